Source: an optimization exercise on an open RTL-to-GDS flow (aim: small area). Production flows keep margins and buffers that such runs may drop.
Where RTL was checked, it was by simulation tests only, not by an equivalence proof against the original.
The runs stand in the order in which they began. Some may have run side by side, so a run need not build on the results above it, and the first need not be the original design.
Not every run is shown, and edits may drop behaviour that the tests do not exercise.
The RTL of runs 4 to 8 was laid out without a check of its function.
Power and IR drop assume default switching activity.

[flow/design.v]
`timescale 1ns / 1ps
`timescale 1ns / 1ps
module ROM(
input reset,
input wire [1:0]AD,
input wire [3:0]lsby,
output reg [7:0]data,
input wire [3:0] sel_caracter
);
reg [7:0]adress;
always @*
adress <= {AD,lsby};
always @*
if(reset)
		data <=0;
else begin
if (sel_caracter==1) begin
	case (adress)
		16: data <= 8'b00000000;   
		6'h11: data <= 8'b00111110;
		6'h12: data <= 8'b01000000;
		6'h13: data <= 8'b01000000;
		6'h14: data <= 8'b01000000;
		6'h15: data <= 8'b01000000;
		6'h16: data <= 8'b01000000;
		6'h17: data <= 8'b00111110;
		6'h18: data <= 8'b01000000;
		6'h19: data <= 8'b01000000;
		6'h1a: data <= 8'b01000000;
		6'h1b: data <= 8'b01000000;
		6'h1c: data <= 8'b01000000;
		6'h1d: data <= 8'b01000000;
		6'h1e: data <= 8'b00000000;
		6'h1f: data <= 8'b00000000;
		6'h20: data <= 8'b00000000; 
		6'h21: data <= 8'b00111110;
		6'h22: data <= 8'b01000000;
		6'h23: data <= 8'b01000000;
		6'h24: data <= 8'b01000000;
		6'h25: data <= 8'b01000000;
		6'h26: data <= 8'b01000000;
		6'h27: data <= 8'b00111110;
		6'h28: data <= 8'b01000000;
		6'h29: data <= 8'b01000000;
		6'h2a: data <= 8'b01000000;
		6'h2b: data <= 8'b01000000;
		6'h2c: data <= 8'b01000000;
		6'h2d: data <= 8'b00111110;
		6'h2e: data <= 8'b00000000;
		6'h2f: data <= 8'b00000000;
		6'h30: data <= 8'b00000000; 
		6'h31: data <= 8'b00111110;
		6'h32: data <= 8'b01000000;
		6'h33: data <= 8'b01000000;
		6'h34: data <= 8'b01000000;
		6'h35: data <= 8'b01000000;
		6'h36: data <= 8'b01000000;
		6'h37: data <= 8'b01000000;
		6'h38: data <= 8'b01000000;
		6'h39: data <= 8'b01000000;
		6'h3a: data <= 8'b01000000;
		6'h3b: data <= 8'b01000000;
		6'h3c: data <= 8'b01000000;
		6'h3d: data <= 8'b00111110;
		6'h3e: data <= 8'b00000000;
		6'h3f: data <= 8'b00000000;
	default : data <= 8'b11111111;
	endcase
	end
else if(sel_caracter==2)begin
	case (adress)
		6'h00: data <= 8'b00000000; 
		6'h01: data <= 8'b01000010;
		6'h02: data <= 8'b01000010;
		6'h03: data <= 8'b01000010;
		6'h04: data <= 8'b01000010;
		6'h05: data <= 8'b01000010;
		6'h06: data <= 8'b01000010;
		6'h07: data <= 8'b00111100;
		6'h08: data <= 8'b01000010;
		6'h09: data <= 8'b01000010;
		6'h0a: data <= 8'b01000010;
		6'h0b: data <= 8'b01000010;
		6'h0c: data <= 8'b01000010;
		6'h0d: data <= 8'b01000010;
		6'h0e: data <= 8'b00000000;
		6'h0f: data <= 8'b00000000;
		6'h10: data <= 8'b00000000; 
		6'h11: data <= 8'b00111100;
		6'h12: data <= 8'b01000010;
		6'h13: data <= 8'b01000010;
		6'h14: data <= 8'b01000010;
		6'h15: data <= 8'b01000010;
		6'h16: data <= 8'b01000010;
		6'h17: data <= 8'b01111110;
		6'h18: data <= 8'b01000010;
		6'h19: data <= 8'b01000010;
		6'h1a: data <= 8'b01000010;
		6'h1b: data <= 8'b01000010;
		6'h1c: data <= 8'b01000010;
		6'h1d: data <= 8'b01000010;
		6'h1e: data <= 8'b00000000;
		6'h1f: data <= 8'b00000000;
		6'h20: data <= 8'b00000000; 
		6'h21: data <= 8'b01111110;
		6'h22: data <= 8'b00010000;
		6'h23: data <= 8'b00010000;
		6'h24: data <= 8'b00010000;
		6'h25: data <= 8'b00010000;
		6'h26: data <= 8'b00010000;
		6'h27: data <= 8'b00010000;
		6'h28: data <= 8'b00010000;
		6'h29: data <= 8'b00010000;
		6'h2a: data <= 8'b00010000;
		6'h2b: data <= 8'b00010000;
		6'h2c: data <= 8'b00010000;
		6'h2d: data <= 8'b00010000;
		6'h2e: data <= 8'b00000000;
		6'h2f: data <= 8'b00000000;
		6'h30: data <= 8'b00000000; 
		6'h31: data <= 8'b01111110;
		6'h32: data <= 8'b00010000;
		6'h33: data <= 8'b00010000;
		6'h34: data <= 8'b00010000;
		6'h35: data <= 8'b00010000;
		6'h36: data <= 8'b00010000;
		6'h37: data <= 8'b00010000;
		6'h38: data <= 8'b00010000;
		6'h39: data <= 8'b00010000;
		6'h3a: data <= 8'b00010000;
		6'h3b: data <= 8'b00010000;
		6'h3c: data <= 8'b00010000;
		6'h3d: data <= 8'b01111110;
		6'h3e: data <= 8'b00000000;
		6'h3f: data <= 8'b00000000;
		default : data <= 8'b11111111;
		endcase
	end
else if (sel_caracter==3) begin
	case (adress)
		6'h30: data <= 8'b00000000; 
		6'h31: data <= 8'b00111100;
		6'h32: data <= 8'b01000010;
		6'h33: data <= 8'b01000010;
		6'h34: data <= 8'b01000010;
		6'h35: data <= 8'b01000010;
		6'h36: data <= 8'b01000010;
		6'h37: data <= 8'b00111100;
		6'h38: data <= 8'b01001100;
		6'h39: data <= 8'b01000110;
		6'h3a: data <= 8'b01000010;
		6'h3b: data <= 8'b01000010;
		6'h3c: data <= 8'b01000010;
		6'h3d: data <= 8'b01000010;
		6'h3e: data <= 8'b00000000;
		6'h3f: data <= 8'b00000000;
		6'h10: data <= 8'b00000000; 
		6'h11: data <= 8'b01111110;
		6'h12: data <= 8'b01000010;
		6'h13: data <= 8'b01000010;
		6'h14: data <= 8'b01000010;
		6'h15: data <= 8'b01000010;
		6'h16: data <= 8'b01000010;
		6'h17: data <= 8'b01000010;
		6'h18: data <= 8'b01000010;
		6'h19: data <= 8'b01000010;
		6'h1a: data <= 8'b01000010;
		6'h1b: data <= 8'b01000010;
		6'h1c: data <= 8'b01000010;
		6'h1d: data <= 8'b01111110;
		6'h1e: data <= 8'b00000000;
		6'h1f: data <= 8'b00000000;
		6'h20: data <= 8'b00000000; 
		6'h21: data <= 8'b01000010;
		6'h22: data <= 8'b01100110;
		6'h23: data <= 8'b01011010;
		6'h24: data <= 8'b01011010;
		6'h25: data <= 8'b01000010;
		6'h26: data <= 8'b01000010;
		6'h27: data <= 8'b01000010;
		6'h28: data <= 8'b01000010;
		6'h29: data <= 8'b01000010;
		6'h2a: data <= 8'b01000010;
		6'h2b: data <= 8'b01000010;
		6'h2c: data <= 8'b01000010;
		6'h2d: data <= 8'b01000010;
		6'h2e: data <= 8'b00000000;
		6'h2f: data <= 8'b00000000;
		6'h00: data <= 8'b00000100; 
		6'h01: data <= 8'b00000100;
		6'h02: data <= 8'b00001100;
		6'h03: data <= 8'b00001000;
		6'h04: data <= 8'b00001000;
		6'h05: data <= 8'b00011000;
		6'h06: data <= 8'b00010000;
		6'h07: data <= 8'b00010000;
		6'h08: data <= 8'b00110000;
		6'h09: data <= 8'b00100000;
		6'h0a: data <= 8'b00100000;
		6'h0b: data <= 8'b01100000;
		6'h0c: data <= 8'b01100000;
		6'h0d: data <= 8'b01000000;
		6'h0e: data <= 8'b01000000;
		6'h0f: data <= 8'b01000000;
		default : data <= 8'b00000000;
		endcase
		end
else if(sel_caracter==4)begin
	case (adress)
		6'h00: data <= 8'b00000000; 
		6'h01: data <= 8'b00111100;
		6'h02: data <= 8'b01000010;
		6'h03: data <= 8'b01000010;
		6'h04: data <= 8'b01000010;
		6'h05: data <= 8'b01000010;
		6'h06: data <= 8'b01000010;
		6'h07: data <= 8'b01000010;
		6'h08: data <= 8'b01000010;
		6'h09: data <= 8'b01000010;
		6'h0a: data <= 8'b01000010;
		6'h0b: data <= 8'b01000010;
		6'h0c: data <= 8'b01000010;
		6'h0d: data <= 8'b00111100;
		6'h0e: data <= 8'b00000000;
		6'h0f: data <= 8'b00000000;
		6'h10: data <= 8'b00000000; 
		6'h11: data <= 8'b00010000;
		6'h12: data <= 8'b00010000;
		6'h13: data <= 8'b00010000;
		6'h14: data <= 8'b00010000;
		6'h15: data <= 8'b00010000;
		6'h16: data <= 8'b00010000;
		6'h17: data <= 8'b00000000;
		6'h18: data <= 8'b00010000;
		6'h19: data <= 8'b00010000;
		6'h1a: data <= 8'b00010000;
		6'h1b: data <= 8'b00010000;
		6'h1c: data <= 8'b00010000;
		6'h1d: data <= 8'b00010000;
		6'h1e: data <= 8'b00000000;
		6'h1f: data <= 8'b00000000;
		6'h20: data <= 8'b00000000; 
		6'h21: data <= 8'b01111100;
		6'h22: data <= 8'b00000010;
		6'h23: data <= 8'b00000010;
		6'h24: data <= 8'b00000010;
		6'h25: data <= 8'b00000010;
		6'h26: data <= 8'b00000010;
		6'h27: data <= 8'b00111100;
		6'h28: data <= 8'b01000000;
		6'h29: data <= 8'b01000000;
		6'h2a: data <= 8'b01000000;
		6'h2b: data <= 8'b01000000;
		6'h2c: data <= 8'b01000000;
		6'h2d: data <= 8'b00111110;
		6'h2e: data <= 8'b00000000;
		6'h2f: data <= 8'b00000000;
		6'h30: data <= 8'b00000000; 
		6'h31: data <= 8'b01111100;
		6'h32: data <= 8'b00000010;
		6'h33: data <= 8'b00000010;
		6'h34: data <= 8'b00000010;
		6'h35: data <= 8'b00000010;
		6'h36: data <= 8'b00000010;
		6'h37: data <= 8'b01111100;
		6'h38: data <= 8'b00000010;
		6'h39: data <= 8'b00000010;
		6'h3a: data <= 8'b00000010;
		6'h3b: data <= 8'b00000010;
		6'h3c: data <= 8'b00000010;
		6'h3d: data <= 8'b01111100;
		6'h3e: data <= 8'b00000000;
		6'h3f: data <= 8'b00000000;
		default : data <= 8'b00000000;
		endcase
	end
else if(sel_caracter==5)begin
	case (adress)
		6'h00: data <= 8'b00000000; 
		6'h01: data <= 8'b01000010;
		6'h02: data <= 8'b01000010;
		6'h03: data <= 8'b01000010;
		6'h04: data <= 8'b01000010;
		6'h05: data <= 8'b01000010;
		6'h06: data <= 8'b01000010;
		6'h07: data <= 8'b00111100;
		6'h08: data <= 8'b00000010;
		6'h09: data <= 8'b00000010;
		6'h0a: data <= 8'b00000010;
		6'h0b: data <= 8'b00000010;
		6'h0c: data <= 8'b00000010;
		6'h0d: data <= 8'b00000010;
		6'h0e: data <= 8'b00000000;
		6'h0f: data <= 8'b00000000;
		6'h10: data <= 8'b00000000; 
		6'h11: data <= 8'b00111110;
		6'h12: data <= 8'b01000000;
		6'h13: data <= 8'b01000000;
		6'h14: data <= 8'b01000000;
		6'h15: data <= 8'b01000000;
		6'h16: data <= 8'b01000000;
		6'h17: data <= 8'b00111100;
		6'h18: data <= 8'b00000010;
		6'h19: data <= 8'b00000010;
		6'h1a: data <= 8'b00000010;
		6'h1b: data <= 8'b00000010;
		6'h1c: data <= 8'b00000010;
		6'h1d: data <= 8'b01111100;
		6'h1e: data <= 8'b00000000;
		6'h1f: data <= 8'b00000000;
		6'h20: data <= 8'b00000000; 
		6'h21: data <= 8'b00111110;
		6'h22: data <= 8'b01000000;
		6'h23: data <= 8'b01000000;
		6'h24: data <= 8'b01000000;
		6'h25: data <= 8'b01000000;
		6'h26: data <= 8'b01000000;
		6'h27: data <= 8'b00111100;
		6'h28: data <= 8'b01000010;
		6'h29: data <= 8'b01000010;
		6'h2a: data <= 8'b01000010;
		6'h2b: data <= 8'b01000010;
		6'h2c: data <= 8'b01000010;
		6'h2d: data <= 8'b00111100;
		6'h2e: data <= 8'b00000000;
		6'h2f: data <= 8'b00000000;
		6'h30: data <= 8'b00000000; 
		6'h31: data <= 8'b01111100;
		6'h32: data <= 8'b00000010;
		6'h33: data <= 8'b00000010;
		6'h34: data <= 8'b00000010;
		6'h35: data <= 8'b00000010;
		6'h36: data <= 8'b00000010;
		6'h37: data <= 8'b00000010;
		6'h38: data <= 8'b00000010;
		6'h39: data <= 8'b00000010;
		6'h3a: data <= 8'b00000010;
		6'h3b: data <= 8'b00000010;
		6'h3c: data <= 8'b00000010;
		6'h3d: data <= 8'b00000010;
		6'h3e: data <= 8'b00000000;
		6'h3f: data <= 8'b00000000;
		default : data <= 8'b00000000;
		endcase
	end
else if(sel_caracter==6)begin
	case (adress)
		6'h00: data <= 8'b00000000; 
		6'h01: data <= 8'b00111100;
		6'h02: data <= 8'b01000010;
		6'h03: data <= 8'b01000010;
		6'h04: data <= 8'b01000010;
		6'h05: data <= 8'b01000010;
		6'h06: data <= 8'b01000010;
		6'h07: data <= 8'b00111100;
		6'h08: data <= 8'b01000010;
		6'h09: data <= 8'b01000010;
		6'h0a: data <= 8'b01000010;
		6'h0b: data <= 8'b01000010;
		6'h0c: data <= 8'b01000010;
		6'h0d: data <= 8'b00111100;
		6'h0e: data <= 8'b00000000;
		6'h0f: data <= 8'b00000000;
		6'h10: data <= 8'b00000000; 
		6'h11: data <= 8'b00111100;
		6'h12: data <= 8'b01000010;
		6'h13: data <= 8'b01000010;
		6'h14: data <= 8'b01000010;
		6'h15: data <= 8'b01000010;
		6'h16: data <= 8'b01000010;
		6'h17: data <= 8'b00111100;
		6'h18: data <= 8'b00000010;
		6'h19: data <= 8'b00000010;
		6'h1a: data <= 8'b00000010;
		6'h1b: data <= 8'b00000010;
		6'h1c: data <= 8'b00000010;
		6'h1d: data <= 8'b00000010;
		6'h1e: data <= 8'b00000000;
		6'h1f: data <= 8'b00000000;
		6'h20: data <= 8'b00000000; 
		6'h21: data <= 8'b00000000;
		6'h22: data <= 8'b00000000;
		6'h23: data <= 8'b00000000;
		6'h24: data <= 8'b00000000;
		6'h25: data <= 8'b00110000;
		6'h26: data <= 8'b00000000;
		6'h27: data <= 8'b00000000;
		6'h28: data <= 8'b00000000;
		6'h29: data <= 8'b00000000;
		6'h2a: data <= 8'b00000000;
		6'h2b: data <= 8'b00110000;
		6'h2c: data <= 8'b00000000;
		6'h2d: data <= 8'b00000000;
		6'h2e: data <= 8'b00000000;
		6'h2f: data <= 8'b00000000;
		6'h30: data <= 8'b00000000; 
		6'h31: data <= 8'b00000000;
		6'h32: data <= 8'b00000000;
		6'h33: data <= 8'b00000000;
		6'h34: data <= 8'b00000000;
		6'h35: data <= 8'b10010010;
		6'h36: data <= 8'b10010010;
		6'h37: data <= 8'b10010010;
		6'h38: data <= 8'b00000000;
		6'h39: data <= 8'b10010010;
		6'h3a: data <= 8'b00000000;
		6'h3b: data <= 8'b00000000;
		6'h3c: data <= 8'b00000000;
		6'h3d: data <= 8'b00000000;
		6'h3e: data <= 8'b00000000;
		6'h3f: data <= 8'b00000000;
		default : data <= 8'b00000000;
		endcase
	end
else if(sel_caracter==7)begin
	case (adress)
		6'h00: data <= 8'b00000000; 
		6'h01: data <= 8'b00000000;
		6'h02: data <= 8'b00000000;
		6'h03: data <= 8'b00000000;
		6'h04: data <= 8'b00111000;
		6'h05: data <= 8'b01111100;
		6'h06: data <= 8'b11111110;
		6'h07: data <= 8'b11111110;
		6'h08: data <= 8'b11111110;
		6'h09: data <= 8'b01111100;
		6'h0a: data <= 8'b00111000;
		6'h0b: data <= 8'b00000000;
		6'h0c: data <= 8'b00000000;
		6'h0d: data <= 8'b00000000;
		6'h0e: data <= 8'b00000000;
		6'h0f: data <= 8'b00000000;
		default : data <= 8'b00000000;
		endcase
	end
else
	data <= 8'b00000000;
end
endmodule
`timescale 1ns / 1ps
module DECODER(
  input enable,
  input [3:0] bcd_num,
  output  reg [1:0] address_out_reg, 
  output   reg [3:0] sel_address_out_reg  
    );
always@* begin
	 if(enable) begin
          case(bcd_num)
             4'b0000 :begin
                  address_out_reg = 2'h0;
                  sel_address_out_reg=4;end
             4'b0001 :begin
                  address_out_reg = 2'h1;
                 sel_address_out_reg=4;end
             4'b0010 :begin
					        address_out_reg = 2'h2;
                  sel_address_out_reg=4;end
             4'b0011 :begin
                    address_out_reg = 2'h3;
                    sel_address_out_reg=4;end
             4'b0100 :begin
                   address_out_reg = 2'h0;
                   sel_address_out_reg=5;end
             4'b0101 : begin
                   address_out_reg = 2'h1;
                   sel_address_out_reg=5;end
             4'b0110 : begin
                    address_out_reg = 2'h2;
                    sel_address_out_reg=5;end
             4'b0111 : begin
                   address_out_reg = 2'h3;
                   sel_address_out_reg=5;end
             4'b1000 : begin
                   address_out_reg = 2'h0;
                   sel_address_out_reg=6;end
             4'b1001 : begin
                   address_out_reg = 2'h1;
                   sel_address_out_reg=6;end
             default:  begin address_out_reg = 0;sel_address_out_reg=0;end
        	endcase
		  end
		  else begin
		   address_out_reg = 0;sel_address_out_reg=0;end
		end
endmodule
`timescale 1ns / 1ps
module SINCRONIZADOR(
	input wire clk, reset,  
	output wire hsync, vsync, video_activado, instante_pulso,  
	output wire [9:0] pixel_x, pixel_y  
   );
	localparam Horizontal_Display = 640;
	localparam Horizontal_front_border=48;  
	localparam Horizontal_back_border=16;  
	localparam Hor_retrace=96;  
	localparam Ver_Display = 480;
	localparam Ver_left_border= 10;  
	localparam Ver_right_border=30;  
	localparam Ver_retrace= 2;  
	reg modo2_reg;  
	wire modo2_siguiente;
	reg [9:0] h_contador_reg, h_contador_siguiente;  
	reg [9:0] v_contador_reg, v_contador_siguiente;	 
	reg v_sync_reg,h_sync_reg;
	wire v_sync_next, h_sync_next;
	wire h_final,v_final,pixel_tick;  
	always @(posedge clk)   
		if (reset)
			begin
			modo2_reg <=1'b0;  
			v_contador_reg <= 0;
			h_contador_reg <= 0;
			v_sync_reg <= 1'b0;
			h_sync_reg <= 1'b0;
			end
		else
			begin  
			modo2_reg <= modo2_siguiente;
			v_contador_reg <= v_contador_siguiente;
			h_contador_reg <= h_contador_siguiente;
			v_sync_reg <= v_sync_next ;
			h_sync_reg <= h_sync_next;
			end
	reg [1:0]modo4reg;	 
	wire [1:0]mode4next;
	always @(posedge clk)
			if(reset)
				modo4reg <= 0;
			else
				modo4reg <= modo4reg + 1;
	assign modo2_siguiente=~modo2_reg;
	wire enable;
	wire enable2;
	wire enable2tick;
	assign enable2tick=enable2;
	assign pixel_tick=enable;
	assign enable=modo4reg[1];
	assign enable2=modo4reg[0];
	assign h_final=(h_contador_reg==(Hor_retrace+Horizontal_Display+Horizontal_front_border+Horizontal_back_border-1));
	assign v_final=(v_contador_reg==(Ver_left_border+Ver_right_border+Ver_retrace+Ver_Display-1));
	always@*  
		if (pixel_tick & enable2tick)  
			if(h_final)
				h_contador_siguiente = 0;
			else
				h_contador_siguiente = h_contador_reg + 1;
		else
			h_contador_siguiente=h_contador_reg;
	always@*
		if ((pixel_tick) & (enable2tick) & (h_final))  
			if(v_final)
				v_contador_siguiente=0;
			else
				v_contador_siguiente= v_contador_reg+1;
		else
			v_contador_siguiente=v_contador_reg;
	assign h_sync_next=(h_contador_reg>=(Horizontal_Display+Horizontal_back_border) && h_contador_reg<=(Horizontal_Display+Horizontal_back_border+Hor_retrace-1));
	assign v_sync_next=(v_contador_reg>=(Ver_Display+Ver_right_border) && v_contador_reg<=(Ver_Display+Ver_right_border+Ver_retrace-1));
	assign video_activado=(h_contador_reg<Horizontal_Display) && (v_contador_reg<Ver_Display);
	assign hsync= ~h_sync_reg;
	assign vsync= ~v_sync_reg;
	assign pixel_x= h_contador_reg;
	assign pixel_y= v_contador_reg;
	assign instante_pulso=pixel_tick;
endmodule
`timescale 1ns / 1ps
module SIMBOLOS(
input okmaquina,
input [9:0] pix_y, pix_x,
input wire video_on,
input clk,reset,
output wire [11:0] rgbtext
);
reg pixelbit;
wire ruedaon1;
wire [2:0] lsbx;
wire [3:0] lsby;
reg [2:0] lsbx_reg;
reg [3:0] lsby_reg;
assign lsbx= lsbx_reg;
assign lsby=lsby_reg;
reg [11:0] letter_rgb;
wire barrafecha;
wire [7:0] Data_rom;
   reg [1:0] AD;
   reg [3:0] sel_car;
ROM FONT(reset,AD,lsby,Data_rom,sel_car);
parameter h0=0,h1=1;
reg state;
always @(posedge clk) begin
      if(reset) begin
          AD<=0;
          sel_car<=0;
        	 lsby_reg<= 0;
          lsbx_reg<= 0;
          state<=h0;
        end
      else if (okmaquina) begin
        case(state)
        		h0: begin
            		if (ruedaon1)begin
            				  AD <=2'h2;
            				  lsby_reg<= pix_y[5:2];lsbx_reg<= pix_x[2:0];
            				  sel_car<=6;
            				  state<=h0;end
            		else if (~ruedaon1)
            				state<=h1;end
        		h1: begin
            		if (barrafecha)begin
            				  AD <=2'h0 ;
            				  lsby_reg<= pix_y[5:2];lsbx_reg<= pix_x[2:0];
            				  sel_car<=3;
            				  state<=h1;
            				  end
            		else if (~barrafecha)
            			state<=h0;
      			   	end
              default: begin  state<=h0;sel_car<=15;AD <=2'h3; end
        		endcase
				end
		else begin
		    AD<=1;
          sel_car<=15;
        	 lsby_reg<= 0;
          lsbx_reg<= 0;
			 end
end
  assign ruedaon1= ((280<=pix_x) && (pix_x<=287) && ((64<=pix_y) && (pix_y<=127)|(320<=pix_y) && (pix_y<=383)))|
  ((416<=pix_x) && (pix_x<=423) && ((64<=pix_y) && (pix_y<=127)|(320<=pix_y) && (pix_y<=383)));
  assign barrafecha=((416<=pix_x) && (pix_x<=423) && (192<=pix_y) && (pix_y<=255))|(
      (256<=pix_x) && (pix_x<=263) && (192<=pix_y) && (pix_y<=255));
    always @*
    if(reset)
        pixelbit<=0;
    else begin
      case (lsbx)
        0: pixelbit <= Data_rom[7];
        1: pixelbit <= Data_rom[6];
        2: pixelbit <= Data_rom[5];
        3: pixelbit <= Data_rom[4];
        4: pixelbit <= Data_rom[3];
        5: pixelbit <= Data_rom[2];
        6: pixelbit <= Data_rom[1];
        7: pixelbit <= Data_rom[0];
        default:pixelbit<=0;
      endcase
      end
    always @(posedge clk)
    if(reset)
        letter_rgb<=12'hfff;
    else begin
        if (pixelbit)
          letter_rgb <= 12'h0ff;
        else
          letter_rgb <= 12'h000;end
reg [11:0]rgbtext1;
always@(posedge clk)
  if(~video_on)
        rgbtext1<=12'hfff;
   else begin
          if (barrafecha | ruedaon1)
              rgbtext1 <= letter_rgb;
          else
              rgbtext1<=0;
        end
  assign rgbtext=rgbtext1;
endmodule
`timescale 1ns / 1ps
module HOURNUMBERS(
		input okmaquina,
		input [9:0] pix_y, pix_x,
		input wire video_on,programar_on,
    input [3:0] direccion_actual_pantalla,
		input clk,reset,
		output wire [11:0] rgbtext,
		input [7:0] hour_in1,hour_in2,hour_in3
);
wire hora_1,hora_2,hora_3,hora_4,hora_5,hora_6;
	assign hora_1 =(192<=pix_x) && (pix_x<=223) &&(64<=pix_y) && (pix_y<=127);
	assign hora_2 =(224<=pix_x) && (pix_x<=255) && (64<=pix_y) && (pix_y<=127);
	assign hora_3 =(320<=pix_x) && (pix_x<=351) &&(64<=pix_y) && (pix_y<=127);
	assign hora_4 =(352<=pix_x) && (pix_x<=383) && (64<=pix_y) && (pix_y<=127);
	assign hora_5 =(448<=pix_x) && (pix_x<=479) &&(64<=pix_y) && (pix_y<=127);
	assign hora_6 =(480<=pix_x) && (pix_x<=511) &&(64<=pix_y) && (pix_y<=127);
reg pixelbit;
wire enable;  
reg enablereg;
assign enable=enablereg;
wire [2:0] lsbx;
wire [3:0] lsby;
reg [2:0] lsbx_reg;
reg [3:0] lsby_reg;
assign lsbx= lsbx_reg;
assign lsby=lsby_reg;
reg [11:0] letter_rgb;
wire hour_1,hour_2,hour_3,hour_4,hour_5,hour_6;
wire [7:0] Data_rom;
wire [1:0] AD_from_deco;  
reg [3:0] bcd_to_deco;  
wire [3:0] bcd_to_deco_out;
wire [3:0] sel_car_from_deco;  
DECODER deco(.enable(enable),
  .bcd_num(bcd_to_deco),
  .address_out_reg(AD_from_deco),
  .sel_address_out_reg(sel_car_from_deco));
ROM FONT(reset,AD_from_deco,lsby,Data_rom,sel_car_from_deco);
parameter  h1=1,h2=2,h3=3,h4=4,h5=5,h6=6;
reg [2:0] estado;
always @(posedge clk) begin
		if(reset) begin
			bcd_to_deco<=0;
			lsby_reg<=0;
			lsbx_reg<=0;
			enablereg<=0;
			estado<=h1;end
		else if(okmaquina) begin
				case(estado)
						h1: begin
								if (hora_1)begin
								      bcd_to_deco<=hour_in1[7:4];
											enablereg<=1;
								      lsby_reg<= pix_y[5:2];lsbx_reg<= pix_x[4:2];
											estado<=h1;
											end
								else if(~hora_1)
										estado<=h2;
								end
						h2:begin
							if (hora_2)begin
								      bcd_to_deco<=hour_in1[3:0];enablereg<=1;
								      lsby_reg<= pix_y[5:2];lsbx_reg<= pix_x[4:2];
											estado<=h2;
											end
								else if(~hora_2)
										estado<=h3;end
						h3:begin
								 if (hora_3)begin
								    bcd_to_deco<=hour_in2[7:4];enablereg<=1;
								    lsby_reg<= pix_y[5:2];lsbx_reg<= pix_x[4:2];
										estado<=h3;
										end
							else if(~hora_3)
									estado<=h4;end
						h4:begin
								if (hora_4)begin
								    bcd_to_deco<=hour_in2[3:0];enablereg<=1;
								    lsby_reg<= pix_y[5:2];lsbx_reg<= pix_x[4:2];
										estado<=h4;
										end
							else if(~hora_4)
									estado<=h5;end
						h5:begin
							 if (hora_5)begin
								   bcd_to_deco<=hour_in3[7:4];enablereg<=1;
								   lsby_reg<= pix_y[5:2];lsbx_reg<= pix_x[4:2];
									 estado<=h5;
			 						end
			 			else if(~hora_5)
			 					estado<=h6;end
						h6: begin
								 if (hora_6)begin
								    bcd_to_deco<=hour_in3[3:0];enablereg<=1;
								    lsby_reg<= pix_y[5:2];lsbx_reg<= pix_x[4:2];
										estado<=h6;
									 end
						 else if(~hora_6)
								 estado<=h1;end
						default:  estado<=h1;
					endcase
			end
		else begin
			bcd_to_deco<=0;
			lsby_reg<=0;
			lsbx_reg<=0;
			enablereg<=0;end
end
  always @*
  if(reset)
        pixelbit<=0;
  else begin
      case (lsbx)
        0: pixelbit <= Data_rom[7];
        1: pixelbit <= Data_rom[6];
        2: pixelbit <= Data_rom[5];
        3: pixelbit <= Data_rom[4];
        4: pixelbit <= Data_rom[3];
        5: pixelbit <= Data_rom[2];
        6: pixelbit <= Data_rom[1];
        7: pixelbit <= Data_rom[0];
        default:pixelbit<=0;
      endcase
end
						parameter progra=0,noprogra=1;
		        reg state;
		        always @(posedge clk)
		        if (reset) begin
		            letter_rgb<=12'hfff;
		            state<=0;
		            end
		        else begin
		            case(state)
		                  noprogra: begin
		                      if(~programar_on)begin
		                              state<=noprogra;
		                          		if (pixelbit)
		                          			letter_rgb <=12'h0ff;
		                          		else
		                          			letter_rgb <= 0; end
		                      else if(programar_on)
		                          state<=progra;
		                  end
		                  progra: begin
		                      if(programar_on)begin
		                            state<=progra;
		                            if (pixelbit && (hora_1|hora_2))begin
		                                  if(direccion_actual_pantalla==0)
		                                      letter_rgb <=12'hf00;
		                                  else letter_rgb <=12'h0ff;end
		                            else if (pixelbit && (hora_3|hora_4))begin
		                                  if(direccion_actual_pantalla==1)
		                                      letter_rgb <=12'hf00;
		                                  else letter_rgb <=12'h0ff;end
		                            else if (pixelbit && (hora_5|hora_6))begin
		                                  if(direccion_actual_pantalla==2)
		                                      letter_rgb <=12'hf00;
		                                  else letter_rgb <=12'h0ff;end
		                            else
		                              letter_rgb <= 0;
		                      end
		                      else if(~programar_on)
		                            state<=noprogra;
		                  end
		            endcase
		            end
reg [11:0] rgbtext1;
always@*
  if(~video_on)
        rgbtext1<=12'hfff;
  else begin
          if ( hora_1|hora_2|hora_3|hora_4|hora_5|hora_6)
              rgbtext1 <= letter_rgb;
          else
              rgbtext1<=0;
        end
assign rgbtext=rgbtext1;
endmodule
`timescale 1ns / 1ps
module DATENUMBERS(
    input okmaquina,
    input [9:0] pix_y, pix_x,
    input wire video_on,programar_on,
    input [3:0] direccion_actual_pantalla,
    input clk,reset,
    output [11:0] rgbtext,
    input [7:0] fecha_in1,fecha_in2,fecha_in3
    );
    wire enable;  
    reg enablereg;
    assign enable=enablereg;
     reg pixelbit;
	  wire [2:0] lsbx;
  	  wire [3:0] lsby;
	  reg [2:0] lsbx_reg;
	  reg [3:0] lsby_reg;
    assign lsbx= lsbx_reg;
    assign lsby=lsby_reg;
	  reg [11:0] letter_rgb;
    wire fecha_1,fecha_2,fecha_3,fecha_4,fecha_5,fecha_6;
    wire [7:0] Data_rom;
    wire [1:0] AD_from_deco;  
    reg [3:0] bcd_to_deco;  
    wire [3:0] bcd_to_deco_out;
    wire [3:0] sel_car_from_deco;  
     DECODER deco(.enable(enable),
       .bcd_num(bcd_to_deco),
       .address_out_reg(AD_from_deco),
       .sel_address_out_reg(sel_car_from_deco));
     ROM FONT(reset,AD_from_deco,lsby,Data_rom,sel_car_from_deco);
parameter  h1=1,h2=2,h3=3,h4=4,h5=5,h6=6;
reg [2:0] estado;
always @(posedge clk) begin
		if(reset) begin
			bcd_to_deco<=0;
			lsby_reg<=0;
			lsbx_reg<=0;
			enablereg<=0;
			estado<=h1;end
		else  if(okmaquina) begin
				case(estado)
						h1: begin
								if (fecha_1)begin
								      bcd_to_deco<=fecha_in1[7:4];
											enablereg<=1;
								      lsby_reg<= pix_y[5:2];lsbx_reg<= pix_x[4:2];
											estado<=h1;
											end
								else if(~fecha_1)
										estado<=h2;
								end
						h2:begin
							if (fecha_2)begin
								      bcd_to_deco<=fecha_in1[3:0];enablereg<=1;
								      lsby_reg<= pix_y[5:2];lsbx_reg<= pix_x[4:2];
											estado<=h2;
											end
								else if(~fecha_2)
										estado<=h3;end
						h3:begin
								 if (fecha_3)begin
								    bcd_to_deco<=fecha_in2[7:4];enablereg<=1;
								    lsby_reg<= pix_y[5:2];lsbx_reg<= pix_x[4:2];
										estado<=h3;
										end
							else if(~fecha_3)
									estado<=h4;end
						h4:begin
								if (fecha_4)begin
								    bcd_to_deco<=fecha_in2[3:0];enablereg<=1;
								    lsby_reg<= pix_y[5:2];lsbx_reg<= pix_x[4:2];
										estado<=h4;
										end
							else if(~fecha_4)
									estado<=h5;end
						h5:begin
							 if (fecha_5)begin
								   bcd_to_deco<=fecha_in3[7:4];enablereg<=1;
								   lsby_reg<= pix_y[5:2];lsbx_reg<= pix_x[4:2];
									 estado<=h5;
			 						end
			 			else if(~fecha_5)
			 					estado<=h6;end
						h6: begin
								 if (fecha_6)begin
								    bcd_to_deco<=fecha_in3[3:0];enablereg<=1;
								    lsby_reg<= pix_y[5:2];lsbx_reg<= pix_x[4:2];
										estado<=h6;
									 end
						 else if(~fecha_6)
								 estado<=h1;end
						default:  estado<=h1;
					endcase
			end
			else begin
			bcd_to_deco<=0;
			lsby_reg<=0;
			lsbx_reg<=0;
			enablereg<=0;end
     end
    	assign fecha_1 =(160<=pix_x) && (pix_x<=192) && (192<=pix_y) && (pix_y<=255);
    	assign fecha_2 =(192<=pix_x) && (pix_x<=223) &&(192<=pix_y) && (pix_y<=255);
      assign fecha_3 =(320<=pix_x) && (pix_x<=351) &&(192<=pix_y) && (pix_y<=255);
      assign fecha_4 =(352<=pix_x) && (pix_x<=383) && (192<=pix_y) && (pix_y<=255);
      assign fecha_5 =(480<=pix_x) && (pix_x<=511) &&(192<=pix_y) && (pix_y<=255);
      assign fecha_6 =(512<=pix_x) && (pix_x<=543) && (192<=pix_y) && (pix_y<=255);
        always @*
          if(reset)
              pixelbit<=0;
        else begin
        	case (lsbx)
        		0: pixelbit <= Data_rom[7];
        		1: pixelbit <= Data_rom[6];
        		2: pixelbit <= Data_rom[5];
        		3: pixelbit <= Data_rom[4];
        		4: pixelbit <= Data_rom[3];
        		5: pixelbit <= Data_rom[2];
        		6: pixelbit <= Data_rom[1];
        		7: pixelbit <= Data_rom[0];
            default:pixelbit<=0;
        	endcase
        end
        parameter progra=0,noprogra=1;
        reg state;
        always @(posedge clk)
        if (reset) begin
            letter_rgb<=12'hfff;
            state<=0;
            end
        else begin
            case(state)
                  noprogra: begin
                      if(~programar_on)begin
                              state<=noprogra;
                          		if (pixelbit)
                          			letter_rgb <=12'h0ff;
                          		else
                          			letter_rgb <= 0; end
                      else if(programar_on)
                          state<=progra;
                  end
                  progra: begin
                      if(programar_on)begin
                            state<=progra;
                            if (pixelbit && (fecha_1|fecha_2))begin
                                  if(direccion_actual_pantalla==3)
                                      letter_rgb <=12'hf00;
                                  else letter_rgb <=12'h0ff;end
                            else if (pixelbit && (fecha_3|fecha_4))begin
                                  if(direccion_actual_pantalla==4)
                                      letter_rgb <=12'hf00;
                                  else letter_rgb <=12'h0ff;end
                            else if (pixelbit && (fecha_5|fecha_6))begin
                                  if(direccion_actual_pantalla==5)
                                      letter_rgb <=12'hf00;
                                  else letter_rgb <=12'h0ff;end
                            else
                              letter_rgb <= 0;
                      end
                      else if(~programar_on)
                            state<=noprogra;
                  end
            endcase
            end
 reg [11:0] rgbtext1;
 always@*
   		if(~video_on)
      			rgbtext1<=0;
    		else begin
          		if ( fecha_1  | fecha_2 | fecha_3 | fecha_4 | fecha_5 | fecha_6)
          				rgbtext1 <= letter_rgb;
          		else
          				rgbtext1<=0;
        		end
	assign rgbtext=rgbtext1;
  endmodule
`timescale 1ns / 1ps
module TIMERNUMBERS(
      input okmaquina,
      input [9:0] pix_y, pix_x,
      input wire video_on,programar_on,
      input [3:0] direccion_actual_pantalla,
      input clk,reset,
      output [11:0] rgbtext,
      input [7:0] timer_in1,timer_in2,timer_in3
      );
wire enable;  
reg enablereg;
assign enable=enablereg;
reg pixelbit;
wire [2:0] lsbx;
wire [3:0] lsby;
reg [2:0] lsbx_reg;
reg [3:0] lsby_reg;
assign lsbx= lsbx_reg;
assign lsby=lsby_reg;
reg [11:0] letter_rgb;
wire timer_1,timer_2,timer_3,timer_4,timer_5,timer_6;
      assign timer_1 =(192<=pix_x) && (pix_x<=223) && (320<=pix_y) && (pix_y<=383);
      assign timer_2 =(224<=pix_x) && (pix_x<=255) &&(320<=pix_y) && (pix_y<=383);
      assign timer_3 =(320<=pix_x) && (pix_x<=351) &&(320<=pix_y) && (pix_y<=383);
      assign timer_4 =(352<=pix_x) && (pix_x<=383) && (320<=pix_y) && (pix_y<=383);
      assign timer_5 =(448<=pix_x) && (pix_x<=479) &&(320<=pix_y) && (pix_y<=383);
      assign timer_6 =(480<=pix_x) && (pix_x<=511) && (320<=pix_y) && (pix_y<=383);
wire [7:0] Data_rom;
wire [1:0] AD_from_deco;
reg  [3:0] bcd_to_deco;
wire [3:0] sel_car_from_deco;  
DECODER deco(.enable(enable),
  .bcd_num(bcd_to_deco),
  .address_out_reg(AD_from_deco),
  .sel_address_out_reg(sel_car_from_deco));
ROM FONT(reset,AD_from_deco,lsby,Data_rom,sel_car_from_deco);
parameter  h1=1,h2=2,h3=3,h4=4,h5=5,h6=6;
reg [2:0] estado;
always @(posedge clk) begin
		if(reset) begin
			bcd_to_deco<=0;
			lsby_reg<=0;
			lsbx_reg<=0;
			enablereg<=0;
			estado<=h1;end
		else if(okmaquina) begin
				case(estado)
						h1: begin
								if (timer_1)begin
								      bcd_to_deco<=timer_in1[7:4];
											enablereg<=1;
								      lsby_reg<= pix_y[5:2];lsbx_reg<= pix_x[4:2];
											estado<=h1;
											end
								else if(~timer_1)
										estado<=h2;end
							h2:begin
                  if (timer_2) begin
								      bcd_to_deco<=timer_in1[3:0];enablereg<=1;
								      lsby_reg<= pix_y[5:2];lsbx_reg<= pix_x[4:2];
											estado<=h2;
											end
								else if(~timer_2)
										estado<=h3;end
						h3:begin
								 if (timer_3)begin
								    bcd_to_deco<=timer_in2[7:4];enablereg<=1;
								    lsby_reg<= pix_y[5:2];lsbx_reg<= pix_x[4:2];
										estado<=h3;
										end
							else if(~timer_3)
									estado<=h4;end
						h4:begin
								if (timer_4)begin
								    bcd_to_deco<=timer_in2[3:0];enablereg<=1;
								    lsby_reg<= pix_y[5:2];lsbx_reg<= pix_x[4:2];
										estado<=h4;
										end
							else if(~timer_4)
									estado<=h5;end
						h5:begin
							 if (timer_5)begin
								   bcd_to_deco<=timer_in3[7:4];enablereg<=1;
								   lsby_reg<= pix_y[5:2];lsbx_reg<= pix_x[4:2];
									 estado<=h5;
			 						end
			 			else if(~timer_5)
			 					estado<=h6;end
						h6: begin
								 if (timer_6)begin
								    bcd_to_deco<=timer_in3[3:0];enablereg<=1;
								    lsby_reg<= pix_y[5:2];lsbx_reg<= pix_x[4:2];
										estado<=h6;
									 end
						 else if(~timer_6)
								 estado<=h1;
                 end
						default:  estado<=h1;
					endcase
    end
	 else begin
			bcd_to_deco<=0;
			lsby_reg<=0;
			lsbx_reg<=0;
			enablereg<=0;end
end
          always @*
          if(reset)
              pixelbit<=0;
          else begin
            case (lsbx)
              0: pixelbit <= Data_rom[7];
              1: pixelbit <= Data_rom[6];
              2: pixelbit <= Data_rom[5];
              3: pixelbit <= Data_rom[4];
              4: pixelbit <= Data_rom[3];
              5: pixelbit <= Data_rom[2];
              6: pixelbit <= Data_rom[1];
              7: pixelbit <= Data_rom[0];
              default:pixelbit<=0;
            endcase
          end
          parameter progra=0,noprogra=1;
          reg state;
          always @(posedge clk)
          if (reset) begin
              letter_rgb<=12'hfff;
              state<=0;
              end
          else begin
              case(state)
                    noprogra: begin
                        if(~programar_on)begin
                                state<=noprogra;
                                if (pixelbit)
                                  letter_rgb <=12'h0ff;
                                else
                                  letter_rgb <= 0; end
                        else if(programar_on)
                            state<=progra;
                    end
                    progra: begin
                        if(programar_on)begin
                              state<=progra;
                              if (pixelbit && (timer_1|timer_2))begin
                                    if(direccion_actual_pantalla==6)
                                        letter_rgb <=12'hf00;
                                    else letter_rgb <=12'h0ff;end
                              else if (pixelbit && (timer_3|timer_4))begin
                                    if(direccion_actual_pantalla==7)
                                        letter_rgb <=12'hf00;
                                    else letter_rgb <=12'h0ff;end
                              else if (pixelbit && (timer_5|timer_6))begin
                                    if(direccion_actual_pantalla==8)
                                        letter_rgb <=12'hf00;
                                    else letter_rgb <=12'h0ff;end
                              else
                                letter_rgb <= 0;
                        end
                        else if(~programar_on)
                              state<=noprogra;
                    end
              endcase
              end
reg [11:0] rgbtext1;
      always@*
        if(~video_on)
              rgbtext1<=12'hfff;
          else begin
                if ( timer_1  | timer_2  | timer_3 | timer_4 | timer_5 | timer_6)
                    rgbtext1 <= letter_rgb;
                else
                    rgbtext1<=0;
              end
assign rgbtext=rgbtext1;
endmodule
`timescale 1ns / 1ps
module RING(
	 input activar_alarma,
    input okmaquina,
    input [9:0] pix_y, pix_x,
    input wire video_on,
    input clk,reset,
    output wire [11:0] rgbtext
  );
  reg pixelbit;
	wire [2:0] lsbx;
	wire [3:0] lsby;
	reg [2:0] lsbx_reg;
	reg [3:0] lsby_reg;
  assign lsbx= lsbx_reg;
  assign lsby=lsby_reg;
	reg [3:0] sel_car;
	reg [11:0] letter_rgb;
	wire [7:0] Data;
	reg [1:0] AD;
ROM FONT(reset,AD,lsby,Data,sel_car); 
	wire on_ring;
  wire bola_ring;
	assign on_ring =(608<=pix_x) && (pix_x<=623) &&(320<=pix_y) && (pix_y<=383);
  assign bola_ring =(576<=pix_x) && (pix_x<=607) &&(320<=pix_y) && (pix_y<=383);
parameter h1=0,h2=1;
reg state;
always @(posedge clk) begin
	if(reset) begin
    		AD<=0;
    		sel_car<=0;
    		lsby_reg<=0;
    		lsbx_reg<=0;
    		state<=h1;
	      end
	else if(okmaquina && activar_alarma) begin
      case(state)
      h1: begin
    		if (on_ring) begin
    			AD <= 2'h3;   
    			sel_car<=6;
    			lsby_reg<= pix_y[5:2];lsbx_reg<= pix_x[3:1];
          state<=h1;
    			end
        else if(~on_ring)
            state<=h2;
      end
        h2: begin
         if (bola_ring) begin
        			AD <= 2'h0;   
        			sel_car<=7;
        			lsby_reg<= pix_y[5:2];lsbx_reg<= pix_x[4:2];
              state<=h2;
        			end
          else if (~bola_ring)
            state<=h1;
        end
        default:  begin state<=h1;AD <= 2'h3;   
        			sel_car<=15;end
      endcase
	end
	else begin
    		AD<=1;
    		sel_car<=15;
    		lsby_reg<=0;
    		lsbx_reg<=0;
	      end
end
always @*
if(reset)
      pixelbit<=0;
else begin
	case (lsbx)
		0: pixelbit <= Data[7];
		1: pixelbit <= Data[6];
		2: pixelbit <= Data[5];
		3: pixelbit <= Data[4];
		4: pixelbit <= Data[3];
		5: pixelbit <= Data[2];
		6: pixelbit <= Data[1];
		7: pixelbit <= Data[0];
    default:pixelbit<=0;
	endcase
end
always @(posedge clk)
  if(reset)
      letter_rgb<=12'hfff;
  else begin
		  if (pixelbit)
			   letter_rgb <= 12'hf00;   
		  else
			    letter_rgb <= 0;end     
reg [11:0] rgbtext1;
always@(posedge clk)
		if(~video_on)
			rgbtext1<=12'hfff;
		else begin
  		if (on_ring|bola_ring)
  				rgbtext1 <= letter_rgb;
  		else
  				rgbtext1<=0;
		end
  assign rgbtext=rgbtext1;
endmodule
`timescale 1ns / 1ps
module SQUARE(
	input [9:0] pix_y, pix_x,
	 input wire video_on,
	 input reset,
	 output  [11:0] rgbtext
);
	 localparam MAX_Y= 480;
	 localparam MAX_X= 640;
	wire [11:0] color_rgb;  
	localparam grande1v_left=169;
	localparam grande1v_right=173;
	localparam grande1v_y_t = 40;
	localparam grande1v_y_b = 150;
	wire  grande1v_on;
	assign grande1v_on = (grande1v_left<=pix_x) && (pix_x<=grande1v_right) &&
	(grande1v_y_t<=pix_y) && (pix_y<=grande1v_y_b);
	localparam grande2v_left=530;
	localparam grande2v_right=534;
	localparam grande2v_y_t = 40;
	localparam grande2v_y_b = 150;
	wire  grande2v_on;
	assign grande2v_on = (grande2v_left<=pix_x) && (pix_x<=grande2v_right) &&
	(grande2v_y_t<=pix_y) && (pix_y<=grande2v_y_b);
	localparam grande1h_left=174;
	localparam grande1h_right=529;
	localparam grande1h_y_t = 40;
	localparam grande1h_y_b = 44;
	wire  grande1h_on;
	assign grande1h_on = (grande1h_left<=pix_x) && (pix_x<=grande1h_right) &&
	(grande1h_y_t<=pix_y) && (pix_y<=grande1h_y_b);
	localparam grande2h_left=174;
	localparam grande2h_right=529;
	localparam grande2h_y_t = 146;
	localparam grande2h_y_b = 150;
	wire  grande2h_on;
	assign grande2h_on = (grande2h_left<=pix_x) && (pix_x<=grande2h_right) &&
	(grande2h_y_t<=pix_y) && (pix_y<=grande2h_y_b);
	localparam grandef1v_left=140;
	localparam grandef1v_right=144;
	localparam grandef1v_y_t = 175;
	localparam grandef1v_y_b = 275;
	wire  grandef1v_on;
	assign grandef1v_on = (grandef1v_left<=pix_x) && (pix_x<=grandef1v_right) &&
	(grandef1v_y_t<=pix_y) && (pix_y<=grandef1v_y_b);
	localparam grandef2v_left=564;
	localparam grandef2v_right=568;
	localparam grandef2v_y_t = 175;
	localparam grandef2v_y_b = 275;
	wire  grandef2v_on;
	assign grandef2v_on = (grandef2v_left<=pix_x) && (pix_x<=grandef2v_right) &&
	(grandef2v_y_t<=pix_y) && (pix_y<=grandef2v_y_b);
	localparam grandef1h_left=145;
	localparam grandef1h_right=563;
	localparam grandef1h_y_t = 175;
	localparam grandef1h_y_b = 179;
	wire  grandef1h_on;
	assign grandef1h_on = (grandef1h_left<=pix_x) && (pix_x<=grandef1h_right) &&
	(grandef1h_y_t<=pix_y) && (pix_y<=grandef1h_y_b);
	localparam grandef2h_left=145;
	localparam grandef2h_right=563;
	localparam grandef2h_y_t = 271;
	localparam grandef2h_y_b = 275;
	wire  grandef2h_on;
	assign grandef2h_on = (grandef2h_left<=pix_x) && (pix_x<=grandef2h_right) &&
	(grandef2h_y_t<=pix_y) && (pix_y<=grandef2h_y_b);
	localparam grandec1v_left=169;
	localparam grandec1v_right=173;
	localparam grandec1v_y_t = 298;
	localparam grandec1v_y_b = 410;
	wire  grandec1v_on;
	assign grandec1v_on = (grandec1v_left<=pix_x) && (pix_x<=grandec1v_right) &&
	(grandec1v_y_t<=pix_y) && (pix_y<=grandec1v_y_b);
	localparam grandec2v_left=530;
	localparam grandec2v_right=534;
	localparam grandec2v_y_t = 298;
	localparam grandec2v_y_b = 410;
	wire  grandec2v_on;
	assign grandec2v_on = (grandec2v_left<=pix_x) && (pix_x<=grandec2v_right) &&
	(grandec2v_y_t<=pix_y) && (pix_y<=grandec2v_y_b);
	localparam grandec1h_left=174;
	localparam grandec1h_right=529;
	localparam grandec1h_y_t = 298;
	localparam grandec1h_y_b = 302;
	wire  grandec1h_on;
	assign grandec1h_on = (grandec1h_left<=pix_x) && (pix_x<=grandec1h_right) &&
	(grandec1h_y_t<=pix_y) && (pix_y<=grandec1h_y_b);
	localparam grandec2h_left=174;
	localparam grandec2h_right=529;
	localparam grandec2h_y_t = 406;
	localparam grandec2h_y_b = 410;
	wire  grandec2h_on;
	assign grandec2h_on = (grandec2h_left<=pix_x) && (pix_x<=grandec2h_right) &&
	(grandec2h_y_t<=pix_y) && (pix_y<=grandec2h_y_b);
	localparam media1v_left=179;
	localparam media1v_right=182;
	localparam media1v_y_t = 54;
	localparam media1v_y_b = 137;
	wire  media1v_on;
	assign media1v_on = (media1v_left<=pix_x) && (pix_x<=media1v_right) &&
	(media1v_y_t<=pix_y) && (pix_y<=media1v_y_b);
	localparam media2v_left=265;
	localparam media2v_right=268;
	localparam media2v_y_t = 54;
	localparam media2v_y_b = 137;
	wire  media2v_on;
	assign media2v_on = (media2v_left<=pix_x) && (pix_x<=media2v_right) &&
	(media2v_y_t<=pix_y) && (pix_y<=media2v_y_b);
	localparam media1h_left=183;
	localparam media1h_right=264;
	localparam media1h_y_t = 54;
	localparam media1h_y_b = 57;
	wire  media1h_on;
	assign media1h_on = (media1h_left<=pix_x) && (pix_x<=media1h_right) &&
	(media1h_y_t<=pix_y) && (pix_y<=media1h_y_b);
	localparam media2h_left=183;
	localparam media2h_right=264;
	localparam media2h_y_t = 134;
	localparam media2h_y_b = 137;
	wire  media2h_on;
	assign media2h_on = (media2h_left<=pix_x) && (pix_x<=media2h_right) &&
	(media2h_y_t<=pix_y) && (pix_y<=media2h_y_b);
	localparam media1v2_left=307;
	localparam media1v2_right=310;
	localparam media1v2_y_t = 54;  
	localparam media1v2_y_b = 137;
	wire  media1v2_on;
	assign media1v2_on = (media1v2_left<=pix_x) && (pix_x<=media1v2_right) &&
	(media1v2_y_t<=pix_y) && (pix_y<=media1v2_y_b);
	localparam media2v2_left=393;
	localparam media2v2_right=396;
	localparam media2v2_y_t = 54;
	localparam media2v2_y_b = 137;
	wire  media2v2_on;
	assign media2v2_on = (media2v2_left<=pix_x) && (pix_x<=media2v2_right) &&
	(media2v2_y_t<=pix_y) && (pix_y<=media2v2_y_b);
	localparam media1h2_left=307;
	localparam media1h2_right=392;
	localparam media1h2_y_t = 54;
	localparam media1h2_y_b = 57;
	wire  media1h2_on;
	assign media1h2_on = (media1h2_left<=pix_x) && (pix_x<=media1h2_right) &&
	(media1h2_y_t<=pix_y) && (pix_y<=media1h2_y_b);
	localparam media2h2_left=307;
	localparam media2h2_right=392;
	localparam media2h2_y_t = 134;  
	localparam media2h2_y_b = 137;
	wire  media2h2_on;
	assign media2h2_on = (media2h2_left<=pix_x) && (pix_x<=media2h2_right) &&
	(media2h2_y_t<=pix_y) && (pix_y<=media2h2_y_b);
	localparam media1v3_left=435;
	localparam media1v3_right=438;
	localparam media1v3_y_t = 54;  
	localparam media1v3_y_b = 137;
	wire  media1v3_on;
	assign media1v3_on = (media1v3_left<=pix_x) && (pix_x<=media1v3_right) &&
	(media1v3_y_t<=pix_y) && (pix_y<=media1v3_y_b);
	localparam media2v3_left=521;
	localparam media2v3_right=523;
	localparam media2v3_y_t = 54;
	localparam media2v3_y_b = 137;
	wire  media2v3_on;
	assign media2v3_on = (media2v3_left<=pix_x) && (pix_x<=media2v3_right) &&
	(media2v3_y_t<=pix_y) && (pix_y<=media2v3_y_b);
	localparam media1h3_left=436;
	localparam media1h3_right=520;
	localparam media1h3_y_t = 54;
	localparam media1h3_y_b = 57;
	wire  media1h3_on;
	assign media1h3_on = (media1h3_left<=pix_x) && (pix_x<=media1h3_right) &&
	(media1h3_y_t<=pix_y) && (pix_y<=media1h3_y_b);
	localparam media2h3_left=436;
	localparam media2h3_right=520;
	localparam media2h3_y_t = 134;  
	localparam media2h3_y_b = 137;
	wire  media2h3_on;
	assign media2h3_on = (media2h3_left<=pix_x) && (pix_x<=media2h3_right) &&
	(media2h3_y_t<=pix_y) && (pix_y<=media2h3_y_b);
	localparam fecha1v_left=150;
	localparam fecha1v_right=153;
	localparam fecha1v_y_t = 182;
	localparam fecha1v_y_b = 265;
	wire  fecha1v_on;
	assign fecha1v_on = (fecha1v_left<=pix_x) && (pix_x<=fecha1v_right) &&
	(fecha1v_y_t<=pix_y) && (pix_y<=fecha1v_y_b);
	localparam fecha2v_left=232;
	localparam fecha2v_right=235;
	localparam fecha2v_y_t = 182;  
	localparam fecha2v_y_b = 265;
	wire  fecha2v_on;
	assign fecha2v_on = (fecha2v_left<=pix_x) && (pix_x<=fecha2v_right) &&
	(fecha2v_y_t<=pix_y) && (pix_y<=fecha2v_y_b);
	localparam fecha1h_left=154;
	localparam fecha1h_right=231;
	localparam fecha1h_y_t = 182;  
	localparam fecha1h_y_b = 185;
	wire  fecha1h_on;
	assign fecha1h_on = (fecha1h_left<=pix_x) && (pix_x<=fecha1h_right) &&
	(fecha1h_y_t<=pix_y) && (pix_y<=fecha1h_y_b);
	localparam fecha2h_left=154;
	localparam fecha2h_right=231;
	localparam fecha2h_y_t = 262;  
	localparam fecha2h_y_b = 265;
	wire  fecha2h_on;
	assign fecha2h_on = (fecha2h_left<=pix_x) && (pix_x<=fecha2h_right) &&
	(fecha2h_y_t<=pix_y) && (pix_y<=fecha2h_y_b);
	localparam fecha1v2_left=307;
	localparam fecha1v2_right=310;
	localparam fecha1v2_y_t = 182;   
	localparam fecha1v2_y_b = 265;
	wire  fecha1v2_on;
	assign fecha1v2_on = (fecha1v2_left<=pix_x) && (pix_x<=fecha1v2_right) &&
	(fecha1v2_y_t<=pix_y) && (pix_y<=fecha1v2_y_b);
	localparam fecha2v2_left=389;
	localparam fecha2v2_right=392;
	localparam fecha2v2_y_t = 182;
	localparam fecha2v2_y_b = 265;
	wire  fecha2v2_on;
	assign fecha2v2_on = (fecha2v2_left<=pix_x) && (pix_x<=fecha2v2_right) &&
	(fecha2v2_y_t<=pix_y) && (pix_y<=fecha2v2_y_b);
	localparam fecha1h2_left=311;
	localparam fecha1h2_right=388;
	localparam fecha1h2_y_t = 182; 
	localparam fecha1h2_y_b = 185;
	wire  fecha1h2_on;
	assign fecha1h2_on = (fecha1h2_left<=pix_x) && (pix_x<=fecha1h2_right) &&
	(fecha1h2_y_t<=pix_y) && (pix_y<=fecha1h2_y_b);
	localparam fecha2h2_left=311;
	localparam fecha2h2_right=388;
	localparam fecha2h2_y_t = 262; 
	localparam fecha2h2_y_b = 265;
	wire  fecha2h2_on;
	assign fecha2h2_on = (fecha2h2_left<=pix_x) && (pix_x<=fecha2h2_right) &&
	(fecha2h2_y_t<=pix_y) && (pix_y<=fecha2h2_y_b);
	localparam fecha1v3_left=469;
	localparam fecha1v3_right=472;
	localparam fecha1v3_y_t = 182;  
	localparam fecha1v3_y_b = 265;
	wire  fecha1v3_on;
	assign fecha1v3_on = (fecha1v3_left<=pix_x) && (pix_x<=fecha1v3_right) &&
	(fecha1v3_y_t<=pix_y) && (pix_y<=fecha1v3_y_b);
	localparam fecha2v3_left=552;
	localparam fecha2v3_right=555;
	localparam fecha2v3_y_t = 182;
	localparam fecha2v3_y_b = 265;
	wire  fecha2v3_on;
	assign fecha2v3_on = (fecha2v3_left<=pix_x) && (pix_x<=fecha2v3_right) &&
	(fecha2v3_y_t<=pix_y) && (pix_y<=fecha2v3_y_b);
	localparam fecha1h3_left=473;
	localparam fecha1h3_right=551;
	localparam fecha1h3_y_t = 182; 
	localparam fecha1h3_y_b = 185;
	wire  fecha1h3_on;
	assign fecha1h3_on = (fecha1h3_left<=pix_x) && (pix_x<=fecha1h3_right) &&
	(fecha1h3_y_t<=pix_y) && (pix_y<=fecha1h3_y_b);
	localparam fecha2h3_left=473;
	localparam fecha2h3_right=551;
	localparam fecha2h3_y_t = 262; 
	localparam fecha2h3_y_b = 265;
	wire  fecha2h3_on;
	assign fecha2h3_on = (fecha2h3_left<=pix_x) && (pix_x<=fecha2h3_right) &&
	(fecha2h3_y_t<=pix_y) && (pix_y<=fecha2h3_y_b);
	localparam crono1v_left=179;
	localparam crono1v_right=182;
	localparam crono1v_y_t = 310;
	localparam crono1v_y_b = 393;
	wire  crono1v_on;
	assign crono1v_on = (crono1v_left<=pix_x) && (pix_x<=crono1v_right) &&
	(crono1v_y_t<=pix_y) && (pix_y<=crono1v_y_b);
	localparam crono2v_left=265;
	localparam crono2v_right=268;
	localparam crono2v_y_t = 310;
	localparam crono2v_y_b = 393;
	wire  crono2v_on;
	assign crono2v_on = (crono2v_left<=pix_x) && (pix_x<=crono2v_right) &&
	(crono2v_y_t<=pix_y) && (pix_y<=crono2v_y_b);
	localparam crono1h_left=183;
	localparam crono1h_right=264;
	localparam crono1h_y_t = 310;
	localparam crono1h_y_b = 313;
	wire  crono1h_on;
	assign crono1h_on = (crono1h_left<=pix_x) && (pix_x<=crono1h_right) &&
	(crono1h_y_t<=pix_y) && (pix_y<=crono1h_y_b);
	localparam crono2h_left=183;
	localparam crono2h_right=264;
	localparam crono2h_y_t = 390;
	localparam crono2h_y_b = 393;
	wire  crono2h_on;
	assign crono2h_on = (crono2h_left<=pix_x) && (pix_x<=crono2h_right) &&
	(crono2h_y_t<=pix_y) && (pix_y<=crono2h_y_b);
	localparam crono1v2_left=307;
	localparam crono1v2_right=310;
	localparam crono1v2_y_t = 310;
	localparam crono1v2_y_b = 393;
	wire  crono1v2_on;
	assign crono1v2_on = (crono1v2_left<=pix_x) && (pix_x<=crono1v2_right) &&
	(crono1v2_y_t<=pix_y) && (pix_y<=crono1v2_y_b);
	localparam crono2v2_left=393;
	localparam crono2v2_right=396;
	localparam crono2v2_y_t = 310;
	localparam crono2v2_y_b = 393;
	wire  crono2v2_on;
	assign crono2v2_on = (crono2v2_left<=pix_x) && (pix_x<=crono2v2_right) &&
	(crono2v2_y_t<=pix_y) && (pix_y<=crono2v2_y_b);
	localparam crono1h2_left=307;
	localparam crono1h2_right=392;
	localparam crono1h2_y_t = 310;
	localparam crono1h2_y_b = 313;
	wire  crono1h2_on;
	assign crono1h2_on = (crono1h2_left<=pix_x) && (pix_x<=crono1h2_right) &&
	(crono1h2_y_t<=pix_y) && (pix_y<=crono1h2_y_b);
	localparam crono2h2_left=307;
	localparam crono2h2_right=392;
	localparam crono2h2_y_t = 390;
	localparam crono2h2_y_b = 393;
	wire  crono2h2_on;
	assign crono2h2_on = (crono2h2_left<=pix_x) && (pix_x<=crono2h2_right) &&
	(crono2h2_y_t<=pix_y) && (pix_y<=crono2h2_y_b);
	localparam crono1v3_left=435;
	localparam crono1v3_right=438;
	localparam crono1v3_y_t = 310;
	localparam crono1v3_y_b = 393;
	wire  crono1v3_on;
	assign crono1v3_on = (crono1v3_left<=pix_x) && (pix_x<=crono1v3_right) &&
	(crono1v3_y_t<=pix_y) && (pix_y<=crono1v3_y_b);
	localparam crono2v3_left=521;
	localparam crono2v3_right=523;
	localparam crono2v3_y_t = 310;
	localparam crono2v3_y_b = 393;
	wire  crono2v3_on;
	assign crono2v3_on = (crono2v3_left<=pix_x) && (pix_x<=crono2v3_right) &&
	(crono2v3_y_t<=pix_y) && (pix_y<=crono2v3_y_b);
	localparam crono1h3_left=436; 
	localparam crono1h3_right=520;
	localparam crono1h3_y_t = 310;
	localparam crono1h3_y_b = 313;
	wire  crono1h3_on;
	assign crono1h3_on = (crono1h3_left<=pix_x) && (pix_x<=crono1h3_right) &&
	(crono1h3_y_t<=pix_y) && (pix_y<=crono1h3_y_b);
	localparam crono2h3_left=436;
	localparam crono2h3_right=520;
	localparam crono2h3_y_t = 390;
	localparam crono2h3_y_b = 393;
	wire  crono2h3_on;
	assign crono2h3_on = (crono2h3_left<=pix_x) && (pix_x<=crono2h3_right) &&
	(crono2h3_y_t<=pix_y) && (pix_y<=crono2h3_y_b);
	localparam B1v2_left=28;
	localparam B1v2_right=30;
	localparam B1v2_y_t = 30;
	localparam B1v2_y_b = 157;
	wire  B1v2_on;
	assign B1v2_on = (B1v2_left<=pix_x) && (pix_x<=B1v2_right) &&
	(B1v2_y_t<=pix_y) && (pix_y<=B1v2_y_b);
	localparam B2v2_left=548;
	localparam B2v2_right=550;
	localparam B2v2_y_t = 30;
	localparam B2v2_y_b = 157;
	wire  B2v2_on;
	assign B2v2_on = (B2v2_left<=pix_x) && (pix_x<=B2v2_right) &&
	(B2v2_y_t<=pix_y) && (pix_y<=B2v2_y_b);
	localparam B1h2_left=31;
	localparam B1h2_right=547;
	localparam B1h2_y_t = 30;
	localparam B1h2_y_b = 32;
	wire  B1h2_on;
	assign B1h2_on = (B1h2_left<=pix_x) && (pix_x<=B1h2_right) &&
	(B1h2_y_t<=pix_y) && (pix_y<=B1h2_y_b);
	localparam B2h2_left=31;
	localparam B2h2_right=547;
	localparam B2h2_y_t = 155;
	localparam B2h2_y_b = 157;
	wire  B2h2_on;
	assign B2h2_on = (B2h2_left<=pix_x) && (pix_x<=B2h2_right) &&
	(B2h2_y_t<=pix_y) && (pix_y<=B2h2_y_b);
	localparam B1v2b_left=28;
	localparam B1v2b_right=30;
	localparam B1v2b_y_t = 165;
	localparam B1v2b_y_b = 285;
	wire  B1v2b_on;
	assign B1v2b_on = (B1v2b_left<=pix_x) && (pix_x<=B1v2b_right) &&
	(B1v2b_y_t<=pix_y) && (pix_y<=B1v2b_y_b);
	localparam B2v2b_left=578;
	localparam B2v2b_right=580;
	localparam B2v2b_y_t = 165;
	localparam B2v2b_y_b = 285;
	wire  B2v2b_on;
	assign B2v2b_on = (B2v2b_left<=pix_x) && (pix_x<=B2v2b_right) &&
	(B2v2b_y_t<=pix_y) && (pix_y<=B2v2b_y_b);
	localparam B1h2b_left=31;
	localparam B1h2b_right=577;
	localparam B1h2b_y_t = 165;
	localparam B1h2b_y_b = 167;
	wire  B1h2b_on;
	assign B1h2b_on = (B1h2b_left<=pix_x) && (pix_x<=B1h2b_right) &&
	(B1h2b_y_t<=pix_y) && (pix_y<=B1h2b_y_b);
	localparam B2h2b_left=31;
	localparam B2h2b_right=577;
	localparam B2h2b_y_t = 283;
	localparam B2h2b_y_b = 285;
	wire  B2h2b_on;
	assign B2h2b_on = (B2h2b_left<=pix_x) && (pix_x<=B2h2b_right) &&
	(B2h2b_y_t<=pix_y) && (pix_y<=B2h2b_y_b);
	localparam B1v2c_left=28;
	localparam B1v2c_right=30;
	localparam B1v2c_y_t = 290;
	localparam B1v2c_y_b = 420;
	wire  B1v2c_on;
	assign B1v2c_on = (B1v2c_left<=pix_x) && (pix_x<=B1v2c_right) &&
	(B1v2c_y_t<=pix_y) && (pix_y<=B1v2c_y_b);
	localparam B2v2c_left=545;
	localparam B2v2c_right=547;
	localparam B2v2c_y_t = 290;
	localparam B2v2c_y_b = 420;
	wire  B2v2c_on;
	assign B2v2c_on = (B2v2c_left<=pix_x) && (pix_x<=B2v2c_right) &&
	(B2v2c_y_t<=pix_y) && (pix_y<=B2v2c_y_b);
	localparam B1h2c_left=31;
	localparam B1h2c_right=544;
	localparam B1h2c_y_t = 290;
	localparam B1h2c_y_b = 292;
	wire  B1h2c_on;
	assign B1h2c_on = (B1h2c_left<=pix_x) && (pix_x<=B1h2c_right) &&
	(B1h2c_y_t<=pix_y) && (pix_y<=B1h2c_y_b);
	localparam B2h2c_left=31;
	localparam B2h2c_right=544;
	localparam B2h2c_y_t = 418;
	localparam B2h2c_y_b = 420;
	wire  B2h2c_on;
	assign B2h2c_on = (B2h2c_left<=pix_x) && (pix_x<=B2h2c_right) &&
	(B2h2c_y_t<=pix_y) && (pix_y<=B2h2c_y_b);
wire [11:0] color;
assign color=12'h009;
reg [11:0] rgbtext1;
always@*
if(reset)
		rgbtext1<=12'hfff;
else begin
	case(video_on)
	0: begin
			rgbtext1<=12'hfff;
			end
	1: begin
				if (grandec2h_on | grandec1h_on | grandec1v_on |grandec2v_on | grandef2h_on | grandef1h_on | grandef2v_on | grandef1v_on | grande2h_on | grande1h_on | grande2v_on | grande1v_on)
					rgbtext1<=12'h00f;
				else if (media1v_on | media2v_on | media1h_on | media2h_on |media1v2_on | media2v2_on|media1h2_on |media2h2_on |media1v3_on | media2v3_on|media1h3_on |media2h3_on)
					rgbtext1<=color;
				else if(fecha1v_on | fecha2v_on | fecha1h_on | fecha2h_on |fecha1v2_on | fecha2v2_on | fecha1h2_on | fecha2h2_on |fecha1v3_on | fecha2v3_on | fecha1h3_on | fecha2h3_on)
					rgbtext1<=color;
				else if(crono1v_on | crono2v_on | crono1h_on | crono2h_on |crono1v2_on | crono2v2_on | crono1h2_on | crono2h2_on |crono1v3_on | crono2v3_on | crono1h3_on | crono2h3_on)
					rgbtext1<=color;
				else if(B2h2_on | B1h2_on |B1v2_on | B2v2_on|B2h2b_on | B1h2b_on |B1v2b_on | B2v2b_on|B2h2c_on | B1h2c_on |B1v2c_on | B2v2c_on)
						rgbtext1<=12'h049;
				else
				rgbtext1<=0;
	   end
	default:
		rgbtext1<=12'hfff;
	endcase
end
assign rgbtext=rgbtext1;
endmodule
`timescale 1ns / 1ps
module TEXTO(
	 input [9:0] pix_y, pix_x,
	 input wire video_on,
	 input clk,reset,
	 output [11:0] rgbtext
    );
	wire [2:0] lsbx;
	wire [3:0] lsby;
	reg [2:0] lsbx_reg;
	reg [3:0] lsby_reg;
	assign lsbx = lsbx_reg;
	assign lsby = lsby_reg;
	reg [3:0] sel_car;
	reg [11:0] letter_rgb;
	wire [7:0] Data;
	reg [1:0] AD;
	wire Fon, Eon, Con,Hon,Aon,Ton, Ion, Ron,Oon,Mon;
	assign Hon =((64<=pix_x) && (pix_x<=79) &&(64<=pix_y) && (pix_y<=95))|
	((96<=pix_x) && (pix_x<=111) &&(192<=pix_y) && (pix_y<=223));
	assign Fon =(48<=pix_x) && (pix_x<=63) &&(192<=pix_y) && (pix_y<=223);
	assign Eon =((64<=pix_x) && (pix_x<=79) && (192<=pix_y) && (pix_y<=223))|(
		(112<=pix_x) && (pix_x<=127) && (320<=pix_y) && (pix_y<=351));
	assign Con =(80<=pix_x) && (pix_x<=95) &&(192<=pix_y) && (pix_y<=223);
	assign Aon =((112<=pix_x) && (pix_x<=127) &&	(64<=pix_y) && (pix_y<=95))|
	((112<=pix_x) && (pix_x<=127) &&(192<=pix_y) && (pix_y<=223));
	assign Ton =	(64<=pix_x) && (pix_x<=79) &&	(320<=pix_y) && (pix_y<=351);
	assign Ion =	(80<=pix_x) && (pix_x<=95) &&	(320<=pix_y) && (pix_y<=351);
	assign Ron =	((96<=pix_x) && (pix_x<=111) &&(64<=pix_y) && (pix_y<=95))|
	((128<=pix_x) && (pix_x<=143) &&(320<=pix_y) && (pix_y<=351));
	assign Oon =	(80<=pix_x) && (pix_x<=95) &&(64<=pix_y) && (pix_y<=95);
	assign Mon =	(96<=pix_x) && (pix_x<=111) &&(320<=pix_y) && (pix_y<=351);
always @(posedge clk) begin
	if(reset) begin
		AD<=0;
		sel_car<=0;
		lsbx_reg<=0;
		lsby_reg<=0;
	end
	else begin
	lsbx_reg<=pix_x[3:1];
	lsby_reg<=pix_y[4:1];
		if (Fon) begin
			AD <= 2'h1;
			sel_car<=1;end
		else if (Eon)begin
			AD <= 2'h2;
			sel_car<=1;end
		else if (Con)begin
			AD <= 2'h3;
			sel_car<=1;end
		else if (Hon)begin
			AD <= 2'h0;
			sel_car<=2;end
		else if (Aon)begin
			AD <= 2'h1;
			sel_car<=2;end
		else if (Ton)begin
			AD <= 2'h2;
			sel_car<=2;end
		else if (Ion)begin
			AD <= 2'h3;
			sel_car<=2;end
		else if (Ron)begin
			AD <= 2'h3;
			sel_car<=3;end
		else if (Oon)begin
			AD <= 2'h1;
			sel_car<=3;end
		else if (Mon)begin
			AD <= 2'h2;
			sel_car<=3;end
		else begin
			AD <= 2'h0;sel_car<=15;end
	    end
	end
	ROM FONT(reset,AD,lsby,Data,sel_car);
	reg pixelbit;
	always @*
	if(reset)
				pixelbit<=0;
	else begin
	case (lsbx)
		0: pixelbit <= Data[7];
		1: pixelbit <= Data[6];
		2: pixelbit <= Data[5];
		3: pixelbit <= Data[4];
		4: pixelbit <= Data[3];
		5: pixelbit <= Data[2];
		6: pixelbit <= Data[1];
		7: pixelbit <= Data[0];
		default:pixelbit<=0;
	endcase
	end
	always @*
	if(reset)
			letter_rgb<=12'hfff;
	else begin
		if (pixelbit)
			letter_rgb <= 12'hfff;
		else
			letter_rgb <= 0;end
	reg [11:0] rgbtext1;
	always@*
		if(~video_on)
			rgbtext1<=0;
		else begin
			if (Fon|Eon|Con|Hon|Aon|Ton|Ron|Oon|Ion|Mon)
				rgbtext1 <= letter_rgb;
			else if(~Fon|~Eon|~Con|~Hon|~Aon|~Ton|~Ron|~Oon|~Ion|~Mon)
				rgbtext1<=0;
			else
				rgbtext1<=12'b111111111111;
			end
assign rgbtext=rgbtext1;
endmodule
`timescale 1ns / 1ps
module SELECCIONADOR_RGB(
    input clk,
    input wire video_on,reset,
    input wire [9:0] pix_x,pix_y,
    input wire [11:0] rgb_numero_hora,rgb_numero_fecha,rgb_numero_timer,
    input wire [11:0] rgb_ring,rgb_letra,rgb_bordes,rgb_simbolo,
    output wire [11:0] rgb_screen,
    output reg okh,okf,okt,oksimbolo,okring
    );
    wire hour1on,hour2on,hour3on;
    wire date1on,date2on,date3on;
    wire timer1on,timer2on,timer3on;
    assign hour1on=(192<=pix_x) && (pix_x<=255) &&(64<=pix_y) && (pix_y<=127);
    assign hour2on=(320<=pix_x) && (pix_x<=383) &&(64<=pix_y) && (pix_y<=127);
    assign hour3on=(448<=pix_x) && (pix_x<=511) &&(64<=pix_y) && (pix_y<=127);
    assign date1on=(160<=pix_x) && (pix_x<=223) &&(192<=pix_y) && (pix_y<=255);
    assign date2on=(320<=pix_x) && (pix_x<=383) &&(192<=pix_y) && (pix_y<=255);
    assign date3on=(480<=pix_x) && (pix_x<=543) &&(192<=pix_y) && (pix_y<=255);
    assign timer1on=(192<=pix_x) && (pix_x<=255) &&(320<=pix_y) && (pix_y<=383);
    assign timer2on=(320<=pix_x) && (pix_x<=383) &&(320<=pix_y) && (pix_y<=383);
    assign timer3on=(448<=pix_x) && (pix_x<=511) &&(320<=pix_y) && (pix_y<=383);
  wire barrafecha_on;
  wire ruedaon1_on;
assign barrafecha_on=((416<=pix_x) && (pix_x<=423) && (192<=pix_y) && (pix_y<=255))|(
  (256<=pix_x) && (pix_x<=263) && (192<=pix_y) && (pix_y<=255));
assign ruedaon1_on= ((280<=pix_x) && (pix_x<=287) && ((64<=pix_y) && (pix_y<=127)|(320<=pix_y) && (pix_y<=383)))|
  ((416<=pix_x) && (pix_x<=423) && ((64<=pix_y) && (pix_y<=127)|(320<=pix_y) && (pix_y<=383)));
    wire fecha_word,hora_word,timer_word;
    assign fecha_word=(48<=pix_x) && (pix_x<=127) &&(192<=pix_y) && (pix_y<=223);
    assign hora_word=(64<=pix_x) && (pix_x<=127) &&(64<=pix_y) && (pix_y<=95);
    assign timer_word=(64<=pix_x) && (pix_x<=143) &&(320<=pix_y) && (pix_y<=351);
    wire ring_word;
    assign ring_word=(576<=pix_x) && (pix_x<=623) &&(320<=pix_y) && (pix_y<=383);
     reg [11:0] rgb_screenreg;
always@(posedge clk)
    if(reset) begin
        rgb_screenreg<=0;
        okf<=0;
        oksimbolo<=0;
        okh<=0;
        okt<=0;
		    okring<=0;
    end
    else begin
            		if(~video_on)
            			rgb_screenreg<=0;
            		else begin
              		if  (hour1on | hour2on | hour3on ) begin
              				rgb_screenreg <= rgb_numero_hora;
                      okh<=1;end
                  else if ( date1on | date2on | date3on )begin
              				rgb_screenreg <= rgb_numero_fecha;
                      okf<=1;end
                  else if ( timer1on | timer2on | timer3on) begin
              				rgb_screenreg <= rgb_numero_timer;
                      okt<=1;end
              		else if(fecha_word | hora_word | timer_word)
              				rgb_screenreg <= rgb_letra;
                  else if (barrafecha_on | ruedaon1_on ) begin
              				rgb_screenreg <= rgb_simbolo;oksimbolo<=1;end
                  else if(ring_word) begin
                  			rgb_screenreg <= rgb_ring;
                        okring<=1;
                        end
                  else
                    rgb_screenreg <= rgb_bordes;
                  end
            end
 assign rgb_screen=rgb_screenreg;
endmodule
`timescale 1ns / 1ps
module VGATOP(
	input wire clk,reset,
	input activar_alarma,
  	output wire hsync, vsync,
  	output wire [11:0] rgb,
	input [7:0] hour_in1,
	input programar_on,
	input [3:0] direccion_actual_pantalla
);
wire [7:0] fecha_in1,fecha_in2,fecha_in3;
wire [7:0] timer_in1,timer_in2,timer_in3;
wire [7:0] hour_in2,hour_in3;
assign fecha_in1= hour_in1;
assign fecha_in2= hour_in1;
assign fecha_in3= hour_in1;
assign timer_in1= hour_in1;
assign timer_in2= hour_in1;
assign timer_in3= hour_in1;
assign hour_in2=hour_in1;
assign hour_in3=hour_in1;
  wire [9:0] pixel_y,pixel_x;
  wire video_on , pixel_tick;
  reg [11:0] rgb_reg;
  wire [11:0] rgb_next;
  wire [11:0] rgb_ring,rgb_letra,rgb_bordes;
  reg [11:0] rgb_ring_reg;
  reg [11:0]rgb_letra_reg;
  reg [11:0]rgb_bordes_reg;
  wire [11:0] rgb_ring_next,rgb_letra_next,rgb_bordes_next;
  wire [11:0] rgb_numero_hora;
  wire [11:0] rgb_numero_hora_next;
  reg [11:0] rgb_numero_hora_reg;
  wire [11:0] rgb_numero_fecha;
  wire [11:0] rgb_numero_fecha_next;
  reg [11:0] rgb_numero_fecha_reg;
  wire [11:0] rgb_numero_timer;
  wire [11:0] rgb_numero_timer_next;
  reg [11:0] rgb_numero_timer_reg;
	wire [11:0] rgb_simbolo;
	wire [11:0] rgb_simbolo_next;
	reg [11:0] rgb_simbolo_reg;
wire okh,okf,okt,oksimbolo,okring;
SIMBOLOS simb(.okmaquina(oksimbolo),
.pix_y(pixel_y),.pix_x(pixel_x),
.video_on(video_on),
.clk(clk),.reset(reset),
.rgbtext(rgb_simbolo_next)
);
HOURNUMBERS horasvga(
 .okmaquina(okh),
 .pix_y(pixel_y), .pix_x(pixel_x),
 .video_on(video_on),.programar_on(programar_on),
 .direccion_actual_pantalla(direccion_actual_pantalla),
 .clk(clk),.reset(reset),
 .rgbtext(rgb_numero_hora_next),
 .hour_in1(hour_in1),.hour_in2(hour_in2),.hour_in3(hour_in3)
 );
 DATENUMBERS datevg(
	.okmaquina(okf),
  .pix_y(pixel_y), .pix_x(pixel_x),
  .video_on(video_on),.programar_on(programar_on),
  .direccion_actual_pantalla(direccion_actual_pantalla),
  .clk(clk),.reset(reset),
  .rgbtext(rgb_numero_fecha_next),
  .fecha_in1(fecha_in1),.fecha_in2(fecha_in2),.fecha_in3(fecha_in3)
  );
  TIMERNUMBERS cronovga(
	 .okmaquina(okt),
   .pix_y(pixel_y), .pix_x(pixel_x),
   .video_on(video_on),.programar_on(programar_on),
   .direccion_actual_pantalla(direccion_actual_pantalla),
   .clk(clk),.reset(reset),
   .rgbtext(rgb_numero_timer_next),
   .timer_in1(timer_in1),.timer_in2(timer_in2),.timer_in3(timer_in3)
   );
SINCRONIZADOR sync(.clk(clk),
.reset(reset),
.hsync(hsync),
.vsync(vsync),
.video_activado(video_on),
.instante_pulso(pixel_tick),
.pixel_x(pixel_x),
.pixel_y(pixel_y)
);
RING finish(.activar_alarma(activar_alarma),
.okmaquina(okring),
.pix_y(pixel_y),
.pix_x(pixel_x),
.video_on(video_on),
.clk(clk),
.reset(reset),
.rgbtext(rgb_ring_next)
);
SQUARE sq(
.pix_y(pixel_y),.pix_x(pixel_x),
.video_on(video_on),
.reset(reset),
.rgbtext(rgb_bordes_next)
);
TEXTO texto(
.pix_y(pixel_y),.pix_x(pixel_x),
.video_on(video_on),
.clk(clk),.reset(reset),
.rgbtext(rgb_letra_next)
);
SELECCIONADOR_RGB selector(.clk(clk),.video_on(video_on),.reset(reset),.pix_x(pixel_x),.pix_y(pixel_y),
.rgb_numero_hora(rgb_numero_hora),.rgb_numero_fecha(rgb_numero_fecha),.rgb_numero_timer(rgb_numero_timer),
.rgb_ring(rgb_ring),.rgb_letra(rgb_letra),.rgb_simbolo(rgb_simbolo),
.rgb_bordes(rgb_bordes),.rgb_screen(rgb_next),
.okh(okh),.okf(okf),.okt(okt),.oksimbolo(oksimbolo),.okring(okring)
);
always @(posedge clk)
if(reset)begin
	rgb_reg <= 0;
  rgb_numero_hora_reg<=0;
  rgb_numero_fecha_reg<=0;
  rgb_numero_timer_reg<=0;
  rgb_ring_reg<=0;
  rgb_letra_reg<=0;
  rgb_bordes_reg<=0;
	rgb_simbolo_reg<=0;
end
else if(pixel_tick) begin
  rgb_reg <= rgb_next;
  rgb_numero_hora_reg<=rgb_numero_hora_next;
  rgb_numero_fecha_reg<=rgb_numero_fecha_next;
  rgb_numero_timer_reg<=rgb_numero_timer_next;
  rgb_ring_reg<=rgb_ring_next;
  rgb_letra_reg<=rgb_letra_next;
  rgb_bordes_reg<=rgb_bordes_next;
	rgb_simbolo_reg<=rgb_simbolo_next;
  end
assign rgb_simbolo=rgb_simbolo_reg;
assign rgb=rgb_reg;
assign rgb_numero_hora=rgb_numero_hora_reg;
assign rgb_numero_fecha=rgb_numero_fecha_reg;
assign rgb_numero_timer=rgb_numero_timer_reg;
assign rgb_ring=rgb_ring_reg;
assign rgb_letra=rgb_letra_reg;
assign rgb_bordes = rgb_bordes_reg;
endmodule
[flow/run.sh]
#!/bin/bash
# synth_recipe.tcl (not shown) runs the flow's synth.tcl, then flattens the netlist and writes it again
# the make line also repeats each setting of config.mk as NAME=value (left out here)
make -C /OpenROAD-flow-scripts/flow DESIGN_CONFIG=/design/flow/config.mk WORK_HOME=/design/flow/orfs CLKGATE_MAP_FILE= SYNTH_SCRIPT=/design/flow/synth_recipe.tcl finish
[flow/config.mk]
export PLATFORM = sky130hd
export DESIGN_NAME = VGATOP
export DESIGN_NICKNAME = VGATOP
export VERILOG_FILES = /design/flow/design.v
export SDC_FILE = /design/flow/constraint.sdc
export NUM_CORES = 4
export LEC_CHECK = 0
export CAP_MARGIN = 20
export CORE_MARGIN = 2
export CORE_UTILIZATION = 40
export SLEW_MARGIN = 20
[flow/constraint.sdc]
create_clock -name core_clock -period 10.0 [get_ports {clk}]
set_input_delay 2.0000 -clock core_clock [delete_from_list [all_inputs] [get_ports {clk}]]
set_output_delay 2.0000 -clock core_clock [all_outputs]
set_load 0.01 [all_outputs]
==> summary.md, run 1 <==
| Metric | Value |
|---|---|
| Routed vias/inst | 6.38 |
| Internal reg-to-reg setup slack | 6.21 ns |
| Hpwl dp | 37.9 mm |
| Clock root cell | sky130_fd_sc_hd__clkbuf_16 |
| Vertical die dimension | 206 microns |
| Largest net degree at the start of global routing | 72 |
| Element type at the critical path end | flip-flop |
| Hold-fix buffers, CTS | 0 |
| Top cells by area in the synthesized netlist | sky130_fd_sc_hd__dfxtp_1 22%, sky130_fd_sc_hd__a21oi_1 6.9%, sky130_fd_sc_hd__nor2_1 6.2%, sky130_fd_sc_hd__o21ai_0 5.7%, sky130_fd_sc_hd__nand2_1 5.6% |
| Final Net Count | 2,327 |
| Row count | 74 |
| DRC violation count after routing | 0 |
| Power per Cell Area | 87.4 mW/mm^2 |
| Total met3 wirelength after detailed routing | 4.15 mm |
| Amount of wire on met2 after detailed routing | 23.8 mm |
| Wire length of the first global-routing pass | 86.1 mm |
| Sequential-to-total area share from yosys stat | 0.221 |
| Cts bufs inserted | 17 |
| Max Buffers Root-to-Sink | 2 |
| CP Class | in -> reg |
| Final setup TNS | 0 ns |
| Vias | 18,022 |
| Count of final hold-check violations | 0 |
| Core footprint | 0.0406 sq mm |
| Most common cell after layout, fill and taps aside | sky130_fd_sc_hd__nor2_1 |
| Worst-Skew Late Latency | 0.44 ns |
| Number of synthesized register bits | 181 |
| Highest layer used for signal routing | met5 |
| Count of max-cap constraint violations | 0 |
| Clock H-tree levels | 4 |
| Post-CTS Setup Bufs | 0 |
| Unrepaired setup endpoints after global routing | false |
| Worst EP required | 10.31 ns |
| Number of antenna violations at the first check in global routing | 1 |
| Post-layout min period | 4.64 ns |
| Result of the run | timing/DRC/antenna clean |
| Inserted Diodes | 0 |
| Worst-case vdd ir drop | 0.000102 V |
| Fmax | 215 MHz |
| Horiz. Die Dim | 206 microns |
| Commonest cells after routing, fill and taps aside | 270 x sky130_fd_sc_hd__nor2_1, 245 x sky130_fd_sc_hd__nand2_1, 225 x sky130_fd_sc_hd__a21oi_1, 186 x sky130_fd_sc_hd__o21ai_0, 180 x sky130_fd_sc_hd__dfxtp_1 |
| Area leader, netlist | sky130_fd_sc_hd__dfxtp_1 |
| Initial Utilization | 0.403 |
| Fraction of the cycle the final worst path needs | 0.464 |
| Data arrival time of the critical path | 4.95 ns |
| All-layer global routing usage | 0.248 |
| Portion of synthesized cell area occupied by the leading cell type | 0.221 |
| Global route total overflow | 0 |
| Share of flip-flops with an asynchronous set or reset | 0 |
| Last weighted congestion value of the routability-driven placer | 0.956 |
| Setup violations, final | 0 |
| Worst Tran Pin Value | 1.05 ns |
| Antenna-violating nets left | 0 |
| Number of pins exceeding their max-slew limit in the final report | 0 |
| Clock slew at the register clock pins of the worst setup and hold paths | 0.07 ns |
| Initial detailed-routing violation count | 2,336 |
| Peak fanout along the critical path | 71 |
| Path class of the lowest-slack min-delay path | reg -> reg |
| CTS sink cnt | 181 |
| Synthesized area | 0.0164 sq mm |
| Worst clock skew | 0.0121 ns |
| Hold slack final | 0.409 ns |
| Post-synth EDFFs | 0 |
| Clock tree from TritonCTS | done |
| Number of resized instances in the post-cts repair step | 0 |
| Most used flip-flop cell after synthesis | sky130_fd_sc_hd__dfxtp_1 |
| Area of the die | 0.0425 sq mm |
| Distinct cells, synth | 91 |
| Syn. warnings | 12 |
| Average footprint of a synthesized cell | 6.77 sq um |
| Met1 WL | 24.5 mm |
| Via count of the first global-routing pass | 16,047 |
| Detailed-route wire length per cell | 19.1 microns |
| Syn nets | 2,465 |
| Rel. slew slack | 0.298 |
| Fraction of final layout cells sized beyond drive strength 1 | 0.0484 |
| Routed WL | 54.1 mm |
| Number of port buffers | 29 |
| P_leak | 5.82 nW |
| Number of search-and-repair iterations in the first detailed-routing pass | 8 |
| Number of standard cells after synthesis | 2,419 |
| Num ports | 30 |
| Critical path launch point type | input port |
| Layout overhead on the synthesized area | 5.37% |
[layer usage]
layer | up-vias | track usage
met3 | 128 | 0.0356
met2 | 852 | 0.383
li1 | 8646 | -
met5 | - | 0
met1 | 8394 | 0.350
met4 | 2 | 0.0870
[Yosys cell counts, types with 11 or more instances]
master and count:
sky130_fd_sc_hd__or2_2 13, sky130_fd_sc_hd__o311ai_0 11, sky130_fd_sc_hd__o22ai_1 26, sky130_fd_sc_hd__nand4_1 28, sky130_fd_sc_hd__nand2b_1 57, sky130_fd_sc_hd__a311oi_1 17, sky130_fd_sc_hd__nor3_1 92, sky130_fd_sc_hd__o21a_1 16
sky130_fd_sc_hd__a211o_1 11, sky130_fd_sc_hd__nor4_1 22, sky130_fd_sc_hd__and2_1 21, sky130_fd_sc_hd__a211oi_1 34, sky130_fd_sc_hd__buf_2 26, sky130_fd_sc_hd__o21bai_1 11, sky130_fd_sc_hd__nand3_1 82, sky130_fd_sc_hd__mux2i_1 60
sky130_fd_sc_hd__buf_1 27, sky130_fd_sc_hd__nand3b_1 15, sky130_fd_sc_hd__a21o_1 17, sky130_fd_sc_hd__a31oi_1 57, sky130_fd_sc_hd__xor2_1 16, sky130_fd_sc_hd__nor2b_1 50, sky130_fd_sc_hd__nor2_1 270, sky130_fd_sc_hd__dfxtp_1 181
sky130_fd_sc_hd__o21ai_0 186, sky130_fd_sc_hd__o31ai_1 26, sky130_fd_sc_hd__a21oi_1 225, sky130_fd_sc_hd__inv_1 54, sky130_fd_sc_hd__nand2_1 245, sky130_fd_sc_hd__or3_1 22, sky130_fd_sc_hd__clkbuf_1 152, sky130_fd_sc_hd__o211ai_1 30
sky130_fd_sc_hd__and3_1 23, sky130_fd_sc_hd__a32oi_1 13, sky130_fd_sc_hd__xnor2_1 16, sky130_fd_sc_hd__ha_1 30
[power by group]
group	leakage [nW]	total, mW	internal [mW]	switching, mW
clock	0.296	0.687	0.363	0.324
sequential	1.47	0.744	0.731	0.0124
combinational	4.05	0.0755	0.0310	0.0445
[critical path, stage by stage]
cell                       delay, ns
sky130_fd_sc_hd__buf_2          0.08
sky130_fd_sc_hd__buf_4          0.61
sky130_fd_sc_hd__clkinv_1       0.88
sky130_fd_sc_hd__nand2_1        0.78
sky130_fd_sc_hd__nor2_1         0.20
sky130_fd_sc_hd__o21ai_0        0.22
sky130_fd_sc_hd__o21ai_0        0.11
[final cells by class]
cell class,count,area (sq um)
inverters,64,240
clock inverters,14,158
flip-flops and latches,181,3620
repair buffers,58,503
multi-input cells,1959,11600
well taps,532,666
fillers,4171,23400
clock buffers,18,439
[kinds of logic (layout without fill, tap and decap cells)]
family,count (synthesis),count (layout),share of synthesized area
buf+inv,279,154,0.0690
simple gates,1008,1008,0.305
fa+ha+maj,34,34,0.0254
flops,181,181,0.221
xor+xnor,32,32,0.0171
compound gates,819,819,0.321
mux,66,66,0.0410
[metrics by stage]
stage / worst slack (ns) / std cells / utilization / area (sq um) / power [mW]
after floorplan: 6.70 / 2419 / - / 16400 / 0.808
after global placement: 5.00 / 2794 / 0.410 / 16600 / 0.834
after detailed placement: 4.88 / 2794 / 0.410 / 16600 / 0.835
after CTS: 5.35 / 2826 / 0.424 / 17200 / 1.52
after global routing: 5.11 / 2826 / 0.424 / 17200 / 1.56
final: 5.36 / 2826 / 0.424 / 17200 / 1.51
[final timing paths]
path / cells past startpoint / from / endpoint
setup / recovery: 7 / reset / flip-flop
hold / removal: 1 / sync.modo4reg[0] / sync.modo4reg[0]
setup reg to reg: 10 / sync.h_contador_reg[1] / flip-flop
hold reg to reg: 1 / sync.modo4reg[0] / sync.modo4reg[0]
==> inputs of run 2 (changes only) <==
==> flow/design.v (replaced) <==
module ROM_DIGIT(input wire [3:0] nib, input wire [3:0] row, output reg [7:0] data);
always @* begin
  case ({nib, row})
    8'h01: data = 8'b00111100;
    8'h02: data = 8'b01000010;
    8'h03: data = 8'b01000010;
    8'h04: data = 8'b01000010;
    8'h05: data = 8'b01000010;
    8'h06: data = 8'b01000010;
    8'h07: data = 8'b01000010;
    8'h08: data = 8'b01000010;
    8'h09: data = 8'b01000010;
    8'h0a: data = 8'b01000010;
    8'h0b: data = 8'b01000010;
    8'h0c: data = 8'b01000010;
    8'h0d: data = 8'b00111100;
    8'h11: data = 8'b00010000;
    8'h12: data = 8'b00010000;
    8'h13: data = 8'b00010000;
    8'h14: data = 8'b00010000;
    8'h15: data = 8'b00010000;
    8'h16: data = 8'b00010000;
    8'h18: data = 8'b00010000;
    8'h19: data = 8'b00010000;
    8'h1a: data = 8'b00010000;
    8'h1b: data = 8'b00010000;
    8'h1c: data = 8'b00010000;
    8'h1d: data = 8'b00010000;
    8'h21: data = 8'b01111100;
    8'h22: data = 8'b00000010;
    8'h23: data = 8'b00000010;
    8'h24: data = 8'b00000010;
    8'h25: data = 8'b00000010;
    8'h26: data = 8'b00000010;
    8'h27: data = 8'b00111100;
    8'h28: data = 8'b01000000;
    8'h29: data = 8'b01000000;
    8'h2a: data = 8'b01000000;
    8'h2b: data = 8'b01000000;
    8'h2c: data = 8'b01000000;
    8'h2d: data = 8'b00111110;
    8'h31: data = 8'b01111100;
    8'h32: data = 8'b00000010;
    8'h33: data = 8'b00000010;
    8'h34: data = 8'b00000010;
    8'h35: data = 8'b00000010;
    8'h36: data = 8'b00000010;
    8'h37: data = 8'b01111100;
    8'h38: data = 8'b00000010;
    8'h39: data = 8'b00000010;
    8'h3a: data = 8'b00000010;
    8'h3b: data = 8'b00000010;
    8'h3c: data = 8'b00000010;
    8'h3d: data = 8'b01111100;
    8'h41: data = 8'b01000010;
    8'h42: data = 8'b01000010;
    8'h43: data = 8'b01000010;
    8'h44: data = 8'b01000010;
    8'h45: data = 8'b01000010;
    8'h46: data = 8'b01000010;
    8'h47: data = 8'b00111100;
    8'h48: data = 8'b00000010;
    8'h49: data = 8'b00000010;
    8'h4a: data = 8'b00000010;
    8'h4b: data = 8'b00000010;
    8'h4c: data = 8'b00000010;
    8'h4d: data = 8'b00000010;
    8'h51: data = 8'b00111110;
    8'h52: data = 8'b01000000;
    8'h53: data = 8'b01000000;
    8'h54: data = 8'b01000000;
    8'h55: data = 8'b01000000;
    8'h56: data = 8'b01000000;
    8'h57: data = 8'b00111100;
    8'h58: data = 8'b00000010;
    8'h59: data = 8'b00000010;
    8'h5a: data = 8'b00000010;
    8'h5b: data = 8'b00000010;
    8'h5c: data = 8'b00000010;
    8'h5d: data = 8'b01111100;
    8'h61: data = 8'b00111110;
    8'h62: data = 8'b01000000;
    8'h63: data = 8'b01000000;
    8'h64: data = 8'b01000000;
    8'h65: data = 8'b01000000;
    8'h66: data = 8'b01000000;
    8'h67: data = 8'b00111100;
    8'h68: data = 8'b01000010;
    8'h69: data = 8'b01000010;
    8'h6a: data = 8'b01000010;
    8'h6b: data = 8'b01000010;
    8'h6c: data = 8'b01000010;
    8'h6d: data = 8'b00111100;
    8'h71: data = 8'b01111100;
    8'h72: data = 8'b00000010;
    8'h73: data = 8'b00000010;
    8'h74: data = 8'b00000010;
    8'h75: data = 8'b00000010;
    8'h76: data = 8'b00000010;
    8'h77: data = 8'b00000010;
    8'h78: data = 8'b00000010;
    8'h79: data = 8'b00000010;
    8'h7a: data = 8'b00000010;
    8'h7b: data = 8'b00000010;
    8'h7c: data = 8'b00000010;
    8'h7d: data = 8'b00000010;
    8'h81: data = 8'b00111100;
    8'h82: data = 8'b01000010;
    8'h83: data = 8'b01000010;
    8'h84: data = 8'b01000010;
    8'h85: data = 8'b01000010;
    8'h86: data = 8'b01000010;
    8'h87: data = 8'b00111100;
    8'h88: data = 8'b01000010;
    8'h89: data = 8'b01000010;
    8'h8a: data = 8'b01000010;
    8'h8b: data = 8'b01000010;
    8'h8c: data = 8'b01000010;
    8'h8d: data = 8'b00111100;
    8'h91: data = 8'b00111100;
    8'h92: data = 8'b01000010;
    8'h93: data = 8'b01000010;
    8'h94: data = 8'b01000010;
    8'h95: data = 8'b01000010;
    8'h96: data = 8'b01000010;
    8'h97: data = 8'b00111100;
    8'h98: data = 8'b00000010;
    8'h99: data = 8'b00000010;
    8'h9a: data = 8'b00000010;
    8'h9b: data = 8'b00000010;
    8'h9c: data = 8'b00000010;
    8'h9d: data = 8'b00000010;
    default: data = 8'b00000000;
  endcase
end
endmodule
module ROM_GLYPH(input wire [3:0] code, input wire [3:0] row, output reg [7:0] data);
always @* begin
  case ({code, row})
    8'h01: data = 8'b00111110;
    8'h02: data = 8'b01000000;
    8'h03: data = 8'b01000000;
    8'h04: data = 8'b01000000;
    8'h05: data = 8'b01000000;
    8'h06: data = 8'b01000000;
    8'h07: data = 8'b00111110;
    8'h08: data = 8'b01000000;
    8'h09: data = 8'b01000000;
    8'h0a: data = 8'b01000000;
    8'h0b: data = 8'b01000000;
    8'h0c: data = 8'b01000000;
    8'h0d: data = 8'b01000000;
    8'h11: data = 8'b00111110;
    8'h12: data = 8'b01000000;
    8'h13: data = 8'b01000000;
    8'h14: data = 8'b01000000;
    8'h15: data = 8'b01000000;
    8'h16: data = 8'b01000000;
    8'h17: data = 8'b00111110;
    8'h18: data = 8'b01000000;
    8'h19: data = 8'b01000000;
    8'h1a: data = 8'b01000000;
    8'h1b: data = 8'b01000000;
    8'h1c: data = 8'b01000000;
    8'h1d: data = 8'b00111110;
    8'h21: data = 8'b00111110;
    8'h22: data = 8'b01000000;
    8'h23: data = 8'b01000000;
    8'h24: data = 8'b01000000;
    8'h25: data = 8'b01000000;
    8'h26: data = 8'b01000000;
    8'h27: data = 8'b01000000;
    8'h28: data = 8'b01000000;
    8'h29: data = 8'b01000000;
    8'h2a: data = 8'b01000000;
    8'h2b: data = 8'b01000000;
    8'h2c: data = 8'b01000000;
    8'h2d: data = 8'b00111110;
    8'h31: data = 8'b01000010;
    8'h32: data = 8'b01000010;
    8'h33: data = 8'b01000010;
    8'h34: data = 8'b01000010;
    8'h35: data = 8'b01000010;
    8'h36: data = 8'b01000010;
    8'h37: data = 8'b00111100;
    8'h38: data = 8'b01000010;
    8'h39: data = 8'b01000010;
    8'h3a: data = 8'b01000010;
    8'h3b: data = 8'b01000010;
    8'h3c: data = 8'b01000010;
    8'h3d: data = 8'b01000010;
    8'h41: data = 8'b00111100;
    8'h42: data = 8'b01000010;
    8'h43: data = 8'b01000010;
    8'h44: data = 8'b01000010;
    8'h45: data = 8'b01000010;
    8'h46: data = 8'b01000010;
    8'h47: data = 8'b01111110;
    8'h48: data = 8'b01000010;
    8'h49: data = 8'b01000010;
    8'h4a: data = 8'b01000010;
    8'h4b: data = 8'b01000010;
    8'h4c: data = 8'b01000010;
    8'h4d: data = 8'b01000010;
    8'h51: data = 8'b01111110;
    8'h52: data = 8'b00010000;
    8'h53: data = 8'b00010000;
    8'h54: data = 8'b00010000;
    8'h55: data = 8'b00010000;
    8'h56: data = 8'b00010000;
    8'h57: data = 8'b00010000;
    8'h58: data = 8'b00010000;
    8'h59: data = 8'b00010000;
    8'h5a: data = 8'b00010000;
    8'h5b: data = 8'b00010000;
    8'h5c: data = 8'b00010000;
    8'h5d: data = 8'b00010000;
    8'h61: data = 8'b01111110;
    8'h62: data = 8'b00010000;
    8'h63: data = 8'b00010000;
    8'h64: data = 8'b00010000;
    8'h65: data = 8'b00010000;
    8'h66: data = 8'b00010000;
    8'h67: data = 8'b00010000;
    8'h68: data = 8'b00010000;
    8'h69: data = 8'b00010000;
    8'h6a: data = 8'b00010000;
    8'h6b: data = 8'b00010000;
    8'h6c: data = 8'b00010000;
    8'h6d: data = 8'b01111110;
    8'h71: data = 8'b00111100;
    8'h72: data = 8'b01000010;
    8'h73: data = 8'b01000010;
    8'h74: data = 8'b01000010;
    8'h75: data = 8'b01000010;
    8'h76: data = 8'b01000010;
    8'h77: data = 8'b00111100;
    8'h78: data = 8'b01001100;
    8'h79: data = 8'b01000110;
    8'h7a: data = 8'b01000010;
    8'h7b: data = 8'b01000010;
    8'h7c: data = 8'b01000010;
    8'h7d: data = 8'b01000010;
    8'h81: data = 8'b01111110;
    8'h82: data = 8'b01000010;
    8'h83: data = 8'b01000010;
    8'h84: data = 8'b01000010;
    8'h85: data = 8'b01000010;
    8'h86: data = 8'b01000010;
    8'h87: data = 8'b01000010;
    8'h88: data = 8'b01000010;
    8'h89: data = 8'b01000010;
    8'h8a: data = 8'b01000010;
    8'h8b: data = 8'b01000010;
    8'h8c: data = 8'b01000010;
    8'h8d: data = 8'b01111110;
    8'h91: data = 8'b01000010;
    8'h92: data = 8'b01100110;
    8'h93: data = 8'b01011010;
    8'h94: data = 8'b01011010;
    8'h95: data = 8'b01000010;
    8'h96: data = 8'b01000010;
    8'h97: data = 8'b01000010;
    8'h98: data = 8'b01000010;
    8'h99: data = 8'b01000010;
    8'h9a: data = 8'b01000010;
    8'h9b: data = 8'b01000010;
    8'h9c: data = 8'b01000010;
    8'h9d: data = 8'b01000010;
    8'ha5: data = 8'b00110000;
    8'hab: data = 8'b00110000;
    8'hb0: data = 8'b00000100;
    8'hb1: data = 8'b00000100;
    8'hb2: data = 8'b00001100;
    8'hb3: data = 8'b00001000;
    8'hb4: data = 8'b00001000;
    8'hb5: data = 8'b00011000;
    8'hb6: data = 8'b00010000;
    8'hb7: data = 8'b00010000;
    8'hb8: data = 8'b00110000;
    8'hb9: data = 8'b00100000;
    8'hba: data = 8'b00100000;
    8'hbb: data = 8'b01100000;
    8'hbc: data = 8'b01100000;
    8'hbd: data = 8'b01000000;
    8'hbe: data = 8'b01000000;
    8'hbf: data = 8'b01000000;
    8'hc5: data = 8'b10010010;
    8'hc6: data = 8'b10010010;
    8'hc7: data = 8'b10010010;
    8'hc9: data = 8'b10010010;
    8'hd4: data = 8'b00111000;
    8'hd5: data = 8'b01111100;
    8'hd6: data = 8'b11111110;
    8'hd7: data = 8'b11111110;
    8'hd8: data = 8'b11111110;
    8'hd9: data = 8'b01111100;
    8'hda: data = 8'b00111000;
    default: data = 8'b00000000;
  endcase
end
endmodule
module SQUARE(
	input [9:0] pix_y, pix_x,
	input wire video_on,
	output reg [3:0] code
);
	 localparam MAX_Y= 480;
	 localparam MAX_X= 640;
	localparam grande1v_left=169;
	localparam grande1v_right=173;
	localparam grande1v_y_t = 40;
	localparam grande1v_y_b = 150;
	wire  grande1v_on;
	assign grande1v_on = (grande1v_left<=pix_x) && (pix_x<=grande1v_right) &&
	(grande1v_y_t<=pix_y) && (pix_y<=grande1v_y_b);
	localparam grande2v_left=530;
	localparam grande2v_right=534;
	localparam grande2v_y_t = 40;
	localparam grande2v_y_b = 150;
	wire  grande2v_on;
	assign grande2v_on = (grande2v_left<=pix_x) && (pix_x<=grande2v_right) &&
	(grande2v_y_t<=pix_y) && (pix_y<=grande2v_y_b);
	localparam grande1h_left=174;
	localparam grande1h_right=529;
	localparam grande1h_y_t = 40;
	localparam grande1h_y_b = 44;
	wire  grande1h_on;
	assign grande1h_on = (grande1h_left<=pix_x) && (pix_x<=grande1h_right) &&
	(grande1h_y_t<=pix_y) && (pix_y<=grande1h_y_b);
	localparam grande2h_left=174;
	localparam grande2h_right=529;
	localparam grande2h_y_t = 146;
	localparam grande2h_y_b = 150;
	wire  grande2h_on;
	assign grande2h_on = (grande2h_left<=pix_x) && (pix_x<=grande2h_right) &&
	(grande2h_y_t<=pix_y) && (pix_y<=grande2h_y_b);
	localparam grandef1v_left=140;
	localparam grandef1v_right=144;
	localparam grandef1v_y_t = 175;
	localparam grandef1v_y_b = 275;
	wire  grandef1v_on;
	assign grandef1v_on = (grandef1v_left<=pix_x) && (pix_x<=grandef1v_right) &&
	(grandef1v_y_t<=pix_y) && (pix_y<=grandef1v_y_b);
	localparam grandef2v_left=564;
	localparam grandef2v_right=568;
	localparam grandef2v_y_t = 175;
	localparam grandef2v_y_b = 275;
	wire  grandef2v_on;
	assign grandef2v_on = (grandef2v_left<=pix_x) && (pix_x<=grandef2v_right) &&
	(grandef2v_y_t<=pix_y) && (pix_y<=grandef2v_y_b);
	localparam grandef1h_left=145;
	localparam grandef1h_right=563;
	localparam grandef1h_y_t = 175;
	localparam grandef1h_y_b = 179;
	wire  grandef1h_on;
	assign grandef1h_on = (grandef1h_left<=pix_x) && (pix_x<=grandef1h_right) &&
	(grandef1h_y_t<=pix_y) && (pix_y<=grandef1h_y_b);
	localparam grandef2h_left=145;
	localparam grandef2h_right=563;
	localparam grandef2h_y_t = 271;
	localparam grandef2h_y_b = 275;
	wire  grandef2h_on;
	assign grandef2h_on = (grandef2h_left<=pix_x) && (pix_x<=grandef2h_right) &&
	(grandef2h_y_t<=pix_y) && (pix_y<=grandef2h_y_b);
	localparam grandec1v_left=169;
	localparam grandec1v_right=173;
	localparam grandec1v_y_t = 298;
	localparam grandec1v_y_b = 410;
	wire  grandec1v_on;
	assign grandec1v_on = (grandec1v_left<=pix_x) && (pix_x<=grandec1v_right) &&
	(grandec1v_y_t<=pix_y) && (pix_y<=grandec1v_y_b);
	localparam grandec2v_left=530;
	localparam grandec2v_right=534;
	localparam grandec2v_y_t = 298;
	localparam grandec2v_y_b = 410;
	wire  grandec2v_on;
	assign grandec2v_on = (grandec2v_left<=pix_x) && (pix_x<=grandec2v_right) &&
	(grandec2v_y_t<=pix_y) && (pix_y<=grandec2v_y_b);
	localparam grandec1h_left=174;
	localparam grandec1h_right=529;
	localparam grandec1h_y_t = 298;
	localparam grandec1h_y_b = 302;
	wire  grandec1h_on;
	assign grandec1h_on = (grandec1h_left<=pix_x) && (pix_x<=grandec1h_right) &&
	(grandec1h_y_t<=pix_y) && (pix_y<=grandec1h_y_b);
	localparam grandec2h_left=174;
	localparam grandec2h_right=529;
	localparam grandec2h_y_t = 406;
	localparam grandec2h_y_b = 410;
	wire  grandec2h_on;
	assign grandec2h_on = (grandec2h_left<=pix_x) && (pix_x<=grandec2h_right) &&
	(grandec2h_y_t<=pix_y) && (pix_y<=grandec2h_y_b);
	localparam media1v_left=179;
	localparam media1v_right=182;
	localparam media1v_y_t = 54;
	localparam media1v_y_b = 137;
	wire  media1v_on;
	assign media1v_on = (media1v_left<=pix_x) && (pix_x<=media1v_right) &&
	(media1v_y_t<=pix_y) && (pix_y<=media1v_y_b);
	localparam media2v_left=265;
	localparam media2v_right=268;
	localparam media2v_y_t = 54;
	localparam media2v_y_b = 137;
	wire  media2v_on;
	assign media2v_on = (media2v_left<=pix_x) && (pix_x<=media2v_right) &&
	(media2v_y_t<=pix_y) && (pix_y<=media2v_y_b);
	localparam media1h_left=183;
	localparam media1h_right=264;
	localparam media1h_y_t = 54;
	localparam media1h_y_b = 57;
	wire  media1h_on;
	assign media1h_on = (media1h_left<=pix_x) && (pix_x<=media1h_right) &&
	(media1h_y_t<=pix_y) && (pix_y<=media1h_y_b);
	localparam media2h_left=183;
	localparam media2h_right=264;
	localparam media2h_y_t = 134;
	localparam media2h_y_b = 137;
	wire  media2h_on;
	assign media2h_on = (media2h_left<=pix_x) && (pix_x<=media2h_right) &&
	(media2h_y_t<=pix_y) && (pix_y<=media2h_y_b);
	localparam media1v2_left=307;
	localparam media1v2_right=310;
	localparam media1v2_y_t = 54;  
	localparam media1v2_y_b = 137;
	wire  media1v2_on;
	assign media1v2_on = (media1v2_left<=pix_x) && (pix_x<=media1v2_right) &&
	(media1v2_y_t<=pix_y) && (pix_y<=media1v2_y_b);
	localparam media2v2_left=393;
	localparam media2v2_right=396;
	localparam media2v2_y_t = 54;
	localparam media2v2_y_b = 137;
	wire  media2v2_on;
	assign media2v2_on = (media2v2_left<=pix_x) && (pix_x<=media2v2_right) &&
	(media2v2_y_t<=pix_y) && (pix_y<=media2v2_y_b);
	localparam media1h2_left=307;
	localparam media1h2_right=392;
	localparam media1h2_y_t = 54;
	localparam media1h2_y_b = 57;
	wire  media1h2_on;
	assign media1h2_on = (media1h2_left<=pix_x) && (pix_x<=media1h2_right) &&
	(media1h2_y_t<=pix_y) && (pix_y<=media1h2_y_b);
	localparam media2h2_left=307;
	localparam media2h2_right=392;
	localparam media2h2_y_t = 134;  
	localparam media2h2_y_b = 137;
	wire  media2h2_on;
	assign media2h2_on = (media2h2_left<=pix_x) && (pix_x<=media2h2_right) &&
	(media2h2_y_t<=pix_y) && (pix_y<=media2h2_y_b);
	localparam media1v3_left=435;
	localparam media1v3_right=438;
	localparam media1v3_y_t = 54;  
	localparam media1v3_y_b = 137;
	wire  media1v3_on;
	assign media1v3_on = (media1v3_left<=pix_x) && (pix_x<=media1v3_right) &&
	(media1v3_y_t<=pix_y) && (pix_y<=media1v3_y_b);
	localparam media2v3_left=521;
	localparam media2v3_right=523;
	localparam media2v3_y_t = 54;
	localparam media2v3_y_b = 137;
	wire  media2v3_on;
	assign media2v3_on = (media2v3_left<=pix_x) && (pix_x<=media2v3_right) &&
	(media2v3_y_t<=pix_y) && (pix_y<=media2v3_y_b);
	localparam media1h3_left=436;
	localparam media1h3_right=520;
	localparam media1h3_y_t = 54;
	localparam media1h3_y_b = 57;
	wire  media1h3_on;
	assign media1h3_on = (media1h3_left<=pix_x) && (pix_x<=media1h3_right) &&
	(media1h3_y_t<=pix_y) && (pix_y<=media1h3_y_b);
	localparam media2h3_left=436;
	localparam media2h3_right=520;
	localparam media2h3_y_t = 134;  
	localparam media2h3_y_b = 137;
	wire  media2h3_on;
	assign media2h3_on = (media2h3_left<=pix_x) && (pix_x<=media2h3_right) &&
	(media2h3_y_t<=pix_y) && (pix_y<=media2h3_y_b);
	localparam fecha1v_left=150;
	localparam fecha1v_right=153;
	localparam fecha1v_y_t = 182;
	localparam fecha1v_y_b = 265;
	wire  fecha1v_on;
	assign fecha1v_on = (fecha1v_left<=pix_x) && (pix_x<=fecha1v_right) &&
	(fecha1v_y_t<=pix_y) && (pix_y<=fecha1v_y_b);
	localparam fecha2v_left=232;
	localparam fecha2v_right=235;
	localparam fecha2v_y_t = 182;  
	localparam fecha2v_y_b = 265;
	wire  fecha2v_on;
	assign fecha2v_on = (fecha2v_left<=pix_x) && (pix_x<=fecha2v_right) &&
	(fecha2v_y_t<=pix_y) && (pix_y<=fecha2v_y_b);
	localparam fecha1h_left=154;
	localparam fecha1h_right=231;
	localparam fecha1h_y_t = 182;  
	localparam fecha1h_y_b = 185;
	wire  fecha1h_on;
	assign fecha1h_on = (fecha1h_left<=pix_x) && (pix_x<=fecha1h_right) &&
	(fecha1h_y_t<=pix_y) && (pix_y<=fecha1h_y_b);
	localparam fecha2h_left=154;
	localparam fecha2h_right=231;
	localparam fecha2h_y_t = 262;  
	localparam fecha2h_y_b = 265;
	wire  fecha2h_on;
	assign fecha2h_on = (fecha2h_left<=pix_x) && (pix_x<=fecha2h_right) &&
	(fecha2h_y_t<=pix_y) && (pix_y<=fecha2h_y_b);
	localparam fecha1v2_left=307;
	localparam fecha1v2_right=310;
	localparam fecha1v2_y_t = 182;   
	localparam fecha1v2_y_b = 265;
	wire  fecha1v2_on;
	assign fecha1v2_on = (fecha1v2_left<=pix_x) && (pix_x<=fecha1v2_right) &&
	(fecha1v2_y_t<=pix_y) && (pix_y<=fecha1v2_y_b);
	localparam fecha2v2_left=389;
	localparam fecha2v2_right=392;
	localparam fecha2v2_y_t = 182;
	localparam fecha2v2_y_b = 265;
	wire  fecha2v2_on;
	assign fecha2v2_on = (fecha2v2_left<=pix_x) && (pix_x<=fecha2v2_right) &&
	(fecha2v2_y_t<=pix_y) && (pix_y<=fecha2v2_y_b);
	localparam fecha1h2_left=311;
	localparam fecha1h2_right=388;
	localparam fecha1h2_y_t = 182; 
	localparam fecha1h2_y_b = 185;
	wire  fecha1h2_on;
	assign fecha1h2_on = (fecha1h2_left<=pix_x) && (pix_x<=fecha1h2_right) &&
	(fecha1h2_y_t<=pix_y) && (pix_y<=fecha1h2_y_b);
	localparam fecha2h2_left=311;
	localparam fecha2h2_right=388;
	localparam fecha2h2_y_t = 262; 
	localparam fecha2h2_y_b = 265;
	wire  fecha2h2_on;
	assign fecha2h2_on = (fecha2h2_left<=pix_x) && (pix_x<=fecha2h2_right) &&
	(fecha2h2_y_t<=pix_y) && (pix_y<=fecha2h2_y_b);
	localparam fecha1v3_left=469;
	localparam fecha1v3_right=472;
	localparam fecha1v3_y_t = 182;  
	localparam fecha1v3_y_b = 265;
	wire  fecha1v3_on;
	assign fecha1v3_on = (fecha1v3_left<=pix_x) && (pix_x<=fecha1v3_right) &&
	(fecha1v3_y_t<=pix_y) && (pix_y<=fecha1v3_y_b);
	localparam fecha2v3_left=552;
	localparam fecha2v3_right=555;
	localparam fecha2v3_y_t = 182;
	localparam fecha2v3_y_b = 265;
	wire  fecha2v3_on;
	assign fecha2v3_on = (fecha2v3_left<=pix_x) && (pix_x<=fecha2v3_right) &&
	(fecha2v3_y_t<=pix_y) && (pix_y<=fecha2v3_y_b);
	localparam fecha1h3_left=473;
	localparam fecha1h3_right=551;
	localparam fecha1h3_y_t = 182; 
	localparam fecha1h3_y_b = 185;
	wire  fecha1h3_on;
	assign fecha1h3_on = (fecha1h3_left<=pix_x) && (pix_x<=fecha1h3_right) &&
	(fecha1h3_y_t<=pix_y) && (pix_y<=fecha1h3_y_b);
	localparam fecha2h3_left=473;
	localparam fecha2h3_right=551;
	localparam fecha2h3_y_t = 262; 
	localparam fecha2h3_y_b = 265;
	wire  fecha2h3_on;
	assign fecha2h3_on = (fecha2h3_left<=pix_x) && (pix_x<=fecha2h3_right) &&
	(fecha2h3_y_t<=pix_y) && (pix_y<=fecha2h3_y_b);
	localparam crono1v_left=179;
	localparam crono1v_right=182;
	localparam crono1v_y_t = 310;
	localparam crono1v_y_b = 393;
	wire  crono1v_on;
	assign crono1v_on = (crono1v_left<=pix_x) && (pix_x<=crono1v_right) &&
	(crono1v_y_t<=pix_y) && (pix_y<=crono1v_y_b);
	localparam crono2v_left=265;
	localparam crono2v_right=268;
	localparam crono2v_y_t = 310;
	localparam crono2v_y_b = 393;
	wire  crono2v_on;
	assign crono2v_on = (crono2v_left<=pix_x) && (pix_x<=crono2v_right) &&
	(crono2v_y_t<=pix_y) && (pix_y<=crono2v_y_b);
	localparam crono1h_left=183;
	localparam crono1h_right=264;
	localparam crono1h_y_t = 310;
	localparam crono1h_y_b = 313;
	wire  crono1h_on;
	assign crono1h_on = (crono1h_left<=pix_x) && (pix_x<=crono1h_right) &&
	(crono1h_y_t<=pix_y) && (pix_y<=crono1h_y_b);
	localparam crono2h_left=183;
	localparam crono2h_right=264;
	localparam crono2h_y_t = 390;
	localparam crono2h_y_b = 393;
	wire  crono2h_on;
	assign crono2h_on = (crono2h_left<=pix_x) && (pix_x<=crono2h_right) &&
	(crono2h_y_t<=pix_y) && (pix_y<=crono2h_y_b);
	localparam crono1v2_left=307;
	localparam crono1v2_right=310;
	localparam crono1v2_y_t = 310;
	localparam crono1v2_y_b = 393;
	wire  crono1v2_on;
	assign crono1v2_on = (crono1v2_left<=pix_x) && (pix_x<=crono1v2_right) &&
	(crono1v2_y_t<=pix_y) && (pix_y<=crono1v2_y_b);
	localparam crono2v2_left=393;
	localparam crono2v2_right=396;
	localparam crono2v2_y_t = 310;
	localparam crono2v2_y_b = 393;
	wire  crono2v2_on;
	assign crono2v2_on = (crono2v2_left<=pix_x) && (pix_x<=crono2v2_right) &&
	(crono2v2_y_t<=pix_y) && (pix_y<=crono2v2_y_b);
	localparam crono1h2_left=307;
	localparam crono1h2_right=392;
	localparam crono1h2_y_t = 310;
	localparam crono1h2_y_b = 313;
	wire  crono1h2_on;
	assign crono1h2_on = (crono1h2_left<=pix_x) && (pix_x<=crono1h2_right) &&
	(crono1h2_y_t<=pix_y) && (pix_y<=crono1h2_y_b);
	localparam crono2h2_left=307;
	localparam crono2h2_right=392;
	localparam crono2h2_y_t = 390;
	localparam crono2h2_y_b = 393;
	wire  crono2h2_on;
	assign crono2h2_on = (crono2h2_left<=pix_x) && (pix_x<=crono2h2_right) &&
	(crono2h2_y_t<=pix_y) && (pix_y<=crono2h2_y_b);
	localparam crono1v3_left=435;
	localparam crono1v3_right=438;
	localparam crono1v3_y_t = 310;
	localparam crono1v3_y_b = 393;
	wire  crono1v3_on;
	assign crono1v3_on = (crono1v3_left<=pix_x) && (pix_x<=crono1v3_right) &&
	(crono1v3_y_t<=pix_y) && (pix_y<=crono1v3_y_b);
	localparam crono2v3_left=521;
	localparam crono2v3_right=523;
	localparam crono2v3_y_t = 310;
	localparam crono2v3_y_b = 393;
	wire  crono2v3_on;
	assign crono2v3_on = (crono2v3_left<=pix_x) && (pix_x<=crono2v3_right) &&
	(crono2v3_y_t<=pix_y) && (pix_y<=crono2v3_y_b);
	localparam crono1h3_left=436; 
	localparam crono1h3_right=520;
	localparam crono1h3_y_t = 310;
	localparam crono1h3_y_b = 313;
	wire  crono1h3_on;
	assign crono1h3_on = (crono1h3_left<=pix_x) && (pix_x<=crono1h3_right) &&
	(crono1h3_y_t<=pix_y) && (pix_y<=crono1h3_y_b);
	localparam crono2h3_left=436;
	localparam crono2h3_right=520;
	localparam crono2h3_y_t = 390;
	localparam crono2h3_y_b = 393;
	wire  crono2h3_on;
	assign crono2h3_on = (crono2h3_left<=pix_x) && (pix_x<=crono2h3_right) &&
	(crono2h3_y_t<=pix_y) && (pix_y<=crono2h3_y_b);
	localparam B1v2_left=28;
	localparam B1v2_right=30;
	localparam B1v2_y_t = 30;
	localparam B1v2_y_b = 157;
	wire  B1v2_on;
	assign B1v2_on = (B1v2_left<=pix_x) && (pix_x<=B1v2_right) &&
	(B1v2_y_t<=pix_y) && (pix_y<=B1v2_y_b);
	localparam B2v2_left=548;
	localparam B2v2_right=550;
	localparam B2v2_y_t = 30;
	localparam B2v2_y_b = 157;
	wire  B2v2_on;
	assign B2v2_on = (B2v2_left<=pix_x) && (pix_x<=B2v2_right) &&
	(B2v2_y_t<=pix_y) && (pix_y<=B2v2_y_b);
	localparam B1h2_left=31;
	localparam B1h2_right=547;
	localparam B1h2_y_t = 30;
	localparam B1h2_y_b = 32;
	wire  B1h2_on;
	assign B1h2_on = (B1h2_left<=pix_x) && (pix_x<=B1h2_right) &&
	(B1h2_y_t<=pix_y) && (pix_y<=B1h2_y_b);
	localparam B2h2_left=31;
	localparam B2h2_right=547;
	localparam B2h2_y_t = 155;
	localparam B2h2_y_b = 157;
	wire  B2h2_on;
	assign B2h2_on = (B2h2_left<=pix_x) && (pix_x<=B2h2_right) &&
	(B2h2_y_t<=pix_y) && (pix_y<=B2h2_y_b);
	localparam B1v2b_left=28;
	localparam B1v2b_right=30;
	localparam B1v2b_y_t = 165;
	localparam B1v2b_y_b = 285;
	wire  B1v2b_on;
	assign B1v2b_on = (B1v2b_left<=pix_x) && (pix_x<=B1v2b_right) &&
	(B1v2b_y_t<=pix_y) && (pix_y<=B1v2b_y_b);
	localparam B2v2b_left=578;
	localparam B2v2b_right=580;
	localparam B2v2b_y_t = 165;
	localparam B2v2b_y_b = 285;
	wire  B2v2b_on;
	assign B2v2b_on = (B2v2b_left<=pix_x) && (pix_x<=B2v2b_right) &&
	(B2v2b_y_t<=pix_y) && (pix_y<=B2v2b_y_b);
	localparam B1h2b_left=31;
	localparam B1h2b_right=577;
	localparam B1h2b_y_t = 165;
	localparam B1h2b_y_b = 167;
	wire  B1h2b_on;
	assign B1h2b_on = (B1h2b_left<=pix_x) && (pix_x<=B1h2b_right) &&
	(B1h2b_y_t<=pix_y) && (pix_y<=B1h2b_y_b);
	localparam B2h2b_left=31;
	localparam B2h2b_right=577;
	localparam B2h2b_y_t = 283;
	localparam B2h2b_y_b = 285;
	wire  B2h2b_on;
	assign B2h2b_on = (B2h2b_left<=pix_x) && (pix_x<=B2h2b_right) &&
	(B2h2b_y_t<=pix_y) && (pix_y<=B2h2b_y_b);
	localparam B1v2c_left=28;
	localparam B1v2c_right=30;
	localparam B1v2c_y_t = 290;
	localparam B1v2c_y_b = 420;
	wire  B1v2c_on;
	assign B1v2c_on = (B1v2c_left<=pix_x) && (pix_x<=B1v2c_right) &&
	(B1v2c_y_t<=pix_y) && (pix_y<=B1v2c_y_b);
	localparam B2v2c_left=545;
	localparam B2v2c_right=547;
	localparam B2v2c_y_t = 290;
	localparam B2v2c_y_b = 420;
	wire  B2v2c_on;
	assign B2v2c_on = (B2v2c_left<=pix_x) && (pix_x<=B2v2c_right) &&
	(B2v2c_y_t<=pix_y) && (pix_y<=B2v2c_y_b);
	localparam B1h2c_left=31;
	localparam B1h2c_right=544;
	localparam B1h2c_y_t = 290;
	localparam B1h2c_y_b = 292;
	wire  B1h2c_on;
	assign B1h2c_on = (B1h2c_left<=pix_x) && (pix_x<=B1h2c_right) &&
	(B1h2c_y_t<=pix_y) && (pix_y<=B1h2c_y_b);
	localparam B2h2c_left=31;
	localparam B2h2c_right=544;
	localparam B2h2c_y_t = 418;
	localparam B2h2c_y_b = 420;
	wire  B2h2c_on;
	assign B2h2c_on = (B2h2c_left<=pix_x) && (pix_x<=B2h2c_right) &&
	(B2h2c_y_t<=pix_y) && (pix_y<=B2h2c_y_b);
wire big = grandec2h_on | grandec1h_on | grandec1v_on |grandec2v_on | grandef2h_on | grandef1h_on | grandef2v_on | grandef1v_on | grande2h_on | grande1h_on | grande2v_on | grande1v_on;
wire mid = media1v_on | media2v_on | media1h_on | media2h_on |media1v2_on | media2v2_on|media1h2_on |media2h2_on |media1v3_on | media2v3_on|media1h3_on |media2h3_on |
	fecha1v_on | fecha2v_on | fecha1h_on | fecha2h_on |fecha1v2_on | fecha2v2_on | fecha1h2_on | fecha2h2_on |fecha1v3_on | fecha2v3_on | fecha1h3_on | fecha2h3_on |
	crono1v_on | crono2v_on | crono1h_on | crono2h_on |crono1v2_on | crono2v2_on | crono1h2_on | crono2h2_on |crono1v3_on | crono2v3_on | crono1h3_on | crono2h3_on;
wire outer = B2h2_on | B1h2_on |B1v2_on | B2v2_on|B2h2b_on | B1h2b_on |B1v2b_on | B2v2b_on|B2h2c_on | B1h2c_on |B1v2c_on | B2v2c_on;
always @*
	if (!video_on)  code = 4'b1111;
	else if (big)   code = 4'b0011;
	else if (mid)   code = 4'b0010;
	else if (outer) code = 4'b0110;
	else            code = 4'b0000;
endmodule
`timescale 1ns / 1ps
module VGATOP(
	input wire clk,reset,
	input activar_alarma,
	output wire hsync, vsync,
	output wire [11:0] rgb,
	input [7:0] hour_in1,
	input programar_on,
	input [3:0] direccion_actual_pantalla
);
function inr;
	input [9:0] v;
	input [9:0] lo, hi;
	inr = (v >= lo) && (v <= hi);
endfunction
reg [1:0] m;
reg [9:0] x, y;
wire hend = (x == 10'd799);
wire vend = (y == 10'd521);
reg hs_q, vs_q;
always @(posedge clk)
	if (reset) begin
		m <= 2'd0; x <= 10'd0; y <= 10'd0;
		hs_q <= 1'b0; vs_q <= 1'b0;
	end else begin
		m <= m + 2'd1;
		if (m == 2'd3) begin
			x <= hend ? 10'd0 : x + 10'd1;
			if (hend) y <= vend ? 10'd0 : y + 10'd1;
		end
		hs_q <= inr(x, 656, 751);
		vs_q <= inr(y, 510, 511);
	end
assign hsync = ~hs_q;
assign vsync = ~vs_q;
wire video = (x < 10'd640) && (y < 10'd480);
wire rowH = inr(y, 64, 127);
wire rowF = inr(y, 192, 255);
wire rowT = inr(y, 320, 383);
wire colHT = inr(x, 192, 255) | inr(x, 320, 383) | inr(x, 448, 511);
wire colF  = inr(x, 160, 223) | inr(x, 320, 383) | inr(x, 480, 543);
wire dig_on = ((rowH | rowT) & colHT) | (rowF & colF);
wire hi = rowF ? (x[5] ^ inr(x, 320, 383)) : ~x[5];
wire [3:0] nib = hi ? hour_in1[7:4] : hour_in1[3:0];
wire [7:0] dig_row;
ROM_DIGIT fdig(.nib(nib), .row(y[5:2]), .data(dig_row));
reg pb;
always @(posedge clk)
	pb <= dig_on & dig_row[~x[4:2]];
wire [1:0] rowc = rowH ? 2'd1 : rowF ? 2'd2 : 2'd3;
wire [1:0] pair = (x < 10'd288) ? 2'd0 : (x < 10'd416) ? 2'd1 : 2'd2;
wire [3:0] idx = {2'b00, pair} + (rowH ? 4'd0 : rowF ? 4'd3 : 4'd6);
wire red = programar_on & (direccion_actual_pantalla == idx);
reg pprog;
reg [2:0] e;
always @(posedge clk)
	if (reset) begin
		pprog <= 1'b1;
		e <= 3'b100;
	end else begin
		pprog <= programar_on;
		if (programar_on == pprog)
			e <= pb ? {red, rowc} : 3'b000;
	end
wire on_ring = inr(x, 608, 623) & rowT;
wire bola    = inr(x, 576, 607) & rowT;
reg okr, rs, en_r;
wire act = okr & activar_alarma;
always @(posedge clk)
	if (reset) begin
		okr <= 1'b0;
		rs <= 1'b0;
	end else begin
		if (on_ring | bola) okr <= 1'b1;
		if (act) rs <= on_ring ? 1'b0 : bola ? 1'b1 : ~rs;
	end
always @(posedge clk)
	if (m == 2'd0)
		en_r <= act & (rs ? bola : on_ring);
wire [7:0] ring_row;
ROM_GLYPH fring(.code(on_ring ? 4'd12 : 4'd13), .row(y[5:2]), .data(ring_row));
wire ring_bit = on_ring ? ring_row[~x[3:1]] : ring_row[~x[4:2]];
wire yw1 = inr(y, 64, 95);
wire yw2 = inr(y, 192, 223);
wire yw3 = inr(y, 320, 351);
reg [3:0] tcode;
always @* begin
	tcode = 4'd15;
	case (x[9:4])
		6'd3: if (yw2) tcode = 4'd0;                                    
		6'd4: if (yw1) tcode = 4'd3; else if (yw2) tcode = 4'd1; else if (yw3) tcode = 4'd5;  
		6'd5: if (yw1) tcode = 4'd8; else if (yw2) tcode = 4'd2; else if (yw3) tcode = 4'd6;  
		6'd6: if (yw1) tcode = 4'd7; else if (yw2) tcode = 4'd3; else if (yw3) tcode = 4'd9;  
		6'd7: if (yw1 | yw2) tcode = 4'd4; else if (yw3) tcode = 4'd1;    
		6'd8: if (yw3) tcode = 4'd7;                                    
		default: tcode = 4'd15;
	endcase
end
wire [7:0] txt_row;
ROM_GLYPH ftxt(.code(tcode), .row(y[4:1]), .data(txt_row));
wire txt_bit = txt_row[~x[3:1]];
wire rueda = (inr(x, 280, 287) | inr(x, 416, 423)) & (rowH | rowT);
wire barra = (inr(x, 416, 423) | inr(x, 256, 263)) & rowF;
wire [7:0] sym_row;
ROM_GLYPH fsym(.code(barra ? 4'd11 : 4'd10), .row(y[5:2]), .data(sym_row));
wire sym_bit = (rueda | barra) & sym_row[~x[2:0]];
wire [3:0] sq;
SQUARE fr(.pix_x(x), .pix_y(y), .video_on(video), .code(sq));
wire v_n = (x < 10'd639 && y < 10'd480) || (hend && (y < 10'd479 || vend));
wire digsel_n = ((rowH | rowT) & (inr(x, 191, 254) | inr(x, 319, 382) | inr(x, 447, 510))) |
                (rowF & (inr(x, 159, 222) | inr(x, 319, 382) | inr(x, 479, 542)));
wire word_n = (inr(y, 64, 95) & inr(x, 63, 126)) | (inr(y, 192, 223) & inr(x, 47, 126)) |
              (inr(y, 320, 351) & inr(x, 63, 142));
wire sym_n = ((inr(x, 415, 422) | inr(x, 255, 262)) & rowF) |
             ((inr(x, 279, 286) | inr(x, 415, 422)) & (rowH | rowT));
wire ring_n = inr(x, 575, 622) & rowT;
reg [3:0] dig_c;
always @*
	if (dig_on && e[1:0] != 2'd0 && e[1:0] == rowc)
		dig_c = e[2] ? 4'b1000 : 4'b0111;
	else if (dig_on && e == 3'b100)
		dig_c = 4'b1111;
	else
		dig_c = 4'b0000;
reg [3:0] s_n;
always @*
	if (!v_n)                 s_n = 4'b0000;
	else if (digsel_n)        s_n = dig_c;
	else if (word_n)          s_n = (tcode != 4'd15 && txt_bit) ? 4'b1111 : 4'b0000;
	else if (sym_n)           s_n = sym_bit ? 4'b0111 : 4'b0000;
	else if (ring_n)          s_n = (en_r && ring_bit) ? 4'b1000 : 4'b0000;
	else                      s_n = sq;
reg [3:0] nxt, cur;
always @(posedge clk)
	if (reset) begin
		nxt <= 4'd0;
		cur <= 4'd0;
	end else begin
		if (m == 2'd3) nxt <= s_n;
		if (m == 2'd2) cur <= nxt;
	end
wire g = cur[2] & cur[0];
assign rgb = {cur[3], cur[3], cur[3], cur[3], g, cur[2], g, g, cur[1], cur[0], cur[0], cur[1]};
endmodule
==> summary.md, run 2 <==
| Metric | Value |
|---|---|
| Result of the run | timing/DRC/antenna clean |
| Final Net Count | 1,016 |
| Number of port buffers | 29 |
| Final setup TNS | 0 ns |
| DRC violation count after routing | 0 |
| Start of the worst register-to-register path | y[3] |
| Psw | 0.0975 mW |
| Highest-delay cell along the critical path | sky130_fd_sc_hd__nor2_1 |
| Post-layout min period | 4.17 ns |
| Path class of the lowest-slack min-delay path | reg -> reg |
| Number of search-and-repair iterations in the first detailed-routing pass | 6 |
| Row count | 47 |
| Core footprint | 0.0166 sq mm |
| Clock tree from TritonCTS | done |
| Initial Utilization | 0.409 |
| Distinct cells, synth | 97 |
| Vertical die dimension | 134 microns |
| Worst clock skew | 0.00989 ns |
| P_leak | 2.32 nW |
| Count of final hold-check violations | 0 |
| Top cells by instance count after synthesis | 117 x sky130_fd_sc_hd__nor2_1, 89 x sky130_fd_sc_hd__nand2_1, 86 x sky130_fd_sc_hd__a21oi_1, 65 x sky130_fd_sc_hd__o21ai_0, 44 x sky130_fd_sc_hd__clkbuf_1 |
| Max Buffers Root-to-Sink | 2 |
| Routed WL | 26.3 mm |
| Worst-Skew Late Latency | 0.30 ns |
| All-layer global routing usage | 0.283 |
| Number of antenna violations at the first check in global routing | 1 |
| Routed vias/inst | 6.79 |
| Share of power burned in registers | 0.417 |
| Setup violations, final | 0 |
| Worst-case vdd ir drop | 0.0000592 V |
| Portion of synthesized cell area occupied by the leading cell type | 0.115 |
| Data arrival time of the critical path | 4.39 ns |
| Horiz. Die Dim | 134 microns |
| Antenna-violating nets left | 0 |
| Share of flip-flops with an asynchronous set or reset | 0 |
| Post-CTS Setup Bufs | 0 |
| Hpwl dp | 18.3 mm |
| Peak fanout along the critical path | 13 |
| Most common cell after layout, fill and taps aside | sky130_fd_sc_hd__nor2_1 |
| Critical path launch point type | input port |
| Num ports | 30 |
| Clock H-tree levels | 2 |
| CTS sink cnt | 40 |
| Fmax | 240 MHz |
| Clock slew at the register clock pins of the worst setup and hold paths | 0.07 ns |
| Cts bufs inserted | 5 |
| Top cells by area in the synthesized netlist | sky130_fd_sc_hd__dfxtp_1 12%, sky130_fd_sc_hd__nor2_1 6.5%, sky130_fd_sc_hd__a21oi_1 6.4%, sky130_fd_sc_hd__nand2_1 4.9%, sky130_fd_sc_hd__o21ai_0 4.8% |
| Internal power component | 0.295 mW |
| Largest net degree at the start of global routing | 49 |
| Via count of the first global-routing pass | 7,150 |
| Number of synthesized register bits | 40 |
| Wire length of the first global-routing pass | 40.9 mm |
| Number of resized instances in the post-cts repair step | 0 |
| Average footprint of a synthesized cell | 6.67 sq um |
| Number of standard cells after synthesis | 1,016 |
| Number of pins exceeding their max-slew limit in the final report | 0 |
| Most repeated cell in the gate-level netlist after synthesis | sky130_fd_sc_hd__nor2_1 |
| Startpoint of the tightest hold check path | m[0] |
| Hold-fix buffers, CTS | 0 |
| Element type at the critical path end | flip-flop |
| CP most frequent cell | sky130_fd_sc_hd__nor2_1 |
| Detailed-route wire length per cell | 22.0 microns |
| Syn nets | 1,058 |
| Share of power burned in the clock network | 0.502 |
| Commonest cells after routing, fill and taps aside | 117 x sky130_fd_sc_hd__nor2_1, 89 x sky130_fd_sc_hd__nand2_1, 86 x sky130_fd_sc_hd__a21oi_1, 65 x sky130_fd_sc_hd__o21ai_0, 39 x sky130_fd_sc_hd__dfxtp_1 |
| CP Class | in -> reg |
| Fraction of power spent switching nets | 0.249 |
| Fill cell total of the finished layout | 1,791 |
| Combinational power share | 0.081 |
| Count of max-cap constraint violations | 0 |
| Registers with the most flip-flops | x (10), y (10) |
| Sequential-to-total area share from yosys stat | 0.120 |
| Total power | 0.392 mW |
| Placed Cells incl. Taps | 1,187 |
| Inserted Diodes | 0 |
| Area leader, netlist | sky130_fd_sc_hd__dfxtp_1 |
| Unrepaired setup endpoints after global routing | false |
| Rel. slew slack | 0.261 |
| Layout overhead on the synthesized area | 6.19% |
| Util after Layout | 0.434 |
| Power per Cell Area | 54.5 mW/mm^2 |
| Fraction of final layout cells sized beyond drive strength 1 | 0.0687 |
| Clock root cell | sky130_fd_sc_hd__clkbuf_16 |
| Synthesized area | 0.00678 sq mm |
| Worst Tran Pin Value | 1.11 ns |
| Critical path, cell by cell | clkdlybuf4s50_1 > a21boi_0 > nor2_1 > nor2_1 > o311ai_0 > o211ai_1 > a211o_1 > a41oi_1 |
| Vias | 8,112 |
| Worst setup path start | hour_in1[0] |
| Syn. warnings | 4 |
| Post-synth EDFFs | 1 |
| Initial detailed-routing violation count | 1,325 |
| Fraction of the cycle the final worst path needs | 0.417 |
| Filler-free cell count of the finished design | 1,195 |
| Global route total overflow | 0 |
| Area of the die | 0.0180 sq mm |
| Worst EP required | 10.23 ns |
| Most used flip-flop cell after synthesis | sky130_fd_sc_hd__dfxtp_1 |
| Peak per-stage delay on the critical path | 0.69 ns |
| Last weighted congestion value of the routability-driven placer | 1.02 |
[run 2: cell count changes in the layout (fill, tap and decap cells not counted), sizes merged, moves of 29 or more]
cell	before	now
dfxtp	181	39
nand2b	57	26
inv	65	26
o21ai	193	68
a31oi	57	16
mux2i	61	15
a21oi	225	88
nand2	246	90
nor2	271	118
nor3	92	34
nand3	82	26
nor2b	50	21
[run 2: stage by stage]
step / hold WS (ns) / setup WS (ns) / instance area (sq um)
after floorplan: 0.417 / 6.56 / 6780
after global placement: 0.429 / 5.57 / 7020
after detailed placement: 0.440 / 5.55 / 7020
after CTS: 0.455 / 5.84 / 7200
after global routing: 0.497 / 5.68 / 7200
final: 0.447 / 5.83 / 7200
[run 2: layout make-up]
class	instances	area (sq um)	share of cell area
Clock inverter	3	46.3	0.00643
Multi-Input combinational cell	852	5400	0.751
Clock buffer	5	125	0.0174
Inverter	27	101	0.0141
Tap cell	220	275	0.0383
Timing Repair Buffer	48	433	0.0602
Sequential cell	40	811	0.113
[run 2: power by group through the flow]
stage	combinational (mW)	clock (mW)	sequential (mW)
final	0.0319	0.197	0.163
after global routing	0.0347	0.207	0.164
after CTS	0.0315	0.198	0.163
after detailed placement	0.0314	0	0.167
after global placement	0.0312	0	0.167
after floorplan	0.0182	0	0.167
[run 2: layer usage]
metal,GRT usage,part of all wire,vias to the layer above,routed length (microns)
met2,0.413,0.43,503,11200
met3,0.0510,0.11,86,2780
met1,0.415,0.43,3809,11400
met4,0.0953,0.034,0,882
met5,0,0,-,0
li1,-,-,3714,-
[run 2: cells by family (layout without fill, tap and decap cells)]
| logic type | Yosys count | in the layout | synth area share |
|---|---|---|---|
| and+or+nand+nor | 451 | 451 | 0.359 |
| AOI/OAI and AO/OA | 332 | 332 | 0.328 |
| buffers and inverters | 124 | 83 | 0.0829 |
| DFF | 40 | 40 | 0.120 |
| adders and majority gates | 27 | 27 | 0.0506 |
| xor gates and xnor gates | 25 | 25 | 0.0323 |
| muxes | 17 | 17 | 0.0273 |
[run 2: critical path, delay by kind of cell]
family / cells / cell delay, ns
AND/OR/NAND/NOR: 2 / 0.81
buffers and inverters: 1 / 0.44
AO/OA/AOI/OAI: 5 / 1.16
[run 2: path summary, 6_finish.rpt]
kind	end	slack, ns	cells after the start
hold / removal	m[0]	0.45	1
setup / recovery	pb	5.83	8
hold reg to reg	m[0]	0.45	1
setup reg to reg	nxt[2]	5.96	10
==> inputs of run 3 (changes only) <==
==> flow/design.v (replaced) <==
module ROM_DIGIT(input wire [3:0] nib, input wire [3:0] row, output reg [7:0] data);
always @* begin
  case ({nib, row})
    8'h01: data = 8'b00111100;
    8'h02: data = 8'b01000010;
    8'h03: data = 8'b01000010;
    8'h04: data = 8'b01000010;
    8'h05: data = 8'b01000010;
    8'h06: data = 8'b01000010;
    8'h07: data = 8'b01000010;
    8'h08: data = 8'b01000010;
    8'h09: data = 8'b01000010;
    8'h0a: data = 8'b01000010;
    8'h0b: data = 8'b01000010;
    8'h0c: data = 8'b01000010;
    8'h0d: data = 8'b00111100;
    8'h11: data = 8'b00010000;
    8'h12: data = 8'b00010000;
    8'h13: data = 8'b00010000;
    8'h14: data = 8'b00010000;
    8'h15: data = 8'b00010000;
    8'h16: data = 8'b00010000;
    8'h18: data = 8'b00010000;
    8'h19: data = 8'b00010000;
    8'h1a: data = 8'b00010000;
    8'h1b: data = 8'b00010000;
    8'h1c: data = 8'b00010000;
    8'h1d: data = 8'b00010000;
    8'h21: data = 8'b01111100;
    8'h22: data = 8'b00000010;
    8'h23: data = 8'b00000010;
    8'h24: data = 8'b00000010;
    8'h25: data = 8'b00000010;
    8'h26: data = 8'b00000010;
    8'h27: data = 8'b00111100;
    8'h28: data = 8'b01000000;
    8'h29: data = 8'b01000000;
    8'h2a: data = 8'b01000000;
    8'h2b: data = 8'b01000000;
    8'h2c: data = 8'b01000000;
    8'h2d: data = 8'b00111110;
    8'h31: data = 8'b01111100;
    8'h32: data = 8'b00000010;
    8'h33: data = 8'b00000010;
    8'h34: data = 8'b00000010;
    8'h35: data = 8'b00000010;
    8'h36: data = 8'b00000010;
    8'h37: data = 8'b01111100;
    8'h38: data = 8'b00000010;
    8'h39: data = 8'b00000010;
    8'h3a: data = 8'b00000010;
    8'h3b: data = 8'b00000010;
    8'h3c: data = 8'b00000010;
    8'h3d: data = 8'b01111100;
    8'h41: data = 8'b01000010;
    8'h42: data = 8'b01000010;
    8'h43: data = 8'b01000010;
    8'h44: data = 8'b01000010;
    8'h45: data = 8'b01000010;
    8'h46: data = 8'b01000010;
    8'h47: data = 8'b00111100;
    8'h48: data = 8'b00000010;
    8'h49: data = 8'b00000010;
    8'h4a: data = 8'b00000010;
    8'h4b: data = 8'b00000010;
    8'h4c: data = 8'b00000010;
    8'h4d: data = 8'b00000010;
    8'h51: data = 8'b00111110;
    8'h52: data = 8'b01000000;
    8'h53: data = 8'b01000000;
    8'h54: data = 8'b01000000;
    8'h55: data = 8'b01000000;
    8'h56: data = 8'b01000000;
    8'h57: data = 8'b00111100;
    8'h58: data = 8'b00000010;
    8'h59: data = 8'b00000010;
    8'h5a: data = 8'b00000010;
    8'h5b: data = 8'b00000010;
    8'h5c: data = 8'b00000010;
    8'h5d: data = 8'b01111100;
    8'h61: data = 8'b00111110;
    8'h62: data = 8'b01000000;
    8'h63: data = 8'b01000000;
    8'h64: data = 8'b01000000;
    8'h65: data = 8'b01000000;
    8'h66: data = 8'b01000000;
    8'h67: data = 8'b00111100;
    8'h68: data = 8'b01000010;
    8'h69: data = 8'b01000010;
    8'h6a: data = 8'b01000010;
    8'h6b: data = 8'b01000010;
    8'h6c: data = 8'b01000010;
    8'h6d: data = 8'b00111100;
    8'h71: data = 8'b01111100;
    8'h72: data = 8'b00000010;
    8'h73: data = 8'b00000010;
    8'h74: data = 8'b00000010;
    8'h75: data = 8'b00000010;
    8'h76: data = 8'b00000010;
    8'h77: data = 8'b00000010;
    8'h78: data = 8'b00000010;
    8'h79: data = 8'b00000010;
    8'h7a: data = 8'b00000010;
    8'h7b: data = 8'b00000010;
    8'h7c: data = 8'b00000010;
    8'h7d: data = 8'b00000010;
    8'h81: data = 8'b00111100;
    8'h82: data = 8'b01000010;
    8'h83: data = 8'b01000010;
    8'h84: data = 8'b01000010;
    8'h85: data = 8'b01000010;
    8'h86: data = 8'b01000010;
    8'h87: data = 8'b00111100;
    8'h88: data = 8'b01000010;
    8'h89: data = 8'b01000010;
    8'h8a: data = 8'b01000010;
    8'h8b: data = 8'b01000010;
    8'h8c: data = 8'b01000010;
    8'h8d: data = 8'b00111100;
    8'h91: data = 8'b00111100;
    8'h92: data = 8'b01000010;
    8'h93: data = 8'b01000010;
    8'h94: data = 8'b01000010;
    8'h95: data = 8'b01000010;
    8'h96: data = 8'b01000010;
    8'h97: data = 8'b00111100;
    8'h98: data = 8'b00000010;
    8'h99: data = 8'b00000010;
    8'h9a: data = 8'b00000010;
    8'h9b: data = 8'b00000010;
    8'h9c: data = 8'b00000010;
    8'h9d: data = 8'b00000010;
    default: data = 8'b00000000;
  endcase
end
endmodule
module ROM_GLYPH(input wire [3:0] code, input wire [3:0] row, output reg [7:0] data);
always @* begin
  case ({code, row})
    8'h01: data = 8'b00111110;
    8'h02: data = 8'b01000000;
    8'h03: data = 8'b01000000;
    8'h04: data = 8'b01000000;
    8'h05: data = 8'b01000000;
    8'h06: data = 8'b01000000;
    8'h07: data = 8'b00111110;
    8'h08: data = 8'b01000000;
    8'h09: data = 8'b01000000;
    8'h0a: data = 8'b01000000;
    8'h0b: data = 8'b01000000;
    8'h0c: data = 8'b01000000;
    8'h0d: data = 8'b01000000;
    8'h11: data = 8'b00111110;
    8'h12: data = 8'b01000000;
    8'h13: data = 8'b01000000;
    8'h14: data = 8'b01000000;
    8'h15: data = 8'b01000000;
    8'h16: data = 8'b01000000;
    8'h17: data = 8'b00111110;
    8'h18: data = 8'b01000000;
    8'h19: data = 8'b01000000;
    8'h1a: data = 8'b01000000;
    8'h1b: data = 8'b01000000;
    8'h1c: data = 8'b01000000;
    8'h1d: data = 8'b00111110;
    8'h21: data = 8'b00111110;
    8'h22: data = 8'b01000000;
    8'h23: data = 8'b01000000;
    8'h24: data = 8'b01000000;
    8'h25: data = 8'b01000000;
    8'h26: data = 8'b01000000;
    8'h27: data = 8'b01000000;
    8'h28: data = 8'b01000000;
    8'h29: data = 8'b01000000;
    8'h2a: data = 8'b01000000;
    8'h2b: data = 8'b01000000;
    8'h2c: data = 8'b01000000;
    8'h2d: data = 8'b00111110;
    8'h31: data = 8'b01000010;
    8'h32: data = 8'b01000010;
    8'h33: data = 8'b01000010;
    8'h34: data = 8'b01000010;
    8'h35: data = 8'b01000010;
    8'h36: data = 8'b01000010;
    8'h37: data = 8'b00111100;
    8'h38: data = 8'b01000010;
    8'h39: data = 8'b01000010;
    8'h3a: data = 8'b01000010;
    8'h3b: data = 8'b01000010;
    8'h3c: data = 8'b01000010;
    8'h3d: data = 8'b01000010;
    8'h41: data = 8'b00111100;
    8'h42: data = 8'b01000010;
    8'h43: data = 8'b01000010;
    8'h44: data = 8'b01000010;
    8'h45: data = 8'b01000010;
    8'h46: data = 8'b01000010;
    8'h47: data = 8'b01111110;
    8'h48: data = 8'b01000010;
    8'h49: data = 8'b01000010;
    8'h4a: data = 8'b01000010;
    8'h4b: data = 8'b01000010;
    8'h4c: data = 8'b01000010;
    8'h4d: data = 8'b01000010;
    8'h51: data = 8'b01111110;
    8'h52: data = 8'b00010000;
    8'h53: data = 8'b00010000;
    8'h54: data = 8'b00010000;
    8'h55: data = 8'b00010000;
    8'h56: data = 8'b00010000;
    8'h57: data = 8'b00010000;
    8'h58: data = 8'b00010000;
    8'h59: data = 8'b00010000;
    8'h5a: data = 8'b00010000;
    8'h5b: data = 8'b00010000;
    8'h5c: data = 8'b00010000;
    8'h5d: data = 8'b00010000;
    8'h61: data = 8'b01111110;
    8'h62: data = 8'b00010000;
    8'h63: data = 8'b00010000;
    8'h64: data = 8'b00010000;
    8'h65: data = 8'b00010000;
    8'h66: data = 8'b00010000;
    8'h67: data = 8'b00010000;
    8'h68: data = 8'b00010000;
    8'h69: data = 8'b00010000;
    8'h6a: data = 8'b00010000;
    8'h6b: data = 8'b00010000;
    8'h6c: data = 8'b00010000;
    8'h6d: data = 8'b01111110;
    8'h71: data = 8'b00111100;
    8'h72: data = 8'b01000010;
    8'h73: data = 8'b01000010;
    8'h74: data = 8'b01000010;
    8'h75: data = 8'b01000010;
    8'h76: data = 8'b01000010;
    8'h77: data = 8'b00111100;
    8'h78: data = 8'b01001100;
    8'h79: data = 8'b01000110;
    8'h7a: data = 8'b01000010;
    8'h7b: data = 8'b01000010;
    8'h7c: data = 8'b01000010;
    8'h7d: data = 8'b01000010;
    8'h81: data = 8'b01111110;
    8'h82: data = 8'b01000010;
    8'h83: data = 8'b01000010;
    8'h84: data = 8'b01000010;
    8'h85: data = 8'b01000010;
    8'h86: data = 8'b01000010;
    8'h87: data = 8'b01000010;
    8'h88: data = 8'b01000010;
    8'h89: data = 8'b01000010;
    8'h8a: data = 8'b01000010;
    8'h8b: data = 8'b01000010;
    8'h8c: data = 8'b01000010;
    8'h8d: data = 8'b01111110;
    8'h91: data = 8'b01000010;
    8'h92: data = 8'b01100110;
    8'h93: data = 8'b01011010;
    8'h94: data = 8'b01011010;
    8'h95: data = 8'b01000010;
    8'h96: data = 8'b01000010;
    8'h97: data = 8'b01000010;
    8'h98: data = 8'b01000010;
    8'h99: data = 8'b01000010;
    8'h9a: data = 8'b01000010;
    8'h9b: data = 8'b01000010;
    8'h9c: data = 8'b01000010;
    8'h9d: data = 8'b01000010;
    8'ha5: data = 8'b00110000;
    8'hab: data = 8'b00110000;
    8'hb0: data = 8'b00000100;
    8'hb1: data = 8'b00000100;
    8'hb2: data = 8'b00001100;
    8'hb3: data = 8'b00001000;
    8'hb4: data = 8'b00001000;
    8'hb5: data = 8'b00011000;
    8'hb6: data = 8'b00010000;
    8'hb7: data = 8'b00010000;
    8'hb8: data = 8'b00110000;
    8'hb9: data = 8'b00100000;
    8'hba: data = 8'b00100000;
    8'hbb: data = 8'b01100000;
    8'hbc: data = 8'b01100000;
    8'hbd: data = 8'b01000000;
    8'hbe: data = 8'b01000000;
    8'hbf: data = 8'b01000000;
    8'hc5: data = 8'b10010010;
    8'hc6: data = 8'b10010010;
    8'hc7: data = 8'b10010010;
    8'hc9: data = 8'b10010010;
    8'hd4: data = 8'b00111000;
    8'hd5: data = 8'b01111100;
    8'hd6: data = 8'b11111110;
    8'hd7: data = 8'b11111110;
    8'hd8: data = 8'b11111110;
    8'hd9: data = 8'b01111100;
    8'hda: data = 8'b00111000;
    default: data = 8'b00000000;
  endcase
end
endmodule
module SQUARE(
	input [9:0] pix_y, pix_x,
	input wire video_on,
	output reg [3:0] code
);
function ge10;    
	input [9:0] v;
	input [9:0] k;
	integer i;
	reg gt, eq;
	begin
		gt = 1'b0; eq = 1'b1;
		for (i = 9; i >= 0; i = i - 1) begin
			gt = gt | (eq & v[i] & ~k[i]);
			eq = eq & ~(v[i] ^ k[i]);
		end
		ge10 = gt | eq;
	end
endfunction
function inr;
	input [9:0] v;
	input [9:0] lo, hi;
	inr = ge10(v, lo) & ge10(hi, v);
endfunction
function frame;
	input [9:0] x, y;
	input [9:0] x0, x1, y0, y1;    
	input [9:0] x2, x3, y2, y3;    
	frame = inr(x, x0, x1) && inr(y, y0, y1) && !(inr(x, x2, x3) && inr(y, y2, y3));
endfunction
wire [9:0] x = pix_x, y = pix_y;
wire big = frame(x, y, 169, 534,  40, 150, 174, 529,  45, 145) |
           frame(x, y, 140, 568, 175, 275, 145, 563, 180, 270) |
           frame(x, y, 169, 534, 298, 410, 174, 529, 303, 405);
wire mid = frame(x, y, 179, 268,  54, 137, 183, 264,  58, 133) |
           frame(x, y, 307, 396,  54, 137, 311, 392,  58, 133) |
           frame(x, y, 435, 523,  54, 137, 439, 520,  58, 133) |
           frame(x, y, 150, 235, 182, 265, 154, 231, 186, 261) |
           frame(x, y, 307, 392, 182, 265, 311, 388, 186, 261) |
           frame(x, y, 469, 555, 182, 265, 473, 551, 186, 261) |
           frame(x, y, 179, 268, 310, 393, 183, 264, 314, 389) |
           frame(x, y, 307, 396, 310, 393, 311, 392, 314, 389) |
           frame(x, y, 435, 523, 310, 393, 439, 520, 314, 389);
wire outer = frame(x, y, 28, 550,  30, 157, 31, 547,  33, 154) |
             frame(x, y, 28, 580, 165, 285, 31, 577, 168, 282) |
             frame(x, y, 28, 547, 290, 420, 31, 544, 293, 417);
always @*
	if (!video_on)  code = 4'b1111;
	else if (big)   code = 4'b0011;
	else if (mid)   code = 4'b0010;
	else if (outer) code = 4'b0110;
	else            code = 4'b0000;
endmodule
`timescale 1ns / 1ps
module VGATOP(
	input wire clk,reset,
	input activar_alarma,
	output wire hsync, vsync,
	output wire [11:0] rgb,
	input [7:0] hour_in1,
	input programar_on,
	input [3:0] direccion_actual_pantalla
);
function ge10;    
	input [9:0] v;
	input [9:0] k;
	integer i;
	reg gt, eq;
	begin
		gt = 1'b0; eq = 1'b1;
		for (i = 9; i >= 0; i = i - 1) begin
			gt = gt | (eq & v[i] & ~k[i]);
			eq = eq & ~(v[i] ^ k[i]);
		end
		ge10 = gt | eq;
	end
endfunction
function inr;
	input [9:0] v;
	input [9:0] lo, hi;
	inr = ge10(v, lo) & ge10(hi, v);
endfunction
reg [1:0] m;
reg [9:0] x, y;
wire hend = (x == 10'd799);
wire vend = (y == 10'd521);
reg hs_q, vs_q;
always @(posedge clk)
	if (reset) begin
		m <= 2'd0; x <= 10'd0; y <= 10'd0;
		hs_q <= 1'b0; vs_q <= 1'b0;
	end else begin
		m <= m + 2'd1;
		if (m == 2'd3) begin
			x <= hend ? 10'd0 : x + 10'd1;
			if (hend) y <= vend ? 10'd0 : y + 10'd1;
		end
		hs_q <= inr(x, 656, 751);
		vs_q <= inr(y, 510, 511);
	end
assign hsync = ~hs_q;
assign vsync = ~vs_q;
wire video = ~ge10(x, 640) & ~ge10(y, 480);
wire rowH = inr(y, 64, 127);
wire rowF = inr(y, 192, 255);
wire rowT = inr(y, 320, 383);
wire colHT = inr(x, 192, 255) | inr(x, 320, 383) | inr(x, 448, 511);
wire colF  = inr(x, 160, 223) | inr(x, 320, 383) | inr(x, 480, 543);
wire dig_on = ((rowH | rowT) & colHT) | (rowF & colF);
wire hi = rowF ? (x[5] ^ inr(x, 320, 383)) : ~x[5];
wire [3:0] nib = hi ? hour_in1[7:4] : hour_in1[3:0];
wire [7:0] dig_row;
ROM_DIGIT fdig(.nib(nib), .row(y[5:2]), .data(dig_row));
reg pb;
always @(posedge clk)
	pb <= dig_on & dig_row[~x[4:2]];
wire [1:0] rowc = rowH ? 2'd1 : rowF ? 2'd2 : 2'd3;
wire [1:0] pair = ~ge10(x, 288) ? 2'd0 : ~ge10(x, 416) ? 2'd1 : 2'd2;
wire [3:0] idx = {2'b00, pair} + (rowH ? 4'd0 : rowF ? 4'd3 : 4'd6);
wire red = programar_on & (direccion_actual_pantalla == idx);
reg pprog;
reg [2:0] e;
always @(posedge clk)
	if (reset) begin
		pprog <= 1'b1;
		e <= 3'b100;
	end else begin
		pprog <= programar_on;
		if (programar_on == pprog)
			e <= pb ? {red, rowc} : 3'b000;
	end
wire on_ring = inr(x, 608, 623) & rowT;
wire bola    = inr(x, 576, 607) & rowT;
reg okr, rs, en_r;
wire act = okr & activar_alarma;
always @(posedge clk)
	if (reset) begin
		okr <= 1'b0;
		rs <= 1'b0;
	end else begin
		if (on_ring | bola) okr <= 1'b1;
		if (act) rs <= on_ring ? 1'b0 : bola ? 1'b1 : ~rs;
	end
always @(posedge clk)
	if (m == 2'd0)
		en_r <= act & (rs ? bola : on_ring);
wire [7:0] ring_row;
ROM_GLYPH fring(.code(on_ring ? 4'd12 : 4'd13), .row(y[5:2]), .data(ring_row));
wire ring_bit = on_ring ? ring_row[~x[3:1]] : ring_row[~x[4:2]];
wire yw1 = inr(y, 64, 95);
wire yw2 = inr(y, 192, 223);
wire yw3 = inr(y, 320, 351);
reg [3:0] tcode;
always @* begin
	tcode = 4'd15;
	case (x[9:4])
		6'd3: if (yw2) tcode = 4'd0;                                    
		6'd4: if (yw1) tcode = 4'd3; else if (yw2) tcode = 4'd1; else if (yw3) tcode = 4'd5;  
		6'd5: if (yw1) tcode = 4'd8; else if (yw2) tcode = 4'd2; else if (yw3) tcode = 4'd6;  
		6'd6: if (yw1) tcode = 4'd7; else if (yw2) tcode = 4'd3; else if (yw3) tcode = 4'd9;  
		6'd7: if (yw1 | yw2) tcode = 4'd4; else if (yw3) tcode = 4'd1;    
		6'd8: if (yw3) tcode = 4'd7;                                    
		default: tcode = 4'd15;
	endcase
end
wire [7:0] txt_row;
ROM_GLYPH ftxt(.code(tcode), .row(y[4:1]), .data(txt_row));
wire txt_bit = txt_row[~x[3:1]];
wire rueda = (inr(x, 280, 287) | inr(x, 416, 423)) & (rowH | rowT);
wire barra = (inr(x, 416, 423) | inr(x, 256, 263)) & rowF;
wire [7:0] sym_row;
ROM_GLYPH fsym(.code(barra ? 4'd11 : 4'd10), .row(y[5:2]), .data(sym_row));
wire sym_bit = (rueda | barra) & sym_row[~x[2:0]];
wire [3:0] sq;
SQUARE fr(.pix_x(x), .pix_y(y), .video_on(video), .code(sq));
wire v_n = (~ge10(x, 639) & ~ge10(y, 480)) | (hend & (~ge10(y, 479) | vend));
wire digsel_n = ((rowH | rowT) & (inr(x, 191, 254) | inr(x, 319, 382) | inr(x, 447, 510))) |
                (rowF & (inr(x, 159, 222) | inr(x, 319, 382) | inr(x, 479, 542)));
wire word_n = (inr(y, 64, 95) & inr(x, 63, 126)) | (inr(y, 192, 223) & inr(x, 47, 126)) |
              (inr(y, 320, 351) & inr(x, 63, 142));
wire sym_n = ((inr(x, 415, 422) | inr(x, 255, 262)) & rowF) |
             ((inr(x, 279, 286) | inr(x, 415, 422)) & (rowH | rowT));
wire ring_n = inr(x, 575, 622) & rowT;
reg [3:0] dig_c;
always @*
	if (dig_on && e[1:0] != 2'd0 && e[1:0] == rowc)
		dig_c = e[2] ? 4'b1000 : 4'b0111;
	else if (dig_on && e == 3'b100)
		dig_c = 4'b1111;
	else
		dig_c = 4'b0000;
reg [3:0] s_n;
always @*
	if (!v_n)                 s_n = 4'b0000;
	else if (digsel_n)        s_n = dig_c;
	else if (word_n)          s_n = (tcode != 4'd15 && txt_bit) ? 4'b1111 : 4'b0000;
	else if (sym_n)           s_n = sym_bit ? 4'b0111 : 4'b0000;
	else if (ring_n)          s_n = (en_r && ring_bit) ? 4'b1000 : 4'b0000;
	else                      s_n = sq;
reg [3:0] nxt, cur;
always @(posedge clk)
	if (reset) begin
		nxt <= 4'd0;
		cur <= 4'd0;
	end else begin
		if (m == 2'd3) nxt <= s_n;
		if (m == 2'd2) cur <= nxt;
	end
wire g = cur[2] & cur[0];
assign rgb = {cur[3], cur[3], cur[3], cur[3], g, cur[2], g, g, cur[1], cur[0], cur[0], cur[1]};
endmodule
==> flow/flow/run.sh (new file) <==
#!/bin/bash
# Own layout flow: the standard flow, except that synthesis maps the logic
# with an area-oriented ABC script (flow/area.abc) instead of ORFS's speed script.
# Registers, their names and cell types are those of the standard synthesis.
set -euo pipefail
W=$PWD
# ORFS's synth.tcl with only its ABC call changed to run flow/area.abc
sed 's#^\(\s*\)log_cmd abc {\*}\$abc_args#\1log_cmd abc -script '"$W"'/flow/area.abc {*}[lrange $abc_args 2 end]#' \
  "$FLOW_HOME/scripts/synth.tcl" > "$W/synth_area.tcl"
grep -q 'flow/area.abc' "$W/synth_area.tcl"
sed "s#\$::env(SCRIPTS_DIR)/synth.tcl#$W/synth_area.tcl#" synth_recipe.tcl > "$W/synth_top.tcl"
grep -q 'synth_area.tcl' "$W/synth_top.tcl"
sed "s#SYNTH_SCRIPT=[^ ]*#SYNTH_SCRIPT=$W/synth_top.tcl#" standard.sh > "$W/synth_only.sh"
grep -q 'synth_top.tcl' "$W/synth_only.sh"
bash "$W/synth_only.sh" synth > "$W/synth.log" 2>&1
bash standard.sh finish > "$W/layout.log" 2>&1
==> flow/flow/area.abc (new file) <==
strash
&get -n
&deepsyn -T 60
&put
dch -f
amap
topo
==> flow/standard.sh (new file) <==
#!/bin/bash
# synth_recipe.tcl (not shown) runs the flow's synth.tcl, then flattens the netlist and writes it again
# the make line also repeats each setting of config.mk as NAME=value (left out here)
make -C /OpenROAD-flow-scripts/flow DESIGN_CONFIG=/design/flow/config.mk WORK_HOME=/design/flow/orfs CLKGATE_MAP_FILE= SYNTH_SCRIPT=/design/flow/synth_recipe.tcl "${@:-finish}"
removed: flow/run.sh
==> summary.md, run 3 <==
| Metric | Value |
|---|---|
| Count of max-cap constraint violations | 0 |
| Syn. warnings | 4 |
| Number of search-and-repair iterations in the first detailed-routing pass | 5 |
| Sequential-to-total area share from yosys stat | 0.225 |
| Number of synthesized register bits | 40 |
| P_leak | 1.35 nW |
| Syn nets | 596 |
| Element type at the critical path end | flip-flop |
| Worst Tran Pin Value | 0.691 ns |
| Fmax | 232 MHz |
| Routed WL | 14.2 mm |
| Cell area after layout | 0.00412 sq mm |
| Antenna-violating nets left | 0 |
| Most common cell after layout, fill and taps aside | sky130_fd_sc_hd__nor2_1 |
| Wire length of the first global-routing pass | 22.5 mm |
| Share of flip-flops with an asynchronous set or reset | 0 |
| Global route total overflow | 0 |
| Path class of the lowest-slack min-delay path | reg -> reg |
| Clock H-tree levels | 2 |
| Number of antenna violations at the first check in global routing | 0 |
| Initial detailed-routing violation count | 425 |
| Internal reg-to-reg setup slack | 5.69 ns |
| Portion of synthesized cell area occupied by the leading cell type | 0.216 |
| Placed cell areas | 0.00400 sq mm |
| Horiz. Die Dim | 99.0 microns |
| Unrepaired setup endpoints after global routing | false |
| Post-synth EDFFs | 1 |
| Largest net degree at the start of global routing | 20 |
| All-layer global routing usage | 0.291 |
| DRC violation count after routing | 0 |
| Registers with the most flip-flops | x (10), y (10) |
| Amount of wire on met2 after detailed routing | 6.35 mm |
| Initial Utilization | 0.414 |
| Worst clock skew | 0.00757 ns |
| Top cells by area in the synthesized netlist | sky130_fd_sc_hd__dfxtp_1 22%, sky130_fd_sc_hd__nor2_1 13%, sky130_fd_sc_hd__clkinv_1 9.7%, sky130_fd_sc_hd__ha_1 5.5%, sky130_fd_sc_hd__nand2_1 5.1% |
| Last weighted congestion value of the routability-driven placer | 1.01 |
| Core footprint | 0.00872 sq mm |
| Synthesized area | 0.00361 sq mm |
| Final Net Count | 627 |
| Area leader, netlist | sky130_fd_sc_hd__dfxtp_1 |
| Row count | 34 |
| Power per Cell Area | 81.1 mW/mm^2 |
| Via count of the first global-routing pass | 4,099 |
| Hold slack final | 0.459 ns |
| Result of the run | timing/DRC/antenna clean |
| Area of the die | 0.00979 sq mm |
| Setup violations, final | 0 |
| Worst-Skew Late Latency | 0.30 ns |
| Most repeated cell in the gate-level netlist after synthesis | sky130_fd_sc_hd__nor2_1 |
| Depth of the worst hold-timing path | 1 |
| Highest layer used for signal routing | met4 |
| Most used flip-flop cell after synthesis | sky130_fd_sc_hd__dfxtp_1 |
| Clock root cell | sky130_fd_sc_hd__clkbuf_8 |
| Rel. slew slack | 0.539 |
| Fraction of the cycle the final worst path needs | 0.431 |
| Layout overhead on the synthesized area | 14.1% |
| CTS sink cnt | 40 |
| Data arrival time of the critical path | 4.56 ns |
| Commonest cells after routing, fill and taps aside | 128 x sky130_fd_sc_hd__nor2_1, 93 x sky130_fd_sc_hd__clkinv_1, 49 x sky130_fd_sc_hd__nand2_1, 39 x sky130_fd_sc_hd__dfxtp_1, 32 x sky130_fd_sc_hd__o21ai_0 |
| Peak fanout along the critical path | 12 |
| Vertical die dimension | 99.0 microns |
| Number of resized instances in the post-cts repair step | 0 |
| Max Buffers Root-to-Sink | 2 |
| Hold-fix buffers, CTS | 0 |
| Number of pins exceeding their max-slew limit in the final report | 0 |
| Detailed-route wire length per cell | 20.2 microns |
| Post-CTS Setup Bufs | 0 |
| Worst EP required | 10.25 ns |
| Number of port buffers | 29 |
| Worst-case vdd ir drop | 0.0000434 V |
| Routed vias/inst | 6.29 |
| Distinct cells, synth | 45 |
| Critical path launch point type | flip-flop |
| Fraction of final layout cells sized beyond drive strength 1 | 0.0185 |
| Inserted Diodes | 0 |
| Count of final hold-check violations | 0 |
| Vias | 4,422 |
| Num ports | 30 |
| Average footprint of a synthesized cell | 6.41 sq um |
| Clock slew at the register clock pins of the worst setup and hold paths | 0.09 ns |
| Total met3 wirelength after detailed routing | 1.09 mm |
| Hpwl dp | 11.2 mm |
| Util after Layout | 0.472 |
| Final setup TNS | 0 ns |
| CP Class | reg -> reg |
| Reg2Reg Depth | 13 |
| Cts bufs inserted | 5 |
| Number of standard cells after synthesis | 563 |
| Met1 WL | 6.40 mm |
| Top cells by instance count after synthesis | 128 x sky130_fd_sc_hd__nor2_1, 93 x sky130_fd_sc_hd__clkinv_1, 49 x sky130_fd_sc_hd__nand2_1, 39 x sky130_fd_sc_hd__dfxtp_1, 32 x sky130_fd_sc_hd__o21ai_0 |
| Clock tree from TritonCTS | done |
| Post-layout min period | 4.31 ns |
## run 3: layout make-up
class | count | area (sq um)
clock buffers | 8 | 121
repair buffers | 32 | 313
well taps | 108 | 135
fillers | 921 | 4600
inverters | 93 | 349
multi-input cells | 422 | 2390
flip-flops and latches | 40 | 811
## run 3: critical path, cell delays in order (launching register included)
cell                        delay (ns)
sky130_fd_sc_hd__dfxtp_1          0.70
sky130_fd_sc_hd__clkinv_1         0.53
sky130_fd_sc_hd__o21ai_0          0.40
sky130_fd_sc_hd__nand2_1          0.08
sky130_fd_sc_hd__o21ai_0          0.23
sky130_fd_sc_hd__clkinv_1         0.29
sky130_fd_sc_hd__o22ai_1          0.44
sky130_fd_sc_hd__clkinv_1         0.33
sky130_fd_sc_hd__nor2_1           0.21
sky130_fd_sc_hd__nor2_1           0.06
sky130_fd_sc_hd__a2111oi_0        0.43
sky130_fd_sc_hd__nor3_1           0.13
sky130_fd_sc_hd__a211oi_1         0.27
sky130_fd_sc_hd__o21a_1           0.16
## run 3: final timing paths
kind	start	to
max reg2reg	y[7]	pb
min reg2reg	m[0]	m[0]
max	y[7]	pb
min	m[0]	m[0]
## run 3: kinds of logic after synthesis
group,count (synthesis),synth area share
buffers and inverters,101,0.113
XOR/XNOR,1,0.00243
AO/OA/AOI/OAI,171,0.326
AND/OR/NAND/NOR,233,0.273
adder cells (fa/ha/maj),17,0.0610
flip-flops,40,0.225
## run 3: power by group
| part | leakage (nW) | switching [mW] | internal (mW) |
|---|---|---|---|
| clock network | 0.0627 | 0.0651 | 0.0782 |
| registers | 0.326 | 0.00145 | 0.162 |
| logic | 0.957 | 0.0158 | 0.0116 |
| total | 1.35 | 0.0823 | 0.252 |
## run 3: through the flow
| step | instances | power (mW) | setup slack [ns] |
|---|---|---|---|
| detailed placement | 695 | 0.194 | 5.58 |
| global route | 703 | 0.346 | 5.24 |
| finish | 703 | 0.334 | 5.69 |
| global placement | 695 | 0.193 | 5.66 |
| floorplan | 563 | 0.181 | 6.32 |
| CTS | 703 | 0.336 | 5.82 |
## run 3: metal layers
metal,vias to the layer above,global-route usage
li1,2079,-
met1,2063,0.412
met2,243,0.459
met3,37,0.0397
met4,0,0.0885
met5,-,0
==> inputs of run 4 (changes only) <==
--- a/flow/design.v
+++ b/flow/design.v
@@ -302,8 +302,7 @@
 endmodule
 module SQUARE(
 	input [9:0] pix_y, pix_x,
-	input wire video_on,
-	output reg [3:0] code
+	output reg [2:0] code
 );
 function ge10;    
 	input [9:0] v;
@@ -347,11 +346,10 @@
              frame(x, y, 28, 580, 165, 285, 31, 577, 168, 282) |
              frame(x, y, 28, 547, 290, 420, 31, 544, 293, 417);
 always @*
-	if (!video_on)  code = 4'b1111;
-	else if (big)   code = 4'b0011;
-	else if (mid)   code = 4'b0010;
-	else if (outer) code = 4'b0110;
-	else            code = 4'b0000;
+	if (big)        code = 3'b101;
+	else if (mid)   code = 3'b001;
+	else if (outer) code = 3'b011;
+	else            code = 3'b000;
 endmodule
 `timescale 1ns / 1ps
 module VGATOP(
@@ -390,16 +388,17 @@
 always @(posedge clk)
 	if (reset) begin
 		m <= 2'd0; x <= 10'd0; y <= 10'd0;
-		hs_q <= 1'b0; vs_q <= 1'b0;
 	end else begin
 		m <= m + 2'd1;
 		if (m == 2'd3) begin
 			x <= hend ? 10'd0 : x + 10'd1;
 			if (hend) y <= vend ? 10'd0 : y + 10'd1;
 		end
-		hs_q <= inr(x, 656, 751);
-		vs_q <= inr(y, 510, 511);
 	end
+always @(posedge clk) begin
+	hs_q <= inr(x, 656, 751);
+	vs_q <= inr(y, 510, 511);
+end
 assign hsync = ~hs_q;
 assign vsync = ~vs_q;
 wire video = ~ge10(x, 640) & ~ge10(y, 480);
@@ -473,41 +472,38 @@
 wire [7:0] sym_row;
 ROM_GLYPH fsym(.code(barra ? 4'd11 : 4'd10), .row(y[5:2]), .data(sym_row));
 wire sym_bit = (rueda | barra) & sym_row[~x[2:0]];
-wire [3:0] sq;
-SQUARE fr(.pix_x(x), .pix_y(y), .video_on(video), .code(sq));
-wire v_n = (~ge10(x, 639) & ~ge10(y, 480)) | (hend & (~ge10(y, 479) | vend));
-wire digsel_n = ((rowH | rowT) & (inr(x, 191, 254) | inr(x, 319, 382) | inr(x, 447, 510))) |
-                (rowF & (inr(x, 159, 222) | inr(x, 319, 382) | inr(x, 479, 542)));
-wire word_n = (inr(y, 64, 95) & inr(x, 63, 126)) | (inr(y, 192, 223) & inr(x, 47, 126)) |
-              (inr(y, 320, 351) & inr(x, 63, 142));
-wire sym_n = ((inr(x, 415, 422) | inr(x, 255, 262)) & rowF) |
-             ((inr(x, 279, 286) | inr(x, 415, 422)) & (rowH | rowT));
-wire ring_n = inr(x, 575, 622) & rowT;
-reg [3:0] dig_c;
+wire [2:0] sq;
+SQUARE fr(.pix_x(x), .pix_y(y), .code(sq));
+wire dig_last = ~hi & (x[4:0] == 5'b11111);
+reg [2:0] dig_c;
 always @*
-	if (dig_on && e[1:0] != 2'd0 && e[1:0] == rowc)
-		dig_c = e[2] ? 4'b1000 : 4'b0111;
-	else if (dig_on && e == 3'b100)
-		dig_c = 4'b1111;
+	if (e[1:0] != 2'd0 && e[1:0] == rowc)
+		dig_c = e[2] ? 3'b100 : 3'b111;
+	else if (e == 3'b100)
+		dig_c = 3'b110;
 	else
-		dig_c = 4'b0000;
-reg [3:0] s_n;
+		dig_c = 3'b000;
+reg [2:0] s_n;
 always @*
-	if (!v_n)                 s_n = 4'b0000;
-	else if (digsel_n)        s_n = dig_c;
-	else if (word_n)          s_n = (tcode != 4'd15 && txt_bit) ? 4'b1111 : 4'b0000;
-	else if (sym_n)           s_n = sym_bit ? 4'b0111 : 4'b0000;
-	else if (ring_n)          s_n = (en_r && ring_bit) ? 4'b1000 : 4'b0000;
-	else                      s_n = sq;
-reg [3:0] nxt, cur;
+	if (dig_on)               s_n = dig_last ? 3'b000 : dig_c;
+	else if (tcode != 4'd15)  s_n = txt_bit ? 3'b110 : 3'b000;
+	else if (rueda | barra)   s_n = sym_bit ? 3'b111 : 3'b000;
+	else if (on_ring | bola)  s_n = (en_r && ring_bit) ? 3'b100 : 3'b000;
+	else if (video)           s_n = sq;
+	else                      s_n = (hend & (~ge10(y, 479) | vend)) ? 3'b110 : 3'b000;
+reg [2:0] nxt, cur;
 always @(posedge clk)
 	if (reset) begin
-		nxt <= 4'd0;
-		cur <= 4'd0;
+		nxt <= 3'd0;
+		cur <= 3'd0;
 	end else begin
 		if (m == 2'd3) nxt <= s_n;
 		if (m == 2'd2) cur <= nxt;
 	end
-wire g = cur[2] & cur[0];
-assign rgb = {cur[3], cur[3], cur[3], cur[3], g, cur[2], g, g, cur[1], cur[0], cur[0], cur[1]};
+wire r_o   = cur[2] & ~cur[0];
+wire g_o   = cur[2] & cur[1];
+wire g6_o  = cur[1];
+wire b30_o = cur[0] | (cur[2] & cur[1]);
+wire b21_o = cur[2] & (cur[1] | cur[0]);
+assign rgb = {r_o, r_o, r_o, r_o, g_o, g6_o, g_o, g_o, b30_o, b21_o, b21_o, b30_o};
 endmodule
--- a/flow/flow/run.sh
+++ b/flow/flow/run.sh
@@ -2,6 +2,7 @@
 # Own layout flow: the standard flow, except that synthesis maps the logic
 # with an area-oriented ABC script (flow/area.abc) instead of ORFS's speed script.
 # Registers, their names and cell types are those of the standard synthesis.
+# Ports are buffered with the smallest buffer cell.
 set -euo pipefail
 W=$PWD
 # ORFS's synth.tcl with only its ABC call changed to run flow/area.abc
@@ -13,4 +14,6 @@
 sed "s#SYNTH_SCRIPT=[^ ]*#SYNTH_SCRIPT=$W/synth_top.tcl#" standard.sh > "$W/synth_only.sh"
 grep -q 'synth_top.tcl' "$W/synth_only.sh"
 bash "$W/synth_only.sh" synth > "$W/synth.log" 2>&1
+# port buffers: the smallest buffer cell
+export BUFFER_PORTS_ARGS="-buffer_cell sky130_fd_sc_hd__buf_1"
 bash standard.sh finish > "$W/layout.log" 2>&1
--- a/flow/config.mk
+++ b/flow/config.mk
@@ -8,4 +8,8 @@
 export CAP_MARGIN = 20
 export CORE_MARGIN = 2
 export CORE_UTILIZATION = 40
+export CTS_BUF_LIST = sky130_fd_sc_hd__clkbuf_8
+export CTS_CLUSTER_DIAMETER = 200
+export CTS_CLUSTER_SIZE = 50
+export GPL_TIMING_DRIVEN = 0
 export SLEW_MARGIN = 20
==> summary.md, run 4 <==
| Metric | Value |
|---|---|
| Result of the run | timing/DRC/antenna clean |
| Layout overhead on the synthesized area | 10.4% |
| Count of max-cap constraint violations | 0 |
| Core footprint | 0.00915 sq mm |
| Commonest cells after routing, fill and taps aside | 143 x sky130_fd_sc_hd__nor2_1, 87 x sky130_fd_sc_hd__clkinv_1, 52 x sky130_fd_sc_hd__nand2_1, 37 x sky130_fd_sc_hd__dfxtp_1, 36 x sky130_fd_sc_hd__o21ai_0 |
| All-layer global routing usage | 0.291 |
| Top cells by instance count after synthesis | 143 x sky130_fd_sc_hd__nor2_1, 87 x sky130_fd_sc_hd__clkinv_1, 52 x sky130_fd_sc_hd__nand2_1, 37 x sky130_fd_sc_hd__dfxtp_1, 36 x sky130_fd_sc_hd__o21ai_0 |
| Worst-case vdd ir drop | 0.0000620 V |
| P_leak | 1.36 nW |
| Vias | 4,639 |
| Cell depth of the worst setup path | 13 |
| Initial detailed-routing violation count | 479 |
| Critical path, cell by cell | clkinv_1 > nor3_1 > o21ai_0 > a21oi_1 > clkinv_1 > o22ai_1 > clkinv_1 > nor2_1 > nor4_1 > a2111oi_0 > o21ai_0 > a31oi_1 > o21a_1 |
| Count of final hold-check violations | 0 |
| Via count of the first global-routing pass | 4,330 |
| Post-layout min period | 4.85 ns |
| Endpoint of the most critical register-to-register path | pb |
| Worst Tran Pin Value | 0.869 ns |
| Initial Utilization | 0.410 |
| Post-synth EDFFs | 1 |
| Most common cell after layout, fill and taps aside | sky130_fd_sc_hd__nor2_1 |
| Vertical die dimension | 101 microns |
| Post-synthesis mux area share | 0 |
| Area leader, netlist | sky130_fd_sc_hd__dfxtp_1 |
| Element type at the critical path end | flip-flop |
| CP Class | reg -> reg |
| Final Net Count | 664 |
| DRC violation count after routing | 0 |
| Xor/xnor share of the synthesized area | 0.00233 |
| Power per Cell Area | 83.8 mW/mm^2 |
| GR Layer Usage met2 | 0.462 |
| Num ports | 30 |
| GR Layer Usage met3 | 0.0374 |
| Hpwl dp | 11.4 mm |
| Clock root cell | sky130_fd_sc_hd__clkbuf_8 |
| Data arrival time of the critical path | 5.12 ns |
| Largest family of logic cells by synthesized area | compound AO/OA/AOI/OAI gates |
| Highest-utilization routing layer at the global route stage | met2 |
| CP most frequent cell | sky130_fd_sc_hd__clkinv_1 |
| Peak fanout along the critical path | 17 |
| Peak per-stage delay on the critical path | 0.81 ns |
| Number of antenna violations at the first check in global routing | 0 |
| Unrepaired setup endpoints after global routing | false |
| Number of resized instances in the post-cts repair step | 0 |
| Setup violations, final | 0 |
| Routed vias/inst | 6.26 |
| Rel. slew slack | 0.420 |
| Psw | 0.0848 mW |
| Hold slack final | 0.457 ns |
| Distinct cells, synth | 49 |
| Critical path launch point type | flip-flop |
| Internal reg-to-reg setup slack | 5.15 ns |
| Share of power burned in registers | 0.452 |
| Row count | 35 |
| Antenna-violating nets left | 0 |
| Area of the die | 0.0102 sq mm |
| Combinational power share | 0.064 |
| Fraction of the cycle the final worst path needs | 0.485 |
| CP delay by family, top | compound AO/OA/AOI/OAI gates |
| Most used flip-flop cell after synthesis | sky130_fd_sc_hd__dfxtp_1 |
| Clock tree from TritonCTS | done |
| Clock H-tree levels | 2 |
| Horiz. Die Dim | 101 microns |
| Start of the worst register-to-register path | y[7] |
| Number of synthesized register bits | 38 |
| Global route total overflow | 0 |
| Last weighted congestion value of the routability-driven placer | 0.996 |
| Synthesized-area fraction occupied by ao, oa, aoi and oai cells | 0.326 |
| Clock slew at the register clock pins of the worst setup and hold paths | 0.11 ns |
| Post-CTS Setup Bufs | 0 |
| Fmax | 206 MHz |
| Synthesized area | 0.00375 sq mm |
| Worst-Skew Late Latency | 0.32 ns |
| Reg2Reg Depth | 13 |
| Total power | 0.347 mW |
| Top cells by area in the synthesized netlist | sky130_fd_sc_hd__dfxtp_1 20%, sky130_fd_sc_hd__nor2_1 14%, sky130_fd_sc_hd__clkinv_1 8.7%, sky130_fd_sc_hd__ha_1 6.0%, sky130_fd_sc_hd__nand2_1 5.2% |
| Final setup TNS | 0 ns |
| Registers with the most flip-flops | x (10), y (10) |
| Share of flip-flops with an asynchronous set or reset | 0 |
| Syn nets | 628 |
| Worst EP required | 10.27 ns |
| Cts bufs inserted | 5 |
| Max Buffers Root-to-Sink | 2 |
| Fraction of power spent switching nets | 0.244 |
| CTS sink cnt | 38 |
| Post-synthesis share of cell area spent on full adders, half adders and majority gates | 0.0653 |
| Crit path buffers/inverters | 3 |
| Highest-delay cell along the critical path | sky130_fd_sc_hd__nor3_1 |
| Routed WL | 14.5 mm |
| Number of pins exceeding their max-slew limit in the final report | 0 |
| Number of standard cells after synthesis | 593 |
| Portion of synthesized cell area occupied by the leading cell type | 0.197 |
| Hold-fix buffers, CTS | 0 |
| Share of power burned in the clock network | 0.485 |
| Fraction of final layout cells sized beyond drive strength 1 | 0.0333 |
| Worst clock skew | 0.0199 ns |
| Number of port buffers | 29 |
| Wire length of the first global-routing pass | 23.1 mm |
| Synth Area in Simple Gates | 0.290 |
| Sequential-to-total area share from yosys stat | 0.205 |
| Path class of the lowest-slack min-delay path | reg -> reg |
| Critical path capture point | pb |
| Average footprint of a synthesized cell | 6.33 sq um |
| Global Route met1 Usage | 0.406 |
| Number of search-and-repair iterations in the first detailed-routing pass | 6 |
| Worst setup path start | y[7] |
| Inserted Diodes | 0 |
| Syn. warnings | 4 |
| Internal power component | 0.263 mW |
| Detailed-route wire length per cell | 19.6 microns |
| Largest net degree at the start of global routing | 25 |
| Most repeated cell in the gate-level netlist after synthesis | sky130_fd_sc_hd__nor2_1 |
==> run 4: worst min path at each step <==
stage,end,cells after the start,startpoint
floorplan,m[0],1,m[0]
global placement,m[0],1,m[0]
detailed placement,m[0],1,m[0]
CTS,m[0],1,m[0]
global route,m[0],1,m[0]
finish,m[0],1,m[0]
==> run 4: kinds of logic after synthesis <==
kind of cell               count (synthesis)
adders and majority gates                 19
and+or+nand+nor                          258
buffers and inverters                     99
AOI/OAI and AO/OA                        178
xor gates and xnor gates                   1
DFF                                       38
==> run 4: power groups by stage <==
| stage | clock (mW) | sequential (mW) | combinational (mW) |
|---|---|---|---|
| finish | 0.168 | 0.157 | 0.0221 |
| global route | 0.175 | 0.157 | 0.0252 |
| CTS | 0.169 | 0.157 | 0.0220 |
| detailed placement | 0 | 0.160 | 0.0219 |
| global placement | 0 | 0.160 | 0.0218 |
| floorplan | 0 | 0.160 | 0.0139 |
==> run 4: cell type report <==
| class | count | area, sq um |
|---|---|---|
| clock buffers | 5 | 68.8 |
| fillers | 1002 | 5010 |
| clock inverters | 3 | 68.8 |
| plain buffers | 12 | 90.1 |
| well taps | 111 | 139 |
| flip-flops and latches | 38 | 771 |
| multi-input cells | 456 | 2570 |
| repair buffers | 29 | 109 |
| inverters | 87 | 327 |
==> run 4: per-layer routing <==
layer,share of wire,wire (microns)
met5,0,0
met4,0.029,423
met3,0.075,1090
met2,0.45,6580
met1,0.44,6440
==> run 4: metrics by stage <==
step	area, sq um	instances	setup slack, ns	util
final	4140	741	5.15	0.453
after floorplan	3750	593	6.52	-
after global routing	4140	741	4.64	0.453
after global placement	4000	733	5.27	0.437
after detailed placement	4000	733	5.31	0.437
after CTS	4140	741	5.28	0.452
==> run 4: worst reg2reg max path: cells and delay by family, from the launching register on <==
family                 cells  cell delay, ns
buffers and inverters      3            1.04
AO/OA/AOI/OAI              7            2.06
AND/OR/NAND/NOR            3            1.17
flip-flops                 1            0.54
==> inputs of run 5 (changes only) <==
--- a/flow/flow/run.sh
+++ b/flow/flow/run.sh
@@ -16,4 +16,5 @@
 bash "$W/synth_only.sh" synth > "$W/synth.log" 2>&1
 # port buffers: the smallest buffer cell
 export BUFFER_PORTS_ARGS="-buffer_cell sky130_fd_sc_hd__buf_1"
+export CTS_ARGS="-sink_clustering_enable -repair_clock_nets -sink_clustering_size 50 -sink_clustering_max_diameter 500 -buf_list sky130_fd_sc_hd__clkbuf_8 -root_buf sky130_fd_sc_hd__clkbuf_8 -dont_use_dummy_load"
 bash standard.sh finish > "$W/layout.log" 2>&1
==> summary.md, run 5 <==
| Metric | Value |
|---|---|
| Setup violations, final | 0 |
| Final setup TNS | 0 ns |
| Number of synthesized register bits | 38 |
| GR Layer Usage met3 | 0.0374 |
| Hpwl dp | 11.4 mm |
| Result of the run | timing/DRC/antenna clean |
| Final Net Count | 664 |
| Most repeated cell in the gate-level netlist after synthesis | sky130_fd_sc_hd__nor2_1 |
| Highest-utilization routing layer at the global route stage | met2 |
| CP Class | reg -> reg |
| Global Route met1 Usage | 0.405 |
| Post-CTS Setup Bufs | 0 |
| Worst EP required | 10.25 ns |
| Syn nets | 628 |
| Portion of synthesized cell area occupied by the leading cell type | 0.197 |
| All-layer global routing usage | 0.290 |
| Util after Layout | 0.445 |
| Fraction of final layout cells sized beyond drive strength 1 | 0.0287 |
| Commonest cells after routing, fill and taps aside | 143 x sky130_fd_sc_hd__nor2_1, 87 x sky130_fd_sc_hd__clkinv_1, 52 x sky130_fd_sc_hd__nand2_1, 37 x sky130_fd_sc_hd__dfxtp_1, 36 x sky130_fd_sc_hd__o21ai_0 |
| Max Buffers Root-to-Sink | 2 |
| Syn. warnings | 4 |
| Filler-free cell count of the finished design | 738 |
| Startpoint of the tightest hold check path | m[0] |
| Initial Utilization | 0.410 |
| Antenna-violating nets left | 0 |
| Fill cell total of the finished layout | 1,005 |
| Fraction of the cycle the final worst path needs | 0.485 |
| Clock H-tree levels | 2 |
| Share of flip-flops with an asynchronous set or reset | 0 |
| Area leader, netlist | sky130_fd_sc_hd__dfxtp_1 |
| Element type at the critical path end | flip-flop |
| Fmax | 206 MHz |
| Cts bufs inserted | 5 |
| P_leak | 1.32 nW |
| Rel. slew slack | 0.434 |
| Distinct cells, synth | 49 |
| Count of max-cap constraint violations | 0 |
| Most used flip-flop cell after synthesis | sky130_fd_sc_hd__dfxtp_1 |
| Hold-fix buffers, CTS | 0 |
| Via count of the first global-routing pass | 4,329 |
| Clock root cell | sky130_fd_sc_hd__clkbuf_8 |
| Number of standard cells after synthesis | 593 |
| GR Layer Usage met2 | 0.462 |
| Power per Cell Area | 69.5 mW/mm^2 |
| Number of pins exceeding their max-slew limit in the final report | 0 |
| Worst-case vdd ir drop | 0.0000356 V |
| Clock tree from TritonCTS | done |
| Most common cell after layout, fill and taps aside | sky130_fd_sc_hd__nor2_1 |
| Critical path launch point type | flip-flop |
| Worst setup path start | y[7] |
| Registers with the most flip-flops | x (10), y (10) |
| Routed vias/inst | 6.29 |
| Average footprint of a synthesized cell | 6.33 sq um |
| Layout overhead on the synthesized area | 8.57% |
| Placed Cells incl. Taps | 733 |
| Number of port buffers | 29 |
| Global route total overflow | 0 |
| Start of the worst register-to-register path | y[7] |
| Num ports | 30 |
| Detailed-route wire length per cell | 19.7 microns |
| Number of search-and-repair iterations in the first detailed-routing pass | 5 |
| CTS sink cnt | 38 |
| Top cells by area in the synthesized netlist | sky130_fd_sc_hd__dfxtp_1 20%, sky130_fd_sc_hd__nor2_1 14%, sky130_fd_sc_hd__clkinv_1 8.7%, sky130_fd_sc_hd__ha_1 6.0%, sky130_fd_sc_hd__nand2_1 5.2% |
| Internal reg-to-reg setup slack | 5.15 ns |
| Area of the die | 0.0102 sq mm |
| Clock slew at the register clock pins of the worst setup and hold paths | 0.09 ns |
| Unrepaired setup endpoints after global routing | false |
| Post-layout min period | 4.85 ns |
| Vias | 4,641 |
| Top cells by instance count after synthesis | 143 x sky130_fd_sc_hd__nor2_1, 87 x sky130_fd_sc_hd__clkinv_1, 52 x sky130_fd_sc_hd__nand2_1, 37 x sky130_fd_sc_hd__dfxtp_1, 36 x sky130_fd_sc_hd__o21ai_0 |
| Sequential-to-total area share from yosys stat | 0.205 |
| Last weighted congestion value of the routability-driven placer | 0.996 |
| Inserted Diodes | 0 |
| Peak fanout along the critical path | 17 |
| Count of final hold-check violations | 0 |
| Number of antenna violations at the first check in global routing | 0 |
| Worst-Skew Late Latency | 0.30 ns |
| Synthesized area | 0.00375 sq mm |
| Routed WL | 14.5 mm |
| DRC violation count after routing | 0 |
| Post-synth EDFFs | 1 |
| Worst Tran Pin Value | 0.848 ns |
| Path class of the lowest-slack min-delay path | reg -> reg |
| Vertical die dimension | 101 microns |
| Data arrival time of the critical path | 5.10 ns |
| Number of resized instances in the post-cts repair step | 0 |
| Row count | 35 |
| Wire length of the first global-routing pass | 23.1 mm |
| Horiz. Die Dim | 101 microns |
| Initial detailed-routing violation count | 500 |
| Largest net degree at the start of global routing | 25 |
| Core footprint | 0.00915 sq mm |
| Worst clock skew | 0.0151 ns |
==> run 5: cell counts after synthesis <==
Identical to the previous run, type by type.
==> run 5: area by class of cell <==
| type | instances | area (sq um) | share of cell area |
|---|---|---|---|
| sequential | 38 | 771 | 0.189 |
| multi-input combinational | 456 | 2570 | 0.631 |
| inverter | 87 | 327 | 0.0801 |
| clock buffer | 5 | 68.8 | 0.0169 |
| timing repair buffer | 29 | 109 | 0.0267 |
| tap | 111 | 139 | 0.0341 |
| buffer | 12 | 90.1 | 0.0221 |
==> run 5: cells by family after synthesis <==
logic type | count (synthesis) | share of synthesized area
compound gates | 178 | 0.326
xor+xnor | 1 | 0.00233
fa+ha+maj | 19 | 0.0653
buf+inv | 99 | 0.111
flops | 38 | 0.205
simple gates | 258 | 0.290
==> run 5: path summary, 6_finish.rpt <==
| path | to | depth (start not counted) |
|---|---|---|
| setup / recovery | pb | 13 |
| hold / removal | m[0] | 1 |
| hold reg to reg | m[0] | 1 |
| setup reg to reg | pb | 13 |
==> run 5: routing by layer <==
layer / share of wire / routed length (microns)
met2: 0.45 / 6590
met4: 0.027 / 397
met5: 0 / 0
met3: 0.078 / 1130
met1: 0.44 / 6380
==> run 5: report_power, final <==
group / internal, mW / switching, mW / total (mW)
clock: 0.0452 / 0.0590 / 0.104
sequential: 0.155 / 0.00223 / 0.157
combinational: 0.00771 / 0.0144 / 0.0221
total: 0.208 / 0.0756 / 0.283
==> run 5: through the flow <==
| step | setup WS, ns | area, sq um | total power, mW | hold WS, ns |
|---|---|---|---|---|
| 2_1_floorplan | 6.52 | 3750 | 0.174 | 0.421 |
| 3_3_place_gp | 5.27 | 4000 | 0.182 | 0.430 |
| 3_5_place_dp | 5.31 | 4000 | 0.182 | 0.440 |
| 4_1_cts | 5.28 | 4070 | 0.284 | 0.460 |
| 5_1_grt | 4.64 | 4080 | 0.293 | 0.488 |
| 6_report | 5.15 | 4080 | 0.283 | 0.459 |
==> run 5: worst max-delay path, stage by stage (launching register included) <==
cell,delay (ns)
sky130_fd_sc_hd__dfxtp_1,0.54
sky130_fd_sc_hd__clkinv_1,0.51
sky130_fd_sc_hd__nor3_1,0.81
sky130_fd_sc_hd__o21ai_0,0.32
sky130_fd_sc_hd__a21oi_1,0.46
sky130_fd_sc_hd__clkinv_1,0.26
sky130_fd_sc_hd__o22ai_1,0.45
sky130_fd_sc_hd__clkinv_1,0.27
sky130_fd_sc_hd__nor2_1,0.25
sky130_fd_sc_hd__nor4_1,0.10
sky130_fd_sc_hd__a2111oi_0,0.33
sky130_fd_sc_hd__o21ai_0,0.15
sky130_fd_sc_hd__a31oi_1,0.20
sky130_fd_sc_hd__o21a_1,0.14
==> inputs of run 6 (changes only) <==
--- a/flow/flow/run.sh
+++ b/flow/flow/run.sh
@@ -16,5 +16,5 @@
 bash "$W/synth_only.sh" synth > "$W/synth.log" 2>&1
 # port buffers: the smallest buffer cell
 export BUFFER_PORTS_ARGS="-buffer_cell sky130_fd_sc_hd__buf_1"
-export CTS_ARGS="-sink_clustering_enable -repair_clock_nets -sink_clustering_size 50 -sink_clustering_max_diameter 500 -buf_list sky130_fd_sc_hd__clkbuf_8 -root_buf sky130_fd_sc_hd__clkbuf_8 -dont_use_dummy_load"
+export CTS_ARGS="-repair_clock_nets -buf_list sky130_fd_sc_hd__clkbuf_16 -root_buf sky130_fd_sc_hd__clkbuf_16 -dont_use_dummy_load"
 bash standard.sh finish > "$W/layout.log" 2>&1
==> summary.md, run 6 <==
| Metric | Value |
|---|---|
| Worst EP required | 10.23 ns |
| Fraction of the cycle the final worst path needs | 0.482 |
| Share of flip-flops with an asynchronous set or reset | 0 |
| Distinct cells, synth | 49 |
| Initial Utilization | 0.410 |
| Path class of the lowest-slack min-delay path | reg -> reg |
| Most common cell after layout, fill and taps aside | sky130_fd_sc_hd__nor2_1 |
| Post-synth EDFFs | 1 |
| Count of max-cap constraint violations | 0 |
| Worst-case vdd ir drop | 0.0000575 V |
| Depth of the worst hold-timing path | 1 |
| Peak fanout along the critical path | 17 |
| Worst-Skew Late Latency | 0.28 ns |
| Average footprint of a synthesized cell | 6.33 sq um |
| Number of antenna violations at the first check in global routing | 0 |
| Via count of the first global-routing pass | 4,328 |
| Worst setup path start | y[7] |
| Fmax | 207 MHz |
| Internal reg-to-reg setup slack | 5.18 ns |
| Inserted Diodes | 0 |
| Critical path capture point | pb |
| Setup violations, final | 0 |
| Global route total overflow | 0 |
| All-layer global routing usage | 0.290 |
| Horiz. Die Dim | 101 microns |
| Detailed-route wire length per cell | 19.8 microns |
| Post-placement worst setup slack | 5.31 ns |
| CTS sink cnt | 38 |
| Placed Cells incl. Taps | 733 |
| Reg2Reg Depth | 13 |
| Number of search-and-repair iterations in the first detailed-routing pass | 9 |
| Most used flip-flop cell after synthesis | sky130_fd_sc_hd__dfxtp_1 |
| Fill cell total of the finished layout | 997 |
| Antenna-violating nets left | 0 |
| Commonest cells after routing, fill and taps aside | 143 x sky130_fd_sc_hd__nor2_1, 87 x sky130_fd_sc_hd__clkinv_1, 52 x sky130_fd_sc_hd__nand2_1, 37 x sky130_fd_sc_hd__dfxtp_1, 36 x sky130_fd_sc_hd__o21ai_0 |
| Hold-fix buffers, CTS | 0 |
| Count of final hold-check violations | 0 |
| Layout overhead on the synthesized area | 10.1% |
| Vias | 4,666 |
| Top cells by instance count after synthesis | 143 x sky130_fd_sc_hd__nor2_1, 87 x sky130_fd_sc_hd__clkinv_1, 52 x sky130_fd_sc_hd__nand2_1, 37 x sky130_fd_sc_hd__dfxtp_1, 36 x sky130_fd_sc_hd__o21ai_0 |
| Unrepaired setup endpoints after global routing | false |
| Routed WL | 14.6 mm |
| Num ports | 30 |
| GR Layer Usage met3 | 0.0374 |
| Number of synthesized register bits | 38 |
| Core footprint | 0.00915 sq mm |
| Post-CTS Setup Bufs | 0 |
| Clock tree from TritonCTS | done |
| Result of the run | timing/DRC/antenna clean |
| Global Route met1 Usage | 0.406 |
| Area of the die | 0.0102 sq mm |
| Final WS setup | 5.18 ns |
| Sequential-to-total area share from yosys stat | 0.205 |
| Registers with the most flip-flops | x (10), y (10) |
| Synthesized area | 0.00375 sq mm |
| Filler-free cell count of the finished design | 738 |
| P_leak | 1.35 nW |
| Max Buffers Root-to-Sink | 2 |
| Fraction of final layout cells sized beyond drive strength 1 | 0.0287 |
| CP Class | reg -> reg |
| Final Net Count | 664 |
| Syn. warnings | 4 |
| Critical path launch point type | flip-flop |
| Largest net degree at the start of global routing | 25 |
| Post-layout min period | 4.82 ns |
| Number of standard cells after synthesis | 593 |
| Clock root cell | sky130_fd_sc_hd__clkbuf_16 |
| Number of pins exceeding their max-slew limit in the final report | 0 |
| Number of resized instances in the post-cts repair step | 0 |
| Endpoint of the most critical register-to-register path | pb |
| Data arrival time of the critical path | 5.05 ns |
| Hpwl dp | 11.4 mm |
| Area leader, netlist | sky130_fd_sc_hd__dfxtp_1 |
| Final setup TNS | 0 ns |
| DRC violation count after routing | 0 |
| Element type at the critical path end | flip-flop |
| Most repeated cell in the gate-level netlist after synthesis | sky130_fd_sc_hd__nor2_1 |
| Portion of synthesized cell area occupied by the leading cell type | 0.197 |
| Clock H-tree levels | 2 |
| Cts bufs inserted | 5 |
| Vertical die dimension | 101 microns |
| Row count | 35 |
| Top cells by area in the synthesized netlist | sky130_fd_sc_hd__dfxtp_1 20%, sky130_fd_sc_hd__nor2_1 14%, sky130_fd_sc_hd__clkinv_1 8.7%, sky130_fd_sc_hd__ha_1 6.0%, sky130_fd_sc_hd__nand2_1 5.2% |
| Worst Tran Pin Value | 0.818 ns |
| Number of port buffers | 29 |
| Syn nets | 628 |
| Start of the worst register-to-register path | y[7] |
| Hold slack final | 0.451 ns |
| Rel. slew slack | 0.441 |
| Worst clock skew | 0.00730 ns |
| Initial detailed-routing violation count | 524 |
| Last weighted congestion value of the routability-driven placer | 0.996 |
| Wire length of the first global-routing pass | 23.1 mm |
| GR Layer Usage met2 | 0.462 |
| Clock slew at the register clock pins of the worst setup and hold paths | 0.06 ns |
| Highest-utilization routing layer at the global route stage | met2 |
| Util after Layout | 0.451 |
| Routed vias/inst | 6.32 |
| Power per Cell Area | 80.2 mW/mm^2 |
[run 6: cell counts after synthesis]
No cell type changed its count.
[run 6: stage by stage]
step / area, sq um / total power, mW
after floorplan: 3750 / 0.174
after global placement: 4000 / 0.182
after detailed placement: 4000 / 0.182
after CTS: 4130 / 0.332
after global routing: 4130 / 0.342
final: 4130 / 0.331
[run 6: power breakdown]
group          internal, mW  switching, mW  total (mW)
registers             0.155        0.00226       0.157
logic               0.00771         0.0144      0.0221
clock network        0.0884         0.0636       0.152
total                 0.251         0.0803       0.331
[run 6: logic make-up (layout without fill, tap and decap cells)]
| family | count (synthesis) | count (layout) | share of synthesized area |
|---|---|---|---|
| adders and majority gates | 19 | 19 | 0.0653 |
| buffers and inverters | 99 | 133 | 0.111 |
| and+or+nand+nor | 258 | 258 | 0.290 |
| AOI/OAI and AO/OA | 178 | 178 | 0.326 |
| xor gates and xnor gates | 1 | 1 | 0.00233 |
| DFF | 38 | 38 | 0.205 |
[run 6: how the worst min path moves through the flow]
| stage | slack [ns] | startpoint | end |
|---|---|---|---|
| after detailed placement | 0.44 | m[0] | m[0] |
| after floorplan | 0.42 | m[0] | m[0] |
| final | 0.45 | m[0] | m[0] |
| after global placement | 0.43 | m[0] | m[0] |
| after global routing | 0.48 | m[0] | m[0] |
| after CTS | 0.45 | m[0] | m[0] |
[run 6: layout make-up]
type / count / area, sq um / share of cell area
Buffer: 12 / 90.1 / 0.0218
Clock buffer: 5 / 125 / 0.0303
Inverter: 87 / 327 / 0.0790
Multi-Input combinational cell: 456 / 2570 / 0.622
Sequential cell: 38 / 771 / 0.187
Tap cell: 111 / 139 / 0.0336
Timing Repair Buffer: 29 / 109 / 0.0263
[run 6: critical path, cell delays in order (launching register included)]
cell and delay [ns]:
sky130_fd_sc_hd__dfxtp_1 0.53, sky130_fd_sc_hd__clkinv_1 0.51, sky130_fd_sc_hd__nor3_1 0.78, sky130_fd_sc_hd__o21ai_0 0.32, sky130_fd_sc_hd__a21oi_1 0.46, sky130_fd_sc_hd__clkinv_1 0.26, sky130_fd_sc_hd__o22ai_1 0.45, sky130_fd_sc_hd__clkinv_1 0.27
sky130_fd_sc_hd__nor2_1 0.25, sky130_fd_sc_hd__nor4_1 0.10, sky130_fd_sc_hd__a2111oi_0 0.33, sky130_fd_sc_hd__o21ai_0 0.15, sky130_fd_sc_hd__a31oi_1 0.20, sky130_fd_sc_hd__o21a_1 0.14
[run 6: metal layers]
| metal | up-vias | wire [microns] |
|---|---|---|
| met1 | 2142 | 6430 |
| met2 | 272 | 6490 |
| met5 | - | 0 |
| met4 | 0 | 478 |
| li1 | 2198 | - |
| met3 | 54 | 1170 |
==> inputs of run 7 (changes only) <==
--- a/flow/flow/run.sh
+++ b/flow/flow/run.sh
@@ -16,5 +16,5 @@
 bash "$W/synth_only.sh" synth > "$W/synth.log" 2>&1
 # port buffers: the smallest buffer cell
 export BUFFER_PORTS_ARGS="-buffer_cell sky130_fd_sc_hd__buf_1"
-export CTS_ARGS="-repair_clock_nets -buf_list sky130_fd_sc_hd__clkbuf_16 -root_buf sky130_fd_sc_hd__clkbuf_16 -dont_use_dummy_load"
+export CTS_ARGS="-sink_clustering_enable -repair_clock_nets -sink_clustering_size 50 -sink_clustering_max_diameter 500 -buf_list sky130_fd_sc_hd__clkbuf_16 -root_buf sky130_fd_sc_hd__clkbuf_16 -dont_use_dummy_load -sink_buffer_max_cap_derate 1.0"
 bash standard.sh finish > "$W/layout.log" 2>&1
==> summary.md, run 7 <==
| Metric | Value |
|---|---|
| Commonest cells after routing, fill and taps aside | 143 x sky130_fd_sc_hd__nor2_1, 87 x sky130_fd_sc_hd__clkinv_1, 52 x sky130_fd_sc_hd__nand2_1, 37 x sky130_fd_sc_hd__dfxtp_1, 36 x sky130_fd_sc_hd__o21ai_0 |
| Initial detailed-routing violation count | 524 |
| Worst-case vdd ir drop | 0.0000575 V |
| Count of final hold-check violations | 0 |
| Worst-Skew Late Latency | 0.28 ns |
| Average footprint of a synthesized cell | 6.33 sq um |
| Peak fanout along the critical path | 17 |
| CTS sink cnt | 38 |
| Fmax | 207 MHz |
| Power per Cell Area | 80.2 mW/mm^2 |
| Max Buffers Root-to-Sink | 2 |
| Rel. slew slack | 0.441 |
| Horiz. Die Dim | 101 microns |
| All-layer global routing usage | 0.290 |
| Setup violations, final | 0 |
| Path class of the lowest-slack min-delay path | reg -> reg |
| Vias | 4,666 |
| Inserted Diodes | 0 |
| Fraction of final layout cells sized beyond drive strength 1 | 0.0287 |
| Num ports | 30 |
| CP Class | reg -> reg |
| Hpwl dp | 11.4 mm |
| Worst EP required | 10.23 ns |
| P_leak | 1.35 nW |
| Fill cell total of the finished layout | 997 |
| Syn. warnings | 4 |
| Syn nets | 628 |
| Most common cell after layout, fill and taps aside | sky130_fd_sc_hd__nor2_1 |
| Clock root cell | sky130_fd_sc_hd__clkbuf_16 |
| Worst clock skew | 0.00730 ns |
| Top cells by instance count after synthesis | 143 x sky130_fd_sc_hd__nor2_1, 87 x sky130_fd_sc_hd__clkinv_1, 52 x sky130_fd_sc_hd__nand2_1, 37 x sky130_fd_sc_hd__dfxtp_1, 36 x sky130_fd_sc_hd__o21ai_0 |
| Routed vias/inst | 6.32 |
| Worst Tran Pin Value | 0.818 ns |
| Via count of the first global-routing pass | 4,328 |
| Post-layout min period | 4.82 ns |
| Result of the run | timing/DRC/antenna clean |
| Most used flip-flop cell after synthesis | sky130_fd_sc_hd__dfxtp_1 |
| Cts bufs inserted | 5 |
| Area leader, netlist | sky130_fd_sc_hd__dfxtp_1 |
| Number of synthesized register bits | 38 |
| Data arrival time of the critical path | 5.05 ns |
| Global route total overflow | 0 |
| Initial Utilization | 0.410 |
| Critical path launch point type | flip-flop |
| Unrepaired setup endpoints after global routing | false |
| Row count | 35 |
| Number of pins exceeding their max-slew limit in the final report | 0 |
| Wire length of the first global-routing pass | 23.1 mm |
| Portion of synthesized cell area occupied by the leading cell type | 0.197 |
| Met1 WL | 6.43 mm |
| Clock slew at the register clock pins of the worst setup and hold paths | 0.06 ns |
| Routed WL | 14.6 mm |
| Most repeated cell in the gate-level netlist after synthesis | sky130_fd_sc_hd__nor2_1 |
| Amount of wire on met2 after detailed routing | 6.49 mm |
| Post-CTS Setup Bufs | 0 |
| Number of search-and-repair iterations in the first detailed-routing pass | 9 |
| Detailed-route wire length per cell | 19.8 microns |
| Distinct cells, synth | 49 |
| Hold-fix buffers, CTS | 0 |
| Highest layer used for signal routing | met4 |
| Synthesized area | 0.00375 sq mm |
| Number of standard cells after synthesis | 593 |
| Clock H-tree levels | 2 |
| Fraction of the cycle the final worst path needs | 0.482 |
| Final setup TNS | 0 ns |
| Antenna-violating nets left | 0 |
| Last weighted congestion value of the routability-driven placer | 0.996 |
| Share of flip-flops with an asynchronous set or reset | 0 |
| Hold slack final | 0.451 ns |
| Registers with the most flip-flops | x (10), y (10) |
| Element type at the critical path end | flip-flop |
| Post-synth EDFFs | 1 |
| Number of antenna violations at the first check in global routing | 0 |
| Sequential-to-total area share from yosys stat | 0.205 |
| Number of port buffers | 29 |
| Count of max-cap constraint violations | 0 |
| Largest net degree at the start of global routing | 25 |
| DRC violation count after routing | 0 |
| Final Net Count | 664 |
| Total met3 wirelength after detailed routing | 1.17 mm |
| Number of resized instances in the post-cts repair step | 0 |
| Layout overhead on the synthesized area | 10.1% |
| Area of the die | 0.0102 sq mm |
| Clock tree from TritonCTS | done |
| Vertical die dimension | 101 microns |
| Top cells by area in the synthesized netlist | sky130_fd_sc_hd__dfxtp_1 20%, sky130_fd_sc_hd__nor2_1 14%, sky130_fd_sc_hd__clkinv_1 8.7%, sky130_fd_sc_hd__ha_1 6.0%, sky130_fd_sc_hd__nand2_1 5.2% |
| Core footprint | 0.00915 sq mm |
==> run 7: worst paths after layout <==
check / start / to / slack [ns] / depth (start not counted)
min reg2reg: m[0] / m[0] / 0.45 / 1
max: y[7] / pb / 5.18 / 13
min: m[0] / m[0] / 0.45 / 1
max reg2reg: y[7] / pb / 5.18 / 13
==> run 7: layout make-up <==
| type | count | area (sq um) | area share |
|---|---|---|---|
| Buffer | 12 | 90.1 | 0.0218 |
| Multi-Input combinational cell | 456 | 2570 | 0.622 |
| Timing Repair Buffer | 29 | 109 | 0.0263 |
| Clock buffer | 5 | 125 | 0.0303 |
| Sequential cell | 38 | 771 | 0.187 |
| Inverter | 87 | 327 | 0.0790 |
| Tap cell | 111 | 139 | 0.0336 |
==> run 7: per-layer routing <==
metal,vias up,global-route usage
met4,0,0.0927
met3,54,0.0374
met2,272,0.462
met5,-,0
met1,2142,0.406
li1,2198,-
==> run 7: logic make-up after synthesis <==
logic type,after synthesis,share of synthesized area
AND/OR/NAND/NOR,258,0.290
AO/OA/AOI/OAI,178,0.326
buffers and inverters,99,0.111
flip-flops,38,0.205
adder cells (fa/ha/maj),19,0.0653
XOR/XNOR,1,0.00233
==> run 7: stage by stage <==
stage | cell area, sq um | util | std cells | setup WS, ns | total power [mW]
global placement | 4000 | 0.437 | 733 | 5.27 | 0.182
detailed placement | 4000 | 0.437 | 733 | 5.31 | 0.182
global route | 4130 | 0.451 | 738 | 4.64 | 0.342
finish | 4130 | 0.451 | 738 | 5.18 | 0.331
CTS | 4130 | 0.451 | 738 | 5.28 | 0.332
floorplan | 3750 | - | 593 | 6.52 | 0.174
==> run 7: power by group <==
group,internal [mW],total [mW],switching (mW),leakage [nW]
Clock,0.0884,0.152,0.0636,0.0616
Sequential,0.155,0.157,0.00226,0.310
Combinational,0.00771,0.0221,0.0144,0.977
==> run 7: critical path, stage by stage, from the launching register on <==
cell	delay, ns
sky130_fd_sc_hd__dfxtp_1	0.53
sky130_fd_sc_hd__clkinv_1	0.51
sky130_fd_sc_hd__nor3_1	0.78
sky130_fd_sc_hd__o21ai_0	0.32
sky130_fd_sc_hd__a21oi_1	0.46
sky130_fd_sc_hd__clkinv_1	0.26
sky130_fd_sc_hd__o22ai_1	0.45
sky130_fd_sc_hd__clkinv_1	0.27
sky130_fd_sc_hd__nor2_1	0.25
sky130_fd_sc_hd__nor4_1	0.10
sky130_fd_sc_hd__a2111oi_0	0.33
sky130_fd_sc_hd__o21ai_0	0.15
sky130_fd_sc_hd__a31oi_1	0.20
sky130_fd_sc_hd__o21a_1	0.14
==> inputs of run 8 (changes only) <==
--- a/flow/flow/run.sh
+++ b/flow/flow/run.sh
@@ -16,5 +16,5 @@
 bash "$W/synth_only.sh" synth > "$W/synth.log" 2>&1
 # port buffers: the smallest buffer cell
 export BUFFER_PORTS_ARGS="-buffer_cell sky130_fd_sc_hd__buf_1"
-export CTS_ARGS="-sink_clustering_enable -repair_clock_nets -sink_clustering_size 50 -sink_clustering_max_diameter 500 -buf_list sky130_fd_sc_hd__clkbuf_16 -root_buf sky130_fd_sc_hd__clkbuf_16 -dont_use_dummy_load -sink_buffer_max_cap_derate 1.0"
+export CTS_ARGS="-sink_clustering_enable -repair_clock_nets -sink_clustering_size 50 -sink_clustering_max_diameter 500 -buf_list sky130_fd_sc_hd__clkbuf_8 -root_buf sky130_fd_sc_hd__clkbuf_8 -dont_use_dummy_load -sink_buffer_max_cap_derate 1.0"
 bash standard.sh finish > "$W/layout.log" 2>&1
==> summary.md, run 8 <==
| Metric | Value |
|---|---|
| Result of the run | timing/DRC/antenna clean |
| Clock H-tree levels | 2 |
| Inserted Diodes | 0 |
| Combinational power share | 0.078 |
| Final Net Count | 664 |
| DRC violation count after routing | 0 |
| Fill cell total of the finished layout | 1,005 |
| Worst-case vdd ir drop | 0.0000356 V |
| Final setup TNS | 0 ns |
| Wire length of the first global-routing pass | 23.1 mm |
| Number of port buffers | 29 |
| Most repeated cell in the gate-level netlist after synthesis | sky130_fd_sc_hd__nor2_1 |
| CP most frequent cell | sky130_fd_sc_hd__clkinv_1 |
| Count of final hold-check violations | 0 |
| Setup violations, final | 0 |
| Path class of the lowest-slack min-delay path | reg -> reg |
| Most used flip-flop cell after synthesis | sky130_fd_sc_hd__dfxtp_1 |
| Core footprint | 0.00915 sq mm |
| Worst setup path start | y[7] |
| Internal reg-to-reg setup slack | 5.15 ns |
| Peak per-stage delay on the critical path | 0.81 ns |
| Row count | 35 |
| Layout overhead on the synthesized area | 8.57% |
| Power per Cell Area | 69.5 mW/mm^2 |
| Share of power burned in registers | 0.554 |
| Initial Utilization | 0.410 |
| Top cells by area in the synthesized netlist | sky130_fd_sc_hd__dfxtp_1 20%, sky130_fd_sc_hd__nor2_1 14%, sky130_fd_sc_hd__clkinv_1 8.7%, sky130_fd_sc_hd__ha_1 6.0%, sky130_fd_sc_hd__nand2_1 5.2% |
| Worst-Skew Late Latency | 0.30 ns |
| Hpwl dp | 11.4 mm |
| Number of standard cells after synthesis | 593 |
| CTS sink cnt | 38 |
| All-layer global routing usage | 0.290 |
| Average footprint of a synthesized cell | 6.33 sq um |
| Fraction of final layout cells sized beyond drive strength 1 | 0.0287 |
| Element type at the critical path end | flip-flop |
| Number of search-and-repair iterations in the first detailed-routing pass | 5 |
| Start of the worst register-to-register path | y[7] |
| Portion of synthesized cell area occupied by the leading cell type | 0.197 |
| Share of power burned in the clock network | 0.368 |
| Worst EP required | 10.25 ns |
| Hold-fix buffers, CTS | 0 |
| Worst Tran Pin Value | 0.848 ns |
| Worst clock skew | 0.0151 ns |
| Syn nets | 628 |
| Distinct cells, synth | 49 |
| Commonest cells after routing, fill and taps aside | 143 x sky130_fd_sc_hd__nor2_1, 87 x sky130_fd_sc_hd__clkinv_1, 52 x sky130_fd_sc_hd__nand2_1, 37 x sky130_fd_sc_hd__dfxtp_1, 36 x sky130_fd_sc_hd__o21ai_0 |
| Horiz. Die Dim | 101 microns |
| Synthesized area | 0.00375 sq mm |
| Initial detailed-routing violation count | 500 |
| Unrepaired setup endpoints after global routing | false |
| Critical path capture point | pb |
| Count of max-cap constraint violations | 0 |
| Via count of the first global-routing pass | 4,329 |
| Top cells by instance count after synthesis | 143 x sky130_fd_sc_hd__nor2_1, 87 x sky130_fd_sc_hd__clkinv_1, 52 x sky130_fd_sc_hd__nand2_1, 37 x sky130_fd_sc_hd__dfxtp_1, 36 x sky130_fd_sc_hd__o21ai_0 |
| Fraction of power spent switching nets | 0.267 |
| Highest-delay cell along the critical path | sky130_fd_sc_hd__nor3_1 |
| Psw | 0.0756 mW |
| Last weighted congestion value of the routability-driven placer | 0.996 |
| Endpoint of the most critical register-to-register path | pb |
| Number of antenna violations at the first check in global routing | 0 |
| Number of resized instances in the post-cts repair step | 0 |
| Reg2Reg Depth | 13 |
| Share of flip-flops with an asynchronous set or reset | 0 |
| Area of the die | 0.0102 sq mm |
| Number of synthesized register bits | 38 |
| Cell area after layout | 0.00408 sq mm |
| Cts bufs inserted | 5 |
| Routed vias/inst | 6.29 |
| Post-CTS Setup Bufs | 0 |
| Routed WL | 14.5 mm |
| P_leak | 1.32 nW |
| Number of pins exceeding their max-slew limit in the final report | 0 |
| Internal power component | 0.208 mW |
| Antenna-violating nets left | 0 |
| Num ports | 30 |
| Placed cell areas | 0.00400 sq mm |
| Critical path launch point type | flip-flop |
| Syn. warnings | 4 |
| Data arrival time of the critical path | 5.10 ns |
| CP Class | reg -> reg |
| Clock slew at the register clock pins of the worst setup and hold paths | 0.09 ns |
| Peak fanout along the critical path | 17 |
| Post-synth EDFFs | 1 |
| Total power | 0.283 mW |
| Sequential-to-total area share from yosys stat | 0.205 |
| Critical path, cell by cell | clkinv_1 > nor3_1 > o21ai_0 > a21oi_1 > clkinv_1 > o22ai_1 > clkinv_1 > nor2_1 > nor4_1 > a2111oi_0 > o21ai_0 > a31oi_1 > o21a_1 |
| Vias | 4,641 |
| Post-layout min period | 4.85 ns |
| Clock root cell | sky130_fd_sc_hd__clkbuf_8 |
| Registers with the most flip-flops | x (10), y (10) |
| Vertical die dimension | 101 microns |
| Max Buffers Root-to-Sink | 2 |
| CP delay by family, top | compound AO/OA/AOI/OAI gates |
| Largest net degree at the start of global routing | 25 |
| Global route total overflow | 0 |
| Cell depth of the worst setup path | 13 |
| Most common cell after layout, fill and taps aside | sky130_fd_sc_hd__nor2_1 |
| Clock tree from TritonCTS | done |
| Fraction of the cycle the final worst path needs | 0.485 |
| Fmax | 206 MHz |
| Crit path buffers/inverters | 3 |
| Rel. slew slack | 0.434 |
| Area leader, netlist | sky130_fd_sc_hd__dfxtp_1 |
| Detailed-route wire length per cell | 19.7 microns |
run 8: cell counts after synthesis:
No cell type changed its count.
run 8: power by group through the flow:
stage / Combinational, mW / Clock [mW] / Sequential, mW
after global placement: 0.0218 / 0 / 0.160
after global routing: 0.0252 / 0.111 / 0.157
final: 0.0221 / 0.104 / 0.157
after detailed placement: 0.0219 / 0 / 0.160
after floorplan: 0.0139 / 0 / 0.160
after CTS: 0.0220 / 0.105 / 0.157
run 8: metal layers:
| metal | track usage | share of wire | vias up |
|---|---|---|---|
| li1 | - | - | 2201 |
| met3 | 0.0374 | 0.078 | 40 |
| met1 | 0.405 | 0.44 | 2147 |
| met5 | 0 | 0 | - |
| met4 | 0.0959 | 0.027 | 0 |
| met2 | 0.462 | 0.45 | 253 |
run 8: layout make-up:
cell class	instances	area, sq um	area share
Multi-Input combinational cell	456	2570	0.631
Sequential cell	38	771	0.189
Inverter	87	327	0.0801
Tap cell	111	139	0.0341
Timing Repair Buffer	29	109	0.0267
Buffer	12	90.1	0.0221
Clock buffer	5	68.8	0.0169
run 8: worst min path at each step:
stage | from | end | slack (ns) | depth (start not counted)
finish | m[0] | m[0] | 0.46 | 1
CTS | m[0] | m[0] | 0.46 | 1
global placement | m[0] | m[0] | 0.43 | 1
floorplan | m[0] | m[0] | 0.42 | 1
detailed placement | m[0] | m[0] | 0.44 | 1
global route | m[0] | m[0] | 0.49 | 1
run 8: cells by family (layout without fill, tap and decap cells):
group                    count (synthesis)  after routing  synth area share
AND/OR/NAND/NOR                        258            258             0.290
buffers and inverters                   99            133             0.111
AO/OA/AOI/OAI                          178            178             0.326
flip-flops                              38             38             0.205
XOR/XNOR                                 1              1           0.00233
adder cells (fa/ha/maj)                 19             19            0.0653
run 8: metrics by stage:
step | cells | hold WS [ns] | util | worst slack (ns)
finish | 738 | 0.459 | 0.445 | 5.15
floorplan | 593 | 0.421 | - | 6.52
global placement | 733 | 0.430 | 0.437 | 5.27
global route | 738 | 0.488 | 0.445 | 4.64
CTS | 738 | 0.460 | 0.445 | 5.28
detailed placement | 733 | 0.440 | 0.437 | 5.31
==> inputs of run 9 (changes only) <==
==> flow/design.v (replaced) <==
module VGATOP(clk, reset, activar_alarma, hsync, vsync, rgb, hour_in1, programar_on, direccion_actual_pantalla);
  input clk;
  wire clk;
  input reset;
  wire reset;
  input activar_alarma;
  wire activar_alarma;
  output hsync;
  wire hsync;
  output vsync;
  wire vsync;
  output [11:0] rgb;
  wire [11:0] rgb;
  input [7:0] hour_in1;
  wire [7:0] hour_in1;
  input programar_on;
  wire programar_on;
  input [3:0] direccion_actual_pantalla;
  wire [3:0] direccion_actual_pantalla;
  wire _0000_;
  wire _0001_;
  wire _0002_;
  wire _0003_;
  wire _0004_;
  wire _0005_;
  wire _0006_;
  wire _0007_;
  wire _0008_;
  wire _0009_;
  wire _0010_;
  wire _0011_;
  wire _0012_;
  wire _0013_;
  wire _0014_;
  wire _0015_;
  wire _0016_;
  wire _0017_;
  wire _0018_;
  wire _0019_;
  wire _0020_;
  wire _0021_;
  wire _0022_;
  wire _0023_;
  wire _0024_;
  wire _0025_;
  wire _0026_;
  wire _0027_;
  wire _0028_;
  wire _0029_;
  wire _0030_;
  wire _0031_;
  wire _0032_;
  wire _0033_;
  wire _0034_;
  wire _0035_;
  wire _0036_;
  wire _0037_;
  wire _0038_;
  wire _0039_;
  wire _0040_;
  wire _0041_;
  wire _0042_;
  wire _0043_;
  wire _0044_;
  wire _0045_;
  wire _0046_;
  wire _0047_;
  wire _0048_;
  wire _0049_;
  wire _0050_;
  wire _0051_;
  wire _0052_;
  wire _0053_;
  wire _0054_;
  wire _0055_;
  wire _0056_;
  wire _0057_;
  wire _0058_;
  wire _0059_;
  wire _0060_;
  wire _0061_;
  wire _0062_;
  wire _0063_;
  wire _0064_;
  wire _0065_;
  wire _0066_;
  wire _0067_;
  wire _0068_;
  wire _0069_;
  wire _0070_;
  wire _0071_;
  wire _0072_;
  wire _0073_;
  wire _0074_;
  wire _0075_;
  wire _0076_;
  wire _0077_;
  wire _0078_;
  wire _0079_;
  wire _0080_;
  wire _0081_;
  wire _0082_;
  wire _0083_;
  wire _0084_;
  wire _0085_;
  wire _0086_;
  wire _0087_;
  wire _0088_;
  wire _0089_;
  wire _0090_;
  wire _0091_;
  wire _0092_;
  wire _0093_;
  wire _0094_;
  wire _0095_;
  wire _0096_;
  wire _0097_;
  wire _0098_;
  wire _0099_;
  wire _0100_;
  wire _0101_;
  wire _0102_;
  wire _0103_;
  wire _0104_;
  wire _0105_;
  wire _0106_;
  wire _0107_;
  wire _0108_;
  wire _0109_;
  wire _0110_;
  wire _0111_;
  wire _0112_;
  wire _0113_;
  wire _0114_;
  wire _0115_;
  wire _0116_;
  wire _0117_;
  wire _0118_;
  wire _0119_;
  wire _0120_;
  wire _0121_;
  wire _0122_;
  wire _0123_;
  wire _0124_;
  wire _0125_;
  wire _0126_;
  wire _0127_;
  wire _0128_;
  wire _0129_;
  wire _0130_;
  wire _0131_;
  wire _0132_;
  wire _0133_;
  wire _0134_;
  wire _0135_;
  wire _0136_;
  wire _0137_;
  wire _0138_;
  wire _0139_;
  wire _0140_;
  wire _0141_;
  wire _0142_;
  wire _0143_;
  wire _0144_;
  wire _0145_;
  wire _0146_;
  wire _0147_;
  wire _0148_;
  wire _0149_;
  wire _0150_;
  wire _0151_;
  wire _0152_;
  wire _0153_;
  wire _0154_;
  wire _0155_;
  wire _0156_;
  wire _0157_;
  wire _0158_;
  wire _0159_;
  wire _0160_;
  wire _0161_;
  wire _0162_;
  wire _0163_;
  wire _0164_;
  wire _0165_;
  wire _0166_;
  wire _0167_;
  wire _0168_;
  wire _0169_;
  wire _0170_;
  wire _0171_;
  wire _0172_;
  wire _0173_;
  wire _0174_;
  wire _0175_;
  wire _0176_;
  wire _0177_;
  wire _0178_;
  wire _0179_;
  wire _0180_;
  wire _0181_;
  wire _0182_;
  wire _0183_;
  wire _0184_;
  wire _0185_;
  wire _0186_;
  wire _0187_;
  wire _0188_;
  wire _0189_;
  wire _0190_;
  wire _0191_;
  wire _0192_;
  wire _0193_;
  wire _0194_;
  wire _0195_;
  wire _0196_;
  wire _0197_;
  wire _0198_;
  wire _0199_;
  wire _0200_;
  wire _0201_;
  wire _0202_;
  wire _0203_;
  wire _0204_;
  wire _0205_;
  wire _0206_;
  wire _0207_;
  wire _0208_;
  wire _0209_;
  wire _0210_;
  wire _0211_;
  wire _0212_;
  wire _0213_;
  wire _0214_;
  wire _0215_;
  wire _0216_;
  wire _0217_;
  wire _0218_;
  wire _0219_;
  wire _0220_;
  wire _0221_;
  wire _0222_;
  wire _0223_;
  wire _0224_;
  wire _0225_;
  wire _0226_;
  wire _0227_;
  wire _0228_;
  wire _0229_;
  wire _0230_;
  wire _0231_;
  wire _0232_;
  wire _0233_;
  wire _0234_;
  wire _0235_;
  wire _0236_;
  wire _0237_;
  wire _0238_;
  wire _0239_;
  wire _0240_;
  wire _0241_;
  wire _0242_;
  wire _0243_;
  wire _0244_;
  wire _0245_;
  wire _0246_;
  wire _0247_;
  wire _0248_;
  wire _0249_;
  wire _0250_;
  wire _0251_;
  wire _0252_;
  wire _0253_;
  wire _0254_;
  wire _0255_;
  wire _0256_;
  wire _0257_;
  wire _0258_;
  wire _0259_;
  wire _0260_;
  wire _0261_;
  wire _0262_;
  wire _0263_;
  wire _0264_;
  wire _0265_;
  wire _0266_;
  wire _0267_;
  wire _0268_;
  wire _0269_;
  wire _0270_;
  wire _0271_;
  wire _0272_;
  wire _0273_;
  wire _0274_;
  wire _0275_;
  wire _0276_;
  wire _0277_;
  wire _0278_;
  wire _0279_;
  wire _0280_;
  wire _0281_;
  wire _0282_;
  wire _0283_;
  wire _0284_;
  wire _0285_;
  wire _0286_;
  wire _0287_;
  wire _0288_;
  wire _0289_;
  wire _0290_;
  wire _0291_;
  wire _0292_;
  wire _0293_;
  wire _0294_;
  wire _0295_;
  wire _0296_;
  wire _0297_;
  wire _0298_;
  wire _0299_;
  wire _0300_;
  wire _0301_;
  wire _0302_;
  wire _0303_;
  wire _0304_;
  wire _0305_;
  wire _0306_;
  wire _0307_;
  wire _0308_;
  wire _0309_;
  wire _0310_;
  wire _0311_;
  wire _0312_;
  wire _0313_;
  wire _0314_;
  wire _0315_;
  wire _0316_;
  wire _0317_;
  wire _0318_;
  wire _0319_;
  wire _0320_;
  wire _0321_;
  wire _0322_;
  wire _0323_;
  wire _0324_;
  wire _0325_;
  wire _0326_;
  wire _0327_;
  wire _0328_;
  wire _0329_;
  wire _0330_;
  wire _0331_;
  wire _0332_;
  wire _0333_;
  wire _0334_;
  wire _0335_;
  wire _0336_;
  wire _0337_;
  wire _0338_;
  wire _0339_;
  wire _0340_;
  wire _0341_;
  wire _0342_;
  wire _0343_;
  wire _0344_;
  wire _0345_;
  wire _0346_;
  wire _0347_;
  wire _0348_;
  wire _0349_;
  wire _0350_;
  wire _0351_;
  wire _0352_;
  wire _0353_;
  wire _0354_;
  wire _0355_;
  wire _0356_;
  wire _0357_;
  wire _0358_;
  wire _0359_;
  wire _0360_;
  wire _0361_;
  wire _0362_;
  wire _0363_;
  wire _0364_;
  wire _0365_;
  wire _0366_;
  wire _0367_;
  wire _0368_;
  wire _0369_;
  wire _0370_;
  wire _0371_;
  wire _0372_;
  wire _0373_;
  wire _0374_;
  wire _0375_;
  wire _0376_;
  wire _0377_;
  wire _0378_;
  wire _0379_;
  wire _0380_;
  wire _0381_;
  wire _0382_;
  wire _0383_;
  wire _0384_;
  wire _0385_;
  wire _0386_;
  wire _0387_;
  wire _0388_;
  wire _0389_;
  wire _0390_;
  wire _0391_;
  wire _0392_;
  wire _0393_;
  wire _0394_;
  wire _0395_;
  wire _0396_;
  wire _0397_;
  wire _0398_;
  wire _0399_;
  wire _0400_;
  wire _0401_;
  wire _0402_;
  wire _0403_;
  wire _0404_;
  wire _0405_;
  wire _0406_;
  wire _0407_;
  wire _0408_;
  wire _0409_;
  wire _0410_;
  wire _0411_;
  wire _0412_;
  wire _0413_;
  wire _0414_;
  wire _0415_;
  wire _0416_;
  wire _0417_;
  wire _0418_;
  wire _0419_;
  wire _0420_;
  wire _0421_;
  wire _0422_;
  wire _0423_;
  wire _0424_;
  wire _0425_;
  wire _0426_;
  wire _0427_;
  wire _0428_;
  wire _0429_;
  wire _0430_;
  wire _0431_;
  wire _0432_;
  wire _0433_;
  wire _0434_;
  wire _0435_;
  wire _0436_;
  wire _0437_;
  wire _0438_;
  wire _0439_;
  wire _0440_;
  wire _0441_;
  wire _0442_;
  wire _0443_;
  wire _0444_;
  wire _0445_;
  wire _0446_;
  wire _0447_;
  wire _0448_;
  wire _0449_;
  wire _0450_;
  wire _0451_;
  wire _0452_;
  wire _0453_;
  wire _0454_;
  wire _0455_;
  wire _0456_;
  wire _0457_;
  wire _0458_;
  wire _0459_;
  wire _0460_;
  wire _0461_;
  wire _0462_;
  wire _0463_;
  wire _0464_;
  wire _0465_;
  wire _0466_;
  wire _0467_;
  wire _0468_;
  wire _0469_;
  wire _0470_;
  wire _0471_;
  wire _0472_;
  wire _0473_;
  wire _0474_;
  wire _0475_;
  wire _0476_;
  wire _0477_;
  wire _0478_;
  wire _0479_;
  wire _0480_;
  wire _0481_;
  wire _0482_;
  wire _0483_;
  wire _0484_;
  wire _0485_;
  wire _0486_;
  wire _0487_;
  wire _0488_;
  wire _0489_;
  wire _0490_;
  wire _0491_;
  wire _0492_;
  wire _0493_;
  wire _0494_;
  wire _0495_;
  wire _0496_;
  wire _0497_;
  wire _0498_;
  wire _0499_;
  wire _0500_;
  wire _0501_;
  wire _0502_;
  wire _0503_;
  wire _0504_;
  wire _0505_;
  wire _0506_;
  wire _0507_;
  wire _0508_;
  wire _0509_;
  wire _0510_;
  wire _0511_;
  wire _0512_;
  wire _0513_;
  wire _0514_;
  wire _0515_;
  wire _0516_;
  wire _0517_;
  wire _0518_;
  wire _0519_;
  wire _0520_;
  wire _0521_;
  wire _0522_;
  wire _0523_;
  wire _0524_;
  wire _0525_;
  wire _0526_;
  wire _0527_;
  wire _0528_;
  wire _0529_;
  wire _0530_;
  wire _0531_;
  wire _0532_;
  wire _0533_;
  wire _0534_;
  wire _0535_;
  wire _0536_;
  wire _0537_;
  wire _0538_;
  wire _0539_;
  wire _0540_;
  wire _0541_;
  wire _0542_;
  wire _0543_;
  wire _0544_;
  wire _0545_;
  wire _0546_;
  wire _0547_;
  wire _0548_;
  wire _0549_;
  wire _0550_;
  wire _0551_;
  wire _0552_;
  wire _0553_;
  wire _0554_;
  wire _0555_;
  wire _0556_;
  wire _0557_;
  wire _0558_;
  wire _0559_;
  wire _0560_;
  wire _0561_;
  wire _0562_;
  wire _0563_;
  wire _0564_;
  wire _0565_;
  wire _0566_;
  wire _0567_;
  wire _0568_;
  wire _0569_;
  wire _0570_;
  wire _0571_;
  wire _0572_;
  wire _0573_;
  wire _0574_;
  wire _0575_;
  wire _0576_;
  wire _0577_;
  wire _0578_;
  wire _0579_;
  wire _0580_;
  wire _0581_;
  wire _0582_;
  wire _0583_;
  wire _0584_;
  wire _0585_;
  wire _0586_;
  wire _0587_;
  wire _0588_;
  wire _0589_;
  wire _0590_;
  wire _0591_;
  wire _0592_;
  wire _0593_;
  wire _0594_;
  wire _0595_;
  wire _0596_;
  wire _0597_;
  wire _0598_;
  wire _0599_;
  wire _0600_;
  wire _0601_;
  wire _0602_;
  wire _0603_;
  wire _0604_;
  wire _0605_;
  wire _0606_;
  wire _0607_;
  wire _0608_;
  wire _0609_;
  wire _0610_;
  wire _0611_;
  wire _0612_;
  wire _0613_;
  wire _0614_;
  wire _0615_;
  wire _0616_;
  wire _0617_;
  wire _0618_;
  wire _0619_;
  wire _0620_;
  wire _0621_;
  wire _0622_;
  wire _0623_;
  wire _0624_;
  wire _0625_;
  wire _0626_;
  wire _0627_;
  wire _0628_;
  wire _0629_;
  wire _0630_;
  wire _0631_;
  wire _0632_;
  wire _0633_;
  wire _0634_;
  wire _0635_;
  wire _0636_;
  wire _0637_;
  wire _0638_;
  wire _0639_;
  wire _0640_;
  wire _0641_;
  wire [1:0] _0642_;
  wire [1:0] _0643_;
  wire act;
  wire b21_o;
  wire b30_o;
  wire [2:0] cur;
  reg [2:0] e;
  reg en_r;
  wire g_o;
  reg hs_q;
  reg [1:0] m;
  reg [2:0] nxt;
  reg okr;
  reg pb;
  reg pprog;
  wire r_o;
  reg rs;
  wire [2:0] s_n;
  reg vs_q;
  reg [9:0] x;
  reg [9:0] y;
  assign _0007_ = 4'h7 >> m;
  assign _0005_ = 4'he >> m;
  assign _0643_[1] = 4'h8 >> { _0005_, _0007_ };
  assign _0641_ = 4'h8 >> { x[4], x[5] };
  assign _0034_ = 4'h4 >> { y[6], y[9] };
  assign _0035_ = 4'h4 >> { _0034_, y[7] };
  assign _0036_ = 4'h8 >> { _0035_, y[8] };
  assign _0037_ = 4'h4 >> { x[6], x[7] };
  assign _0038_ = 4'h2 >> { x[8], x[9] };
  assign _0039_ = 4'h8 >> { _0038_, _0037_ };
  assign _0040_ = 4'h8 >> { _0039_, _0036_ };
  assign _0009_ = 4'h4 >> { _0040_, _0641_ };
  assign _0041_ = 4'h8 >> { _0035_, x[6] };
  assign _0042_ = 4'h4 >> { _0034_, y[8] };
  assign _0043_ = 4'h8 >> { _0042_, y[7] };
  assign _0044_ = 4'h1 >> { _0043_, _0041_ };
  assign _0045_ = 4'h1 >> { x[6], x[7] };
  assign _0046_ = 4'h8 >> { _0045_, _0038_ };
  assign _0047_ = 4'h1 >> { x[8], x[9] };
  assign _0048_ = 4'h8 >> { _0047_, x[7] };
  assign _0049_ = 4'h8 >> { _0048_, x[6] };
  assign _0050_ = 4'h1 >> { _0049_, _0046_ };
  assign _0051_ = 4'h1 >> { _0050_, x[5] };
  assign _0052_ = 4'h2 >> { x[5], x[7] };
  assign _0053_ = 4'h4 >> { x[8], x[9] };
  assign _0054_ = 4'h8 >> { _0053_, x[6] };
  assign _0055_ = 4'h4 >> { _0048_, x[6] };
  assign _0056_ = 4'h1 >> { _0055_, _0054_ };
  assign _0057_ = 4'h1 >> { _0056_, _0052_ };
  assign _0058_ = 4'h1 >> { _0057_, _0051_ };
  assign _0059_ = 4'h1 >> { y[7], x[9] };
  assign _0060_ = 4'h8 >> { _0059_, x[7] };
  assign _0061_ = 4'h2 >> { _0060_, _0058_ };
  assign _0062_ = 4'h1 >> { _0061_, _0044_ };
  assign _0063_ = 4'h8 >> { x[3], x[4] };
  assign _0064_ = 4'h8 >> { x[0], x[1] };
  assign _0065_ = 4'h8 >> { _0064_, x[2] };
  assign _0066_ = 4'h8 >> { _0065_, _0063_ };
  assign _0067_ = 4'h2 >> { _0037_, y[7] };
  assign _0068_ = 4'h2 >> { _0067_, x[5] };
  assign _0069_ = 4'h4 >> { _0067_, x[5] };
  assign _0070_ = 4'h1 >> { _0069_, _0068_ };
  assign _0071_ = 4'h2 >> { _0070_, _0066_ };
  assign _0072_ = 4'h2 >> { _0071_, _0062_ };
  assign _0073_ = 4'h4 >> { e[1], y[8] };
  assign _0074_ = 4'h8 >> { _0073_, e[0] };
  assign _0075_ = 4'h1 >> { e[0], y[7] };
  assign _0076_ = 4'h1 >> y[8:7];
  assign _0077_ = 4'h1 >> { _0076_, e[1] };
  assign _0078_ = 4'h1 >> { _0077_, _0075_ };
  assign _0079_ = 4'h4 >> { _0078_, _0074_ };
  assign _0080_ = 4'h8 >> { _0079_, _0072_ };
  assign _0081_ = 4'h4 >> { _0080_, e[2] };
  assign _0082_ = 4'h1 >> y[4:3];
  assign _0083_ = 4'h4 >> { _0082_, y[6] };
  assign _0084_ = 4'h8 >> { _0083_, y[7] };
  assign _0085_ = 4'h4 >> { _0084_, y[2] };
  assign _0086_ = 4'h1 >> y[6:5];
  assign _0087_ = 4'h2 >> { _0086_, y[7] };
  assign _0088_ = 4'h4 >> { _0086_, y[7] };
  assign _0089_ = 4'h1 >> { _0088_, _0087_ };
  assign _0090_ = 4'h1 >> { _0089_, _0085_ };
  assign _0091_ = 4'h1 >> y[3:2];
  assign _0092_ = 4'h1 >> y[7:6];
  assign _0093_ = 4'h4 >> { _0092_, y[4] };
  assign _0094_ = 4'h8 >> { _0093_, _0091_ };
  assign _0095_ = 4'h1 >> { _0094_, _0090_ };
  assign _0096_ = 4'h1 >> { y[0], y[1] };
  assign _0097_ = 4'h2 >> { _0096_, y[2] };
  assign _0098_ = 4'h1 >> y[2:1];
  assign _0099_ = 4'h2 >> { _0098_, _0083_ };
  assign _0100_ = 4'h4 >> { _0099_, _0097_ };
  assign _0101_ = 4'h1 >> { _0100_, _0095_ };
  assign _0102_ = 4'h4 >> { _0101_, y[8] };
  assign _0103_ = 4'h8 >> { y[4], y[2] };
  assign _0104_ = 4'h8 >> { _0103_, y[3] };
  assign _0105_ = 4'h8 >> { _0104_, y[1] };
  assign _0106_ = 4'h2 >> { _0105_, _0088_ };
  assign _0107_ = 4'h1 >> { _0106_, _0102_ };
  assign _0108_ = 4'h1 >> { _0107_, _0076_ };
  assign _0109_ = 4'h8 >> { x[2], x[3] };
  assign _0110_ = 4'h4 >> { _0109_, x[1] };
  assign _0111_ = 4'h8 >> { x[1], x[2] };
  assign _0112_ = 4'h1 >> { x[1], x[2] };
  assign _0113_ = 4'h1 >> { _0112_, _0111_ };
  assign _0114_ = 4'h1 >> { _0113_, x[3] };
  assign _0115_ = 4'h1 >> { _0114_, _0110_ };
  assign _0116_ = 4'h8 >> { x[6], x[9] };
  assign _0117_ = 4'h8 >> { _0116_, _0115_ };
  assign _0118_ = 4'h1 >> { x[5], x[6] };
  assign _0119_ = 4'h8 >> { _0118_, _0047_ };
  assign _0120_ = 4'h4 >> { _0119_, x[7] };
  assign _0121_ = 4'h4 >> { _0120_, _0064_ };
  assign _0122_ = 4'h8 >> { y[0], y[1] };
  assign _0123_ = 4'h1 >> { _0122_, y[2] };
  assign _0124_ = 4'h8 >> y[4:3];
  assign _0125_ = 4'h8 >> { _0124_, _0086_ };
  assign _0126_ = 4'h4 >> { _0125_, _0123_ };
  assign _0127_ = 4'h1 >> { _0126_, _0121_ };
  assign _0128_ = 4'h4 >> { _0127_, _0084_ };
  assign _0129_ = 4'h4 >> { _0128_, _0117_ };
  assign _0130_ = 4'h2 >> { _0046_, x[9] };
  assign _0131_ = 4'h1 >> { x[0], x[1] };
  assign _0132_ = 4'h2 >> { _0131_, x[2] };
  assign _0133_ = 4'h1 >> { _0132_, x[3] };
  assign _0134_ = 4'h1 >> { x[4], x[5] };
  assign _0135_ = 4'h1 >> { x[7], x[8] };
  assign _0136_ = 4'h8 >> { _0135_, _0134_ };
  assign _0137_ = 4'h8 >> { _0136_, _0133_ };
  assign _0138_ = 4'h2 >> { _0137_, _0130_ };
  assign _0139_ = 4'h1 >> { _0138_, _0129_ };
  assign _0140_ = 4'h8 >> { _0139_, _0108_ };
  assign _0141_ = 4'h4 >> { _0101_, y[0] };
  assign _0142_ = 4'h8 >> { x[5], x[9] };
  assign _0143_ = 4'h8 >> { _0142_, x[2] };
  assign _0144_ = 4'h2 >> { _0143_, _0127_ };
  assign _0145_ = 4'h4 >> { _0144_, _0141_ };
  assign _0146_ = 4'h1 >> { _0145_, y[8] };
  assign _0147_ = 4'h4 >> { _0142_, _0131_ };
  assign _0148_ = 4'h8 >> { _0100_, y[5] };
  assign _0149_ = 4'h1 >> { _0148_, _0147_ };
  assign _0150_ = 4'h2 >> { _0149_, y[8] };
  assign _0151_ = 4'h1 >> { _0150_, _0121_ };
  assign _0152_ = 4'h1 >> { _0143_, _0101_ };
  assign _0153_ = 4'h4 >> { _0152_, _0151_ };
  assign _0154_ = 4'h1 >> { _0153_, _0146_ };
  assign _0155_ = 4'h1 >> { x[3], x[4] };
  assign _0156_ = 4'h4 >> { _0155_, _0050_ };
  assign _0157_ = 4'h1 >> { _0156_, _0051_ };
  assign _0158_ = 4'h8 >> { _0157_, x[9] };
  assign _0159_ = 4'h8 >> { _0143_, _0064_ };
  assign _0160_ = 4'h1 >> { _0159_, _0158_ };
  assign _0161_ = 4'h2 >> y[8:7];
  assign _0162_ = 4'h2 >> { _0105_, _0086_ };
  assign _0163_ = 4'h2 >> { _0162_, _0161_ };
  assign _0164_ = 4'h1 >> { _0163_, _0106_ };
  assign _0165_ = 4'h8 >> { _0164_, _0160_ };
  assign _0166_ = 4'h4 >> { _0165_, _0154_ };
  assign _0167_ = 4'h1 >> { _0166_, _0140_ };
  assign _0168_ = 4'h1 >> { _0109_, x[5] };
  assign _0169_ = 4'h1 >> { _0168_, _0134_ };
  assign _0170_ = 4'h2 >> { _0169_, _0120_ };
  assign _0171_ = 4'h1 >> { _0170_, y[9] };
  assign _0172_ = 4'h4 >> { _0171_, _0167_ };
  assign _0173_ = 4'h1 >> { _0172_, _0081_ };
  assign _0174_ = 4'h1 >> { _0118_, _0044_ };
  assign _0175_ = 4'h1 >> { _0174_, x[7] };
  assign _0176_ = 4'h1 >> { x[4], x[6] };
  assign _0177_ = 4'h2 >> { _0176_, x[7] };
  assign _0178_ = 4'h2 >> { _0177_, _0047_ };
  assign _0179_ = 4'h4 >> { _0178_, y[5] };
  assign _0180_ = 4'h4 >> { _0179_, _0175_ };
  assign _0181_ = 4'h2 >> { x[4], x[5] };
  assign _0182_ = 4'h8 >> { _0181_, _0036_ };
  assign _0183_ = 4'h4 >> { _0176_, _0036_ };
  assign _0184_ = 4'h1 >> { _0183_, _0182_ };
  assign _0185_ = 4'h8 >> { _0184_, _0180_ };
  assign _0186_ = 4'h2 >> { x[5], y[8] };
  assign _0187_ = 4'h4 >> { x[5], y[8] };
  assign _0188_ = 4'h4 >> { _0187_, y[7] };
  assign _0189_ = 4'h1 >> { _0188_, _0186_ };
  assign _0190_ = 4'h1 >> { _0134_, x[6] };
  assign _0191_ = 4'h2 >> { _0641_, x[6] };
  assign _0192_ = 4'h1 >> { _0191_, _0190_ };
  assign _0193_ = 4'h4 >> { _0192_, y[8] };
  assign _0194_ = 4'h2 >> { _0193_, _0189_ };
  assign _0195_ = 4'h8 >> { _0098_, _0082_ };
  assign _0196_ = 4'h1 >> { _0195_, _0104_ };
  assign _0197_ = 4'h4 >> { _0196_, _0194_ };
  assign _0198_ = 4'h8 >> { _0197_, _0185_ };
  assign _0199_ = 4'h4 >> { _0641_, y[3] };
  assign _0200_ = 4'h8 >> { _0134_, x[6] };
  assign _0201_ = 4'h1 >> { _0200_, _0199_ };
  assign _0202_ = 4'h2 >> { x[6], y[8] };
  assign _0203_ = 4'h1 >> { _0202_, _0187_ };
  assign _0204_ = 4'h8 >> y[3:2];
  assign _0205_ = 4'h1 >> { _0204_, _0091_ };
  assign _0206_ = 4'h2 >> { y[4], y[1] };
  assign _0207_ = 4'h4 >> { _0206_, _0205_ };
  assign _0208_ = 4'h1 >> { _0207_, _0203_ };
  assign _0209_ = 4'h4 >> { _0208_, _0091_ };
  assign _0210_ = 4'h1 >> { _0194_, _0082_ };
  assign _0211_ = 4'h1 >> { _0124_, _0082_ };
  assign _0212_ = 4'h2 >> y[2:1];
  assign _0213_ = 4'h4 >> { _0212_, _0211_ };
  assign _0214_ = 4'h8 >> { x[5], y[7] };
  assign _0215_ = 4'h2 >> { _0214_, _0213_ };
  assign _0216_ = 4'h1 >> { _0215_, _0207_ };
  assign _0217_ = 4'h4 >> { _0216_, _0210_ };
  assign _0218_ = 4'h4 >> { _0210_, _0201_ };
  assign _0219_ = 4'h1 >> { x[5], y[7] };
  assign _0220_ = 4'h1 >> { _0219_, _0181_ };
  assign _0221_ = 4'h2 >> { _0220_, _0213_ };
  assign _0222_ = 4'h8 >> { _0221_, _0189_ };
  assign _0223_ = 4'h4 >> { x[4], x[5] };
  assign _0224_ = 4'h4 >> { _0223_, _0213_ };
  assign _0225_ = 4'h1 >> { _0224_, _0222_ };
  assign _0226_ = 4'h4 >> { _0225_, _0218_ };
  assign _0227_ = 4'h4 >> { _0226_, _0217_ };
  assign _0228_ = 4'h8 >> { _0227_, _0185_ };
  assign _0229_ = 4'h4 >> { _0228_, _0209_ };
  assign _0230_ = 4'h4 >> { _0229_, _0201_ };
  assign _0231_ = 4'h1 >> { _0208_, x[4] };
  assign _0232_ = 4'h1 >> { _0231_, _0224_ };
  assign _0233_ = 4'h1 >> { _0232_, _0230_ };
  assign _0234_ = 4'h2 >> { _0233_, _0198_ };
  assign _0235_ = 4'h4 >> { _0194_, _0176_ };
  assign _0236_ = 4'h8 >> { _0235_, _0180_ };
  assign _0237_ = 4'h4 >> { _0220_, x[1] };
  assign _0238_ = 4'h2 >> { _0237_, _0196_ };
  assign _0239_ = 4'h8 >> { _0238_, _0236_ };
  assign _0240_ = 4'h4 >> { _0239_, _0229_ };
  assign _0241_ = 4'h1 >> { _0240_, _0234_ };
  assign _0242_ = 4'h8 >> { _0232_, _0230_ };
  assign _0243_ = 4'h4 >> { _0229_, y[1] };
  assign _0244_ = 4'h2 >> { _0243_, _0110_ };
  assign _0245_ = 4'h1 >> { x[2], x[3] };
  assign _0246_ = 4'h8 >> { _0245_, x[1] };
  assign _0247_ = 4'h1 >> { _0246_, _0244_ };
  assign _0248_ = 4'h1 >> { _0247_, _0242_ };
  assign _0249_ = 4'h4 >> { _0248_, _0241_ };
  assign _0250_ = 4'h2 >> { _0160_, _0045_ };
  assign _0251_ = 4'h2 >> { _0250_, _0066_ };
  assign _0252_ = 4'h1 >> { _0251_, x[5] };
  assign _0253_ = 4'h8 >> { _0252_, _0066_ };
  assign _0254_ = 4'h1 >> { y[3], y[1] };
  assign _0255_ = 4'h1 >> { _0254_, _0212_ };
  assign _0256_ = 4'h1 >> { y[4], y[2] };
  assign _0257_ = 4'h8 >> { _0256_, _0255_ };
  assign _0258_ = 4'h2 >> { y[5], y[9] };
  assign _0259_ = 4'h4 >> { y[0], y[8] };
  assign _0260_ = 4'h8 >> { _0259_, _0258_ };
  assign _0261_ = 4'h8 >> { _0260_, _0092_ };
  assign _0262_ = 4'h8 >> { _0261_, _0257_ };
  assign _0263_ = 4'h2 >> { _0262_, y[9] };
  assign _0264_ = 4'h8 >> y[8:7];
  assign _0265_ = 4'h8 >> { _0264_, _0034_ };
  assign _0266_ = 4'h8 >> { _0204_, _0122_ };
  assign _0267_ = 4'h8 >> { _0266_, y[4] };
  assign _0268_ = 4'h1 >> { _0267_, y[5] };
  assign _0269_ = 4'h2 >> { _0268_, _0265_ };
  assign _0270_ = 4'h1 >> { _0269_, _0263_ };
  assign _0271_ = 4'h8 >> { _0270_, _0253_ };
  assign _0272_ = 4'h4 >> { x[2], x[3] };
  assign _0273_ = 4'h4 >> { _0272_, _0208_ };
  assign _0274_ = 4'h4 >> { _0273_, x[1] };
  assign _0275_ = 4'h2 >> { x[2], x[3] };
  assign _0276_ = 4'h2 >> { _0208_, y[1] };
  assign _0277_ = 4'h1 >> { _0203_, y[1] };
  assign _0278_ = 4'h1 >> { _0277_, x[1] };
  assign _0279_ = 4'h4 >> { _0278_, _0276_ };
  assign _0280_ = 4'h2 >> { _0279_, _0275_ };
  assign _0281_ = 4'h1 >> { _0280_, _0274_ };
  assign _0282_ = 4'h4 >> { _0205_, x[4] };
  assign _0283_ = 4'h1 >> { _0282_, _0213_ };
  assign _0284_ = 4'h2 >> { y[4], y[8] };
  assign _0285_ = 4'h8 >> { _0284_, _0254_ };
  assign _0286_ = 4'h1 >> { _0285_, _0223_ };
  assign _0287_ = 4'h1 >> { _0286_, _0283_ };
  assign _0288_ = 4'h8 >> { _0287_, _0236_ };
  assign _0289_ = 4'h1 >> { _0288_, _0229_ };
  assign _0290_ = 4'h1 >> { _0289_, _0281_ };
  assign _0291_ = 4'h8 >> { _0198_, x[1] };
  assign _0292_ = 4'h1 >> { _0291_, _0228_ };
  assign _0293_ = 4'h2 >> { _0292_, _0273_ };
  assign _0294_ = 4'h8 >> { x[7], x[8] };
  assign _0295_ = 4'h4 >> { _0294_, _0118_ };
  assign _0296_ = 4'h1 >> { _0295_, x[9] };
  assign _0297_ = 4'h4 >> { _0296_, _0063_ };
  assign _0298_ = 4'h4 >> { y[4], y[5] };
  assign _0299_ = 4'h2 >> { y[4], y[5] };
  assign _0300_ = 4'h1 >> { _0299_, _0298_ };
  assign _0301_ = 4'h2 >> { _0300_, _0211_ };
  assign _0302_ = 4'h8 >> { x[1], y[2] };
  assign _0303_ = 4'h8 >> { _0302_, _0035_ };
  assign _0304_ = 4'h8 >> { _0303_, _0301_ };
  assign _0305_ = 4'h4 >> { _0304_, _0297_ };
  assign _0306_ = 4'h2 >> { _0091_, x[0] };
  assign _0307_ = 4'h8 >> { _0306_, _0298_ };
  assign _0308_ = 4'h4 >> { _0091_, y[4] };
  assign _0309_ = 4'h2 >> { _0308_, x[0] };
  assign _0310_ = 4'h2 >> { _0091_, y[4] };
  assign _0311_ = 4'h2 >> { _0310_, y[5] };
  assign _0312_ = 4'h4 >> { _0311_, _0309_ };
  assign _0313_ = 4'h1 >> { _0312_, _0307_ };
  assign _0314_ = 4'h2 >> { _0313_, x[1] };
  assign _0315_ = 4'h1 >> { _0204_, y[4] };
  assign _0316_ = 4'h2 >> { _0315_, x[0] };
  assign _0317_ = 4'h2 >> { _0316_, y[5] };
  assign _0318_ = 4'h1 >> { x[2], y[5] };
  assign _0319_ = 4'h1 >> { _0318_, x[1] };
  assign _0320_ = 4'h4 >> { _0319_, _0317_ };
  assign _0321_ = 4'h1 >> { _0320_, _0314_ };
  assign _0322_ = 4'h1 >> { _0118_, x[7] };
  assign _0323_ = 4'h1 >> { _0322_, _0052_ };
  assign _0324_ = 4'h2 >> { _0323_, _0053_ };
  assign _0325_ = 4'h4 >> { _0324_, _0295_ };
  assign _0326_ = 4'h2 >> { _0325_, _0043_ };
  assign _0327_ = 4'h8 >> { _0326_, _0155_ };
  assign _0328_ = 4'h4 >> { _0327_, _0321_ };
  assign _0329_ = 4'h1 >> { _0328_, _0305_ };
  assign _0330_ = 4'h4 >> { _0082_, x[0] };
  assign _0331_ = 4'h1 >> { _0124_, x[1] };
  assign _0332_ = 4'h4 >> { _0331_, _0330_ };
  assign _0333_ = 4'h4 >> { _0332_, _0316_ };
  assign _0334_ = 4'h2 >> { _0333_, x[2] };
  assign _0335_ = 4'h8 >> { x[3], x[5] };
  assign _0336_ = 4'h1 >> { _0335_, x[6] };
  assign _0337_ = 4'h8 >> { x[4], x[7] };
  assign _0338_ = 4'h2 >> { _0337_, _0053_ };
  assign _0339_ = 4'h8 >> { _0338_, _0336_ };
  assign _0340_ = 4'h4 >> { _0339_, _0334_ };
  assign _0341_ = 4'h4 >> { _0340_, _0329_ };
  assign _0342_ = 4'h2 >> { _0223_, _0220_ };
  assign _0343_ = 4'h2 >> { _0342_, _0283_ };
  assign _0344_ = 4'h2 >> { _0216_, _0110_ };
  assign _0345_ = 4'h1 >> { _0245_, _0109_ };
  assign _0346_ = 4'h4 >> { _0345_, _0113_ };
  assign _0347_ = 4'h8 >> y[2:1];
  assign _0348_ = 4'h1 >> { _0347_, _0098_ };
  assign _0349_ = 4'h8 >> { _0284_, _0181_ };
  assign _0350_ = 4'h4 >> { _0349_, _0348_ };
  assign _0351_ = 4'h1 >> { _0350_, _0223_ };
  assign _0352_ = 4'h2 >> { _0351_, _0346_ };
  assign _0353_ = 4'h1 >> { _0352_, _0344_ };
  assign _0354_ = 4'h1 >> { _0353_, _0343_ };
  assign _0355_ = 4'h8 >> { _0354_, _0236_ };
  assign _0356_ = 4'h2 >> { e[1], e[2] };
  assign _0357_ = 4'h4 >> { _0356_, e[0] };
  assign _0358_ = 4'h8 >> { _0357_, _0072_ };
  assign _0359_ = 4'h1 >> { _0358_, _0355_ };
  assign _0360_ = 4'h4 >> { _0359_, _0341_ };
  assign _0361_ = 4'h4 >> { _0360_, _0293_ };
  assign _0362_ = 4'h4 >> { _0361_, _0290_ };
  assign _0363_ = 4'h4 >> { _0362_, _0271_ };
  assign _0364_ = 4'h4 >> { _0363_, _0249_ };
  assign s_n[1] = 4'h7 >> { _0364_, _0173_ };
  assign _0365_ = 4'h4 >> { _0310_, _0254_ };
  assign _0366_ = 4'h8 >> { _0365_, y[5] };
  assign _0367_ = 4'h1 >> { _0366_, y[6] };
  assign _0368_ = 4'h1 >> { _0257_, _0082_ };
  assign _0369_ = 4'h2 >> { _0368_, y[8] };
  assign _0370_ = 4'h2 >> { _0369_, _0367_ };
  assign _0371_ = 4'h1 >> { _0370_, _0164_ };
  assign _0372_ = 4'h2 >> { _0133_, x[4] };
  assign _0373_ = 4'h1 >> { _0372_, x[5] };
  assign _0374_ = 4'h2 >> { _0373_, _0054_ };
  assign _0375_ = 4'h4 >> { _0119_, x[3] };
  assign _0376_ = 4'h8 >> { _0190_, _0048_ };
  assign _0377_ = 4'h2 >> { _0376_, _0157_ };
  assign _0378_ = 4'h1 >> { _0377_, _0375_ };
  assign _0379_ = 4'h1 >> { _0378_, _0374_ };
  assign _0380_ = 4'h1 >> { _0204_, y[6] };
  assign _0381_ = 4'h8 >> { _0380_, _0255_ };
  assign _0382_ = 4'h4 >> { _0381_, _0379_ };
  assign _0383_ = 4'h8 >> { _0275_, _0181_ };
  assign _0384_ = 4'h4 >> { _0383_, _0050_ };
  assign _0385_ = 4'h8 >> { _0337_, _0119_ };
  assign _0386_ = 4'h8 >> { _0385_, _0346_ };
  assign _0387_ = 4'h1 >> { _0386_, _0384_ };
  assign _0388_ = 4'h4 >> { _0387_, _0382_ };
  assign _0389_ = 4'h2 >> { _0388_, _0371_ };
  assign _0390_ = 4'h1 >> { _0053_, _0049_ };
  assign _0391_ = 4'h8 >> { _0390_, _0058_ };
  assign _0392_ = 4'h2 >> { _0391_, _0089_ };
  assign _0393_ = 4'h2 >> { _0065_, x[5] };
  assign _0394_ = 4'h4 >> { _0112_, x[0] };
  assign _0395_ = 4'h2 >> { _0394_, x[3] };
  assign _0396_ = 4'h1 >> { _0395_, _0393_ };
  assign _0397_ = 4'h2 >> { _0396_, _0336_ };
  assign _0398_ = 4'h1 >> { _0397_, _0381_ };
  assign _0399_ = 4'h2 >> { _0368_, y[7] };
  assign _0400_ = 4'h2 >> { _0399_, _0367_ };
  assign _0401_ = 4'h1 >> { _0400_, _0398_ };
  assign _0402_ = 4'h8 >> { _0401_, _0392_ };
  assign _0403_ = 4'h2 >> { _0374_, x[6] };
  assign _0404_ = 4'h1 >> { _0403_, _0395_ };
  assign _0405_ = 4'h2 >> { _0404_, x[7] };
  assign _0406_ = 4'h8 >> { _0371_, _0324_ };
  assign _0407_ = 4'h4 >> { _0406_, _0405_ };
  assign _0408_ = 4'h1 >> { _0407_, _0402_ };
  assign _0409_ = 4'h2 >> { _0133_, x[7] };
  assign _0410_ = 4'h2 >> { _0409_, _0398_ };
  assign _0411_ = 4'h4 >> { _0131_, x[9] };
  assign _0412_ = 4'h2 >> { _0411_, _0109_ };
  assign _0413_ = 4'h2 >> { _0412_, _0134_ };
  assign _0414_ = 4'h4 >> { _0245_, _0064_ };
  assign _0415_ = 4'h2 >> { _0414_, _0641_ };
  assign _0416_ = 4'h1 >> { _0415_, x[6] };
  assign _0417_ = 4'h4 >> { _0416_, _0413_ };
  assign _0418_ = 4'h1 >> { _0417_, _0410_ };
  assign _0419_ = 4'h4 >> { _0418_, _0408_ };
  assign _0420_ = 4'h1 >> { _0419_, _0389_ };
  assign _0421_ = 4'h1 >> { _0420_, y[9] };
  assign _0422_ = 4'h8 >> { x[4], x[9] };
  assign _0423_ = 4'h8 >> { _0422_, x[5] };
  assign _0424_ = 4'h4 >> { _0423_, _0245_ };
  assign _0425_ = 4'h8 >> { _0245_, _0131_ };
  assign _0426_ = 4'h2 >> { _0425_, x[4] };
  assign _0427_ = 4'h2 >> { _0426_, _0119_ };
  assign _0428_ = 4'h1 >> { _0427_, _0424_ };
  assign _0429_ = 4'h4 >> { y[4], y[8] };
  assign _0430_ = 4'h1 >> { _0429_, _0284_ };
  assign _0431_ = 4'h4 >> { _0430_, _0043_ };
  assign _0432_ = 4'h1 >> { _0431_, _0428_ };
  assign _0433_ = 4'h1 >> { _0266_, y[4] };
  assign _0028_ = 4'h1 >> { _0433_, _0267_ };
  assign _0434_ = 4'h1 >> { _0310_, _0043_ };
  assign _0435_ = 4'h8 >> { _0434_, _0028_ };
  assign _0436_ = 4'h1 >> { _0435_, _0432_ };
  assign _0437_ = 4'h2 >> { _0168_, x[7] };
  assign _0438_ = 4'h2 >> { _0437_, _0178_ };
  assign _0439_ = 4'h1 >> { _0438_, _0130_ };
  assign _0440_ = 4'h4 >> { _0439_, _0436_ };
  assign _0441_ = 4'h8 >> { _0440_, _0108_ };
  assign _0442_ = 4'h8 >> { _0161_, y[4] };
  assign _0443_ = 4'h8 >> { _0347_, y[0] };
  assign _0444_ = 4'h1 >> { _0443_, y[3] };
  assign _0445_ = 4'h2 >> { _0444_, _0442_ };
  assign _0446_ = 4'h8 >> { _0365_, y[7] };
  assign _0447_ = 4'h4 >> { _0178_, _0111_ };
  assign _0448_ = 4'h4 >> { _0422_, _0112_ };
  assign _0449_ = 4'h4 >> { _0442_, _0098_ };
  assign _0450_ = 4'h1 >> { _0449_, _0448_ };
  assign _0451_ = 4'h4 >> { _0450_, _0447_ };
  assign _0452_ = 4'h4 >> { _0451_, _0446_ };
  assign _0453_ = 4'h1 >> { _0452_, _0445_ };
  assign _0454_ = 4'h4 >> { _0097_, y[8] };
  assign _0455_ = 4'h2 >> { _0443_, _0093_ };
  assign _0456_ = 4'h4 >> { _0455_, _0454_ };
  assign _0457_ = 4'h1 >> { _0456_, _0453_ };
  assign _0458_ = 4'h1 >> { _0369_, _0082_ };
  assign _0459_ = 4'h2 >> { _0458_, _0092_ };
  assign _0460_ = 4'h1 >> { _0065_, x[3] };
  assign _0461_ = 4'h2 >> { _0460_, _0422_ };
  assign _0462_ = 4'h2 >> { _0395_, _0178_ };
  assign _0463_ = 4'h1 >> { _0462_, _0126_ };
  assign _0464_ = 4'h4 >> { _0463_, _0461_ };
  assign _0465_ = 4'h4 >> { _0464_, _0459_ };
  assign _0466_ = 4'h8 >> { _0465_, _0392_ };
  assign _0467_ = 4'h4 >> { _0466_, _0457_ };
  assign _0468_ = 4'h1 >> { _0467_, _0441_ };
  assign _0469_ = 4'h8 >> { _0423_, _0395_ };
  assign _0470_ = 4'h1 >> { _0469_, y[9] };
  assign _0471_ = 4'h4 >> { _0470_, _0468_ };
  assign _0472_ = 4'h1 >> { _0471_, _0341_ };
  assign _0473_ = 4'h4 >> { _0472_, _0421_ };
  assign s_n[0] = 4'h7 >> { _0473_, _0173_ };
  assign _0008_ = 4'hb >> m;
  assign _0474_ = 4'h4 >> { _0035_, y[8] };
  assign _0011_ = 4'h2 >> { _0474_, pb };
  assign _0010_ = 4'h2 >> { _0043_, pb };
  assign _0475_ = 4'h2 >> { programar_on, pprog };
  assign _0476_ = 4'h4 >> { programar_on, pprog };
  assign _0006_ = 4'he >> { _0476_, _0475_ };
  assign _0477_ = 4'h8 >> { _0267_, y[5] };
  assign _0478_ = 4'h8 >> { _0477_, y[6] };
  assign _0479_ = 4'h8 >> { _0478_, y[7] };
  assign _0480_ = 4'h1 >> { _0479_, y[8] };
  assign _0481_ = 4'h8 >> { _0479_, y[8] };
  assign _0032_ = 4'h1 >> { _0481_, _0480_ };
  assign _0482_ = 4'h1 >> { _0478_, y[7] };
  assign _0031_ = 4'h1 >> { _0482_, _0479_ };
  assign _0483_ = 4'h1 >> { _0477_, y[6] };
  assign _0030_ = 4'h1 >> { _0483_, _0478_ };
  assign _0029_ = 4'h1 >> { _0477_, _0268_ };
  assign _0484_ = 4'h1 >> { _0444_, _0266_ };
  assign _0027_ = 4'h4 >> { _0484_, _0262_ };
  assign _0026_ = 4'h1 >> { _0443_, _0123_ };
  assign _0485_ = 4'h1 >> { _0122_, _0096_ };
  assign _0025_ = 4'h4 >> { _0485_, _0262_ };
  assign _0486_ = 4'h8 >> { _0066_, x[5] };
  assign _0487_ = 4'h8 >> { _0486_, x[6] };
  assign _0488_ = 4'h8 >> { _0487_, x[7] };
  assign _0489_ = 4'h1 >> { _0488_, x[8] };
  assign _0490_ = 4'h8 >> { _0488_, x[8] };
  assign _0491_ = 4'h1 >> { _0490_, _0253_ };
  assign _0022_ = 4'h4 >> { _0491_, _0489_ };
  assign _0492_ = 4'h1 >> { _0487_, x[7] };
  assign _0021_ = 4'h1 >> { _0492_, _0488_ };
  assign _0493_ = 4'h1 >> { _0486_, x[6] };
  assign _0020_ = 4'h1 >> { _0493_, _0487_ };
  assign _0019_ = 4'h1 >> { _0486_, _0252_ };
  assign _0494_ = 4'h2 >> { _0065_, x[4] };
  assign _0495_ = 4'h1 >> { _0155_, _0063_ };
  assign _0496_ = 4'h8 >> { _0495_, _0065_ };
  assign _0018_ = 4'he >> { _0496_, _0494_ };
  assign _0497_ = 4'h1 >> { _0064_, x[2] };
  assign _0016_ = 4'h1 >> { _0497_, _0065_ };
  assign _0498_ = 4'h1 >> { _0016_, _0345_ };
  assign _0017_ = 4'h1 >> { _0498_, _0460_ };
  assign _0015_ = 4'h1 >> { _0131_, _0064_ };
  assign _0004_ = 4'h4 >> { _0253_, _0007_ };
  assign _0499_ = 4'h4 >> { _0495_, _0272_ };
  assign _0500_ = 4'h1 >> { _0308_, _0124_ };
  assign _0501_ = 4'h8 >> { _0272_, y[2] };
  assign _0502_ = 4'h2 >> { _0501_, _0500_ };
  assign _0503_ = 4'h4 >> { _0502_, _0499_ };
  assign _0504_ = 4'h1 >> { _0503_, _0169_ };
  assign _0505_ = 4'h4 >> { _0181_, _0091_ };
  assign _0506_ = 4'h4 >> { _0505_, _0115_ };
  assign _0507_ = 4'h1 >> { _0506_, _0504_ };
  assign _0508_ = 4'h8 >> { _0082_, y[5] };
  assign _0509_ = 4'h1 >> { _0508_, _0298_ };
  assign _0510_ = 4'h1 >> { x[5], y[2] };
  assign _0511_ = 4'h8 >> { _0510_, _0299_ };
  assign _0512_ = 4'h2 >> { _0511_, _0509_ };
  assign _0513_ = 4'h8 >> { _0040_, en_r };
  assign _0514_ = 4'h4 >> { _0513_, _0512_ };
  assign _0515_ = 4'h4 >> { _0514_, _0507_ };
  assign _0516_ = 4'h1 >> { _0515_, _0080_ };
  assign _0517_ = 4'h4 >> { _0516_, _0471_ };
  assign s_n[2] = 4'h7 >> { _0517_, _0364_ };
  assign g_o = 4'h8 >> { cur[2], rgb[6] };
  assign b30_o = 4'he >> { g_o, cur[0] };
  assign b21_o = 4'h8 >> { b30_o, cur[2] };
  assign r_o = 4'h4 >> { cur[2], cur[0] };
  assign act = 4'h8 >> { okr, activar_alarma };
  assign _0518_ = 4'h2 >> { rs, x[5] };
  assign _0519_ = 4'h4 >> { rs, x[5] };
  assign _0520_ = 4'h1 >> { _0519_, _0518_ };
  assign _0521_ = 4'h2 >> { _0520_, act };
  assign _0003_ = 4'h8 >> { _0521_, _0009_ };
  assign _0522_ = 4'h4 >> { _0040_, x[4] };
  assign _0523_ = 4'h1 >> { _0522_, rs };
  assign _0524_ = 4'h4 >> { _0040_, x[5] };
  assign _0013_ = 4'he >> { _0524_, _0523_ };
  assign _0525_ = 4'h4 >> { _0325_, _0043_ };
  assign _0526_ = 4'h1 >> { _0525_, _0326_ };
  assign _0527_ = 4'h1 >> { _0526_, direccion_actual_pantalla[0] };
  assign _0528_ = 4'h8 >> { _0526_, direccion_actual_pantalla[0] };
  assign _0529_ = 4'h1 >> { _0296_, direccion_actual_pantalla[1] };
  assign _0530_ = 4'h8 >> { _0529_, direccion_actual_pantalla[3] };
  assign _0531_ = 4'h8 >> { _0296_, direccion_actual_pantalla[1] };
  assign _0532_ = 4'h8 >> { _0531_, _0042_ };
  assign _0533_ = 4'h1 >> { _0474_, direccion_actual_pantalla[2] };
  assign _0534_ = 4'h4 >> { _0533_, _0532_ };
  assign _0535_ = 4'h4 >> { _0534_, _0530_ };
  assign _0536_ = 4'h8 >> { programar_on, pb };
  assign _0537_ = 4'h4 >> { _0536_, _0535_ };
  assign _0538_ = 4'h4 >> { _0537_, _0528_ };
  assign _0539_ = 4'h4 >> { _0538_, _0527_ };
  assign _0540_ = 4'h1 >> { _0531_, _0529_ };
  assign _0541_ = 4'h1 >> { _0540_, _0326_ };
  assign _0542_ = 4'h1 >> { _0541_, direccion_actual_pantalla[3] };
  assign _0543_ = 4'h2 >> { _0542_, _0042_ };
  assign _0544_ = 4'h2 >> { _0529_, _0326_ };
  assign _0545_ = 4'h1 >> { _0531_, _0043_ };
  assign _0546_ = 4'h1 >> { _0545_, direccion_actual_pantalla[3] };
  assign _0547_ = 4'h4 >> { _0546_, _0544_ };
  assign _0548_ = 4'h2 >> { _0547_, direccion_actual_pantalla[2] };
  assign _0549_ = 4'h1 >> { _0548_, _0543_ };
  assign _0012_ = 4'h8 >> { _0549_, _0539_ };
  assign _0550_ = 4'h2 >> { _0103_, y[5] };
  assign _0551_ = 4'h1 >> { _0550_, _0082_ };
  assign _0552_ = 4'h4 >> { _0551_, _0104_ };
  assign _0553_ = 4'h8 >> { _0070_, hour_in1[5] };
  assign _0554_ = 4'h2 >> { _0070_, hour_in1[1] };
  assign _0555_ = 4'h1 >> { _0554_, _0553_ };
  assign _0556_ = 4'h8 >> { _0070_, hour_in1[6] };
  assign _0557_ = 4'h2 >> { _0070_, hour_in1[2] };
  assign _0558_ = 4'h1 >> { _0557_, _0556_ };
  assign _0559_ = 4'h8 >> { _0558_, _0555_ };
  assign _0560_ = 4'h8 >> { _0070_, hour_in1[4] };
  assign _0561_ = 4'h2 >> { _0070_, hour_in1[0] };
  assign _0562_ = 4'h1 >> { _0561_, _0560_ };
  assign _0563_ = 4'h8 >> { _0562_, _0559_ };
  assign _0564_ = 4'h4 >> { _0555_, _0124_ };
  assign _0565_ = 4'h8 >> { _0564_, _0562_ };
  assign _0566_ = 4'h2 >> { _0555_, y[4] };
  assign _0567_ = 4'h4 >> { _0566_, _0562_ };
  assign _0568_ = 4'h1 >> { _0567_, _0565_ };
  assign _0569_ = 4'h1 >> { _0568_, _0558_ };
  assign _0570_ = 4'h4 >> { _0509_, _0211_ };
  assign _0571_ = 4'h2 >> { _0301_, _0103_ };
  assign _0572_ = 4'h1 >> { _0571_, _0570_ };
  assign _0573_ = 4'h1 >> { _0572_, _0298_ };
  assign _0574_ = 4'h8 >> { _0573_, _0500_ };
  assign _0575_ = 4'h4 >> { y[2], y[5] };
  assign _0576_ = 4'h8 >> { _0575_, _0124_ };
  assign _0577_ = 4'h4 >> { _0576_, _0559_ };
  assign _0578_ = 4'h1 >> { _0577_, _0574_ };
  assign _0579_ = 4'h1 >> { _0578_, _0569_ };
  assign _0580_ = 4'h8 >> { _0572_, _0559_ };
  assign _0581_ = 4'h1 >> { _0580_, _0579_ };
  assign _0582_ = 4'h1 >> { _0581_, _0563_ };
  assign _0583_ = 4'h4 >> { _0582_, _0552_ };
  assign _0584_ = 4'h8 >> { _0070_, hour_in1[7] };
  assign _0585_ = 4'h2 >> { _0070_, hour_in1[3] };
  assign _0586_ = 4'h1 >> { _0585_, _0584_ };
  assign _0587_ = 4'h2 >> { _0573_, _0563_ };
  assign _0588_ = 4'h2 >> { _0587_, _0586_ };
  assign _0589_ = 4'h1 >> { _0562_, _0555_ };
  assign _0590_ = 4'h4 >> { _0570_, y[2] };
  assign _0591_ = 4'h1 >> { _0590_, _0589_ };
  assign _0592_ = 4'h2 >> { _0562_, _0552_ };
  assign _0593_ = 4'h2 >> { _0592_, y[5] };
  assign _0594_ = 4'h1 >> { _0593_, _0558_ };
  assign _0595_ = 4'h2 >> { _0555_, _0550_ };
  assign _0596_ = 4'h1 >> { _0595_, _0594_ };
  assign _0597_ = 4'h2 >> { _0596_, _0591_ };
  assign _0598_ = 4'h2 >> { _0597_, _0588_ };
  assign _0599_ = 4'h1 >> { _0598_, x[3] };
  assign _0600_ = 4'h4 >> { _0599_, _0583_ };
  assign _0601_ = 4'h2 >> { _0566_, _0562_ };
  assign _0602_ = 4'h1 >> { _0589_, x[3] };
  assign _0603_ = 4'h4 >> { _0602_, _0601_ };
  assign _0604_ = 4'h2 >> { _0603_, _0598_ };
  assign _0605_ = 4'h8 >> { _0604_, _0582_ };
  assign _0606_ = 4'h1 >> { _0605_, _0600_ };
  assign _0607_ = 4'h1 >> { _0586_, _0572_ };
  assign _0608_ = 4'h4 >> { x[2], x[4] };
  assign _0609_ = 4'h4 >> { _0608_, _0607_ };
  assign _0610_ = 4'h4 >> { _0609_, _0606_ };
  assign _0611_ = 4'h2 >> { _0562_, _0559_ };
  assign _0612_ = 4'h2 >> { _0611_, _0579_ };
  assign _0613_ = 4'h8 >> { _0607_, _0575_ };
  assign _0614_ = 4'h1 >> { _0613_, _0612_ };
  assign _0615_ = 4'h2 >> { _0614_, _0495_ };
  assign _0616_ = 4'h4 >> { _0589_, _0570_ };
  assign _0617_ = 4'h4 >> { _0616_, _0579_ };
  assign _0618_ = 4'h2 >> { _0555_, _0551_ };
  assign _0619_ = 4'h1 >> { _0618_, _0558_ };
  assign _0620_ = 4'h8 >> { _0618_, _0558_ };
  assign _0621_ = 4'h1 >> { _0620_, _0619_ };
  assign _0622_ = 4'h1 >> { _0592_, _0104_ };
  assign _0623_ = 4'h8 >> { _0622_, _0591_ };
  assign _0624_ = 4'h4 >> { _0623_, _0621_ };
  assign _0625_ = 4'h2 >> { _0624_, _0588_ };
  assign _0626_ = 4'h4 >> { _0625_, _0617_ };
  assign _0627_ = 4'h4 >> { _0607_, _0592_ };
  assign _0628_ = 4'h8 >> { _0275_, x[4] };
  assign _0629_ = 4'h4 >> { _0628_, _0627_ };
  assign _0630_ = 4'h4 >> { _0629_, _0626_ };
  assign _0631_ = 4'h1 >> { _0630_, _0615_ };
  assign _0632_ = 4'h4 >> { _0631_, _0610_ };
  assign _0633_ = 4'h1 >> { _0586_, _0559_ };
  assign _0634_ = 4'h2 >> { _0633_, _0062_ };
  assign _0002_ = 4'h4 >> { _0634_, _0632_ };
  assign _0635_ = 4'h8 >> { _0265_, y[5] };
  assign _0001_ = 4'h8 >> { _0635_, _0105_ };
  assign _0636_ = 4'h8 >> { _0038_, x[7] };
  assign _0000_ = 4'h4 >> { _0636_, _0192_ };
  assign _0637_ = 4'h4 >> { _0481_, _0263_ };
  assign _0638_ = 4'h2 >> { _0481_, _0263_ };
  assign _0033_ = 4'he >> { _0638_, _0637_ };
  assign _0639_ = 4'h8 >> { _0491_, x[9] };
  assign _0640_ = 4'h4 >> { _0490_, x[9] };
  assign _0023_ = 4'he >> { _0640_, _0639_ };
  assign _0642_[0] = 2'h1 >> m[0];
  assign _0024_ = 2'h1 >> y[0];
  assign _0014_ = 2'h1 >> x[0];
  assign vsync = 2'h1 >> vs_q;
  assign hsync = 2'h1 >> hs_q;
  always @(posedge clk)
    if (reset) nxt[0] <= 1'h0;
    else if (!_0007_) nxt[0] <= s_n[0];
  always @(posedge clk)
    if (reset) nxt[1] <= 1'h0;
    else if (!_0007_) nxt[1] <= s_n[1];
  always @(posedge clk)
    if (reset) nxt[2] <= 1'h0;
    else if (!_0007_) nxt[2] <= s_n[2];
  reg \cur_reg[0] ;
  always @(posedge clk)
    if (reset) \cur_reg[0]  <= 1'h0;
    else if (!_0008_) \cur_reg[0]  <= nxt[0];
  assign cur[0] = \cur_reg[0] ;
  reg \rgb_reg[6] ;
  always @(posedge clk)
    if (reset) \rgb_reg[6]  <= 1'h0;
    else if (!_0008_) \rgb_reg[6]  <= nxt[1];
  assign rgb[6] = \rgb_reg[6] ;
  reg \cur_reg[2] ;
  always @(posedge clk)
    if (reset) \cur_reg[2]  <= 1'h0;
    else if (!_0008_) \cur_reg[2]  <= nxt[2];
  assign cur[2] = \cur_reg[2] ;
  always @(posedge clk)
    if (!_0005_) en_r <= _0003_;
  always @(posedge clk)
    if (reset) okr <= 1'h0;
    else if (_0009_) okr <= 1'h1;
  always @(posedge clk)
    if (reset) rs <= 1'h0;
    else if (act) rs <= _0013_;
  always @(posedge clk)
    if (reset) pprog <= 1'h1;
    else pprog <= programar_on;
  always @(posedge clk)
    if (reset) e[0] <= 1'h0;
    else if (!_0006_) e[0] <= _0010_;
  always @(posedge clk)
    if (reset) e[1] <= 1'h0;
    else if (!_0006_) e[1] <= _0011_;
  always @(posedge clk)
    if (reset) e[2] <= 1'h1;
    else if (!_0006_) e[2] <= _0012_;
  always @(posedge clk)
    if (reset) y[0] <= 1'h0;
    else if (_0004_) y[0] <= _0024_;
  always @(posedge clk)
    if (reset) y[1] <= 1'h0;
    else if (_0004_) y[1] <= _0025_;
  always @(posedge clk)
    if (reset) y[2] <= 1'h0;
    else if (_0004_) y[2] <= _0026_;
  always @(posedge clk)
    if (reset) y[3] <= 1'h0;
    else if (_0004_) y[3] <= _0027_;
  always @(posedge clk)
    if (reset) y[4] <= 1'h0;
    else if (_0004_) y[4] <= _0028_;
  always @(posedge clk)
    if (reset) y[5] <= 1'h0;
    else if (_0004_) y[5] <= _0029_;
  always @(posedge clk)
    if (reset) y[6] <= 1'h0;
    else if (_0004_) y[6] <= _0030_;
  always @(posedge clk)
    if (reset) y[7] <= 1'h0;
    else if (_0004_) y[7] <= _0031_;
  always @(posedge clk)
    if (reset) y[8] <= 1'h0;
    else if (_0004_) y[8] <= _0032_;
  always @(posedge clk)
    if (reset) y[9] <= 1'h0;
    else if (_0004_) y[9] <= _0033_;
  always @(posedge clk)
    if (reset) m[0] <= 1'h0;
    else m[0] <= _0642_[0];
  always @(posedge clk)
    if (reset) m[1] <= 1'h0;
    else m[1] <= _0643_[1];
  always @(posedge clk)
    if (reset) x[0] <= 1'h0;
    else if (!_0007_) x[0] <= _0014_;
  always @(posedge clk)
    if (reset) x[1] <= 1'h0;
    else if (!_0007_) x[1] <= _0015_;
  always @(posedge clk)
    if (reset) x[2] <= 1'h0;
    else if (!_0007_) x[2] <= _0016_;
  always @(posedge clk)
    if (reset) x[3] <= 1'h0;
    else if (!_0007_) x[3] <= _0017_;
  always @(posedge clk)
    if (reset) x[4] <= 1'h0;
    else if (!_0007_) x[4] <= _0018_;
  always @(posedge clk)
    if (reset) x[5] <= 1'h0;
    else if (!_0007_) x[5] <= _0019_;
  always @(posedge clk)
    if (reset) x[6] <= 1'h0;
    else if (!_0007_) x[6] <= _0020_;
  always @(posedge clk)
    if (reset) x[7] <= 1'h0;
    else if (!_0007_) x[7] <= _0021_;
  always @(posedge clk)
    if (reset) x[8] <= 1'h0;
    else if (!_0007_) x[8] <= _0022_;
  always @(posedge clk)
    if (reset) x[9] <= 1'h0;
    else if (!_0007_) x[9] <= _0023_;
  always @(posedge clk)
    pb <= _0002_;
  always @(posedge clk)
    hs_q <= _0000_;
  always @(posedge clk)
    vs_q <= _0001_;
  assign _0642_[1] = m[1];
  assign _0643_[0] = _0642_[0];
  assign cur[1] = rgb[6];
  assign { rgb[11:7], rgb[5:0] } = { r_o, r_o, r_o, r_o, g_o, g_o, g_o, b30_o, b21_o, b21_o, b30_o };
endmodule
==> flow/flow/run.sh (replaced) <==
#!/bin/bash
# Own layout flow: the standard flow, except that synthesis maps the logic
# with an area-oriented ABC script (flow/area.abc) instead of ORFS's speed script.
# ADDER_MAP_FILE is cleared so that ABC also maps the counters, the ports are
# buffered with buf_1, and CTS uses clkbuf_8 without dummy loads.
# Registers, their names and cell types are those of the standard synthesis.
set -euo pipefail
W=$PWD
# ORFS's synth.tcl with only its ABC call changed to run flow/area.abc
sed 's#^\(\s*\)log_cmd abc {\*}\$abc_args#\1log_cmd abc -script '"$W"'/flow/area.abc {*}[lrange $abc_args 2 end]#' \
  "$FLOW_HOME/scripts/synth.tcl" > "$W/synth_area.tcl"
grep -q 'flow/area.abc' "$W/synth_area.tcl"
sed "s#\$::env(SCRIPTS_DIR)/synth.tcl#$W/synth_area.tcl#" synth_recipe.tcl > "$W/synth_top.tcl"
grep -q 'synth_area.tcl' "$W/synth_top.tcl"
sed "s#SYNTH_SCRIPT=[^ ]*#SYNTH_SCRIPT=$W/synth_top.tcl#" standard.sh > "$W/synth_only.sh"
grep -q 'synth_top.tcl' "$W/synth_only.sh"
# no half/full adder cells: ABC maps the counters along with the rest
sed -i 's#"\${@:-finish}"#ADDER_MAP_FILE= "${@:-finish}"#' "$W/synth_only.sh"
grep -q 'ADDER_MAP_FILE= ' "$W/synth_only.sh"
bash "$W/synth_only.sh" synth > "$W/synth.log" 2>&1
# port buffers: the smallest buffer cell
export BUFFER_PORTS_ARGS="-buffer_cell sky130_fd_sc_hd__buf_1"
export CTS_ARGS="-sink_clustering_enable -repair_clock_nets -sink_clustering_size 50 -sink_clustering_max_diameter 500 -buf_list sky130_fd_sc_hd__clkbuf_8 -root_buf sky130_fd_sc_hd__clkbuf_8 -dont_use_dummy_load"
bash standard.sh finish > "$W/layout.log" 2>&1
--- a/flow/config.mk
+++ b/flow/config.mk
@@ -8,8 +8,5 @@
 export CAP_MARGIN = 20
 export CORE_MARGIN = 2
 export CORE_UTILIZATION = 40
-export CTS_BUF_LIST = sky130_fd_sc_hd__clkbuf_8
-export CTS_CLUSTER_DIAMETER = 200
-export CTS_CLUSTER_SIZE = 50
 export GPL_TIMING_DRIVEN = 0
 export SLEW_MARGIN = 20
==> summary.md, run 9 <==
| Metric | Value |
|---|---|
| Result of the run | timing/DRC/antenna clean |
| DRC violation count after routing | 0 |
| Most repeated cell in the gate-level netlist after synthesis | sky130_fd_sc_hd__nor2_1 |
| Hold slack final | 0.446 ns |
| Most used flip-flop cell after synthesis | sky130_fd_sc_hd__dfxtp_1 |
| Post-layout min period | 4.90 ns |
| Internal reg-to-reg setup slack | 5.10 ns |
| Inserted Diodes | 0 |
| Vias | 3,960 |
| Setup violations, final | 0 |
| Number of pins exceeding their max-slew limit in the final report | 0 |
| Distinct cells, synth | 44 |
| CP most frequent cell | sky130_fd_sc_hd__clkinv_1 |
| Area of the die | 0.00862 sq mm |
| Critical path launch point type | flip-flop |
| Clock tree from TritonCTS | done |
| Clock slew at the register clock pins of the worst setup and hold paths | 0.08 ns |
| Worst-case vdd ir drop | 0.0000454 V |
| Share of flip-flops with an asynchronous set or reset | 0 |
| Top cells by area in the synthesized netlist | sky130_fd_sc_hd__dfxtp_1 23%, sky130_fd_sc_hd__nor2_1 15%, sky130_fd_sc_hd__clkinv_1 8.0%, sky130_fd_sc_hd__nand2_1 4.6%, sky130_fd_sc_hd__o21ai_0 4.6% |
| Final WS setup | 5.10 ns |
| Layout overhead on the synthesized area | 9.71% |
| Initial Utilization | 0.410 |
| Rel. slew slack | 0.520 |
| Number of search-and-repair iterations in the first detailed-routing pass | 5 |
| Filler-free cell count of the finished design | 639 |
| Post-placement worst setup slack | 5.27 ns |
| Row count | 32 |
| Registers with the most flip-flops | x (10), y (10) |
| Number of standard cells after synthesis | 503 |
| Syn. warnings | 1 |
| Number of resized instances in the post-cts repair step | 0 |
| Portion of synthesized cell area occupied by the leading cell type | 0.235 |
| Critical path, cell by cell | clkinv_1 > a21oi_1 > clkinv_1 > o22ai_1 > clkinv_1 > nor2_1 > clkinv_1 > a32o_1 > nand3_1 > nand2_1 > o221ai_1 > o21ai_0 > o311a_1 > a2111oi_0 > a31oi_1 > o32ai_1 > o211a_1 |
| Peak fanout along the critical path | 17 |
| Global route total overflow | 0 |
| Unrepaired setup endpoints after global routing | false |
| Final setup TNS | 0 ns |
| Average footprint of a synthesized cell | 6.27 sq um |
| Post-synth EDFFs | 1 |
| Power per Cell Area | 80.3 mW/mm^2 |
| Clock root cell | sky130_fd_sc_hd__clkbuf_8 |
| Clock H-tree levels | 2 |
| Most common cell after layout, fill and taps aside | sky130_fd_sc_hd__nor2_1 |
| Fill cell total of the finished layout | 866 |
| Worst Tran Pin Value | 0.718 ns |
| Peak per-stage delay on the critical path | 0.79 ns |
| Last weighted congestion value of the routability-driven placer | 0.976 |
| Synthesized area | 0.00316 sq mm |
| Cts bufs inserted | 5 |
| Highest-delay cell along the critical path | sky130_fd_sc_hd__dfxtp_1 |
| CP Class | reg -> reg |
| Sequential-to-total area share from yosys stat | 0.244 |
| Commonest cells after routing, fill and taps aside | 128 x sky130_fd_sc_hd__nor2_1, 67 x sky130_fd_sc_hd__clkinv_1, 39 x sky130_fd_sc_hd__nand2_1, 37 x sky130_fd_sc_hd__dfxtp_1, 29 x sky130_fd_sc_hd__o21ai_0 |
| Num ports | 30 |
| Path class of the lowest-slack min-delay path | reg -> reg |
| Antenna-violating nets left | 0 |
| Placed Cells incl. Taps | 634 |
| Routed WL | 12.4 mm |
| Number of synthesized register bits | 38 |
| Element type at the critical path end | flip-flop |
| Worst clock skew | 0.0103 ns |
| Fmax | 204 MHz |
| Count of max-cap constraint violations | 0 |
| Detailed-route wire length per cell | 19.4 microns |
| Post-CTS Setup Bufs | 0 |
| CP delay by family, top | compound AO/OA/AOI/OAI gates |
| Worst-Skew Late Latency | 0.29 ns |
| Crit path buffers/inverters | 4 |
| Syn nets | 519 |
| Fraction of the cycle the final worst path needs | 0.490 |
| CTS sink cnt | 38 |
| Via count of the first global-routing pass | 3,690 |
| Final Net Count | 555 |
| P_leak | 1.06 nW |
| Routed vias/inst | 6.20 |
| Wire length of the first global-routing pass | 19.9 mm |
| Hold-fix buffers, CTS | 0 |
| Data arrival time of the critical path | 5.13 ns |
| Largest net degree at the start of global routing | 29 |
| Top cells by instance count after synthesis | 128 x sky130_fd_sc_hd__nor2_1, 67 x sky130_fd_sc_hd__clkinv_1, 39 x sky130_fd_sc_hd__nand2_1, 37 x sky130_fd_sc_hd__dfxtp_1, 29 x sky130_fd_sc_hd__o21ai_0 |
| Horiz. Die Dim | 92.8 microns |
| Max Buffers Root-to-Sink | 2 |
| Core footprint | 0.00769 sq mm |
| Area leader, netlist | sky130_fd_sc_hd__dfxtp_1 |
| All-layer global routing usage | 0.298 |
| Vertical die dimension | 92.8 microns |
| Worst EP required | 10.23 ns |
| Number of port buffers | 29 |
| Number of antenna violations at the first check in global routing | 0 |
| Count of final hold-check violations | 0 |
| Initial detailed-routing violation count | 369 |
| Fraction of final layout cells sized beyond drive strength 1 | 0.0335 |
| Hpwl dp | 9.58 mm |
## run 9: cell count changes in the layout (fill, tap and decap cells not counted), sizes merged, moves of 4 or more
cell / before / now
a22oi: 2 / 6
ha: 18 / 0
nand2: 52 / 39
nand3: 10 / 5
clkinv: 87 / 67
or2: 5 / 1
o211ai: 6 / 2
o21ai: 36 / 29
nor3: 23 / 28
a31oi: 14 / 9
nor2: 143 / 128
## run 9: per-stage QoR
step	area, sq um	utilization	power (mW)
final	3460	0.450	0.278
after global routing	3460	0.450	0.289
after CTS	3460	0.450	0.280
after detailed placement	3390	0.441	0.181
after global placement	3390	0.441	0.180
after floorplan	3160	-	0.172
## run 9: worst reg2reg max path, stage by stage (launching register included)
cell	delay [ns]
sky130_fd_sc_hd__dfxtp_1	0.79
sky130_fd_sc_hd__clkinv_1	0.62
sky130_fd_sc_hd__a21oi_1	0.64
sky130_fd_sc_hd__clkinv_1	0.25
sky130_fd_sc_hd__o22ai_1	0.39
sky130_fd_sc_hd__clkinv_1	0.19
sky130_fd_sc_hd__nor2_1	0.24
sky130_fd_sc_hd__clkinv_1	0.17
sky130_fd_sc_hd__a32o_1	0.22
sky130_fd_sc_hd__nand3_1	0.10
sky130_fd_sc_hd__nand2_1	0.08
sky130_fd_sc_hd__o221ai_1	0.18
sky130_fd_sc_hd__o21ai_0	0.12
sky130_fd_sc_hd__o311a_1	0.12
sky130_fd_sc_hd__a2111oi_0	0.28
sky130_fd_sc_hd__a31oi_1	0.08
sky130_fd_sc_hd__o32ai_1	0.13
sky130_fd_sc_hd__o211a_1	0.25
## run 9: report_power, final
group	internal [mW]	switching, mW
Combinational	0.00733	0.0142
Sequential	0.154	0.00159
Clock	0.0451	0.0552
Total	0.207	0.0710
## run 9: per-layer routing
metal	global-route usage	wire (microns)	vias to the layer above
li1	-	-	1885
met3	0.0480	1060	27
met1	0.424	5570	1854
met5	0	0	-
met4	0.0931	316	0
met2	0.458	5450	194
## run 9: area by class of cell
type                    instances  area (sq um)  share of cell area
inverters                      67           251              0.0726
plain buffers                  12          90.1              0.0260
clock buffers                   5          68.8              0.0199
repair buffers                 29           110              0.0318
well taps                     102           128              0.0369
multi-input cells             386          2040               0.590
flip-flops and latches         38           771               0.223
## run 9: cell families (layout without fill, tap and decap cells)
group	after synthesis	in the layout	synth area share
AO/OA/AOI/OAI	157	157	0.337
flip-flops	38	38	0.244
AND/OR/NAND/NOR	229	229	0.310
buffers and inverters	79	113	0.108
## run 9: path summary, 6_finish.rpt
kind	endpoint	start	cells after the start
min reg2reg	m[0]	m[0]	1
max	pb	x[5]	17
min	m[0]	m[0]	1
max reg2reg	pb	x[5]	17
==> inputs of run 10 (changes only) <==
==> flow/design.v (replaced) <==
module VGATOP(clk, reset, activar_alarma, hsync, vsync, rgb, hour_in1, programar_on, direccion_actual_pantalla);
  input clk;
  wire clk;
  input reset;
  wire reset;
  input activar_alarma;
  wire activar_alarma;
  output hsync;
  reg hsync;
  output vsync;
  reg vsync;
  output [11:0] rgb;
  wire [11:0] rgb;
  input [7:0] hour_in1;
  wire [7:0] hour_in1;
  input programar_on;
  wire programar_on;
  input [3:0] direccion_actual_pantalla;
  wire [3:0] direccion_actual_pantalla;
  wire _0000_;
  wire _0001_;
  wire _0002_;
  wire _0003_;
  wire _0004_;
  wire _0005_;
  wire _0006_;
  wire _0007_;
  wire _0008_;
  wire _0009_;
  wire _0010_;
  wire _0011_;
  wire _0012_;
  wire _0013_;
  wire _0014_;
  wire _0015_;
  wire _0016_;
  wire _0017_;
  wire _0018_;
  wire _0019_;
  wire _0020_;
  wire _0021_;
  wire _0022_;
  wire _0023_;
  wire _0024_;
  wire _0025_;
  wire _0026_;
  wire _0027_;
  wire _0028_;
  wire _0029_;
  wire _0030_;
  wire _0031_;
  wire _0032_;
  wire _0033_;
  wire _0034_;
  wire _0035_;
  wire _0036_;
  wire _0037_;
  wire _0038_;
  wire _0039_;
  wire _0040_;
  wire _0041_;
  wire _0042_;
  wire _0043_;
  wire _0044_;
  wire _0045_;
  wire _0046_;
  wire _0047_;
  wire _0048_;
  wire _0049_;
  wire _0050_;
  wire _0051_;
  wire _0052_;
  wire _0053_;
  wire _0054_;
  wire _0055_;
  wire _0056_;
  wire _0057_;
  wire _0058_;
  wire _0059_;
  wire _0060_;
  wire _0061_;
  wire _0062_;
  wire _0063_;
  wire _0064_;
  wire _0065_;
  wire _0066_;
  wire _0067_;
  wire _0068_;
  wire _0069_;
  wire _0070_;
  wire _0071_;
  wire _0072_;
  wire _0073_;
  wire _0074_;
  wire _0075_;
  wire _0076_;
  wire _0077_;
  wire _0078_;
  wire _0079_;
  wire _0080_;
  wire _0081_;
  wire _0082_;
  wire _0083_;
  wire _0084_;
  wire _0085_;
  wire _0086_;
  wire _0087_;
  wire _0088_;
  wire _0089_;
  wire _0090_;
  wire _0091_;
  wire _0092_;
  wire _0093_;
  wire _0094_;
  wire _0095_;
  wire _0096_;
  wire _0097_;
  wire _0098_;
  wire _0099_;
  wire _0100_;
  wire _0101_;
  wire _0102_;
  wire _0103_;
  wire _0104_;
  wire _0105_;
  wire _0106_;
  wire _0107_;
  wire _0108_;
  wire _0109_;
  wire _0110_;
  wire _0111_;
  wire _0112_;
  wire _0113_;
  wire _0114_;
  wire _0115_;
  wire _0116_;
  wire _0117_;
  wire _0118_;
  wire _0119_;
  wire _0120_;
  wire _0121_;
  wire _0122_;
  wire _0123_;
  wire _0124_;
  wire _0125_;
  wire _0126_;
  wire _0127_;
  wire _0128_;
  wire _0129_;
  wire _0130_;
  wire _0131_;
  wire _0132_;
  wire _0133_;
  wire _0134_;
  wire _0135_;
  wire _0136_;
  wire _0137_;
  wire _0138_;
  wire _0139_;
  wire _0140_;
  wire _0141_;
  wire _0142_;
  wire _0143_;
  wire _0144_;
  wire _0145_;
  wire _0146_;
  wire _0147_;
  wire _0148_;
  wire _0149_;
  wire _0150_;
  wire _0151_;
  wire _0152_;
  wire _0153_;
  wire _0154_;
  wire _0155_;
  wire _0156_;
  wire _0157_;
  wire _0158_;
  wire _0159_;
  wire _0160_;
  wire _0161_;
  wire _0162_;
  wire _0163_;
  wire _0164_;
  wire _0165_;
  wire _0166_;
  wire _0167_;
  wire _0168_;
  wire _0169_;
  wire _0170_;
  wire _0171_;
  wire _0172_;
  wire _0173_;
  wire _0174_;
  wire _0175_;
  wire _0176_;
  wire _0177_;
  wire _0178_;
  wire _0179_;
  wire _0180_;
  wire _0181_;
  wire _0182_;
  wire _0183_;
  wire _0184_;
  wire _0185_;
  wire _0186_;
  wire _0187_;
  wire _0188_;
  wire _0189_;
  wire _0190_;
  wire _0191_;
  wire _0192_;
  wire _0193_;
  wire _0194_;
  wire _0195_;
  wire _0196_;
  wire _0197_;
  wire _0198_;
  wire _0199_;
  wire _0200_;
  wire _0201_;
  wire _0202_;
  wire _0203_;
  wire _0204_;
  wire _0205_;
  wire _0206_;
  wire _0207_;
  wire _0208_;
  wire _0209_;
  wire _0210_;
  wire _0211_;
  wire _0212_;
  wire _0213_;
  wire _0214_;
  wire _0215_;
  wire _0216_;
  wire _0217_;
  wire _0218_;
  wire _0219_;
  wire _0220_;
  wire _0221_;
  wire _0222_;
  wire _0223_;
  wire _0224_;
  wire _0225_;
  wire _0226_;
  wire _0227_;
  wire _0228_;
  wire _0229_;
  wire _0230_;
  wire _0231_;
  wire _0232_;
  wire _0233_;
  wire _0234_;
  wire _0235_;
  wire _0236_;
  wire _0237_;
  wire _0238_;
  wire _0239_;
  wire _0240_;
  wire _0241_;
  wire _0242_;
  wire _0243_;
  wire _0244_;
  wire _0245_;
  wire _0246_;
  wire _0247_;
  wire _0248_;
  wire _0249_;
  wire _0250_;
  wire _0251_;
  wire _0252_;
  wire _0253_;
  wire _0254_;
  wire _0255_;
  wire _0256_;
  wire _0257_;
  wire _0258_;
  wire _0259_;
  wire _0260_;
  wire _0261_;
  wire _0262_;
  wire _0263_;
  wire _0264_;
  wire _0265_;
  wire _0266_;
  wire _0267_;
  wire _0268_;
  wire _0269_;
  wire _0270_;
  wire _0271_;
  wire _0272_;
  wire _0273_;
  wire _0274_;
  wire _0275_;
  wire _0276_;
  wire _0277_;
  wire _0278_;
  wire _0279_;
  wire _0280_;
  wire _0281_;
  wire _0282_;
  wire _0283_;
  wire _0284_;
  wire _0285_;
  wire _0286_;
  wire _0287_;
  wire _0288_;
  wire _0289_;
  wire _0290_;
  wire _0291_;
  wire _0292_;
  wire _0293_;
  wire _0294_;
  wire _0295_;
  wire _0296_;
  wire _0297_;
  wire _0298_;
  wire _0299_;
  wire _0300_;
  wire _0301_;
  wire _0302_;
  wire _0303_;
  wire _0304_;
  wire _0305_;
  wire _0306_;
  wire _0307_;
  wire _0308_;
  wire _0309_;
  wire _0310_;
  wire _0311_;
  wire _0312_;
  wire _0313_;
  wire _0314_;
  wire _0315_;
  wire _0316_;
  wire _0317_;
  wire _0318_;
  wire _0319_;
  wire _0320_;
  wire _0321_;
  wire _0322_;
  wire _0323_;
  wire _0324_;
  wire _0325_;
  wire _0326_;
  wire _0327_;
  wire _0328_;
  wire _0329_;
  wire _0330_;
  wire _0331_;
  wire _0332_;
  wire _0333_;
  wire _0334_;
  wire _0335_;
  wire _0336_;
  wire _0337_;
  wire _0338_;
  wire _0339_;
  wire _0340_;
  wire _0341_;
  wire _0342_;
  wire _0343_;
  wire _0344_;
  wire _0345_;
  wire _0346_;
  wire _0347_;
  wire _0348_;
  wire _0349_;
  wire _0350_;
  wire _0351_;
  wire _0352_;
  wire _0353_;
  wire _0354_;
  wire _0355_;
  wire _0356_;
  wire _0357_;
  wire _0358_;
  wire _0359_;
  wire _0360_;
  wire _0361_;
  wire _0362_;
  wire _0363_;
  wire _0364_;
  wire _0365_;
  wire _0366_;
  wire _0367_;
  wire _0368_;
  wire _0369_;
  wire _0370_;
  wire _0371_;
  wire _0372_;
  wire _0373_;
  wire _0374_;
  wire _0375_;
  wire _0376_;
  wire _0377_;
  wire _0378_;
  wire _0379_;
  wire _0380_;
  wire _0381_;
  wire _0382_;
  wire _0383_;
  wire _0384_;
  wire _0385_;
  wire _0386_;
  wire _0387_;
  wire _0388_;
  wire _0389_;
  wire _0390_;
  wire _0391_;
  wire _0392_;
  wire _0393_;
  wire _0394_;
  wire _0395_;
  wire _0396_;
  wire _0397_;
  wire _0398_;
  wire _0399_;
  wire _0400_;
  wire _0401_;
  wire _0402_;
  wire _0403_;
  wire _0404_;
  wire _0405_;
  wire _0406_;
  wire _0407_;
  wire _0408_;
  wire _0409_;
  wire _0410_;
  wire _0411_;
  wire _0412_;
  wire _0413_;
  wire _0414_;
  wire _0415_;
  wire _0416_;
  wire _0417_;
  wire _0418_;
  wire _0419_;
  wire _0420_;
  wire _0421_;
  wire _0422_;
  wire _0423_;
  wire _0424_;
  wire _0425_;
  wire _0426_;
  wire _0427_;
  wire _0428_;
  wire _0429_;
  wire _0430_;
  wire _0431_;
  wire _0432_;
  wire _0433_;
  wire _0434_;
  wire _0435_;
  wire _0436_;
  wire _0437_;
  wire _0438_;
  wire _0439_;
  wire _0440_;
  wire _0441_;
  wire _0442_;
  wire _0443_;
  wire _0444_;
  wire _0445_;
  wire _0446_;
  wire _0447_;
  wire _0448_;
  wire _0449_;
  wire _0450_;
  wire _0451_;
  wire _0452_;
  wire _0453_;
  wire _0454_;
  wire _0455_;
  wire _0456_;
  wire _0457_;
  wire _0458_;
  wire _0459_;
  wire _0460_;
  wire _0461_;
  wire _0462_;
  wire _0463_;
  wire _0464_;
  wire _0465_;
  wire _0466_;
  wire _0467_;
  wire _0468_;
  wire _0469_;
  wire _0470_;
  wire _0471_;
  wire _0472_;
  wire _0473_;
  wire _0474_;
  wire _0475_;
  wire _0476_;
  wire _0477_;
  wire _0478_;
  wire _0479_;
  wire _0480_;
  wire _0481_;
  wire _0482_;
  wire _0483_;
  wire _0484_;
  wire _0485_;
  wire _0486_;
  wire _0487_;
  wire _0488_;
  wire _0489_;
  wire _0490_;
  wire _0491_;
  wire _0492_;
  wire _0493_;
  wire _0494_;
  wire _0495_;
  wire _0496_;
  wire _0497_;
  wire _0498_;
  wire _0499_;
  wire _0500_;
  wire _0501_;
  wire _0502_;
  wire _0503_;
  wire _0504_;
  wire _0505_;
  wire _0506_;
  wire _0507_;
  wire _0508_;
  wire _0509_;
  wire _0510_;
  wire _0511_;
  wire _0512_;
  wire _0513_;
  wire _0514_;
  wire _0515_;
  wire _0516_;
  wire _0517_;
  wire _0518_;
  wire _0519_;
  wire _0520_;
  wire _0521_;
  wire _0522_;
  wire _0523_;
  wire _0524_;
  wire _0525_;
  wire _0526_;
  wire _0527_;
  wire _0528_;
  wire _0529_;
  wire _0530_;
  wire _0531_;
  wire _0532_;
  wire _0533_;
  wire _0534_;
  wire _0535_;
  wire _0536_;
  wire _0537_;
  wire _0538_;
  wire _0539_;
  wire _0540_;
  wire _0541_;
  wire _0542_;
  wire _0543_;
  wire _0544_;
  wire _0545_;
  wire _0546_;
  wire _0547_;
  wire _0548_;
  wire _0549_;
  wire _0550_;
  wire _0551_;
  wire _0552_;
  wire _0553_;
  wire _0554_;
  wire _0555_;
  wire _0556_;
  wire _0557_;
  wire _0558_;
  wire _0559_;
  wire _0560_;
  wire _0561_;
  wire _0562_;
  wire _0563_;
  wire _0564_;
  wire _0565_;
  wire _0566_;
  wire _0567_;
  wire _0568_;
  wire _0569_;
  wire _0570_;
  wire _0571_;
  wire _0572_;
  wire _0573_;
  wire _0574_;
  wire _0575_;
  wire _0576_;
  wire _0577_;
  wire _0578_;
  wire _0579_;
  wire _0580_;
  wire _0581_;
  wire _0582_;
  wire _0583_;
  wire _0584_;
  wire _0585_;
  wire _0586_;
  wire _0587_;
  wire _0588_;
  wire _0589_;
  wire _0590_;
  wire _0591_;
  wire _0592_;
  wire _0593_;
  wire _0594_;
  wire _0595_;
  wire _0596_;
  wire _0597_;
  wire _0598_;
  wire _0599_;
  wire _0600_;
  wire _0601_;
  wire _0602_;
  wire _0603_;
  wire _0604_;
  wire _0605_;
  wire _0606_;
  wire _0607_;
  wire _0608_;
  wire _0609_;
  wire _0610_;
  wire _0611_;
  wire _0612_;
  wire _0613_;
  wire _0614_;
  wire _0615_;
  wire _0616_;
  wire _0617_;
  wire _0618_;
  wire _0619_;
  wire _0620_;
  wire _0621_;
  wire _0622_;
  wire _0623_;
  wire _0624_;
  wire _0625_;
  wire _0626_;
  wire _0627_;
  wire _0628_;
  wire _0629_;
  wire _0630_;
  wire _0631_;
  wire _0632_;
  wire [1:0] _0633_;
  wire [1:0] _0634_;
  wire act;
  wire b21_o;
  wire b30_o;
  wire [2:0] cur;
  reg [2:0] e;
  reg en_r;
  wire g_o;
  reg [1:0] m;
  reg [2:0] nxt;
  reg okr;
  reg pb;
  reg pprog;
  wire r_o;
  reg rs;
  wire [2:0] s_n;
  reg [9:0] x;
  reg [9:0] y;
  assign _0005_ = 4'he >> m;
  assign _0007_ = 4'h7 >> m;
  assign _0634_[1] = 4'h8 >> { _0007_, _0005_ };
  assign _0628_ = 4'h8 >> { x[4], x[5] };
  assign _0629_ = 4'h8 >> y[8:7];
  assign _0630_ = 4'h4 >> { y[6], y[9] };
  assign _0631_ = 4'h4 >> { _0630_, _0629_ };
  assign _0632_ = 4'h8 >> { x[6], x[9] };
  assign _0034_ = 4'h1 >> { x[7], x[8] };
  assign _0035_ = 4'h8 >> { _0034_, y[8] };
  assign _0036_ = 4'h8 >> { _0035_, _0632_ };
  assign _0037_ = 4'h8 >> { _0036_, _0631_ };
  assign _0009_ = 4'h4 >> { _0037_, _0628_ };
  assign _0038_ = 4'h1 >> { x[4], x[6] };
  assign _0039_ = 4'h8 >> { x[4], x[6] };
  assign _0040_ = 4'h1 >> { _0039_, _0038_ };
  assign _0041_ = 4'h8 >> { x[5], y[7] };
  assign _0042_ = 4'h8 >> { _0041_, _0040_ };
  assign _0043_ = 4'h2 >> { x[5], x[6] };
  assign _0044_ = 4'h1 >> { _0043_, y[8] };
  assign _0045_ = 4'h4 >> { _0044_, _0042_ };
  assign _0046_ = 4'h1 >> { x[8], x[9] };
  assign _0047_ = 4'h4 >> { _0046_, y[5] };
  assign _0048_ = 4'h8 >> { _0047_, _0631_ };
  assign _0049_ = 4'h8 >> { x[5], x[6] };
  assign _0050_ = 4'h2 >> { _0049_, y[8] };
  assign _0051_ = 4'h1 >> { _0050_, x[7] };
  assign _0052_ = 4'h8 >> { _0051_, _0048_ };
  assign _0053_ = 4'h4 >> { _0052_, _0045_ };
  assign _0054_ = 4'h4 >> { _0038_, x[7] };
  assign _0055_ = 4'h2 >> { _0054_, _0048_ };
  assign _0056_ = 4'h1 >> { x[6], y[7] };
  assign _0057_ = 4'h1 >> { _0056_, x[7] };
  assign _0058_ = 4'h1 >> { _0057_, _0038_ };
  assign _0059_ = 4'h4 >> { x[6], y[8] };
  assign _0060_ = 4'h4 >> { _0059_, x[4] };
  assign _0061_ = 4'h2 >> { x[5], y[8] };
  assign _0062_ = 4'h1 >> { _0061_, _0628_ };
  assign _0063_ = 4'h4 >> { _0062_, _0060_ };
  assign _0064_ = 4'h1 >> { _0063_, _0058_ };
  assign _0065_ = 4'h8 >> { _0064_, _0055_ };
  assign _0066_ = 4'h1 >> y[3:2];
  assign _0067_ = 4'h4 >> { _0066_, y[4] };
  assign _0068_ = 4'h8 >> y[4:3];
  assign _0069_ = 4'h1 >> { _0068_, _0067_ };
  assign _0070_ = 4'h2 >> y[2:1];
  assign _0071_ = 4'h4 >> { _0070_, _0069_ };
  assign _0072_ = 4'h8 >> { _0071_, x[4] };
  assign _0073_ = 4'h8 >> { x[1], x[2] };
  assign _0074_ = 4'h2 >> { _0073_, _0043_ };
  assign _0075_ = 4'h4 >> { _0074_, _0067_ };
  assign _0076_ = 4'h4 >> { _0075_, _0072_ };
  assign _0077_ = 4'h2 >> { _0076_, _0065_ };
  assign _0078_ = 4'h1 >> { _0077_, _0053_ };
  assign _0079_ = 4'h1 >> y[2:1];
  assign _0080_ = 4'h2 >> { _0079_, y[3] };
  assign _0081_ = 4'h2 >> y[3:2];
  assign _0082_ = 4'h4 >> { _0081_, y[1] };
  assign _0083_ = 4'h1 >> { _0082_, _0066_ };
  assign _0084_ = 4'h4 >> { _0083_, _0080_ };
  assign _0085_ = 4'h1 >> { x[1], x[3] };
  assign _0086_ = 4'h8 >> { x[1], x[3] };
  assign _0087_ = 4'h1 >> { _0086_, _0085_ };
  assign _0088_ = 4'h8 >> { _0087_, _0084_ };
  assign _0089_ = 4'h1 >> { x[1], x[2] };
  assign _0090_ = 4'h1 >> { _0089_, _0073_ };
  assign _0091_ = 4'h8 >> { _0090_, _0082_ };
  assign _0092_ = 4'h1 >> { _0091_, _0088_ };
  assign _0093_ = 4'h2 >> { y[4], y[8] };
  assign _0094_ = 4'h4 >> { _0093_, _0092_ };
  assign _0095_ = 4'h1 >> { _0072_, _0065_ };
  assign _0096_ = 4'h8 >> { x[2], x[3] };
  assign _0097_ = 4'h1 >> { x[2], x[3] };
  assign _0098_ = 4'h1 >> { _0097_, _0096_ };
  assign _0099_ = 4'h4 >> { _0098_, _0095_ };
  assign _0100_ = 4'h1 >> { _0099_, _0094_ };
  assign _0101_ = 4'h1 >> y[8:7];
  assign _0102_ = 4'h8 >> { x[4], y[2] };
  assign _0103_ = 4'h2 >> { _0102_, y[7] };
  assign _0104_ = 4'h2 >> { _0103_, x[5] };
  assign _0105_ = 4'h4 >> { x[4], y[3] };
  assign _0106_ = 4'h4 >> { _0103_, x[5] };
  assign _0107_ = 4'h1 >> { _0106_, _0105_ };
  assign _0108_ = 4'h4 >> { _0107_, _0104_ };
  assign _0109_ = 4'h1 >> { _0108_, _0101_ };
  assign _0110_ = 4'h8 >> { _0109_, _0071_ };
  assign _0111_ = 4'h8 >> y[3:2];
  assign _0112_ = 4'h8 >> { _0111_, y[4] };
  assign _0113_ = 4'h4 >> { _0067_, y[1] };
  assign _0114_ = 4'h1 >> { _0113_, _0112_ };
  assign _0115_ = 4'h1 >> { _0067_, _0043_ };
  assign _0116_ = 4'h2 >> { _0115_, _0114_ };
  assign _0117_ = 4'h8 >> { _0066_, y[4] };
  assign _0118_ = 4'h2 >> { x[1], y[1] };
  assign _0119_ = 4'h4 >> { x[3], x[4] };
  assign _0120_ = 4'h4 >> { _0119_, _0118_ };
  assign _0121_ = 4'h8 >> { _0120_, _0117_ };
  assign _0122_ = 4'h1 >> { _0121_, _0116_ };
  assign _0123_ = 4'h1 >> { _0122_, _0053_ };
  assign _0124_ = 4'h8 >> { _0111_, y[1] };
  assign _0125_ = 4'h4 >> { _0124_, y[4] };
  assign _0126_ = 4'h2 >> { _0125_, _0065_ };
  assign _0127_ = 4'h4 >> { _0126_, _0123_ };
  assign _0128_ = 4'h4 >> { _0127_, _0110_ };
  assign _0129_ = 4'h1 >> { _0128_, _0100_ };
  assign _0130_ = 4'h1 >> { _0124_, _0071_ };
  assign _0131_ = 4'h1 >> { _0130_, _0108_ };
  assign _0132_ = 4'h2 >> { _0131_, x[1] };
  assign _0133_ = 4'h4 >> { _0131_, x[1] };
  assign _0134_ = 4'h2 >> { x[4], x[5] };
  assign _0135_ = 4'h1 >> { _0134_, _0101_ };
  assign _0136_ = 4'h8 >> { _0135_, _0053_ };
  assign _0137_ = 4'h4 >> { _0136_, _0133_ };
  assign _0138_ = 4'h4 >> { _0137_, _0132_ };
  assign _0139_ = 4'h4 >> { _0124_, x[4] };
  assign _0140_ = 4'h4 >> { _0139_, _0109_ };
  assign _0141_ = 4'h4 >> { _0067_, _0043_ };
  assign _0142_ = 4'h1 >> { _0141_, _0121_ };
  assign _0143_ = 4'h1 >> { _0142_, _0053_ };
  assign _0144_ = 4'h8 >> { _0090_, _0087_ };
  assign _0145_ = 4'h8 >> { _0144_, _0114_ };
  assign _0146_ = 4'h4 >> { _0145_, _0143_ };
  assign _0147_ = 4'h4 >> { _0146_, _0140_ };
  assign _0148_ = 4'h4 >> { _0147_, _0138_ };
  assign _0149_ = 4'h1 >> { _0148_, _0129_ };
  assign _0150_ = 4'h1 >> { _0149_, _0078_ };
  assign _0151_ = 4'h8 >> { x[3], x[4] };
  assign _0152_ = 4'h1 >> { _0151_, x[5] };
  assign _0153_ = 4'h4 >> { y[2], y[7] };
  assign _0154_ = 4'h8 >> { _0153_, x[1] };
  assign _0155_ = 4'h4 >> { _0154_, _0152_ };
  assign _0156_ = 4'h4 >> { y[4], y[5] };
  assign _0157_ = 4'h1 >> { _0156_, y[3] };
  assign _0158_ = 4'h2 >> { y[4], y[5] };
  assign _0159_ = 4'h2 >> { _0158_, y[3] };
  assign _0160_ = 4'h1 >> { _0159_, _0157_ };
  assign _0161_ = 4'h8 >> { _0160_, _0155_ };
  assign _0162_ = 4'h2 >> { _0066_, y[4] };
  assign _0163_ = 4'h2 >> { _0162_, y[5] };
  assign _0164_ = 4'h2 >> { _0067_, x[0] };
  assign _0165_ = 4'h2 >> { _0164_, _0163_ };
  assign _0166_ = 4'h4 >> { x[0], y[5] };
  assign _0167_ = 4'h8 >> { _0166_, _0162_ };
  assign _0168_ = 4'h8 >> { _0166_, _0111_ };
  assign _0169_ = 4'h1 >> { _0168_, x[1] };
  assign _0170_ = 4'h1 >> { _0169_, _0167_ };
  assign _0171_ = 4'h4 >> { _0170_, _0165_ };
  assign _0172_ = 4'h1 >> { x[3], x[4] };
  assign _0173_ = 4'h8 >> { _0172_, y[7] };
  assign _0174_ = 4'h4 >> { _0173_, _0171_ };
  assign _0175_ = 4'h1 >> { _0174_, _0161_ };
  assign _0176_ = 4'h1 >> { x[0], y[3] };
  assign _0177_ = 4'h8 >> { y[4], y[7] };
  assign _0178_ = 4'h2 >> { _0177_, _0176_ };
  assign _0179_ = 4'h2 >> { _0176_, y[4] };
  assign _0180_ = 4'h1 >> { _0179_, y[5] };
  assign _0181_ = 4'h4 >> { _0180_, _0178_ };
  assign _0182_ = 4'h2 >> { _0181_, x[2] };
  assign _0183_ = 4'h4 >> { _0158_, _0111_ };
  assign _0184_ = 4'h1 >> { _0183_, _0156_ };
  assign _0185_ = 4'h8 >> { x[0], y[5] };
  assign _0186_ = 4'h8 >> { _0185_, _0184_ };
  assign _0187_ = 4'h2 >> { _0186_, _0089_ };
  assign _0188_ = 4'h1 >> { x[5], x[7] };
  assign _0189_ = 4'h2 >> { x[3], x[7] };
  assign _0190_ = 4'h8 >> { _0189_, _0134_ };
  assign _0191_ = 4'h1 >> { _0190_, _0188_ };
  assign _0192_ = 4'h4 >> { x[8], x[9] };
  assign _0193_ = 4'h4 >> { _0192_, x[6] };
  assign _0194_ = 4'h8 >> { _0193_, _0631_ };
  assign _0195_ = 4'h4 >> { _0194_, _0191_ };
  assign _0196_ = 4'h4 >> { _0195_, _0187_ };
  assign _0197_ = 4'h4 >> { _0196_, _0182_ };
  assign _0198_ = 4'h4 >> { _0197_, _0175_ };
  assign _0199_ = 4'h4 >> { x[6], x[7] };
  assign _0200_ = 4'h2 >> { _0199_, y[7] };
  assign _0201_ = 4'h1 >> { _0200_, x[5] };
  assign _0202_ = 4'h2 >> { _0199_, _0041_ };
  assign _0203_ = 4'h1 >> { _0202_, _0201_ };
  assign _0204_ = 4'h8 >> { x[0], x[1] };
  assign _0205_ = 4'h8 >> { _0151_, x[2] };
  assign _0206_ = 4'h8 >> { _0205_, _0204_ };
  assign _0207_ = 4'h8 >> { _0206_, _0203_ };
  assign _0208_ = 4'h1 >> { _0199_, _0049_ };
  assign _0209_ = 4'h2 >> { _0208_, x[8] };
  assign _0210_ = 4'h4 >> { _0208_, x[8] };
  assign _0211_ = 4'h2 >> { _0210_, y[7] };
  assign _0212_ = 4'h4 >> { _0211_, _0209_ };
  assign _0213_ = 4'h1 >> { x[5], x[6] };
  assign _0214_ = 4'h4 >> { x[7], x[9] };
  assign _0215_ = 4'h4 >> { _0214_, _0213_ };
  assign _0216_ = 4'h1 >> { _0215_, _0192_ };
  assign _0217_ = 4'h2 >> { x[6], x[9] };
  assign _0218_ = 4'h8 >> { _0217_, _0034_ };
  assign _0219_ = 4'h4 >> { _0218_, x[5] };
  assign _0220_ = 4'h2 >> { _0219_, _0216_ };
  assign _0221_ = 4'h2 >> { _0056_, _0631_ };
  assign _0222_ = 4'h4 >> { _0221_, _0220_ };
  assign _0223_ = 4'h4 >> { _0222_, _0212_ };
  assign _0224_ = 4'h4 >> { _0223_, _0207_ };
  assign _0225_ = 4'h2 >> { e[1], e[2] };
  assign _0226_ = 4'h4 >> { _0225_, e[0] };
  assign _0227_ = 4'h8 >> { _0226_, _0224_ };
  assign _0228_ = 4'h8 >> { _0217_, _0188_ };
  assign _0229_ = 4'h8 >> { _0228_, _0206_ };
  assign _0230_ = 4'h8 >> { _0229_, x[8] };
  assign _0231_ = 4'h1 >> y[7:6];
  assign _0232_ = 4'h4 >> { _0231_, y[4] };
  assign _0233_ = 4'h2 >> { y[5], y[9] };
  assign _0234_ = 4'h8 >> { _0233_, y[0] };
  assign _0235_ = 4'h4 >> { y[3], y[8] };
  assign _0236_ = 4'h8 >> { _0235_, _0079_ };
  assign _0237_ = 4'h8 >> { _0236_, _0234_ };
  assign _0238_ = 4'h8 >> { _0237_, _0232_ };
  assign _0239_ = 4'h2 >> { _0238_, y[9] };
  assign _0240_ = 4'h8 >> { y[0], y[1] };
  assign _0241_ = 4'h8 >> { _0240_, _0112_ };
  assign _0242_ = 4'h1 >> { _0241_, y[5] };
  assign _0243_ = 4'h8 >> { _0630_, _0629_ };
  assign _0244_ = 4'h4 >> { _0243_, _0242_ };
  assign _0245_ = 4'h1 >> { _0244_, _0239_ };
  assign _0246_ = 4'h8 >> { _0245_, _0230_ };
  assign _0247_ = 4'h1 >> { _0246_, _0227_ };
  assign _0248_ = 4'h4 >> { _0247_, _0198_ };
  assign _0249_ = 4'h4 >> { _0248_, _0150_ };
  assign _0250_ = 4'h4 >> { e[1], y[8] };
  assign _0251_ = 4'h8 >> { _0250_, e[0] };
  assign _0252_ = 4'h1 >> { e[0], y[7] };
  assign _0253_ = 4'h1 >> { _0101_, e[1] };
  assign _0254_ = 4'h1 >> { _0253_, _0252_ };
  assign _0255_ = 4'h4 >> { _0254_, _0251_ };
  assign _0256_ = 4'h8 >> { _0255_, _0224_ };
  assign _0257_ = 4'h4 >> { _0256_, e[2] };
  assign _0258_ = 4'h1 >> y[6:5];
  assign _0259_ = 4'h8 >> { _0124_, y[4] };
  assign _0260_ = 4'h2 >> { _0259_, _0258_ };
  assign _0261_ = 4'h4 >> { _0260_, y[7] };
  assign _0262_ = 4'h4 >> { _0213_, x[7] };
  assign _0263_ = 4'h8 >> { _0262_, _0046_ };
  assign _0264_ = 4'h4 >> { _0263_, _0204_ };
  assign _0265_ = 4'h2 >> { _0089_, _0632_ };
  assign _0266_ = 4'h1 >> { _0265_, _0264_ };
  assign _0267_ = 4'h1 >> { _0240_, y[2] };
  assign _0268_ = 4'h2 >> { _0267_, _0068_ };
  assign _0269_ = 4'h2 >> { _0268_, _0266_ };
  assign _0270_ = 4'h2 >> { _0269_, _0261_ };
  assign _0271_ = 4'h1 >> y[4:3];
  assign _0272_ = 4'h4 >> { _0271_, y[6] };
  assign _0273_ = 4'h1 >> { y[0], y[1] };
  assign _0274_ = 4'h2 >> { _0273_, y[2] };
  assign _0275_ = 4'h2 >> { _0274_, _0272_ };
  assign _0276_ = 4'h2 >> { _0079_, y[5] };
  assign _0277_ = 4'h8 >> { _0276_, _0275_ };
  assign _0278_ = 4'h1 >> { x[0], x[1] };
  assign _0279_ = 4'h8 >> { x[5], x[9] };
  assign _0280_ = 4'h4 >> { _0279_, _0278_ };
  assign _0281_ = 4'h1 >> { _0280_, _0264_ };
  assign _0282_ = 4'h4 >> { _0281_, _0277_ };
  assign _0283_ = 4'h2 >> { _0113_, y[5] };
  assign _0284_ = 4'h2 >> { _0283_, _0231_ };
  assign _0285_ = 4'h8 >> { _0204_, x[2] };
  assign _0286_ = 4'h1 >> { _0285_, x[3] };
  assign _0287_ = 4'h8 >> { _0286_, _0134_ };
  assign _0288_ = 4'h2 >> { _0213_, x[9] };
  assign _0289_ = 4'h4 >> { _0288_, _0287_ };
  assign _0290_ = 4'h8 >> { _0279_, x[2] };
  assign _0291_ = 4'h2 >> { _0258_, y[7] };
  assign _0292_ = 4'h4 >> { _0291_, _0275_ };
  assign _0293_ = 4'h1 >> { _0292_, _0290_ };
  assign _0294_ = 4'h4 >> { _0293_, _0289_ };
  assign _0295_ = 4'h4 >> { _0294_, _0284_ };
  assign _0296_ = 4'h4 >> { _0295_, _0282_ };
  assign _0297_ = 4'h1 >> { _0296_, _0270_ };
  assign _0298_ = 4'h2 >> { _0297_, y[8] };
  assign _0299_ = 4'h2 >> { _0272_, _0266_ };
  assign _0300_ = 4'h2 >> { _0299_, _0292_ };
  assign _0301_ = 4'h1 >> { _0290_, _0264_ };
  assign _0302_ = 4'h4 >> { _0231_, y[0] };
  assign _0303_ = 4'h8 >> { _0302_, _0113_ };
  assign _0304_ = 4'h8 >> { _0268_, _0258_ };
  assign _0305_ = 4'h1 >> { _0304_, _0303_ };
  assign _0306_ = 4'h8 >> { _0305_, _0301_ };
  assign _0307_ = 4'h2 >> { _0260_, y[7] };
  assign _0308_ = 4'h1 >> { _0289_, _0261_ };
  assign _0309_ = 4'h4 >> { _0308_, _0307_ };
  assign _0310_ = 4'h4 >> { _0309_, _0306_ };
  assign _0311_ = 4'h1 >> { _0310_, _0300_ };
  assign _0312_ = 4'h1 >> { _0311_, y[8] };
  assign _0313_ = 4'h1 >> { _0312_, _0298_ };
  assign _0314_ = 4'h2 >> { _0278_, x[2] };
  assign _0315_ = 4'h1 >> { _0314_, x[3] };
  assign _0316_ = 4'h1 >> { x[4], x[5] };
  assign _0317_ = 4'h8 >> { _0316_, _0315_ };
  assign _0318_ = 4'h2 >> { _0317_, _0632_ };
  assign _0319_ = 4'h4 >> { _0263_, _0205_ };
  assign _0320_ = 4'h2 >> { _0034_, x[9] };
  assign _0321_ = 4'h1 >> { _0320_, y[9] };
  assign _0322_ = 4'h4 >> { _0321_, _0319_ };
  assign _0323_ = 4'h4 >> { _0322_, _0318_ };
  assign _0324_ = 4'h4 >> { _0323_, _0313_ };
  assign _0325_ = 4'h1 >> { _0324_, _0257_ };
  assign s_n[1] = 4'h7 >> { _0325_, _0249_ };
  assign _0326_ = 4'h4 >> { _0084_, y[6] };
  assign _0327_ = 4'h8 >> { _0326_, x[6] };
  assign _0328_ = 4'h4 >> { _0327_, _0152_ };
  assign _0329_ = 4'h4 >> { _0089_, x[0] };
  assign _0330_ = 4'h2 >> { _0329_, x[3] };
  assign _0331_ = 4'h1 >> { _0040_, x[5] };
  assign _0332_ = 4'h4 >> { _0331_, _0315_ };
  assign _0333_ = 4'h4 >> { _0332_, _0330_ };
  assign _0334_ = 4'h1 >> { _0333_, _0328_ };
  assign _0335_ = 4'h2 >> { _0334_, x[8] };
  assign _0336_ = 4'h8 >> { _0049_, x[3] };
  assign _0337_ = 4'h2 >> { _0089_, x[3] };
  assign _0338_ = 4'h2 >> { _0337_, _0213_ };
  assign _0339_ = 4'h1 >> { _0338_, _0336_ };
  assign _0340_ = 4'h4 >> { _0339_, _0326_ };
  assign _0341_ = 4'h1 >> { _0096_, x[4] };
  assign _0342_ = 4'h2 >> { _0341_, x[5] };
  assign _0343_ = 4'h8 >> { _0342_, x[6] };
  assign _0344_ = 4'h4 >> { _0038_, x[5] };
  assign _0345_ = 4'h1 >> { _0344_, x[8] };
  assign _0346_ = 4'h4 >> { _0213_, x[3] };
  assign _0347_ = 4'h4 >> { _0346_, _0073_ };
  assign _0348_ = 4'h2 >> { _0347_, _0345_ };
  assign _0349_ = 4'h4 >> { _0348_, _0343_ };
  assign _0350_ = 4'h4 >> { _0349_, _0340_ };
  assign _0351_ = 4'h1 >> { _0350_, _0335_ };
  assign _0352_ = 4'h2 >> { _0351_, _0214_ };
  assign _0353_ = 4'h2 >> { _0215_, _0192_ };
  assign _0354_ = 4'h4 >> { _0353_, _0262_ };
  assign _0355_ = 4'h4 >> { x[5], x[6] };
  assign _0356_ = 4'h8 >> { _0355_, _0286_ };
  assign _0357_ = 4'h1 >> { _0356_, _0326_ };
  assign _0358_ = 4'h1 >> { _0286_, x[5] };
  assign _0359_ = 4'h8 >> { _0278_, x[8] };
  assign _0360_ = 4'h2 >> { _0359_, _0096_ };
  assign _0361_ = 4'h2 >> { _0360_, _0316_ };
  assign _0362_ = 4'h2 >> { _0204_, _0097_ };
  assign _0363_ = 4'h2 >> { _0362_, _0628_ };
  assign _0364_ = 4'h1 >> { _0363_, x[6] };
  assign _0365_ = 4'h4 >> { _0364_, _0361_ };
  assign _0366_ = 4'h1 >> { _0365_, _0358_ };
  assign _0367_ = 4'h4 >> { _0366_, _0357_ };
  assign _0368_ = 4'h1 >> { _0367_, _0327_ };
  assign _0369_ = 4'h2 >> { _0368_, _0354_ };
  assign _0370_ = 4'h8 >> { x[3], x[5] };
  assign _0371_ = 4'h1 >> { _0370_, _0326_ };
  assign _0372_ = 4'h2 >> { _0342_, _0218_ };
  assign _0373_ = 4'h4 >> { _0372_, _0371_ };
  assign _0374_ = 4'h1 >> { _0373_, _0369_ };
  assign _0375_ = 4'h4 >> { _0374_, _0352_ };
  assign _0376_ = 4'h2 >> { _0162_, y[8] };
  assign _0377_ = 4'h2 >> { _0376_, _0258_ };
  assign _0378_ = 4'h1 >> { _0258_, y[7] };
  assign _0379_ = 4'h1 >> { _0378_, _0629_ };
  assign _0380_ = 4'h4 >> { _0379_, _0377_ };
  assign _0381_ = 4'h4 >> { _0380_, _0375_ };
  assign _0382_ = 4'h8 >> { _0330_, _0213_ };
  assign _0383_ = 4'h2 >> { _0382_, _0357_ };
  assign _0384_ = 4'h8 >> { _0258_, y[7] };
  assign _0385_ = 4'h4 >> { _0384_, y[4] };
  assign _0386_ = 4'h1 >> { _0385_, _0378_ };
  assign _0387_ = 4'h1 >> { _0386_, _0220_ };
  assign _0388_ = 4'h4 >> { _0387_, _0365_ };
  assign _0389_ = 4'h4 >> { _0388_, _0383_ };
  assign _0390_ = 4'h1 >> { _0389_, _0381_ };
  assign _0391_ = 4'h4 >> { _0162_, _0082_ };
  assign _0392_ = 4'h1 >> { _0080_, y[5] };
  assign _0393_ = 4'h1 >> { _0392_, y[6] };
  assign _0394_ = 4'h4 >> { _0393_, _0391_ };
  assign _0395_ = 4'h1 >> { _0394_, y[9] };
  assign _0396_ = 4'h4 >> { _0395_, _0390_ };
  assign _0397_ = 4'h8 >> { _0124_, y[0] };
  assign _0398_ = 4'h4 >> { _0397_, y[4] };
  assign _0399_ = 4'h1 >> { _0398_, _0117_ };
  assign _0400_ = 4'h4 >> { _0630_, y[8] };
  assign _0401_ = 4'h1 >> { _0400_, _0399_ };
  assign _0402_ = 4'h2 >> { _0400_, _0158_ };
  assign _0403_ = 4'h8 >> { _0346_, _0329_ };
  assign _0404_ = 4'h1 >> { _0403_, _0344_ };
  assign _0405_ = 4'h2 >> { _0404_, _0046_ };
  assign _0406_ = 4'h8 >> { x[4], x[9] };
  assign _0407_ = 4'h1 >> { _0213_, _0097_ };
  assign _0408_ = 4'h8 >> { _0407_, _0406_ };
  assign _0409_ = 4'h1 >> { _0408_, _0405_ };
  assign _0410_ = 4'h1 >> { _0409_, _0402_ };
  assign _0411_ = 4'h1 >> { _0410_, _0401_ };
  assign _0412_ = 4'h8 >> { _0330_, _0628_ };
  assign _0413_ = 4'h2 >> { _0412_, _0218_ };
  assign _0414_ = 4'h2 >> { _0341_, _0214_ };
  assign _0415_ = 4'h2 >> { _0414_, _0216_ };
  assign _0416_ = 4'h4 >> { _0415_, _0413_ };
  assign _0417_ = 4'h2 >> { _0416_, _0380_ };
  assign _0418_ = 4'h4 >> { _0417_, _0411_ };
  assign _0419_ = 4'h8 >> { _0240_, y[2] };
  assign _0420_ = 4'h2 >> { _0419_, _0232_ };
  assign _0421_ = 4'h1 >> { _0420_, _0177_ };
  assign _0422_ = 4'h1 >> { _0079_, y[8] };
  assign _0423_ = 4'h1 >> { _0422_, _0083_ };
  assign _0424_ = 4'h8 >> { _0274_, _0235_ };
  assign _0425_ = 4'h1 >> { _0424_, _0423_ };
  assign _0426_ = 4'h4 >> { _0425_, _0421_ };
  assign _0427_ = 4'h4 >> { _0406_, _0089_ };
  assign _0428_ = 4'h8 >> { _0046_, _0038_ };
  assign _0429_ = 4'h4 >> { _0428_, _0073_ };
  assign _0430_ = 4'h1 >> { _0429_, _0427_ };
  assign _0431_ = 4'h4 >> { _0430_, _0426_ };
  assign _0432_ = 4'h2 >> { _0397_, y[4] };
  assign _0433_ = 4'h1 >> { _0419_, y[3] };
  assign _0434_ = 4'h1 >> { _0433_, y[8] };
  assign _0435_ = 4'h8 >> { _0434_, _0432_ };
  assign _0436_ = 4'h4 >> { _0384_, _0268_ };
  assign _0437_ = 4'h4 >> { _0436_, _0435_ };
  assign _0438_ = 4'h1 >> { _0437_, _0378_ };
  assign _0439_ = 4'h4 >> { _0428_, _0330_ };
  assign _0440_ = 4'h1 >> { _0439_, _0220_ };
  assign _0441_ = 4'h1 >> { _0235_, _0080_ };
  assign _0442_ = 4'h8 >> { _0441_, _0232_ };
  assign _0443_ = 4'h4 >> { _0406_, _0286_ };
  assign _0444_ = 4'h1 >> { _0443_, _0442_ };
  assign _0445_ = 4'h8 >> { _0444_, _0440_ };
  assign _0446_ = 4'h4 >> { _0445_, _0438_ };
  assign _0447_ = 4'h4 >> { _0446_, _0431_ };
  assign _0448_ = 4'h1 >> { _0447_, _0418_ };
  assign _0449_ = 4'h1 >> { _0448_, y[9] };
  assign _0450_ = 4'h1 >> { _0449_, _0198_ };
  assign _0451_ = 4'h8 >> { _0450_, _0325_ };
  assign s_n[0] = 4'hb >> { _0451_, _0396_ };
  assign _0008_ = 4'hb >> m;
  assign _0452_ = 4'h4 >> { _0400_, y[7] };
  assign _0011_ = 4'h2 >> { _0452_, pb };
  assign _0453_ = 4'h8 >> { _0400_, y[7] };
  assign _0010_ = 4'h2 >> { _0453_, pb };
  assign _0454_ = 4'h1 >> { programar_on, pprog };
  assign _0455_ = 4'h8 >> { programar_on, pprog };
  assign _0006_ = 4'h1 >> { _0455_, _0454_ };
  assign _0456_ = 4'h8 >> { _0241_, y[5] };
  assign _0457_ = 4'h8 >> { _0456_, y[6] };
  assign _0458_ = 4'h8 >> { _0457_, y[7] };
  assign _0459_ = 4'h1 >> { _0458_, y[8] };
  assign _0460_ = 4'h8 >> { _0458_, y[8] };
  assign _0032_ = 4'h1 >> { _0460_, _0459_ };
  assign _0461_ = 4'h1 >> { _0457_, y[7] };
  assign _0031_ = 4'h1 >> { _0461_, _0458_ };
  assign _0462_ = 4'h1 >> { _0456_, y[6] };
  assign _0030_ = 4'h1 >> { _0462_, _0457_ };
  assign _0029_ = 4'h1 >> { _0456_, _0242_ };
  assign _0028_ = 4'he >> { _0432_, _0398_ };
  assign _0463_ = 4'h1 >> { _0433_, _0397_ };
  assign _0027_ = 4'h4 >> { _0463_, _0238_ };
  assign _0026_ = 4'h1 >> { _0419_, _0267_ };
  assign _0464_ = 4'h1 >> { _0273_, _0240_ };
  assign _0025_ = 4'h4 >> { _0464_, _0238_ };
  assign _0465_ = 4'h8 >> { _0049_, x[4] };
  assign _0466_ = 4'h8 >> { _0285_, x[3] };
  assign _0467_ = 4'h8 >> { _0466_, _0465_ };
  assign _0468_ = 4'h8 >> { _0467_, x[7] };
  assign _0469_ = 4'h2 >> { _0468_, x[8] };
  assign _0470_ = 4'h4 >> { _0468_, x[8] };
  assign _0471_ = 4'h1 >> { _0470_, _0469_ };
  assign _0022_ = 4'h1 >> { _0471_, _0229_ };
  assign _0472_ = 4'h1 >> { _0467_, x[7] };
  assign _0021_ = 4'h1 >> { _0472_, _0468_ };
  assign _0473_ = 4'h8 >> { _0206_, x[5] };
  assign _0474_ = 4'h1 >> { _0473_, x[6] };
  assign _0020_ = 4'h1 >> { _0474_, _0467_ };
  assign _0475_ = 4'h1 >> { _0206_, x[5] };
  assign _0476_ = 4'h1 >> { _0475_, _0473_ };
  assign _0019_ = 4'h4 >> { _0476_, _0230_ };
  assign _0477_ = 4'h1 >> { _0466_, x[4] };
  assign _0018_ = 4'h1 >> { _0477_, _0206_ };
  assign _0017_ = 4'h1 >> { _0466_, _0286_ };
  assign _0478_ = 4'h1 >> { _0204_, x[2] };
  assign _0016_ = 4'h1 >> { _0478_, _0285_ };
  assign _0015_ = 4'h1 >> { _0278_, _0204_ };
  assign _0004_ = 4'h4 >> { _0230_, _0007_ };
  assign _0479_ = 4'h1 >> { _0096_, _0069_ };
  assign _0480_ = 4'h8 >> { _0097_, x[4] };
  assign _0481_ = 4'h4 >> { x[2], x[3] };
  assign _0482_ = 4'h8 >> { _0481_, y[2] };
  assign _0483_ = 4'h1 >> { _0482_, _0119_ };
  assign _0484_ = 4'h4 >> { _0483_, _0480_ };
  assign _0485_ = 4'h4 >> { _0484_, _0479_ };
  assign _0486_ = 4'h1 >> { _0485_, x[5] };
  assign _0487_ = 4'h2 >> { _0087_, x[2] };
  assign _0488_ = 4'h1 >> { _0085_, x[2] };
  assign _0489_ = 4'h1 >> { _0081_, _0068_ };
  assign _0490_ = 4'h2 >> { _0489_, _0134_ };
  assign _0491_ = 4'h4 >> { _0490_, _0488_ };
  assign _0492_ = 4'h4 >> { _0491_, _0487_ };
  assign _0493_ = 4'h1 >> { _0492_, _0486_ };
  assign _0494_ = 4'h2 >> { _0184_, en_r };
  assign _0495_ = 4'h8 >> { _0494_, _0037_ };
  assign _0496_ = 4'h4 >> { _0495_, _0493_ };
  assign _0497_ = 4'h1 >> { _0496_, _0256_ };
  assign _0498_ = 4'h4 >> { _0497_, _0449_ };
  assign s_n[2] = 4'h7 >> { _0498_, _0249_ };
  assign g_o = 4'h8 >> { cur[2], rgb[6] };
  assign b30_o = 4'he >> { g_o, cur[0] };
  assign b21_o = 4'h8 >> { b30_o, cur[2] };
  assign r_o = 4'h4 >> { cur[2], cur[0] };
  assign act = 4'h8 >> { okr, activar_alarma };
  assign _0499_ = 4'h1 >> { _0134_, rs };
  assign _0500_ = 4'h8 >> { rs, x[5] };
  assign _0501_ = 4'h2 >> { _0500_, act };
  assign _0502_ = 4'h4 >> { _0501_, _0499_ };
  assign _0003_ = 4'h8 >> { _0502_, _0037_ };
  assign _0503_ = 4'h4 >> { _0037_, x[4] };
  assign _0504_ = 4'h1 >> { _0503_, rs };
  assign _0505_ = 4'h4 >> { _0037_, x[5] };
  assign _0013_ = 4'he >> { _0505_, _0504_ };
  assign _0506_ = 4'h1 >> { _0353_, _0046_ };
  assign _0507_ = 4'h2 >> { _0506_, direccion_actual_pantalla[1] };
  assign _0508_ = 4'h4 >> { _0506_, direccion_actual_pantalla[1] };
  assign _0509_ = 4'h1 >> { _0508_, _0507_ };
  assign _0510_ = 4'h2 >> { _0509_, _0400_ };
  assign _0511_ = 4'h4 >> { _0354_, direccion_actual_pantalla[0] };
  assign _0512_ = 4'h2 >> { _0511_, direccion_actual_pantalla[2] };
  assign _0513_ = 4'h1 >> { _0512_, _0510_ };
  assign _0514_ = 4'h1 >> { _0508_, _0400_ };
  assign _0515_ = 4'h2 >> { _0354_, direccion_actual_pantalla[0] };
  assign _0516_ = 4'h2 >> { _0508_, direccion_actual_pantalla[2] };
  assign _0517_ = 4'h2 >> { _0516_, _0515_ };
  assign _0518_ = 4'h1 >> { _0517_, _0514_ };
  assign _0519_ = 4'h4 >> { _0518_, _0513_ };
  assign _0520_ = 4'h4 >> { _0507_, direccion_actual_pantalla[2] };
  assign _0521_ = 4'h1 >> { _0515_, _0511_ };
  assign _0522_ = 4'h4 >> { _0521_, _0520_ };
  assign _0523_ = 4'h1 >> { _0522_, _0453_ };
  assign _0524_ = 4'h4 >> { _0508_, direccion_actual_pantalla[0] };
  assign _0525_ = 4'h2 >> { _0524_, direccion_actual_pantalla[3] };
  assign _0526_ = 4'h1 >> { _0400_, direccion_actual_pantalla[3] };
  assign _0527_ = 4'h4 >> { _0453_, direccion_actual_pantalla[2] };
  assign _0528_ = 4'h1 >> { _0527_, _0526_ };
  assign _0529_ = 4'h1 >> { _0528_, _0507_ };
  assign _0530_ = 4'h8 >> { programar_on, pb };
  assign _0531_ = 4'h4 >> { _0530_, _0529_ };
  assign _0532_ = 4'h4 >> { _0531_, _0525_ };
  assign _0533_ = 4'h4 >> { _0532_, _0523_ };
  assign _0012_ = 4'h4 >> { _0533_, _0519_ };
  assign _0534_ = 4'h1 >> { _0203_, hour_in1[5] };
  assign _0535_ = 4'h4 >> { _0203_, hour_in1[1] };
  assign _0536_ = 4'h1 >> { _0535_, _0534_ };
  assign _0537_ = 4'h4 >> { _0203_, hour_in1[0] };
  assign _0538_ = 4'h1 >> { _0203_, hour_in1[4] };
  assign _0539_ = 4'h1 >> { _0538_, _0537_ };
  assign _0540_ = 4'h1 >> { _0539_, _0536_ };
  assign _0541_ = 4'h4 >> { _0203_, hour_in1[2] };
  assign _0542_ = 4'h1 >> { _0203_, hour_in1[6] };
  assign _0543_ = 4'h1 >> { _0542_, _0541_ };
  assign _0544_ = 4'h4 >> { _0543_, y[4] };
  assign _0545_ = 4'h4 >> { _0544_, _0540_ };
  assign _0546_ = 4'h2 >> { _0539_, y[4] };
  assign _0547_ = 4'h8 >> { _0543_, _0158_ };
  assign _0548_ = 4'h2 >> { _0547_, _0081_ };
  assign _0549_ = 4'h4 >> { _0548_, _0546_ };
  assign _0550_ = 4'h4 >> { _0549_, _0545_ };
  assign _0551_ = 4'h1 >> { _0539_, _0163_ };
  assign _0552_ = 4'h2 >> { _0551_, _0536_ };
  assign _0553_ = 4'h1 >> { _0543_, _0536_ };
  assign _0554_ = 4'h1 >> { _0271_, y[5] };
  assign _0555_ = 4'h4 >> { _0554_, _0112_ };
  assign _0556_ = 4'h8 >> { _0555_, _0543_ };
  assign _0557_ = 4'h1 >> { _0556_, _0553_ };
  assign _0558_ = 4'h4 >> { _0557_, _0552_ };
  assign _0559_ = 4'h4 >> { _0558_, _0550_ };
  assign _0560_ = 4'h1 >> { _0536_, _0068_ };
  assign _0561_ = 4'h1 >> { _0560_, _0271_ };
  assign _0562_ = 4'h8 >> { _0561_, _0559_ };
  assign _0563_ = 4'h8 >> { _0539_, _0536_ };
  assign _0564_ = 4'h8 >> { _0563_, y[4] };
  assign _0565_ = 4'h1 >> { _0564_, _0540_ };
  assign _0566_ = 4'h4 >> { _0565_, _0559_ };
  assign _0567_ = 4'h2 >> { _0566_, _0543_ };
  assign _0568_ = 4'h4 >> { _0567_, _0562_ };
  assign _0569_ = 4'h8 >> { _0568_, y[4] };
  assign _0570_ = 4'h1 >> { _0554_, _0163_ };
  assign _0571_ = 4'h4 >> { _0570_, _0081_ };
  assign _0572_ = 4'h1 >> { _0555_, _0163_ };
  assign _0573_ = 4'h4 >> { _0572_, _0571_ };
  assign _0574_ = 4'h4 >> { _0573_, _0569_ };
  assign _0575_ = 4'h1 >> { _0539_, y[3] };
  assign _0576_ = 4'h1 >> { _0203_, hour_in1[7] };
  assign _0577_ = 4'h4 >> { _0203_, hour_in1[3] };
  assign _0578_ = 4'h1 >> { _0577_, _0576_ };
  assign _0579_ = 4'h4 >> { _0578_, y[5] };
  assign _0580_ = 4'h2 >> { _0579_, _0553_ };
  assign _0581_ = 4'h4 >> { _0580_, _0575_ };
  assign _0582_ = 4'h2 >> { _0581_, _0574_ };
  assign _0583_ = 4'h2 >> { _0578_, _0539_ };
  assign _0584_ = 4'h1 >> { _0583_, _0543_ };
  assign _0585_ = 4'h1 >> { _0584_, _0552_ };
  assign _0586_ = 4'h8 >> { _0584_, _0552_ };
  assign _0587_ = 4'h1 >> { _0586_, _0585_ };
  assign _0588_ = 4'h4 >> { _0587_, _0582_ };
  assign _0589_ = 4'h1 >> { _0588_, _0568_ };
  assign _0590_ = 4'h4 >> { _0151_, x[2] };
  assign _0591_ = 4'h4 >> { _0590_, _0571_ };
  assign _0592_ = 4'h4 >> { _0591_, _0589_ };
  assign _0593_ = 4'h2 >> { _0574_, _0563_ };
  assign _0594_ = 4'h1 >> { _0570_, _0539_ };
  assign _0595_ = 4'h2 >> { _0578_, _0553_ };
  assign _0596_ = 4'h4 >> { _0595_, _0594_ };
  assign _0597_ = 4'h2 >> { _0539_, _0163_ };
  assign _0598_ = 4'h4 >> { _0578_, _0555_ };
  assign _0599_ = 4'h4 >> { _0598_, _0597_ };
  assign _0600_ = 4'h2 >> { _0599_, _0481_ };
  assign _0601_ = 4'h4 >> { _0600_, _0596_ };
  assign _0602_ = 4'h4 >> { _0601_, _0559_ };
  assign _0603_ = 4'h4 >> { _0602_, _0593_ };
  assign _0604_ = 4'h2 >> { _0112_, _0096_ };
  assign _0605_ = 4'h4 >> { _0604_, _0571_ };
  assign _0606_ = 4'h8 >> { _0605_, _0596_ };
  assign _0607_ = 4'h1 >> { _0606_, _0603_ };
  assign _0608_ = 4'h1 >> { _0607_, x[4] };
  assign _0609_ = 4'h1 >> { x[2], y[3] };
  assign _0610_ = 4'h4 >> { _0609_, _0543_ };
  assign _0611_ = 4'h8 >> { _0610_, _0559_ };
  assign _0612_ = 4'h2 >> { _0611_, _0151_ };
  assign _0613_ = 4'h8 >> { _0544_, _0540_ };
  assign _0614_ = 4'h1 >> { _0613_, _0172_ };
  assign _0615_ = 4'h4 >> { _0614_, _0612_ };
  assign _0616_ = 4'h8 >> { _0615_, _0582_ };
  assign _0617_ = 4'h1 >> { _0616_, _0608_ };
  assign _0618_ = 4'h4 >> { _0617_, _0592_ };
  assign _0619_ = 4'h4 >> { _0578_, _0553_ };
  assign _0620_ = 4'h2 >> { _0619_, _0223_ };
  assign _0001_ = 4'h4 >> { _0620_, _0618_ };
  assign _0621_ = 4'h8 >> { _0243_, y[5] };
  assign _0002_ = 4'h7 >> { _0621_, _0259_ };
  assign _0622_ = 4'h2 >> { _0465_, _0320_ };
  assign _0000_ = 4'h7 >> { _0622_, _0345_ };
  assign _0623_ = 4'h4 >> { _0460_, _0239_ };
  assign _0624_ = 4'h2 >> { _0460_, _0239_ };
  assign _0033_ = 4'he >> { _0624_, _0623_ };
  assign _0625_ = 4'h2 >> { _0022_, x[8] };
  assign _0626_ = 4'h2 >> { _0625_, x[9] };
  assign _0627_ = 4'h8 >> { _0468_, _0192_ };
  assign _0023_ = 4'he >> { _0627_, _0626_ };
  assign _0633_[0] = 2'h1 >> m[0];
  assign _0024_ = 2'h1 >> y[0];
  assign _0014_ = 2'h1 >> x[0];
  always @(posedge clk)
    if (reset) nxt[0] <= 1'h0;
    else if (!_0007_) nxt[0] <= s_n[0];
  always @(posedge clk)
    if (reset) nxt[1] <= 1'h0;
    else if (!_0007_) nxt[1] <= s_n[1];
  always @(posedge clk)
    if (reset) nxt[2] <= 1'h0;
    else if (!_0007_) nxt[2] <= s_n[2];
  reg \cur_reg[0] ;
  always @(posedge clk)
    if (reset) \cur_reg[0]  <= 1'h0;
    else if (!_0008_) \cur_reg[0]  <= nxt[0];
  assign cur[0] = \cur_reg[0] ;
  reg \rgb_reg[6] ;
  always @(posedge clk)
    if (reset) \rgb_reg[6]  <= 1'h0;
    else if (!_0008_) \rgb_reg[6]  <= nxt[1];
  assign rgb[6] = \rgb_reg[6] ;
  reg \cur_reg[2] ;
  always @(posedge clk)
    if (reset) \cur_reg[2]  <= 1'h0;
    else if (!_0008_) \cur_reg[2]  <= nxt[2];
  assign cur[2] = \cur_reg[2] ;
  always @(posedge clk)
    if (!_0005_) en_r <= _0003_;
  always @(posedge clk)
    if (reset) okr <= 1'h0;
    else if (_0009_) okr <= 1'h1;
  always @(posedge clk)
    if (reset) rs <= 1'h0;
    else if (act) rs <= _0013_;
  always @(posedge clk)
    if (reset) pprog <= 1'h1;
    else pprog <= programar_on;
  always @(posedge clk)
    if (reset) e[0] <= 1'h0;
    else if (!_0006_) e[0] <= _0010_;
  always @(posedge clk)
    if (reset) e[1] <= 1'h0;
    else if (!_0006_) e[1] <= _0011_;
  always @(posedge clk)
    if (reset) e[2] <= 1'h1;
    else if (!_0006_) e[2] <= _0012_;
  always @(posedge clk)
    if (reset) y[0] <= 1'h0;
    else if (_0004_) y[0] <= _0024_;
  always @(posedge clk)
    if (reset) y[1] <= 1'h0;
    else if (_0004_) y[1] <= _0025_;
  always @(posedge clk)
    if (reset) y[2] <= 1'h0;
    else if (_0004_) y[2] <= _0026_;
  always @(posedge clk)
    if (reset) y[3] <= 1'h0;
    else if (_0004_) y[3] <= _0027_;
  always @(posedge clk)
    if (reset) y[4] <= 1'h0;
    else if (_0004_) y[4] <= _0028_;
  always @(posedge clk)
    if (reset) y[5] <= 1'h0;
    else if (_0004_) y[5] <= _0029_;
  always @(posedge clk)
    if (reset) y[6] <= 1'h0;
    else if (_0004_) y[6] <= _0030_;
  always @(posedge clk)
    if (reset) y[7] <= 1'h0;
    else if (_0004_) y[7] <= _0031_;
  always @(posedge clk)
    if (reset) y[8] <= 1'h0;
    else if (_0004_) y[8] <= _0032_;
  always @(posedge clk)
    if (reset) y[9] <= 1'h0;
    else if (_0004_) y[9] <= _0033_;
  always @(posedge clk)
    if (reset) m[0] <= 1'h0;
    else m[0] <= _0633_[0];
  always @(posedge clk)
    if (reset) m[1] <= 1'h0;
    else m[1] <= _0634_[1];
  always @(posedge clk)
    if (reset) x[0] <= 1'h0;
    else if (!_0007_) x[0] <= _0014_;
  always @(posedge clk)
    if (reset) x[1] <= 1'h0;
    else if (!_0007_) x[1] <= _0015_;
  always @(posedge clk)
    if (reset) x[2] <= 1'h0;
    else if (!_0007_) x[2] <= _0016_;
  always @(posedge clk)
    if (reset) x[3] <= 1'h0;
    else if (!_0007_) x[3] <= _0017_;
  always @(posedge clk)
    if (reset) x[4] <= 1'h0;
    else if (!_0007_) x[4] <= _0018_;
  always @(posedge clk)
    if (reset) x[5] <= 1'h0;
    else if (!_0007_) x[5] <= _0019_;
  always @(posedge clk)
    if (reset) x[6] <= 1'h0;
    else if (!_0007_) x[6] <= _0020_;
  always @(posedge clk)
    if (reset) x[7] <= 1'h0;
    else if (!_0007_) x[7] <= _0021_;
  always @(posedge clk)
    if (reset) x[8] <= 1'h0;
    else if (!_0007_) x[8] <= _0022_;
  always @(posedge clk)
    if (reset) x[9] <= 1'h0;
    else if (!_0007_) x[9] <= _0023_;
  always @(posedge clk)
    pb <= _0001_;
  always @(posedge clk)
    hsync <= _0000_;
  always @(posedge clk)
    vsync <= _0002_;
  assign _0633_[1] = m[1];
  assign _0634_[0] = _0633_[0];
  assign cur[1] = rgb[6];
  assign { rgb[11:7], rgb[5:0] } = { r_o, r_o, r_o, r_o, g_o, g_o, g_o, b30_o, b21_o, b21_o, b30_o };
endmodule
--- a/flow/flow/run.sh
+++ b/flow/flow/run.sh
@@ -1,7 +1,8 @@
 #!/bin/bash
 # Own layout flow: the standard flow, except that synthesis maps the logic
 # with an area-oriented ABC script (flow/area.abc) instead of ORFS's speed script.
-# ADDER_MAP_FILE is cleared so that ABC also maps the counters, the ports are
+# ADDER_MAP_FILE is cleared so that ABC also maps the counters, outputs that
+# share a net get buf_1 (not buf_4) in synthesis, the ports are
 # buffered with buf_1, and CTS uses clkbuf_8 without dummy loads.
 # Registers, their names and cell types are those of the standard synthesis.
 set -euo pipefail
@@ -15,7 +16,7 @@
 sed "s#SYNTH_SCRIPT=[^ ]*#SYNTH_SCRIPT=$W/synth_top.tcl#" standard.sh > "$W/synth_only.sh"
 grep -q 'synth_top.tcl' "$W/synth_only.sh"
 # no half/full adder cells: ABC maps the counters along with the rest
-sed -i 's#"\${@:-finish}"#ADDER_MAP_FILE= "${@:-finish}"#' "$W/synth_only.sh"
+sed -i 's#"\${@:-finish}"#ADDER_MAP_FILE= "MIN_BUF_CELL_AND_PORTS=sky130_fd_sc_hd__buf_1 A X" "${@:-finish}"#' "$W/synth_only.sh"
 grep -q 'ADDER_MAP_FILE= ' "$W/synth_only.sh"
 bash "$W/synth_only.sh" synth > "$W/synth.log" 2>&1
 # port buffers: the smallest buffer cell
==> summary.md, run 10 <==
| Metric | Value |
|---|---|
| CTS sink cnt | 38 |
| Post-synth EDFFs | 1 |
| Util after Layout | 0.448 |
| Initial detailed-routing violation count | 470 |
| Number of port buffers | 29 |
| Largest net degree at the start of global routing | 22 |
| Detailed-route wire length per cell | 18.4 microns |
| Worst Hold Path EP | m[0] |
| Routed WL | 11.9 mm |
| Rel. slew slack | 0.441 |
| Row count | 32 |
| Top cells by area in the synthesized netlist | sky130_fd_sc_hd__dfxtp_1 24%, sky130_fd_sc_hd__nor2_1 16%, sky130_fd_sc_hd__clkinv_1 7.8%, sky130_fd_sc_hd__o21ai_0 6.7%, sky130_fd_sc_hd__nand2_1 4.9% |
| Number of synthesized register bits | 38 |
| Depth of the worst hold-timing path | 1 |
| Unrepaired setup endpoints after global routing | false |
| Post-CTS Setup Bufs | 0 |
| Post-placement worst setup slack | 4.46 ns |
| Data arrival time of the critical path | 5.91 ns |
| Internal reg-to-reg setup slack | 4.25 ns |
| Critical path launch point type | flip-flop |
| Core footprint | 0.00765 sq mm |
| Share of flip-flops with an asynchronous set or reset | 0 |
| DRC violation count after routing | 0 |
| Fmax | 174 MHz |
| CP delay by family, top | compound AO/OA/AOI/OAI gates |
| Placed cell areas | 0.00336 sq mm |
| Placed Cells incl. Taps | 642 |
| Number of resized instances in the post-cts repair step | 0 |
| Worst setup path start | y[7] |
| Final setup TNS | 0 ns |
| Peak per-stage delay on the critical path | 0.70 ns |
| Most common cell after layout, fill and taps aside | sky130_fd_sc_hd__nor2_1 |
| Reg2Reg Depth | 16 |
| Endpoint of the most critical register-to-register path | pb |
| Element type at the critical path end | flip-flop |
| Hold-fix buffers, CTS | 0 |
| Portion of synthesized cell area occupied by the leading cell type | 0.237 |
| P_leak | 1.02 nW |
| Vertical die dimension | 92.3 microns |
| Area leader, netlist | sky130_fd_sc_hd__dfxtp_1 |
| Vias | 4,021 |
| Most repeated cell in the gate-level netlist after synthesis | sky130_fd_sc_hd__nor2_1 |
| Sequential-to-total area share from yosys stat | 0.247 |
| Setup violations, final | 0 |
| Count of final hold-check violations | 0 |
| Global route total overflow | 0 |
| Commonest cells after routing, fill and taps aside | 136 x sky130_fd_sc_hd__nor2_1, 65 x sky130_fd_sc_hd__clkinv_1, 42 x sky130_fd_sc_hd__o21ai_0, 41 x sky130_fd_sc_hd__nand2_1, 40 x sky130_fd_sc_hd__buf_1 |
| Routed vias/inst | 6.21 |
| Max Buffers Root-to-Sink | 2 |
| Count of max-cap constraint violations | 0 |
| Number of pins exceeding their max-slew limit in the final report | 0 |
| Result of the run | timing/DRC/antenna clean |
| Syn nets | 527 |
| Fraction of final layout cells sized beyond drive strength 1 | 0.0110 |
| Top cells by instance count after synthesis | 136 x sky130_fd_sc_hd__nor2_1, 65 x sky130_fd_sc_hd__clkinv_1, 42 x sky130_fd_sc_hd__o21ai_0, 41 x sky130_fd_sc_hd__nand2_1, 37 x sky130_fd_sc_hd__dfxtp_1 |
| Power per Cell Area | 79.9 mW/mm^2 |
| Filler-free cell count of the finished design | 647 |
| Start of the worst register-to-register path | y[7] |
| Critical path, cell by cell | clkinv_1 > nor2_1 > clkinv_1 > o22ai_1 > clkinv_1 > o22ai_1 > clkinv_1 > nand2_1 > nand2_1 > a2111oi_0 > o221ai_1 > a32oi_1 > a31oi_1 > o21a_1 > or4_1 > a31oi_1 |
| Wire length of the first global-routing pass | 19.4 mm |
| Worst Tran Pin Value | 0.817 ns |
| Inserted Diodes | 0 |
| CP Class | reg -> reg |
| All-layer global routing usage | 0.286 |
| Area of the die | 0.00853 sq mm |
| Final Net Count | 563 |
| Syn. warnings | 1 |
| Antenna-violating nets left | 0 |
| Clock tree from TritonCTS | done |
| Average footprint of a synthesized cell | 6.11 sq um |
| Crit path buffers/inverters | 4 |
| Highest-delay cell along the critical path | sky130_fd_sc_hd__a2111oi_0 |
| Cts bufs inserted | 5 |
| Registers with the most flip-flops | x (10), y (10) |
| Worst clock skew | 0.0112 ns |
| Number of antenna violations at the first check in global routing | 0 |
| Clock root cell | sky130_fd_sc_hd__clkbuf_8 |
| Final WS setup | 4.25 ns |
| Horiz. Die Dim | 92.3 microns |
| Worst EP required | 10.16 ns |
| Via count of the first global-routing pass | 3,677 |
| Hpwl dp | 9.27 mm |
| Peak fanout along the critical path | 17 |
| Worst-Skew Late Latency | 0.28 ns |
| Num ports | 30 |
| Synthesized area | 0.00312 sq mm |
| Clock slew at the register clock pins of the worst setup and hold paths | 0.08 ns |
| Startpoint of the tightest hold check path | m[0] |
| Path class of the lowest-slack min-delay path | reg -> reg |
| Worst-case vdd ir drop | 0.0000731 V |
| Layout overhead on the synthesized area | 9.82% |
| Number of standard cells after synthesis | 511 |
| Most used flip-flop cell after synthesis | sky130_fd_sc_hd__dfxtp_1 |
| CP most frequent cell | sky130_fd_sc_hd__clkinv_1 |
| Initial Utilization | 0.408 |
| Post-layout min period | 5.75 ns |
| Last weighted congestion value of the routability-driven placer | 1.02 |
| Clock H-tree levels | 2 |
| Fraction of the cycle the final worst path needs | 0.575 |
| Distinct cells, synth | 45 |
| Cell area after layout | 0.00343 sq mm |
| Number of search-and-repair iterations in the first detailed-routing pass | 6 |
[run 10: changes by cell type in the layout (fill, tap and decap cells not counted), moves of 4 or more]
| cell | before | now |
|---|---|---|
| sky130_fd_sc_hd__o22ai_1 | 16 | 10 |
| sky130_fd_sc_hd__nor2b_1 | 5 | 1 |
| sky130_fd_sc_hd__o21a_1 | 11 | 7 |
| sky130_fd_sc_hd__nand4_1 | 3 | 7 |
| sky130_fd_sc_hd__nor2_1 | 128 | 136 |
| sky130_fd_sc_hd__o21ai_0 | 29 | 42 |
| sky130_fd_sc_hd__a211oi_1 | 18 | 14 |
| sky130_fd_sc_hd__buf_1 | 28 | 40 |
| sky130_fd_sc_hd__nand3_1 | 5 | 12 |
| sky130_fd_sc_hd__a22oi_1 | 6 | 1 |
| sky130_fd_sc_hd__buf_4 | 12 | 0 |
| sky130_fd_sc_hd__a21oi_1 | 28 | 21 |
[run 10: cell type report]
cell class | instances | area [sq um]
clock buffers | 5 | 68.8
plain buffers | 12 | 45.0
inverters | 65 | 244
flip-flops and latches | 38 | 771
fillers | 851 | 4220
repair buffers | 29 | 110
well taps | 102 | 128
multi-input cells | 396 | 2060
[run 10: worst max-delay path by stage]
stage / to / slack, ns / cells past startpoint
floorplan: pb / 5.55 / 11
global placement: pb / 4.52 / 16
detailed placement: pb / 4.46 / 16
CTS: pb / 4.39 / 16
global route: pb / 3.61 / 16
finish: pb / 4.25 / 16
[run 10: layer usage]
layer	up-vias	global-route usage	share of wire
met5	-	0	0
met4	0	0.0858	0.030
met3	32	0.0504	0.083
met2	220	0.446	0.44
met1	1847	0.401	0.44
li1	1922	-	-
[run 10: cell families (layout without fill, tap and decap cells)]
logic type / count (synthesis) / after routing / synth area share
AND/OR/NAND/NOR: 246 / 246 / 0.337
AO/OA/AOI/OAI: 150 / 150 / 0.324
buffers and inverters: 77 / 111 / 0.0926
flip-flops: 38 / 38 / 0.247
[run 10: report_power, final]
part / internal, mW / total (mW) / switching, mW / leakage [nW]
Sequential: 0.154 / 0.156 / 0.00163 / 0.310
Combinational: 0.00636 / 0.0198 / 0.0134 / 0.670
Clock: 0.0451 / 0.0983 / 0.0532 / 0.0359
[run 10: worst reg2reg max path, cell delays in order (launching register included)]
cell and delay (ns):
sky130_fd_sc_hd__dfxtp_1 0.66, sky130_fd_sc_hd__clkinv_1 0.64, sky130_fd_sc_hd__nor2_1 0.31, sky130_fd_sc_hd__clkinv_1 0.12
sky130_fd_sc_hd__o22ai_1 0.43, sky130_fd_sc_hd__clkinv_1 0.32, sky130_fd_sc_hd__o22ai_1 0.34, sky130_fd_sc_hd__clkinv_1 0.23
sky130_fd_sc_hd__nand2_1 0.13, sky130_fd_sc_hd__nand2_1 0.09, sky130_fd_sc_hd__a2111oi_0 0.70, sky130_fd_sc_hd__o221ai_1 0.31
sky130_fd_sc_hd__a32oi_1 0.34, sky130_fd_sc_hd__a31oi_1 0.10, sky130_fd_sc_hd__o21a_1 0.20, sky130_fd_sc_hd__or4_1 0.40
sky130_fd_sc_hd__a31oi_1 0.30
[run 10: stage by stage]
stage | hold slack [ns] | total power, mW
final | 0.459 | 0.274
after CTS | 0.463 | 0.277
after detailed placement | 0.445 | 0.179
after global routing | 0.496 | 0.284
after global placement | 0.437 | 0.179
after floorplan | 0.421 | 0.171

==> what the ideal ports hide <==
The flow's constraints put no driver on any port. The routed layouts listed below were extracted and timed again, unchanged, in two steps. Step 1 assumes that a clkbuf_16 drives the clock port and a buf_2 every other input. Step 2 moves the port delays by t, midway between the first and last clock arrival at a register: inputs arrive t later, outputs are due t later. That takes back most of the time a late clock gives input paths. Three values: ideal, step 1, step 2; two values: the first two.
run	t (ns)	setup slack, ns	hold WS [ns]	clock arrival spread, ns	worst data-port slew with drivers (ns)
run 1	0.491	5.356 / 5.386 / 4.895	0.409 / 0.409 / 0.409	0.015 / 0.015	0.10
run 2	0.338	5.834 / 5.845 / 5.507	0.447 / 0.447 / 0.447	0.010 / 0.010	0.04
run 3	0.330	5.690 / 5.690 / 5.542	0.459 / 0.459 / 0.459	0.008 / 0.008	0.03
run 4	0.335	5.153 / 5.153 / 5.153	0.457 / 0.457 / 0.457	0.020 / 0.020	0.03
run 5	0.327	5.147 / 5.147 / 5.147	0.459 / 0.459 / 0.459	0.015 / 0.016	0.03
run 6	0.317	5.179 / 5.179 / 5.179	0.451 / 0.451 / 0.451	0.007 / 0.008	0.03
run 7	0.317	5.179 / 5.179 / 5.179	0.451 / 0.451 / 0.451	0.007 / 0.008	0.03
run 8	0.327	5.147 / 5.147 / 5.147	0.459 / 0.459 / 0.459	0.015 / 0.016	0.03
run 9	0.322	5.100 / 5.100 / 5.100	0.446 / 0.446 / 0.446	0.011 / 0.011	0.03
run 10	0.311	4.252 / 4.252 / 4.252	0.459 / 0.459 / 0.459	0.011 / 0.011	0.03
After both steps setup and hold are still met in every run listed. The setup slack of run 1, which loses most, moves by +0.030 ns with the drivers and by -0.461 ns with both steps.
